Context: an optimization exercise on an open-source flow, tuned for small area, a short achievable clock period and few clock cycles per item. The choices shown serve that exercise and are no tape-out recipe. RTL that was checked went through simulation tests only; none was proved equivalent to the original. Order is by start time. A run may have started before the one above it ended, and the first run may already hold edits. Not every run is shown, and edits may drop behaviour that the tests do not exercise. The RTL of runs 6, 10, 13 to 16, 19, 25, 27, 29 to 32, 36, 38, 39, 41 and 44 was laid out without a check of its function.

===== flow/constraint.sdc =====
create_clock -name core_clock -period 7.0 [get_ports {clk}]
set_input_delay 1.4000 -clock core_clock [delete_from_list [all_inputs] [get_ports {clk}]]
set_output_delay 1.4000 -clock core_clock [all_outputs]
set_load 0.01 [all_outputs]

===== flow/run.sh =====
#!/bin/bash
# synth_recipe.tcl (not shown) runs the flow's synth.tcl, then flattens the netlist and writes it again
# the make line also repeats each setting of config.mk as NAME=value (left out here)
make -C /OpenROAD-flow-scripts/flow DESIGN_CONFIG=/design/flow/config.mk WORK_HOME=/design/flow/orfs CLKGATE_MAP_FILE= SYNTH_SCRIPT=/design/flow/synth_recipe.tcl finish

===== flow/config.mk =====
export PLATFORM = sky130hd
export DESIGN_NAME = top
export DESIGN_NICKNAME = top
export VERILOG_FILES = /design/flow/design.v
export SDC_FILE = /design/flow/constraint.sdc
export NUM_CORES = 4
export LEC_CHECK = 0
export CAP_MARGIN = 20
export CORE_MARGIN = 2
export CORE_UTILIZATION = 40
export SLEW_MARGIN = 20

===== flow/design.v =====
module length (
	input wire [31:0] op,
	output wire [5:0] op_length
);
assign op_length = (op[31:16] == 16'd0)? 
						(
							(op[15:8] == 8'd0)?
								(
									(op[7:4] == 4'd0)?
									(
										(op[3:2] == 2'd0)?
											(
												(op[1] == 1'd0)?op[0]:6'd2
											)
											:
											(
												(op[3] == 1'd0)?6'd3:6'd4
											)
									)
									:
									(
										(op[7:6] == 2'd0)?
											(
												(op[5] == 1'd0)?6'd5:6'd6
											)
											:
											(
												(op[7] == 1'd0)?6'd7:6'd8
											)
									)
								)
								:
								(
									(op[15:12] == 4'd0)?
									(
										(op[11:10] == 2'd0)?
											(
												(op[9] == 1'd0)?6'd9:6'd10
											)
											:
											(
												(op[11] == 1'd0)?6'd11:6'd12
											)
									)
									:
									(
										(op[15:14] == 2'd0)?
											(
												(op[13] == 1'd0)?6'd13:6'd14
											)
											:
											(
												(op[15] == 1'd0)?6'd15:6'd16
											)
									)
								) 
						)
						: 
						(
								(op[31:24] == 8'd0)?
								(
									(op[23:20] == 4'd0)?
									(
										(op[19:18] == 2'd0)?
											(
												(op[17] == 1'd0)?6'd17:6'd18
											)
											:
											(
												(op[19] == 1'd0)?6'd19:6'd20
											)
									)
									:
									(
										(op[23:22] == 2'd0)?
											(
												(op[21] == 1'd0)?6'd21:6'd22
											)
											:
											(
												(op[23] == 1'd0)?6'd23:6'd24
											)
									)
								)
								:
								(
									(op[31:28] == 4'd0)?
									(
										(op[27:26] == 2'd0)?
											(
												(op[25] == 1'd0)?6'd25:6'd26
											)
											:
											(
												(op[27] == 1'd0)?6'd27:6'd28
											)
									)
									:
									(
										(op[31:30] == 2'd0)?
											(
												(op[29] == 1'd0)?6'd29:6'd30
											)
											:
											(
												(op[31] == 1'd0)?6'd31:6'd32
											)
									)
								) 
						) ;
endmodule
module top(
		input wire [31:0] opa,
		input wire [31:0] opb,
		input wire start,
		input wire rst,
		input wire clk,
		output reg done,
		output reg [31:0] result
);
reg [2:0] current_state;
reg [2:0] next_state;
reg [31:0] regopa;
reg [31:0] regopb;
reg [5:0] length_diff_reg;
wire [5:0] length_opa;
wire [5:0] length_opb;
wire [5:0] length_diff;
wire [31:0] length_in_opa;
wire [31:0] length_in_opb;
parameter IDLE = 3'd0;
parameter INPUT = 3'd1;
parameter ADJUDICATE = 3'd2;
parameter CAMP_SWITCH = 3'd3;
parameter ALIGN = 3'd4;
parameter ABSOLUTE = 3'd5;
parameter OUTPUT = 3'd6;
parameter ZEROS = 32'd0;
parameter ZEROS_C = 7'b0; 
always @(posedge clk or negedge rst) begin : proc_current_state
	if(~rst) begin
		current_state <= IDLE;
	end else begin
		current_state <= next_state ;
	end
end
always @ * begin : proc_next_state
	case (current_state)
		IDLE:begin 
			if(start == 1) 
				next_state <= INPUT;
			else 
				next_state <= IDLE;			
		end
		INPUT:next_state <= ADJUDICATE;
		ADJUDICATE:begin 
			if(regopa == regopb || regopa == 0 || regopb == 0) begin
				next_state <= OUTPUT;
			end
			else begin 
				next_state <= CAMP_SWITCH;
			end
		end
		CAMP_SWITCH:next_state <= ALIGN;
		ALIGN:next_state <= ABSOLUTE;
		ABSOLUTE:next_state <= ADJUDICATE;
		OUTPUT:begin 
			if(start == 1) 
				next_state <= INPUT;
			else 
				next_state <= IDLE;
		end
		default : next_state <= IDLE;
	endcase
end
always @(posedge clk or negedge rst) begin : proc_regopa
	if(~rst) begin
		regopa <= ZEROS;
	end else begin
		case (next_state)
			IDLE:regopa <= ZEROS;
			INPUT:regopa <= opa;
			ADJUDICATE:regopa <= regopa;
			CAMP_SWITCH:begin 
				if(regopa < regopb) begin
					regopa <= regopb;
				end
				else begin 
					regopa <= regopa;
				end
			end
			ALIGN:regopa <= regopa;
			ABSOLUTE:begin 
				if (regopa >= regopb ) begin 
					regopa <= regopa - regopb;
				end
				else begin 
					regopa <= regopb - regopa;
				end
			end		
			default :regopa <= regopa;
		endcase		
	end
end
always @(posedge clk or negedge rst) begin : proc_regopb
	if(~rst) begin
		regopb <= ZEROS;
	end else begin
		case (next_state)
			IDLE:regopb <= ZEROS;
			INPUT:regopb <= opb;
			ADJUDICATE:regopb <= regopb;
			CAMP_SWITCH:begin 
				if(regopa < regopb) begin
					regopb <= regopa <<< length_diff;
				end
				else begin 
					regopb <= regopb <<< length_diff;
				end
			end
			ALIGN:regopb <= regopb ;
			ABSOLUTE:regopb <= regopb >>> length_diff_reg;
			default:regopb <= regopb;
		endcase		
	end
end
assign length_in_opa = regopa;
assign length_in_opb = regopb;
length cal_opa_length(.op(length_in_opa), .op_length(length_opa));
length cal_opp_length(.op(length_in_opb), .op_length(length_opb));
assign length_diff = (length_opa >= length_opb)? (length_opa - length_opb):(length_opb - length_opa);
always @(posedge clk or negedge rst) begin : proc_length_diff_reg
	if(~rst) begin
		length_diff_reg <= 0;
	end else begin
		case (next_state)
			CAMP_SWITCH:begin 
				length_diff_reg <= length_diff;
			end
			default : length_diff_reg <= length_diff_reg;
		endcase
	end
end
always @(posedge clk or negedge rst) begin : proc_result
	if(~rst) begin
		result <= ZEROS;
	end else begin
		case (next_state)
			OUTPUT:begin 
				if(regopa == regopb) begin 
					result <= regopa ;
				end
				else if (regopa == 0 ) begin
					result <=  regopb ;
				end
				else begin 
					result <= regopa ;
				end
			end
			default : begin 
				result <= result;
			end
		endcase
	end
end
always @(posedge clk or negedge rst) begin : proc_done
	if(~rst) begin
		done <= 1'b0;
	end else begin
		case (next_state)
			OUTPUT: begin 
				done <= 1'b1;
			end
			default : done <= 1'b0;
		endcase
	end
end
endmodule  

==> results.sh, run 1 <==
export IMPL_synth_edf_count=0
export IMPL_io_buffers=99
export IMPL_synth_cells=1704
export IMPL_detail_route_vias_per_cell=6.65
export IMPL_grt_use_met1=0.449
export IMPL_grt_util_met3=0.0613
export IMPL_fp_dieH_um=185
export IMPL_dieArea_sq_um=34300
export IMPL_tritoncts="yes"
export IMPL_cts_sinks=106
export IMPL_outcome="complete, no violations"
export IMPL_cts_buffer_depth=2
export IMPL_finalSetupTns_ps=0
export IMPL_ant_nets=0
export IMPL_r2r_end="regopb[13]"
export IMPL_wl_per_cell_um=25.9
export IMPL_yosysWarnings=1
export IMPL_antenna_found_initial=0
export IMPL_fill_cells=3208
export IMPL_ff2ff_path_depth=19
export IMPL_fin_crit_sh=0.927
export IMPL_async_flop_share=1.00
export IMPL_rsz0062_at_grt="false"
export IMPL_fin_nets=1852
export IMPL_htreeDepth=3
export IMPL_max_stage_delay_ps=880
export IMPL_area_growth_synth_to_final_pct=11.8
export IMPL_clockRootBuffer="clkbuf_16"
export IMPL_fin_crit_ps=6490
export IMPL_grt_usage=0.325
export IMPL_cts_resized=0
export IMPL_synth_ff_type="dfrtp_1"
export IMPL_yosysTopAreaCell="dfrtp_1"
export IMPL_critPathArrivalTime_ps=6720
export IMPL_syn_mean_instance_area_sq_um=7.71
export IMPL_grt_busiest_layer="met2"
export IMPL_skew_ps=10.3
export IMPL_drt_wl_total_mm=55.9
export IMPL_fmax_mhz=154
export IMPL_core_sq_um=32500
export IMPL_rows=66
export IMPL_synth_fp_nets=1849
export IMPL_clkSlewWorstSetupHoldPaths_ps=80
export IMPL_cts_buffers_inserted=9
export IMPL_worstMarginPinSlew_ps=1100
export IMPL_start_kind="flop"
export IMPL_start_util=0.405
export IMPL_finalSetupViolations=0
export IMPL_cp_data_required_time_ps=7230
export IMPL_dieWidth_um=185
export IMPL_num_vias=14323
export IMPL_synth_top_cell_area_share=0.202
export IMPL_grt_pass1_wl_mm=84.1
export IMPL_endpoint_kind="flop"
export IMPL_drive_above_1_share=0.0970
export IMPL_crit_chain="nor4_1 > nand2_1 > nor2_1 > o21ai_0 > a32oi_1 > ha_1 > inv_1 > fa_1 > a21o_1 > a2111o_1 > o211ai_2 > nand2_1 > nand2_1 > o21ai_0 > mux2_2 > mux4_2 > nor2_2 > a21oi_2 > o21ai_1"
export IMPL_firstDrtPassIters=8
export IMPL_post_cts_setup_buffers=0
export IMPL_place_gp_congestion=1.01
export IMPL_mappedNetlistArea_sq_um=13100
export IMPL_clk_latency_ps=380
export IMPL_cp_slowest_cell="nand2_1"
export IMPL_yosysSeqAreaShare=0.202
export IMPL_slew_violations=0
export IMPL_met2_usage=0.503
export IMPL_rrSetupSlack_ps=510
export IMPL_max_slew_margin_rel=0.265
export IMPL_synthMostInstantiatedCell="a21oi_1"
export IMPL_cts_hold_buf=0
export IMPL_grt_overflow=0
export IMPL_min_path_type="reg -> reg"
export IMPL_timing_rr_start="regopb[12]"
export IMPL_crit_top_cell="nand2_1"
export IMPL_grt_pass1_vias=13338
export IMPL_holdPathEnd="result[14]"
export IMPL_cp_max_fo=28
export IMPL_drtIter0Drc=2183
export IMPL_drc=0
export IMPL_holdPathStages=2
export IMPL_synth_area_leaders="dfrtp_1, a21oi_1, ha_1"
export IMPL_diodes=0
export IMPL_drv_cap=0
export IMPL_largestRegisters="regopa x32, regopb x32, result x32"
export IMPL_crit_type="reg -> reg"
export IMPL_synth_common_cells="a21oi_1, nand2_1, nor2_1, o21ai_0, dfrtp_1"
export IMPL_grt_max_degree=69
export IMPL_postLayoutCoreUtil=0.453
export IMPL_hpwlAfterDp_mm=41.5
export IMPL_boundaryPins=100
export IMPL_hold_viol=0
export IMPL_holdCritStartpoint="result[14]"
export IMPL_synth_seq_cells=106
export IMPL_synth_distinct_cells=88
[critical path, delay by kind of cell (launching register included)]
| kind | cells | cell delay (ps) |
|---|---|---|
| compound gates | 8 | 1970 |
| fa+ha+maj | 2 | 650 |
| buf+inv | 1 | 70 |
| flops | 1 | 570 |
| mux | 2 | 870 |
| simple gates | 6 | 2190 |
[worst max-delay path by stage]
stage	endpoint	slack [ps]	depth (start not counted)	startpoint
2_1_floorplan	regopb[26]	2190	22	regopa[27]
3_3_place_gp	regopb[13]	740	19	regopb[12]
3_5_place_dp	regopb[13]	750	19	regopb[12]
4_1_cts	regopb[13]	700	19	regopb[12]
5_1_grt	regopb[28]	230	19	regopb[12]
6_report	regopb[13]	510	19	regopb[12]
[kinds of logic after synthesis]
| kind of cell | after synthesis | synth area share |
|---|---|---|
| AOI/OAI and AO/OA | 634 | 0.317 |
| xor gates and xnor gates | 33 | 0.0220 |
| adders and majority gates | 78 | 0.0766 |
| buffers and inverters | 257 | 0.0803 |
| DFF | 106 | 0.202 |
| muxes | 141 | 0.145 |
| and+or+nand+nor | 455 | 0.157 |
[cell usage in the layout, fill, tap and decap left out, types with 29 or more instances in the layout]
cell             count
a21oi_1            216
mux4_2              37
a211oi_1            29
nand2_1            178
inv_1              101
clkdlybuf4s50_1     98
ha_1                74
nor2_1             137
mux2i_1             80
a222oi_1            37
dfrtp_1            105
buf_4               48
o21ai_0            124
[layout make-up]
type / count / area [sq um] / area share
clock buffer: 10 / 229 / 0.0156
clock inverter: 6 / 48.8 / 0.00332
inverter: 103 / 387 / 0.0263
multi-input combinational: 1341 / 9470 / 0.645
sequential: 106 / 2650 / 0.181
tap: 442 / 553 / 0.0377
timing repair buffer: 146 / 1340 / 0.0913
[routing by layer]
metal / routed length (um) / part of all wire
met5: 0 / 0
met4: 2320 / 0.041
met3: 5930 / 0.11
met2: 24500 / 0.44
met1: 23200 / 0.41
[through the flow]
step                setup WS (ps)  instance area, sq um  hold WS, ps  instances
global placement              743                 14400          508       2138
floorplan                    2190                 13100          523       1704
CTS                           700                 14700          536       2154
finish                        514                 14700          531       2154
global route                  228                 14700          549       2154
detailed placement            745                 14400          519       2138
Testbench counts, summed over its fixed seeds: cycles 199,960, items 2,400.
Power of run 1 is left out: the tool's default activity adds up to more than one toggle a clock period on the data nets, which glitch-free logic cannot reach.
==> run 2, diff against run 1 <==
==> flow/design.v (replaced) <==
module absdiff (
	input  wire [30:0] x,
	input  wire [30:0] y,
	output wire [30:0] d,
	output wire        xlty
);
wire [31:0] d1 = {1'b0, x} - {1'b0, y};
assign xlty = d1[31];
assign d = xlty ? (y - x) : d1[30:0];
endmodule
module top(
		input wire [31:0] opa,
		input wire [31:0] opb,
		input wire start,
		input wire rst,
		input wire clk,
		output reg done,
		output reg [31:0] result
);
localparam SMAX = 4;
reg        busy;
reg        first;
reg        sb;      
reg  [4:0] k;
reg [31:0] a;
reg [31:0] b;
wire za  = (a == 32'd0);
wire eq  = (a == b);
wire kz  = (k == 5'd0);
wire eqt = eq & (first | b[0]);
wire fin = za | eqt;
always @* begin
	done   = busy & (first ? (za | eq) : ((fin | sb) & kz));
	result = b;
end
wire accept = start & (~busy | done);
wire shiftb = ~first & (fin | sb);
wire [30:0] ah = a[31:1];
wire [30:0] bh = b[31:1];
wire        altb;
wire [30:0] dh;
absdiff u_absdiff(.x(ah), .y(bh), .d(dh), .xlty(altb));
wire sub = a[0] & b[0];
wire [30:0] xh = sub ? dh : (~b[0] ? b[31:1] : a[31:1]);
wire [31:0] y  = sub ? (a ^ b) : (~b[0] ? b : a);
reg  [30:0] xs;
always @* begin
	if (y[1])      xs = xh;
	else if (y[2]) xs = {1'b0, xh[30:1]};
	else if (y[3]) xs = {2'b0, xh[30:2]};
	else           xs = {3'b0, xh[30:3]};
end
reg  [4:0] kinit;
wire [31:0] ab = a | b;
integer i;
always @* begin
	kinit = 5'd0;
	for (i = 31; i >= 0; i = i - 1)
		if (ab[i]) kinit = i[4:0];
	if (b == 32'd0) kinit = 5'd0;
end
always @(posedge clk or negedge rst) begin
	if (~rst) begin
		busy <= 1'b0;
	end else begin
		busy <= start | (busy & ~done);
	end
end
always @(posedge clk) begin
	first <= accept;
	sb    <= shiftb & ~accept;
	if (accept) begin
		a <= opa;
		b <= opb;
	end else begin
		a <= {1'b0, xs};
		if (shiftb)
			b <= {b[30:0], 1'b0};
		else if (~b[0] | (sub & altb))
			b <= a;
	end
	if (first)
		k <= kinit;
	else if (shiftb)
		k <= k - 5'd1;
end
endmodule
==> results.sh, run 2 <==
export IMPL_clk_latency_ps=360
export IMPL_pre_cts_slack_ps=2060
export IMPL_async_flop_share=0.0139
export IMPL_endpoint_kind="primary output"
export IMPL_grt_pass1_wl_mm=56.0
export IMPL_clkSlewWorstSetupHoldPaths_ps=70
export IMPL_area_growth_synth_to_final_pct=15.3
export IMPL_cp_num_buf_inv=2
export IMPL_drive_above_1_share=0.0615
export IMPL_core_sq_um=22600
export IMPL_synth_top_cell_area_share=0.129
export IMPL_cts_hold_buf=0
export IMPL_grt_max_degree=66
export IMPL_critPathArrivalTime_ps=3770
export IMPL_whs_ps=520
export IMPL_cp_max_fo=10
export IMPL_postLayoutCoreUtil=0.470
export IMPL_synthMostInstantiatedCell="a21oi_1"
export IMPL_synth_ff_type="edfxtp_1"
export IMPL_htreeDepth=3
export IMPL_synth_fp_nets=1389
export IMPL_cp_slowest_cell="or4_1"
export IMPL_post_cts_setup_buffers=0
export IMPL_tritoncts="yes"
export IMPL_wl_met3_mm=2.97
export IMPL_fin_crit_sh=0.738
export IMPL_met2_usage=0.466
export IMPL_detail_route_vias_per_cell=6.23
export IMPL_yosysSeqAreaShare=0.197
export IMPL_finalSetupTns_ps=0
export IMPL_crit_type="reg -> out"
export IMPL_finalNonFillerCells=1569
export IMPL_dieArea_sq_um=24300
export IMPL_diodes=0
export IMPL_top_layer="met5"
export IMPL_grt_util_met3=0.0522
export IMPL_cts_resized=0
export IMPL_drc=0
export IMPL_grt_use_met1=0.428
export IMPL_drt_met1_wl_mm=16.6
export IMPL_cts_buffers_inserted=9
export IMPL_wl_met2_mm=16.2
export IMPL_fmax_mhz=193
export IMPL_synth_edf_count=37
export IMPL_cts_buffer_depth=2
export IMPL_fin_nets=1443
export IMPL_setup_ws_ps=1830
export IMPL_skew_ps=8.24
export IMPL_grt_overflow=0
export IMPL_boundaryPins=100
export IMPL_synth_area_leaders="ha_1, edfxtp_1, dfxtp_1"
export IMPL_rows=55
export IMPL_drtIter0Drc=1138
export IMPL_drv_cap=0
export IMPL_most_common_layout_cells="a21oi_1, nor2_1, nand2_1, inv_1, clkdlybuf4s50_1"
export IMPL_ant_nets=0
export IMPL_grt_busiest_layer="met2"
export IMPL_cp_data_required_time_ps=5600
export IMPL_final_cell_area_sq_um=10600
export IMPL_grt_usage=0.305
export IMPL_syn_mean_instance_area_sq_um=7.53
export IMPL_wl_per_cell_um=23.7
export IMPL_io_buffers=99
export IMPL_antenna_found_initial=2
export IMPL_outcome="complete, no violations"
export IMPL_rsz0062_at_grt="false"
export IMPL_num_vias=9775
export IMPL_largestRegisters="a x32, b x32, k x5"
export IMPL_dp_cells=1553
export IMPL_rrSetupSlack_ps=1920
export IMPL_firstDrtPassIters=5
[run 2: cell count changes after synthesis, sizes merged, moves of 21 or more]
cell,change
a211oi,-25
a21oi,-86
a222oi,-37
clkbuf,-69
dfrtp,-105
dfxtp,+34
edfxtp,+37
ha,+21
mux2i,-41
mux4,-36
nand2,-59
nor4,+27
o21ai,-43
[run 2: path summary, 6_finish.rpt]
check,startpoint,end,cells past startpoint
setup / recovery,b[8],done,9
hold / removal,busy,busy,2
hold reg to reg,busy,busy,2
min in group asynchronous,rst,busy,1
setup reg to reg,b[8],a[2],15
max in group asynchronous,rst,busy,1
[run 2: worst min-delay path, stage by stage, from the launching register on]
cell and delay, ps:
dfrtp_1 340, nand2b_1 80, nand2b_1 70
[run 2: final cells by class]
| type | instances | area [sq um] |
|---|---|---|
| flip-flops and latches | 72 | 1820 |
| multi-input cells | 975 | 6680 |
| repair buffers | 111 | 1080 |
| clock buffers | 9 | 225 |
| inverters | 110 | 417 |
| fillers | 2310 | 12000 |
| clock inverters | 7 | 62.6 |
| well taps | 285 | 357 |
[run 2: cell families after synthesis]
logic type / synth area share
XOR/XNOR: 0.0237
AND/OR/NAND/NOR: 0.202
flip-flops: 0.197
AO/OA/AOI/OAI: 0.312
multiplexers: 0.0499
adder cells (fa/ha/maj): 0.133
buffers and inverters: 0.0821
Testbench counts for the RTL of run 2, summed over its fixed seeds: cycles 52,913, items 2,400.
Power of run 2 is left out for the same reason.
==> run 3, diff against run 2 <==
==> flow/design.v (replaced) <==
module absdiff (
	input  wire [30:0] x,
	input  wire [30:0] y,
	output wire [30:0] d,
	output wire        xgty,
	output wire        xeqy
);
localparam N = 31;
localparam L = 5;
wire [N-1:0] p0 = ~(x ^ y);
wire [N-1:0] g0 = x & ~y;
reg [N-1:0] G;
reg [N-1:0] P;
reg [N-1:0] c;
integer l, i;
always @* begin
	G = g0;
	P = p0;
	for (l = 0; l < L; l = l + 1)
		for (i = 0; i < N; i = i + 1)
			if ((i >> l) & 1) begin
				G[i] = G[i] | (P[i] & G[((i >> l) << l) - 1]);
				P[i] = P[i] & P[((i >> l) << l) - 1];
			end
	c[0] = G[N-1];
	for (i = 1; i < N; i = i + 1)
		c[i] = G[i-1] | (P[i-1] & G[N-1]);
end
wire gall = G[N-1];
assign d    = p0 ^ c ^ {N{~gall}};
assign xgty = gall;
assign xeqy = P[N-1];
endmodule
module top(
		input wire [31:0] opa,
		input wire [31:0] opb,
		input wire start,
		input wire rst,
		input wire clk,
		output reg done,
		output reg [31:0] result
);
reg        busy;
reg        sb;      
reg  [4:0] k;
reg [31:0] a;
reg [31:0] b;
wire        xgty;
wire        xeqy;
wire [30:0] dh;
wire [30:0] xh = a[31:1] & {31{b[0]}};
wire [30:0] yh = b[31:1] & {31{(a[0] | ~b[0]) & ~sb}};
absdiff u_absdiff(.x(xh), .y(yh), .d(dh), .xgty(xgty), .xeqy(xeqy));
wire za  = (a == 32'd0);
wire eqt = xeqy & a[0] & b[0];
wire fin = za | eqt;
wire kz  = (k == 5'd0);
always @* begin
	done   = busy & fin & kz;
	result = b;
end
wire accept = start & (~busy | done);
wire [2:0] tz = xh[2:0] ^ yh[2:0];
reg  [30:0] ds;
always @* begin
	if (tz[0])      ds = dh;
	else if (tz[1]) ds = {1'b0, dh[30:1]};
	else if (tz[2]) ds = {2'b0, dh[30:2]};
	else            ds = {3'b0, dh[30:3]};
end
reg  [4:0] kin;
wire [31:0] oab = opa | opb;
integer i;
always @* begin
	kin = 5'd0;
	for (i = 31; i >= 0; i = i - 1)
		if (oab[i]) kin = i[4:0];
	if (opa == 32'd0 || opb == 32'd0) kin = 5'd0;
end
always @(posedge clk or negedge rst) begin
	if (~rst) begin
		busy <= 1'b0;
	end else begin
		busy <= start | (busy & ~done);
	end
end
always @(posedge clk) begin
	sb <= fin & ~accept;
	if (accept) begin
		a <= opa;
		b <= opb;
		k <= kin;
	end else begin
		a <= {1'b0, ds};
		if (fin) begin
			b <= {b[30:0], 1'b0};
			k <= k - 5'd1;
		end else if (~xgty)
			b <= a;
	end
end
endmodule
==> results.sh, run 3 <==
export IMPL_post_cts_setup_buffers=0
export IMPL_cp_slowest_cell="edfxtp_1"
export IMPL_synth_area_leaders="edfxtp_1, dfxtp_1, nand2_1"
export IMPL_clkSlewWorstSetupHoldPaths_ps=60
export IMPL_fill_cells=1614
export IMPL_final_cell_area_sq_um=8080
export IMPL_finalSetupTns_ps=0
export IMPL_endpoint_kind="primary output"
export IMPL_placed_cell_area_sq_um=7760
export IMPL_largestRegisters="a x32, b x32, k x5"
export IMPL_fin_crit_sh=0.863
export IMPL_grt_usage=0.269
export IMPL_crit_type="reg -> out"
export IMPL_diodes=0
export IMPL_io_buffers=99
export IMPL_fp_dieH_um=133
export IMPL_tap_cells=216
export IMPL_seq_area_frac=0.222
export IMPL_synth_edf_count=37
export IMPL_clk_latency_ps=330
export IMPL_top_layer="met4"
export IMPL_fmax_mhz=166
export IMPL_boundaryPins=100
export IMPL_cp_max_fo=35
export IMPL_synth_seq_cells=71
export IMPL_ant_nets=0
export IMPL_dieArea_sq_um=17600
export IMPL_wl_met2_mm=10.1
export IMPL_detail_route_vias_per_cell=6.00
export IMPL_grt_use_met1=0.416
export IMPL_fin_crit_ps=6040
export IMPL_syn_mean_instance_area_sq_um=8.02
export IMPL_drt_met1_wl_mm=11.5
export IMPL_dieWidth_um=133
export IMPL_yosysSeqAreaShare=0.272
export IMPL_cts_sinks=71
export IMPL_rows=46
export IMPL_cp_num_buf_inv=2
export IMPL_drive_above_1_share=0.0695
export IMPL_synth_top_cell_area_share=0.168
export IMPL_multi_input_area_sq_um=4570
export IMPL_core_sq_um=16000
export IMPL_drv_cap=0
export IMPL_buffers=108
export IMPL_nClkBuffers=12
export IMPL_skew_ps=11.7
export IMPL_largest_cell_class="multi-input gates"
export IMPL_start_kind="flop"
export IMPL_antenna_found_initial=0
export IMPL_cp_top_family="simple AND/OR/NAND/NOR gates"
export IMPL_wl_met3_mm=1.87
export IMPL_crit_chain="a21oi_2 > buf_4 > nand2_1 > ha_1 > nand4_1 > nor2_1 > and3_1 > a41oi_4 > nor4b_1 > clkdlybuf4s50_1"
export IMPL_final_common_cell="nand2_1"
export IMPL_most_common_layout_cells="nand2_1, clkdlybuf4s50_1, nor2_1, o21ai_0, a21oi_1"
export IMPL_grt_busiest_layer="met1"
export IMPL_bufAreaShareNonClock=0.133
export IMPL_grt_overflow=0
export IMPL_yosysWarnings=2
export IMPL_area_growth_synth_to_final_pct=22.2
export IMPL_multi_input_area_share=0.566
export IMPL_seqCellArea_sq_um=1800
export IMPL_yosysTopAreaCell="edfxtp_1"
export IMPL_mappedNetlistArea_sq_um=6610
export IMPL_grt_pass1_vias=6372
export IMPL_worstMarginPinSlew_ps=1010
export IMPL_finalSetupViolations=0
export IMPL_synth_fp_nets=924
export IMPL_cts_hold_buf=0
export IMPL_outcome="complete, no violations"
export IMPL_max_slew_margin_rel=0.326
export IMPL_clk_share=0.0395
-- run 3: cell count changes in the layout (fill, tap and decap cells not counted), sizes merged, moves of 14 or more --
cell and change:
nor2 -41, and2 +29, xor2 +14, o211a -16, o21ai -17, a21oi -81
inv -95, ha -62
-- run 3: logic make-up (layout without fill, tap and decap cells) --
logic type      after synthesis  after routing  synth area share
buf+inv                      55            137            0.0413
compound gates              238            238             0.246
simple gates                336            336             0.242
mux                          43             43            0.0661
xor+xnor                     48             48            0.0704
flops                        71             71             0.272
fa+ha+maj                    33             33            0.0625
-- run 3: worst paths after layout --
| check | slack, ps | depth (start not counted) | endpoint | start |
|---|---|---|---|---|
| setup / recovery | 960 | 10 | done | b[0] |
| min in group asynchronous | 1210 | 1 | busy | rst |
| hold / removal | 620 | 2 | busy | busy |
| max in group asynchronous | 5700 | 1 | busy | rst |
| hold reg to reg | 620 | 2 | busy | busy |
| setup reg to reg | 1340 | 14 | a[12] | b[0] |
-- run 3: worst reg2reg max path, cell delays in order, from the launching register on --
cell	delay (ps)
edfxtp_1	800
a21oi_2	740
buf_4	330
nand2_1	90
ha_1	430
nand4_1	250
nor2_1	150
and3_1	320
a41oi_4	180
buf_4	390
o31ai_1	510
and2_2	690
nor2_1	290
a32oi_1	230
nand3_1	120
Testbench counts for the RTL of run 3, summed over its fixed seeds: cycles 52,913, items 2,400.
Power of run 3 is left out for the same reason.
==> run 4, diff against run 3 <==
--- a/flow/config.mk
+++ b/flow/config.mk
@@ -10,2 +10,3 @@
 export CORE_UTILIZATION = 40
+export SETUP_SLACK_MARGIN = 3.5
 export SLEW_MARGIN = 20
==> results.sh, run 4 <==
export IMPL_outcome="complete, no violations"
export IMPL_endpoint_kind="primary output"
export IMPL_grt_max_degree=58
export IMPL_rsz0062_at_grt="true"
export IMPL_yosysSeqAreaShare=0.272
export IMPL_hold_viol=0
export IMPL_pre_cts_slack_ps=1810
export IMPL_grt_pass1_vias=7332
export IMPL_synth_cells=824
export IMPL_dieWidth_um=133
export IMPL_skew_ps=5.94
export IMPL_fin_crit_ps=4220
export IMPL_most_common_layout_cells="clkdlybuf4s50_1, nand2_1, buf_4, nor2_1"
export IMPL_yosysTopAreaCell="edfxtp_1"
export IMPL_fmax_mhz=237
export IMPL_cp_slowest_cell="edfxtp_1"
export IMPL_cts_buffers_inserted=9
export IMPL_crit_type="reg -> out"
export IMPL_setup_ws_ps=2780
export IMPL_dp_cells=1102
export IMPL_cts_buffer_depth=2
export IMPL_async_flop_share=0.0141
export IMPL_cp_data_required_time_ps=5600
export IMPL_postLayoutCoreUtil=0.695
export IMPL_io_buffers=99
export IMPL_mappedNetlistArea_sq_um=6610
export IMPL_synth_common_cells="nand2_1, nor2_1, o21ai_0, a21oi_1, mux2i_1"
export IMPL_fin_crit_sh=0.603
export IMPL_worstMarginPinSlew_ps=1050
export IMPL_clkSlewWorstSetupHoldPaths_ps=60
export IMPL_synth_top_cell_area_share=0.168
export IMPL_cp_max_fo=8
export IMPL_drtIter0Drc=993
export IMPL_detail_route_vias_per_cell=6.29
export IMPL_fin_nets=1142
export IMPL_syn_mean_instance_area_sq_um=8.02
export IMPL_diodes=0
export IMPL_cts_hold_buf=0
export IMPL_firstDrtPassIters=7
export IMPL_place_gp_congestion=0.946
export IMPL_placed_cell_area_sq_um=7940
export IMPL_fill_cells=1235
export IMPL_grt_pass1_wl_mm=42.7
export IMPL_start_kind="flop"
export IMPL_grt_usage=0.317
export IMPL_drt_wl_total_mm=32.0
export IMPL_yosysWarnings=2
export IMPL_final_cell_area_sq_um=11100
export IMPL_largestRegisters="a x32, b x32, k x5"
export IMPL_synth_ff_type="edfxtp_1"
export IMPL_tritoncts="yes"
export IMPL_clockRootBuffer="clkbuf_16"
export IMPL_synth_seq_cells=71
export IMPL_cp_num_buf_inv=3
export IMPL_core_sq_um=16000
export IMPL_grt_overflow=0
export IMPL_start_util=0.413
export IMPL_drv_cap=0
export IMPL_cts_sinks=71
export IMPL_drive_above_1_share=0.367
export IMPL_synth_fp_nets=924
export IMPL_slew_violations=0
export IMPL_clk_latency_ps=340
export IMPL_max_stage_delay_ps=460
export IMPL_finalNonFillerCells=1263
export IMPL_synth_edf_count=37
export IMPL_final_common_cell="clkdlybuf4s50_1"
export IMPL_dieArea_sq_um=17600
export IMPL_area_growth_synth_to_final_pct=68.3
export IMPL_htreeDepth=3
export IMPL_num_vias=7940
## run 4: per-layer routing
metal  vias up  track usage  part of all wire
li1       3509            -                 -
met3        89       0.0697              0.10
met4         0       0.0986             0.036
met2       524        0.489              0.44
met5         -            0                 0
met1      3818        0.442              0.42
## run 4: cell type report
cell class | count | area, sq um | area share
multi-input cells | 704 | 6130 | 0.551
repair buffers | 243 | 2570 | 0.232
flip-flops and latches | 71 | 1800 | 0.162
well taps | 216 | 270 | 0.0243
clock buffers | 9 | 225 | 0.0202
clock inverters | 7 | 72.6 | 0.00652
inverters | 13 | 48.8 | 0.00439
## run 4: kinds of logic (layout without fill, tap and decap cells)
family / after synthesis / after routing / synth area share
compound gates: 238 / 238 / 0.246
xor+xnor: 48 / 48 / 0.0704
fa+ha+maj: 33 / 33 / 0.0625
buf+inv: 55 / 272 / 0.0413
flops: 71 / 71 / 0.272
mux: 43 / 43 / 0.0661
simple gates: 336 / 342 / 0.242
## run 4: path summary, 6_finish.rpt
kind / cells after the start / to / start
setup / recovery: 11 / done / b[0]
hold / removal: 2 / b[0] / a[0]
setup reg to reg: 17 / a[21] / b[0]
hold reg to reg: 2 / b[0] / a[0]
max in group asynchronous: 1 / busy / rst
min in group asynchronous: 1 / busy / rst
## run 4: what timing repair did
action,CTS,global route
setup endpoints to repair,109,101
setup buffers,51,75
pin swaps,36,105
gates resized for setup,110,205
gates cloned,8,11
Power of run 4 is left out for the same reason.
==> run 5, diff against run 4 <==
--- a/flow/config.mk
+++ b/flow/config.mk
@@ -10,3 +10,3 @@
 export CORE_UTILIZATION = 40
-export SETUP_SLACK_MARGIN = 3.5
+export SETUP_SLACK_MARGIN = 3
 export SLEW_MARGIN = 20
==> results.sh, run 5 <==
export IMPL_outcome="complete, no violations"
export IMPL_synth_edf_count=37
export IMPL_nClkBuffers=14
export IMPL_grt_pass1_wl_mm=40.7
export IMPL_final_cell_area_sq_um=9290
export IMPL_tap_cells=216
export IMPL_synth_area_leaders="edfxtp_1, dfxtp_1, nand2_1"
export IMPL_fp_dieH_um=133
export IMPL_multi_input_area_share=0.560
export IMPL_synth_top_cell_area_share=0.168
export IMPL_place_gp_congestion=0.960
export IMPL_synthMostInstantiatedCell="nand2_1"
export IMPL_finalNonFillerCells=1180
export IMPL_synth_adder_area_share=0.0625
export IMPL_synth_ff_type="edfxtp_1"
export IMPL_htreeDepth=3
export IMPL_hpwlAfterDp_mm=19.8
export IMPL_buffers=164
export IMPL_fmax_mhz=241
export IMPL_rsz0062_at_grt="true"
export IMPL_hold_viol=0
export IMPL_largestRegisters="a x32, b x32, k x5"
export IMPL_placed_cell_area_sq_um=7800
export IMPL_num_vias=7402
export IMPL_crit_type="reg -> out"
export IMPL_finalSetupTns_ps=0
export IMPL_critPathArrivalTime_ps=2750
export IMPL_pre_cts_slack_ps=1470
export IMPL_synth_common_cells="nand2_1, nor2_1, o21ai_0, a21oi_1, mux2i_1"
export IMPL_synth_xor_area_frac=0.0704
export IMPL_firstDrtPassIters=6
export IMPL_max_slew_margin_rel=0.480
export IMPL_yosysWarnings=2
export IMPL_drv_cap=0
export IMPL_cts_buffer_depth=2
export IMPL_fin_nets=1060
export IMPL_timing_rr_start="b[0]"
export IMPL_antenna_found_initial=0
export IMPL_wl_per_cell_um=23.5
export IMPL_min_path_type="reg -> reg"
export IMPL_cts_sinks=71
export IMPL_synth_top_family_by_area="compound AO/OA/AOI/OAI gates"
export IMPL_setup_ws_ps=2850
export IMPL_area_growth_synth_to_final_pct=40.5
export IMPL_dp_cells=1105
export IMPL_drc=0
export IMPL_boundaryPins=100
export IMPL_cp_data_required_time_ps=5600
export IMPL_sequential_cell_total=71
==> run 5: cell types whose count changed in the layout (fill, tap and decap cells not counted), moves of 12 or more <==
cell / before / now
buf_4: 88 / 48
buf_6: 29 / 6
xnor2_1: 10 / 22
nand2_1: 88 / 105
a21oi_1: 30 / 46
o21ai_0: 37 / 62
o21ai_2: 21 / 2
==> run 5: final timing paths <==
kind	endpoint	slack, ps	depth (start not counted)
worst min-delay path	busy	620	2
worst max register to register	a[4]	3020	16
min in group asynchronous	busy	1200	1
worst min register to register	busy	620	2
max in group asynchronous	busy	5710	1
worst max-delay path	done	2850	11
==> run 5: what timing repair did <==
item,in CTS,in global routing
hold endpoints to repair,0,0
endpoints found under the setup margin,109,70
pin swaps,14,27
gates cloned,4,1
buffers inserted,23,32
gates resized for setup,65,34
==> run 5: metal layers <==
metal	global-route usage	vias to the layer above
li1	-	3340
met1	0.442	3546
met2	0.447	460
met3	0.0433	56
met4	0.0908	0
met5	0	-
==> run 5: kinds of logic (layout without fill, tap and decap cells) <==
family,after synthesis,count (layout)
buffers and inverters,55,192
adders and majority gates,33,33
AOI/OAI and AO/OA,238,238
and+or+nand+nor,336,339
xor gates and xnor gates,48,48
muxes,43,43
DFF,71,71
==> run 5: through the flow <==
stage	utilization	hold slack, ps
after global placement	0.487	574
after floorplan	-	516
final	0.580	619
after global routing	0.580	663
after detailed placement	0.487	577
after CTS	0.553	577
Power of run 5 is left out for the same reason.
==> run 6, diff against run 5 <==
--- a/flow/design.v
+++ b/flow/design.v
@@ -43,3 +43,3 @@
 reg        busy;
-reg        sb;      
+reg        gy;      
 reg  [4:0] k;
@@ -51,3 +51,3 @@
 wire [30:0] xh = a[31:1] & {31{b[0]}};
-wire [30:0] yh = b[31:1] & {31{(a[0] | ~b[0]) & ~sb}};
+wire [30:0] yh = b[31:1] & {31{gy}};
 absdiff u_absdiff(.x(xh), .y(yh), .d(dh), .xgty(xgty), .xeqy(xeqy));
@@ -86,4 +86,6 @@
 end
+wire an0 = accept ? opa[0] : ((|tz) | dh[3]);
+wire bn0 = accept ? opb[0] : (~fin & (xgty ? b[0] : a[0]));
 always @(posedge clk) begin
-	sb <= fin & ~accept;
+	gy <= (an0 | ~bn0) & (accept | ~fin);
 	if (accept) begin
--- a/flow/config.mk
+++ b/flow/config.mk
@@ -10,3 +10,3 @@
 export CORE_UTILIZATION = 40
-export SETUP_SLACK_MARGIN = 3
+export SETUP_SLACK_MARGIN = 2
 export SLEW_MARGIN = 20
==> results.sh, run 6 <==
export IMPL_skew_ps=14.0
export IMPL_firstDrtPassIters=6
export IMPL_cp_data_required_time_ps=5600
export IMPL_finalNonFillerCells=1185
export IMPL_crit_top_cell="buf_4"
export IMPL_holdPathStages=2
export IMPL_largestRegisters="a x32, b x32, k x5"
export IMPL_start_kind="flop"
export IMPL_synth_common_cells="nand2_1, o21ai_0, nor2_1, a21oi_1, and2_1"
export IMPL_cp_max_fo=13
export IMPL_start_util=0.411
export IMPL_setup_ws_ps=2140
export IMPL_cts_buffer_depth=2
export IMPL_drt_wl_total_mm=27.1
export IMPL_r2r_end="a[21]"
export IMPL_wl_per_cell_um=22.9
export IMPL_final_common_cell="nand2_1"
export IMPL_clkSlewWorstSetupHoldPaths_ps=60
export IMPL_pre_cts_slack_ps=1570
export IMPL_drv_cap=0
export IMPL_grt_max_degree=39
export IMPL_io_buffers=99
export IMPL_placed_cell_area_sq_um=7970
export IMPL_cts_sinks=71
export IMPL_rows=47
export IMPL_fill_cells=1691
export IMPL_whs_ps=563
export IMPL_rsz0062_at_grt="false"
export IMPL_cts_hold_buf=0
export IMPL_fin_crit_ps=4860
export IMPL_rrSetupSlack_ps=2430
export IMPL_top_layer="met4"
export IMPL_min_path_type="reg -> reg"
export IMPL_hold_viol=0
export IMPL_synth_area_leaders="edfxtp_1, dfxtp_1, nand2_1"
export IMPL_mappedNetlistArea_sq_um=6840
export IMPL_holdCritStartpoint="busy"
export IMPL_yosysSeqAreaShare=0.263
export IMPL_drc=0
export IMPL_crit_type="reg -> out"
export IMPL_drt_met1_wl_mm=12.8
export IMPL_drtIter0Drc=732
export IMPL_syn_mean_instance_area_sq_um=7.74
export IMPL_wl_met3_mm=2.44
export IMPL_synth_edf_count=37
export IMPL_fmax_mhz=206
export IMPL_yosysTopAreaCell="edfxtp_1"
export IMPL_ant_nets=0
export IMPL_final_cell_area_sq_um=8400
export IMPL_finalSetupTns_ps=0
export IMPL_grt_pass1_vias=7044
export IMPL_detail_route_vias_per_cell=6.35
export IMPL_ff2ff_path_depth=13
export IMPL_place_gp_congestion=0.955
export IMPL_dieWidth_um=135
export IMPL_synth_ff_type="edfxtp_1"
export IMPL_clk_latency_ps=330
export IMPL_wl_met2_mm=11.3
export IMPL_synth_seq_cells=71
export IMPL_antenna_found_initial=0
export IMPL_most_common_layout_cells="nand2_1, clkdlybuf4s50_1, o21ai_0, nor2_1, a21oi_1"
export IMPL_drive_above_1_share=0.0560
export IMPL_outcome="complete, no violations"
export IMPL_slew_violations=0
export IMPL_grt_pass1_wl_mm=41.3
export IMPL_fin_crit_sh=0.694
export IMPL_area_growth_synth_to_final_pct=22.7
export IMPL_seqCellArea_sq_um=1800
export IMPL_diodes=0
export IMPL_synth_cells=884
export IMPL_max_stage_delay_ps=580
## run 6: layout make-up
cell class / instances / area share
Timing Repair Buffer: 112 / 0.131
Sequential cell: 71 / 0.214
Tap cell: 220 / 0.0328
Inverter: 10 / 0.00447
Clock buffer: 12 / 0.0307
Multi-Input combinational cell: 756 / 0.578
Clock inverter: 4 / 0.00924
## run 6: logic make-up after synthesis
kind of cell | synth area share
multiplexers | 0.0512
AO/OA/AOI/OAI | 0.293
flip-flops | 0.263
adder cells (fa/ha/maj) | 0.0585
XOR/XNOR | 0.0423
AND/OR/NAND/NOR | 0.255
buffers and inverters | 0.0380
## run 6: routing by layer
layer | GRT usage | up-vias
li1 | - | 3528
met1 | 0.454 | 3570
met2 | 0.417 | 386
met3 | 0.0601 | 35
met4 | 0.0754 | 0
met5 | 0 | -
## run 6: worst max-delay path by stage
stage,depth (start not counted),endpoint,slack (ps)
2_1_floorplan,11,done,2570
3_3_place_gp,8,done,1620
3_5_place_dp,12,k[0],1570
4_1_cts,9,done,2020
5_1_grt,9,done,2010
6_report,10,done,2140
## run 6: worst max-delay path: cells and delay by family, from the launching register on
family,cells,cell delay [ps]
adders and majority gates,1,390
and+or+nand+nor,5,1230
DFF,1,360
buffers and inverters,3,930
AOI/OAI and AO/OA,1,200
## run 6: what timing repair did
item,in CTS,in global routing
pin swaps,0,1
setup endpoints to repair,86,3
gates resized for setup,5,8
setup buffers,3,1
Power of run 6 is left out for the same reason.
==> run 7, diff against run 6 <==
--- a/flow/design.v
+++ b/flow/design.v
@@ -43,3 +43,3 @@
 reg        busy;
-reg        gy;      
+reg        sb;      
 reg  [4:0] k;
@@ -51,3 +51,3 @@
 wire [30:0] xh = a[31:1] & {31{b[0]}};
-wire [30:0] yh = b[31:1] & {31{gy}};
+wire [30:0] yh = b[31:1] & {31{(a[0] | ~b[0]) & ~sb}};
 absdiff u_absdiff(.x(xh), .y(yh), .d(dh), .xgty(xgty), .xeqy(xeqy));
@@ -86,6 +86,4 @@
 end
-wire an0 = accept ? opa[0] : ((|tz) | dh[3]);
-wire bn0 = accept ? opb[0] : (~fin & (xgty ? b[0] : a[0]));
 always @(posedge clk) begin
-	gy <= (an0 | ~bn0) & (accept | ~fin);
+	sb <= fin & ~accept;
 	if (accept) begin
==> results.sh, run 7 <==
export IMPL_cp_slowest_cell="a221oi_4"
export IMPL_synth_fp_nets=924
export IMPL_cts_buffers_inserted=9
export IMPL_mappedNetlistArea_sq_um=6610
export IMPL_grt_pass1_vias=6430
export IMPL_grt_pass1_wl_mm=37.4
export IMPL_ant_nets=0
export IMPL_fill_cells=1607
export IMPL_cp_num_buf_inv=3
export IMPL_synth_cells=824
export IMPL_synth_area_leaders="edfxtp_1, dfxtp_1, nand2_1"
export IMPL_yosysWarnings=2
export IMPL_cp_data_required_time_ps=7180
export IMPL_antenna_found_initial=0
export IMPL_io_buffers=99
export IMPL_clk_latency_ps=330
export IMPL_synth_top_cell_area_share=0.168
export IMPL_cts_sinks=71
export IMPL_synth_xor_area_frac=0.0704
export IMPL_holdPathStages=2
export IMPL_dp_cells=1106
export IMPL_synth_compound_area_frac=0.246
export IMPL_most_common_layout_cells="nand2_1, clkdlybuf4s50_1, nor2_1, o21ai_0, a21oi_1"
export IMPL_fin_crit_ps=4610
export IMPL_post_cts_setup_buffers=4
export IMPL_rows=46
export IMPL_hold_viol=0
export IMPL_worstMarginPinSlew_ps=795
export IMPL_grt_usage=0.272
export IMPL_final_common_cell="nand2_1"
export IMPL_hpwlAfterDp_mm=18.7
export IMPL_drtIter0Drc=631
export IMPL_finalSetupViolations=0
export IMPL_finalNonFillerCells=1126
export IMPL_core_sq_um=16000
export IMPL_synth_ff_type="edfxtp_1"
export IMPL_crit_type="reg -> reg"
export IMPL_drive_above_1_share=0.0824
export IMPL_pre_cts_slack_ps=1360
export IMPL_area_growth_synth_to_final_pct=23.2
export IMPL_synthMuxAreaShare=0.0661
export IMPL_drc=0
export IMPL_clockRootBuffer="clkbuf_16"
export IMPL_yosysTopAreaCell="edfxtp_1"
export IMPL_outcome="complete, no violations"
export IMPL_place_gp_congestion=0.897
export IMPL_max_slew_margin_rel=0.470
export IMPL_whs_ps=625
export IMPL_cp_max_fo=16
export IMPL_finalSetupTns_ps=0
export IMPL_ff2ff_path_depth=16
export IMPL_synth_distinct_cells=82
export IMPL_clkSlewWorstSetupHoldPaths_ps=60
export IMPL_async_flop_share=0.0141
export IMPL_synth_seq_cells=71
export IMPL_grt_max_degree=58
export IMPL_largestRegisters="a x32, b x32, k x5"
export IMPL_cp_top_family="compound AO/OA/AOI/OAI gates"
export IMPL_htreeDepth=3
export IMPL_drv_cap=0
export IMPL_cp_depth=16
export IMPL_seqCellArea_sq_um=1800
export IMPL_synth_edf_count=37
export IMPL_start_util=0.413
export IMPL_synthSimpleGateAreaFrac=0.242
export IMPL_fmax_mhz=217
export IMPL_skew_ps=14.5
export IMPL_diodes=0
export IMPL_synth_adder_area_share=0.0625
export IMPL_cts_hold_buf=0
export IMPL_fin_crit_sh=0.658
==> run 7: changes by cell type in the layout (fill, tap and decap cells not counted), sizes merged, moves of 7 or more <==
cell,before,now
a21o,17,8
a21oi,60,52
a221oi,16,5
a22oi,12,4
a31oi,20,8
nand3,26,17
nor2,67,81
nor3,19,12
o21ai,81,73
o22ai,6,18
xor2,7,16
==> run 7: cells by family after synthesis <==
| group | after synthesis |
|---|---|
| AO/OA/AOI/OAI | 238 |
| XOR/XNOR | 48 |
| adder cells (fa/ha/maj) | 33 |
| buffers and inverters | 55 |
| flip-flops | 71 |
| multiplexers | 43 |
| AND/OR/NAND/NOR | 336 |
==> run 7: final timing paths <==
path / from / endpoint / slack (ps)
max: a[0] / a[8] / 2390
min: busy / busy / 630
max reg2reg: a[0] / a[8] / 2390
min reg2reg: busy / busy / 630
max in group asynchronous: rst / busy / 5700
min in group asynchronous: rst / busy / 1210
==> run 7: cell type report <==
cell class / count / share of cell area
repair buffers: 112 / 0.136
flip-flops and latches: 71 / 0.221
clock buffers: 12 / 0.0329
multi-input cells: 698 / 0.565
well taps: 216 / 0.0332
clock inverters: 4 / 0.00630
inverters: 13 / 0.00599
==> run 7: routing by layer <==
metal,vias up,wire [um],global-route usage
met1,3172,11400,0.419
li1,3211,-,-
met3,37,1920,0.0383
met4,0,589,0.0830
met2,325,10100,0.389
met5,-,0,0
Testbench counts for the RTL of run 7, summed over its fixed seeds: cycles 52,913, items 2,400.
Power of run 7 is left out for the same reason.
==> run 8, diff against run 7 <==
==> flow/flow/run.sh (new file) <==
#!/bin/bash
# Standard layout, with plain buf_1 cells as the port buffers.
set -euo pipefail
export BUFFER_PORTS_ARGS="-buffer_cell sky130_fd_sc_hd__buf_1"
bash standard.sh > standard.log 2>&1
==> flow/standard.sh (new file) <==
#!/bin/bash
# synth_recipe.tcl (not shown) runs the flow's synth.tcl, then flattens the netlist and writes it again
# the make line also repeats each setting of config.mk as NAME=value (left out here)
make -C /OpenROAD-flow-scripts/flow DESIGN_CONFIG=/design/flow/config.mk WORK_HOME=/design/flow/orfs CLKGATE_MAP_FILE= SYNTH_SCRIPT=/design/flow/synth_recipe.tcl "${@:-finish}"
removed: flow/run.sh
==> results.sh, run 8 <==
export IMPL_fp_dieH_um=133
export IMPL_place_gp_congestion=0.941
export IMPL_grt_busiest_layer="met1"
export IMPL_synth_common_cells="nand2_1, nor2_1, o21ai_0, a21oi_1, mux2i_1"
export IMPL_outcome="complete, no violations"
export IMPL_mappedNetlistArea_sq_um=6610
export IMPL_num_vias=6936
export IMPL_grt_util_met3=0.0467
export IMPL_syn_mean_instance_area_sq_um=8.02
export IMPL_clockRootBuffer="clkbuf_16"
export IMPL_hpwlAfterDp_mm=18.3
export IMPL_setup_ws_ps=2180
export IMPL_fin_crit_sh=0.688
export IMPL_most_common_layout_cells="nand2_1, buf_1, nor2_1, o21ai_0, a21oi_1"
export IMPL_grt_max_degree=58
export IMPL_ant_nets=0
export IMPL_yosysSeqAreaShare=0.272
export IMPL_synth_distinct_cells=82
export IMPL_crit_type="reg -> out"
export IMPL_antenna_found_initial=0
export IMPL_drc=0
export IMPL_multi_input_area_sq_um=4580
export IMPL_fin_crit_ps=4820
export IMPL_start_kind="flop"
export IMPL_cp_data_required_time_ps=5600
export IMPL_htreeDepth=3
export IMPL_met2_usage=0.383
export IMPL_cts_buffer_depth=2
export IMPL_postLayoutCoreUtil=0.468
export IMPL_start_util=0.413
export IMPL_synthMostInstantiatedCell="nand2_1"
export IMPL_grt_overflow=0
export IMPL_fill_cells=1670
export IMPL_whs_ps=603
export IMPL_wl_met2_mm=10.0
export IMPL_hold_viol=0
export IMPL_min_path_type="reg -> reg"
export IMPL_synth_fp_nets=924
export IMPL_seqCellArea_sq_um=1800
export IMPL_synth_ff_type="edfxtp_1"
export IMPL_dieArea_sq_um=17600
export IMPL_clkSlewWorstSetupHoldPaths_ps=60
export IMPL_io_buffers=99
export IMPL_synth_cells=824
export IMPL_wl_met3_mm=2.07
export IMPL_synth_seq_cells=71
export IMPL_grt_pass1_wl_mm=36.6
export IMPL_yosysTopAreaCell="edfxtp_1"
export IMPL_area_growth_synth_to_final_pct=13.2
export IMPL_synth_edf_count=37
export IMPL_max_slew_margin_rel=0.392
export IMPL_finalNonFillerCells=1126
export IMPL_dieWidth_um=133
export IMPL_rsz0062_at_grt="false"
export IMPL_rows=46
export IMPL_boundaryPins=100
export IMPL_largestRegisters="a x32, b x32, k x5"
export IMPL_core_sq_um=16000
export IMPL_cp_num_buf_inv=4
export IMPL_finalSetupViolations=0
export IMPL_synth_top_cell_area_share=0.168
export IMPL_grt_use_met1=0.393
export IMPL_fin_nets=1005
export IMPL_cts_sinks=71
export IMPL_worstMarginPinSlew_ps=911
export IMPL_diodes=0
export IMPL_drt_met1_wl_mm=10.9
export IMPL_pre_cts_slack_ps=1590
export IMPL_synth_area_leaders="edfxtp_1, dfxtp_1, nand2_1"
export IMPL_dp_cells=1105
export IMPL_drt_wl_total_mm=23.7
==> run 8: layout make-up <==
| cell class | instances | share of cell area |
|---|---|---|
| flip-flops and latches | 71 | 0.240 |
| clock buffers | 10 | 0.0334 |
| inverters | 13 | 0.00652 |
| multi-input cells | 698 | 0.612 |
| well taps | 216 | 0.0361 |
| clock inverters | 6 | 0.00652 |
| repair buffers | 112 | 0.0649 |
==> run 8: path summary, 6_finish.rpt <==
path / from / to / slack, ps / depth (start not counted)
min reg2reg: busy / busy / 600 / 2
min: busy / busy / 600 / 2
max in group asynchronous: rst / busy / 6080 / 1
min in group asynchronous: rst / busy / 820 / 1
max reg2reg: a[0] / b[13] / 2380 / 12
max: a[0] / done / 2180 / 12
==> run 8: timing repair <==
item                       4_1_cts  5_1_grt
buffers inserted                 5        0
resized for setup                3        2
gates cloned                     0        0
pin swaps                        1        0
hold buffers                     0        0
setup endpoints to repair       93       37
==> run 8: logic make-up (layout without fill, tap and decap cells) <==
group | count (synthesis) | after routing | share of synthesized area
buffers and inverters | 55 | 141 | 0.0413
AND/OR/NAND/NOR | 336 | 336 | 0.242
XOR/XNOR | 48 | 48 | 0.0704
flip-flops | 71 | 71 | 0.272
adder cells (fa/ha/maj) | 33 | 33 | 0.0625
multiplexers | 43 | 43 | 0.0661
AO/OA/AOI/OAI | 238 | 238 | 0.246
Power of run 8 is left out for the same reason.
==> run 9, diff against run 8 <==
--- a/flow/config.mk
+++ b/flow/config.mk
@@ -9,3 +9,3 @@
 export CORE_MARGIN = 2
-export CORE_UTILIZATION = 40
+export CORE_UTILIZATION = 60
 export SETUP_SLACK_MARGIN = 2
==> results.sh, run 9 <==
export IMPL_firstDrtPassIters=7
export IMPL_num_vias=7032
export IMPL_synth_compound_area_frac=0.246
export IMPL_max_slew_margin_rel=0.289
export IMPL_hpwlAfterDp_mm=17.5
export IMPL_grt_util_met3=0.0944
export IMPL_holdPathStages=2
export IMPL_drtIter0Drc=953
export IMPL_start_kind="flop"
export IMPL_io_buffers=99
export IMPL_mappedNetlistArea_sq_um=6610
export IMPL_fmax_mhz=204
export IMPL_synth_ff_type="edfxtp_1"
export IMPL_rsz0062_at_grt="true"
export IMPL_drv_cap=0
export IMPL_cp_depth=12
export IMPL_final_common_cell="nand2_1"
export IMPL_antenna_found_initial=0
export IMPL_grt_pass1_wl_mm=35.2
export IMPL_synth_common_cells="nand2_1, nor2_1, o21ai_0, a21oi_1, mux2i_1"
export IMPL_synthMuxAreaShare=0.0661
export IMPL_async_flop_share=0.0141
export IMPL_grt_overflow=0
export IMPL_cts_buffer_depth=2
export IMPL_grt_usage=0.391
export IMPL_boundaryPins=100
export IMPL_max_stage_delay_ps=440
export IMPL_fill_cells=973
export IMPL_synth_cells=824
export IMPL_diodes=0
export IMPL_outcome="complete, no violations"
export IMPL_core_sq_um=10800
export IMPL_cp_top_family="simple AND/OR/NAND/NOR gates"
export IMPL_clk_latency_ps=370
export IMPL_wl_met3_mm=2.83
export IMPL_grt_use_met1=0.578
export IMPL_fp_dieH_um=109
export IMPL_yosysWarnings=2
export IMPL_cp_max_fo=36
export IMPL_cp_num_buf_inv=4
export IMPL_synth_area_leaders="edfxtp_1, dfxtp_1, nand2_1"
export IMPL_critPathArrivalTime_ps=3500
export IMPL_synth_fp_nets=924
export IMPL_met2_usage=0.544
export IMPL_largestRegisters="a x32, b x32, k x5"
export IMPL_top_layer="met4"
export IMPL_detail_route_vias_per_cell=6.70
export IMPL_area_growth_synth_to_final_pct=10.4
export IMPL_synth_top_family_by_area="compound AO/OA/AOI/OAI gates"
export IMPL_grt_max_degree=58
export IMPL_ant_nets=0
export IMPL_rrSetupSlack_ps=2310
export IMPL_finalSetupTns_ps=0
export IMPL_start_util=0.612
export IMPL_htreeDepth=3
export IMPL_drc=0
export IMPL_whs_ps=608
export IMPL_ff2ff_path_depth=14
export IMPL_fin_nets=1004
export IMPL_syn_mean_instance_area_sq_um=8.02
export IMPL_rows=38
export IMPL_min_path_type="reg -> reg"
export IMPL_skew_ps=14.3
export IMPL_synth_top_cell_area_share=0.168
export IMPL_yosysSeqAreaShare=0.272
export IMPL_endpoint_kind="primary output"
export IMPL_grt_pass1_vias=6429
export IMPL_clkSlewWorstSetupHoldPaths_ps=80
export IMPL_slew_violations=0
export IMPL_drive_above_1_share=0.0759
export IMPL_synth_xor_area_frac=0.0704
[run 9: cell counts after synthesis]
No cell type changed its count.
[run 9: layout make-up]
type / count / area [sq um] / share of cell area
multi-input cells: 699 / 4610 / 0.632
flip-flops and latches: 71 / 1800 / 0.246
repair buffers: 110 / 462 / 0.0632
well taps: 140 / 175 / 0.0240
clock buffers: 11 / 151 / 0.0207
clock inverters: 5 / 55.1 / 0.00754
inverters: 13 / 48.8 / 0.00668
[run 9: worst paths after layout]
path | from | end
min reg2reg | busy | busy
max reg2reg | a[0] | b[5]
min | busy | busy
max in group asynchronous | rst | busy
max | a[0] | done
min in group asynchronous | rst | busy
[run 9: per-stage QoR]
| step | worst slack, ps | util | cells | area, sq um |
|---|---|---|---|---|
| 2_1_floorplan | 2440 | - | 824 | 6610 |
| 3_3_place_gp | 1520 | 0.650 | 1028 | 7020 |
| 3_5_place_dp | 1160 | 0.650 | 1028 | 7020 |
| 4_1_cts | 2060 | 0.674 | 1048 | 7280 |
| 5_1_grt | 1920 | 0.676 | 1049 | 7300 |
| 6_report | 2100 | 0.676 | 1049 | 7300 |
[run 9: repair_timing]
item	CTS	global route
gates cloned	0	1
setup endpoints to repair	107	62
gates resized for setup	4	3
hold endpoints to repair	0	0
hold buffers	0	0
pin swaps	1	2
setup buffers	4	0
Power of run 9 is left out for the same reason.
==> run 10, diff against run 9 <==
--- a/flow/design.v
+++ b/flow/design.v
@@ -13,3 +13,3 @@
 reg [N-1:0] P;
-reg [N-1:0] c;
+reg [N-1:0] dt, df;
 integer l, i;
@@ -24,8 +24,11 @@
 			end
-	c[0] = G[N-1];
-	for (i = 1; i < N; i = i + 1)
-		c[i] = G[i-1] | (P[i-1] & G[N-1]);
+	dt[0] = ~p0[0];
+	df[0] = ~p0[0];
+	for (i = 1; i < N; i = i + 1) begin
+		dt[i] = p0[i] ^ (G[i-1] | P[i-1]);
+		df[i] = ~(p0[i] ^ G[i-1]);
+	end
 end
 wire gall = G[N-1];
-assign d    = p0 ^ c ^ {N{~gall}};
+assign d    = gall ? dt : df;
 assign xgty = gall;
@@ -43,3 +46,3 @@
 reg        busy;
-reg        sb;      
+reg        gy;      
 reg  [4:0] k;
@@ -51,3 +54,3 @@
 wire [30:0] xh = a[31:1] & {31{b[0]}};
-wire [30:0] yh = b[31:1] & {31{(a[0] | ~b[0]) & ~sb}};
+wire [30:0] yh = b[31:1] & {31{gy}};
 absdiff u_absdiff(.x(xh), .y(yh), .d(dh), .xgty(xgty), .xeqy(xeqy));
@@ -86,4 +89,6 @@
 end
+wire an0 = accept ? opa[0] : ((|tz) | dh[3]);
+wire bn0 = accept ? opb[0] : (~fin & (xgty ? b[0] : a[0]));
 always @(posedge clk) begin
-	sb <= fin & ~accept;
+	gy <= (an0 | ~bn0) & (accept | ~fin);
 	if (accept) begin
--- a/flow/config.mk
+++ b/flow/config.mk
@@ -9,4 +9,4 @@
 export CORE_MARGIN = 2
-export CORE_UTILIZATION = 60
-export SETUP_SLACK_MARGIN = 2
+export CORE_UTILIZATION = 40
+export SETUP_SLACK_MARGIN = 2.5
 export SLEW_MARGIN = 20
==> results.sh, run 10 <==
export IMPL_cts_hold_buf=0
export IMPL_clockRootBuffer="clkbuf_16"
export IMPL_fin_nets=1027
export IMPL_crit_type="reg -> out"
export IMPL_diodes=0
export IMPL_drtIter0Drc=677
export IMPL_timing_rr_start="b[0]"
export IMPL_min_path_type="reg -> reg"
export IMPL_grt_pass1_vias=6529
export IMPL_critPathArrivalTime_ps=2980
export IMPL_slew_violations=0
export IMPL_finalNonFillerCells=1150
export IMPL_crit_top_cell="buf_12"
export IMPL_start_kind="flop"
export IMPL_fmax_mhz=228
export IMPL_drv_cap=0
export IMPL_outcome="complete, no violations"
export IMPL_synth_distinct_cells=72
export IMPL_io_buffers=99
export IMPL_rows=48
export IMPL_finalSetupTns_ps=0
export IMPL_cts_sinks=71
export IMPL_cp_data_required_time_ps=5600
export IMPL_mappedNetlistArea_sq_um=6910
export IMPL_firstDrtPassIters=6
export IMPL_fin_crit_ps=4380
export IMPL_place_gp_congestion=0.965
export IMPL_ant_nets=0
export IMPL_r2r_end="a[14]"
export IMPL_yosysWarnings=2
export IMPL_cp_top_family="simple AND/OR/NAND/NOR gates"
export IMPL_yosysTopAreaCell="edfxtp_1"
export IMPL_antenna_found_initial=0
export IMPL_crit_chain="buf_12 > and2_1 > ha_1 > buf_12 > nand4_1 > nor4_4 > and4b_2 > o2111ai_4 > nor2_1 > clkbuf_2"
export IMPL_cp_max_fo=35
export IMPL_synth_top_cell_area_share=0.161
export IMPL_dieWidth_um=135
export IMPL_async_flop_share=0.0141
export IMPL_tritoncts="yes"
export IMPL_drive_above_1_share=0.0714
export IMPL_synth_cells=854
export IMPL_holdPathStages=1
export IMPL_hpwlAfterDp_mm=18.0
export IMPL_hold_viol=0
export IMPL_holdPathEnd="busy"
export IMPL_grt_max_degree=100
export IMPL_endpoint_kind="primary output"
export IMPL_synth_seq_cells=71
export IMPL_grt_overflow=0
export IMPL_synth_ff_type="edfxtp_1"
export IMPL_max_stage_delay_ps=410
export IMPL_rsz0062_at_grt="false"
export IMPL_final_common_cell="nand2_1"
export IMPL_setup_ws_ps=2620
export IMPL_rrSetupSlack_ps=2720
export IMPL_ff2ff_path_depth=17
export IMPL_htreeDepth=3
export IMPL_clk_latency_ps=360
export IMPL_fin_crit_sh=0.625
export IMPL_synthMostInstantiatedCell="nand2_1"
export IMPL_largestRegisters="a x32, b x32, k x5"
export IMPL_start_util=0.404
export IMPL_synth_fp_nets=959
export IMPL_wl_per_cell_um=21.1
export IMPL_drt_wl_total_mm=24.3
export IMPL_worstMarginPinSlew_ps=972
export IMPL_placed_cell_area_sq_um=7380
export IMPL_fp_dieH_um=135
export IMPL_cts_buffers_inserted=9
export IMPL_clkSlewWorstSetupHoldPaths_ps=60
export IMPL_num_vias=7083
[run 10: worst max-delay path by stage]
stage,startpoint,end,slack [ps],cells after the start
finish,b[0],done,2620,10
global route,b[0],a[16],2480,17
CTS,b[0],done,2490,9
detailed placement,gy,b[20],2120,10
global placement,gy,b[20],2270,10
floorplan,b[0],a[16],3110,17
[run 10: per-layer routing]
layer,GRT usage,up-vias,share of wire
li1,-,3340,-
met1,0.372,3330,0.45
met2,0.398,345,0.43
met3,0.0486,68,0.087
met4,0.101,0,0.034
met5,0,-,0
[run 10: final cells by class]
class / count / area [sq um]
Clock buffer: 12 / 246
Multi-Input combinational cell: 702 / 4850
Clock inverter: 2 / 8.76
Inverter: 27 / 101
Tap cell: 225 / 282
Timing Repair Buffer: 111 / 492
Fill cell: 1737 / 9340
Sequential cell: 71 / 1800
[run 10: kinds of logic after synthesis]
kind of cell / share of synthesized area
adder cells (fa/ha/maj): 0.0742
AND/OR/NAND/NOR: 0.223
XOR/XNOR: 0.0514
flip-flops: 0.260
AO/OA/AOI/OAI: 0.229
buffers and inverters: 0.0520
multiplexers: 0.111
[run 10: what timing repair did]
action	CTS	global route
setup buffers	3	2
gates resized for setup	10	16
setup endpoints to repair	44	42
pin swaps	2	4
gates cloned	0	0
[run 10: stage by stage]
step                utilization  hold slack, ps
floorplan                     -             494
global placement          0.431             567
detailed placement        0.431             580
CTS                       0.450             592
global route              0.455             635
finish                    0.455             615
Power of run 10 is left out for the same reason.
==> run 11, diff against run 10 <==
--- a/flow/design.v
+++ b/flow/design.v
@@ -13,3 +13,3 @@
 reg [N-1:0] P;
-reg [N-1:0] dt, df;
+reg [N-1:0] c;
 integer l, i;
@@ -24,11 +24,8 @@
 			end
-	dt[0] = ~p0[0];
-	df[0] = ~p0[0];
-	for (i = 1; i < N; i = i + 1) begin
-		dt[i] = p0[i] ^ (G[i-1] | P[i-1]);
-		df[i] = ~(p0[i] ^ G[i-1]);
-	end
+	c[0] = G[N-1];
+	for (i = 1; i < N; i = i + 1)
+		c[i] = G[i-1] | (P[i-1] & G[N-1]);
 end
 wire gall = G[N-1];
-assign d    = gall ? dt : df;
+assign d    = p0 ^ c ^ {N{~gall}};
 assign xgty = gall;
@@ -46,3 +43,3 @@
 reg        busy;
-reg        gy;      
+reg        sb;      
 reg  [4:0] k;
@@ -54,3 +51,3 @@
 wire [30:0] xh = a[31:1] & {31{b[0]}};
-wire [30:0] yh = b[31:1] & {31{gy}};
+wire [30:0] yh = b[31:1] & {31{(a[0] | ~b[0]) & ~sb}};
 absdiff u_absdiff(.x(xh), .y(yh), .d(dh), .xgty(xgty), .xeqy(xeqy));
@@ -89,6 +86,4 @@
 end
-wire an0 = accept ? opa[0] : ((|tz) | dh[3]);
-wire bn0 = accept ? opb[0] : (~fin & (xgty ? b[0] : a[0]));
 always @(posedge clk) begin
-	gy <= (an0 | ~bn0) & (accept | ~fin);
+	sb <= fin & ~accept;
 	if (accept) begin
--- a/flow/config.mk
+++ b/flow/config.mk
@@ -10,3 +10,3 @@
 export CORE_UTILIZATION = 40
-export SETUP_SLACK_MARGIN = 2.5
+export SETUP_SLACK_MARGIN = 3.5
 export SLEW_MARGIN = 20
==> results.sh, run 11 <==
export IMPL_dp_cells=1103
export IMPL_clockRootBuffer="clkbuf_16"
export IMPL_yosysWarnings=2
export IMPL_htreeDepth=3
export IMPL_final_cell_area_sq_um=9280
export IMPL_cp_max_fo=7
export IMPL_syn_mean_instance_area_sq_um=8.02
export IMPL_grt_pass1_wl_mm=39.2
export IMPL_max_stage_delay_ps=440
export IMPL_yosysSeqAreaShare=0.272
export IMPL_cts_hold_buf=0
export IMPL_cts_buffers_inserted=9
export IMPL_drive_above_1_share=0.261
export IMPL_synth_ff_type="edfxtp_1"
export IMPL_drv_cap=0
export IMPL_num_vias=7491
export IMPL_max_slew_margin_rel=0.357
export IMPL_worstMarginPinSlew_ps=965
export IMPL_critPathArrivalTime_ps=2810
export IMPL_synth_distinct_cells=82
export IMPL_firstDrtPassIters=6
export IMPL_hpwlAfterDp_mm=18.3
export IMPL_diodes=0
export IMPL_fmax_mhz=238
export IMPL_most_common_layout_cells="nand2_1, buf_1, nor2_1, buf_4, o21ai_0"
export IMPL_rows=46
export IMPL_cp_data_required_time_ps=5600
export IMPL_largestRegisters="a x32, b x32, k x5"
export IMPL_grt_overflow=0
export IMPL_boundaryPins=100
export IMPL_yosysTopAreaCell="edfxtp_1"
export IMPL_drc=0
export IMPL_pre_cts_slack_ps=1380
export IMPL_dieArea_sq_um=17600
export IMPL_fin_nets=1085
export IMPL_fin_crit_ps=4210
export IMPL_place_gp_congestion=0.923
export IMPL_whs_ps=589
export IMPL_min_path_type="reg -> reg"
export IMPL_outcome="complete, no violations"
export IMPL_mappedNetlistArea_sq_um=6610
export IMPL_drt_wl_total_mm=27.1
export IMPL_fin_crit_sh=0.601
export IMPL_endpoint_kind="primary output"
export IMPL_synth_seq_cells=71
export IMPL_grt_pass1_vias=6757
export IMPL_detail_route_vias_per_cell=6.21
export IMPL_synthMostInstantiatedCell="nand2_1"
export IMPL_async_flop_share=0.0141
export IMPL_start_util=0.413
export IMPL_post_cts_setup_buffers=39
export IMPL_setup_ws_ps=2790
export IMPL_crit_type="reg -> out"
export IMPL_synth_common_cells="nand2_1, nor2_1, o21ai_0, a21oi_1, mux2i_1"
export IMPL_synth_area_leaders="edfxtp_1, dfxtp_1, nand2_1"
export IMPL_antenna_found_initial=0
export IMPL_postLayoutCoreUtil=0.580
export IMPL_io_buffers=99
export IMPL_rsz0062_at_grt="true"
export IMPL_start_kind="flop"
export IMPL_synth_top_cell_area_share=0.168
export IMPL_cp_num_buf_inv=3
export IMPL_wl_per_cell_um=22.5
export IMPL_placed_cell_area_sq_um=7340
export IMPL_cp_slowest_cell="edfxtp_1"
export IMPL_area_growth_synth_to_final_pct=40.3
export IMPL_slew_violations=0
export IMPL_finalSetupTns_ps=0
export IMPL_synth_fp_nets=924
export IMPL_cts_resized=92
export IMPL_clk_latency_ps=330
## run 11: cell types whose count changed in the layout (fill, tap and decap cells not counted), moves of 10 or more
cell and change:
ha_4 +25, xnor2_2 +14, mux2i_1 -36, a21oi_2 +10
inv_1 -12, buf_6 +12, xnor2_1 -16, buf_4 +59
ha_1 -21, nor2_1 +21
## run 11: path summary, 6_finish.rpt
kind	startpoint	to	slack (ps)	cells after the start
worst max-delay path	b[0]	done	2790	11
worst min-delay path	a[0]	b[0]	590	2
worst max register to register	b[0]	a[4]	2800	22
worst min register to register	a[0]	b[0]	590	2
max in group asynchronous	rst	busy	6080	1
min in group asynchronous	rst	busy	820	1
## run 11: logic make-up after synthesis
logic type,synth area share
simple gates,0.242
compound gates,0.246
flops,0.272
buf+inv,0.0413
xor+xnor,0.0704
mux,0.0661
fa+ha+maj,0.0625
## run 11: final cells by class
type	count	area (sq um)	area share
timing repair buffer	189	1220	0.131
inverter	13	48.8	0.00526
clock buffer	11	243	0.0262
tap	216	270	0.0291
sequential	71	1800	0.194
multi-input combinational	701	5590	0.603
clock inverter	5	105	0.0113
## run 11: metal layers
metal  share of wire  track usage  vias to the layer above
met3           0.095       0.0418                       84
met5               0            0                        -
li1                -            -                     3384
met4           0.034       0.0974                        0
met1            0.43        0.419                     3555
met2            0.45        0.431                      468
Testbench counts for the RTL of run 11, summed over its fixed seeds: cycles 52,913, items 2,400.
Power of run 11 is left out for the same reason.
==> run 12, diff against run 11 <==
--- a/flow/config.mk
+++ b/flow/config.mk
@@ -10,3 +10,3 @@
 export CORE_UTILIZATION = 40
-export SETUP_SLACK_MARGIN = 3.5
+export SETUP_SLACK_MARGIN = 3
 export SLEW_MARGIN = 20
==> results.sh, run 12 <==
export IMPL_outcome="complete, no violations"
export IMPL_max_stage_delay_ps=460
export IMPL_synth_edf_count=37
export IMPL_setup_ws_ps=2800
export IMPL_yosysWarnings=2
export IMPL_seqCellArea_sq_um=1800
export IMPL_fin_nets=1042
export IMPL_rsz0062_at_grt="true"
export IMPL_whs_ps=599
export IMPL_num_vias=7079
export IMPL_cp_data_required_time_ps=5600
export IMPL_synth_area_leaders="edfxtp_1, dfxtp_1, nand2_1"
export IMPL_endpoint_kind="primary output"
export IMPL_cts_sinks=71
export IMPL_area_growth_synth_to_final_pct=29.3
export IMPL_detail_route_vias_per_cell=6.09
export IMPL_place_gp_congestion=0.941
export IMPL_grt_pass1_vias=6669
export IMPL_clk_latency_ps=340
export IMPL_firstDrtPassIters=5
export IMPL_start_util=0.413
export IMPL_drv_cap=0
export IMPL_dieWidth_um=133
export IMPL_synth_fp_nets=924
export IMPL_synth_top_cell_area_share=0.168
export IMPL_grt_overflow=0
export IMPL_synth_seq_cells=71
export IMPL_fin_crit_ps=4200
export IMPL_clockRootBuffer="clkbuf_16"
export IMPL_synth_distinct_cells=82
export IMPL_hpwlAfterDp_mm=18.3
export IMPL_multi_input_area_sq_um=5280
export IMPL_pre_cts_slack_ps=1590
export IMPL_crit_type="reg -> out"
export IMPL_ant_nets=0
export IMPL_synth_ff_type="edfxtp_1"
export IMPL_cp_num_buf_inv=3
export IMPL_wl_per_cell_um=21.8
export IMPL_mappedNetlistArea_sq_um=6610
export IMPL_holdCritStartpoint="busy"
export IMPL_r2r_end="a[4]"
export IMPL_htreeDepth=3
export IMPL_tritoncts="yes"
export IMPL_rows=46
export IMPL_syn_mean_instance_area_sq_um=8.02
export IMPL_post_cts_setup_buffers=9
export IMPL_fill_cells=1545
export IMPL_skew_ps=5.01
export IMPL_largestRegisters="a x32, b x32, k x5"
## run 12: cell counts after synthesis
No cell type changed its count.
## run 12: worst max path at each step
stage | from | end | slack (ps) | cells after the start
6_report | b[0] | done | 2800 | 11
5_1_grt | b[0] | done | 2730 | 11
4_1_cts | b[0] | done | 2840 | 10
3_5_place_dp | b[0] | a[4] | 1590 | 15
3_3_place_gp | b[0] | a[4] | 1680 | 15
2_1_floorplan | b[0] | done | 3000 | 12
## run 12: logic make-up (layout without fill, tap and decap cells)
group | count (synthesis) | in the layout | share of synthesized area
AOI/OAI and AO/OA | 238 | 238 | 0.246
xor gates and xnor gates | 48 | 48 | 0.0704
adders and majority gates | 33 | 33 | 0.0625
buffers and inverters | 55 | 177 | 0.0413
DFF | 71 | 71 | 0.272
muxes | 43 | 43 | 0.0661
and+or+nand+nor | 336 | 337 | 0.242
## run 12: metal layers
| layer | part of all wire | track usage | vias up |
|---|---|---|---|
| li1 | - | - | 3304 |
| met1 | 0.43 | 0.403 | 3339 |
| met2 | 0.45 | 0.423 | 389 |
| met3 | 0.10 | 0.0494 | 47 |
| met4 | 0.018 | 0.0675 | 0 |
| met5 | 0 | 0 | - |
## run 12: area by class of cell
class | instances | area share
clock inverter | 7 | 0.0101
clock buffer | 9 | 0.0263
sequential | 71 | 0.211
multi-input combinational | 699 | 0.617
timing repair buffer | 148 | 0.0986
tap | 216 | 0.0316
inverter | 13 | 0.00571
Power of run 12 is left out for the same reason.
==> run 13, diff against run 12 <==
--- a/flow/design.v
+++ b/flow/design.v
@@ -43,3 +43,3 @@
 reg        busy;
-reg        sb;      
+reg        gy;      
 reg  [4:0] k;
@@ -51,3 +51,3 @@
 wire [30:0] xh = a[31:1] & {31{b[0]}};
-wire [30:0] yh = b[31:1] & {31{(a[0] | ~b[0]) & ~sb}};
+wire [30:0] yh = b[31:1] & {31{gy}};
 absdiff u_absdiff(.x(xh), .y(yh), .d(dh), .xgty(xgty), .xeqy(xeqy));
@@ -86,16 +86,16 @@
 end
+wire        bkeep = ~accept & ~fin & xgty;
+wire        bcopy = ~accept & ~fin & ~xgty;
+wire [31:0] bn = ({32{accept}} & opb) | ({32{~accept & fin}} & {b[30:0], 1'b0})
+               | ({32{bkeep}} & b) | ({32{bcopy}} & a);
+wire an0 = accept ? opa[0] : ((|tz) | dh[3]);
+wire bn0 = accept ? opb[0] : (~fin & (xgty ? b[0] : a[0]));
 always @(posedge clk) begin
-	sb <= fin & ~accept;
-	if (accept) begin
-		a <= opa;
-		b <= opb;
+	gy <= (an0 | ~bn0) & (accept | ~fin);
+	a <= accept ? opa : {1'b0, ds};
+	b <= bn;
+	if (accept)
 		k <= kin;
-	end else begin
-		a <= {1'b0, ds};
-		if (fin) begin
-			b <= {b[30:0], 1'b0};
-			k <= k - 5'd1;
-		end else if (~xgty)
-			b <= a;
-	end
+	else if (fin)
+		k <= k - 5'd1;
 end
--- a/flow/config.mk
+++ b/flow/config.mk
@@ -10,3 +10,3 @@
 export CORE_UTILIZATION = 40
-export SETUP_SLACK_MARGIN = 3
+export SETUP_SLACK_MARGIN = 2
 export SLEW_MARGIN = 20
==> results.sh, run 13 <==
export IMPL_syn_mean_instance_area_sq_um=7.01
export IMPL_cp_max_fo=66
export IMPL_tritoncts="yes"
export IMPL_drive_above_1_share=0.0528
export IMPL_grt_util_met3=0.0522
export IMPL_cts_hold_buf=0
export IMPL_dieWidth_um=135
export IMPL_min_path_type="reg -> reg"
export IMPL_num_vias=8103
export IMPL_firstDrtPassIters=6
export IMPL_crit_type="reg -> out"
export IMPL_grt_pass1_vias=7228
export IMPL_io_buffers=99
export IMPL_drt_wl_total_mm=27.4
export IMPL_fill_cells=1779
export IMPL_core_sq_um=16700
export IMPL_cts_resized=4
export IMPL_yosysSeqAreaShare=0.215
export IMPL_holdPathStages=2
export IMPL_synth_ff_type="dfxtp_1"
export IMPL_drc=0
export IMPL_grt_usage=0.292
export IMPL_dp_cells=1243
export IMPL_start_kind="flop"
export IMPL_fmax_mhz=211
export IMPL_cts_buffers_inserted=9
export IMPL_synth_distinct_cells=81
export IMPL_grt_use_met1=0.422
export IMPL_rsz0062_at_grt="false"
export IMPL_detail_route_vias_per_cell=6.43
export IMPL_fin_crit_ps=4750
export IMPL_wl_per_cell_um=21.7
export IMPL_synth_area_leaders="dfxtp_1, nand2_1, o21ai_0"
export IMPL_r2r_end="k[4]"
export IMPL_clk_latency_ps=340
export IMPL_hpwlAfterDp_mm=20.8
export IMPL_cts_sinks=71
export IMPL_largestRegisters="a x32, b x32, k x5"
export IMPL_outcome="complete, no violations"
export IMPL_skew_ps=7.23
export IMPL_slew_violations=0
export IMPL_clkSlewWorstSetupHoldPaths_ps=60
export IMPL_holdCritStartpoint="busy"
export IMPL_area_growth_synth_to_final_pct=11.2
export IMPL_drv_cap=0
export IMPL_synth_seq_cells=71
export IMPL_postLayoutCoreUtil=0.457
export IMPL_antenna_found_initial=0
export IMPL_clockRootBuffer="clkbuf_16"
export IMPL_synth_edf_count=5
export IMPL_timing_rr_start="gy"
export IMPL_rows=47
export IMPL_finalNonFillerCells=1261
export IMPL_seqCellArea_sq_um=1480
export IMPL_drtIter0Drc=1013
export IMPL_async_flop_share=0.0141
export IMPL_synth_cells=980
export IMPL_critPathArrivalTime_ps=3350
export IMPL_cp_data_required_time_ps=5600
export IMPL_htreeDepth=3
export IMPL_mappedNetlistArea_sq_um=6870
export IMPL_grt_max_degree=67
export IMPL_fin_crit_sh=0.678
export IMPL_start_util=0.411
export IMPL_startpoint="gy"
export IMPL_synth_common_cells="nand2_1, o21ai_0, nor2_1, dfxtp_1, a21oi_1"
export IMPL_grt_busiest_layer="met2"
export IMPL_multi_input_area_sq_um=5090
export IMPL_synthMostInstantiatedCell="nand2_1"
export IMPL_endpoint_kind="primary output"
export IMPL_hold_viol=0
## run 13: cell types whose count changed after synthesis, moves of 12 or more
cell / change
edfxtp_1: -32
mux2i_1: -36
dfxtp_1: +32
o21ai_0: +34
nand3_1: +30
o22a_1: +12
nand2_1: +55
nor2_1: -13
## run 13: stage by stage
step,worst slack (ps),hold WS (ps),area (sq um)
finish,2250,549,7640
global route,2030,591,7640
CTS,2100,547,7610
detailed placement,1800,533,7300
global placement,1920,530,7300
floorplan,2800,494,6870
## run 13: kinds of logic after synthesis
family,count (synthesis),synth area share
adder cells (fa/ha/maj),32,0.0583
AO/OA/AOI/OAI,326,0.323
buffers and inverters,74,0.0468
XOR/XNOR,37,0.0483
multiplexers,5,0.00728
AND/OR/NAND/NOR,435,0.302
flip-flops,71,0.215
## run 13: layer usage
layer / up-vias / wire length, um
met5: - / 0
met4: 0 / 694
li1: 3794 / -
met1: 3771 / 12000
met3: 60 / 2710
met2: 478 / 12000
## run 13: final cells by class
cell class	count	share of cell area
Clock buffer	12	0.0323
Timing Repair Buffer	108	0.0588
Clock inverter	4	0.00721
Tap cell	220	0.0360
Inverter	11	0.00541
Multi-Input combinational cell	835	0.666
Sequential cell	71	0.194
## run 13: worst max-delay path, cell delays in order (launching register included)
cell and delay [ps]:
dfxtp_4 460, buf_4 210, nand2_1 80, ha_1 410, nand4_1 280, nor2_2 230
nand3_1 250, o31a_2 430, buf_6 230, nor3b_1 230, buf_1 180
Power of run 13 is left out for the same reason.
==> run 14, diff against run 13 <==
--- a/flow/config.mk
+++ b/flow/config.mk
@@ -10,3 +10,3 @@
 export CORE_UTILIZATION = 40
-export SETUP_SLACK_MARGIN = 2
+export SETUP_SLACK_MARGIN = 2.5
 export SLEW_MARGIN = 20
==> results.sh, run 14 <==
export IMPL_cp_top_family="simple AND/OR/NAND/NOR gates"
export IMPL_grt_busiest_layer="met2"
export IMPL_skew_ps=7.76
export IMPL_cp_data_required_time_ps=5600
export IMPL_synth_edf_count=5
export IMPL_crit_type="reg -> out"
export IMPL_dieWidth_um=135
export IMPL_fmax_mhz=225
export IMPL_drtIter0Drc=953
export IMPL_grt_usage=0.295
export IMPL_core_sq_um=16700
export IMPL_synthSimpleGateAreaFrac=0.302
export IMPL_grt_use_met1=0.422
export IMPL_mappedNetlistArea_sq_um=6870
export IMPL_synth_top_cell_area_share=0.189
export IMPL_min_path_type="reg -> reg"
export IMPL_num_vias=8096
export IMPL_largestRegisters="a x32, b x32, k x5"
export IMPL_drt_wl_total_mm=27.7
export IMPL_yosysWarnings=2
export IMPL_yosysTopAreaCell="dfxtp_1"
export IMPL_cts_hold_buf=0
export IMPL_yosysSeqAreaShare=0.215
export IMPL_synth_ff_type="dfxtp_1"
export IMPL_area_growth_synth_to_final_pct=13.4
export IMPL_place_gp_congestion=1.00
export IMPL_wl_met2_mm=12.2
export IMPL_slew_violations=0
export IMPL_antenna_found_initial=0
export IMPL_async_flop_share=0.0141
export IMPL_rsz0062_at_grt="true"
export IMPL_finalSetupTns_ps=0
export IMPL_fill_cells=1759
export IMPL_grt_max_degree=67
export IMPL_syn_mean_instance_area_sq_um=7.01
export IMPL_synth_cells=980
export IMPL_finalSetupViolations=0
export IMPL_cp_num_buf_inv=3
export IMPL_io_buffers=99
export IMPL_synth_xor_area_frac=0.0483
export IMPL_hpwlAfterDp_mm=20.8
export IMPL_clkSlewWorstSetupHoldPaths_ps=60
export IMPL_cts_sinks=71
export IMPL_outcome="complete, no violations"
export IMPL_max_slew_margin_rel=0.418
export IMPL_worstMarginPinSlew_ps=862
export IMPL_grt_util_met3=0.0529
export IMPL_synth_adder_area_share=0.0583
export IMPL_top_layer="met4"
export IMPL_fin_nets=1138
export IMPL_met2_usage=0.448
export IMPL_hold_viol=0
export IMPL_setup_ws_ps=2560
export IMPL_max_stage_delay_ps=430
export IMPL_cts_buffers_inserted=9
export IMPL_fin_crit_ps=4440
export IMPL_pre_cts_slack_ps=1800
export IMPL_drc=0
export IMPL_dp_cells=1243
export IMPL_wl_met3_mm=2.52
export IMPL_rows=47
export IMPL_postLayoutCoreUtil=0.466
export IMPL_grt_overflow=0
export IMPL_fp_dieH_um=135
export IMPL_synthMostInstantiatedCell="nand2_1"
export IMPL_grt_pass1_vias=7320
export IMPL_synth_area_leaders="dfxtp_1, nand2_1, o21ai_0"
export IMPL_fin_crit_sh=0.634
export IMPL_final_common_cell="nand2_1"
export IMPL_tritoncts="yes"
export IMPL_synthMuxAreaShare=0.00728
## run 14: changes by cell type in the layout (fill, tap and decap cells not counted), moves of 3 or more
cell	change
nand3_1	-3
nand3_2	+3
ha_2	+4
ha_4	+6
ha_1	-10
buf_4	+4
## run 14: cell type report
cell class	instances	area, sq um	share of cell area
multi-input cells	835	5220	0.670
clock inverters	4	55.1	0.00707
clock buffers	12	246	0.0316
flip-flops and latches	71	1480	0.191
inverters	11	41.3	0.00530
repair buffers	111	470	0.0604
well taps	220	275	0.0353
## run 14: worst paths after layout
check	from	end	slack (ps)	depth (start not counted)
worst max-delay path	gy	done	2560	10
worst max register to register	gy	a[17]	2750	12
min in group asynchronous	rst	busy	810	1
max in group asynchronous	rst	busy	6080	1
worst min register to register	busy	busy	580	2
worst min-delay path	busy	busy	580	2
## run 14: cell families after synthesis
logic type	count (synthesis)
flip-flops	71
AND/OR/NAND/NOR	435
buffers and inverters	74
XOR/XNOR	37
AO/OA/AOI/OAI	326
adder cells (fa/ha/maj)	32
multiplexers	5
## run 14: repair_timing
item / 4_1_cts / 5_1_grt
gates cloned: 0 / 0
resized for setup: 16 / 17
setup buffers: 5 / 0
endpoints found under the setup margin: 75 / 15
pin swaps: 3 / 1
## run 14: metrics by stage
step           hold WS, ps  cell area (sq um)
5_1_grt                633               7790
3_5_place_dp           533               7300
6_report               575               7790
2_1_floorplan          494               6870
4_1_cts                547               7710
3_3_place_gp           530               7300
Power of run 14 is left out for the same reason.
==> run 15, diff against run 14 <==
--- a/flow/config.mk
+++ b/flow/config.mk
@@ -10,2 +10,3 @@
 export CORE_UTILIZATION = 40
+export PLACE_DENSITY = 0.4
 export SETUP_SLACK_MARGIN = 2.5
==> results.sh, run 15 <==
export IMPL_grt_overflow=0
export IMPL_rows=47
export IMPL_top_layer="met4"
export IMPL_cts_hold_buf=0
export IMPL_fin_crit_ps=4390
export IMPL_grt_usage=0.325
export IMPL_async_flop_share=0.0141
export IMPL_place_gp_congestion=0.936
export IMPL_worstMarginPinSlew_ps=910
export IMPL_skew_ps=6.89
export IMPL_largestRegisters="a x32, b x32, k x5"
export IMPL_seqCellArea_sq_um=1480
export IMPL_wl_met2_mm=12.3
export IMPL_cts_buffer_depth=2
export IMPL_grt_util_met3=0.0608
export IMPL_critPathArrivalTime_ps=2990
export IMPL_clk_share=0.0396
export IMPL_synthSimpleGateAreaFrac=0.302
export IMPL_slew_violations=0
export IMPL_grt_max_degree=65
export IMPL_hold_viol=0
export IMPL_drtIter0Drc=805
export IMPL_finalSetupTns_ps=0
export IMPL_yosysWarnings=2
export IMPL_cp_max_fo=31
export IMPL_cts_sinks=71
export IMPL_ant_nets=0
export IMPL_synth_top_cell_area_share=0.189
export IMPL_dieArea_sq_um=18200
export IMPL_fmax_mhz=228
export IMPL_bufAreaShareNonClock=0.0627
export IMPL_tap_cells=220
export IMPL_grt_pass1_vias=7425
export IMPL_post_cts_setup_buffers=2
export IMPL_synth_top_family_by_area="compound AO/OA/AOI/OAI gates"
export IMPL_drt_wl_total_mm=29.9
export IMPL_rrSetupSlack_ps=2770
export IMPL_timing_rr_start="b[0]"
export IMPL_synth_common_cells="nand2_1, o21ai_0, nor2_1, dfxtp_1, a21oi_1"
export IMPL_clkSlewWorstSetupHoldPaths_ps=60
export IMPL_rsz0062_at_grt="false"
export IMPL_crit_top_cell="nand2_1"
export IMPL_min_path_type="reg -> reg"
export IMPL_synth_fp_nets=1079
export IMPL_dieWidth_um=135
export IMPL_drive_above_1_share=0.0707
export IMPL_grt_busiest_layer="met1"
export IMPL_max_slew_margin_rel=0.394
export IMPL_cp_slowest_cell="ha_1"
export IMPL_yosysTopAreaCell="dfxtp_1"
export IMPL_synth_adder_area_share=0.0583
export IMPL_nClkBuffers=12
export IMPL_outcome="complete, no violations"
export IMPL_fin_crit_sh=0.627
export IMPL_most_common_layout_cells="nand2_1, buf_1, o21ai_0, nor2_1, dfxtp_1"
export IMPL_fp_dieH_um=135
export IMPL_grt_pass1_wl_mm=45.4
export IMPL_met2_usage=0.461
export IMPL_cp_data_required_time_ps=5600
export IMPL_multi_input_cells=836
export IMPL_buffers=112
export IMPL_synth_cells=980
export IMPL_mappedNetlistArea_sq_um=6870
export IMPL_crit_type="reg -> out"
export IMPL_r2r_end="a[5]"
export IMPL_seq_area_frac=0.190
export IMPL_detail_route_vias_per_cell=6.37
export IMPL_max_stage_delay_ps=420
export IMPL_clk_latency_ps=340
export IMPL_hpwlAfterDp_mm=22.6
export IMPL_synth_area_leaders="dfxtp_1, nand2_1, o21ai_0"
-- run 15: changes by cell type in the layout (fill, tap and decap cells not counted), sizes merged --
cell,delta
clkbuf,-1
nor2,+1
buf,+2
clkinvlp,-1
inv,+1
-- run 15: how the worst max path moves through the flow --
stage                  to  slack, ps  start
finish               done       2610     gy
global route         done       2500   b[0]
CTS                  done       2510   b[0]
detailed placement  a[18]       1980   b[0]
global placement    a[18]       2020   b[0]
floorplan            done       2800     gy
-- run 15: critical path, delay by kind of cell, from the launching register on --
family / cells / cell delay (ps)
simple gates: 5 / 1040
buf+inv: 2 / 430
fa+ha+maj: 1 / 420
compound gates: 1 / 420
flops: 1 / 330
-- run 15: cell families (layout without fill, tap and decap cells) --
kind of cell | count (synthesis) | after routing
AOI/OAI and AO/OA | 326 | 326
xor gates and xnor gates | 37 | 37
adders and majority gates | 32 | 32
buffers and inverters | 74 | 139
DFF | 71 | 71
muxes | 5 | 5
and+or+nand+nor | 435 | 436
-- run 15: per-stage QoR --
stage	cell area [sq um]	hold slack [ps]	std cells	util
after floorplan	6870	494	980	-
after global routing	7800	606	1266	0.467
after global placement	7320	534	1245	0.439
after CTS	7710	553	1263	0.462
final	7800	550	1266	0.467
after detailed placement	7320	531	1245	0.439
Power of run 15 is left out for the same reason.
==> run 16, diff against run 15 <==
--- a/flow/config.mk
+++ b/flow/config.mk
@@ -10,3 +10,3 @@
 export CORE_UTILIZATION = 40
-export PLACE_DENSITY = 0.4
+export PLACE_DENSITY = 0.8
 export SETUP_SLACK_MARGIN = 2.5
==> results.sh, run 16 <==
export IMPL_firstDrtPassIters=6
export IMPL_max_slew_margin_rel=0.417
export IMPL_dieArea_sq_um=18200
export IMPL_tritoncts="yes"
export IMPL_crit_chain="and2_1 > ha_1 > nand4_1 > nor2_2 > nand3_2 > o31a_2 > nor3b_1 > buf_1"
export IMPL_clkSlewWorstSetupHoldPaths_ps=60
export IMPL_finalSetupViolations=0
export IMPL_start_kind="flop"
export IMPL_buffers=110
export IMPL_cp_slowest_cell="dfxtp_4"
export IMPL_grt_overflow=0
export IMPL_post_cts_setup_buffers=0
export IMPL_tap_cells=220
export IMPL_holdPathStages=2
export IMPL_hold_viol=0
export IMPL_most_common_layout_cells="nand2_1, buf_1, o21ai_0, nor2_1, dfxtp_1"
export IMPL_outcome="complete, no violations"
export IMPL_max_stage_delay_ps=450
export IMPL_syn_mean_instance_area_sq_um=7.01
export IMPL_synth_ff_type="dfxtp_1"
export IMPL_yosysSeqAreaShare=0.215
export IMPL_drtIter0Drc=1321
export IMPL_diodes=0
export IMPL_min_path_type="reg -> reg"
export IMPL_core_sq_um=16700
export IMPL_fill_cells=1701
export IMPL_ff2ff_path_depth=11
export IMPL_synth_common_cells="nand2_1, o21ai_0, nor2_1, dfxtp_1, a21oi_1"
export IMPL_cp_max_fo=35
export IMPL_critPathArrivalTime_ps=2980
export IMPL_cts_resized=7
export IMPL_cp_depth=8
export IMPL_grt_usage=0.285
export IMPL_cp_top_family="simple AND/OR/NAND/NOR gates"
export IMPL_synth_distinct_cells=81
export IMPL_cp_data_required_time_ps=5600
export IMPL_rows=47
export IMPL_num_vias=8490
export IMPL_rsz0062_at_grt="false"
export IMPL_seq_area_frac=0.192
export IMPL_sequential_cell_total=71
export IMPL_grt_pass1_vias=7562
export IMPL_fin_nets=1138
export IMPL_fmax_mhz=228
export IMPL_fin_crit_ps=4380
export IMPL_finalSetupTns_ps=0
export IMPL_clk_share=0.0397
export IMPL_htreeDepth=3
export IMPL_skew_ps=7.27
export IMPL_synth_top_cell_area_share=0.189
export IMPL_multi_input_area_share=0.667
export IMPL_synth_edf_count=5
export IMPL_hpwlAfterDp_mm=19.8
export IMPL_final_common_cell="nand2_1"
export IMPL_synth_seq_cells=71
export IMPL_drive_above_1_share=0.0632
export IMPL_clk_latency_ps=340
export IMPL_largest_cell_class="multi-input gates"
export IMPL_wl_per_cell_um=21.2
export IMPL_nClkBuffers=12
export IMPL_yosysTopAreaCell="dfxtp_1"
export IMPL_drc=0
export IMPL_async_flop_share=0.0141
export IMPL_worstMarginPinSlew_ps=874
export IMPL_endpoint_kind="primary output"
export IMPL_bufAreaShareNonClock=0.0604
export IMPL_detail_route_vias_per_cell=6.72
export IMPL_seqCellArea_sq_um=1480
export IMPL_multi_input_area_sq_um=5150
export IMPL_fin_crit_sh=0.626
export IMPL_mappedNetlistArea_sq_um=6870
==> run 16: cell counts after synthesis <==
Identical to the previous run, type by type.
==> run 16: worst paths after layout <==
kind                             end  from  slack (ps)
max in group asynchronous       busy   rst        6070
worst max register to register  a[9]  b[0]        2830
min in group asynchronous       busy   rst         820
worst min-delay path            busy  busy         570
worst max-delay path            done  b[0]        2620
worst min register to register  busy  busy         570
==> run 16: per-stage QoR <==
stage	cells	utilization	instance area, sq um	worst slack (ps)	hold slack (ps)
floorplan	980	-	6870	2800	494
global placement	1244	0.437	7300	2270	522
detailed placement	1244	0.437	7300	2160	548
CTS	1260	0.458	7640	2510	565
global route	1264	0.462	7720	2490	624
finish	1264	0.462	7720	2620	568
==> run 16: tightest hold or removal path: stages (launching register included) <==
cell      delay (ps)
dfrtp_1          340
o21ai_1          110
nand2b_1          80
==> run 16: layer usage <==
| metal | wire length [um] | GRT usage |
|---|---|---|
| met1 | 10400 | 0.377 |
| met2 | 11800 | 0.446 |
| met3 | 3360 | 0.0664 |
| met4 | 1210 | 0.120 |
| met5 | 0 | 0 |
==> run 16: cell families after synthesis <==
logic type,after synthesis,share of synthesized area
simple gates,435,0.302
compound gates,326,0.323
buf+inv,74,0.0468
flops,71,0.215
xor+xnor,37,0.0483
fa+ha+maj,32,0.0583
mux,5,0.00728
Power of run 16 is left out for the same reason.
==> run 17, diff against run 16 <==
--- a/flow/design.v
+++ b/flow/design.v
@@ -43,3 +43,3 @@
 reg        busy;
-reg        gy;      
+reg        sb;      
 reg  [4:0] k;
@@ -51,3 +51,3 @@
 wire [30:0] xh = a[31:1] & {31{b[0]}};
-wire [30:0] yh = b[31:1] & {31{gy}};
+wire [30:0] yh = b[31:1] & {31{(a[0] | ~b[0]) & ~sb}};
 absdiff u_absdiff(.x(xh), .y(yh), .d(dh), .xgty(xgty), .xeqy(xeqy));
@@ -86,16 +86,16 @@
 end
-wire        bkeep = ~accept & ~fin & xgty;
-wire        bcopy = ~accept & ~fin & ~xgty;
-wire [31:0] bn = ({32{accept}} & opb) | ({32{~accept & fin}} & {b[30:0], 1'b0})
-               | ({32{bkeep}} & b) | ({32{bcopy}} & a);
-wire an0 = accept ? opa[0] : ((|tz) | dh[3]);
-wire bn0 = accept ? opb[0] : (~fin & (xgty ? b[0] : a[0]));
 always @(posedge clk) begin
-	gy <= (an0 | ~bn0) & (accept | ~fin);
-	a <= accept ? opa : {1'b0, ds};
-	b <= bn;
-	if (accept)
+	sb <= fin & ~accept;
+	if (accept) begin
+		a <= opa;
+		b <= opb;
 		k <= kin;
-	else if (fin)
-		k <= k - 5'd1;
+	end else begin
+		a <= {1'b0, ds};
+		if (fin) begin
+			b <= {b[30:0], 1'b0};
+			k <= k - 5'd1;
+		end else if (~xgty)
+			b <= a;
+	end
 end
--- a/flow/config.mk
+++ b/flow/config.mk
@@ -10,3 +10,2 @@
 export CORE_UTILIZATION = 40
-export PLACE_DENSITY = 0.8
 export SETUP_SLACK_MARGIN = 2.5
==> results.sh, run 17 <==
export IMPL_outcome="complete, no violations"
export IMPL_largestRegisters="a x32, b x32, k x5"
export IMPL_drv_cap=0
export IMPL_synth_distinct_cells=82
export IMPL_synthMostInstantiatedCell="nand2_1"
export IMPL_whs_ps=612
export IMPL_synth_ff_type="edfxtp_1"
export IMPL_cp_slowest_cell="edfxtp_1"
export IMPL_min_path_type="reg -> reg"
export IMPL_cts_buffer_depth=2
export IMPL_grt_usage=0.264
export IMPL_placed_cell_area_sq_um=7110
export IMPL_wl_met2_mm=10.3
export IMPL_detail_route_vias_per_cell=6.08
export IMPL_area_growth_synth_to_final_pct=15.3
export IMPL_max_stage_delay_ps=460
export IMPL_final_common_cell="nand2_1"
export IMPL_worstMarginPinSlew_ps=836
export IMPL_synth_top_cell_area_share=0.168
export IMPL_cp_top_family="simple AND/OR/NAND/NOR gates"
export IMPL_dieWidth_um=133
export IMPL_dp_cells=1103
export IMPL_htreeDepth=3
export IMPL_setup_ws_ps=2650
export IMPL_async_flop_share=0.0141
export IMPL_cp_num_buf_inv=2
export IMPL_hold_viol=0
export IMPL_cp_max_fo=16
export IMPL_post_cts_setup_buffers=4
export IMPL_boundaryPins=100
export IMPL_yosysWarnings=2
export IMPL_fin_crit_ps=4350
export IMPL_grt_max_degree=58
export IMPL_drc=0
export IMPL_synth_seq_cells=71
export IMPL_drt_met1_wl_mm=11.0
export IMPL_top_layer="met4"
export IMPL_drt_wl_total_mm=23.8
export IMPL_synth_common_cells="nand2_1, nor2_1, o21ai_0, a21oi_1, mux2i_1"
export IMPL_finalSetupTns_ps=0
export IMPL_diodes=0
export IMPL_wl_met3_mm=1.83
export IMPL_drive_above_1_share=0.0996
export IMPL_synth_area_leaders="edfxtp_1, dfxtp_1, nand2_1"
export IMPL_postLayoutCoreUtil=0.476
export IMPL_start_util=0.413
export IMPL_grt_busiest_layer="met2"
export IMPL_ant_nets=0
export IMPL_grt_overflow=0
==> run 17: cell count changes after synthesis, moves of 7 or more <==
cell      change
o221ai_1      -7
nand3_1      -30
dfxtp_1      -32
edfxtp_1     +32
nand2_1      -55
nor2_1       +13
o21ai_0      -34
mux2i_1      +36
buf_2         -8
clkbuf_1     -10
and3_1        -8
a31oi_1       -8
nor3_1        -7
o22a_1       -12
==> run 17: path summary, 6_finish.rpt <==
path	start	endpoint	slack [ps]
max	b[0]	done	2650
min in group asynchronous	rst	busy	820
max reg2reg	b[0]	b[3]	2770
min reg2reg	busy	busy	610
min	busy	busy	610
max in group asynchronous	rst	busy	6080
==> run 17: cell families (layout without fill, tap and decap cells) <==
| logic type | Yosys count | count (layout) | share of synthesized area |
|---|---|---|---|
| compound gates | 238 | 238 | 0.246 |
| xor+xnor | 48 | 48 | 0.0704 |
| buf+inv | 55 | 145 | 0.0413 |
| fa+ha+maj | 33 | 33 | 0.0625 |
| simple gates | 336 | 336 | 0.242 |
| mux | 43 | 43 | 0.0661 |
| flops | 71 | 71 | 0.272 |
==> run 17: area by class of cell <==
class                   count  area (sq um)
clock buffers              10           239
clock inverters             6          60.1
inverters                  13          48.8
flip-flops and latches     71          1800
fillers                  1707          8380
well taps                 216           270
repair buffers            116           519
multi-input cells         698          4690
==> run 17: worst min-delay path, cell delays in order, from the launching register on <==
cell and delay, ps:
dfrtp_1 350, o31ai_1 130, nand2b_1 100
Testbench counts for the RTL of run 17, summed over its fixed seeds: cycles 52,913, items 2,400.
Power of run 17 is left out for the same reason.
==> run 18, diff against run 17 <==
--- a/flow/config.mk
+++ b/flow/config.mk
@@ -10,2 +10,3 @@
 export CORE_UTILIZATION = 40
+export PLACE_DENSITY = 0.8
 export SETUP_SLACK_MARGIN = 2.5
==> results.sh, run 18 <==
export IMPL_finalNonFillerCells=1134
export IMPL_endpoint_kind="primary output"
export IMPL_fmax_mhz=227
export IMPL_hpwlAfterDp_mm=17.0
export IMPL_grt_usage=0.254
export IMPL_final_common_cell="nand2_1"
export IMPL_synth_edf_count=37
export IMPL_cts_buffer_depth=2
export IMPL_wl_per_cell_um=20.9
export IMPL_synth_top_family_by_area="compound AO/OA/AOI/OAI gates"
export IMPL_dp_cells=1104
export IMPL_clk_latency_ps=340
export IMPL_ant_nets=0
export IMPL_start_util=0.413
export IMPL_core_sq_um=16000
export IMPL_slew_violations=0
export IMPL_synthMuxAreaShare=0.0661
export IMPL_boundaryPins=100
export IMPL_io_buffers=99
export IMPL_grt_pass1_wl_mm=35.6
export IMPL_htreeDepth=3
export IMPL_cts_buffers_inserted=9
export IMPL_clkSlewWorstSetupHoldPaths_ps=60
export IMPL_synthMostInstantiatedCell="nand2_1"
export IMPL_grt_pass1_vias=6678
export IMPL_place_gp_congestion=1.02
export IMPL_synth_distinct_cells=82
export IMPL_drv_cap=0
export IMPL_worstMarginPinSlew_ps=773
export IMPL_fill_cells=1549
export IMPL_detail_route_vias_per_cell=6.35
export IMPL_dieArea_sq_um=17600
export IMPL_largestRegisters="a x32, b x32, k x5"
export IMPL_num_vias=7200
export IMPL_pre_cts_slack_ps=1660
export IMPL_synth_adder_area_share=0.0625
export IMPL_holdCritStartpoint="busy"
export IMPL_most_common_layout_cells="nand2_1, buf_1, nor2_1, o21ai_0, a21oi_1"
export IMPL_placed_cell_area_sq_um=7120
export IMPL_fin_crit_sh=0.629
export IMPL_rsz0062_at_grt="true"
export IMPL_area_growth_synth_to_final_pct=17.5
export IMPL_yosysWarnings=2
export IMPL_finalSetupViolations=0
export IMPL_post_cts_setup_buffers=3
export IMPL_cts_resized=20
export IMPL_fp_dieH_um=133
export IMPL_dieWidth_um=133
export IMPL_drc=0
export IMPL_cts_sinks=71
export IMPL_timing_rr_start="b[0]"
export IMPL_tritoncts="yes"
export IMPL_synth_xor_area_frac=0.0704
export IMPL_async_flop_share=0.0141
export IMPL_finalSetupTns_ps=0
export IMPL_clockRootBuffer="clkbuf_16"
export IMPL_yosysTopAreaCell="edfxtp_1"
export IMPL_synthSimpleGateAreaFrac=0.242
export IMPL_critPathArrivalTime_ps=3000
export IMPL_skew_ps=8.10
export IMPL_postLayoutCoreUtil=0.485
export IMPL_hold_viol=0
export IMPL_grt_overflow=0
export IMPL_synth_fp_nets=924
export IMPL_synth_cells=824
export IMPL_startpoint="a[0]"
export IMPL_synth_ff_type="edfxtp_1"
export IMPL_diodes=0
export IMPL_grt_max_degree=59
export IMPL_yosysSeqAreaShare=0.272
export IMPL_outcome="complete, no violations"
[run 18: cell counts after synthesis]
No cell type changed its count.
[run 18: cell families after synthesis]
family,after synthesis
adder cells (fa/ha/maj),33
AO/OA/AOI/OAI,238
flip-flops,71
AND/OR/NAND/NOR,336
buffers and inverters,55
XOR/XNOR,48
multiplexers,43
[run 18: worst max-delay path, stage by stage, from the launching register on]
cell	delay, ps
dfxtp_2	380
inv_1	90
a21oi_4	220
buf_12	180
nand2_1	80
ha_2	390
nand4_1	170
nor2_1	160
and3_4	250
a41oi_4	180
buf_12	180
nor4b_2	220
buf_2	160
[run 18: layer usage]
metal  GRT usage  up-vias  share of wire
li1            -     3238              -
met1       0.339     3337           0.39
met2       0.401      532           0.46
met3      0.0421       93           0.12
met4       0.116        0          0.043
met5           0        -              0
[run 18: worst paths after layout]
path / endpoint / slack [ps] / cells after the start
min reg2reg: busy / 600 / 2
max: done / 2600 / 12
min in group asynchronous: busy / 810 / 1
max reg2reg: a[5] / 2640 / 16
max in group asynchronous: busy / 6090 / 1
min: busy / 600 / 2
[run 18: cell type report]
class	instances	area (sq um)	share of cell area
Timing Repair Buffer	120	609	0.0785
Sequential cell	71	1800	0.232
Multi-Input combinational cell	698	4720	0.608
Clock inverter	6	85.1	0.0110
Tap cell	216	270	0.0348
Clock buffer	10	229	0.0295
Inverter	13	48.8	0.00629
Power of run 18 is left out for the same reason.
==> run 19, diff against run 18 <==
==> flow/design.v (replaced) <==
module addc (
	input  wire [31:0] x,
	input  wire [31:0] y,
	input  wire        ci,
	output wire [31:0] s,
	output wire        ones
);
localparam N = 32;
localparam L = 5;
wire [N-1:0] p0 = x ^ y;
wire [N-1:0] g0 = x & y;
reg [N-1:0] G;
reg [N-1:0] P;
reg [N-1:0] c;
integer l, i;
always @* begin
	G = g0;
	P = p0;
	for (l = 0; l < L; l = l + 1)
		for (i = 0; i < N; i = i + 1)
			if ((i >> l) & 1) begin
				G[i] = G[i] | (P[i] & G[((i >> l) << l) - 1]);
				P[i] = P[i] & P[((i >> l) << l) - 1];
			end
	c[0] = ci;
	for (i = 1; i < N; i = i + 1)
		c[i] = G[i-1] | (P[i-1] & ci);
end
assign s    = p0 ^ c;
assign ones = P[N-1];
endmodule
module top(
		input wire [31:0] opa,
		input wire [31:0] opb,
		input wire start,
		input wire rst,
		input wire clk,
		output reg done,
		output reg [31:0] result
);
reg        busy;
reg        sb;      
reg  [4:0] k;
reg [32:0] a;
reg [31:0] b;
wire sub = a[0] & b[0];
wire [31:0] xh = a[32:1] & {32{b[0]}};
wire [31:0] yh = {1'b0, b[31:1]} & {32{(a[0] | ~b[0]) & ~sb}};
wire        inv = sub & ~a[32];
wire [31:0] yi  = yh ^ {32{inv}};
wire [31:0] dh;
wire        deq;
addc u_add(.x(xh), .y(yi), .ci(sub), .s(dh), .ones(deq));
wire za  = (a == 33'd0);
wire eqt = sub & deq;
wire fin = za | eqt;
wire kz  = (k == 5'd0);
always @* begin
	done   = busy & fin & kz;
	result = b;
end
wire accept = start & (~busy | done);
wire [2:0] tz = xh[2:0] ^ yi[2:0] ^ {3{sub}};
reg  [31:0] ds;
always @* begin
	if (tz[0])      ds = dh;
	else if (tz[1]) ds = {{1{dh[31]}}, dh[31:1]};
	else if (tz[2]) ds = {{2{dh[31]}}, dh[31:2]};
	else            ds = {{3{dh[31]}}, dh[31:3]};
end
wire        bcopy = ~b[0] | (sub & (dh[31] ^ a[32]));
wire [31:0] aabs  = a[32] ? {~a[31:1], 1'b1} : a[31:0];
reg  [4:0] kin;
wire [31:0] oab = opa | opb;
integer i;
always @* begin
	kin = 5'd0;
	for (i = 31; i >= 0; i = i - 1)
		if (oab[i]) kin = i[4:0];
	if (opa == 32'd0 || opb == 32'd0) kin = 5'd0;
end
always @(posedge clk or negedge rst) begin
	if (~rst) begin
		busy <= 1'b0;
	end else begin
		busy <= start | (busy & ~done);
	end
end
always @(posedge clk) begin
	sb <= fin & ~accept;
	if (accept) begin
		a <= {1'b0, opa};
		b <= opb;
		k <= kin;
	end else begin
		a <= {ds[31], ds};
		if (fin) begin
			b <= {b[30:0], 1'b0};
			k <= k - 5'd1;
		end else if (bcopy)
			b <= aabs;
	end
end
endmodule
--- a/flow/config.mk
+++ b/flow/config.mk
@@ -10,3 +10,2 @@
 export CORE_UTILIZATION = 40
-export PLACE_DENSITY = 0.8
 export SETUP_SLACK_MARGIN = 2.5
==> results.sh, run 19 <==
export IMPL_outcome="complete, no violations"
export IMPL_setup_ws_ps=2510
export IMPL_drt_met1_wl_mm=12.6
export IMPL_worstMarginPinSlew_ps=974
export IMPL_endpoint_kind="primary output"
export IMPL_holdPathEnd="busy"
export IMPL_synth_common_cells="nand2_1, o21ai_0, nor2_1, xnor2_1, xor2_1"
export IMPL_rsz0062_at_grt="true"
export IMPL_critPathArrivalTime_ps=3090
export IMPL_synth_distinct_cells=87
export IMPL_finalSetupTns_ps=0
export IMPL_diodes=0
export IMPL_drv_cap=0
export IMPL_holdCritStartpoint="busy"
export IMPL_wl_per_cell_um=22.1
export IMPL_synthMostInstantiatedCell="nand2_1"
export IMPL_fp_dieH_um=140
export IMPL_firstDrtPassIters=6
export IMPL_min_path_type="reg -> reg"
export IMPL_fmax_mhz=223
export IMPL_fin_crit_ps=4490
export IMPL_crit_chain="buf_12 > and2_4 > nand2b_4 > xor2_1 > ha_1 > nand3_2 > nor4_4 > a31oi_4 > and3b_1 > buf_2"
export IMPL_dieWidth_um=140
export IMPL_cts_sinks=72
export IMPL_grt_use_met1=0.406
export IMPL_clkSlewWorstSetupHoldPaths_ps=60
export IMPL_max_slew_margin_rel=0.347
export IMPL_place_gp_congestion=0.968
export IMPL_cts_hold_buf=0
export IMPL_cp_top_family="simple AND/OR/NAND/NOR gates"
export IMPL_grt_pass1_vias=7289
export IMPL_rrSetupSlack_ps=2530
export IMPL_grt_pass1_wl_mm=43.2
export IMPL_fin_crit_sh=0.641
export IMPL_start_kind="flop"
export IMPL_r2r_end="b[22]"
export IMPL_yosysSeqAreaShare=0.247
export IMPL_clockRootBuffer="clkbuf_16"
export IMPL_grt_busiest_layer="met2"
export IMPL_timing_rr_start="b[0]"
export IMPL_cts_buffer_depth=2
export IMPL_synth_area_leaders="edfxtp_1, dfxtp_1, nand2_1"
export IMPL_cp_slowest_cell="ha_1"
export IMPL_async_flop_share=0.0139
export IMPL_htreeDepth=3
export IMPL_synth_fp_nets=1072
export IMPL_wl_met3_mm=2.38
export IMPL_hold_viol=0
export IMPL_pre_cts_slack_ps=1280
-- run 19: cell families after synthesis --
logic type | synth area share
and+or+nand+nor | 0.258
AOI/OAI and AO/OA | 0.266
xor gates and xnor gates | 0.118
buffers and inverters | 0.0428
DFF | 0.247
adders and majority gates | 0.0571
muxes | 0.0114
-- run 19: how the worst max path moves through the flow --
stage	startpoint	to	slack [ps]	depth (start not counted)
floorplan	b[0]	b[0]	2540	16
global placement	b[0]	done	1440	10
detailed placement	b[0]	done	1280	10
CTS	b[0]	done	2510	12
global route	b[0]	done	2400	11
finish	b[0]	done	2510	10
-- run 19: area by class of cell --
| cell class | instances | area [sq um] | share of cell area |
|---|---|---|---|
| tap | 229 | 287 | 0.0325 |
| clock inverter | 7 | 62.6 | 0.00709 |
| clock buffer | 9 | 225 | 0.0255 |
| timing repair buffer | 153 | 852 | 0.0965 |
| multi-input combinational | 827 | 5520 | 0.625 |
| sequential | 72 | 1820 | 0.206 |
| inverter | 17 | 63.8 | 0.00723 |
-- run 19: through the flow --
step	instances	util	hold slack, ps	cell area, sq um
floorplan	972	-	503	7380
global placement	1256	0.441	586	7950
detailed placement	1256	0.441	578	7950
CTS	1307	0.482	590	8690
global route	1314	0.490	621	8830
finish	1314	0.490	589	8830
-- run 19: what timing repair did --
action	in CTS	in global routing
cloned	2	1
endpoints found under the setup margin	107	29
resized for setup	38	11
buffers inserted	33	6
pin swaps	25	14
Power of run 19 is left out for the same reason.
==> run 20, diff against run 19 <==
==> flow/design.v (replaced) <==
module absdiff (
	input  wire [30:0] x,
	input  wire [30:0] y,
	output wire [30:0] d,
	output wire        xgty,
	output wire        xeqy
);
localparam N = 31;
localparam L = 5;
wire [N-1:0] p0 = ~(x ^ y);
wire [N-1:0] g0 = x & ~y;
reg [N-1:0] G;
reg [N-1:0] P;
reg [N-1:0] c;
integer l, i;
always @* begin
	G = g0;
	P = p0;
	for (l = 0; l < L; l = l + 1)
		for (i = 0; i < N; i = i + 1)
			if ((i >> l) & 1) begin
				G[i] = G[i] | (P[i] & G[((i >> l) << l) - 1]);
				P[i] = P[i] & P[((i >> l) << l) - 1];
			end
	c[0] = G[N-1];
	for (i = 1; i < N; i = i + 1)
		c[i] = G[i-1] | (P[i-1] & G[N-1]);
end
wire gall = G[N-1];
assign d    = p0 ^ c ^ {N{~gall}};
assign xgty = gall;
assign xeqy = P[N-1];
endmodule
module top(
		input wire [31:0] opa,
		input wire [31:0] opb,
		input wire start,
		input wire rst,
		input wire clk,
		output reg done,
		output reg [31:0] result
);
reg        busy;
reg        sb;      
reg  [4:0] k;
reg [31:0] a;
reg [31:0] b;
wire        xgty;
wire        xeqy;
wire [30:0] dh;
wire [30:0] xh = a[31:1] & {31{b[0]}};
wire [30:0] yh = b[31:1] & {31{(a[0] | ~b[0]) & ~sb}};
absdiff u_absdiff(.x(xh), .y(yh), .d(dh), .xgty(xgty), .xeqy(xeqy));
wire za  = (a == 32'd0);
wire eqt = xeqy & a[0] & b[0];
wire fin = za | eqt;
wire kz  = (k == 5'd0);
always @* begin
	done   = busy & fin & kz;
	result = b;
end
wire accept = start & (~busy | done);
wire [2:0] tz = xh[2:0] ^ yh[2:0];
reg  [30:0] ds;
always @* begin
	if (tz[0])      ds = dh;
	else if (tz[1]) ds = {1'b0, dh[30:1]};
	else if (tz[2]) ds = {2'b0, dh[30:2]};
	else            ds = {3'b0, dh[30:3]};
end
reg  [4:0] kin;
wire [31:0] oab = opa | opb;
integer i;
always @* begin
	kin = 5'd0;
	for (i = 31; i >= 0; i = i - 1)
		if (oab[i]) kin = i[4:0];
	if (opa == 32'd0 || opb == 32'd0) kin = 5'd0;
end
always @(posedge clk or negedge rst) begin
	if (~rst) begin
		busy <= 1'b0;
	end else begin
		busy <= start | (busy & ~done);
	end
end
always @(posedge clk) begin
	sb <= fin & ~accept;
	if (accept) begin
		a <= opa;
		b <= opb;
		k <= kin;
	end else begin
		a <= {1'b0, ds};
		if (fin) begin
			b <= {b[30:0], 1'b0};
			k <= k - 5'd1;
		end else if (~xgty)
			b <= a;
	end
end
endmodule
--- a/flow/config.mk
+++ b/flow/config.mk
@@ -10,3 +10,3 @@
 export CORE_UTILIZATION = 40
-export SETUP_SLACK_MARGIN = 2.5
+export SETUP_SLACK_MARGIN = 2.75
 export SLEW_MARGIN = 20
==> results.sh, run 20 <==
export IMPL_wl_per_cell_um=22.0
export IMPL_async_flop_share=0.0141
export IMPL_antenna_found_initial=0
export IMPL_hold_viol=0
export IMPL_synth_cells=824
export IMPL_cts_buffers_inserted=9
export IMPL_synth_area_leaders="edfxtp_1, dfxtp_1, nand2_1"
export IMPL_outcome="complete, no violations"
export IMPL_cp_data_required_time_ps=5600
export IMPL_cp_slowest_cell="edfxtp_1"
export IMPL_holdPathStages=2
export IMPL_start_kind="flop"
export IMPL_largest_cell_class="multi-input gates"
export IMPL_pre_cts_slack_ps=1860
export IMPL_synth_seq_cells=71
export IMPL_cts_sinks=71
export IMPL_boundaryPins=100
export IMPL_rrSetupSlack_ps=2770
export IMPL_clk_latency_ps=330
export IMPL_fin_nets=1065
export IMPL_fin_crit_sh=0.622
export IMPL_clkSlewWorstSetupHoldPaths_ps=60
export IMPL_crit_top_cell="buf_12"
export IMPL_detail_route_vias_per_cell=6.21
export IMPL_fmax_mhz=229
export IMPL_multi_input_area_sq_um=5240
export IMPL_drv_cap=0
export IMPL_grt_max_degree=59
export IMPL_synthMostInstantiatedCell="nand2_1"
export IMPL_cp_depth=13
export IMPL_num_vias=7363
export IMPL_area_growth_synth_to_final_pct=32.9
export IMPL_sequential_cell_total=71
export IMPL_dieWidth_um=133
export IMPL_nClkBuffers=10
export IMPL_min_path_type="reg -> reg"
export IMPL_dieArea_sq_um=17600
export IMPL_skew_ps=7.30
export IMPL_grt_pass1_vias=6951
export IMPL_postLayoutCoreUtil=0.549
export IMPL_drt_wl_total_mm=26.1
export IMPL_io_buffers=99
export IMPL_multi_input_cells=698
export IMPL_whs_ps=594
export IMPL_max_slew_margin_rel=0.448
export IMPL_rsz0062_at_grt="true"
export IMPL_place_gp_congestion=0.908
export IMPL_grt_overflow=0
export IMPL_clockRootBuffer="clkbuf_16"
run 20: cell types whose count changed in the layout (fill, tap and decap cells not counted), moves of 9 or more:
cell	change
o22ai_1	+11
nand2_2	+13
xor2_1	-26
ha_1	-17
ha_4	+20
o21ai_0	-44
nor4_1	+10
xnor2_2	+9
buf_4	+13
mux2i_1	+35
xnor2_1	-32
nand2_1	-52
run 20: timing repair:
action                     4_1_cts  5_1_grt
pin swaps                       32       29
setup buffers                   39       21
setup endpoints to repair      106       72
gates resized for setup         84       39
gates cloned                     5        0
run 20: per-layer routing:
layer | share of wire | wire length [um] | vias up | track usage
li1 | - | - | 3340 | -
met1 | 0.42 | 11000 | 3482 | 0.401
met2 | 0.45 | 11800 | 471 | 0.433
met3 | 0.096 | 2510 | 70 | 0.0525
met4 | 0.032 | 840 | 0 | 0.106
met5 | 0 | 0 | - | 0
run 20: cells by family after synthesis:
| kind of cell | after synthesis | synth area share |
|---|---|---|
| XOR/XNOR | 48 | 0.0704 |
| AO/OA/AOI/OAI | 238 | 0.246 |
| buffers and inverters | 55 | 0.0413 |
| adder cells (fa/ha/maj) | 33 | 0.0625 |
| AND/OR/NAND/NOR | 336 | 0.242 |
| multiplexers | 43 | 0.0661 |
| flip-flops | 71 | 0.272 |
run 20: metrics by stage:
stage	instance area [sq um]	instances
floorplan	6630	824
global placement	7150	1105
detailed placement	7150	1105
CTS	8410	1165
global route	8780	1186
finish	8780	1186
Testbench counts for the RTL of run 20, summed over its fixed seeds: cycles 52,913, items 2,400.
Power of run 20 is left out for the same reason.
==> run 21, diff against run 20 <==
--- a/flow/config.mk
+++ b/flow/config.mk
@@ -7,6 +7,6 @@
 export LEC_CHECK = 0
-export CAP_MARGIN = 20
+export CAP_MARGIN = 0
 export CORE_MARGIN = 2
 export CORE_UTILIZATION = 40
-export SETUP_SLACK_MARGIN = 2.75
-export SLEW_MARGIN = 20
+export SETUP_SLACK_MARGIN = 2.5
+export SLEW_MARGIN = 0
==> results.sh, run 21 <==
export IMPL_outcome="complete, no violations"
export IMPL_cp_data_required_time_ps=5600
export IMPL_yosysTopAreaCell="edfxtp_1"
export IMPL_cts_buffers_inserted=9
export IMPL_cp_max_fo=16
export IMPL_synth_ff_type="edfxtp_1"
export IMPL_dp_cells=1103
export IMPL_finalSetupViolations=0
export IMPL_largestRegisters="a x32, b x32, k x5"
export IMPL_grt_usage=0.264
export IMPL_clkSlewWorstSetupHoldPaths_ps=60
export IMPL_htreeDepth=3
export IMPL_wl_per_cell_um=21.0
export IMPL_clockRootBuffer="clkbuf_16"
export IMPL_fin_nets=1009
export IMPL_cts_buffer_depth=2
export IMPL_fin_crit_sh=0.621
export IMPL_firstDrtPassIters=6
export IMPL_synth_fp_nets=924
export IMPL_whs_ps=612
export IMPL_synth_cells=824
export IMPL_fmax_mhz=230
export IMPL_hpwlAfterDp_mm=18.2
export IMPL_pre_cts_slack_ps=1460
export IMPL_drv_cap=0
export IMPL_grt_max_degree=58
export IMPL_dieArea_sq_um=17600
export IMPL_synth_top_cell_area_share=0.168
export IMPL_synthSimpleGateAreaFrac=0.242
export IMPL_drc=0
export IMPL_ant_nets=0
export IMPL_worstMarginPinSlew_ps=836
export IMPL_clk_latency_ps=340
export IMPL_synth_top_family_by_area="compound AO/OA/AOI/OAI gates"
export IMPL_rows=46
export IMPL_synth_distinct_cells=82
export IMPL_drt_wl_total_mm=23.8
export IMPL_yosysSeqAreaShare=0.272
export IMPL_final_cell_area_sq_um=7620
export IMPL_io_buffers=99
export IMPL_min_path_type="reg -> reg"
export IMPL_finalNonFillerCells=1130
export IMPL_detail_route_vias_per_cell=6.08
export IMPL_async_flop_share=0.0141
export IMPL_postLayoutCoreUtil=0.476
export IMPL_synth_xor_area_frac=0.0704
export IMPL_fin_crit_ps=4350
export IMPL_synthMuxAreaShare=0.0661
export IMPL_placed_cell_area_sq_um=7110
export IMPL_tritoncts="yes"
export IMPL_start_util=0.413
export IMPL_diodes=0
export IMPL_num_vias=6875
export IMPL_hold_viol=0
export IMPL_most_common_layout_cells="nand2_1, buf_1, nor2_1, o21ai_0, a21oi_1"
export IMPL_grt_busiest_layer="met2"
export IMPL_place_gp_congestion=0.934
export IMPL_cts_sinks=71
export IMPL_area_growth_synth_to_final_pct=15.3
export IMPL_grt_pass1_vias=6391
export IMPL_setup_ws_ps=2650
export IMPL_synth_seq_cells=71
export IMPL_syn_mean_instance_area_sq_um=8.02
export IMPL_top_layer="met4"
export IMPL_boundaryPins=100
export IMPL_wl_met2_mm=10.3
export IMPL_final_common_cell="nand2_1"
export IMPL_grt_use_met1=0.387
export IMPL_synth_area_leaders="edfxtp_1, dfxtp_1, nand2_1"
export IMPL_mappedNetlistArea_sq_um=6610
export IMPL_synth_edf_count=37
-- run 21: repair_timing --
item                       in CTS  in global routing
cloned                          0                  0
hold buffers                    0                  0
setup buffers                   4                  7
pin swaps                       2                  4
gates resized for setup        15                 17
setup endpoints to repair     107                 48
-- run 21: final timing paths --
| check | start | to | slack, ps | cells past startpoint |
|---|---|---|---|---|
| worst max register to register | b[0] | b[3] | 2770 | 12 |
| worst max-delay path | b[0] | done | 2650 | 10 |
| max in group asynchronous | rst | busy | 6080 | 1 |
| min in group asynchronous | rst | busy | 820 | 1 |
| worst min register to register | busy | busy | 610 | 2 |
| worst min-delay path | busy | busy | 610 | 2 |
-- run 21: critical path, stage by stage, from the launching register on --
cell	delay [ps]
edfxtp_1	460
a21oi_4	280
buf_8	190
nand2_1	100
ha_2	400
and4_1	230
nand3_2	160
nor2_4	180
a41oi_4	170
nor4b_2	280
clkbuf_2	170
-- run 21: logic make-up after synthesis --
kind of cell	Yosys count
AND/OR/NAND/NOR	336
buffers and inverters	55
XOR/XNOR	48
flip-flops	71
adder cells (fa/ha/maj)	33
AO/OA/AOI/OAI	238
multiplexers	43
-- run 21: layout make-up --
type | instances | area [sq um]
inverter | 13 | 48.8
timing repair buffer | 116 | 519
tap | 216 | 270
multi-input combinational | 698 | 4690
clock inverter | 6 | 60.1
fill | 1707 | 8380
sequential | 71 | 1800
clock buffer | 10 | 239
Power of run 21 is left out for the same reason.
==> run 22, diff against run 21 <==
--- a/flow/config.mk
+++ b/flow/config.mk
@@ -7,6 +7,6 @@
 export LEC_CHECK = 0
-export CAP_MARGIN = 0
+export CAP_MARGIN = 20
 export CORE_MARGIN = 2
-export CORE_UTILIZATION = 40
+export CORE_UTILIZATION = 50
 export SETUP_SLACK_MARGIN = 2.5
-export SLEW_MARGIN = 0
+export SLEW_MARGIN = 20
==> results.sh, run 22 <==
export IMPL_outcome="complete, no violations"
export IMPL_synth_top_cell_area_share=0.168
export IMPL_critPathArrivalTime_ps=3060
export IMPL_finalSetupTns_ps=0
export IMPL_slew_violations=0
export IMPL_hpwlAfterDp_mm=18.3
export IMPL_fin_crit_sh=0.638
export IMPL_cts_buffers_inserted=9
export IMPL_wl_met3_mm=2.45
export IMPL_ff2ff_path_depth=14
export IMPL_top_layer="met4"
export IMPL_dieWidth_um=119
export IMPL_fin_nets=1004
export IMPL_grt_overflow=0
export IMPL_mappedNetlistArea_sq_um=6610
export IMPL_startpoint="b[0]"
export IMPL_clockRootBuffer="clkbuf_16"
export IMPL_synth_seq_cells=71
export IMPL_fill_cells=1249
export IMPL_rsz0062_at_grt="false"
export IMPL_grt_pass1_vias=6514
export IMPL_endpoint_kind="primary output"
export IMPL_synth_xor_area_frac=0.0704
export IMPL_area_growth_synth_to_final_pct=13.8
export IMPL_clkSlewWorstSetupHoldPaths_ps=60
export IMPL_synth_top_family_by_area="compound AO/OA/AOI/OAI gates"
export IMPL_num_vias=6932
export IMPL_grt_pass1_wl_mm=36.5
export IMPL_io_buffers=99
export IMPL_synth_ff_type="edfxtp_1"
export IMPL_ant_nets=0
export IMPL_grt_util_met3=0.0647
export IMPL_synth_cells=824
export IMPL_grt_busiest_layer="met1"
export IMPL_tritoncts="yes"
export IMPL_setup_ws_ps=2540
export IMPL_met2_usage=0.475
export IMPL_synth_edf_count=37
export IMPL_max_slew_margin_rel=0.476
export IMPL_async_flop_share=0.0141
export IMPL_drc=0
export IMPL_cp_data_required_time_ps=5600
export IMPL_pre_cts_slack_ps=1380
export IMPL_yosysSeqAreaShare=0.272
export IMPL_wl_per_cell_um=22.2
export IMPL_antenna_found_initial=0
export IMPL_crit_type="reg -> out"
export IMPL_diodes=0
export IMPL_rrSetupSlack_ps=2740
export IMPL_drive_above_1_share=0.0858
export IMPL_postLayoutCoreUtil=0.575
export IMPL_skew_ps=7.99
export IMPL_finalNonFillerCells=1085
export IMPL_largestRegisters="a x32, b x32, k x5"
export IMPL_drt_met1_wl_mm=11.0
export IMPL_synth_area_leaders="edfxtp_1, dfxtp_1, nand2_1"
export IMPL_r2r_end="a[25]"
export IMPL_drv_cap=0
export IMPL_final_common_cell="nand2_1"
export IMPL_fmax_mhz=224
export IMPL_hold_viol=0
export IMPL_htreeDepth=3
export IMPL_timing_rr_start="b[0]"
export IMPL_synthMostInstantiatedCell="nand2_1"
export IMPL_start_util=0.505
export IMPL_place_gp_congestion=0.984
export IMPL_min_path_type="reg -> reg"
export IMPL_crit_path_end="done"
export IMPL_start_kind="flop"
export IMPL_fin_crit_ps=4460
export IMPL_fp_dieH_um=119
[run 22: cell count changes in the layout (fill, tap and decap cells not counted), sizes merged]
cell    before  now
buf        115  110
clkinv       4    3
nor2        81   82
[run 22: kinds of logic (layout without fill, tap and decap cells)]
group | Yosys count | after routing
AOI/OAI and AO/OA | 238 | 238
xor gates and xnor gates | 48 | 48
adders and majority gates | 33 | 33
buffers and inverters | 55 | 139
DFF | 71 | 71
muxes | 43 | 43
and+or+nand+nor | 336 | 337
[run 22: worst max-delay path: stages, from the launching register on]
cell and delay (ps):
edfxtp_1 440, buf_4 240, buf_6 180, and2_1 180, ha_1 410, nand4_1 230, nor2_1 150, and3_4 250
a41oi_4 170, nor4b_2 270, buf_1 180
[run 22: per-stage QoR]
step	instance area, sq um	hold slack [ps]
floorplan	6620	504
global placement	7070	550
detailed placement	7070	572
CTS	7470	584
global route	7520	644
finish	7520	577
[run 22: repair_timing]
action                     CTS  global route
gates cloned                 1             0
setup buffers                4             1
setup endpoints to repair  107            15
resized for setup           11            11
pin swaps                    3             1
[run 22: area by class of cell]
| type | instances | share of cell area |
|---|---|---|
| sequential | 71 | 0.239 |
| clock inverter | 5 | 0.00748 |
| multi-input combinational | 699 | 0.619 |
| inverter | 13 | 0.00649 |
| clock buffer | 11 | 0.0338 |
| timing repair buffer | 110 | 0.0647 |
| tap | 176 | 0.0293 |
Power of run 22 is left out for the same reason.
==> run 23, diff against run 22 <==
--- a/flow/config.mk
+++ b/flow/config.mk
@@ -9,3 +9,3 @@
 export CORE_MARGIN = 2
-export CORE_UTILIZATION = 50
+export CORE_UTILIZATION = 30
 export SETUP_SLACK_MARGIN = 2.5
==> results.sh, run 23 <==
export IMPL_outcome="complete, no violations"
export IMPL_drt_met1_wl_mm=10.7
export IMPL_cp_depth=11
export IMPL_clk_latency_ps=330
export IMPL_cts_sinks=71
export IMPL_worstMarginPinSlew_ps=826
export IMPL_cts_resized=2
export IMPL_ff2ff_path_depth=13
export IMPL_fp_dieH_um=152
export IMPL_ant_nets=0
export IMPL_cts_buffers_inserted=9
export IMPL_clkSlewWorstSetupHoldPaths_ps=50
export IMPL_drt_wl_total_mm=24.2
export IMPL_firstDrtPassIters=5
export IMPL_fin_nets=1010
export IMPL_fin_crit_ps=4370
export IMPL_hold_viol=0
export IMPL_grt_use_met1=0.283
export IMPL_dieArea_sq_um=23200
export IMPL_seqCellArea_sq_um=1800
export IMPL_drtIter0Drc=778
export IMPL_fmax_mhz=229
export IMPL_clockRootBuffer="clkbuf_16"
export IMPL_synth_area_leaders="edfxtp_1, dfxtp_1, nand2_1"
export IMPL_most_common_layout_cells="nand2_1, buf_1, nor2_1, o21ai_0, a21oi_1"
export IMPL_fin_crit_sh=0.624
export IMPL_grt_pass1_wl_mm=37.3
export IMPL_wl_met2_mm=10.9
export IMPL_grt_overflow=0
export IMPL_endpoint_kind="primary output"
export IMPL_num_vias=6854
export IMPL_antenna_found_initial=0
export IMPL_final_common_cell="nand2_1"
export IMPL_mappedNetlistArea_sq_um=6610
export IMPL_pre_cts_slack_ps=2180
export IMPL_wl_met3_mm=1.77
export IMPL_finalSetupViolations=0
export IMPL_top_layer="met4"
export IMPL_crit_type="reg -> out"
export IMPL_core_sq_um=21800
export IMPL_holdPathStages=2
export IMPL_yosysWarnings=2
export IMPL_grt_pass1_vias=6491
export IMPL_start_kind="flop"
export IMPL_largestRegisters="a x32, b x32, k x5"
export IMPL_async_flop_share=0.0141
export IMPL_met2_usage=0.314
export IMPL_cp_data_required_time_ps=5600
export IMPL_cp_top_family="simple AND/OR/NAND/NOR gates"
export IMPL_finalSetupTns_ps=0
export IMPL_wl_per_cell_um=20.2
export IMPL_htreeDepth=3
export IMPL_syn_mean_instance_area_sq_um=8.02
export IMPL_io_buffers=99
export IMPL_tritoncts="yes"
export IMPL_synth_fp_nets=924
export IMPL_synth_top_cell_area_share=0.168
export IMPL_grt_util_met3=0.0307
export IMPL_place_gp_congestion=0.924
export IMPL_slew_violations=0
export IMPL_area_growth_synth_to_final_pct=15.1
export IMPL_rrSetupSlack_ps=2770
export IMPL_grt_busiest_layer="met2"
export IMPL_multi_input_area_sq_um=4620
export IMPL_r2r_end="b[9]"
export IMPL_yosysSeqAreaShare=0.272
export IMPL_boundaryPins=100
export IMPL_crit_chain="a21oi_4 > buf_12 > buf_4 > nand2_1 > ha_2 > and3_1 > nand3_1 > nor2_2 > a41oi_4 > nor4b_2 > clkbuf_2"
export IMPL_cp_max_fo=14
export IMPL_dieWidth_um=152
export IMPL_cts_hold_buf=0
==> run 23: logic make-up (layout without fill, tap and decap cells) <==
group                    count (synthesis)  after routing  share of synthesized area
multiplexers                            43             43                     0.0661
buffers and inverters                   55            145                     0.0413
flip-flops                              71             71                      0.272
XOR/XNOR                                48             48                     0.0704
AO/OA/AOI/OAI                          238            239                      0.246
adder cells (fa/ha/maj)                 33             33                     0.0625
AND/OR/NAND/NOR                        336            336                      0.242
==> run 23: how the worst min path moves through the flow <==
stage          from  endpoint
3_3_place_gp   busy      busy
2_1_floorplan  busy      busy
5_1_grt        a[0]      b[0]
3_5_place_dp   busy      busy
4_1_cts        busy      busy
6_report       busy      busy
==> run 23: area by class of cell <==
class | count | area share
Clock buffer | 11 | 0.0306
Clock inverter | 5 | 0.00329
Inverter | 13 | 0.00641
Multi-Input combinational cell | 699 | 0.608
Sequential cell | 71 | 0.236
Tap cell | 280 | 0.0460
Timing Repair Buffer | 116 | 0.0696
==> run 23: stage by stage <==
step	hold slack, ps	std cells	utilization	instance area [sq um]
after floorplan	504	824	-	6620
after global placement	560	1170	0.332	7230
after CTS	589	1193	0.348	7570
after global routing	660	1195	0.350	7610
final	612	1195	0.350	7610
after detailed placement	574	1170	0.332	7230
Power of run 23 is left out for the same reason.
==> run 24, diff against run 23 <==
--- a/flow/config.mk
+++ b/flow/config.mk
@@ -9,4 +9,4 @@
 export CORE_MARGIN = 2
-export CORE_UTILIZATION = 30
-export SETUP_SLACK_MARGIN = 2.5
+export CORE_UTILIZATION = 40
+export SETUP_SLACK_MARGIN = 2.4
 export SLEW_MARGIN = 20
==> results.sh, run 24 <==
export IMPL_postLayoutCoreUtil=0.490
export IMPL_nClkBuffers=10
export IMPL_holdPathStages=2
export IMPL_synthMostInstantiatedCell="nand2_1"
export IMPL_bufAreaShareNonClock=0.0783
export IMPL_synth_ff_type="edfxtp_1"
export IMPL_synth_top_cell_area_share=0.168
export IMPL_io_buffers=99
export IMPL_rows=46
export IMPL_sequential_cell_total=71
export IMPL_timing_rr_start="b[0]"
export IMPL_placed_cell_area_sq_um=7130
export IMPL_ff2ff_path_depth=16
export IMPL_crit_type="reg -> out"
export IMPL_cts_buffer_depth=2
export IMPL_antenna_found_initial=0
export IMPL_clk_latency_ps=340
export IMPL_critPathArrivalTime_ps=3050
export IMPL_final_common_cell="nand2_1"
export IMPL_worstMarginPinSlew_ps=966
export IMPL_synth_distinct_cells=82
export IMPL_start_kind="flop"
export IMPL_finalSetupViolations=0
export IMPL_max_slew_margin_rel=0.355
export IMPL_drt_wl_total_mm=24.8
export IMPL_multi_input_cells=699
export IMPL_dp_cells=1105
export IMPL_hpwlAfterDp_mm=18.3
export IMPL_cp_top_family="simple AND/OR/NAND/NOR gates"
export IMPL_clkSlewWorstSetupHoldPaths_ps=60
export IMPL_num_vias=6988
export IMPL_cts_buffers_inserted=9
export IMPL_dieWidth_um=133
export IMPL_largestRegisters="a x32, b x32, k x5"
export IMPL_outcome="complete, no violations"
export IMPL_core_sq_um=16000
export IMPL_most_common_layout_cells="nand2_1, buf_1, nor2_1, o21ai_0, a21oi_1"
export IMPL_holdCritStartpoint="busy"
export IMPL_firstDrtPassIters=6
export IMPL_buffers=121
export IMPL_syn_mean_instance_area_sq_um=8.02
export IMPL_inverters=13
export IMPL_fin_crit_ps=4450
export IMPL_fp_dieH_um=133
export IMPL_seq_area_frac=0.230
export IMPL_clockRootBuffer="clkbuf_16"
export IMPL_synth_cells=824
export IMPL_clk_share=0.0382
export IMPL_yosysWarnings=2
export IMPL_r2r_end="a[14]"
export IMPL_htreeDepth=3
export IMPL_final_cell_area_sq_um=7830
export IMPL_area_growth_synth_to_final_pct=18.5
export IMPL_cp_data_required_time_ps=5600
export IMPL_diodes=0
export IMPL_skew_ps=10.3
export IMPL_endpoint_kind="primary output"
export IMPL_yosysTopAreaCell="edfxtp_1"
export IMPL_rrSetupSlack_ps=2580
export IMPL_tritoncts="yes"
export IMPL_setup_ws_ps=2550
export IMPL_largest_cell_class="multi-input gates"
export IMPL_cp_slowest_cell="edfxtp_1"
export IMPL_synth_area_leaders="edfxtp_1, dfxtp_1, nand2_1"
export IMPL_fill_cells=1622
export IMPL_finalNonFillerCells=1136
export IMPL_synth_seq_cells=71
export IMPL_grt_overflow=0
export IMPL_ant_nets=0
export IMPL_tap_cells=216
export IMPL_crit_chain="a21oi_4 > buf_4 > buf_8 > nand2_1 > ha_2 > and4_1 > nand3_4 > nor2_4 > a41oi_4 > buf_12 > nor4b_1 > buf_2"
[run 24: changes by cell type in the layout (fill, tap and decap cells not counted), sizes merged]
cell,delta
inv,+4
nor2,+1
clkinv,-3
buf,+4
a21oi,-1
[run 24: timing repair]
action,in CTS,in global routing
setup buffers,7,5
gates cloned,0,3
setup endpoints to repair,107,52
pin swaps,4,3
resized for setup,21,25
[run 24: worst max path at each step]
stage | from | endpoint | cells past startpoint
global route | b[0] | done | 11
CTS | a[0] | done | 12
floorplan | b[0] | done | 12
detailed placement | b[0] | b[6] | 13
global placement | b[0] | b[7] | 13
finish | b[0] | done | 12
[run 24: routing by layer]
metal / vias to the layer above / GRT usage / share of wire / wire length (um)
met5: - / 0 / 0 / 0
met4: 0 / 0.0848 / 0.025 / 632
met2: 400 / 0.392 / 0.43 / 10800
li1: 3239 / - / - / -
met3: 48 / 0.0448 / 0.086 / 2150
met1: 3301 / 0.395 / 0.45 / 11300
[run 24: logic make-up after synthesis]
logic type	after synthesis	synth area share
AND/OR/NAND/NOR	336	0.242
AO/OA/AOI/OAI	238	0.246
flip-flops	71	0.272
buffers and inverters	55	0.0413
XOR/XNOR	48	0.0704
multiplexers	43	0.0661
adder cells (fa/ha/maj)	33	0.0625
Power of run 24 is left out for the same reason.
==> run 25, diff against run 24 <==
--- a/flow/design.v
+++ b/flow/design.v
@@ -43,3 +43,4 @@
 reg        busy;
-reg        sb;      
+reg        zf;      
+reg        zbp;     
 reg  [4:0] k;
@@ -51,7 +52,6 @@
 wire [30:0] xh = a[31:1] & {31{b[0]}};
-wire [30:0] yh = b[31:1] & {31{(a[0] | ~b[0]) & ~sb}};
+wire [30:0] yh = b[31:1] & {31{(a[0] | ~b[0]) & ~zf}};
 absdiff u_absdiff(.x(xh), .y(yh), .d(dh), .xgty(xgty), .xeqy(xeqy));
-wire za  = (a == 32'd0);
 wire eqt = xeqy & a[0] & b[0];
-wire fin = za | eqt;
+wire fin = zf | eqt;
 wire kz  = (k == 5'd0);
@@ -70,2 +70,4 @@
 end
+wire opaz = (opa == 32'd0);
+wire opbz = (opb == 32'd0);
 reg  [4:0] kin;
@@ -77,3 +79,3 @@
 		if (oab[i]) kin = i[4:0];
-	if (opa == 32'd0 || opb == 32'd0) kin = 5'd0;
+	if (opaz || opbz) kin = 5'd0;
 end
@@ -87,3 +89,4 @@
 always @(posedge clk) begin
-	sb <= fin & ~accept;
+	zf  <= accept ? opaz : (fin | zbp);
+	zbp <= accept & opbz;
 	if (accept) begin
--- a/flow/config.mk
+++ b/flow/config.mk
@@ -10,3 +10,3 @@
 export CORE_UTILIZATION = 40
-export SETUP_SLACK_MARGIN = 2.4
+export SETUP_SLACK_MARGIN = 2.5
 export SLEW_MARGIN = 20
==> results.sh, run 25 <==
export IMPL_fp_dieH_um=131
export IMPL_whs_ps=462
export IMPL_synth_seq_cells=72
export IMPL_synth_compound_area_frac=0.249
export IMPL_cts_buffers_inserted=9
export IMPL_final_common_cell="nand2_1"
export IMPL_cp_data_required_time_ps=5600
export IMPL_drc=0
export IMPL_cp_slowest_cell="edfxtp_1"
export IMPL_fmax_mhz=223
export IMPL_grt_pass1_wl_mm=36.8
export IMPL_hpwlAfterDp_mm=17.0
export IMPL_clk_latency_ps=360
export IMPL_synthSimpleGateAreaFrac=0.238
export IMPL_synth_cells=822
export IMPL_clockRootBuffer="clkbuf_16"
export IMPL_grt_usage=0.274
export IMPL_tritoncts="yes"
export IMPL_yosysTopAreaCell="edfxtp_1"
export IMPL_min_path_type="reg -> reg"
export IMPL_htreeDepth=3
export IMPL_max_slew_margin_rel=0.339
export IMPL_grt_overflow=0
export IMPL_synth_fp_nets=922
export IMPL_rows=46
export IMPL_synth_distinct_cells=73
export IMPL_cts_buffer_depth=2
export IMPL_dieArea_sq_um=17300
export IMPL_worstMarginPinSlew_ps=988
export IMPL_synth_top_cell_area_share=0.171
export IMPL_most_common_layout_cells="nand2_1, buf_1, nor2_1, a21oi_1, o21ai_0"
export IMPL_synth_edf_count=37
export IMPL_diodes=0
export IMPL_start_kind="flop"
export IMPL_drt_met1_wl_mm=10.6
export IMPL_largestRegisters="a x32, b x32, k x5"
export IMPL_mappedNetlistArea_sq_um=6490
export IMPL_synthMuxAreaShare=0.0650
export IMPL_outcome="complete, no violations"
export IMPL_firstDrtPassIters=5
export IMPL_detail_route_vias_per_cell=6.09
export IMPL_clkSlewWorstSetupHoldPaths_ps=60
export IMPL_synth_xor_area_frac=0.0662
export IMPL_synth_common_cells="nand2_1, nor2_1, a21oi_1, o21ai_0, mux2i_1"
export IMPL_fill_cells=1568
export IMPL_yosysSeqAreaShare=0.280
export IMPL_critPathArrivalTime_ps=3080
export IMPL_grt_use_met1=0.377
export IMPL_core_sq_um=15900
run 25: cell types whose count changed in the layout (fill, tap and decap cells not counted), moves of 6 or more:
| cell | previous run | this run |
|---|---|---|
| nand2_1 | 118 | 101 |
| a21oi_1 | 46 | 61 |
| buf_4 | 15 | 25 |
| nor4_1 | 37 | 29 |
| nand2_2 | 1 | 7 |
| o21ai_1 | 9 | 3 |
| xnor2_1 | 29 | 35 |
run 25: path summary, 6_finish.rpt:
kind,start,to,depth (start not counted)
worst max-delay path,b[0],done,11
worst min-delay path,zbp,zf,2
worst max register to register,b[0],a[20],16
worst min register to register,zbp,zf,2
max in group asynchronous,rst,busy,1
min in group asynchronous,rst,busy,1
run 25: timing repair:
action | 4_1_cts | 5_1_grt
pin swaps | 16 | 6
cloned | 1 | 0
setup endpoints to repair | 99 | 79
gates resized for setup | 40 | 28
buffers inserted | 22 | 1
run 25: area by class of cell:
cell class                 count  area, sq um  area share
clock inverter                 6          106      0.0133
tap                          216          270      0.0338
multi-input combinational    693         4810       0.601
clock buffer                  10          239      0.0299
inverter                      18         67.6     0.00845
timing repair buffer         131          691      0.0863
sequential                    72         1820       0.228
run 25: through the flow:
stage,setup slack [ps],util,std cells,area (sq um)
6_report,2520,0.504,1146,8000
5_1_grt,2400,0.504,1146,8000
4_1_cts,2460,0.493,1145,7840
3_5_place_dp,1870,0.444,1106,7060
3_3_place_gp,1950,0.444,1106,7060
2_1_floorplan,2590,-,822,6510
Power of run 25 is left out for the same reason.
==> run 26, diff against run 25 <==
--- a/flow/design.v
+++ b/flow/design.v
@@ -43,4 +43,3 @@
 reg        busy;
-reg        zf;      
-reg        zbp;     
+reg        sb;      
 reg  [4:0] k;
@@ -52,6 +51,7 @@
 wire [30:0] xh = a[31:1] & {31{b[0]}};
-wire [30:0] yh = b[31:1] & {31{(a[0] | ~b[0]) & ~zf}};
+wire [30:0] yh = b[31:1] & {31{(a[0] | ~b[0]) & ~sb}};
 absdiff u_absdiff(.x(xh), .y(yh), .d(dh), .xgty(xgty), .xeqy(xeqy));
+wire za  = (a == 32'd0);
 wire eqt = xeqy & a[0] & b[0];
-wire fin = zf | eqt;
+wire fin = za | eqt;
 wire kz  = (k == 5'd0);
@@ -70,4 +70,2 @@
 end
-wire opaz = (opa == 32'd0);
-wire opbz = (opb == 32'd0);
 reg  [4:0] kin;
@@ -79,3 +77,3 @@
 		if (oab[i]) kin = i[4:0];
-	if (opaz || opbz) kin = 5'd0;
+	if (opa == 32'd0 || opb == 32'd0) kin = 5'd0;
 end
@@ -89,4 +87,3 @@
 always @(posedge clk) begin
-	zf  <= accept ? opaz : (fin | zbp);
-	zbp <= accept & opbz;
+	sb <= fin & ~accept;
 	if (accept) begin
--- a/flow/config.mk
+++ b/flow/config.mk
@@ -10,3 +10,3 @@
 export CORE_UTILIZATION = 40
-export SETUP_SLACK_MARGIN = 2.5
+export SETUP_SLACK_MARGIN = 2.6
 export SLEW_MARGIN = 20
==> results.sh, run 26 <==
export IMPL_outcome="complete, no violations"
export IMPL_crit_type="reg -> out"
export IMPL_start_util=0.413
export IMPL_num_vias=7055
export IMPL_clkSlewWorstSetupHoldPaths_ps=60
export IMPL_max_slew_margin_rel=0.459
export IMPL_ant_nets=0
export IMPL_drtIter0Drc=650
export IMPL_wl_per_cell_um=21.9
export IMPL_grt_overflow=0
export IMPL_dieWidth_um=133
export IMPL_dp_cells=1104
export IMPL_pre_cts_slack_ps=1380
export IMPL_holdPathStages=2
export IMPL_holdPathEnd="busy"
export IMPL_ff2ff_path_depth=17
export IMPL_drc=0
export IMPL_dieArea_sq_um=17600
export IMPL_clk_latency_ps=340
export IMPL_fill_cells=1604
export IMPL_synth_fp_nets=924
export IMPL_seqCellArea_sq_um=1800
export IMPL_rrSetupSlack_ps=2720
export IMPL_finalNonFillerCells=1165
export IMPL_rows=46
export IMPL_timing_rr_start="b[0]"
export IMPL_multi_input_area_sq_um=5000
export IMPL_endpoint_kind="primary output"
export IMPL_largestRegisters="a x32, b x32, k x5"
export IMPL_bufAreaShareNonClock=0.106
export IMPL_final_common_cell="nand2_1"
export IMPL_synth_top_cell_area_share=0.168
export IMPL_yosysWarnings=2
export IMPL_finalSetupViolations=0
export IMPL_clockRootBuffer="clkbuf_16"
export IMPL_crit_top_cell="buf_12"
export IMPL_setup_ws_ps=2570
export IMPL_fin_nets=1044
export IMPL_cts_hold_buf=0
export IMPL_cp_slowest_cell="edfxtp_1"
export IMPL_cp_num_buf_inv=4
export IMPL_grt_usage=0.270
export IMPL_slew_violations=0
export IMPL_firstDrtPassIters=5
export IMPL_cts_buffer_depth=2
export IMPL_fin_crit_ps=4430
export IMPL_multi_input_area_share=0.602
export IMPL_synth_ff_type="edfxtp_1"
export IMPL_clk_share=0.0376
export IMPL_io_buffers=99
export IMPL_start_kind="flop"
export IMPL_placed_cell_area_sq_um=7130
export IMPL_diodes=0
export IMPL_cts_sinks=71
export IMPL_grt_pass1_wl_mm=37.0
export IMPL_fmax_mhz=226
export IMPL_yosysSeqAreaShare=0.272
export IMPL_whs_ps=605
export IMPL_crit_chain="a21oi_4 > buf_12 > clkbuf_16 > nand2_4 > ha_4 > and3_4 > nand3_4 > nor2_4 > a41oi_4 > buf_12 > nor4b_4 > buf_2"
export IMPL_place_gp_congestion=0.948
export IMPL_cp_top_family="simple AND/OR/NAND/NOR gates"
export IMPL_syn_mean_instance_area_sq_um=8.02
export IMPL_most_common_layout_cells="nand2_1, buf_1, nor2_1, o21ai_0, a21oi_1"
export IMPL_detail_route_vias_per_cell=6.06
export IMPL_synth_distinct_cells=82
export IMPL_sequential_cell_total=71
export IMPL_synth_edf_count=37
export IMPL_antenna_found_initial=0
export IMPL_synth_cells=824
export IMPL_multi_input_cells=699
export IMPL_final_cell_area_sq_um=8310
## run 26: cell types whose count changed in the layout (fill, tap and decap cells not counted), sizes merged, moves of 5 or more
cell / delta
or3: -5
a21oi: -12
buf: +16
nor4: +7
nand2: +7
a31oi: -5
o22a: -5
o21ai: +12
## run 26: what timing repair did
action	in CTS	in global routing
gates cloned	1	4
setup buffers	5	35
endpoints found under the setup margin	109	88
pin swaps	5	24
resized for setup	14	70
## run 26: routing by layer
layer  track usage  up-vias  share of wire
met2         0.395      385           0.44
li1              -     3293              -
met1         0.395     3315           0.44
met3        0.0548       62          0.091
met5             0        -              0
met4        0.0902        0          0.029
## run 26: worst max-delay path by stage
stage	start	endpoint	slack (ps)	cells after the start
floorplan	b[0]	done	2650	12
global placement	b[0]	b[8]	1490	14
detailed placement	b[0]	b[7]	1380	14
CTS	b[0]	done	2410	11
global route	b[0]	done	2500	12
finish	b[0]	done	2570	12
## run 26: cells by family (layout without fill, tap and decap cells)
family / count (synthesis) / in the layout / share of synthesized area
buffers and inverters: 55 / 179 / 0.0413
multiplexers: 43 / 43 / 0.0661
XOR/XNOR: 48 / 48 / 0.0704
AND/OR/NAND/NOR: 336 / 337 / 0.242
flip-flops: 71 / 71 / 0.272
AO/OA/AOI/OAI: 238 / 238 / 0.246
adder cells (fa/ha/maj): 33 / 33 / 0.0625
Testbench counts for the RTL of run 26, summed over its fixed seeds: cycles 52,913, items 2,400.
Power of run 26 is left out for the same reason.
==> run 27, diff against run 26 <==
--- a/flow/design.v
+++ b/flow/design.v
@@ -43,3 +43,4 @@
 reg        busy;
-reg        sb;      
+reg        zf;      
+reg        zbp;     
 reg  [4:0] k;
@@ -51,7 +52,6 @@
 wire [30:0] xh = a[31:1] & {31{b[0]}};
-wire [30:0] yh = b[31:1] & {31{(a[0] | ~b[0]) & ~sb}};
+wire [30:0] yh = b[31:1] & {31{(a[0] | ~b[0]) & ~zf}};
 absdiff u_absdiff(.x(xh), .y(yh), .d(dh), .xgty(xgty), .xeqy(xeqy));
-wire za  = (a == 32'd0);
 wire eqt = xeqy & a[0] & b[0];
-wire fin = za | eqt;
+wire fin = zf | eqt;
 wire kz  = (k == 5'd0);
@@ -70,2 +70,4 @@
 end
+wire opaz = (opa == 32'd0);
+wire opbz = (opb == 32'd0);
 reg  [4:0] kin;
@@ -77,3 +79,3 @@
 		if (oab[i]) kin = i[4:0];
-	if (opa == 32'd0 || opb == 32'd0) kin = 5'd0;
+	if (opaz || opbz) kin = 5'd0;
 end
@@ -87,3 +89,4 @@
 always @(posedge clk) begin
-	sb <= fin & ~accept;
+	zf  <= accept ? opaz : (fin | zbp);
+	zbp <= accept & opbz;
 	if (accept) begin
--- a/flow/config.mk
+++ b/flow/config.mk
@@ -10,3 +10,3 @@
 export CORE_UTILIZATION = 40
-export SETUP_SLACK_MARGIN = 2.6
+export SETUP_SLACK_MARGIN = 2.3
 export SLEW_MARGIN = 20
==> results.sh, run 27 <==
export IMPL_synth_common_cells="nand2_1, nor2_1, a21oi_1, o21ai_0, mux2i_1"
export IMPL_grt_pass1_wl_mm=35.6
export IMPL_max_stage_delay_ps=470
export IMPL_synthMostInstantiatedCell="nand2_1"
export IMPL_outcome="complete, no violations"
export IMPL_cp_slowest_cell="edfxtp_1"
export IMPL_detail_route_vias_per_cell=6.09
export IMPL_drc=0
export IMPL_hold_viol=0
export IMPL_area_growth_synth_to_final_pct=16.2
export IMPL_core_sq_um=15900
export IMPL_place_gp_congestion=0.964
export IMPL_top_layer="met4"
export IMPL_mappedNetlistArea_sq_um=6490
export IMPL_final_common_cell="nand2_1"
export IMPL_yosysTopAreaCell="edfxtp_1"
export IMPL_cp_num_buf_inv=3
export IMPL_cp_top_family="simple AND/OR/NAND/NOR gates"
export IMPL_fin_crit_sh=0.653
export IMPL_synth_seq_cells=72
export IMPL_max_slew_margin_rel=0.348
export IMPL_cts_hold_buf=0
export IMPL_pre_cts_slack_ps=1450
export IMPL_wl_per_cell_um=20.5
export IMPL_min_path_type="reg -> reg"
export IMPL_largestRegisters="a x32, b x32, k x5"
export IMPL_drtIter0Drc=730
export IMPL_cp_max_fo=18
export IMPL_grt_max_degree=58
export IMPL_diodes=0
export IMPL_whs_ps=439
export IMPL_cts_buffer_depth=2
export IMPL_ant_nets=0
export IMPL_grt_pass1_vias=6279
export IMPL_synth_cells=822
export IMPL_worstMarginPinSlew_ps=969
export IMPL_wl_met3_mm=2.22
export IMPL_grt_use_met1=0.383
export IMPL_drt_wl_total_mm=23.2
export IMPL_fin_nets=1010
export IMPL_yosysSeqAreaShare=0.280
export IMPL_synth_area_leaders="edfxtp_1, dfxtp_1, nand2_1"
export IMPL_async_flop_share=0.0139
export IMPL_endpoint_kind="primary output"
export IMPL_drv_cap=0
export IMPL_grt_util_met3=0.0694
export IMPL_met2_usage=0.379
export IMPL_hpwlAfterDp_mm=16.8
export IMPL_synth_edf_count=37
export IMPL_start_kind="flop"
export IMPL_rsz0062_at_grt="false"
export IMPL_crit_type="reg -> out"
export IMPL_critPathArrivalTime_ps=3170
export IMPL_drt_met1_wl_mm=10.7
export IMPL_syn_mean_instance_area_sq_um=7.89
export IMPL_finalSetupViolations=0
export IMPL_skew_ps=9.12
export IMPL_io_buffers=99
export IMPL_slew_violations=0
export IMPL_htreeDepth=3
export IMPL_setup_ws_ps=2430
export IMPL_fin_crit_ps=4570
export IMPL_start_util=0.408
export IMPL_dieArea_sq_um=17300
export IMPL_cp_data_required_time_ps=5600
export IMPL_fmax_mhz=219
export IMPL_cts_sinks=72
export IMPL_grt_overflow=0
export IMPL_final_cell_area_sq_um=7540
export IMPL_firstDrtPassIters=8
export IMPL_most_common_layout_cells="nand2_1, buf_1, nor2_1, a21oi_1, o21ai_0"
[run 27: cell types whose count changed after synthesis, moves of 6 or more]
| cell | change |
|---|---|
| a21oi_1 | +16 |
| nand2_1 | -8 |
| nor4_1 | -8 |
| o21ai_1 | -6 |
| xnor2_1 | +6 |
[run 27: metrics by stage]
| step | instances | utilization |
|---|---|---|
| global route | 1131 | 0.475 |
| finish | 1131 | 0.475 |
| global placement | 1105 | 0.443 |
| CTS | 1125 | 0.470 |
| detailed placement | 1105 | 0.443 |
| floorplan | 822 | - |
[run 27: worst paths after layout]
path,from,to,slack [ps],depth (start not counted)
max in group asynchronous,rst,busy,6110,1
hold reg to reg,zbp,zf,440,2
setup / recovery,b[0],done,2430,10
min in group asynchronous,rst,busy,790,1
hold / removal,zbp,zf,440,2
setup reg to reg,b[0],a[3],2600,15
[run 27: cell families after synthesis]
group	Yosys count	synth area share
DFF	72	0.280
AOI/OAI and AO/OA	246	0.249
xor gates and xnor gates	49	0.0662
buffers and inverters	57	0.0388
adders and majority gates	33	0.0636
and+or+nand+nor	323	0.238
muxes	42	0.0650
[run 27: cell type report]
class	count	area [sq um]
Clock buffer	12	246
Clock inverter	4	20.0
Fill cell	1676	8350
Inverter	18	67.6
Multi-Input combinational cell	693	4560
Sequential cell	72	1820
Tap cell	216	270
Timing Repair Buffer	116	562
Power of run 27 is left out for the same reason.
==> run 28, diff against run 27 <==
--- a/flow/design.v
+++ b/flow/design.v
@@ -43,4 +43,3 @@
 reg        busy;
-reg        zf;      
-reg        zbp;     
+reg        sb;      
 reg  [4:0] k;
@@ -52,6 +51,7 @@
 wire [30:0] xh = a[31:1] & {31{b[0]}};
-wire [30:0] yh = b[31:1] & {31{(a[0] | ~b[0]) & ~zf}};
+wire [30:0] yh = b[31:1] & {31{(a[0] | ~b[0]) & ~sb}};
 absdiff u_absdiff(.x(xh), .y(yh), .d(dh), .xgty(xgty), .xeqy(xeqy));
+wire za  = (a == 32'd0);
 wire eqt = xeqy & a[0] & b[0];
-wire fin = zf | eqt;
+wire fin = za | eqt;
 wire kz  = (k == 5'd0);
@@ -70,4 +70,2 @@
 end
-wire opaz = (opa == 32'd0);
-wire opbz = (opb == 32'd0);
 reg  [4:0] kin;
@@ -79,3 +77,3 @@
 		if (oab[i]) kin = i[4:0];
-	if (opaz || opbz) kin = 5'd0;
+	if (opa == 32'd0 || opb == 32'd0) kin = 5'd0;
 end
@@ -89,4 +87,3 @@
 always @(posedge clk) begin
-	zf  <= accept ? opaz : (fin | zbp);
-	zbp <= accept & opbz;
+	sb <= fin & ~accept;
 	if (accept) begin
==> flow/flow/run.sh (replaced) <==
#!/bin/bash
# Standard layout, with plain buf_1 cells as the port buffers and a power
# (size) recovery pass on non-critical gates after global-route repair.
set -euo pipefail
export BUFFER_PORTS_ARGS="-buffer_cell sky130_fd_sc_hd__buf_1"
export RECOVER_POWER=100
bash standard.sh > standard.log 2>&1
--- a/flow/config.mk
+++ b/flow/config.mk
@@ -10,3 +10,3 @@
 export CORE_UTILIZATION = 40
-export SETUP_SLACK_MARGIN = 2.3
+export SETUP_SLACK_MARGIN = 2.5
 export SLEW_MARGIN = 20
==> results.sh, run 28 <==
export IMPL_outcome="complete, no violations"
export IMPL_rrSetupSlack_ps=1540
export IMPL_synth_cells=824
export IMPL_fp_dieH_um=133
export IMPL_clk_latency_ps=340
export IMPL_yosysTopAreaCell="edfxtp_1"
export IMPL_most_common_layout_cells="nand2_1, buf_1, nor2_1, o21ai_0, a21oi_1"
export IMPL_dieArea_sq_um=17600
export IMPL_num_vias=6853
export IMPL_final_cell_area_sq_um=7520
export IMPL_cp_top_family="compound AO/OA/AOI/OAI gates"
export IMPL_yosysSeqAreaShare=0.272
export IMPL_detail_route_vias_per_cell=6.06
export IMPL_setup_ws_ps=1540
export IMPL_drt_met1_wl_mm=11.2
export IMPL_antenna_found_initial=0
export IMPL_start_util=0.413
export IMPL_finalSetupViolations=0
export IMPL_top_layer="met4"
export IMPL_synth_top_family_by_area="compound AO/OA/AOI/OAI gates"
export IMPL_drc=0
export IMPL_synthMuxAreaShare=0.0661
export IMPL_tritoncts="yes"
export IMPL_drt_wl_total_mm=23.9
export IMPL_worstMarginPinSlew_ps=885
export IMPL_cp_num_buf_inv=2
export IMPL_skew_ps=4.75
export IMPL_fmax_mhz=183
export IMPL_cp_max_fo=17
export IMPL_fin_crit_ps=5460
export IMPL_wl_met2_mm=10.4
export IMPL_cp_slowest_cell="a221oi_1"
export IMPL_boundaryPins=100
export IMPL_diodes=0
export IMPL_cts_buffers_inserted=9
export IMPL_synth_fp_nets=924
export IMPL_yosysWarnings=2
export IMPL_final_common_cell="nand2_1"
export IMPL_fin_crit_sh=0.780
export IMPL_finalSetupTns_ps=0
export IMPL_ff2ff_path_depth=14
export IMPL_synth_seq_cells=71
export IMPL_core_sq_um=16000
export IMPL_timing_rr_start="b[0]"
export IMPL_ant_nets=0
export IMPL_async_flop_share=0.0141
export IMPL_grt_usage=0.264
export IMPL_synth_xor_area_frac=0.0704
export IMPL_synth_compound_area_frac=0.246
export IMPL_placed_cell_area_sq_um=7110
export IMPL_hold_viol=0
export IMPL_max_slew_margin_rel=0.410
export IMPL_synth_edf_count=37
export IMPL_synthMostInstantiatedCell="nand2_1"
export IMPL_drv_cap=0
export IMPL_max_stage_delay_ps=750
export IMPL_crit_type="reg -> reg"
export IMPL_min_path_type="reg -> reg"
export IMPL_postLayoutCoreUtil=0.470
export IMPL_cp_data_required_time_ps=7230
export IMPL_whs_ps=609
export IMPL_fill_cells=1723
export IMPL_synth_top_cell_area_share=0.168
export IMPL_dieWidth_um=133
export IMPL_synth_distinct_cells=82
export IMPL_synthSimpleGateAreaFrac=0.242
export IMPL_area_growth_synth_to_final_pct=13.7
export IMPL_critPathArrivalTime_ps=5690
export IMPL_slew_violations=0
export IMPL_clockRootBuffer="clkbuf_16"
export IMPL_pre_cts_slack_ps=1460
run 28: cell types whose count changed in the layout (fill, tap and decap cells not counted), sizes merged, moves of 5 or more:
cell / before / now
o22a: 8 / 3
o21ai: 61 / 73
nor4: 30 / 37
or3: 8 / 3
a31oi: 13 / 8
a21oi: 64 / 52
nand2: 112 / 119
run 28: kinds of logic after synthesis:
kind of cell / count (synthesis)
muxes: 43
adders and majority gates: 33
AOI/OAI and AO/OA: 238
xor gates and xnor gates: 48
DFF: 71
and+or+nand+nor: 336
buffers and inverters: 55
run 28: timing repair:
action / CTS / global route
pin swaps: 2 / 4
hold buffers: 0 / 0
buffers inserted: 4 / 7
endpoints found under the setup margin: 107 / 48
gates resized for setup: 15 / 17
run 28: per-layer routing:
metal,vias up,global-route usage
li1,3223,-
met1,3279,0.387
met2,308,0.400
met3,43,0.0372
met4,0,0.0824
met5,-,0
run 28: layout make-up:
cell class                      count  area (sq um)  area share
Timing Repair Buffer              116           508      0.0676
Clock buffer                       10           239      0.0318
Multi-Input combinational cell    698          4590       0.611
Tap cell                          216           270      0.0359
Clock inverter                      6          60.1     0.00799
Inverter                           13          48.8     0.00649
Sequential cell                    71          1800       0.239
run 28: worst min-delay path by stage:
stage                       to  from  depth (start not counted)
final                     busy  busy                          2
after global routing      b[0]  a[0]                          2
after CTS                 busy  busy                          2
after detailed placement  busy  busy                          2
after global placement    busy  busy                          2
after floorplan           busy  busy                          2
Testbench counts for the RTL of run 28, summed over its fixed seeds: cycles 52,913, items 2,400.
Power of run 28 is left out for the same reason.
==> run 29, diff against run 28 <==
--- a/flow/design.v
+++ b/flow/design.v
@@ -43,3 +43,4 @@
 reg        busy;
-reg        sb;      
+reg        zf;      
+reg        zbp;     
 reg  [4:0] k;
@@ -51,7 +52,6 @@
 wire [30:0] xh = a[31:1] & {31{b[0]}};
-wire [30:0] yh = b[31:1] & {31{(a[0] | ~b[0]) & ~sb}};
+wire [30:0] yh = b[31:1] & {31{(a[0] | ~b[0]) & ~zf}};
 absdiff u_absdiff(.x(xh), .y(yh), .d(dh), .xgty(xgty), .xeqy(xeqy));
-wire za  = (a == 32'd0);
 wire eqt = xeqy & a[0] & b[0];
-wire fin = za | eqt;
+wire fin = zf | eqt;
 wire kz  = (k == 5'd0);
@@ -70,2 +70,4 @@
 end
+wire opaz = (opa == 32'd0);
+wire opbz = (opb == 32'd0);
 reg  [4:0] kin;
@@ -77,3 +79,3 @@
 		if (oab[i]) kin = i[4:0];
-	if (opa == 32'd0 || opb == 32'd0) kin = 5'd0;
+	if (opaz || opbz) kin = 5'd0;
 end
@@ -87,3 +89,4 @@
 always @(posedge clk) begin
-	sb <= fin & ~accept;
+	zf  <= accept ? opaz : (fin | zbp);
+	zbp <= accept & opbz;
 	if (accept) begin
==> flow/flow/run.sh (replaced) <==
#!/bin/bash
# Standard layout, with plain buf_1 cells as the port buffers.
set -euo pipefail
export BUFFER_PORTS_ARGS="-buffer_cell sky130_fd_sc_hd__buf_1"
bash standard.sh > standard.log 2>&1
--- a/flow/config.mk
+++ b/flow/config.mk
@@ -10,3 +10,3 @@
 export CORE_UTILIZATION = 40
-export SETUP_SLACK_MARGIN = 2.5
+export SETUP_SLACK_MARGIN = 2.7
 export SLEW_MARGIN = 20
==> results.sh, run 29 <==
export IMPL_slew_violations=0
export IMPL_cp_top_family="simple AND/OR/NAND/NOR gates"
export IMPL_cp_slowest_cell="edfxtp_1"
export IMPL_fin_crit_sh=0.631
export IMPL_diodes=0
export IMPL_core_sq_um=15900
export IMPL_grt_util_met3=0.0548
export IMPL_drt_met1_wl_mm=10.8
export IMPL_fin_crit_ps=4410
export IMPL_clk_latency_ps=350
export IMPL_crit_chain="a21oi_4 > buf_12 > nand2_2 > ha_4 > nand4_4 > or3_4 > nor4_4 > a41oi_4 > nor4b_4 > buf_2"
export IMPL_antenna_found_initial=0
export IMPL_timing_rr_start="b[0]"
export IMPL_grt_overflow=0
export IMPL_place_gp_congestion=0.999
export IMPL_most_common_layout_cells="nand2_1, buf_1, nor2_1, a21oi_1, o21ai_0"
export IMPL_synth_top_cell_area_share=0.171
export IMPL_fin_nets=1033
export IMPL_syn_mean_instance_area_sq_um=7.89
export IMPL_top_layer="met4"
export IMPL_multi_input_area_share=0.604
export IMPL_fmax_mhz=227
export IMPL_ff2ff_path_depth=19
export IMPL_hpwlAfterDp_mm=17.6
export IMPL_cts_buffers_inserted=9
export IMPL_largestRegisters="a x32, b x32, k x5"
export IMPL_clkSlewWorstSetupHoldPaths_ps=60
export IMPL_grt_busiest_layer="met2"
export IMPL_grt_pass1_wl_mm=38.3
export IMPL_synth_ff_type="edfxtp_1"
export IMPL_num_vias=7126
export IMPL_drt_wl_total_mm=25.2
export IMPL_boundaryPins=100
export IMPL_postLayoutCoreUtil=0.500
export IMPL_synth_common_cells="nand2_1, nor2_1, a21oi_1, o21ai_0, mux2i_1"
export IMPL_tap_cells=216
export IMPL_ant_nets=0
export IMPL_area_growth_synth_to_final_pct=22.5
export IMPL_io_buffers=99
export IMPL_rows=46
export IMPL_synth_edf_count=37
export IMPL_clk_share=0.0354
export IMPL_placed_cell_area_sq_um=7060
export IMPL_mappedNetlistArea_sq_um=6490
export IMPL_rrSetupSlack_ps=2690
export IMPL_outcome="complete, no violations"
export IMPL_nClkBuffers=12
export IMPL_start_kind="flop"
export IMPL_cts_sinks=72
export IMPL_tritoncts="yes"
export IMPL_firstDrtPassIters=5
export IMPL_cp_max_fo=7
export IMPL_min_path_type="reg -> reg"
export IMPL_finalNonFillerCells=1154
export IMPL_r2r_end="a[18]"
export IMPL_multi_input_area_sq_um=4800
export IMPL_synth_area_leaders="edfxtp_1, dfxtp_1, nand2_1"
export IMPL_largest_cell_class="multi-input gates"
export IMPL_crit_type="reg -> out"
export IMPL_met2_usage=0.431
export IMPL_max_slew_margin_rel=0.193
export IMPL_whs_ps=446
export IMPL_yosysWarnings=2
export IMPL_inverters=18
export IMPL_holdPathStages=2
export IMPL_critPathArrivalTime_ps=3010
export IMPL_start_util=0.408
export IMPL_finalSetupTns_ps=0
export IMPL_final_common_cell="nand2_1"
export IMPL_cp_data_required_time_ps=5600
export IMPL_dp_cells=1106
==> run 29: changes by cell type in the layout (fill, tap and decap cells not counted), sizes merged, moves of 4 or more <==
cell and change:
buf +25, a21oi +12, o21ai -12, nand2 -7, nor4 -7, a31oi +5
o22a +5, or3 +5, inv +4
==> run 29: worst max-delay path by stage <==
stage | to | slack [ps] | cells past startpoint
final | done | 2590 | 10
after global routing | done | 2480 | 10
after CTS | done | 2510 | 11
after detailed placement | a[22] | 1830 | 16
after global placement | a[19] | 1900 | 16
after floorplan | done | 2710 | 11
==> run 29: timing repair <==
item	CTS	global route
endpoints found under the setup margin	98	78
pin swaps	10	15
gates cloned	2	0
buffers inserted	16	14
resized for setup	30	38
==> run 29: cells by family after synthesis <==
logic type / synth area share
simple gates: 0.238
compound gates: 0.249
flops: 0.280
buf+inv: 0.0388
xor+xnor: 0.0662
mux: 0.0650
fa+ha+maj: 0.0636
==> run 29: worst reg2reg max path, stage by stage, from the launching register on <==
cell and delay (ps):
edfxtp_1 440, a21oi_4 270, buf_6 150, buf_16 130, buf_6 110, nand2_2 60
ha_4 220, buf_4 130, buf_4 130, nand3_1 100, nand2_1 110, a2111o_1 440
a21oi_2 300, o21ba_4 280, buf_4 280, xnor2_1 130, xnor2_1 360, o22ai_1 160
a221oi_1 250, a21oi_1 110
Power of run 29 is left out for the same reason.
==> run 30, diff against run 29 <==
--- a/flow/config.mk
+++ b/flow/config.mk
@@ -10,3 +10,4 @@
 export CORE_UTILIZATION = 40
-export SETUP_SLACK_MARGIN = 2.7
+export CTS_BUF_LIST = sky130_fd_sc_hd__clkbuf_8
+export SETUP_SLACK_MARGIN = 2.5
 export SLEW_MARGIN = 20
==> results.sh, run 30 <==
export IMPL_holdPathEnd="zf"
export IMPL_drc=0
export IMPL_pre_cts_slack_ps=1870
export IMPL_yosysSeqAreaShare=0.280
export IMPL_dieArea_sq_um=17300
export IMPL_skew_ps=13.5
export IMPL_final_cell_area_sq_um=7970
export IMPL_tritoncts="yes"
export IMPL_start_util=0.408
export IMPL_wl_per_cell_um=21.0
export IMPL_whs_ps=464
export IMPL_htreeDepth=3
export IMPL_synth_ff_type="edfxtp_1"
export IMPL_min_path_type="reg -> reg"
export IMPL_r2r_end="a[20]"
export IMPL_clkSlewWorstSetupHoldPaths_ps=90
export IMPL_boundaryPins=100
export IMPL_setup_ws_ps=2460
export IMPL_dieWidth_um=131
export IMPL_rrSetupSlack_ps=2600
export IMPL_synth_top_cell_area_share=0.171
export IMPL_detail_route_vias_per_cell=6.16
export IMPL_cts_buffer_depth=2
export IMPL_grt_overflow=0
export IMPL_syn_mean_instance_area_sq_um=7.89
export IMPL_firstDrtPassIters=5
export IMPL_postLayoutCoreUtil=0.502
export IMPL_cts_resized=41
export IMPL_outcome="complete, no violations"
export IMPL_wl_met2_mm=10.3
export IMPL_start_kind="flop"
export IMPL_fin_crit_sh=0.648
export IMPL_hold_viol=0
export IMPL_synth_area_leaders="edfxtp_1, dfxtp_1, nand2_1"
export IMPL_slew_violations=0
export IMPL_drtIter0Drc=781
export IMPL_wl_met3_mm=2.01
export IMPL_holdPathStages=2
export IMPL_async_flop_share=0.0139
export IMPL_holdCritStartpoint="zbp"
export IMPL_max_stage_delay_ps=440
export IMPL_cts_buffers_inserted=9
export IMPL_timing_rr_start="b[0]"
export IMPL_ant_nets=0
export IMPL_max_slew_margin_rel=0.330
export IMPL_dp_cells=1106
export IMPL_synth_distinct_cells=73
export IMPL_placed_cell_area_sq_um=7060
export IMPL_mappedNetlistArea_sq_um=6490
export IMPL_clk_latency_ps=400
export IMPL_final_common_cell="nand2_1"
export IMPL_place_gp_congestion=0.947
export IMPL_largestRegisters="a x32, b x32, k x5"
export IMPL_cp_data_required_time_ps=5600
export IMPL_yosysWarnings=2
export IMPL_rsz0062_at_grt="true"
export IMPL_synthMostInstantiatedCell="nand2_1"
export IMPL_post_cts_setup_buffers=23
export IMPL_ff2ff_path_depth=15
export IMPL_drive_above_1_share=0.130
export IMPL_grt_usage=0.274
export IMPL_fp_dieH_um=131
export IMPL_most_common_layout_cells="nand2_1, buf_1, nor2_1, a21oi_1, o21ai_0"
export IMPL_drt_wl_total_mm=24.1
export IMPL_drv_cap=0
export IMPL_synth_seq_cells=72
export IMPL_diodes=0
export IMPL_num_vias=7067
export IMPL_finalSetupTns_ps=0
export IMPL_finalNonFillerCells=1148
export IMPL_io_buffers=99
-- run 30: area by class of cell --
type | count | area (sq um)
Clock buffer | 10 | 138
Clock inverter | 6 | 106
Fill cell | 1575 | 7910
Inverter | 18 | 67.6
Multi-Input combinational cell | 693 | 4860
Sequential cell | 72 | 1820
Tap cell | 216 | 270
Timing Repair Buffer | 133 | 706
-- run 30: worst max-delay path: cells and delay by family (launching register included) --
family,cells,cell delay [ps]
buf+inv,3,440
fa+ha+maj,1,280
simple gates,5,1090
compound gates,2,480
flops,1,440
-- run 30: metal layers --
metal | track usage | vias to the layer above
met2 | 0.409 | 387
met4 | 0.122 | 0
met3 | 0.0482 | 81
met1 | 0.385 | 3326
met5 | 0 | -
li1 | - | 3273
-- run 30: logic make-up (layout without fill, tap and decap cells) --
kind of cell	after synthesis	in the layout	share of synthesized area
AO/OA/AOI/OAI	246	246	0.249
XOR/XNOR	49	49	0.0662
AND/OR/NAND/NOR	323	323	0.238
adder cells (fa/ha/maj)	33	33	0.0636
multiplexers	42	42	0.0650
buffers and inverters	57	167	0.0388
flip-flops	72	72	0.280
-- run 30: how the worst max path moves through the flow --
stage,start,to,slack (ps),cells after the start
3_5_place_dp,a[0],a[3],1870,16
5_1_grt,b[0],done,2350,11
4_1_cts,b[0],done,2420,11
3_3_place_gp,a[0],a[7],1950,16
6_report,b[0],done,2460,11
2_1_floorplan,b[0],done,2590,11
Power of run 30 is left out for the same reason.
==> run 31, diff against run 30 <==
--- a/flow/design.v
+++ b/flow/design.v
@@ -11,4 +11,3 @@
 wire [N-1:0] g0 = x & ~y;
-reg [N-1:0] G;
-reg [N-1:0] P;
+reg [N-1:0] G, P, Gn, Pn;
 reg [N-1:0] c;
@@ -18,16 +17,17 @@
 	P = p0;
-	for (l = 0; l < L; l = l + 1)
-		for (i = 0; i < N; i = i + 1)
-			if ((i >> l) & 1) begin
-				G[i] = G[i] | (P[i] & G[((i >> l) << l) - 1]);
-				P[i] = P[i] & P[((i >> l) << l) - 1];
-			end
-	c[0] = G[N-1];
-	for (i = 1; i < N; i = i + 1)
-		c[i] = G[i-1] | (P[i-1] & G[N-1]);
+	for (l = 0; l < L; l = l + 1) begin
+		for (i = 0; i < N; i = i + 1) begin
+			Gn[i] = G[i] | (P[i] & G[(i + N - (1 << l)) % N]);
+			Pn[i] = P[i] & P[(i + N - (1 << l)) % N];
+		end
+		G = Gn;
+		P = Pn;
+	end
+	for (i = 0; i < N; i = i + 1)
+		c[i] = G[(i + N - 1) % N];
 end
-wire gall = G[N-1];
+wire gall = c[0];
 assign d    = p0 ^ c ^ {N{~gall}};
 assign xgty = gall;
-assign xeqy = P[N-1];
+assign xeqy = P[0];
 endmodule
--- a/flow/config.mk
+++ b/flow/config.mk
@@ -10,3 +10,2 @@
 export CORE_UTILIZATION = 40
-export CTS_BUF_LIST = sky130_fd_sc_hd__clkbuf_8
 export SETUP_SLACK_MARGIN = 2.5
==> results.sh, run 31 <==
export IMPL_outcome="complete, no violations"
export IMPL_clockRootBuffer="clkbuf_16"
export IMPL_skew_ps=8.44
export IMPL_grt_overflow=0
export IMPL_tritoncts="yes"
export IMPL_synth_area_leaders="edfxtp_1, dfxtp_1, nand2_1"
export IMPL_r2r_end="a[10]"
export IMPL_synthSimpleGateAreaFrac=0.263
export IMPL_synth_ff_type="edfxtp_1"
export IMPL_htreeDepth=3
export IMPL_cp_slowest_cell="edfxtp_1"
export IMPL_post_cts_setup_buffers=6
export IMPL_fin_nets=1174
export IMPL_fmax_mhz=220
export IMPL_synthMuxAreaShare=0.0442
export IMPL_grt_pass1_wl_mm=52.6
export IMPL_finalSetupTns_ps=0
export IMPL_dieWidth_um=145
export IMPL_finalNonFillerCells=1345
export IMPL_whs_ps=485
export IMPL_min_path_type="reg -> reg"
export IMPL_clkSlewWorstSetupHoldPaths_ps=70
export IMPL_firstDrtPassIters=5
export IMPL_final_cell_area_sq_um=9000
export IMPL_synth_cells=1017
export IMPL_endpoint_kind="primary output"
export IMPL_synth_common_cells="nand2_1, nor2_1, a21oi_1, o21ai_0"
export IMPL_holdPathEnd="zf"
export IMPL_crit_chain="buf_6 > buf_6 > and2_1 > ha_2 > nand4_4 > nor4_4 > a31oi_4 > buf_12 > nor3b_2 > buf_1"
export IMPL_place_gp_congestion=1.08
export IMPL_cts_hold_buf=0
export IMPL_synth_adder_area_share=0.0503
export IMPL_drc=0
export IMPL_final_common_cell="nand2_1"
export IMPL_antenna_found_initial=0
export IMPL_crit_top_cell="buf_6"
export IMPL_crit_type="reg -> out"
export IMPL_max_slew_margin_rel=0.200
export IMPL_holdCritStartpoint="zbp"
export IMPL_dp_cells=1322
export IMPL_io_buffers=99
export IMPL_drtIter0Drc=1235
export IMPL_yosysTopAreaCell="edfxtp_1"
export IMPL_fp_dieH_um=145
export IMPL_cp_max_fo=18
export IMPL_core_sq_um=19500
export IMPL_wl_per_cell_um=26.1
export IMPL_rows=51
export IMPL_num_vias=8928
export IMPL_dieArea_sq_um=21000
export IMPL_pre_cts_slack_ps=1810
export IMPL_async_flop_share=0.0139
export IMPL_diodes=0
export IMPL_synth_top_cell_area_share=0.140
export IMPL_ant_nets=0
export IMPL_grt_max_degree=79
export IMPL_max_stage_delay_ps=470
export IMPL_fin_crit_sh=0.648
export IMPL_mappedNetlistArea_sq_um=7950
export IMPL_synth_distinct_cells=93
export IMPL_cts_sinks=72
export IMPL_synth_fp_nets=1116
export IMPL_slew_violations=0
export IMPL_yosysWarnings=2
export IMPL_drt_wl_total_mm=35.2
export IMPL_synth_top_family_by_area="compound AO/OA/AOI/OAI gates"
export IMPL_rrSetupSlack_ps=2680
export IMPL_start_kind="flop"
export IMPL_cts_buffer_depth=2
export IMPL_multi_input_area_sq_um=5950
export IMPL_boundaryPins=100
run 31: cell count changes after synthesis, sizes merged, moves of 7 or more:
cell / change
nand2: +42
buf: +32
o21ai: +24
nand4: +22
a21oi: +18
nor2: +13
nor3: +12
a22oi: +10
a31oi: +10
o22ai: +10
mux2i: -7
or4: +7
run 31: worst max-delay path by stage:
stage | from | to | cells after the start
floorplan | b[0] | done | 11
global placement | b[0] | done | 10
detailed placement | b[0] | done | 10
CTS | b[0] | done | 10
global route | a[0] | done | 11
finish | b[0] | done | 10
run 31: per-layer routing:
layer  vias to the layer above  share of wire  track usage
li1                       3940              -            -
met5                         -              0            0
met3                        96           0.11       0.0368
met1                      4252           0.41        0.464
met4                         0          0.049        0.148
met2                       640           0.43        0.503
run 31: cell families (layout without fill, tap and decap cells):
kind of cell             Yosys count  count (layout)
AND/OR/NAND/NOR                  419             419
AO/OA/AOI/OAI                    321             321
buffers and inverters             80             143
flip-flops                        72              72
XOR/XNOR                          58              58
multiplexers                      35              35
adder cells (fa/ha/maj)           32              32
run 31: layout make-up:
type	count	area share
well taps	265	0.0368
inverters	14	0.00584
multi-input cells	865	0.661
clock buffers	10	0.0266
clock inverters	6	0.00834
flip-flops and latches	72	0.202
repair buffers	113	0.0598
Power of run 31 is left out for the same reason.
==> run 32, diff against run 31 <==
--- a/flow/design.v
+++ b/flow/design.v
@@ -11,3 +11,4 @@
 wire [N-1:0] g0 = x & ~y;
-reg [N-1:0] G, P, Gn, Pn;
+reg [N-1:0] G;
+reg [N-1:0] P;
 reg [N-1:0] c;
@@ -17,17 +18,16 @@
 	P = p0;
-	for (l = 0; l < L; l = l + 1) begin
-		for (i = 0; i < N; i = i + 1) begin
-			Gn[i] = G[i] | (P[i] & G[(i + N - (1 << l)) % N]);
-			Pn[i] = P[i] & P[(i + N - (1 << l)) % N];
-		end
-		G = Gn;
-		P = Pn;
-	end
-	for (i = 0; i < N; i = i + 1)
-		c[i] = G[(i + N - 1) % N];
+	for (l = 0; l < L; l = l + 1)
+		for (i = 0; i < N; i = i + 1)
+			if ((i >> l) & 1) begin
+				G[i] = G[i] | (P[i] & G[((i >> l) << l) - 1]);
+				P[i] = P[i] & P[((i >> l) << l) - 1];
+			end
+	c[0] = G[N-1];
+	for (i = 1; i < N; i = i + 1)
+		c[i] = G[i-1] | (P[i-1] & G[N-1]);
 end
-wire gall = c[0];
+wire gall = G[N-1];
 assign d    = p0 ^ c ^ {N{~gall}};
 assign xgty = gall;
-assign xeqy = P[0];
+assign xeqy = P[N-1];
 endmodule
--- a/flow/config.mk
+++ b/flow/config.mk
@@ -10,2 +10,3 @@
 export CORE_UTILIZATION = 40
+export CTS_BUF_LIST = sky130_fd_sc_hd__clkbuf_8 sky130_fd_sc_hd__clkbuf_16
 export SETUP_SLACK_MARGIN = 2.5
==> results.sh, run 32 <==
export IMPL_outcome="complete, no violations"
export IMPL_final_common_cell="nand2_1"
export IMPL_io_buffers=99
export IMPL_synth_fp_nets=922
export IMPL_fp_dieH_um=131
export IMPL_fin_nets=1025
export IMPL_boundaryPins=100
export IMPL_fmax_mhz=223
export IMPL_synth_top_cell_area_share=0.171
export IMPL_detail_route_vias_per_cell=6.09
export IMPL_finalSetupViolations=0
export IMPL_drt_met1_wl_mm=10.6
export IMPL_wl_met3_mm=1.97
export IMPL_rows=46
export IMPL_cp_slowest_cell="edfxtp_1"
export IMPL_critPathArrivalTime_ps=3080
export IMPL_crit_type="reg -> out"
export IMPL_synth_edf_count=37
export IMPL_drc=0
export IMPL_clockRootBuffer="clkbuf_16"
export IMPL_cp_data_required_time_ps=5600
export IMPL_drive_above_1_share=0.123
export IMPL_yosysSeqAreaShare=0.280
export IMPL_syn_mean_instance_area_sq_um=7.89
export IMPL_wl_per_cell_um=20.8
export IMPL_grt_busiest_layer="met2"
export IMPL_largestRegisters="a x32, b x32, k x5"
export IMPL_area_growth_synth_to_final_pct=23.3
export IMPL_worstMarginPinSlew_ps=988
export IMPL_most_common_layout_cells="nand2_1, buf_1, nor2_1, a21oi_1, o21ai_0"
export IMPL_clk_latency_ps=360
export IMPL_cts_buffers_inserted=9
export IMPL_dieArea_sq_um=17300
export IMPL_grt_usage=0.274
export IMPL_tritoncts="yes"
export IMPL_cp_num_buf_inv=3
export IMPL_cts_hold_buf=0
export IMPL_synth_ff_type="edfxtp_1"
export IMPL_crit_chain="a21oi_4 > buf_6 > buf_16 > nand2_4 > ha_4 > nand4_4 > or3_4 > nor4_4 > a41oi_4 > nor4b_4 > buf_2"
export IMPL_min_path_type="reg -> reg"
export IMPL_finalSetupTns_ps=0
export IMPL_hpwlAfterDp_mm=17.0
export IMPL_firstDrtPassIters=5
export IMPL_dp_cells=1106
export IMPL_slew_violations=0
export IMPL_grt_overflow=0
export IMPL_cts_sinks=72
export IMPL_pre_cts_slack_ps=1870
export IMPL_top_layer="met4"
run 32: timing repair:
action / 4_1_cts / 5_1_grt
cloned: 1 / 0
gates resized for setup: 40 / 28
setup buffers: 22 / 1
pin swaps: 16 / 6
endpoints found under the setup margin: 99 / 79
run 32: cell type report:
cell class / count / area, sq um / share of cell area
flip-flops and latches: 72 / 1820 / 0.228
repair buffers: 131 / 691 / 0.0863
well taps: 216 / 270 / 0.0338
clock inverters: 6 / 106 / 0.0133
clock buffers: 10 / 239 / 0.0299
multi-input cells: 693 / 4810 / 0.601
inverters: 18 / 67.6 / 0.00845
run 32: metrics by stage:
step | cell area [sq um] | util
after floorplan | 6510 | -
after global placement | 7060 | 0.444
after detailed placement | 7060 | 0.444
after CTS | 7840 | 0.493
after global routing | 8000 | 0.504
final | 8000 | 0.504
run 32: worst paths after layout:
path / cells past startpoint / slack [ps] / end / from
min in group asynchronous: 1 / 790 / busy / rst
max in group asynchronous: 1 / 6110 / busy / rst
worst max register to register: 16 / 2680 / a[20] / b[0]
worst min register to register: 2 / 460 / zf / zbp
worst max-delay path: 11 / 2520 / done / b[0]
worst min-delay path: 2 / 460 / zf / zbp
run 32: cells by family after synthesis:
group | count (synthesis) | share of synthesized area
mux | 42 | 0.0650
flops | 72 | 0.280
fa+ha+maj | 33 | 0.0636
simple gates | 323 | 0.238
xor+xnor | 49 | 0.0662
buf+inv | 57 | 0.0388
compound gates | 246 | 0.249
Power of run 32 is left out for the same reason.
==> run 33, diff against run 32 <==
--- a/flow/design.v
+++ b/flow/design.v
@@ -43,4 +43,3 @@
 reg        busy;
-reg        zf;      
-reg        zbp;     
+reg        sb;      
 reg  [4:0] k;
@@ -52,6 +51,7 @@
 wire [30:0] xh = a[31:1] & {31{b[0]}};
-wire [30:0] yh = b[31:1] & {31{(a[0] | ~b[0]) & ~zf}};
+wire [30:0] yh = b[31:1] & {31{(a[0] | ~b[0]) & ~sb}};
 absdiff u_absdiff(.x(xh), .y(yh), .d(dh), .xgty(xgty), .xeqy(xeqy));
+wire za  = (a == 32'd0);
 wire eqt = xeqy & a[0] & b[0];
-wire fin = zf | eqt;
+wire fin = za | eqt;
 wire kz  = (k == 5'd0);
@@ -70,4 +70,2 @@
 end
-wire opaz = (opa == 32'd0);
-wire opbz = (opb == 32'd0);
 reg  [4:0] kin;
@@ -79,3 +77,3 @@
 		if (oab[i]) kin = i[4:0];
-	if (opaz || opbz) kin = 5'd0;
+	if (opa == 32'd0 || opb == 32'd0) kin = 5'd0;
 end
@@ -89,4 +87,3 @@
 always @(posedge clk) begin
-	zf  <= accept ? opaz : (fin | zbp);
-	zbp <= accept & opbz;
+	sb <= fin & ~accept;
 	if (accept) begin
--- a/flow/config.mk
+++ b/flow/config.mk
@@ -10,3 +10,3 @@
 export CORE_UTILIZATION = 40
-export CTS_BUF_LIST = sky130_fd_sc_hd__clkbuf_8 sky130_fd_sc_hd__clkbuf_16
+export PLACE_DENSITY = 0.7
 export SETUP_SLACK_MARGIN = 2.5
==> results.sh, run 33 <==
export IMPL_grt_pass1_vias=6496
export IMPL_fp_dieH_um=133
export IMPL_dieArea_sq_um=17600
export IMPL_seqCellArea_sq_um=1800
export IMPL_synth_xor_area_frac=0.0704
export IMPL_start_util=0.413
export IMPL_synth_compound_area_frac=0.246
export IMPL_mappedNetlistArea_sq_um=6610
export IMPL_clkSlewWorstSetupHoldPaths_ps=60
export IMPL_grt_overflow=0
export IMPL_ff2ff_path_depth=13
export IMPL_tritoncts="yes"
export IMPL_diodes=0
export IMPL_synth_cells=824
export IMPL_endpoint_kind="primary output"
export IMPL_clk_latency_ps=340
export IMPL_drt_wl_total_mm=23.4
export IMPL_max_stage_delay_ps=400
export IMPL_yosysWarnings=2
export IMPL_yosysTopAreaCell="edfxtp_1"
export IMPL_fin_crit_ps=4340
export IMPL_area_growth_synth_to_final_pct=15.1
export IMPL_cp_max_fo=15
export IMPL_clockRootBuffer="clkbuf_16"
export IMPL_outcome="complete, no violations"
export IMPL_holdCritStartpoint="busy"
export IMPL_synth_adder_area_share=0.0625
export IMPL_setup_ws_ps=2660
export IMPL_cp_data_required_time_ps=5600
export IMPL_crit_type="reg -> out"
export IMPL_fin_nets=1009
export IMPL_holdPathEnd="busy"
export IMPL_rrSetupSlack_ps=2830
export IMPL_grt_max_degree=58
export IMPL_start_kind="flop"
export IMPL_crit_path_end="done"
export IMPL_finalSetupTns_ps=0
export IMPL_cts_sinks=71
export IMPL_synth_top_family_by_area="compound AO/OA/AOI/OAI gates"
export IMPL_boundaryPins=100
export IMPL_synth_edf_count=37
export IMPL_final_cell_area_sq_um=7610
export IMPL_startpoint="a[0]"
export IMPL_firstDrtPassIters=6
export IMPL_detail_route_vias_per_cell=6.17
export IMPL_place_gp_congestion=0.968
export IMPL_multi_input_area_sq_um=4650
export IMPL_rows=46
export IMPL_synthSimpleGateAreaFrac=0.242
[run 33: cell types whose count changed in the layout (fill, tap and decap cells not counted), sizes merged, moves of 4 or more]
cell,previous run,this run
o21ai,61,73
a21oi,64,52
a31oi,13,8
inv,17,13
nor4,30,37
or3,8,3
o22a,8,3
buf,131,115
nand2,112,119
[run 33: worst register-to-register path, delay by kind of cell (launching register included)]
family,cells,cell delay [ps]
DFF,1,400
adders and majority gates,1,390
and+or+nand+nor,5,1280
AOI/OAI and AO/OA,4,1080
buffers and inverters,3,750
[run 33: layer usage]
metal  vias up  global-route usage  wire length, um
met4         0               0.106              982
met3        85              0.0418             2520
li1       3236                   -                -
met2       479               0.398            10200
met5         -                   0                0
met1      3173               0.365             9760
[run 33: cell type report]
type	instances	share of cell area
clock inverters	4	0.00921
inverters	13	0.00641
well taps	216	0.0355
multi-input cells	699	0.611
flip-flops and latches	71	0.236
clock buffers	12	0.0324
repair buffers	115	0.0694
[run 33: timing repair]
action,CTS,global route
gates cloned,1,0
buffers inserted,5,4
pin swaps,3,3
endpoints found under the hold margin,0,0
resized for setup,5,15
endpoints found under the setup margin,107,75
[run 33: per-stage QoR]
| step | util | std cells |
|---|---|---|
| 2_1_floorplan | - | 824 |
| 3_3_place_gp | 0.445 | 1104 |
| 3_5_place_dp | 0.445 | 1104 |
| 4_1_cts | 0.470 | 1126 |
| 5_1_grt | 0.476 | 1130 |
| 6_report | 0.476 | 1130 |
Testbench counts for the RTL of run 33, summed over its fixed seeds: cycles 52,913, items 2,400.
Power of run 33 is left out for the same reason.
==> run 34, diff against run 33 <==
==> flow/flow/run.sh (replaced) <==
#!/bin/bash
# Standard layout, with plain buf_1 cells as the port buffers and timing
# repair limited to gate sizing and pin swaps (no buffer insertion).
set -euo pipefail
export BUFFER_PORTS_ARGS="-buffer_cell sky130_fd_sc_hd__buf_1"
export SETUP_MOVE_SEQUENCE="unbuffer,sizeup,swap"
bash standard.sh > standard.log 2>&1
--- a/flow/config.mk
+++ b/flow/config.mk
@@ -10,3 +10,2 @@
 export CORE_UTILIZATION = 40
-export PLACE_DENSITY = 0.7
 export SETUP_SLACK_MARGIN = 2.5
==> results.sh, run 34 <==
export IMPL_outcome="complete, no violations"
export IMPL_fin_crit_ps=4920
export IMPL_synth_adder_area_share=0.0625
export IMPL_synth_xor_area_frac=0.0704
export IMPL_diodes=0
export IMPL_critPathArrivalTime_ps=3520
export IMPL_mappedNetlistArea_sq_um=6610
export IMPL_grt_util_met3=0.0310
export IMPL_rows=46
export IMPL_yosysTopAreaCell="edfxtp_1"
export IMPL_final_cell_area_sq_um=7980
export IMPL_core_sq_um=16000
export IMPL_holdPathStages=2
export IMPL_synth_top_cell_area_share=0.168
export IMPL_ff2ff_path_depth=15
export IMPL_synth_fp_nets=924
export IMPL_setup_ws_ps=2080
export IMPL_hold_viol=0
export IMPL_rrSetupSlack_ps=2150
export IMPL_fmax_mhz=203
export IMPL_drc=0
export IMPL_drv_cap=0
export IMPL_grt_max_degree=58
export IMPL_finalNonFillerCells=1119
export IMPL_largestRegisters="a x32, b x32, k x5"
export IMPL_synthMuxAreaShare=0.0661
export IMPL_drtIter0Drc=554
export IMPL_dp_cells=1103
export IMPL_drt_wl_total_mm=24.1
export IMPL_synth_edf_count=37
export IMPL_wl_per_cell_um=21.6
export IMPL_slew_violations=0
export IMPL_dieWidth_um=133
export IMPL_fp_dieH_um=133
export IMPL_syn_mean_instance_area_sq_um=8.02
export IMPL_cp_max_fo=35
export IMPL_synth_seq_cells=71
export IMPL_area_growth_synth_to_final_pct=20.7
export IMPL_synthSimpleGateAreaFrac=0.242
export IMPL_grt_overflow=0
export IMPL_num_vias=6888
export IMPL_hpwlAfterDp_mm=18.2
export IMPL_synth_common_cells="nand2_1, nor2_1, o21ai_0, a21oi_1, mux2i_1"
export IMPL_cts_hold_buf=0
export IMPL_grt_use_met1=0.396
export IMPL_worstMarginPinSlew_ps=953
export IMPL_pre_cts_slack_ps=1460
export IMPL_start_kind="flop"
export IMPL_drive_above_1_share=0.140
export IMPL_cts_buffers_inserted=9
export IMPL_cp_data_required_time_ps=5600
export IMPL_met2_usage=0.398
export IMPL_clkSlewWorstSetupHoldPaths_ps=60
export IMPL_grt_usage=0.265
export IMPL_fill_cells=1633
export IMPL_io_buffers=99
export IMPL_grt_pass1_vias=6376
export IMPL_crit_chain="a21oi_4 > nand2_1 > ha_1 > nand3_2 > nor2_2 > and3_4 > a41oi_4 > nor4b_2 > buf_2"
export IMPL_finalSetupViolations=0
export IMPL_skew_ps=6.34
export IMPL_synth_distinct_cells=82
export IMPL_firstDrtPassIters=7
export IMPL_synth_area_leaders="edfxtp_1, dfxtp_1, nand2_1"
export IMPL_min_path_type="reg -> reg"
export IMPL_rsz0062_at_grt="true"
export IMPL_yosysWarnings=2
export IMPL_htreeDepth=3
export IMPL_synthMostInstantiatedCell="nand2_1"
export IMPL_antenna_found_initial=0
export IMPL_clockRootBuffer="clkbuf_16"
export IMPL_whs_ps=614
run 34: worst paths after layout:
| path | from | end |
|---|---|---|
| worst max-delay path | b[0] | done |
| worst min-delay path | busy | busy |
| worst max register to register | b[0] | a[4] |
| worst min register to register | busy | busy |
| max in group asynchronous | rst | busy |
| min in group asynchronous | rst | busy |
run 34: metal layers:
layer	vias up	wire length [um]
met4	0	536
met2	351	10600
met5	-	0
met1	3294	11000
li1	3204	-
met3	39	2010
run 34: critical path: cells and delay by family (launching register included):
kind	cells	cell delay [ps]
AOI/OAI and AO/OA	2	720
adders and majority gates	1	440
buffers and inverters	1	170
DFF	1	770
and+or+nand+nor	5	1070
run 34: timing repair:
action | CTS | global route
resized for setup | 50 | 42
endpoints found under the setup margin | 107 | 99
buffers inserted | 0 | 0
pin swaps | 17 | 20
run 34: area by class of cell:
class / instances / area [sq um] / share of cell area
well taps: 216 / 270 / 0.0339
clock inverters: 6 / 60.1 / 0.00753
repair buffers: 105 / 438 / 0.0549
multi-input cells: 698 / 5120 / 0.642
flip-flops and latches: 71 / 1800 / 0.225
inverters: 13 / 48.8 / 0.00612
clock buffers: 10 / 239 / 0.0300
run 34: cells by family after synthesis:
group | after synthesis
flops | 71
simple gates | 336
xor+xnor | 48
compound gates | 238
mux | 43
buf+inv | 55
fa+ha+maj | 33
Power of run 34 is left out for the same reason.
==> run 35, diff against run 34 <==
==> flow/flow/run.sh (replaced) <==
#!/bin/bash
# Standard layout, with plain buf_1 cells as the port buffers.
set -euo pipefail
export BUFFER_PORTS_ARGS="-buffer_cell sky130_fd_sc_hd__buf_1"
bash standard.sh > standard.log 2>&1
--- a/flow/config.mk
+++ b/flow/config.mk
@@ -10,2 +10,3 @@
 export CORE_UTILIZATION = 40
+export PLACE_DENSITY = 0.5
 export SETUP_SLACK_MARGIN = 2.5
==> results.sh, run 35 <==
export IMPL_worstMarginPinSlew_ps=817
export IMPL_clk_latency_ps=340
export IMPL_detail_route_vias_per_cell=6.07
export IMPL_synth_fp_nets=924
export IMPL_setup_ws_ps=2640
export IMPL_crit_type="reg -> out"
export IMPL_endpoint_kind="primary output"
export IMPL_cp_max_fo=34
export IMPL_area_growth_synth_to_final_pct=15.0
export IMPL_pre_cts_slack_ps=1760
export IMPL_placed_cell_area_sq_um=7150
export IMPL_skew_ps=10.5
export IMPL_synthSimpleGateAreaFrac=0.242
export IMPL_async_flop_share=0.0141
export IMPL_whs_ps=582
export IMPL_synth_common_cells="nand2_1, nor2_1, o21ai_0, a21oi_1, mux2i_1"
export IMPL_place_gp_congestion=0.931
export IMPL_largestRegisters="a x32, b x32, k x5"
export IMPL_fmax_mhz=230
export IMPL_outcome="complete, no violations"
export IMPL_start_kind="flop"
export IMPL_min_path_type="reg -> reg"
export IMPL_drive_above_1_share=0.0984
export IMPL_cts_buffers_inserted=9
export IMPL_grt_pass1_vias=6597
export IMPL_synth_ff_type="edfxtp_1"
export IMPL_finalSetupTns_ps=0
export IMPL_synthMostInstantiatedCell="nand2_1"
export IMPL_boundaryPins=100
export IMPL_finalNonFillerCells=1131
export IMPL_syn_mean_instance_area_sq_um=8.02
export IMPL_hpwlAfterDp_mm=20.3
export IMPL_yosysSeqAreaShare=0.272
export IMPL_dp_cells=1106
export IMPL_postLayoutCoreUtil=0.475
export IMPL_synth_compound_area_frac=0.246
export IMPL_most_common_layout_cells="nand2_1, buf_1, nor2_1, o21ai_0, a21oi_1"
export IMPL_mappedNetlistArea_sq_um=6610
export IMPL_drv_cap=0
export IMPL_cts_sinks=71
export IMPL_dieWidth_um=133
export IMPL_grt_max_degree=58
export IMPL_tritoncts="yes"
export IMPL_slew_violations=0
export IMPL_antenna_found_initial=0
export IMPL_clkSlewWorstSetupHoldPaths_ps=60
export IMPL_firstDrtPassIters=5
export IMPL_synth_adder_area_share=0.0625
export IMPL_rows=46
export IMPL_final_cell_area_sq_um=7600
export IMPL_final_common_cell="nand2_1"
export IMPL_core_sq_um=16000
export IMPL_fin_crit_sh=0.622
export IMPL_ant_nets=0
export IMPL_yosysWarnings=2
export IMPL_grt_pass1_wl_mm=39.4
export IMPL_start_util=0.413
export IMPL_fin_nets=1010
export IMPL_io_buffers=99
export IMPL_htreeDepth=3
export IMPL_synth_cells=824
export IMPL_clockRootBuffer="clkbuf_16"
export IMPL_synthMuxAreaShare=0.0661
export IMPL_hold_viol=0
export IMPL_finalSetupViolations=0
export IMPL_grt_usage=0.290
export IMPL_num_vias=6865
export IMPL_rsz0062_at_grt="false"
export IMPL_cts_buffer_depth=2
export IMPL_fin_crit_ps=4360
export IMPL_critPathArrivalTime_ps=2960
[run 35: cell counts after synthesis]
Identical to the previous run, type by type.
[run 35: cell type report]
| class | count | area (sq um) |
|---|---|---|
| multi-input combinational | 698 | 4660 |
| timing repair buffer | 117 | 536 |
| inverter | 13 | 48.8 |
| fill | 1713 | 8400 |
| sequential | 71 | 1800 |
| clock buffer | 10 | 250 |
| tap | 216 | 270 |
| clock inverter | 6 | 42.5 |
[run 35: critical path, cell delays in order, from the launching register on]
cell and delay, ps:
edfxtp_1 430, buf_4 270, and2_1 200, ha_2 390, nand3_2 190, nor2_2 210
and3_4 270, a41oi_4 180, nor4b_2 280, buf_1 180
[run 35: metal layers]
| layer | track usage | vias up | wire [um] |
|---|---|---|---|
| met5 | 0 | - | 0 |
| met3 | 0.0406 | 19 | 1930 |
| met2 | 0.428 | 302 | 10900 |
| met4 | 0.0526 | 0 | 263 |
| met1 | 0.448 | 3306 | 12800 |
| li1 | - | 3238 | - |
[run 35: path summary, 6_finish.rpt]
check | start | depth (start not counted) | end
worst max-delay path | b[0] | 9 | done
worst min-delay path | busy | 2 | busy
worst max register to register | a[0] | 15 | a[29]
worst min register to register | busy | 2 | busy
max in group asynchronous | rst | 1 | busy
min in group asynchronous | rst | 1 | busy
[run 35: timing repair]
item                                    CTS  global route
buffers inserted                          3             6
pin swaps                                 4             2
resized for setup                        11            11
hold buffers                              0             0
cloned                                    0             0
endpoints found under the setup margin  102            49
Power of run 35 is left out for the same reason.
==> run 36, diff against run 35 <==
--- a/flow/design.v
+++ b/flow/design.v
@@ -43,3 +43,5 @@
 reg        busy;
-reg        sb;      
+reg        zf;      
+reg        zbp;     
+reg        gy;      
 reg  [4:0] k;
@@ -51,7 +53,6 @@
 wire [30:0] xh = a[31:1] & {31{b[0]}};
-wire [30:0] yh = b[31:1] & {31{(a[0] | ~b[0]) & ~sb}};
+wire [30:0] yh = b[31:1] & {31{gy}};
 absdiff u_absdiff(.x(xh), .y(yh), .d(dh), .xgty(xgty), .xeqy(xeqy));
-wire za  = (a == 32'd0);
 wire eqt = xeqy & a[0] & b[0];
-wire fin = za | eqt;
+wire fin = zf | eqt;
 wire kz  = (k == 5'd0);
@@ -70,2 +71,4 @@
 end
+wire opaz = (opa == 32'd0);
+wire opbz = (opb == 32'd0);
 reg  [4:0] kin;
@@ -77,3 +80,3 @@
 		if (oab[i]) kin = i[4:0];
-	if (opa == 32'd0 || opb == 32'd0) kin = 5'd0;
+	if (opaz || opbz) kin = 5'd0;
 end
@@ -86,4 +89,9 @@
 end
+wire zfn = accept ? opaz : (fin | zbp);
+wire an0 = accept ? opa[0] : ((|tz) | dh[3]);
+wire bn0 = accept ? opb[0] : (~fin & (xgty ? b[0] : a[0]));
 always @(posedge clk) begin
-	sb <= fin & ~accept;
+	zf  <= zfn;
+	gy  <= (an0 | ~bn0) & ~zfn;
+	zbp <= accept & opbz;
 	if (accept) begin
--- a/flow/config.mk
+++ b/flow/config.mk
@@ -10,3 +10,2 @@
 export CORE_UTILIZATION = 40
-export PLACE_DENSITY = 0.5
 export SETUP_SLACK_MARGIN = 2.5
==> results.sh, run 36 <==
export IMPL_endpoint_kind="primary output"
export IMPL_synth_cells=871
export IMPL_async_flop_share=0.0137
export IMPL_hold_viol=0
export IMPL_grt_busiest_layer="met1"
export IMPL_ff2ff_path_depth=12
export IMPL_ant_nets=0
export IMPL_seq_area_frac=0.237
export IMPL_slew_violations=0
export IMPL_yosysWarnings=2
export IMPL_mappedNetlistArea_sq_um=6900
export IMPL_synthMostInstantiatedCell="nand2_1"
export IMPL_final_common_cell="nand2_1"
export IMPL_bufAreaShareNonClock=0.0605
export IMPL_drtIter0Drc=951
export IMPL_fin_nets=1046
export IMPL_synth_xor_area_frac=0.0615
export IMPL_buffers=110
export IMPL_nClkBuffers=12
export IMPL_cts_buffers_inserted=9
export IMPL_dieArea_sq_um=18300
export IMPL_synth_compound_area_frac=0.267
export IMPL_holdCritStartpoint="zbp"
export IMPL_finalSetupTns_ps=0
export IMPL_largest_cell_class="multi-input gates"
export IMPL_seqCellArea_sq_um=1840
export IMPL_grt_use_met1=0.408
export IMPL_cp_data_required_time_ps=5600
export IMPL_crit_chain="buf_12 > and2_1 > ha_2 > nand4_2 > nor4_4 > buf_4 > a41oi_4 > nor4b_1 > buf_1"
export IMPL_cp_depth=9
export IMPL_synth_edf_count=37
export IMPL_synth_fp_nets=970
export IMPL_synth_common_cells="nand2_1, nor2_1, o21ai_0, a21oi_1, and2_1"
export IMPL_synth_seq_cells=73
export IMPL_num_vias=7278
export IMPL_fin_crit_ps=4320
export IMPL_tap_cells=225
export IMPL_outcome="complete, no violations"
export IMPL_firstDrtPassIters=5
export IMPL_cp_slowest_cell="ha_2"
export IMPL_antenna_found_initial=0
export IMPL_synth_adder_area_share=0.0580
export IMPL_drv_cap=0
export IMPL_fin_crit_sh=0.618
export IMPL_synth_ff_type="edfxtp_1"
export IMPL_rows=48
export IMPL_grt_max_degree=47
export IMPL_dieWidth_um=135
export IMPL_cts_buffer_depth=2
run 36: kinds of logic (layout without fill, tap and decap cells):
group,Yosys count,count (layout)
flops,73,73
simple gates,362,362
buf+inv,58,139
fa+ha+maj,32,32
compound gates,266,266
mux,34,34
xor+xnor,46,46
run 36: worst min-delay path by stage:
stage	endpoint	slack [ps]	cells after the start
CTS	zf	510	2
floorplan	zf	440	2
finish	zf	510	2
global placement	zf	500	2
detailed placement	zf	510	2
global route	zf	550	2
run 36: what timing repair did:
action	CTS	global route
endpoints found under the setup margin	89	3
pin swaps	1	1
hold buffers	0	0
buffers inserted	4	0
gates cloned	0	0
resized for setup	2	5
hold endpoints to repair	0	0
run 36: layer usage:
| layer | part of all wire | up-vias | wire [um] |
|---|---|---|---|
| met5 | 0 | - | 0 |
| met4 | 0.030 | 0 | 771 |
| met3 | 0.094 | 51 | 2370 |
| met1 | 0.45 | 3417 | 11500 |
| li1 | - | 3432 | - |
| met2 | 0.42 | 378 | 10700 |
run 36: metrics by stage:
| step | std cells | area (sq um) | util | hold WS [ps] |
|---|---|---|---|---|
| finish | 1177 | 7770 | 0.456 | 510 |
| global route | 1177 | 7770 | 0.456 | 553 |
| CTS | 1177 | 7750 | 0.454 | 514 |
| detailed placement | 1157 | 7390 | 0.433 | 506 |
| global placement | 1157 | 7390 | 0.433 | 502 |
| floorplan | 871 | 6900 | - | 437 |
Power of run 36 is left out for the same reason.
==> run 37, diff against run 36 <==
--- a/flow/design.v
+++ b/flow/design.v
@@ -43,5 +43,3 @@
 reg        busy;
-reg        zf;      
-reg        zbp;     
-reg        gy;      
+reg        sb;      
 reg  [4:0] k;
@@ -53,6 +51,7 @@
 wire [30:0] xh = a[31:1] & {31{b[0]}};
-wire [30:0] yh = b[31:1] & {31{gy}};
+wire [30:0] yh = b[31:1] & {31{(a[0] | ~b[0]) & ~sb}};
 absdiff u_absdiff(.x(xh), .y(yh), .d(dh), .xgty(xgty), .xeqy(xeqy));
+wire za  = (a == 32'd0);
 wire eqt = xeqy & a[0] & b[0];
-wire fin = zf | eqt;
+wire fin = za | eqt;
 wire kz  = (k == 5'd0);
@@ -71,4 +70,2 @@
 end
-wire opaz = (opa == 32'd0);
-wire opbz = (opb == 32'd0);
 reg  [4:0] kin;
@@ -80,3 +77,3 @@
 		if (oab[i]) kin = i[4:0];
-	if (opaz || opbz) kin = 5'd0;
+	if (opa == 32'd0 || opb == 32'd0) kin = 5'd0;
 end
@@ -89,9 +86,4 @@
 end
-wire zfn = accept ? opaz : (fin | zbp);
-wire an0 = accept ? opa[0] : ((|tz) | dh[3]);
-wire bn0 = accept ? opb[0] : (~fin & (xgty ? b[0] : a[0]));
 always @(posedge clk) begin
-	zf  <= zfn;
-	gy  <= (an0 | ~bn0) & ~zfn;
-	zbp <= accept & opbz;
+	sb <= fin & ~accept;
 	if (accept) begin
==> flow/flow/run.sh (replaced) <==
#!/bin/bash
# Standard layout, with plain buf_1 cells as the port buffers and timing
# repair limited to gate sizing and pin swaps (no buffer insertion).
set -euo pipefail
export BUFFER_PORTS_ARGS="-buffer_cell sky130_fd_sc_hd__buf_1"
export SETUP_MOVE_SEQUENCE="unbuffer,sizeup,swap"
bash standard.sh > standard.log 2>&1
--- a/flow/config.mk
+++ b/flow/config.mk
@@ -10,3 +10,3 @@
 export CORE_UTILIZATION = 40
-export SETUP_SLACK_MARGIN = 2.5
+export SETUP_SLACK_MARGIN = 3
 export SLEW_MARGIN = 20
==> results.sh, run 37 <==
export IMPL_boundaryPins=100
export IMPL_fmax_mhz=196
export IMPL_holdPathEnd="busy"
export IMPL_start_kind="flop"
export IMPL_clkSlewWorstSetupHoldPaths_ps=60
export IMPL_grt_overflow=0
export IMPL_cp_data_required_time_ps=5600
export IMPL_rows=46
export IMPL_place_gp_congestion=0.941
export IMPL_min_path_type="reg -> reg"
export IMPL_synth_top_cell_area_share=0.168
export IMPL_final_common_cell="nand2_1"
export IMPL_cts_buffers_inserted=9
export IMPL_synth_area_leaders="edfxtp_1, dfxtp_1, nand2_1"
export IMPL_cts_buffer_depth=2
export IMPL_max_slew_margin_rel=0.326
export IMPL_finalSetupViolations=0
export IMPL_critPathArrivalTime_ps=3710
export IMPL_drt_wl_total_mm=24.1
export IMPL_mappedNetlistArea_sq_um=6610
export IMPL_syn_mean_instance_area_sq_um=8.02
export IMPL_met2_usage=0.411
export IMPL_synth_cells=824
export IMPL_detail_route_vias_per_cell=6.09
export IMPL_firstDrtPassIters=5
export IMPL_ff2ff_path_depth=15
export IMPL_synth_xor_area_frac=0.0704
export IMPL_crit_path_end="done"
export IMPL_core_sq_um=16000
export IMPL_synth_top_family_by_area="compound AO/OA/AOI/OAI gates"
export IMPL_htreeDepth=3
export IMPL_grt_busiest_layer="met2"
export IMPL_wl_per_cell_um=21.5
export IMPL_most_common_layout_cells="nand2_1, buf_1, nor2_1, o21ai_0, a21oi_1"
export IMPL_outcome="complete, no violations"
export IMPL_grt_use_met1=0.404
export IMPL_num_vias=6837
export IMPL_cp_top_family="simple AND/OR/NAND/NOR gates"
export IMPL_synthSimpleGateAreaFrac=0.242
export IMPL_holdPathStages=2
export IMPL_skew_ps=4.93
export IMPL_dieArea_sq_um=17600
export IMPL_largestRegisters="a x32, b x32, k x5"
export IMPL_drtIter0Drc=674
export IMPL_timing_rr_start="b[0]"
export IMPL_dieWidth_um=133
export IMPL_fp_dieH_um=133
export IMPL_holdCritStartpoint="busy"
export IMPL_yosysWarnings=2
export IMPL_hpwlAfterDp_mm=18.3
export IMPL_tritoncts="yes"
export IMPL_rrSetupSlack_ps=2050
export IMPL_fin_crit_ps=5110
export IMPL_endpoint_kind="primary output"
export IMPL_cts_sinks=71
export IMPL_synth_common_cells="nand2_1, nor2_1, o21ai_0, a21oi_1, mux2i_1"
export IMPL_synth_fp_nets=924
export IMPL_synthMostInstantiatedCell="nand2_1"
export IMPL_yosysTopAreaCell="edfxtp_1"
export IMPL_io_buffers=99
export IMPL_grt_max_degree=58
export IMPL_grt_pass1_vias=6631
export IMPL_max_stage_delay_ps=790
export IMPL_cp_slowest_cell="edfxtp_1"
export IMPL_grt_usage=0.275
export IMPL_synthMuxAreaShare=0.0661
export IMPL_yosysSeqAreaShare=0.272
export IMPL_synth_distinct_cells=82
export IMPL_synth_compound_area_frac=0.246
export IMPL_fill_cells=1608
export IMPL_synth_adder_area_share=0.0625
## run 37: repair_timing
| action | 4_1_cts | 5_1_grt |
|---|---|---|
| gates resized for setup | 62 | 22 |
| hold buffers | 0 | 0 |
| pin swaps | 24 | 12 |
| setup endpoints to repair | 108 | 108 |
| setup buffers | 0 | 0 |
## run 37: through the flow
| step | hold WS [ps] | worst slack (ps) | cells | instance area [sq um] |
|---|---|---|---|---|
| 2_1_floorplan | 516 | 3000 | 824 | 6700 |
| 3_3_place_gp | 585 | 1680 | 1106 | 7170 |
| 3_5_place_dp | 565 | 1590 | 1106 | 7170 |
| 4_1_cts | 600 | 1890 | 1122 | 7870 |
| 5_1_grt | 637 | 1660 | 1122 | 8000 |
| 6_report | 601 | 1890 | 1122 | 8000 |
## run 37: cell type report
cell class	count	share of cell area
multi-input combinational	698	0.639
clock buffer	9	0.0281
clock inverter	7	0.0108
inverter	13	0.00610
sequential	71	0.224
tap	216	0.0338
timing repair buffer	108	0.0582
## run 37: metal layers
metal	routed length, um	vias to the layer above
met5	0	-
met4	457	0
met3	2230	36
met2	10600	350
met1	10800	3228
li1	-	3223
## run 37: worst min-delay path: stages, from the launching register on
cell and delay, ps:
dfrtp_1 350, o31ai_1 120, nand2b_1 90
Testbench counts for the RTL of run 37, summed over its fixed seeds: cycles 52,913, items 2,400.
Power of run 37 is left out for the same reason.
==> run 38, diff against run 37 <==
--- a/flow/design.v
+++ b/flow/design.v
@@ -43,3 +43,5 @@
 reg        busy;
-reg        sb;      
+reg        zf;      
+reg        zbp;     
+reg        gy;      
 reg  [4:0] k;
@@ -51,7 +53,6 @@
 wire [30:0] xh = a[31:1] & {31{b[0]}};
-wire [30:0] yh = b[31:1] & {31{(a[0] | ~b[0]) & ~sb}};
+wire [30:0] yh = b[31:1] & {31{gy}};
 absdiff u_absdiff(.x(xh), .y(yh), .d(dh), .xgty(xgty), .xeqy(xeqy));
-wire za  = (a == 32'd0);
 wire eqt = xeqy & a[0] & b[0];
-wire fin = za | eqt;
+wire fin = zf | eqt;
 wire kz  = (k == 5'd0);
@@ -70,2 +71,4 @@
 end
+wire opaz = (opa == 32'd0);
+wire opbz = (opb == 32'd0);
 reg  [4:0] kin;
@@ -77,3 +80,3 @@
 		if (oab[i]) kin = i[4:0];
-	if (opa == 32'd0 || opb == 32'd0) kin = 5'd0;
+	if (opaz || opbz) kin = 5'd0;
 end
@@ -86,4 +89,9 @@
 end
+wire zfn = accept ? opaz : (fin | zbp);
+wire an0 = accept ? opa[0] : ((|tz) | dh[3]);
+wire bn0 = accept ? opb[0] : (~fin & (xgty ? b[0] : a[0]));
 always @(posedge clk) begin
-	sb <= fin & ~accept;
+	zf  <= zfn;
+	gy  <= (an0 | ~bn0) & ~zfn;
+	zbp <= accept & opbz;
 	if (accept) begin
==> flow/flow/run.sh (replaced) <==
#!/bin/bash
# Standard layout, with plain buf_1 cells as the port buffers.
set -euo pipefail
export BUFFER_PORTS_ARGS="-buffer_cell sky130_fd_sc_hd__buf_1"
bash standard.sh > standard.log 2>&1
--- a/flow/config.mk
+++ b/flow/config.mk
@@ -10,3 +10,3 @@
 export CORE_UTILIZATION = 40
-export SETUP_SLACK_MARGIN = 3
+export SETUP_SLACK_MARGIN = 2.7
 export SLEW_MARGIN = 20
==> results.sh, run 38 <==
export IMPL_outcome="complete, no violations"
export IMPL_syn_mean_instance_area_sq_um=7.92
export IMPL_skew_ps=5.77
export IMPL_max_slew_margin_rel=0.373
export IMPL_fmax_mhz=235
export IMPL_drive_above_1_share=0.0836
export IMPL_yosysTopAreaCell="edfxtp_1"
export IMPL_cp_slowest_cell="edfxtp_1"
export IMPL_whs_ps=471
export IMPL_finalSetupTns_ps=0
export IMPL_synth_area_leaders="edfxtp_1, dfxtp_1, nand2_1"
export IMPL_synth_common_cells="nand2_1, nor2_1, o21ai_0, a21oi_1, and2_1"
export IMPL_min_path_type="reg -> reg"
export IMPL_yosysSeqAreaShare=0.266
export IMPL_rsz0062_at_grt="true"
export IMPL_crit_top_cell="buf_4"
export IMPL_start_kind="flop"
export IMPL_max_stage_delay_ps=460
export IMPL_clockRootBuffer="clkbuf_16"
export IMPL_clkSlewWorstSetupHoldPaths_ps=60
export IMPL_largestRegisters="a x32, b x32, k x5"
export IMPL_synth_seq_cells=73
export IMPL_drt_wl_total_mm=26.1
export IMPL_endpoint_kind="primary output"
export IMPL_cp_max_fo=8
export IMPL_synth_ff_type="edfxtp_1"
export IMPL_fin_nets=1051
export IMPL_drc=0
export IMPL_dieArea_sq_um=18300
export IMPL_boundaryPins=100
export IMPL_cp_data_required_time_ps=5600
export IMPL_tritoncts="yes"
export IMPL_drtIter0Drc=1044
export IMPL_async_flop_share=0.0137
export IMPL_postLayoutCoreUtil=0.464
export IMPL_diodes=0
export IMPL_grt_use_met1=0.417
export IMPL_post_cts_setup_buffers=5
export IMPL_antenna_found_initial=0
export IMPL_synth_cells=871
export IMPL_slew_violations=0
export IMPL_ant_nets=0
export IMPL_fin_crit_sh=0.608
export IMPL_grt_max_degree=64
export IMPL_grt_pass1_wl_mm=39.6
export IMPL_mappedNetlistArea_sq_um=6900
export IMPL_cp_top_family="simple AND/OR/NAND/NOR gates"
export IMPL_wl_per_cell_um=22.1
export IMPL_cts_hold_buf=0
export IMPL_hpwlAfterDp_mm=19.8
export IMPL_grt_overflow=0
export IMPL_yosysWarnings=2
export IMPL_clk_latency_ps=340
export IMPL_seqCellArea_sq_um=1840
export IMPL_synth_distinct_cells=87
export IMPL_most_common_layout_cells="nand2_1, buf_1, nor2_1, o21ai_0, a21oi_1"
export IMPL_io_buffers=99
export IMPL_synthMostInstantiatedCell="nand2_1"
export IMPL_crit_type="reg -> out"
export IMPL_htreeDepth=3
export IMPL_hold_viol=0
export IMPL_rows=48
export IMPL_cts_resized=12
export IMPL_synth_fp_nets=970
export IMPL_worstMarginPinSlew_ps=938
export IMPL_core_sq_um=17100
export IMPL_drv_cap=0
export IMPL_cts_sinks=73
export IMPL_cts_buffer_depth=2
export IMPL_rrSetupSlack_ps=2920
export IMPL_firstDrtPassIters=6
-- run 38: final timing paths --
path	startpoint	end	cells past startpoint
worst max-delay path	b[0]	done	9
worst min-delay path	zbp	zf	2
worst max register to register	b[0]	a[20]	12
worst min register to register	zbp	zf	2
max in group asynchronous	rst	busy	1
min in group asynchronous	rst	busy	1
-- run 38: stage by stage --
stage | cell area (sq um) | instances
final | 7920 | 1182
after global routing | 7920 | 1182
after CTS | 7820 | 1177
after detailed placement | 7400 | 1156
after global placement | 7400 | 1156
after floorplan | 6900 | 871
-- run 38: final cells by class --
class,count,share of cell area
flip-flops and latches,73,0.232
clock inverters,7,0.0119
repair buffers,115,0.0668
multi-input cells,740,0.619
well taps,225,0.0356
inverters,13,0.00616
clock buffers,9,0.0284
-- run 38: logic make-up (layout without fill, tap and decap cells) --
group                      after synthesis  in the layout  synth area share
buffers and inverters                   58            144            0.0423
muxes                                   34             34            0.0495
DFF                                     73             73             0.266
adders and majority gates               32             32            0.0580
AOI/OAI and AO/OA                      266            266             0.267
xor gates and xnor gates                46             46            0.0615
and+or+nand+nor                        362            362             0.255
-- run 38: layer usage --
| metal | wire length, um | vias up |
|---|---|---|
| met1 | 11800 | 3469 |
| met4 | 883 | 0 |
| met2 | 11000 | 410 |
| li1 | - | 3457 |
| met3 | 2460 | 54 |
| met5 | 0 | - |
Power of run 38 is left out for the same reason.
==> run 39, diff against run 38 <==
--- a/flow/config.mk
+++ b/flow/config.mk
@@ -9,4 +9,4 @@
 export CORE_MARGIN = 2
-export CORE_UTILIZATION = 40
-export SETUP_SLACK_MARGIN = 2.7
+export CORE_UTILIZATION = 30
+export SETUP_SLACK_MARGIN = 2.5
 export SLEW_MARGIN = 20
==> results.sh, run 39 <==
export IMPL_place_gp_congestion=0.950
export IMPL_yosysSeqAreaShare=0.266
export IMPL_cts_buffer_depth=2
export IMPL_post_cts_setup_buffers=9
export IMPL_dp_cells=1218
export IMPL_rows=55
export IMPL_cp_slowest_cell="edfxtp_1"
export IMPL_tritoncts="yes"
export IMPL_synth_seq_cells=73
export IMPL_start_kind="flop"
export IMPL_dieArea_sq_um=24200
export IMPL_synth_top_cell_area_share=0.161
export IMPL_hold_viol=0
export IMPL_fin_crit_sh=0.632
export IMPL_grt_usage=0.212
export IMPL_cp_max_fo=8
export IMPL_max_slew_margin_rel=0.373
export IMPL_most_common_layout_cells="nand2_1, buf_1, nor2_1, o21ai_0, a21oi_1"
export IMPL_max_stage_delay_ps=440
export IMPL_htreeDepth=3
export IMPL_firstDrtPassIters=5
export IMPL_cts_hold_buf=0
export IMPL_wl_per_cell_um=21.4
export IMPL_dieWidth_um=156
export IMPL_clk_latency_ps=340
export IMPL_fin_nets=1068
export IMPL_min_path_type="reg -> reg"
export IMPL_drive_above_1_share=0.108
export IMPL_grt_busiest_layer="met2"
export IMPL_async_flop_share=0.0137
export IMPL_clockRootBuffer="clkbuf_16"
export IMPL_cts_sinks=73
export IMPL_start_util=0.306
export IMPL_cts_buffers_inserted=9
export IMPL_mappedNetlistArea_sq_um=6900
export IMPL_synth_cells=871
export IMPL_worstMarginPinSlew_ps=933
export IMPL_grt_pass1_wl_mm=39.8
export IMPL_num_vias=7546
export IMPL_met2_usage=0.318
export IMPL_endpoint_kind="primary output"
export IMPL_synth_compound_area_frac=0.267
export IMPL_fin_crit_ps=4420
export IMPL_detail_route_vias_per_cell=5.99
export IMPL_grt_pass1_vias=6845
export IMPL_rsz0062_at_grt="false"
export IMPL_synth_xor_area_frac=0.0615
export IMPL_critPathArrivalTime_ps=3020
export IMPL_ant_nets=0
export IMPL_drtIter0Drc=934
export IMPL_fp_dieH_um=156
export IMPL_grt_util_met3=0.0317
export IMPL_grt_use_met1=0.304
export IMPL_synth_adder_area_share=0.0580
export IMPL_outcome="complete, no violations"
export IMPL_slew_violations=0
export IMPL_syn_mean_instance_area_sq_um=7.92
export IMPL_finalSetupViolations=0
export IMPL_drc=0
export IMPL_synthSimpleGateAreaFrac=0.255
export IMPL_crit_type="reg -> out"
export IMPL_clkSlewWorstSetupHoldPaths_ps=60
export IMPL_finalSetupTns_ps=0
export IMPL_drt_wl_total_mm=27.0
export IMPL_grt_max_degree=47
export IMPL_io_buffers=99
export IMPL_final_common_cell="nand2_1"
export IMPL_synth_fp_nets=970
export IMPL_grt_overflow=0
export IMPL_cp_data_required_time_ps=5600
export IMPL_core_sq_um=22600
## run 39: cell counts after synthesis
Identical to the previous run, type by type.
## run 39: cell type report
class                      instances  area (sq um)
clock buffer                      10           239
fill                            2376         14300
multi-input combinational        740          4990
sequential                        73          1840
timing repair buffer             132           683
clock inverter                     6          90.1
tap                              285           357
inverter                          13          48.8
## run 39: metrics by stage
step                      setup WS (ps)  utilization  instance area, sq um  hold slack [ps]
after detailed placement           2010        0.331                  7460              485
after floorplan                    2610            -                  6900              437
final                              2580        0.365                  8240              485
after global placement             2060        0.331                  7460              468
after global routing               2480        0.365                  8240              523
after CTS                          2440        0.350                  7890              496
## run 39: critical path: cells and delay by family, from the launching register on
family / cells / cell delay, ps
buf+inv: 4 / 730
simple gates: 4 / 1010
flops: 1 / 440
fa+ha+maj: 1 / 330
compound gates: 1 / 180
## run 39: worst paths after layout
check,slack [ps],end,from,cells past startpoint
hold / removal,490,zf,zbp,2
max in group asynchronous,6080,busy,rst,1
setup reg to reg,2670,a[1],b[0],15
min in group asynchronous,820,busy,rst,1
hold reg to reg,490,zf,zbp,2
setup / recovery,2580,done,b[0],10
## run 39: per-layer routing
layer | up-vias | share of wire | wire (um)
met4 | 0 | 0.041 | 1120
met2 | 463 | 0.42 | 11400
met3 | 66 | 0.096 | 2600
met5 | - | 0 | 0
met1 | 3528 | 0.44 | 11800
li1 | 3489 | - | -
Power of run 39 is left out for the same reason.
==> run 40, diff against run 39 <==
--- a/flow/design.v
+++ b/flow/design.v
@@ -56,3 +56,4 @@
 wire eqt = xeqy & a[0] & b[0];
-wire fin = zf | eqt;
+wire b1  = (b == 32'd1);    
+wire fin = zf | eqt | b1;
 wire kz  = (k == 5'd0);
--- a/flow/config.mk
+++ b/flow/config.mk
@@ -9,3 +9,3 @@
 export CORE_MARGIN = 2
-export CORE_UTILIZATION = 30
+export CORE_UTILIZATION = 40
 export SETUP_SLACK_MARGIN = 2.5
==> results.sh, run 40 <==
export IMPL_synth_seq_cells=73
export IMPL_hold_viol=0
export IMPL_rsz0062_at_grt="true"
export IMPL_syn_mean_instance_area_sq_um=7.80
export IMPL_finalNonFillerCells=1175
export IMPL_cts_sinks=73
export IMPL_drtIter0Drc=809
export IMPL_dieWidth_um=133
export IMPL_synth_xor_area_frac=0.0610
export IMPL_cts_buffers_inserted=9
export IMPL_drc=0
export IMPL_clockRootBuffer="clkbuf_16"
export IMPL_boundaryPins=100
export IMPL_final_cell_area_sq_um=7860
export IMPL_fin_nets=1049
export IMPL_largestRegisters="a x32, b x32, k x5"
export IMPL_synthSimpleGateAreaFrac=0.272
export IMPL_antenna_found_initial=0
export IMPL_ant_nets=0
export IMPL_grt_pass1_wl_mm=39.7
export IMPL_core_sq_um=16400
export IMPL_crit_top_cell="buf_4"
export IMPL_mappedNetlistArea_sq_um=6670
export IMPL_min_path_type="reg -> reg"
export IMPL_wl_per_cell_um=22.4
export IMPL_num_vias=7355
export IMPL_max_stage_delay_ps=400
export IMPL_postLayoutCoreUtil=0.479
export IMPL_critPathArrivalTime_ps=3030
export IMPL_synth_adder_area_share=0.0601
export IMPL_endpoint_kind="primary output"
export IMPL_synthMostInstantiatedCell="nand2_1"
export IMPL_start_util=0.406
export IMPL_synth_cells=855
export IMPL_outcome="complete, no violations"
export IMPL_dieArea_sq_um=17700
export IMPL_synthMuxAreaShare=0.0571
export IMPL_fin_crit_sh=0.633
export IMPL_rows=47
export IMPL_firstDrtPassIters=6
export IMPL_yosysSeqAreaShare=0.276
export IMPL_start_kind="flop"
export IMPL_dp_cells=1142
export IMPL_cp_slowest_cell="ha_1"
export IMPL_drt_wl_total_mm=26.3
export IMPL_multi_input_area_sq_um=4770
export IMPL_area_growth_synth_to_final_pct=17.9
export IMPL_finalSetupTns_ps=0
export IMPL_synth_area_leaders="edfxtp_1, dfxtp_1, nand2_1"
## run 40: changes by cell type after synthesis, moves of 9 or more
cell,change
nor3_1,-11
nor4_1,+10
clkbuf_1,+12
and2_1,+11
a221oi_1,-10
buf_4,-9
## run 40: final cells by class
| cell class | count | area share |
|---|---|---|
| Timing Repair Buffer | 125 | 0.0813 |
| Clock buffer | 11 | 0.0296 |
| Tap cell | 220 | 0.0350 |
| Sequential cell | 73 | 0.234 |
| Clock inverter | 5 | 0.00716 |
| Multi-Input combinational cell | 729 | 0.607 |
| Inverter | 12 | 0.00573 |
## run 40: metal layers
layer / track usage / routed length [um]
met1: 0.403 / 11500
met4: 0.111 / 845
met2: 0.454 / 11800
met3: 0.0529 / 2230
met5: 0 / 0
## run 40: what timing repair did
action                     in CTS  in global routing
cloned                          1                  1
resized for setup              17                 19
buffers inserted                3                 12
setup endpoints to repair      93                 83
pin swaps                       0                  4
## run 40: path summary, 6_finish.rpt
| path | end | slack, ps | cells after the start | start |
|---|---|---|---|---|
| worst min register to register | zf | 480 | 2 | zbp |
| max in group asynchronous | busy | 6100 | 1 | rst |
| worst max-delay path | done | 2570 | 11 | b[0] |
| min in group asynchronous | busy | 800 | 1 | rst |
| worst min-delay path | zf | 480 | 2 | zbp |
| worst max register to register | a[26] | 2700 | 14 | b[0] |
Testbench counts for the RTL of run 40, summed over its fixed seeds: cycles 51,745, items 2,400.
Power of run 40 is left out for the same reason.
==> run 41, diff against run 40 <==
--- a/flow/design.v
+++ b/flow/design.v
@@ -46,2 +46,3 @@
 reg        gy;      
+reg        gx;      
 reg  [4:0] k;
@@ -52,3 +53,3 @@
 wire [30:0] dh;
-wire [30:0] xh = a[31:1] & {31{b[0]}};
+wire [30:0] xh = a[31:1] & {31{gx}};
 wire [30:0] yh = b[31:1] & {31{gy}};
@@ -96,2 +97,3 @@
 	gy  <= (an0 | ~bn0) & ~zfn;
+	gx  <= bn0;
 	zbp <= accept & opbz;
==> results.sh, run 41 <==
export IMPL_post_cts_setup_buffers=1
export IMPL_whs_ps=481
export IMPL_yosysSeqAreaShare=0.251
export IMPL_grt_busiest_layer="met2"
export IMPL_drt_wl_total_mm=27.8
export IMPL_cp_top_family="simple AND/OR/NAND/NOR gates"
export IMPL_cts_hold_buf=0
export IMPL_drv_cap=0
export IMPL_synthMostInstantiatedCell="nand2_1"
export IMPL_dieArea_sq_um=19600
export IMPL_drc=0
export IMPL_cp_data_required_time_ps=5600
export IMPL_wl_met3_mm=2.13
export IMPL_place_gp_congestion=0.933
export IMPL_synth_fp_nets=1030
export IMPL_outcome="complete, no violations"
export IMPL_drive_above_1_share=0.0879
export IMPL_grt_max_degree=52
export IMPL_cts_sinks=74
export IMPL_synth_top_cell_area_share=0.150
export IMPL_top_layer="met4"
export IMPL_drt_met1_wl_mm=11.8
export IMPL_grt_usage=0.271
export IMPL_setup_ws_ps=2660
export IMPL_async_flop_share=0.0135
export IMPL_detail_route_vias_per_cell=6.47
export IMPL_largestRegisters="a x32, b x32, k x5"
export IMPL_drtIter0Drc=822
export IMPL_htreeDepth=3
export IMPL_placed_cell_area_sq_um=7880
export IMPL_endpoint_kind="primary output"
export IMPL_tritoncts="yes"
export IMPL_core_sq_um=18100
export IMPL_syn_mean_instance_area_sq_um=7.95
export IMPL_dieWidth_um=140
export IMPL_synth_ff_type="edfxtp_1"
export IMPL_ant_nets=0
export IMPL_antenna_found_initial=0
export IMPL_wl_per_cell_um=22.4
export IMPL_grt_pass1_wl_mm=41.8
export IMPL_start_kind="flop"
export IMPL_cts_resized=6
export IMPL_grt_overflow=0
export IMPL_hpwlAfterDp_mm=21.5
export IMPL_synth_distinct_cells=95
export IMPL_wl_met2_mm=13.0
export IMPL_yosysTopAreaCell="edfxtp_1"
export IMPL_yosysWarnings=2
export IMPL_clockRootBuffer="clkbuf_16"
export IMPL_dp_cells=1213
export IMPL_rsz0062_at_grt="false"
export IMPL_grt_util_met3=0.0441
export IMPL_finalSetupTns_ps=0
export IMPL_synth_cells=931
export IMPL_crit_chain="buf_4 > and2_1 > ha_1 > buf_12 > and3_4 > nand3_1 > nor2_4 > a41oi_4 > nor3b_1 > buf_1"
export IMPL_num_vias=8031
export IMPL_final_common_cell="nand2_1"
export IMPL_clkSlewWorstSetupHoldPaths_ps=60
export IMPL_clk_latency_ps=330
export IMPL_fp_dieH_um=140
export IMPL_critPathArrivalTime_ps=2940
export IMPL_met2_usage=0.441
export IMPL_finalNonFillerCells=1241
export IMPL_synth_edf_count=37
export IMPL_synth_common_cells="nand2_1, o21ai_0, nor2_1, a21oi_1"
export IMPL_cts_buffer_depth=2
export IMPL_grt_use_met1=0.367
export IMPL_cts_buffers_inserted=9
export IMPL_pre_cts_slack_ps=2150
export IMPL_fin_crit_sh=0.619
export IMPL_fin_nets=1106
## run 41: changes by cell type in the layout (fill, tap and decap cells not counted), moves of 5 or more
cell | previous run | this run
a21oi_1 | 61 | 52
buf_4 | 21 | 16
o21a_1 | 2 | 7
o21ai_1 | 1 | 10
o21ai_0 | 58 | 69
o2bb2ai_1 | 1 | 8
nand2b_1 | 4 | 10
o22a_1 | 8 | 13
nor2_1 | 83 | 66
inv_1 | 11 | 16
and2_1 | 46 | 39
and3_1 | 3 | 10
## run 41: logic make-up (layout without fill, tap and decap cells)
kind of cell,Yosys count,after routing,synth area share
AOI/OAI and AO/OA,299,299,0.285
adders and majority gates,32,32,0.0541
buffers and inverters,73,153,0.0461
xor gates and xnor gates,35,35,0.0434
muxes,43,43,0.0590
and+or+nand+nor,375,376,0.262
DFF,74,74,0.251
## run 41: area by class of cell
cell class,instances,area [sq um]
Fill cell,1820,9780
Multi-Input combinational cell,785,5270
Sequential cell,74,1860
Timing Repair Buffer,119,554
Tap cell,229,287
Clock buffer,11,243
Inverter,18,67.6
Clock inverter,5,30.0
## run 41: worst paths after layout
kind / from / end / slack [ps] / cells after the start
max reg2reg: gy / a[10] / 2840 / 12
min reg2reg: zbp / zf / 480 / 2
max in group asynchronous: rst / busy / 6060 / 1
min: zbp / zf / 480 / 2
max: gx / done / 2660 / 10
min in group asynchronous: rst / busy / 840 / 1
Power of run 41 is left out for the same reason.
==> run 42, diff against run 41 <==
--- a/flow/design.v
+++ b/flow/design.v
@@ -46,3 +46,2 @@
 reg        gy;      
-reg        gx;      
 reg  [4:0] k;
@@ -53,3 +52,3 @@
 wire [30:0] dh;
-wire [30:0] xh = a[31:1] & {31{gx}};
+wire [30:0] xh = a[31:1] & {31{b[0]}};
 wire [30:0] yh = b[31:1] & {31{gy}};
@@ -97,3 +96,2 @@
 	gy  <= (an0 | ~bn0) & ~zfn;
-	gx  <= bn0;
 	zbp <= accept & opbz;
--- a/flow/config.mk
+++ b/flow/config.mk
@@ -10,3 +10,3 @@
 export CORE_UTILIZATION = 40
-export SETUP_SLACK_MARGIN = 2.5
+export SETUP_SLACK_MARGIN = 2.7
 export SLEW_MARGIN = 20
==> results.sh, run 42 <==
export IMPL_grt_max_degree=39
export IMPL_synth_edf_count=37
export IMPL_worstMarginPinSlew_ps=1220
export IMPL_cp_slowest_cell="edfxtp_1"
export IMPL_final_cell_area_sq_um=7970
export IMPL_antenna_found_initial=0
export IMPL_post_cts_setup_buffers=8
export IMPL_num_vias=7363
export IMPL_async_flop_share=0.0137
export IMPL_syn_mean_instance_area_sq_um=7.80
export IMPL_clockRootBuffer="clkbuf_16"
export IMPL_crit_path_end="done"
export IMPL_wl_per_cell_um=22.4
export IMPL_diodes=0
export IMPL_drc=0
export IMPL_dieArea_sq_um=17700
export IMPL_r2r_end="a[10]"
export IMPL_fin_nets=1052
export IMPL_grt_pass1_vias=6769
export IMPL_cts_buffer_depth=2
export IMPL_synth_top_family_by_area="simple AND/OR/NAND/NOR gates"
export IMPL_synthSimpleGateAreaFrac=0.272
export IMPL_synth_top_cell_area_share=0.167
export IMPL_grt_overflow=0
export IMPL_fp_dieH_um=133
export IMPL_max_slew_margin_rel=0.181
export IMPL_skew_ps=8.46
export IMPL_drv_cap=0
export IMPL_most_common_layout_cells="nand2_1, buf_1, nor2_1, a21oi_1, o21ai_0"
export IMPL_rsz0062_at_grt="false"
export IMPL_wl_met3_mm=2.33
export IMPL_multi_input_area_sq_um=4910
export IMPL_drive_above_1_share=0.104
export IMPL_wl_met2_mm=11.4
export IMPL_io_buffers=99
export IMPL_startpoint="b[0]"
export IMPL_timing_rr_start="b[0]"
export IMPL_dieWidth_um=133
export IMPL_fin_crit_ps=4250
export IMPL_area_growth_synth_to_final_pct=19.6
export IMPL_outcome="complete, no violations"
export IMPL_grt_busiest_layer="met1"
export IMPL_yosysWarnings=2
export IMPL_yosysTopAreaCell="edfxtp_1"
export IMPL_drt_wl_total_mm=26.4
export IMPL_clk_latency_ps=350
export IMPL_slew_violations=0
export IMPL_cts_buffers_inserted=9
export IMPL_largestRegisters="a x32, b x32, k x5"
## run 42: how the worst min path moves through the flow
stage                     cells past startpoint  slack (ps)  to  from
final                                         2         500  zf   zbp
after global routing                          2         520  zf   zbp
after CTS                                     2         490  zf   zbp
after detailed placement                      2         480  zf   zbp
after global placement                        2         480  zf   zbp
after floorplan                               2         440  zf   zbp
## run 42: area by class of cell
| cell class | instances | area share |
|---|---|---|
| clock inverters | 3 | 0.00204 |
| clock buffers | 13 | 0.0314 |
| flip-flops and latches | 73 | 0.231 |
| inverters | 12 | 0.00565 |
| repair buffers | 128 | 0.0801 |
| well taps | 220 | 0.0345 |
| multi-input cells | 729 | 0.615 |
## run 42: cell families (layout without fill, tap and decap cells)
group	Yosys count	in the layout
AOI/OAI and AO/OA	242	242
xor gates and xnor gates	44	44
adders and majority gates	32	32
buffers and inverters	53	156
DFF	73	73
muxes	38	38
and+or+nand+nor	373	373
## run 42: through the flow
step / util / worst slack (ps) / instances / hold WS, ps
finish: 0.486 / 2750 / 1178 / 502
global route: 0.486 / 2690 / 1178 / 525
CTS: 0.470 / 2700 / 1167 / 490
detailed placement: 0.442 / 1820 / 1142 / 483
global placement: 0.442 / 1940 / 1142 / 480
floorplan: - / 2720 / 855 / 439
## run 42: worst max-delay path: cells and delay by family (launching register included)
kind	cells	cell delay, ps
compound gates	1	160
fa+ha+maj	1	300
buf+inv	4	660
flops	1	350
simple gates	5	1010
Testbench counts for the RTL of run 42, summed over its fixed seeds: cycles 51,745, items 2,400.
Power of run 42 is left out for the same reason.
==> run 43, diff against run 42 <==
--- a/flow/config.mk
+++ b/flow/config.mk
@@ -9,4 +9,4 @@
 export CORE_MARGIN = 2
-export CORE_UTILIZATION = 40
-export SETUP_SLACK_MARGIN = 2.7
+export CORE_UTILIZATION = 30
+export SETUP_SLACK_MARGIN = 2.5
 export SLEW_MARGIN = 20
==> results.sh, run 43 <==
export IMPL_ant_nets=0
export IMPL_antenna_found_initial=0
export IMPL_cts_hold_buf=0
export IMPL_rsz0062_at_grt="true"
export IMPL_crit_type="reg -> out"
export IMPL_fmax_mhz=227
export IMPL_rrSetupSlack_ps=2610
export IMPL_core_sq_um=21800
export IMPL_grt_max_degree=56
export IMPL_cts_buffer_depth=2
export IMPL_finalSetupViolations=0
export IMPL_rows=54
export IMPL_r2r_end="b[30]"
export IMPL_syn_mean_instance_area_sq_um=7.80
export IMPL_largestRegisters="a x32, b x32, k x5"
export IMPL_holdPathStages=2
export IMPL_grt_util_met3=0.0448
export IMPL_clkSlewWorstSetupHoldPaths_ps=60
export IMPL_dieWidth_um=153
export IMPL_synth_cells=855
export IMPL_cp_num_buf_inv=3
export IMPL_place_gp_congestion=0.965
export IMPL_hpwlAfterDp_mm=19.7
export IMPL_cp_data_required_time_ps=5600
export IMPL_fin_crit_sh=0.628
export IMPL_ff2ff_path_depth=12
export IMPL_whs_ps=493
export IMPL_outcome="complete, no violations"
export IMPL_grt_usage=0.219
export IMPL_diodes=0
export IMPL_tritoncts="yes"
export IMPL_timing_rr_start="b[0]"
export IMPL_post_cts_setup_buffers=2
export IMPL_yosysSeqAreaShare=0.276
export IMPL_critPathArrivalTime_ps=3000
export IMPL_cts_buffers_inserted=9
export IMPL_fp_dieH_um=153
export IMPL_clockRootBuffer="clkbuf_16"
export IMPL_grt_pass1_vias=6956
export IMPL_synth_edf_count=37
export IMPL_min_path_type="reg -> reg"
export IMPL_clk_latency_ps=360
export IMPL_drv_cap=0
export IMPL_holdCritStartpoint="zbp"
export IMPL_cp_max_fo=19
export IMPL_finalSetupTns_ps=0
export IMPL_synth_ff_type="edfxtp_1"
export IMPL_dieArea_sq_um=23400
export IMPL_synthSimpleGateAreaFrac=0.272
export IMPL_startpoint="b[0]"
export IMPL_synth_top_cell_area_share=0.167
export IMPL_synth_compound_area_frac=0.243
export IMPL_crit_path_end="done"
export IMPL_num_vias=7414
export IMPL_grt_use_met1=0.285
export IMPL_cts_resized=6
export IMPL_synth_area_leaders="edfxtp_1, dfxtp_1, nand2_1"
export IMPL_grt_pass1_wl_mm=40.2
export IMPL_start_util=0.305
export IMPL_max_stage_delay_ps=410
export IMPL_cp_top_family="simple AND/OR/NAND/NOR gates"
export IMPL_drt_wl_total_mm=27.0
export IMPL_synth_seq_cells=73
export IMPL_crit_chain="buf_12 > and2_1 > ha_2 > buf_12 > nand4_1 > nor2_2 > and2_4 > a41oi_4 > nor4bb_1 > clkbuf_2"
export IMPL_drive_above_1_share=0.0903
export IMPL_boundaryPins=100
export IMPL_slew_violations=0
export IMPL_worstMarginPinSlew_ps=1110
export IMPL_synth_top_family_by_area="simple AND/OR/NAND/NOR gates"
export IMPL_grt_busiest_layer="met2"
export IMPL_fin_nets=1046
## run 43: cell counts after synthesis
No cell type changed its count.
## run 43: layer usage
| metal | part of all wire | wire (um) |
|---|---|---|
| met3 | 0.084 | 2260 |
| met2 | 0.45 | 12300 |
| met5 | 0 | 0 |
| met1 | 0.42 | 11300 |
| met4 | 0.045 | 1210 |
## run 43: cell type report
class / count / area, sq um / share of cell area
multi-input combinational: 729 / 4770 / 0.597
sequential: 73 / 1840 / 0.231
timing repair buffer: 122 / 612 / 0.0766
tap: 280 / 350 / 0.0439
clock buffer: 9 / 225 / 0.0282
clock inverter: 7 / 141 / 0.0177
inverter: 12 / 45.0 / 0.00564
## run 43: worst reg2reg max path, cell delays in order, from the launching register on
cell      delay, ps
edfxtp_1        410
buf_12          180
buf_6           170
and2_1          150
ha_1            340
nand4_1         210
nor2_2           80
and2_4          180
a41oi_4         360
o41ai_2         170
nand2_2          80
buf_4           500
nand3_2         990
## run 43: stage by stage
stage / utilization / std cells / setup slack [ps] / instance area, sq um
floorplan: - / 855 / 2540 / 6670
global placement: 0.335 / 1201 / 1800 / 7310
detailed placement: 0.335 / 1201 / 1660 / 7310
CTS: 0.354 / 1219 / 2480 / 7720
global route: 0.366 / 1232 / 2420 / 7980
finish: 0.366 / 1232 / 2600 / 7980
Power of run 43 is left out for the same reason.
==> run 44, diff against run 43 <==
--- a/flow/design.v
+++ b/flow/design.v
@@ -46,2 +46,3 @@
 reg        gy;      
+reg        gx;      
 reg  [4:0] k;
@@ -52,3 +53,3 @@
 wire [30:0] dh;
-wire [30:0] xh = a[31:1] & {31{b[0]}};
+wire [30:0] xh = a[31:1] & {31{gx}};
 wire [30:0] yh = b[31:1] & {31{gy}};
@@ -96,2 +97,3 @@
 	gy  <= (an0 | ~bn0) & ~zfn;
+	gx  <= bn0;
 	zbp <= accept & opbz;
--- a/flow/config.mk
+++ b/flow/config.mk
@@ -9,4 +9,4 @@
 export CORE_MARGIN = 2
-export CORE_UTILIZATION = 30
-export SETUP_SLACK_MARGIN = 2.5
+export CORE_UTILIZATION = 40
+export SETUP_SLACK_MARGIN = 2.7
 export SLEW_MARGIN = 20
==> results.sh, run 44 <==
export IMPL_grt_busiest_layer="met2"
export IMPL_grt_pass1_wl_mm=42.0
export IMPL_rows=49
export IMPL_core_sq_um=18100
export IMPL_synthMostInstantiatedCell="nand2_1"
export IMPL_antenna_found_initial=0
export IMPL_synth_cells=931
export IMPL_timing_rr_start="gx"
export IMPL_rrSetupSlack_ps=2960
export IMPL_place_gp_congestion=0.933
export IMPL_dieWidth_um=140
export IMPL_grt_max_degree=52
export IMPL_wl_per_cell_um=22.6
export IMPL_clk_share=0.0326
export IMPL_synth_fp_nets=1030
export IMPL_cts_buffers_inserted=9
export IMPL_worstMarginPinSlew_ps=963
export IMPL_yosysWarnings=2
export IMPL_slew_violations=0
export IMPL_top_layer="met4"
export IMPL_buffers=122
export IMPL_cp_max_fo=31
export IMPL_fin_crit_ps=4180
export IMPL_area_growth_synth_to_final_pct=13.1
export IMPL_min_path_type="reg -> reg"
export IMPL_detail_route_vias_per_cell=6.50
export IMPL_sequential_cell_total=74
export IMPL_largestRegisters="a x32, b x32, k x5"
export IMPL_drtIter0Drc=744
export IMPL_hpwlAfterDp_mm=21.5
export IMPL_synth_ff_type="edfxtp_1"
export IMPL_grt_overflow=0
export IMPL_fmax_mhz=239
export IMPL_drt_wl_total_mm=28.1
export IMPL_r2r_end="a[10]"
export IMPL_synth_seq_cells=74
export IMPL_grt_usage=0.273
export IMPL_drv_cap=0
export IMPL_holdPathEnd="zf"
export IMPL_tap_cells=229
export IMPL_final_common_cell="nand2_1"
export IMPL_drt_met1_wl_mm=11.9
export IMPL_clockRootBuffer="clkbuf_16"
export IMPL_synth_edf_count=37
export IMPL_nClkBuffers=11
export IMPL_outcome="complete, no violations"
export IMPL_drive_above_1_share=0.0956
export IMPL_max_slew_margin_rel=0.352
export IMPL_fin_crit_sh=0.598
export IMPL_synth_top_cell_area_share=0.150
export IMPL_multi_input_cells=785
export IMPL_fin_nets=1109
export IMPL_synth_common_cells="nand2_1, o21ai_0, nor2_1, a21oi_1"
export IMPL_cts_sinks=74
export IMPL_io_buffers=99
export IMPL_async_flop_share=0.0135
export IMPL_clkSlewWorstSetupHoldPaths_ps=60
export IMPL_fp_dieH_um=140
export IMPL_most_common_layout_cells="nand2_1, buf_1, o21ai_0, nor2_1, a21oi_1"
export IMPL_endpoint_kind="primary output"
export IMPL_tritoncts="yes"
export IMPL_start_kind="flop"
export IMPL_holdPathStages=2
export IMPL_fill_cells=1816
export IMPL_htreeDepth=3
export IMPL_crit_type="reg -> out"
export IMPL_firstDrtPassIters=24
export IMPL_diodes=0
export IMPL_cts_buffer_depth=2
export IMPL_multi_input_area_sq_um=5300
export IMPL_boundaryPins=100
-- run 44: cell count changes in the layout (fill, tap and decap cells not counted), moves of 6 or more --
cell,delta
nor2_1,-17
o21ai_0,+11
a21oi_1,-9
o21ai_1,+9
and2_1,-7
and3_1,+7
o2bb2ai_1,+7
nand2b_1,+6
-- run 44: cell families after synthesis --
kind of cell	count (synthesis)	synth area share
compound gates	299	0.285
xor+xnor	35	0.0434
fa+ha+maj	32	0.0541
buf+inv	73	0.0461
flops	74	0.251
mux	43	0.0590
simple gates	375	0.262
-- run 44: per-stage QoR --
step | cells | hold WS [ps] | util | setup slack (ps) | instance area [sq um]
2_1_floorplan | 931 | 438 | - | 2930 | 7400
3_3_place_gp | 1213 | 471 | 0.436 | 2290 | 7880
3_5_place_dp | 1213 | 470 | 0.436 | 2150 | 7880
4_1_cts | 1233 | 477 | 0.454 | 2580 | 8210
5_1_grt | 1244 | 498 | 0.463 | 2740 | 8380
6_report | 1244 | 484 | 0.463 | 2820 | 8380
-- run 44: what timing repair did --
action                                 in CTS  in global routing
setup buffers                               3                 10
resized for setup                           8                 14
endpoints found under the hold margin       0                  0
pin swaps                                   3                  2
cloned                                      1                  1
setup endpoints to repair                 106                 97
-- run 44: critical path: stages, from the launching register on --
cell	delay, ps
dfxtp_1	290
buf_4	210
and2_1	180
ha_2	410
buf_12	180
and3_4	240
nand3_2	170
nor2_4	200
a41oi_4	140
nor3b_2	230
buf_1	170
Power of run 44 is left out for the same reason.
==> run 45, diff against run 44 <==
--- a/flow/design.v
+++ b/flow/design.v
@@ -46,3 +46,2 @@
 reg        gy;      
-reg        gx;      
 reg  [4:0] k;
@@ -53,3 +52,3 @@
 wire [30:0] dh;
-wire [30:0] xh = a[31:1] & {31{gx}};
+wire [30:0] xh = a[31:1] & {31{b[0]}};
 wire [30:0] yh = b[31:1] & {31{gy}};
@@ -97,3 +96,2 @@
 	gy  <= (an0 | ~bn0) & ~zfn;
-	gx  <= bn0;
 	zbp <= accept & opbz;
--- a/flow/config.mk
+++ b/flow/config.mk
@@ -9,3 +9,3 @@
 export CORE_MARGIN = 2
-export CORE_UTILIZATION = 40
+export CORE_UTILIZATION = 30
 export SETUP_SLACK_MARGIN = 2.7
==> results.sh, run 45 <==
export IMPL_outcome="complete, no violations"
export IMPL_fp_dieH_um=153
export IMPL_crit_top_cell="buf_12"
export IMPL_detail_route_vias_per_cell=5.93
export IMPL_grt_overflow=0
export IMPL_synthMuxAreaShare=0.0571
export IMPL_fin_nets=1040
export IMPL_htreeDepth=3
export IMPL_finalSetupTns_ps=0
export IMPL_synth_ff_type="edfxtp_1"
export IMPL_cts_buffers_inserted=9
export IMPL_final_cell_area_sq_um=7900
export IMPL_synth_compound_area_frac=0.243
export IMPL_drt_wl_total_mm=27.1
export IMPL_cts_buffer_depth=2
export IMPL_ant_nets=0
export IMPL_grt_usage=0.224
export IMPL_yosysWarnings=2
export IMPL_wl_per_cell_um=22.1
export IMPL_worstMarginPinSlew_ps=1030
export IMPL_crit_type="reg -> out"
export IMPL_clockRootBuffer="clkbuf_16"
export IMPL_yosysSeqAreaShare=0.276
export IMPL_synth_distinct_cells=69
export IMPL_cp_max_fo=36
export IMPL_seqCellArea_sq_um=1840
export IMPL_cp_top_family="simple AND/OR/NAND/NOR gates"
export IMPL_largestRegisters="a x32, b x32, k x5"
export IMPL_max_slew_margin_rel=0.304
export IMPL_diodes=0
export IMPL_drc=0
export IMPL_rows=54
export IMPL_async_flop_share=0.0137
export IMPL_synth_adder_area_share=0.0601
export IMPL_placed_cell_area_sq_um=7340
export IMPL_slew_violations=0
export IMPL_skew_ps=12.6
export IMPL_finalSetupViolations=0
export IMPL_finalNonFillerCells=1226
export IMPL_dp_cells=1203
export IMPL_dieArea_sq_um=23400
export IMPL_cp_slowest_cell="edfxtp_1"
export IMPL_setup_ws_ps=2780
export IMPL_multi_input_area_sq_um=4830
export IMPL_fin_crit_ps=4220
export IMPL_clkSlewWorstSetupHoldPaths_ps=60
export IMPL_drv_cap=0
export IMPL_synth_seq_cells=73
export IMPL_firstDrtPassIters=5
export IMPL_grt_pass1_wl_mm=41.0
export IMPL_crit_chain="buf_12 > and2_1 > ha_4 > buf_12 > nand4_1 > nor2_2 > and2_4 > a41oi_4 > nor4bb_2 > buf_2"
export IMPL_hold_viol=0
export IMPL_min_path_type="reg -> reg"
export IMPL_grt_pass1_vias=6910
export IMPL_synth_fp_nets=954
export IMPL_dieWidth_um=153
export IMPL_yosysTopAreaCell="edfxtp_1"
export IMPL_synth_top_family_by_area="simple AND/OR/NAND/NOR gates"
export IMPL_mappedNetlistArea_sq_um=6670
export IMPL_cp_num_buf_inv=3
export IMPL_clk_latency_ps=360
export IMPL_place_gp_congestion=0.924
export IMPL_io_buffers=99
export IMPL_syn_mean_instance_area_sq_um=7.80
export IMPL_synthSimpleGateAreaFrac=0.272
export IMPL_num_vias=7273
export IMPL_synth_xor_area_frac=0.0610
export IMPL_final_common_cell="nand2_1"
export IMPL_synth_common_cells="nand2_1, nor2_1, a21oi_1, o21ai_0, and2_1"
export IMPL_whs_ps=515
export IMPL_hpwlAfterDp_mm=20.4
[run 45: path summary, 6_finish.rpt]
kind	cells past startpoint	slack [ps]	startpoint	to
worst max register to register	14	2820	b[0]	a[20]
max in group asynchronous	1	6100	rst	busy
worst min-delay path	2	520	zbp	zf
min in group asynchronous	1	800	rst	busy
worst min register to register	2	520	zbp	zf
worst max-delay path	10	2780	b[0]	done
[run 45: timing repair]
item,4_1_cts,5_1_grt
endpoints found under the setup margin,95,21
cloned,0,1
buffers inserted,2,4
gates resized for setup,22,27
pin swaps,4,4
[run 45: cell families after synthesis]
family	count (synthesis)
AO/OA/AOI/OAI	242
XOR/XNOR	44
adder cells (fa/ha/maj)	32
buffers and inverters	53
flip-flops	73
multiplexers	38
AND/OR/NAND/NOR	373
[run 45: layout make-up]
type | count | area share
Clock buffer | 13 | 0.0329
Clock inverter | 3 | 0.00190
Inverter | 12 | 0.00570
Multi-Input combinational cell | 729 | 0.612
Sequential cell | 73 | 0.233
Tap cell | 280 | 0.0443
Timing Repair Buffer | 116 | 0.0703
[run 45: routing by layer]
layer | global-route usage | up-vias | share of wire
met5 | 0 | - | 0
met4 | 0.0838 | 0 | 0.030
met3 | 0.0360 | 51 | 0.056
met2 | 0.358 | 316 | 0.46
met1 | 0.305 | 3508 | 0.45
li1 | - | 3398 | -
Testbench counts for the RTL of run 45, summed over its fixed seeds: cycles 51,745, items 2,400.
Power of run 45 is left out for the same reason.
==> run 46, diff against run 45 <==
--- a/flow/design.v
+++ b/flow/design.v
@@ -20,5 +20,11 @@
 		for (i = 0; i < N; i = i + 1)
-			if ((i >> l) & 1) begin
-				G[i] = G[i] | (P[i] & G[((i >> l) << l) - 1]);
-				P[i] = P[i] & P[((i >> l) << l) - 1];
+			if ((i + 1) % (2 << l) == 0) begin
+				G[i] = G[i] | (P[i] & G[i - (1 << l)]);
+				P[i] = P[i] & P[i - (1 << l)];
+			end
+	for (l = L - 2; l >= 0; l = l - 1)
+		for (i = 0; i < N; i = i + 1)
+			if ((i + 1) % (2 << l) == (1 << l) && i >= (2 << l)) begin
+				G[i] = G[i] | (P[i] & G[i - (1 << l)]);
+				P[i] = P[i] & P[i - (1 << l)];
 			end
--- a/flow/config.mk
+++ b/flow/config.mk
@@ -9,3 +9,3 @@
 export CORE_MARGIN = 2
-export CORE_UTILIZATION = 30
+export CORE_UTILIZATION = 40
 export SETUP_SLACK_MARGIN = 2.7
==> results.sh, run 46 <==
export IMPL_start_util=0.406
export IMPL_fill_cells=1728
export IMPL_io_buffers=99
export IMPL_skew_ps=8.32
export IMPL_final_cell_area_sq_um=7800
export IMPL_boundaryPins=100
export IMPL_syn_mean_instance_area_sq_um=7.94
export IMPL_cts_sinks=73
export IMPL_max_slew_margin_rel=0.440
export IMPL_outcome="complete, no violations"
export IMPL_yosysSeqAreaShare=0.274
export IMPL_yosysTopAreaCell="edfxtp_1"
export IMPL_area_growth_synth_to_final_pct=16.6
export IMPL_max_stage_delay_ps=420
export IMPL_async_flop_share=0.0137
export IMPL_fmax_mhz=236
export IMPL_largestRegisters="a x32, b x32, k x5"
export IMPL_postLayoutCoreUtil=0.474
export IMPL_synth_top_family_by_area="simple AND/OR/NAND/NOR gates"
export IMPL_grt_usage=0.271
export IMPL_synthSimpleGateAreaFrac=0.246
export IMPL_holdCritStartpoint="zbp"
export IMPL_tritoncts="yes"
export IMPL_core_sq_um=16500
export IMPL_placed_cell_area_sq_um=7220
export IMPL_rrSetupSlack_ps=2900
export IMPL_synth_adder_area_share=0.0598
export IMPL_cp_max_fo=18
export IMPL_holdPathStages=2
export IMPL_htreeDepth=3
export IMPL_clk_latency_ps=340
export IMPL_synthMostInstantiatedCell="nand2_1"
export IMPL_grt_pass1_wl_mm=37.3
export IMPL_ant_nets=0
export IMPL_synth_top_cell_area_share=0.166
export IMPL_mappedNetlistArea_sq_um=6690
export IMPL_dieArea_sq_um=17800
export IMPL_synth_xor_area_frac=0.0699
export IMPL_cp_top_family="simple AND/OR/NAND/NOR gates"
export IMPL_grt_overflow=0
export IMPL_grt_max_degree=93
export IMPL_synthMuxAreaShare=0.0752
export IMPL_crit_chain="buf_4 > clkbuf_16 > and2_1 > ha_1 > nand4_1 > nor2_4 > and4_4 > o21ai_2 > nor2_1 > clkbuf_2"
export IMPL_final_common_cell="nand2_1"
export IMPL_synth_ff_type="edfxtp_1"
export IMPL_detail_route_vias_per_cell=6.11
export IMPL_drt_wl_total_mm=25.1
export IMPL_cp_slowest_cell="edfxtp_1"
export IMPL_start_kind="flop"
## run 46: through the flow
stage / hold slack, ps / instances
floorplan: 522 / 843
global placement: 569 / 1130
detailed placement: 565 / 1130
CTS: 581 / 1150
global route: 585 / 1163
finish: 567 / 1164
## run 46: final cells by class
type / count / area, sq um / share of cell area
sequential: 73 / 1840 / 0.236
clock buffer: 10 / 239 / 0.0306
clock inverter: 6 / 66.3 / 0.00850
timing repair buffer: 123 / 621 / 0.0796
multi-input combinational: 721 / 4720 / 0.605
inverter: 10 / 37.5 / 0.00481
tap: 220 / 275 / 0.0353
antenna: 1 / 2.50 / 0.000321
## run 46: per-layer routing
| metal | track usage | part of all wire | up-vias |
|---|---|---|---|
| met5 | 0 | 0 | - |
| met4 | 0.0757 | 0.025 | 0 |
| li1 | - | - | 3367 |
| met3 | 0.0384 | 0.099 | 49 |
| met1 | 0.407 | 0.45 | 3307 |
| met2 | 0.403 | 0.43 | 385 |
## run 46: how the worst max path moves through the flow
stage / from / endpoint / slack [ps] / cells after the start
floorplan: b[0] / done / 3210 / 9
global placement: b[0] / b[18] / 2150 / 11
detailed placement: b[0] / b[18] / 2040 / 11
CTS: b[0] / done / 2640 / 9
global route: b[0] / done / 2660 / 10
finish: b[0] / done / 2760 / 10
## run 46: repair_timing
item,4_1_cts,5_1_grt
cloned,0,2
pin swaps,4,7
setup endpoints to repair,102,34
setup buffers,4,11
hold endpoints to repair,0,0
gates resized for setup,8,20
Testbench counts for the RTL of run 46, summed over its fixed seeds: cycles 51,745, items 2,400.
Power of run 46 is left out for the same reason.
==> run 47, diff against run 46 <==
--- a/flow/config.mk
+++ b/flow/config.mk
@@ -10,3 +10,3 @@
 export CORE_UTILIZATION = 40
-export SETUP_SLACK_MARGIN = 2.7
+export SETUP_SLACK_MARGIN = 2.5
 export SLEW_MARGIN = 20
==> results.sh, run 47 <==
export IMPL_outcome="complete, no violations"
export IMPL_grt_pass1_wl_mm=37.2
export IMPL_fp_dieH_um=133
export IMPL_grt_pass1_vias=6449
export IMPL_grt_usage=0.270
export IMPL_fin_nets=1026
export IMPL_slew_violations=0
export IMPL_yosysWarnings=2
export IMPL_hpwlAfterDp_mm=18.6
export IMPL_htreeDepth=3
export IMPL_mappedNetlistArea_sq_um=6690
export IMPL_io_buffers=99
export IMPL_detail_route_vias_per_cell=6.14
export IMPL_start_util=0.406
export IMPL_seqCellArea_sq_um=1840
export IMPL_startpoint="b[0]"
export IMPL_syn_mean_instance_area_sq_um=7.94
export IMPL_wl_per_cell_um=21.2
export IMPL_endpoint_kind="primary output"
export IMPL_synth_distinct_cells=71
export IMPL_drtIter0Drc=880
export IMPL_hold_viol=0
export IMPL_dieWidth_um=133
export IMPL_finalSetupViolations=0
export IMPL_drc=0
export IMPL_grt_busiest_layer="met1"
export IMPL_grt_max_degree=93
export IMPL_crit_path_end="done"
export IMPL_yosysSeqAreaShare=0.274
export IMPL_top_layer="met4"
export IMPL_firstDrtPassIters=7
export IMPL_synth_seq_cells=73
export IMPL_holdCritStartpoint="zbp"
export IMPL_area_growth_synth_to_final_pct=13.8
export IMPL_yosysTopAreaCell="edfxtp_1"
export IMPL_ff2ff_path_depth=11
export IMPL_grt_use_met1=0.406
export IMPL_multi_input_area_sq_um=4680
export IMPL_min_path_type="reg -> reg"
export IMPL_worstMarginPinSlew_ps=871
export IMPL_cts_sinks=73
export IMPL_rrSetupSlack_ps=2820
export IMPL_synth_top_cell_area_share=0.166
export IMPL_critPathArrivalTime_ps=2960
export IMPL_cts_buffer_depth=2
export IMPL_grt_util_met3=0.0384
export IMPL_fin_crit_sh=0.623
export IMPL_core_sq_um=16500
export IMPL_clockRootBuffer="clkbuf_16"
export IMPL_async_flop_share=0.0137
export IMPL_start_kind="flop"
export IMPL_cp_num_buf_inv=2
export IMPL_synthMostInstantiatedCell="nand2_1"
export IMPL_clk_latency_ps=340
export IMPL_holdPathStages=2
export IMPL_synth_area_leaders="edfxtp_1, dfxtp_1, nand2_1"
export IMPL_drive_above_1_share=0.0676
export IMPL_max_slew_margin_rel=0.417
export IMPL_synth_cells=843
export IMPL_wl_met3_mm=2.35
export IMPL_timing_rr_start="b[0]"
export IMPL_most_common_layout_cells="nand2_1, buf_1, o21ai_0, nor2_1, a21oi_1"
export IMPL_largestRegisters="a x32, b x32, k x5"
export IMPL_cts_buffers_inserted=9
export IMPL_rows=47
export IMPL_ant_nets=0
export IMPL_synth_ff_type="edfxtp_1"
export IMPL_cp_slowest_cell="ha_1"
export IMPL_finalSetupTns_ps=0
export IMPL_met2_usage=0.402
export IMPL_rsz0062_at_grt="false"
-- run 47: cell counts after synthesis --
No cell type changed its count.
-- run 47: through the flow --
stage,utilization,hold WS [ps],worst slack (ps),instances,instance area (sq um)
floorplan,-,522,3210,843,6690
global placement,0.439,569,2150,1130,7220
detailed placement,0.439,565,2040,1130,7220
CTS,0.460,581,2550,1148,7570
global route,0.462,590,2490,1152,7610
finish,0.462,580,2640,1153,7610
-- run 47: logic make-up after synthesis --
family / after synthesis / share of synthesized area
flops: 73 / 0.274
buf+inv: 49 / 0.0333
mux: 48 / 0.0752
xor+xnor: 50 / 0.0699
fa+ha+maj: 32 / 0.0598
compound gates: 251 / 0.242
simple gates: 340 / 0.246
-- run 47: area by class of cell --
class / instances / area share
clock inverter: 6 / 0.00871
clock buffer: 10 / 0.0314
inverter: 10 / 0.00493
multi-input combinational: 721 / 0.615
timing repair buffer: 112 / 0.0621
antenna: 1 / 0.000329
sequential: 73 / 0.241
tap: 220 / 0.0362
-- run 47: worst min-delay path, stage by stage, from the launching register on --
cell     delay [ps]
dfxtp_1         310
nor3_1           40
a21oi_1         180
-- run 47: timing repair --
item	4_1_cts	5_1_grt
resized for setup	6	5
pin swaps	2	3
setup endpoints to repair	80	50
buffers inserted	2	4
cloned	0	0
endpoints found under the hold margin	0	0
Power of run 47 is left out for the same reason.
==> run 48, diff against run 47 <==
--- a/flow/design.v
+++ b/flow/design.v
@@ -20,11 +20,5 @@
 		for (i = 0; i < N; i = i + 1)
-			if ((i + 1) % (2 << l) == 0) begin
-				G[i] = G[i] | (P[i] & G[i - (1 << l)]);
-				P[i] = P[i] & P[i - (1 << l)];
-			end
-	for (l = L - 2; l >= 0; l = l - 1)
-		for (i = 0; i < N; i = i + 1)
-			if ((i + 1) % (2 << l) == (1 << l) && i >= (2 << l)) begin
-				G[i] = G[i] | (P[i] & G[i - (1 << l)]);
-				P[i] = P[i] & P[i - (1 << l)];
+			if ((i >> l) & 1) begin
+				G[i] = G[i] | (P[i] & G[((i >> l) << l) - 1]);
+				P[i] = P[i] & P[((i >> l) << l) - 1];
 			end
--- a/flow/config.mk
+++ b/flow/config.mk
@@ -9,4 +9,4 @@
 export CORE_MARGIN = 2
-export CORE_UTILIZATION = 40
-export SETUP_SLACK_MARGIN = 2.5
+export CORE_UTILIZATION = 30
+export SETUP_SLACK_MARGIN = 2.8
 export SLEW_MARGIN = 20
==> results.sh, run 48 <==
export IMPL_drive_above_1_share=0.161
export IMPL_grt_max_degree=44
export IMPL_async_flop_share=0.0137
export IMPL_yosysTopAreaCell="edfxtp_1"
export IMPL_drtIter0Drc=724
export IMPL_worstMarginPinSlew_ps=1100
export IMPL_boundaryPins=100
export IMPL_grt_overflow=0
export IMPL_holdPathEnd="zf"
export IMPL_drc=0
export IMPL_area_growth_synth_to_final_pct=28.9
export IMPL_synthSimpleGateAreaFrac=0.272
export IMPL_synth_fp_nets=954
export IMPL_synthMuxAreaShare=0.0571
export IMPL_synth_top_family_by_area="simple AND/OR/NAND/NOR gates"
export IMPL_num_vias=7575
export IMPL_placed_cell_area_sq_um=7340
export IMPL_r2r_end="a[10]"
export IMPL_io_buffers=99
export IMPL_yosysWarnings=2
export IMPL_start_kind="flop"
export IMPL_synth_edf_count=37
export IMPL_synth_top_cell_area_share=0.167
export IMPL_min_path_type="reg -> reg"
export IMPL_mappedNetlistArea_sq_um=6670
export IMPL_dieArea_sq_um=23400
export IMPL_ff2ff_path_depth=14
export IMPL_final_common_cell="nand2_1"
export IMPL_cp_max_fo=5
export IMPL_holdCritStartpoint="zbp"
export IMPL_fin_nets=1073
export IMPL_finalSetupTns_ps=0
export IMPL_synth_area_leaders="edfxtp_1, dfxtp_1, nand2_1"
export IMPL_synth_cells=855
export IMPL_cts_buffer_depth=2
export IMPL_dieWidth_um=153
export IMPL_detail_route_vias_per_cell=6.02
export IMPL_finalSetupViolations=0
export IMPL_syn_mean_instance_area_sq_um=7.80
export IMPL_slew_violations=0
export IMPL_ant_nets=0
export IMPL_synth_adder_area_share=0.0601
export IMPL_most_common_layout_cells="nand2_1, buf_1, nor2_1, a21oi_1, o21ai_0"
export IMPL_start_util=0.305
export IMPL_met2_usage=0.364
export IMPL_crit_path_end="done"
export IMPL_diodes=0
export IMPL_synth_ff_type="edfxtp_1"
export IMPL_skew_ps=5.88
export IMPL_fin_crit_ps=4250
export IMPL_cts_buffers_inserted=9
export IMPL_grt_usage=0.229
export IMPL_holdPathStages=2
export IMPL_cts_hold_buf=0
export IMPL_critPathArrivalTime_ps=2850
export IMPL_htreeDepth=3
export IMPL_core_sq_um=21800
export IMPL_outcome="complete, no violations"
export IMPL_synth_distinct_cells=69
export IMPL_pre_cts_slack_ps=1950
export IMPL_firstDrtPassIters=7
export IMPL_tritoncts="yes"
export IMPL_rows=54
export IMPL_dp_cells=1203
export IMPL_hold_viol=0
export IMPL_grt_pass1_wl_mm=41.8
export IMPL_cp_data_required_time_ps=5600
export IMPL_fp_dieH_um=153
export IMPL_setup_ws_ps=2750
export IMPL_clockRootBuffer="clkbuf_16"
export IMPL_clkSlewWorstSetupHoldPaths_ps=60
==> run 48: cell types whose count changed in the layout (fill, tap and decap cells not counted), sizes merged, moves of 5 or more <==
cell / previous run / this run
nand3: 11 / 22
nor2: 63 / 85
mux2i: 46 / 38
a21oi: 54 / 63
and2: 36 / 49
nor3: 17 / 23
o22ai: 20 / 9
buf: 112 / 146
or3: 0 / 7
nand2b: 9 / 4
nand4: 15 / 10
nand2: 132 / 109
o22a: 1 / 8
o21ai: 80 / 59
==> run 48: routing by layer <==
metal	wire [um]	part of all wire	vias up
met4	1130	0.039	0
li1	-	-	3454
met5	0	0	-
met1	12500	0.44	3656
met2	13000	0.46	388
met3	1920	0.067	77
==> run 48: cell type report <==
type                            instances  area, sq um
Tap cell                              280          350
Inverter                               12         45.0
Sequential cell                        73         1840
Multi-Input combinational cell        729         5220
Clock inverter                          6         36.3
Timing Repair Buffer                  149          872
Fill cell                            2216        13200
Clock buffer                           10          229
==> run 48: worst max-delay path: stages, from the launching register on <==
cell      delay, ps
edfxtp_1        410
buf_4           170
and2_1          160
ha_4            320
buf_12          120
nand4_1         150
nor2_2          190
and2_4          180
a41oi_4         190
buf_12          190
nor4bb_4        240
buf_2           160
==> run 48: timing repair <==
action                     CTS  global route
setup buffers               12            24
gates cloned                 2             2
setup endpoints to repair  109            57
pin swaps                    4            29
resized for setup           39            78
Testbench counts for the RTL of run 48, summed over its fixed seeds: cycles 51,745, items 2,400.
Power of run 48 is left out for the same reason.
==> run 49, diff against run 48 <==
--- a/flow/design.v
+++ b/flow/design.v
@@ -43,5 +43,3 @@
 reg        busy;
-reg        zf;      
-reg        zbp;     
-reg        gy;      
+reg        sb;      
 reg  [4:0] k;
@@ -53,7 +51,7 @@
 wire [30:0] xh = a[31:1] & {31{b[0]}};
-wire [30:0] yh = b[31:1] & {31{gy}};
+wire [30:0] yh = b[31:1] & {31{(a[0] | ~b[0]) & ~sb}};
 absdiff u_absdiff(.x(xh), .y(yh), .d(dh), .xgty(xgty), .xeqy(xeqy));
+wire za  = (a == 32'd0);
 wire eqt = xeqy & a[0] & b[0];
-wire b1  = (b == 32'd1);    
-wire fin = zf | eqt | b1;
+wire fin = za | eqt;
 wire kz  = (k == 5'd0);
@@ -72,4 +70,2 @@
 end
-wire opaz = (opa == 32'd0);
-wire opbz = (opb == 32'd0);
 reg  [4:0] kin;
@@ -81,3 +77,3 @@
 		if (oab[i]) kin = i[4:0];
-	if (opaz || opbz) kin = 5'd0;
+	if (opa == 32'd0 || opb == 32'd0) kin = 5'd0;
 end
@@ -90,9 +86,4 @@
 end
-wire zfn = accept ? opaz : (fin | zbp);
-wire an0 = accept ? opa[0] : ((|tz) | dh[3]);
-wire bn0 = accept ? opb[0] : (~fin & (xgty ? b[0] : a[0]));
 always @(posedge clk) begin
-	zf  <= zfn;
-	gy  <= (an0 | ~bn0) & ~zfn;
-	zbp <= accept & opbz;
+	sb <= fin & ~accept;
 	if (accept) begin
--- a/flow/config.mk
+++ b/flow/config.mk
@@ -10,3 +10,3 @@
 export CORE_UTILIZATION = 30
-export SETUP_SLACK_MARGIN = 2.8
+export SETUP_SLACK_MARGIN = 2.7
 export SLEW_MARGIN = 20
==> results.sh, run 49 <==
export IMPL_synth_area_leaders="edfxtp_1, dfxtp_1, nand2_1"
export IMPL_diodes=0
export IMPL_max_slew_margin_rel=0.475
export IMPL_crit_chain="a21oi_4 > buf_8 > nand2_1 > ha_4 > and4_1 > nand3_4 > nor2_4 > a41oi_4 > nor4b_4 > clkbuf_2"
export IMPL_mappedNetlistArea_sq_um=6610
export IMPL_pre_cts_slack_ps=1940
export IMPL_outcome="complete, no violations"
export IMPL_grt_overflow=0
export IMPL_htreeDepth=3
export IMPL_dp_cells=1169
export IMPL_start_util=0.304
export IMPL_crit_path_end="done"
export IMPL_critPathArrivalTime_ps=2880
export IMPL_boundaryPins=100
export IMPL_fin_crit_ps=4280
export IMPL_wl_per_cell_um=20.7
export IMPL_firstDrtPassIters=6
export IMPL_worstMarginPinSlew_ps=787
export IMPL_rows=54
export IMPL_synthMostInstantiatedCell="nand2_1"
export IMPL_fin_crit_sh=0.611
export IMPL_synth_top_cell_area_share=0.168
export IMPL_synth_fp_nets=924
export IMPL_setup_ws_ps=2720
export IMPL_holdPathStages=2
export IMPL_synth_ff_type="edfxtp_1"
export IMPL_io_buffers=99
export IMPL_cts_buffer_depth=2
export IMPL_crit_type="reg -> out"
export IMPL_skew_ps=5.39
export IMPL_synth_cells=824
export IMPL_grt_max_degree=58
export IMPL_num_vias=6941
export IMPL_cp_max_fo=17
export IMPL_rrSetupSlack_ps=2860
export IMPL_async_flop_share=0.0141
export IMPL_yosysWarnings=2
export IMPL_rsz0062_at_grt="true"
export IMPL_syn_mean_instance_area_sq_um=8.02
export IMPL_drtIter0Drc=879
export IMPL_clockRootBuffer="clkbuf_16"
export IMPL_grt_pass1_vias=6539
export IMPL_dieWidth_um=152
export IMPL_synth_seq_cells=71
export IMPL_ant_nets=0
export IMPL_dieArea_sq_um=23200
export IMPL_endpoint_kind="primary output"
export IMPL_cp_num_buf_inv=2
export IMPL_most_common_layout_cells="nand2_1, buf_1, nor2_1, o21ai_0, a21oi_1"
-- run 49: cell types whose count changed in the layout (fill, tap and decap cells not counted), sizes merged, moves of 10 or more --
cell,delta
o21ai,+14
nor3,-11
buf,-24
a21oi,-11
nand2,+10
and2,-13
-- run 49: kinds of logic (layout without fill, tap and decap cells) --
group                      after synthesis  after routing  share of synthesized area
buffers and inverters                   55            152                     0.0413
AOI/OAI and AO/OA                      238            238                      0.246
xor gates and xnor gates                48             48                     0.0704
and+or+nand+nor                        336            338                      0.242
DFF                                     71             71                      0.272
muxes                                   43             43                     0.0661
adders and majority gates               33             33                     0.0625
-- run 49: what timing repair did --
item | in CTS | in global routing
pin swaps | 4 | 7
gates cloned | 1 | 1
resized for setup | 19 | 40
setup endpoints to repair | 102 | 75
buffers inserted | 2 | 14
-- run 49: layer usage --
metal	vias to the layer above	GRT usage	wire, um
met5	-	0	0
met4	0	0.0767	904
met3	64	0.0347	1930
met2	355	0.321	11300
met1	3259	0.277	10800
li1	3263	-	-
-- run 49: stage by stage --
step,hold WS [ps],utilization
floorplan,516,-
global placement,573,0.332
detailed placement,578,0.332
CTS,593,0.351
global route,642,0.369
finish,600,0.369
-- run 49: layout make-up --
class / instances / area [sq um]
fill: 2286 / 13700
clock inverter: 6 / 85.1
multi-input combinational: 700 / 4950
tap: 280 / 350
inverter: 13 / 48.8
sequential: 71 / 1800
clock buffer: 10 / 229
timing repair buffer: 123 / 568
Testbench counts for the RTL of run 49, summed over its fixed seeds: cycles 52,913, items 2,400.
Power of run 49 is left out for the same reason.
==> run 50, diff against run 49 <==
--- a/flow/design.v
+++ b/flow/design.v
@@ -43,3 +43,5 @@
 reg        busy;
-reg        sb;      
+reg        zf;      
+reg        zbp;     
+reg        gy;      
 reg  [4:0] k;
@@ -51,7 +53,7 @@
 wire [30:0] xh = a[31:1] & {31{b[0]}};
-wire [30:0] yh = b[31:1] & {31{(a[0] | ~b[0]) & ~sb}};
+wire [30:0] yh = b[31:1] & {31{gy}};
 absdiff u_absdiff(.x(xh), .y(yh), .d(dh), .xgty(xgty), .xeqy(xeqy));
-wire za  = (a == 32'd0);
 wire eqt = xeqy & a[0] & b[0];
-wire fin = za | eqt;
+wire b1  = (b == 32'd1);    
+wire fin = zf | eqt | b1;
 wire kz  = (k == 5'd0);
@@ -70,2 +72,4 @@
 end
+wire opaz = (opa == 32'd0);
+wire opbz = (opb == 32'd0);
 reg  [4:0] kin;
@@ -77,3 +81,3 @@
 		if (oab[i]) kin = i[4:0];
-	if (opa == 32'd0 || opb == 32'd0) kin = 5'd0;
+	if (opaz || opbz) kin = 5'd0;
 end
@@ -86,4 +90,9 @@
 end
+wire zfn = accept ? opaz : (fin | zbp);
+wire an0 = accept ? opa[0] : ((|tz) | dh[3]);
+wire bn0 = accept ? opb[0] : (~fin & (xgty ? b[0] : a[0]));
 always @(posedge clk) begin
-	sb <= fin & ~accept;
+	zf  <= zfn;
+	gy  <= (an0 | ~bn0) & ~zfn;
+	zbp <= accept & opbz;
 	if (accept) begin
--- a/flow/config.mk
+++ b/flow/config.mk
@@ -10,3 +10,3 @@
 export CORE_UTILIZATION = 30
-export SETUP_SLACK_MARGIN = 2.7
+export SETUP_SLACK_MARGIN = 2.6
 export SLEW_MARGIN = 20
==> results.sh, run 50 <==
export IMPL_holdCritStartpoint="zbp"
export IMPL_most_common_layout_cells="nand2_1, buf_1, nor2_1, a21oi_1, o21ai_0"
export IMPL_boundaryPins=100
export IMPL_setup_ws_ps=2710
export IMPL_cts_sinks=73
export IMPL_wl_per_cell_um=21.5
export IMPL_skew_ps=12.2
export IMPL_synth_common_cells="nand2_1, nor2_1, a21oi_1, o21ai_0, and2_1"
export IMPL_place_gp_congestion=0.908
export IMPL_tritoncts="yes"
export IMPL_cts_buffers_inserted=9
export IMPL_cp_num_buf_inv=2
export IMPL_whs_ps=479
export IMPL_fin_crit_sh=0.612
export IMPL_critPathArrivalTime_ps=2890
export IMPL_synth_cells=855
export IMPL_dp_cells=1202
export IMPL_core_sq_um=21800
export IMPL_grt_pass1_wl_mm=40.5
export IMPL_drt_wl_total_mm=26.5
export IMPL_diodes=0
export IMPL_rrSetupSlack_ps=2720
export IMPL_postLayoutCoreUtil=0.361
export IMPL_clkSlewWorstSetupHoldPaths_ps=60
export IMPL_synth_area_leaders="edfxtp_1, dfxtp_1, nand2_1"
export IMPL_cp_slowest_cell="nor4_4"
export IMPL_drv_cap=0
export IMPL_fp_dieH_um=153
export IMPL_synth_edf_count=37
export IMPL_dieArea_sq_um=23400
export IMPL_rows=54
export IMPL_fin_crit_ps=4290
export IMPL_async_flop_share=0.0137
export IMPL_yosysWarnings=2
export IMPL_mappedNetlistArea_sq_um=6670
export IMPL_top_layer="met4"
export IMPL_dieWidth_um=153
export IMPL_finalSetupTns_ps=0
export IMPL_cp_data_required_time_ps=5600
export IMPL_start_util=0.305
export IMPL_clk_latency_ps=350
export IMPL_detail_route_vias_per_cell=5.96
export IMPL_startpoint="b[0]"
export IMPL_ant_nets=0
export IMPL_drt_met1_wl_mm=11.5
export IMPL_rsz0062_at_grt="false"
export IMPL_r2r_end="a[17]"
export IMPL_ff2ff_path_depth=14
export IMPL_finalNonFillerCells=1229
export IMPL_cp_depth=9
export IMPL_synth_seq_cells=73
export IMPL_wl_met3_mm=1.98
export IMPL_crit_type="reg -> out"
export IMPL_htreeDepth=3
export IMPL_io_buffers=99
export IMPL_hpwlAfterDp_mm=20.0
export IMPL_yosysTopAreaCell="edfxtp_1"
export IMPL_pre_cts_slack_ps=1780
export IMPL_min_path_type="reg -> reg"
export IMPL_max_slew_margin_rel=0.281
export IMPL_start_kind="flop"
export IMPL_finalSetupViolations=0
export IMPL_grt_pass1_vias=6848
export IMPL_holdPathEnd="zf"
export IMPL_endpoint_kind="primary output"
export IMPL_final_cell_area_sq_um=7880
export IMPL_area_growth_synth_to_final_pct=18.2
export IMPL_outcome="complete, no violations"
export IMPL_wl_met2_mm=12.2
export IMPL_holdPathStages=2
export IMPL_synth_top_cell_area_share=0.167
-- run 50: changes by cell type after synthesis, sizes merged, moves of 9 or more --
cell	delta
o21ai	-14
and2	+13
a21oi	+11
nor3	+11
nand2	-10
o22ai	-9
-- run 50: what timing repair did --
action,in CTS,in global routing
pin swaps,0,5
gates cloned,0,0
setup endpoints to repair,107,64
resized for setup,13,22
hold buffers,0,0
buffers inserted,5,6
-- run 50: per-layer routing --
metal	up-vias	global-route usage
met5	-	0
met4	0	0.0728
met2	373	0.350
met1	3519	0.303
li1	3390	-
met3	45	0.0332
-- run 50: cells by family (layout without fill, tap and decap cells) --
| family | after synthesis | count (layout) | share of synthesized area |
|---|---|---|---|
| AO/OA/AOI/OAI | 242 | 242 | 0.243 |
| XOR/XNOR | 44 | 44 | 0.0610 |
| adder cells (fa/ha/maj) | 32 | 32 | 0.0601 |
| buffers and inverters | 53 | 147 | 0.0315 |
| flip-flops | 73 | 73 | 0.276 |
| multiplexers | 38 | 38 | 0.0571 |
| AND/OR/NAND/NOR | 373 | 373 | 0.272 |
-- run 50: layout make-up --
cell class / count / area [sq um]
clock inverter: 7 / 78.8
tap: 280 / 350
fill: 2333 / 13900
multi-input combinational: 729 / 4790
timing repair buffer: 119 / 546
inverter: 12 / 45.0
clock buffer: 9 / 225
sequential: 73 / 1840
Testbench counts for the RTL of run 50, summed over its fixed seeds: cycles 51,745, items 2,400.
Power of run 50 is left out for the same reason.
==> run 51, diff against run 50 <==
--- a/flow/design.v
+++ b/flow/design.v
@@ -20,5 +20,11 @@
 		for (i = 0; i < N; i = i + 1)
-			if ((i >> l) & 1) begin
-				G[i] = G[i] | (P[i] & G[((i >> l) << l) - 1]);
-				P[i] = P[i] & P[((i >> l) << l) - 1];
+			if ((i + 1) % (2 << l) == 0) begin
+				G[i] = G[i] | (P[i] & G[i - (1 << l)]);
+				P[i] = P[i] & P[i - (1 << l)];
+			end
+	for (l = L - 2; l >= 0; l = l - 1)
+		for (i = 0; i < N; i = i + 1)
+			if ((i + 1) % (2 << l) == (1 << l) && i >= (2 << l)) begin
+				G[i] = G[i] | (P[i] & G[i - (1 << l)]);
+				P[i] = P[i] & P[i - (1 << l)];
 			end
--- a/flow/config.mk
+++ b/flow/config.mk
@@ -10,3 +10,3 @@
 export CORE_UTILIZATION = 30
-export SETUP_SLACK_MARGIN = 2.6
+export SETUP_SLACK_MARGIN = 2.7
 export SLEW_MARGIN = 20
==> results.sh, run 51 <==
export IMPL_rsz0062_at_grt="true"
export IMPL_timing_rr_start="b[0]"
export IMPL_crit_chain="buf_4 > buf_4 > and2_1 > ha_4 > nand4_1 > nor4_4 > and4_4 > o21ai_4 > nor2_2 > buf_2"
export IMPL_grt_overflow=0
export IMPL_startpoint="b[0]"
export IMPL_clk_latency_ps=340
export IMPL_hold_viol=0
export IMPL_met2_usage=0.321
export IMPL_diodes=0
export IMPL_grt_pass1_vias=6694
export IMPL_clkSlewWorstSetupHoldPaths_ps=60
export IMPL_seq_area_frac=0.234
export IMPL_area_growth_synth_to_final_pct=17.3
export IMPL_most_common_layout_cells="nand2_1, buf_1, o21ai_0, nor2_1, a21oi_1"
export IMPL_synth_distinct_cells=71
export IMPL_cts_buffer_depth=2
export IMPL_firstDrtPassIters=8
export IMPL_post_cts_setup_buffers=4
export IMPL_min_path_type="reg -> reg"
export IMPL_mappedNetlistArea_sq_um=6690
export IMPL_cp_slowest_cell="edfxtp_1"
export IMPL_io_buffers=99
export IMPL_start_kind="flop"
export IMPL_max_stage_delay_ps=400
export IMPL_async_flop_share=0.0137
export IMPL_clk_share=0.0395
export IMPL_boundaryPins=100
export IMPL_multi_input_area_sq_um=4750
export IMPL_grt_busiest_layer="met2"
export IMPL_crit_top_cell="buf_4"
export IMPL_yosysTopAreaCell="edfxtp_1"
export IMPL_worstMarginPinSlew_ps=860
export IMPL_dieArea_sq_um=23500
export IMPL_fin_crit_ps=4230
export IMPL_detail_route_vias_per_cell=5.99
export IMPL_fp_dieH_um=153
export IMPL_start_util=0.306
export IMPL_place_gp_congestion=0.975
export IMPL_yosysWarnings=2
export IMPL_critPathArrivalTime_ps=2830
export IMPL_hpwlAfterDp_mm=19.7
export IMPL_fill_cells=2364
export IMPL_final_common_cell="nand2_1"
export IMPL_seqCellArea_sq_um=1840
export IMPL_synth_common_cells="nand2_1, o21ai_0, nor2_1, a21oi_1, mux2i_1"
export IMPL_finalSetupViolations=0
export IMPL_fmax_mhz=237
export IMPL_rows=54
export IMPL_synth_top_cell_area_share=0.166
export IMPL_inverters=10
export IMPL_cp_top_family="simple AND/OR/NAND/NOR gates"
export IMPL_synth_area_leaders="edfxtp_1, dfxtp_1, nand2_1"
export IMPL_slew_violations=0
export IMPL_outcome="complete, no violations"
export IMPL_antenna_found_initial=0
export IMPL_dieWidth_um=153
export IMPL_largest_cell_class="multi-input gates"
export IMPL_multi_input_area_share=0.605
export IMPL_skew_ps=5.71
export IMPL_clockRootBuffer="clkbuf_16"
export IMPL_buffers=124
export IMPL_largestRegisters="a x32, b x32, k x5"
export IMPL_synthMostInstantiatedCell="nand2_1"
export IMPL_synth_fp_nets=942
export IMPL_sequential_cell_total=73
export IMPL_tap_cells=280
export IMPL_fin_crit_sh=0.604
export IMPL_wl_met3_mm=2.29
export IMPL_cts_sinks=73
export IMPL_cts_hold_buf=0
export IMPL_grt_usage=0.212
==> run 51: changes by cell type in the layout (fill, tap and decap cells not counted), moves of 7 or more <==
cell / delta
o21ai_0: +13
o22ai_1: +12
nor2_1: -23
buf_4: +7
o22a_1: -7
and2_1: -11
or3_1: -7
nand2_1: +25
nand3_1: -9
a21oi_1: -11
==> run 51: metrics by stage <==
stage	hold slack, ps	instance area (sq um)	std cells	util	setup WS [ps]
2_1_floorplan	522	6690	843	-	3210
6_report	609	7850	1224	0.359	2770
3_5_place_dp	588	7300	1190	0.333	1930
5_1_grt	643	7850	1224	0.359	2640
4_1_cts	598	7660	1210	0.350	2440
3_3_place_gp	587	7300	1190	0.333	2010
==> run 51: path summary, 6_finish.rpt <==
check | endpoint | slack [ps] | cells past startpoint
min in group asynchronous | busy | 820 | 1
min | busy | 610 | 1
max in group asynchronous | busy | 6090 | 1
max reg2reg | a[7] | 2900 | 15
max | done | 2770 | 10
min reg2reg | busy | 610 | 1
==> run 51: kinds of logic (layout without fill, tap and decap cells) <==
kind of cell	Yosys count	in the layout	share of synthesized area
compound gates	251	251	0.242
xor+xnor	50	50	0.0699
fa+ha+maj	32	32	0.0598
buf+inv	49	150	0.0333
flops	73	73	0.274
mux	48	48	0.0752
simple gates	340	340	0.246
Testbench counts for the RTL of run 51, summed over its fixed seeds: cycles 51,745, items 2,400.
Power of run 51 is left out for the same reason.
==> run 52, diff against run 51 <==
--- a/flow/design.v
+++ b/flow/design.v
@@ -20,11 +20,5 @@
 		for (i = 0; i < N; i = i + 1)
-			if ((i + 1) % (2 << l) == 0) begin
-				G[i] = G[i] | (P[i] & G[i - (1 << l)]);
-				P[i] = P[i] & P[i - (1 << l)];
-			end
-	for (l = L - 2; l >= 0; l = l - 1)
-		for (i = 0; i < N; i = i + 1)
-			if ((i + 1) % (2 << l) == (1 << l) && i >= (2 << l)) begin
-				G[i] = G[i] | (P[i] & G[i - (1 << l)]);
-				P[i] = P[i] & P[i - (1 << l)];
+			if ((i >> l) & 1) begin
+				G[i] = G[i] | (P[i] & G[((i >> l) << l) - 1]);
+				P[i] = P[i] & P[((i >> l) << l) - 1];
 			end
--- a/flow/config.mk
+++ b/flow/config.mk
@@ -9,3 +9,3 @@
 export CORE_MARGIN = 2
-export CORE_UTILIZATION = 30
+export CORE_UTILIZATION = 35
 export SETUP_SLACK_MARGIN = 2.7
==> results.sh, run 52 <==
export IMPL_cp_depth=10
export IMPL_critPathArrivalTime_ps=2870
export IMPL_timing_rr_start="b[0]"
export IMPL_tritoncts="yes"
export IMPL_antenna_found_initial=0
export IMPL_hold_viol=0
export IMPL_clk_latency_ps=350
export IMPL_core_sq_um=18700
export IMPL_ant_nets=0
export IMPL_drv_cap=0
export IMPL_io_buffers=99
export IMPL_cp_max_fo=36
export IMPL_ff2ff_path_depth=13
export IMPL_fp_dieH_um=142
export IMPL_synth_compound_area_frac=0.243
export IMPL_wl_per_cell_um=22.2
export IMPL_start_util=0.356
export IMPL_rrSetupSlack_ps=2800
export IMPL_placed_cell_area_sq_um=7280
export IMPL_crit_type="reg -> out"
export IMPL_mappedNetlistArea_sq_um=6670
export IMPL_largestRegisters="a x32, b x32, k x5"
export IMPL_cp_num_buf_inv=3
export IMPL_boundaryPins=100
export IMPL_skew_ps=5.69
export IMPL_syn_mean_instance_area_sq_um=7.80
export IMPL_yosysSeqAreaShare=0.276
export IMPL_cp_slowest_cell="edfxtp_1"
export IMPL_top_layer="met4"
export IMPL_synthSimpleGateAreaFrac=0.272
export IMPL_diodes=0
export IMPL_slew_violations=0
export IMPL_drt_met1_wl_mm=11.3
export IMPL_setup_ws_ps=2730
export IMPL_pre_cts_slack_ps=1760
export IMPL_synth_adder_area_share=0.0601
export IMPL_startpoint="b[0]"
export IMPL_outcome="complete, no violations"
export IMPL_fmax_mhz=234
export IMPL_synth_xor_area_frac=0.0610
export IMPL_fin_crit_sh=0.610
export IMPL_cts_sinks=73
export IMPL_synth_seq_cells=73
export IMPL_grt_pass1_wl_mm=39.6
export IMPL_num_vias=7347
export IMPL_firstDrtPassIters=5
export IMPL_final_common_cell="nand2_1"
export IMPL_fin_crit_ps=4270
export IMPL_hpwlAfterDp_mm=19.0
-- run 52: cell count changes in the layout (fill, tap and decap cells not counted), sizes merged, moves of 6 or more --
cell   previous run  this run
o22a              1         8
nor2             63        85
a21oi            54        63
mux2i            46        38
and2             36        49
nand3            11        22
o21ai            80        59
nor3             17        23
o22ai            20         9
nand2           132       109
or3               0         7
-- run 52: logic make-up (layout without fill, tap and decap cells) --
group / count (synthesis) / count (layout)
DFF: 73 / 73
AOI/OAI and AO/OA: 242 / 242
xor gates and xnor gates: 44 / 44
and+or+nand+nor: 373 / 373
muxes: 38 / 38
adders and majority gates: 32 / 32
buffers and inverters: 53 / 148
-- run 52: what timing repair did --
| action | CTS | global route |
|---|---|---|
| hold endpoints to repair | 0 | 0 |
| cloned | 0 | 1 |
| buffers inserted | 4 | 6 |
| pin swaps | 4 | 6 |
| gates resized for setup | 24 | 26 |
| setup endpoints to repair | 108 | 56 |
-- run 52: worst min-delay path by stage --
stage | endpoint | cells past startpoint
after floorplan | zf | 2
after global placement | zf | 2
after global routing | zf | 2
final | zf | 2
after CTS | zf | 2
after detailed placement | zf | 2
-- run 52: area by class of cell --
class	count	area (sq um)
multi-input combinational	729	4830
timing repair buffer	120	589
fill	1971	10800
clock buffer	12	246
tap	234	293
clock inverter	4	43.8
sequential	73	1840
inverter	12	45.0
-- run 52: tightest hold or removal path: stages (launching register included) --
cell,delay [ps]
dfxtp_1,300
inv_1,40
a31oi_1,140
Testbench counts for the RTL of run 52, summed over its fixed seeds: cycles 51,745, items 2,400.
Power of run 52 is left out for the same reason.
==> run 53, diff against run 52 <==
--- a/flow/config.mk
+++ b/flow/config.mk
@@ -9,3 +9,3 @@
 export CORE_MARGIN = 2
-export CORE_UTILIZATION = 35
+export CORE_UTILIZATION = 25
 export SETUP_SLACK_MARGIN = 2.7
==> results.sh, run 53 <==
export IMPL_outcome="complete, no violations"
export IMPL_fin_nets=1060
export IMPL_drt_wl_total_mm=27.9
export IMPL_grt_overflow=0
export IMPL_start_kind="flop"
export IMPL_yosysTopAreaCell="edfxtp_1"
export IMPL_io_buffers=99
export IMPL_diodes=0
export IMPL_placed_cell_area_sq_um=7400
export IMPL_synth_common_cells="nand2_1, nor2_1, a21oi_1, o21ai_0, and2_1"
export IMPL_synth_area_leaders="edfxtp_1, dfxtp_1, nand2_1"
export IMPL_synth_compound_area_frac=0.243
export IMPL_ant_nets=0
export IMPL_whs_ps=500
export IMPL_cp_max_fo=8
export IMPL_slew_violations=0
export IMPL_synth_edf_count=37
export IMPL_rsz0062_at_grt="true"
export IMPL_hpwlAfterDp_mm=20.6
export IMPL_postLayoutCoreUtil=0.322
export IMPL_final_cell_area_sq_um=8430
export IMPL_detail_route_vias_per_cell=5.69
export IMPL_largestRegisters="a x32, b x32, k x5"
export IMPL_fin_crit_sh=0.612
export IMPL_cts_sinks=73
export IMPL_finalNonFillerCells=1301
export IMPL_final_common_cell="nand2_1"
export IMPL_core_sq_um=26100
export IMPL_mappedNetlistArea_sq_um=6670
export IMPL_clkSlewWorstSetupHoldPaths_ps=60
export IMPL_holdPathEnd="zf"
export IMPL_min_path_type="reg -> reg"
export IMPL_yosysSeqAreaShare=0.276
export IMPL_synthSimpleGateAreaFrac=0.272
export IMPL_synth_xor_area_frac=0.0610
export IMPL_fmax_mhz=233
export IMPL_antenna_found_initial=0
export IMPL_synthMuxAreaShare=0.0571
export IMPL_grt_pass1_wl_mm=41.0
export IMPL_skew_ps=9.95
export IMPL_synthMostInstantiatedCell="nand2_1"
export IMPL_synth_cells=855
export IMPL_wl_per_cell_um=21.4
export IMPL_synth_fp_nets=954
export IMPL_htreeDepth=3
export IMPL_ff2ff_path_depth=16
export IMPL_syn_mean_instance_area_sq_um=7.80
export IMPL_num_vias=7403
export IMPL_drive_above_1_share=0.139
## run 53: logic make-up (layout without fill, tap and decap cells)
group | count (synthesis) | in the layout
simple gates | 373 | 373
compound gates | 242 | 242
flops | 73 | 73
buf+inv | 53 | 164
xor+xnor | 44 | 44
mux | 38 | 38
fa+ha+maj | 32 | 32
## run 53: layout make-up
type	count	area, sq um
Tap cell	335	419
Clock buffer	11	253
Clock inverter	5	53.8
Fill cell	2824	17700
Inverter	12	45.0
Timing Repair Buffer	136	718
Sequential cell	73	1840
Multi-Input combinational cell	729	5100
## run 53: routing by layer
| layer | up-vias | routed length (um) | track usage |
|---|---|---|---|
| met2 | 392 | 13000 | 0.308 |
| met1 | 3533 | 11900 | 0.249 |
| met3 | 54 | 2190 | 0.0326 |
| met4 | 0 | 801 | 0.0692 |
| met5 | - | 0 | 0 |
| li1 | 3424 | - | - |
## run 53: timing repair
item	in CTS	in global routing
resized for setup	20	67
endpoints found under the hold margin	0	0
setup buffers	7	19
cloned	0	2
pin swaps	5	16
setup endpoints to repair	108	52
## run 53: worst max path at each step
stage                 end  cells past startpoint  start  slack (ps)
floorplan            done                     10   b[0]        2720
global placement    a[10]                     13   b[0]        1870
detailed placement  b[20]                     10   b[0]        1790
CTS                  done                     10   b[0]        2700
global route        a[10]                     16   b[0]        2640
finish               done                     10   b[0]        2710
Power of run 53 is left out for the same reason.
==> run 54, diff against run 53 <==
--- a/flow/config.mk
+++ b/flow/config.mk
@@ -9,3 +9,4 @@
 export CORE_MARGIN = 2
-export CORE_UTILIZATION = 25
+export CORE_UTILIZATION = 30
+export PLACE_DENSITY = 0.7
 export SETUP_SLACK_MARGIN = 2.7
==> results.sh, run 54 <==
export IMPL_cts_buffer_depth=2
export IMPL_min_path_type="reg -> reg"
export IMPL_met2_usage=0.339
export IMPL_clk_share=0.0328
export IMPL_grt_use_met1=0.292
export IMPL_finalSetupViolations=0
export IMPL_skew_ps=11.1
export IMPL_bufAreaShareNonClock=0.0959
export IMPL_slew_violations=0
export IMPL_top_layer="met4"
export IMPL_grt_pass1_wl_mm=39.7
export IMPL_hold_viol=0
export IMPL_rows=54
export IMPL_yosysSeqAreaShare=0.276
export IMPL_drv_cap=0
export IMPL_cp_data_required_time_ps=5600
export IMPL_whs_ps=490
export IMPL_dieWidth_um=153
export IMPL_most_common_layout_cells="nand2_1, buf_1, nor2_1, a21oi_1, o21ai_0"
export IMPL_cp_top_family="simple AND/OR/NAND/NOR gates"
export IMPL_drive_above_1_share=0.140
export IMPL_endpoint_kind="primary output"
export IMPL_synth_fp_nets=954
export IMPL_drtIter0Drc=1086
export IMPL_yosysTopAreaCell="edfxtp_1"
export IMPL_tritoncts="yes"
export IMPL_crit_top_cell="buf_6"
export IMPL_async_flop_share=0.0137
export IMPL_boundaryPins=100
export IMPL_drt_met1_wl_mm=11.1
export IMPL_fin_crit_sh=0.608
export IMPL_start_util=0.305
export IMPL_hpwlAfterDp_mm=19.9
export IMPL_place_gp_congestion=0.975
export IMPL_fin_crit_ps=4260
export IMPL_wl_met2_mm=12.4
export IMPL_yosysWarnings=2
export IMPL_multi_input_cells=729
export IMPL_grt_usage=0.215
export IMPL_max_stage_delay_ps=410
export IMPL_outcome="complete, no violations"
export IMPL_cts_sinks=73
export IMPL_ant_nets=0
export IMPL_io_buffers=99
export IMPL_wl_met3_mm=2.44
export IMPL_mappedNetlistArea_sq_um=6670
export IMPL_sequential_cell_total=73
export IMPL_diodes=0
export IMPL_area_growth_synth_to_final_pct=25.2
export IMPL_grt_pass1_vias=6941
export IMPL_fin_nets=1072
export IMPL_final_common_cell="nand2_1"
export IMPL_wl_per_cell_um=21.7
export IMPL_multi_input_area_share=0.604
export IMPL_clkSlewWorstSetupHoldPaths_ps=60
export IMPL_fill_cells=2252
export IMPL_antenna_found_initial=0
export IMPL_grt_overflow=0
export IMPL_synth_distinct_cells=69
export IMPL_drc=0
export IMPL_fmax_mhz=235
export IMPL_synth_edf_count=37
export IMPL_firstDrtPassIters=6
export IMPL_start_kind="flop"
export IMPL_cp_num_buf_inv=3
export IMPL_clockRootBuffer="clkbuf_16"
export IMPL_tap_cells=280
export IMPL_synth_ff_type="edfxtp_1"
export IMPL_worstMarginPinSlew_ps=1010
export IMPL_crit_chain="buf_6 > buf_6 > and2_1 > ha_4 > nand4_1 > nor2_2 > and2_4 > a41oi_4 > nor4bb_2 > buf_2"
export IMPL_drt_wl_total_mm=27.3
run 54: stage by stage:
stage               cells  cell area [sq um]  worst slack [ps]  utilization
global placement     1203               7340              2120        0.336
floorplan             855               6680              2720            -
CTS                  1221               7690              2510        0.352
global route         1258               8350              2650        0.383
detailed placement   1203               7340              2040        0.336
finish               1258               8350              2740        0.383
run 54: path summary, 6_finish.rpt:
check / start / depth (start not counted) / to / slack (ps)
max reg2reg: b[0] / 14 / a[10] / 2770
min in group asynchronous: rst / 1 / busy / 810
min: zbp / 2 / zf / 490
min reg2reg: zbp / 2 / zf / 490
max in group asynchronous: rst / 1 / busy / 6100
max: b[0] / 10 / done / 2740
run 54: worst register-to-register path, delay by kind of cell, from the launching register on:
kind / cells / cell delay (ps)
AO/OA/AOI/OAI: 8 / 2400
XOR/XNOR: 1 / 270
adder cells (fa/ha/maj): 1 / 270
buffers and inverters: 2 / 290
flip-flops: 1 / 410
AND/OR/NAND/NOR: 2 / 490
run 54: timing repair:
action	in CTS	in global routing
pin swaps	0	19
resized for setup	13	74
setup buffers	2	34
endpoints found under the setup margin	105	79
cloned	0	3
hold buffers	0	0
run 54: kinds of logic after synthesis:
logic type	after synthesis	share of synthesized area
compound gates	242	0.243
xor+xnor	44	0.0610
fa+ha+maj	32	0.0601
buf+inv	53	0.0315
flops	73	0.276
mux	38	0.0571
simple gates	373	0.272
Power of run 54 is left out for the same reason.
==> run 55, diff against run 54 <==
--- a/flow/design.v
+++ b/flow/design.v
@@ -20,5 +20,11 @@
 		for (i = 0; i < N; i = i + 1)
-			if ((i >> l) & 1) begin
-				G[i] = G[i] | (P[i] & G[((i >> l) << l) - 1]);
-				P[i] = P[i] & P[((i >> l) << l) - 1];
+			if ((i + 1) % (2 << l) == 0) begin
+				G[i] = G[i] | (P[i] & G[i - (1 << l)]);
+				P[i] = P[i] & P[i - (1 << l)];
+			end
+	for (l = L - 2; l >= 0; l = l - 1)
+		for (i = 0; i < N; i = i + 1)
+			if ((i + 1) % (2 << l) == (1 << l) && i >= (2 << l)) begin
+				G[i] = G[i] | (P[i] & G[i - (1 << l)]);
+				P[i] = P[i] & P[i - (1 << l)];
 			end
--- a/flow/config.mk
+++ b/flow/config.mk
@@ -9,5 +9,4 @@
 export CORE_MARGIN = 2
-export CORE_UTILIZATION = 30
-export PLACE_DENSITY = 0.7
-export SETUP_SLACK_MARGIN = 2.7
+export CORE_UTILIZATION = 40
+export SETUP_SLACK_MARGIN = 2.6
 export SLEW_MARGIN = 20
==> results.sh, run 55 <==
export IMPL_outcome="complete, no violations"
export IMPL_finalSetupTns_ps=0
export IMPL_yosysSeqAreaShare=0.274
export IMPL_synth_compound_area_frac=0.242
export IMPL_fp_dieH_um=133
export IMPL_drc=0
export IMPL_dieArea_sq_um=17800
export IMPL_drive_above_1_share=0.0739
export IMPL_wl_per_cell_um=21.0
export IMPL_endpoint_kind="primary output"
export IMPL_postLayoutCoreUtil=0.465
export IMPL_mappedNetlistArea_sq_um=6690
export IMPL_detail_route_vias_per_cell=6.15
export IMPL_synthMostInstantiatedCell="nand2_1"
export IMPL_diodes=0
export IMPL_synth_top_family_by_area="simple AND/OR/NAND/NOR gates"
export IMPL_dieWidth_um=133
export IMPL_yosysWarnings=2
export IMPL_max_slew_margin_rel=0.446
export IMPL_synth_adder_area_share=0.0598
export IMPL_finalSetupViolations=0
export IMPL_fin_crit_sh=0.611
export IMPL_clkSlewWorstSetupHoldPaths_ps=60
export IMPL_rsz0062_at_grt="false"
export IMPL_hpwlAfterDp_mm=18.6
export IMPL_cts_buffers_inserted=9
export IMPL_drtIter0Drc=865
export IMPL_grt_use_met1=0.405
export IMPL_wl_met2_mm=10.5
export IMPL_synth_common_cells="nand2_1, o21ai_0, nor2_1, a21oi_1, mux2i_1"
export IMPL_largestRegisters="a x32, b x32, k x5"
export IMPL_syn_mean_instance_area_sq_um=7.94
export IMPL_min_path_type="reg -> reg"
export IMPL_synthMuxAreaShare=0.0752
export IMPL_cp_top_family="simple AND/OR/NAND/NOR gates"
export IMPL_cts_sinks=73
export IMPL_synth_ff_type="edfxtp_1"
export IMPL_fin_crit_ps=4280
export IMPL_tritoncts="yes"
export IMPL_crit_path_end="done"
export IMPL_grt_usage=0.270
export IMPL_holdPathEnd="zf"
export IMPL_wl_met3_mm=2.23
export IMPL_drv_cap=0
export IMPL_met2_usage=0.404
export IMPL_yosysTopAreaCell="edfxtp_1"
export IMPL_synthSimpleGateAreaFrac=0.246
export IMPL_place_gp_congestion=0.915
export IMPL_synth_seq_cells=73
==> run 55: kinds of logic (layout without fill, tap and decap cells) <==
| family | count (synthesis) | count (layout) |
|---|---|---|
| AO/OA/AOI/OAI | 251 | 251 |
| AND/OR/NAND/NOR | 340 | 340 |
| XOR/XNOR | 50 | 50 |
| flip-flops | 73 | 73 |
| adder cells (fa/ha/maj) | 32 | 32 |
| buffers and inverters | 49 | 140 |
| multiplexers | 48 | 48 |
==> run 55: area by class of cell <==
| class | instances | area, sq um | share of cell area |
|---|---|---|---|
| flip-flops and latches | 73 | 1840 | 0.240 |
| well taps | 220 | 275 | 0.0359 |
| inverters | 10 | 37.5 | 0.00490 |
| clock buffers | 10 | 239 | 0.0312 |
| clock inverters | 6 | 66.3 | 0.00866 |
| repair buffers | 114 | 504 | 0.0658 |
| multi-input cells | 721 | 4700 | 0.614 |
==> run 55: repair_timing <==
| item | 4_1_cts | 5_1_grt |
|---|---|---|
| setup buffers | 3 | 5 |
| endpoints found under the setup margin | 97 | 51 |
| gates resized for setup | 7 | 13 |
| pin swaps | 4 | 6 |
==> run 55: through the flow <==
stage / hold WS (ps) / instance area (sq um) / instances
floorplan: 522 / 6690 / 843
global placement: 569 / 7220 / 1130
detailed placement: 565 / 7220 / 1130
CTS: 581 / 7580 / 1149
global route: 590 / 7660 / 1154
finish: 572 / 7660 / 1154
Testbench counts for the RTL of run 55, summed over its fixed seeds: cycles 51,745, items 2,400.
Power of run 55 is left out for the same reason.
==> run 56, diff against run 55 <==
--- a/flow/design.v
+++ b/flow/design.v
@@ -20,11 +20,5 @@
 		for (i = 0; i < N; i = i + 1)
-			if ((i + 1) % (2 << l) == 0) begin
-				G[i] = G[i] | (P[i] & G[i - (1 << l)]);
-				P[i] = P[i] & P[i - (1 << l)];
-			end
-	for (l = L - 2; l >= 0; l = l - 1)
-		for (i = 0; i < N; i = i + 1)
-			if ((i + 1) % (2 << l) == (1 << l) && i >= (2 << l)) begin
-				G[i] = G[i] | (P[i] & G[i - (1 << l)]);
-				P[i] = P[i] & P[i - (1 << l)];
+			if ((i >> l) & 1) begin
+				G[i] = G[i] | (P[i] & G[((i >> l) << l) - 1]);
+				P[i] = P[i] & P[((i >> l) << l) - 1];
 			end
--- a/flow/config.mk
+++ b/flow/config.mk
@@ -9,4 +9,4 @@
 export CORE_MARGIN = 2
-export CORE_UTILIZATION = 40
-export SETUP_SLACK_MARGIN = 2.6
+export CORE_UTILIZATION = 30
+export SETUP_SLACK_MARGIN = 2.9
 export SLEW_MARGIN = 20
==> results.sh, run 56 <==
export IMPL_outcome="complete, no violations"
export IMPL_synth_xor_area_frac=0.0610
export IMPL_worstMarginPinSlew_ps=1130
export IMPL_placed_cell_area_sq_um=7360
export IMPL_wl_met3_mm=2.24
export IMPL_cts_hold_buf=0
export IMPL_firstDrtPassIters=5
export IMPL_final_cell_area_sq_um=8480
export IMPL_antenna_found_initial=1
export IMPL_synthSimpleGateAreaFrac=0.272
export IMPL_io_buffers=99
export IMPL_fin_nets=1065
export IMPL_finalNonFillerCells=1251
export IMPL_detail_route_vias_per_cell=6.03
export IMPL_synth_ff_type="edfxtp_1"
export IMPL_synth_common_cells="nand2_1, nor2_1, a21oi_1, o21ai_0, and2_1"
export IMPL_hpwlAfterDp_mm=20.3
export IMPL_drv_cap=0
export IMPL_synthMuxAreaShare=0.0571
export IMPL_yosysSeqAreaShare=0.276
export IMPL_crit_type="reg -> out"
export IMPL_skew_ps=9.16
export IMPL_cts_resized=60
export IMPL_rows=54
export IMPL_endpoint_kind="primary output"
export IMPL_fp_dieH_um=153
export IMPL_dieWidth_um=153
export IMPL_drt_wl_total_mm=28.1
export IMPL_largestRegisters="a x32, b x32, k x5"
export IMPL_postLayoutCoreUtil=0.389
export IMPL_grt_busiest_layer="met2"
export IMPL_synth_top_family_by_area="simple AND/OR/NAND/NOR gates"
export IMPL_yosysTopAreaCell="edfxtp_1"
export IMPL_wl_per_cell_um=22.5
export IMPL_hold_viol=0
export IMPL_max_slew_margin_rel=0.240
export IMPL_grt_usage=0.235
export IMPL_num_vias=7544
export IMPL_final_common_cell="nand2_1"
export IMPL_drc=0
export IMPL_drtIter0Drc=908
export IMPL_ant_nets=0
export IMPL_critPathArrivalTime_ps=2760
export IMPL_pre_cts_slack_ps=1790
export IMPL_yosysWarnings=2
export IMPL_diodes=0
export IMPL_synth_fp_nets=954
export IMPL_synth_compound_area_frac=0.243
export IMPL_finalSetupTns_ps=0
export IMPL_cts_buffers_inserted=9
export IMPL_mappedNetlistArea_sq_um=6670
export IMPL_core_sq_um=21800
export IMPL_post_cts_setup_buffers=23
export IMPL_grt_pass1_vias=7152
export IMPL_cts_sinks=73
export IMPL_synth_distinct_cells=69
export IMPL_fin_crit_sh=0.595
export IMPL_min_path_type="reg -> reg"
export IMPL_area_growth_synth_to_final_pct=27.2
export IMPL_clockRootBuffer="clkbuf_16"
export IMPL_synth_top_cell_area_share=0.167
export IMPL_met2_usage=0.374
export IMPL_clk_latency_ps=370
export IMPL_grt_util_met3=0.0425
export IMPL_clkSlewWorstSetupHoldPaths_ps=60
export IMPL_dp_cells=1203
export IMPL_whs_ps=491
export IMPL_boundaryPins=100
export IMPL_tritoncts="yes"
export IMPL_grt_overflow=0
export IMPL_top_layer="met4"
[run 56: changes by cell type after synthesis, sizes merged, moves of 7 or more]
cell	before	now
o21ai	80	59
and2	36	49
nand2	132	109
a21oi	54	63
mux2i	46	38
nand3	11	22
o22ai	20	9
nor2	63	85
clkbuf	22	30
or3	0	7
o22a	1	8
[run 56: kinds of logic after synthesis]
logic type / Yosys count
XOR/XNOR: 44
multiplexers: 38
AND/OR/NAND/NOR: 373
flip-flops: 73
AO/OA/AOI/OAI: 242
adder cells (fa/ha/maj): 32
buffers and inverters: 53
[run 56: layout make-up]
type,count,area (sq um)
flip-flops and latches,73,1840
multi-input cells,729,5170
inverters,12,45.0
repair buffers,141,753
fillers,2258,13300
well taps,280,350
clock buffers,10,239
clock inverters,6,81.3
[run 56: worst max-delay path: stages (launching register included)]
cell and delay, ps:
edfxtp_1 430, buf_6 180, buf_12 150, and2_4 150
ha_4 280, nand2_4 60, nor4_4 330, and2_4 230
a41oi_4 140, nor4bb_4 280, buf_2 170
[run 56: final timing paths]
check,start,end,slack [ps],cells after the start
min,zbp,zf,490,2
max reg2reg,b[0],a[10],2950,15
max,b[0],done,2840,10
min in group asynchronous,rst,busy,780,1
min reg2reg,zbp,zf,490,2
max in group asynchronous,rst,busy,6120,1
Testbench counts for the RTL of run 56, summed over its fixed seeds: cycles 51,745, items 2,400.
Power of run 56 is left out for the same reason.
==> run 57, diff against run 56 <==
--- a/flow/design.v
+++ b/flow/design.v
@@ -20,5 +20,11 @@
 		for (i = 0; i < N; i = i + 1)
-			if ((i >> l) & 1) begin
-				G[i] = G[i] | (P[i] & G[((i >> l) << l) - 1]);
-				P[i] = P[i] & P[((i >> l) << l) - 1];
+			if ((i + 1) % (2 << l) == 0) begin
+				G[i] = G[i] | (P[i] & G[i - (1 << l)]);
+				P[i] = P[i] & P[i - (1 << l)];
+			end
+	for (l = L - 2; l >= 0; l = l - 1)
+		for (i = 0; i < N; i = i + 1)
+			if ((i + 1) % (2 << l) == (1 << l) && i >= (2 << l)) begin
+				G[i] = G[i] | (P[i] & G[i - (1 << l)]);
+				P[i] = P[i] & P[i - (1 << l)];
 			end
--- a/flow/config.mk
+++ b/flow/config.mk
@@ -9,4 +9,4 @@
 export CORE_MARGIN = 2
-export CORE_UTILIZATION = 30
-export SETUP_SLACK_MARGIN = 2.9
+export CORE_UTILIZATION = 40
+export SETUP_SLACK_MARGIN = 2.8
 export SLEW_MARGIN = 20
==> results.sh, run 57 <==
export IMPL_crit_chain="buf_12 > and2_1 > ha_4 > buf_12 > nand4_1 > nor4_4 > and4_4 > o21ai_2 > nor2_1 > clkbuf_2"
export IMPL_drc=0
export IMPL_synth_ff_type="edfxtp_1"
export IMPL_antenna_found_initial=0
export IMPL_synth_top_cell_area_share=0.166
export IMPL_htreeDepth=3
export IMPL_synth_distinct_cells=71
export IMPL_outcome="complete, no violations"
export IMPL_worstMarginPinSlew_ps=851
export IMPL_start_kind="flop"
export IMPL_cp_depth=10
export IMPL_max_slew_margin_rel=0.430
export IMPL_timing_rr_start="b[0]"
export IMPL_endpoint_kind="primary output"
export IMPL_num_vias=7219
export IMPL_area_growth_synth_to_final_pct=16.7
export IMPL_synthMostInstantiatedCell="nand2_1"
export IMPL_async_flop_share=0.0137
export IMPL_fin_nets=1037
export IMPL_ant_nets=0
export IMPL_detail_route_vias_per_cell=6.21
export IMPL_synth_edf_count=37
export IMPL_fin_crit_ps=4210
export IMPL_crit_path_end="done"
export IMPL_fp_dieH_um=133
export IMPL_clk_latency_ps=340
export IMPL_syn_mean_instance_area_sq_um=7.94
export IMPL_ff2ff_path_depth=15
export IMPL_clkSlewWorstSetupHoldPaths_ps=60
export IMPL_met2_usage=0.403
export IMPL_grt_max_degree=93
export IMPL_grt_use_met1=0.407
export IMPL_cts_buffer_depth=2
export IMPL_final_common_cell="nand2_1"
export IMPL_grt_util_met3=0.0384
export IMPL_core_sq_um=16500
export IMPL_hold_viol=0
export IMPL_skew_ps=7.88
export IMPL_io_buffers=99
export IMPL_cp_slowest_cell="edfxtp_1"
export IMPL_dp_cells=1130
export IMPL_yosysSeqAreaShare=0.274
export IMPL_fmax_mhz=238
export IMPL_drive_above_1_share=0.0859
export IMPL_critPathArrivalTime_ps=2810
export IMPL_yosysTopAreaCell="edfxtp_1"
export IMPL_synth_seq_cells=73
export IMPL_fin_crit_sh=0.601
export IMPL_grt_pass1_vias=6461
export IMPL_grt_usage=0.271
export IMPL_start_util=0.406
export IMPL_cp_num_buf_inv=3
export IMPL_drt_wl_total_mm=25.1
export IMPL_finalSetupViolations=0
export IMPL_crit_type="reg -> out"
export IMPL_holdPathStages=2
export IMPL_wl_per_cell_um=21.6
export IMPL_grt_pass1_wl_mm=37.3
export IMPL_synth_area_leaders="edfxtp_1, dfxtp_1, nand2_1"
export IMPL_cp_top_family="simple AND/OR/NAND/NOR gates"
export IMPL_grt_overflow=0
export IMPL_dieArea_sq_um=17800
export IMPL_startpoint="b[0]"
export IMPL_diodes=0
export IMPL_crit_top_cell="buf_12"
export IMPL_max_stage_delay_ps=420
export IMPL_clockRootBuffer="clkbuf_16"
export IMPL_rrSetupSlack_ps=2980
export IMPL_boundaryPins=100
export IMPL_cp_max_fo=18
export IMPL_cts_hold_buf=0
==> run 57: final cells by class <==
cell class              instances  area [sq um]
fillers                      1725          8660
multi-input cells             721          4730
clock buffers                  10           239
well taps                     220           275
inverters                      10          37.5
flip-flops and latches         73          1840
repair buffers                123           621
clock inverters                 6          66.3
==> run 57: timing repair <==
| action | in CTS | in global routing |
|---|---|---|
| endpoints found under the setup margin | 103 | 47 |
| gates resized for setup | 8 | 22 |
| setup buffers | 4 | 11 |
| cloned | 0 | 2 |
| pin swaps | 4 | 7 |
==> run 57: cells by family (layout without fill, tap and decap cells) <==
group	Yosys count	after routing	synth area share
AND/OR/NAND/NOR	340	340	0.246
AO/OA/AOI/OAI	251	251	0.242
flip-flops	73	73	0.274
XOR/XNOR	50	50	0.0699
buffers and inverters	49	149	0.0333
multiplexers	48	48	0.0752
adder cells (fa/ha/maj)	32	32	0.0598
==> run 57: per-stage QoR <==
| step | worst slack [ps] | utilization | hold WS, ps |
|---|---|---|---|
| finish | 2790 | 0.474 | 572 |
| global route | 2660 | 0.474 | 585 |
| CTS | 2640 | 0.461 | 581 |
| detailed placement | 2040 | 0.439 | 565 |
| global placement | 2150 | 0.439 | 569 |
| floorplan | 3210 | - | 522 |
==> run 57: metal layers <==
metal,up-vias,wire length (um)
met5,-,0
met4,0,702
met3,59,2520
met2,422,10700
met1,3372,11100
li1,3366,-
Testbench counts for the RTL of run 57, summed over its fixed seeds: cycles 51,745, items 2,400.
Power of run 57 is left out for the same reason.
==> run 58, diff against run 57 <==
--- a/flow/config.mk
+++ b/flow/config.mk
@@ -10,3 +10,3 @@
 export CORE_UTILIZATION = 40
-export SETUP_SLACK_MARGIN = 2.8
+export SETUP_SLACK_MARGIN = 2.9
 export SLEW_MARGIN = 20
==> results.sh, run 58 <==
export IMPL_rsz0062_at_grt="true"
export IMPL_outcome="complete, no violations"
export IMPL_pre_cts_slack_ps=2040
export IMPL_grt_pass1_vias=6461
export IMPL_yosysTopAreaCell="edfxtp_1"
export IMPL_placed_cell_area_sq_um=7220
export IMPL_wl_met3_mm=2.43
export IMPL_max_slew_margin_rel=0.427
export IMPL_synth_area_leaders="edfxtp_1, dfxtp_1, nand2_1"
export IMPL_drc=0
export IMPL_grt_overflow=0
export IMPL_async_flop_share=0.0137
export IMPL_dp_cells=1130
export IMPL_grt_use_met1=0.407
export IMPL_cp_data_required_time_ps=5600
export IMPL_largestRegisters="a x32, b x32, k x5"
export IMPL_io_buffers=99
export IMPL_cts_hold_buf=0
export IMPL_area_growth_synth_to_final_pct=18.4
export IMPL_dieArea_sq_um=17800
export IMPL_synth_top_cell_area_share=0.166
export IMPL_setup_ws_ps=2840
export IMPL_fmax_mhz=241
export IMPL_fp_dieH_um=133
export IMPL_synth_common_cells="nand2_1, o21ai_0, nor2_1, a21oi_1, mux2i_1"
export IMPL_firstDrtPassIters=9
export IMPL_synth_distinct_cells=71
export IMPL_wl_per_cell_um=21.3
export IMPL_synth_edf_count=37
export IMPL_rows=47
export IMPL_dieWidth_um=133
export IMPL_detail_route_vias_per_cell=6.09
export IMPL_clkSlewWorstSetupHoldPaths_ps=60
export IMPL_critPathArrivalTime_ps=2760
export IMPL_tritoncts="yes"
export IMPL_synth_seq_cells=73
export IMPL_wl_met2_mm=10.7
export IMPL_holdCritStartpoint="zbp"
export IMPL_grt_usage=0.271
export IMPL_endpoint_kind="primary output"
export IMPL_timing_rr_start="b[0]"
export IMPL_synthMostInstantiatedCell="nand2_1"
export IMPL_antenna_found_initial=0
export IMPL_skew_ps=9.07
export IMPL_crit_type="reg -> out"
export IMPL_yosysSeqAreaShare=0.274
export IMPL_htreeDepth=3
export IMPL_yosysWarnings=2
export IMPL_met2_usage=0.403
export IMPL_holdPathEnd="zf"
export IMPL_drt_met1_wl_mm=11.2
export IMPL_cp_max_fo=13
export IMPL_min_path_type="reg -> reg"
export IMPL_most_common_layout_cells="nand2_1, buf_1, o21ai_0, nor2_1, a21oi_1"
export IMPL_place_gp_congestion=0.915
export IMPL_drt_wl_total_mm=24.9
export IMPL_r2r_end="a[18]"
export IMPL_grt_util_met3=0.0384
export IMPL_ant_nets=0
export IMPL_rrSetupSlack_ps=3150
export IMPL_finalNonFillerCells=1169
export IMPL_hpwlAfterDp_mm=18.6
export IMPL_core_sq_um=16500
export IMPL_diodes=0
export IMPL_drive_above_1_share=0.0969
export IMPL_fin_crit_ps=4160
export IMPL_num_vias=7115
export IMPL_fill_cells=1710
export IMPL_fin_crit_sh=0.594
export IMPL_hold_viol=0
export IMPL_holdPathStages=2
## run 58: cell counts after synthesis
No cell type changed its count.
## run 58: what timing repair did
| action | 4_1_cts | 5_1_grt |
|---|---|---|
| gates resized for setup | 9 | 33 |
| setup buffers | 4 | 17 |
| gates cloned | 0 | 2 |
| endpoints found under the setup margin | 108 | 88 |
| pin swaps | 4 | 11 |
## run 58: worst max path at each step
stage          slack, ps    end
2_1_floorplan       3210   done
3_3_place_gp        2150  b[18]
3_5_place_dp        2040  b[18]
4_1_cts             2640   done
5_1_grt             2750   done
6_report            2840   done
## run 58: cells by family after synthesis
family,share of synthesized area
adders and majority gates,0.0598
buffers and inverters,0.0333
muxes,0.0752
xor gates and xnor gates,0.0699
AOI/OAI and AO/OA,0.242
and+or+nand+nor,0.246
DFF,0.274
## run 58: final cells by class
type / count / area [sq um] / area share
Multi-Input combinational cell: 721 / 4780 / 0.604
Sequential cell: 73 / 1840 / 0.232
Timing Repair Buffer: 129 / 686 / 0.0865
Tap cell: 220 / 275 / 0.0347
Clock buffer: 10 / 239 / 0.0302
Clock inverter: 6 / 66.3 / 0.00837
Inverter: 10 / 37.5 / 0.00474
## run 58: critical path, cell delays in order, from the launching register on
cell	delay [ps]
edfxtp_1	430
buf_12	170
and2_1	160
ha_4	290
buf_12	130
nand4_1	220
nor4_4	350
and4_4	310
o21ai_4	80
nor2_1	130
buf_2	140
Power of run 58 is left out for the same reason.
==> run 59, diff against run 58 <==
--- a/flow/config.mk
+++ b/flow/config.mk
@@ -10,3 +10,3 @@
 export CORE_UTILIZATION = 40
-export SETUP_SLACK_MARGIN = 2.9
+export SETUP_SLACK_MARGIN = 3.0
 export SLEW_MARGIN = 20
==> results.sh, run 59 <==
export IMPL_syn_mean_instance_area_sq_um=7.94
export IMPL_drt_wl_total_mm=25.0
export IMPL_clockRootBuffer="clkbuf_16"
export IMPL_cts_resized=9
export IMPL_wl_met3_mm=2.49
export IMPL_antenna_found_initial=0
export IMPL_cp_num_buf_inv=3
export IMPL_synth_edf_count=37
export IMPL_met2_usage=0.403
export IMPL_cts_buffers_inserted=9
export IMPL_finalSetupViolations=0
export IMPL_min_path_type="reg -> reg"
export IMPL_ant_nets=0
export IMPL_synthMostInstantiatedCell="nand2_1"
export IMPL_grt_util_met3=0.0384
export IMPL_outcome="complete, no violations"
export IMPL_rrSetupSlack_ps=3140
export IMPL_cp_top_family="simple AND/OR/NAND/NOR gates"
export IMPL_cp_slowest_cell="edfxtp_1"
export IMPL_crit_type="reg -> out"
export IMPL_grt_pass1_vias=6461
export IMPL_mappedNetlistArea_sq_um=6690
export IMPL_final_common_cell="nand2_1"
export IMPL_synth_area_leaders="edfxtp_1, dfxtp_1, nand2_1"
export IMPL_grt_busiest_layer="met1"
export IMPL_max_slew_margin_rel=0.456
export IMPL_synth_common_cells="nand2_1, o21ai_0, nor2_1, a21oi_1, mux2i_1"
export IMPL_synth_distinct_cells=71
export IMPL_yosysSeqAreaShare=0.274
export IMPL_rows=47
export IMPL_synth_fp_nets=942
export IMPL_yosysWarnings=2
export IMPL_drive_above_1_share=0.100
export IMPL_synth_cells=843
export IMPL_fin_crit_ps=4160
export IMPL_wl_met2_mm=10.8
export IMPL_drc=0
export IMPL_largestRegisters="a x32, b x32, k x5"
export IMPL_cp_data_required_time_ps=5600
export IMPL_drv_cap=0
export IMPL_io_buffers=99
export IMPL_synth_seq_cells=73
export IMPL_area_growth_synth_to_final_pct=18.7
export IMPL_start_kind="flop"
export IMPL_post_cts_setup_buffers=4
export IMPL_cts_sinks=73
export IMPL_grt_usage=0.271
export IMPL_synth_ff_type="edfxtp_1"
export IMPL_fin_crit_sh=0.595
-- run 59: cell types whose count changed in the layout (fill, tap and decap cells not counted) --
cell     change
xnor2_1      -1
xnor2_2      +1
xor2_1       -2
xor2_2       +2
-- run 59: layout make-up --
class / count / area, sq um
Clock buffer: 10 / 239
Timing Repair Buffer: 129 / 686
Sequential cell: 73 / 1840
Tap cell: 220 / 275
Clock inverter: 6 / 66.3
Inverter: 10 / 37.5
Fill cell: 1708 / 8520
Multi-Input combinational cell: 721 / 4800
-- run 59: path summary, 6_finish.rpt --
path | start | end | depth (start not counted)
setup / recovery | b[0] | done | 10
hold / removal | zbp | zf | 2
setup reg to reg | b[0] | a[18] | 15
hold reg to reg | zbp | zf | 2
max in group asynchronous | rst | busy | 1
min in group asynchronous | rst | busy | 1
-- run 59: stage by stage --
step	setup WS, ps	instances	area, sq um	utilization	hold slack [ps]
2_1_floorplan	3210	843	6690	-	522
3_3_place_gp	2150	1130	7220	0.439	569
3_5_place_dp	2040	1130	7220	0.439	565
4_1_cts	2640	1150	7590	0.461	581
5_1_grt	2750	1169	7950	0.483	585
6_report	2840	1169	7950	0.483	566
-- run 59: logic make-up after synthesis --
kind of cell / share of synthesized area
AOI/OAI and AO/OA: 0.242
adders and majority gates: 0.0598
and+or+nand+nor: 0.246
DFF: 0.274
buffers and inverters: 0.0333
muxes: 0.0752
xor gates and xnor gates: 0.0699
Power of run 59 is left out for the same reason.
==> run 60, diff against run 59 <==
--- a/flow/config.mk
+++ b/flow/config.mk
@@ -9,4 +9,4 @@
 export CORE_MARGIN = 2
-export CORE_UTILIZATION = 40
-export SETUP_SLACK_MARGIN = 3.0
+export CORE_UTILIZATION = 35
+export SETUP_SLACK_MARGIN = 2.8
 export SLEW_MARGIN = 20
==> results.sh, run 60 <==
export IMPL_min_path_type="reg -> reg"
export IMPL_crit_chain="buf_6 > buf_6 > and2_1 > ha_1 > nand4_1 > nor2_4 > and4_4 > o21ai_4 > nor2_2 > buf_2"
export IMPL_synth_common_cells="nand2_1, o21ai_0, nor2_1, a21oi_1, mux2i_1"
export IMPL_dieArea_sq_um=20200
export IMPL_rsz0062_at_grt="true"
export IMPL_antenna_found_initial=0
export IMPL_wl_per_cell_um=21.9
export IMPL_synth_fp_nets=942
export IMPL_clkSlewWorstSetupHoldPaths_ps=60
export IMPL_cts_hold_buf=0
export IMPL_met2_usage=0.390
export IMPL_fin_crit_sh=0.594
export IMPL_max_slew_margin_rel=0.425
export IMPL_rows=50
export IMPL_place_gp_congestion=0.940
export IMPL_grt_max_degree=95
export IMPL_drive_above_1_share=0.118
export IMPL_max_stage_delay_ps=400
export IMPL_final_common_cell="nand2_1"
export IMPL_post_cts_setup_buffers=9
export IMPL_tritoncts="yes"
export IMPL_mappedNetlistArea_sq_um=6690
export IMPL_synth_edf_count=37
export IMPL_grt_util_met3=0.0279
export IMPL_yosysSeqAreaShare=0.274
export IMPL_syn_mean_instance_area_sq_um=7.94
export IMPL_rrSetupSlack_ps=3000
export IMPL_io_buffers=99
export IMPL_fin_crit_ps=4160
export IMPL_grt_pass1_wl_mm=38.6
export IMPL_dieWidth_um=142
export IMPL_yosysTopAreaCell="edfxtp_1"
export IMPL_final_cell_area_sq_um=8140
export IMPL_cp_depth=10
export IMPL_clockRootBuffer="clkbuf_16"
export IMPL_synthMostInstantiatedCell="nand2_1"
export IMPL_grt_pass1_vias=6570
export IMPL_holdPathStages=1
export IMPL_ff2ff_path_depth=18
export IMPL_cp_slowest_cell="ha_1"
export IMPL_grt_busiest_layer="met2"
export IMPL_crit_top_cell="buf_6"
export IMPL_drc=0
export IMPL_outcome="complete, no violations"
export IMPL_yosysWarnings=2
export IMPL_drtIter0Drc=915
export IMPL_hold_viol=0
export IMPL_crit_type="reg -> out"
export IMPL_synth_cells=843
export IMPL_firstDrtPassIters=6
export IMPL_crit_path_end="done"
export IMPL_drt_wl_total_mm=26.1
export IMPL_fp_dieH_um=142
export IMPL_top_layer="met4"
export IMPL_boundaryPins=100
export IMPL_ant_nets=0
export IMPL_postLayoutCoreUtil=0.435
export IMPL_core_sq_um=18700
export IMPL_synth_area_leaders="edfxtp_1, dfxtp_1, nand2_1"
export IMPL_grt_usage=0.248
export IMPL_timing_rr_start="b[0]"
export IMPL_setup_ws_ps=2840
export IMPL_r2r_end="a[3]"
export IMPL_pre_cts_slack_ps=1840
export IMPL_start_util=0.358
export IMPL_cts_sinks=73
export IMPL_diodes=0
export IMPL_worstMarginPinSlew_ps=863
export IMPL_cp_top_family="simple AND/OR/NAND/NOR gates"
export IMPL_wl_met2_mm=11.8
export IMPL_hpwlAfterDp_mm=19.0
## run 60: cell counts after synthesis
No cell type changed its count.
## run 60: kinds of logic (layout without fill, tap and decap cells)
family          Yosys count  in the layout  share of synthesized area
simple gates            340            340                      0.246
flops                    73             73                      0.274
fa+ha+maj                32             32                     0.0598
compound gates          251            252                      0.242
buf+inv                  49            165                     0.0333
mux                      48             48                     0.0752
xor+xnor                 50             50                     0.0699
## run 60: worst register-to-register path, cell delays in order (launching register included)
cell	delay, ps
edfxtp_1	390
buf_6	150
buf_8	130
buf_6	130
and2_1	170
ha_4	260
nand4_1	190
buf_4	150
buf_4	110
nor2_1	50
a221oi_2	380
a21oi_2	170
a21oi_4	270
buf_4	310
mux2i_1	240
xor2_1	360
a221oi_1	170
a21oi_1	170
a21oi_1	60
## run 60: final cells by class
| class | count | area [sq um] |
|---|---|---|
| fill | 1841 | 10600 |
| multi-input combinational | 722 | 4910 |
| sequential | 73 | 1840 |
| timing repair buffer | 139 | 781 |
| tap | 234 | 293 |
| clock buffer | 10 | 229 |
| clock inverter | 6 | 42.5 |
| inverter | 10 | 37.5 |
## run 60: per-stage QoR
step / std cells / hold WS (ps)
floorplan: 843 / 522
global placement: 1144 / 572
detailed placement: 1144 / 576
CTS: 1170 / 587
global route: 1194 / 603
finish: 1194 / 586
Power of run 60 is left out for the same reason.
==> run 61, diff against run 60 <==
--- a/flow/config.mk
+++ b/flow/config.mk
@@ -9,4 +9,5 @@
 export CORE_MARGIN = 2
-export CORE_UTILIZATION = 35
-export SETUP_SLACK_MARGIN = 2.8
+export CORE_UTILIZATION = 40
+export SETUP_SLACK_MARGIN = 3.0
 export SLEW_MARGIN = 20
+export TNS_END_PERCENT = 5
==> results.sh, run 61 <==
export IMPL_ant_nets=0
export IMPL_clockRootBuffer="clkbuf_16"
export IMPL_postLayoutCoreUtil=0.481
export IMPL_dieArea_sq_um=17800
export IMPL_drv_cap=0
export IMPL_synth_seq_cells=73
export IMPL_grt_pass1_vias=6461
export IMPL_async_flop_share=0.0137
export IMPL_grt_overflow=0
export IMPL_final_cell_area_sq_um=7910
export IMPL_start_kind="flop"
export IMPL_synth_edf_count=37
export IMPL_synth_common_cells="nand2_1, o21ai_0, nor2_1, a21oi_1, mux2i_1"
export IMPL_num_vias=7173
export IMPL_fin_nets=1043
export IMPL_whs_ps=569
export IMPL_io_buffers=99
export IMPL_detail_route_vias_per_cell=6.14
export IMPL_min_path_type="reg -> reg"
export IMPL_fin_crit_ps=4160
export IMPL_yosysTopAreaCell="edfxtp_1"
export IMPL_htreeDepth=3
export IMPL_dp_cells=1130
export IMPL_most_common_layout_cells="nand2_1, buf_1, o21ai_0, nor2_1, a21oi_1"
export IMPL_synth_ff_type="edfxtp_1"
export IMPL_finalNonFillerCells=1169
export IMPL_cts_sinks=73
export IMPL_pre_cts_slack_ps=2040
export IMPL_placed_cell_area_sq_um=7220
export IMPL_mappedNetlistArea_sq_um=6690
export IMPL_cts_hold_buf=0
export IMPL_synth_top_cell_area_share=0.166
export IMPL_antenna_found_initial=0
export IMPL_r2r_end="a[27]"
export IMPL_timing_rr_start="b[0]"
export IMPL_grt_pass1_wl_mm=37.3
export IMPL_final_common_cell="nand2_1"
export IMPL_diodes=0
export IMPL_outcome="complete, no violations"
export IMPL_drt_wl_total_mm=25.0
export IMPL_boundaryPins=100
export IMPL_dieWidth_um=133
export IMPL_clk_latency_ps=340
export IMPL_crit_type="reg -> out"
export IMPL_tritoncts="yes"
export IMPL_cp_max_fo=13
export IMPL_cp_data_required_time_ps=5600
export IMPL_fin_crit_sh=0.595
export IMPL_syn_mean_instance_area_sq_um=7.94
export IMPL_finalSetupViolations=0
export IMPL_setup_ws_ps=2840
export IMPL_synthMostInstantiatedCell="nand2_1"
export IMPL_wl_per_cell_um=21.4
export IMPL_drtIter0Drc=1002
export IMPL_synth_area_leaders="edfxtp_1, dfxtp_1, nand2_1"
export IMPL_holdCritStartpoint="zbp"
export IMPL_core_sq_um=16500
export IMPL_synth_cells=843
export IMPL_ff2ff_path_depth=15
export IMPL_startpoint="b[0]"
export IMPL_max_slew_margin_rel=0.402
export IMPL_skew_ps=7.98
export IMPL_rrSetupSlack_ps=3030
export IMPL_clkSlewWorstSetupHoldPaths_ps=60
export IMPL_yosysSeqAreaShare=0.274
export IMPL_grt_usage=0.271
export IMPL_fp_dieH_um=133
export IMPL_largestRegisters="a x32, b x32, k x5"
export IMPL_crit_path_end="done"
export IMPL_worstMarginPinSlew_ps=893
export IMPL_synth_fp_nets=942
[run 61: cell counts after synthesis]
No cell type changed its count.
[run 61: worst max-delay path, stage by stage, from the launching register on]
cell      delay [ps]
edfxtp_1         430
buf_12           170
and2_1           160
ha_4             290
buf_12           130
nand4_1          220
nor4_4           350
and4_4           310
o21ai_4           80
nor2_1           130
buf_2            140
[run 61: area by class of cell]
| cell class | instances | area, sq um |
|---|---|---|
| inverters | 10 | 37.5 |
| flip-flops and latches | 73 | 1840 |
| multi-input cells | 721 | 4780 |
| fillers | 1711 | 8550 |
| repair buffers | 129 | 678 |
| well taps | 220 | 275 |
| clock buffers | 10 | 239 |
| clock inverters | 6 | 66.3 |
[run 61: cell families after synthesis]
logic type,synth area share
AO/OA/AOI/OAI,0.242
XOR/XNOR,0.0699
adder cells (fa/ha/maj),0.0598
buffers and inverters,0.0333
flip-flops,0.274
multiplexers,0.0752
AND/OR/NAND/NOR,0.246
[run 61: metal layers]
| layer | part of all wire | vias to the layer above | GRT usage |
|---|---|---|---|
| met5 | 0 | - | 0 |
| met1 | 0.44 | 3337 | 0.407 |
| met2 | 0.43 | 414 | 0.403 |
| met4 | 0.026 | 0 | 0.0757 |
| met3 | 0.10 | 48 | 0.0384 |
| li1 | - | 3374 | - |
[run 61: timing repair]
item	CTS	global route
endpoints found under the setup margin	108	100
pin swaps	4	11
setup buffers	4	17
gates cloned	0	2
resized for setup	9	30
Power of run 61 is left out for the same reason.
==> run 62, diff against run 61 <==
--- a/flow/config.mk
+++ b/flow/config.mk
@@ -10,3 +10,3 @@
 export CORE_UTILIZATION = 40
-export SETUP_SLACK_MARGIN = 3.0
+export SETUP_SLACK_MARGIN = 2.8
 export SLEW_MARGIN = 20
==> results.sh, run 62 <==
export IMPL_yosysWarnings=2
export IMPL_grt_overflow=0
export IMPL_synth_cells=843
export IMPL_grt_busiest_layer="met1"
export IMPL_clk_latency_ps=340
export IMPL_yosysSeqAreaShare=0.274
export IMPL_critPathArrivalTime_ps=2810
export IMPL_detail_route_vias_per_cell=6.21
export IMPL_cts_buffers_inserted=9
export IMPL_fin_nets=1037
export IMPL_met2_usage=0.403
export IMPL_grt_max_degree=93
export IMPL_cp_slowest_cell="edfxtp_1"
export IMPL_min_path_type="reg -> reg"
export IMPL_grt_util_met3=0.0384
export IMPL_synth_seq_cells=73
export IMPL_grt_usage=0.271
export IMPL_skew_ps=7.88
export IMPL_max_stage_delay_ps=420
export IMPL_crit_top_cell="buf_12"
export IMPL_drive_above_1_share=0.0859
export IMPL_boundaryPins=100
export IMPL_grt_pass1_wl_mm=37.3
export IMPL_synth_distinct_cells=71
export IMPL_firstDrtPassIters=6
export IMPL_mappedNetlistArea_sq_um=6690
export IMPL_synth_edf_count=37
export IMPL_top_layer="met4"
export IMPL_wl_per_cell_um=21.6
export IMPL_cts_hold_buf=0
export IMPL_largestRegisters="a x32, b x32, k x5"
export IMPL_hpwlAfterDp_mm=18.6
export IMPL_rows=47
export IMPL_diodes=0
export IMPL_cp_max_fo=18
export IMPL_num_vias=7219
export IMPL_start_kind="flop"
export IMPL_grt_use_met1=0.407
export IMPL_synth_top_cell_area_share=0.166
export IMPL_wl_met3_mm=2.52
export IMPL_rsz0062_at_grt="true"
export IMPL_drc=0
export IMPL_place_gp_congestion=0.915
export IMPL_syn_mean_instance_area_sq_um=7.94
export IMPL_drtIter0Drc=920
export IMPL_fin_crit_ps=4210
export IMPL_slew_violations=0
export IMPL_drt_wl_total_mm=25.1
export IMPL_io_buffers=99
export IMPL_outcome="complete, no violations"
export IMPL_cts_buffer_depth=2
export IMPL_cts_sinks=73
export IMPL_tritoncts="yes"
export IMPL_synth_fp_nets=942
export IMPL_whs_ps=572
export IMPL_dieArea_sq_um=17800
export IMPL_synth_area_leaders="edfxtp_1, dfxtp_1, nand2_1"
export IMPL_post_cts_setup_buffers=4
export IMPL_final_common_cell="nand2_1"
export IMPL_antenna_found_initial=0
export IMPL_wl_met2_mm=10.7
export IMPL_synth_common_cells="nand2_1, o21ai_0, nor2_1, a21oi_1, mux2i_1"
export IMPL_crit_type="reg -> out"
export IMPL_fp_dieH_um=133
export IMPL_start_util=0.406
export IMPL_async_flop_share=0.0137
export IMPL_ant_nets=0
export IMPL_yosysTopAreaCell="edfxtp_1"
export IMPL_fmax_mhz=238
export IMPL_grt_pass1_vias=6461
export IMPL_finalSetupTns_ps=0
## run 62: cell counts after synthesis
Identical to the previous run, type by type.
## run 62: final cells by class
class	instances	area, sq um
fillers	1725	8660
multi-input cells	721	4730
flip-flops and latches	73	1840
repair buffers	123	621
well taps	220	275
clock buffers	10	239
clock inverters	6	66.3
inverters	10	37.5
## run 62: cells by family after synthesis
kind of cell             Yosys count  share of synthesized area
XOR/XNOR                          50                     0.0699
flip-flops                        73                      0.274
AO/OA/AOI/OAI                    251                      0.242
AND/OR/NAND/NOR                  340                      0.246
buffers and inverters             49                     0.0333
adder cells (fa/ha/maj)           32                     0.0598
multiplexers                      48                     0.0752
## run 62: worst max-delay path, delay by kind of cell, from the launching register on
kind / cells / cell delay (ps)
AND/OR/NAND/NOR: 5 / 1150
buffers and inverters: 3 / 470
flip-flops: 1 / 420
adder cells (fa/ha/maj): 1 / 320
AO/OA/AOI/OAI: 1 / 100
## run 62: through the flow
stage	cells	area (sq um)	setup slack (ps)	util
after CTS	1150	7590	2640	0.461
after global routing	1163	7810	2660	0.474
after detailed placement	1130	7220	2040	0.439
after floorplan	843	6690	3210	-
final	1163	7810	2790	0.474
after global placement	1130	7220	2150	0.439
## run 62: final timing paths
kind / start / endpoint / cells after the start
min: zbp / zf / 2
min in group asynchronous: rst / busy / 1
max: b[0] / done / 10
min reg2reg: zbp / zf / 2
max reg2reg: b[0] / a[9] / 15
max in group asynchronous: rst / busy / 1
Power of run 62 is left out for the same reason.
==> run 63, diff against run 62 <==
--- a/flow/config.mk
+++ b/flow/config.mk
@@ -12,2 +12,2 @@
 export SLEW_MARGIN = 20
-export TNS_END_PERCENT = 5
+export TNS_END_PERCENT = 20
==> results.sh, run 63 <==
export IMPL_most_common_layout_cells="nand2_1, buf_1, o21ai_0, nor2_1, a21oi_1"
export IMPL_drive_above_1_share=0.0859
export IMPL_grt_max_degree=93
export IMPL_largest_cell_class="multi-input gates"
export IMPL_tap_cells=220
export IMPL_crit_path_end="done"
export IMPL_synth_cells=843
export IMPL_synth_ff_type="edfxtp_1"
export IMPL_finalNonFillerCells=1163
export IMPL_bufAreaShareNonClock=0.0795
export IMPL_critPathArrivalTime_ps=2810
export IMPL_yosysSeqAreaShare=0.274
export IMPL_clkSlewWorstSetupHoldPaths_ps=60
export IMPL_drt_wl_total_mm=25.1
export IMPL_cts_buffers_inserted=9
export IMPL_synth_edf_count=37
export IMPL_synth_top_cell_area_share=0.166
export IMPL_slew_violations=0
export IMPL_cp_data_required_time_ps=5600
export IMPL_postLayoutCoreUtil=0.474
export IMPL_grt_usage=0.271
export IMPL_outcome="complete, no violations"
export IMPL_dieArea_sq_um=17800
export IMPL_rsz0062_at_grt="true"
export IMPL_crit_type="reg -> out"
export IMPL_seqCellArea_sq_um=1840
export IMPL_area_growth_synth_to_final_pct=16.7
export IMPL_dieWidth_um=133
export IMPL_multi_input_area_share=0.606
export IMPL_grt_pass1_wl_mm=37.3
export IMPL_startpoint="b[0]"
export IMPL_synthMostInstantiatedCell="nand2_1"
export IMPL_yosysWarnings=2
export IMPL_tritoncts="yes"
export IMPL_cp_slowest_cell="edfxtp_1"
export IMPL_start_kind="flop"
export IMPL_drtIter0Drc=920
export IMPL_core_sq_um=16500
export IMPL_synth_adder_area_share=0.0598
export IMPL_io_buffers=99
export IMPL_cts_buffer_depth=2
export IMPL_dp_cells=1130
export IMPL_synth_distinct_cells=71
export IMPL_clockRootBuffer="clkbuf_16"
export IMPL_timing_rr_start="b[0]"
export IMPL_min_path_type="reg -> reg"
export IMPL_synthSimpleGateAreaFrac=0.246
export IMPL_skew_ps=7.88
export IMPL_cts_hold_buf=0
## run 63: cell counts in the layout (fill, tap and decap cells not counted)
Identical to the previous run, type by type.
## run 63: cell families (layout without fill, tap and decap cells)
kind of cell | after synthesis | in the layout
DFF | 73 | 73
buffers and inverters | 49 | 149
and+or+nand+nor | 340 | 340
adders and majority gates | 32 | 32
xor gates and xnor gates | 50 | 50
muxes | 48 | 48
AOI/OAI and AO/OA | 251 | 251
## run 63: how the worst min path moves through the flow
stage | start | endpoint
floorplan | zbp | zf
global placement | zbp | zf
detailed placement | zbp | zf
CTS | zbp | zf
global route | zbp | zf
finish | zbp | zf
## run 63: critical path, delay by kind of cell (launching register included)
kind	cells	cell delay, ps
AND/OR/NAND/NOR	5	1150
adder cells (fa/ha/maj)	1	320
flip-flops	1	420
AO/OA/AOI/OAI	1	100
buffers and inverters	3	470
## run 63: routing by layer
layer  GRT usage  part of all wire
met5           0                 0
met4      0.0757             0.028
met3      0.0384              0.10
met2       0.403              0.43
met1       0.407              0.44
## run 63: per-stage QoR
stage,instance area [sq um],setup slack [ps]
3_3_place_gp,7220,2150
4_1_cts,7590,2640
6_report,7810,2790
3_5_place_dp,7220,2040
2_1_floorplan,6690,3210
5_1_grt,7810,2660
## run 63: repair_timing
item                       CTS  global route
gates resized for setup      8            22
pin swaps                    4             7
setup endpoints to repair  103            47
gates cloned                 0             2
buffers inserted             4            11
Power of run 63 is left out for the same reason.
==> run 64, diff against run 63 <==
--- a/flow/config.mk
+++ b/flow/config.mk
@@ -10,4 +10,4 @@
 export CORE_UTILIZATION = 40
-export SETUP_SLACK_MARGIN = 2.8
+export SETUP_SLACK_MARGIN = 3.2
 export SLEW_MARGIN = 20
-export TNS_END_PERCENT = 20
+export TNS_END_PERCENT = 5
==> results.sh, run 64 <==
export IMPL_startpoint="b[0]"
export IMPL_synth_area_leaders="edfxtp_1, dfxtp_1, nand2_1"
export IMPL_grt_max_degree=93
export IMPL_clkSlewWorstSetupHoldPaths_ps=60
export IMPL_drt_wl_total_mm=26.0
export IMPL_start_util=0.406
export IMPL_async_flop_share=0.0137
export IMPL_postLayoutCoreUtil=0.513
export IMPL_fp_dieH_um=133
export IMPL_dp_cells=1130
export IMPL_drv_cap=0
export IMPL_io_buffers=99
export IMPL_crit_type="reg -> out"
export IMPL_place_gp_congestion=0.915
export IMPL_crit_top_cell="buf_12"
export IMPL_hpwlAfterDp_mm=18.6
export IMPL_max_slew_margin_rel=0.449
export IMPL_timing_rr_start="b[0]"
export IMPL_fin_crit_sh=0.597
export IMPL_drc=0
export IMPL_cts_hold_buf=0
export IMPL_dieWidth_um=133
export IMPL_rows=47
export IMPL_cp_max_fo=8
export IMPL_endpoint_kind="primary output"
export IMPL_finalNonFillerCells=1194
export IMPL_skew_ps=9.75
export IMPL_holdPathStages=2
export IMPL_synth_edf_count=37
export IMPL_rrSetupSlack_ps=2930
export IMPL_crit_path_end="done"
export IMPL_slew_violations=0
export IMPL_rsz0062_at_grt="true"
export IMPL_largestRegisters="a x32, b x32, k x5"
export IMPL_max_stage_delay_ps=430
export IMPL_core_sq_um=16500
export IMPL_min_path_type="reg -> reg"
export IMPL_grt_pass1_vias=6616
export IMPL_antenna_found_initial=0
export IMPL_yosysTopAreaCell="edfxtp_1"
export IMPL_drive_above_1_share=0.151
export IMPL_fmax_mhz=239
export IMPL_finalSetupViolations=0
export IMPL_start_kind="flop"
export IMPL_cts_buffer_depth=2
export IMPL_syn_mean_instance_area_sq_um=7.94
export IMPL_htreeDepth=3
export IMPL_holdCritStartpoint="zbp"
export IMPL_synthMostInstantiatedCell="nand2_1"
export IMPL_r2r_end="a[19]"
export IMPL_crit_chain="buf_12 > and2_1 > ha_4 > buf_12 > nand4_1 > nor4_4 > and4_4 > o21ai_4 > nor2_1 > buf_2"
export IMPL_mappedNetlistArea_sq_um=6690
export IMPL_grt_overflow=0
export IMPL_num_vias=7402
export IMPL_area_growth_synth_to_final_pct=26.1
export IMPL_cp_slowest_cell="edfxtp_1"
export IMPL_synth_fp_nets=942
export IMPL_clk_latency_ps=340
export IMPL_holdPathEnd="zf"
export IMPL_synth_cells=843
export IMPL_ff2ff_path_depth=14
export IMPL_ant_nets=0
export IMPL_post_cts_setup_buffers=17
export IMPL_synth_ff_type="edfxtp_1"
export IMPL_synth_distinct_cells=71
export IMPL_fin_nets=1067
export IMPL_cp_data_required_time_ps=5600
export IMPL_tritoncts="yes"
export IMPL_firstDrtPassIters=7
export IMPL_outcome="complete, no violations"
export IMPL_synth_common_cells="nand2_1, o21ai_0, nor2_1, a21oi_1, mux2i_1"
==> run 64: metrics by stage <==
stage | hold slack [ps] | worst slack [ps]
after CTS | 581 | 2960
after global routing | 585 | 2740
final | 573 | 2820
after floorplan | 522 | 3210
after global placement | 569 | 2150
after detailed placement | 565 | 2040
==> run 64: cells by family (layout without fill, tap and decap cells) <==
logic type                 Yosys count  after routing  synth area share
xor gates and xnor gates            50             50            0.0699
AOI/OAI and AO/OA                  251            251             0.242
and+or+nand+nor                    340            340             0.246
DFF                                 73             73             0.274
adders and majority gates           32             32            0.0598
muxes                               48             48            0.0752
buffers and inverters               49            179            0.0333
other                                0              1                 0
==> run 64: per-layer routing <==
metal	track usage	vias to the layer above	share of wire	routed length, um
li1	-	3430	-	-
met1	0.406	3454	0.43	11300
met2	0.411	461	0.44	11400
met3	0.0460	57	0.10	2620
met4	0.0822	0	0.026	678
met5	0	-	0	0
==> run 64: final cells by class <==
cell class                 instances  area (sq um)
fill                            1629          8020
multi-input combinational        721          5080
sequential                        73          1840
timing repair buffer             153           897
tap                              220           275
clock buffer                      10           239
clock inverter                     6          66.3
inverter                          10          37.5
antenna                            1          2.50
==> run 64: worst max-delay path: cells and delay by family, from the launching register on <==
family	cells	cell delay, ps
DFF	1	430
adders and majority gates	1	290
buffers and inverters	3	420
AOI/OAI and AO/OA	1	80
and+or+nand+nor	5	1220
Power of run 64 is left out for the same reason.
==> run 65, diff against run 64 <==
--- a/flow/design.v
+++ b/flow/design.v
@@ -52,2 +52,3 @@
 reg        gy;      
+reg        gx;      
 reg  [4:0] k;
@@ -58,3 +59,3 @@
 wire [30:0] dh;
-wire [30:0] xh = a[31:1] & {31{b[0]}};
+wire [30:0] xh = a[31:1] & {31{gx}};
 wire [30:0] yh = b[31:1] & {31{gy}};
@@ -102,2 +103,3 @@
 	gy  <= (an0 | ~bn0) & ~zfn;
+	gx  <= bn0;
 	zbp <= accept & opbz;
--- a/flow/config.mk
+++ b/flow/config.mk
@@ -10,4 +10,3 @@
 export CORE_UTILIZATION = 40
-export SETUP_SLACK_MARGIN = 3.2
+export SETUP_SLACK_MARGIN = 2.8
 export SLEW_MARGIN = 20
-export TNS_END_PERCENT = 5
==> results.sh, run 65 <==
export IMPL_synthMostInstantiatedCell="nand2_1"
export IMPL_fin_crit_ps=4120
export IMPL_clockRootBuffer="clkbuf_16"
export IMPL_grt_pass1_wl_mm=38.4
export IMPL_antenna_found_initial=0
export IMPL_htreeDepth=3
export IMPL_drt_wl_total_mm=25.3
export IMPL_async_flop_share=0.0135
export IMPL_dp_cells=1123
export IMPL_clk_latency_ps=340
export IMPL_fmax_mhz=243
export IMPL_synth_cells=839
export IMPL_synth_fp_nets=938
export IMPL_cts_buffer_depth=2
export IMPL_grt_pass1_vias=6691
export IMPL_yosysSeqAreaShare=0.274
export IMPL_wl_per_cell_um=22.0
export IMPL_outcome="complete, no violations"
export IMPL_fp_dieH_um=134
export IMPL_cp_data_required_time_ps=5600
export IMPL_cp_slowest_cell="ha_4"
export IMPL_placed_cell_area_sq_um=7250
export IMPL_cp_max_fo=31
export IMPL_holdCritStartpoint="zbp"
export IMPL_rsz0062_at_grt="false"
export IMPL_dieWidth_um=134
export IMPL_worstMarginPinSlew_ps=751
export IMPL_most_common_layout_cells="nand2_1, buf_1, o21ai_0, nor2_1, a21oi_1"
export IMPL_area_growth_synth_to_final_pct=15.6
export IMPL_rows=47
export IMPL_pre_cts_slack_ps=2180
export IMPL_ff2ff_path_depth=13
export IMPL_start_kind="flop"
export IMPL_setup_ws_ps=2880
export IMPL_seqCellArea_sq_um=1860
export IMPL_finalNonFillerCells=1152
export IMPL_cts_sinks=74
export IMPL_finalSetupTns_ps=0
export IMPL_fin_nets=1026
export IMPL_critPathArrivalTime_ps=2720
export IMPL_syn_mean_instance_area_sq_um=8.06
export IMPL_synth_compound_area_frac=0.261
export IMPL_synth_edf_count=37
export IMPL_whs_ps=530
export IMPL_synth_seq_cells=74
export IMPL_drive_above_1_share=0.0794
export IMPL_fin_crit_sh=0.588
export IMPL_boundaryPins=100
export IMPL_hold_viol=0
export IMPL_synth_ff_type="edfxtp_1"
export IMPL_place_gp_congestion=0.968
export IMPL_cp_top_family="simple AND/OR/NAND/NOR gates"
export IMPL_timing_rr_start="gy"
export IMPL_max_slew_margin_rel=0.495
export IMPL_firstDrtPassIters=6
export IMPL_grt_usage=0.275
export IMPL_synth_area_leaders="edfxtp_1, dfxtp_1, nand2_1"
export IMPL_min_path_type="reg -> reg"
export IMPL_synth_distinct_cells=78
export IMPL_holdPathEnd="zf"
export IMPL_drtIter0Drc=1167
export IMPL_max_stage_delay_ps=390
export IMPL_synth_adder_area_share=0.0592
export IMPL_tritoncts="yes"
export IMPL_final_common_cell="nand2_1"
export IMPL_slew_violations=0
export IMPL_finalSetupViolations=0
export IMPL_num_vias=7271
export IMPL_io_buffers=99
export IMPL_cts_buffers_inserted=9
export IMPL_post_cts_setup_buffers=4
-- run 65: cell count changes in the layout (fill, tap and decap cells not counted), moves of 6 or more --
cell / delta
a22oi_1: -6
buf_4: -29
ha_1: +11
ha_4: -12
nand2_1: -13
o221ai_1: +7
xnor2_1: +15
-- run 65: how the worst max path moves through the flow --
stage,start,to,slack [ps],depth (start not counted)
floorplan,gy,done,2940,11
global placement,gx,a[9],2300,12
detailed placement,gx,a[9],2180,12
CTS,gy,done,2810,9
global route,gy,done,2800,9
finish,gy,done,2880,9
-- run 65: logic make-up after synthesis --
logic type,after synthesis
compound gates,263
xor+xnor,52
fa+ha+maj,32
buf+inv,55
flops,74
mux,38
simple gates,325
-- run 65: routing by layer --
| metal | global-route usage | part of all wire | vias to the layer above | wire length, um |
|---|---|---|---|---|
| li1 | - | - | 3349 | - |
| met1 | 0.406 | 0.45 | 3438 | 11500 |
| met2 | 0.401 | 0.42 | 412 | 10700 |
| met3 | 0.0537 | 0.094 | 72 | 2390 |
| met4 | 0.0895 | 0.031 | 0 | 794 |
| met5 | 0 | 0 | - | 0 |
-- run 65: layout make-up --
type | instances | share of cell area
flip-flops and latches | 74 | 0.238
inverters | 16 | 0.00768
repair buffers | 115 | 0.0645
well taps | 220 | 0.0352
clock inverters | 4 | 0.0126
clock buffers | 12 | 0.0315
multi-input cells | 711 | 0.611
Testbench counts for the RTL of run 65, summed over its fixed seeds: cycles 51,745, items 2,400.
Power of run 65 is left out for the same reason.
==> run 66, diff against run 65 <==
--- a/flow/config.mk
+++ b/flow/config.mk
@@ -10,3 +10,3 @@
 export CORE_UTILIZATION = 40
-export SETUP_SLACK_MARGIN = 2.8
+export SETUP_SLACK_MARGIN = 2.6
 export SLEW_MARGIN = 20
==> results.sh, run 66 <==
export IMPL_holdPathStages=2
export IMPL_synth_top_cell_area_share=0.164
export IMPL_startpoint="gy"
export IMPL_grt_overflow=0
export IMPL_cts_hold_buf=0
export IMPL_synth_seq_cells=74
export IMPL_fp_dieH_um=134
export IMPL_fin_crit_sh=0.608
export IMPL_fin_nets=1017
export IMPL_grt_busiest_layer="met1"
export IMPL_rrSetupSlack_ps=2810
export IMPL_crit_type="reg -> out"
export IMPL_synthMostInstantiatedCell="nand2_1"
export IMPL_boundaryPins=100
export IMPL_start_util=0.408
export IMPL_holdCritStartpoint="zbp"
export IMPL_holdPathEnd="zf"
export IMPL_diodes=0
export IMPL_place_gp_congestion=0.968
export IMPL_max_slew_margin_rel=0.444
export IMPL_antenna_found_initial=0
export IMPL_start_kind="flop"
export IMPL_wl_met3_mm=2.28
export IMPL_synth_common_cells="nand2_1, o21ai_0, nor2_1, a21oi_1, xnor2_1"
export IMPL_grt_use_met1=0.408
export IMPL_async_flop_share=0.0135
export IMPL_synth_cells=839
export IMPL_drt_met1_wl_mm=11.3
export IMPL_mappedNetlistArea_sq_um=6770
export IMPL_drc=0
export IMPL_num_vias=7121
export IMPL_yosysWarnings=2
export IMPL_grt_usage=0.274
export IMPL_ant_nets=0
export IMPL_outcome="complete, no violations"
export IMPL_drt_wl_total_mm=24.8
export IMPL_finalSetupTns_ps=0
export IMPL_whs_ps=525
export IMPL_cts_buffer_depth=2
export IMPL_clk_latency_ps=340
export IMPL_grt_max_degree=55
export IMPL_grt_util_met3=0.0503
export IMPL_hold_viol=0
export IMPL_worstMarginPinSlew_ps=834
export IMPL_synth_ff_type="edfxtp_1"
export IMPL_cp_data_required_time_ps=5600
export IMPL_yosysTopAreaCell="edfxtp_1"
export IMPL_r2r_end="a[18]"
export IMPL_rows=47
export IMPL_cp_max_fo=31
export IMPL_synth_area_leaders="edfxtp_1, dfxtp_1, nand2_1"
export IMPL_firstDrtPassIters=6
export IMPL_slew_violations=0
export IMPL_finalNonFillerCells=1143
export IMPL_grt_pass1_vias=6650
export IMPL_min_path_type="reg -> reg"
export IMPL_fill_cells=1702
export IMPL_placed_cell_area_sq_um=7250
export IMPL_detail_route_vias_per_cell=6.23
export IMPL_ff2ff_path_depth=12
export IMPL_final_cell_area_sq_um=7680
export IMPL_crit_path_end="done"
export IMPL_fin_crit_ps=4260
export IMPL_most_common_layout_cells="nand2_1, buf_1, o21ai_0, nor2_1, a21oi_1"
export IMPL_cts_sinks=74
export IMPL_wl_per_cell_um=21.7
export IMPL_clockRootBuffer="clkbuf_16"
export IMPL_met2_usage=0.397
export IMPL_critPathArrivalTime_ps=2860
export IMPL_rsz0062_at_grt="false"
export IMPL_tritoncts="yes"
## run 66: cell count changes in the layout (fill, tap and decap cells not counted), sizes merged
cell and delta:
buf -8, a31oi -1
## run 66: cell families after synthesis
group | after synthesis | synth area share
mux | 38 | 0.0564
xor+xnor | 52 | 0.0706
buf+inv | 55 | 0.0399
fa+ha+maj | 32 | 0.0592
flops | 74 | 0.274
compound gates | 263 | 0.261
simple gates | 325 | 0.239
## run 66: layout make-up
cell class / count / area (sq um) / share of cell area
clock inverter: 4 / 98.8 / 0.0129
tap: 220 / 275 / 0.0358
timing repair buffer: 107 / 435 / 0.0567
multi-input combinational: 710 / 4700 / 0.612
sequential: 74 / 1860 / 0.242
inverter: 16 / 60.1 / 0.00782
clock buffer: 12 / 246 / 0.0321
## run 66: timing repair
| item | in CTS | in global routing |
|---|---|---|
| gates cloned | 0 | 0 |
| gates resized for setup | 8 | 3 |
| buffers inserted | 0 | 4 |
| endpoints found under the hold margin | 0 | 0 |
| pin swaps | 1 | 4 |
| endpoints found under the setup margin | 69 | 61 |
## run 66: critical path, cell delays in order (launching register included)
cell and delay (ps):
dfxtp_1 320, buf_6 250, nand2_1 110, ha_1 450
nand4_2 210, or2_4 310, nor3_4 240, a31oi_4 170
nor3b_1 270, buf_1 180
Power of run 66 is left out for the same reason.
==> run 67, diff against run 66 <==
--- a/flow/config.mk
+++ b/flow/config.mk
@@ -10,3 +10,3 @@
 export CORE_UTILIZATION = 40
-export SETUP_SLACK_MARGIN = 2.6
+export SETUP_SLACK_MARGIN = 3.0
 export SLEW_MARGIN = 20
==> results.sh, run 67 <==
export IMPL_outcome="complete, no violations"
export IMPL_hpwlAfterDp_mm=19.2
export IMPL_most_common_layout_cells="nand2_1, buf_1, o21ai_0, nor2_1, a21oi_1"
export IMPL_synthMuxAreaShare=0.0564
export IMPL_min_path_type="reg -> reg"
export IMPL_fmax_mhz=246
export IMPL_drive_above_1_share=0.121
export IMPL_yosysSeqAreaShare=0.274
export IMPL_final_common_cell="nand2_1"
export IMPL_whs_ps=504
export IMPL_hold_viol=0
export IMPL_clkSlewWorstSetupHoldPaths_ps=60
export IMPL_synthMostInstantiatedCell="nand2_1"
export IMPL_r2r_end="a[12]"
export IMPL_cp_data_required_time_ps=5600
export IMPL_antenna_found_initial=0
export IMPL_holdCritStartpoint="zbp"
export IMPL_grt_usage=0.281
export IMPL_start_util=0.408
export IMPL_synth_cells=839
export IMPL_worstMarginPinSlew_ps=774
export IMPL_synth_compound_area_frac=0.261
export IMPL_start_kind="flop"
export IMPL_synthSimpleGateAreaFrac=0.239
export IMPL_fin_nets=1044
export IMPL_cp_depth=11
export IMPL_rsz0062_at_grt="true"
export IMPL_drv_cap=0
export IMPL_dp_cells=1125
export IMPL_setup_ws_ps=2930
export IMPL_synth_ff_type="edfxtp_1"
export IMPL_synth_common_cells="nand2_1, o21ai_0, nor2_1, a21oi_1, xnor2_1"
export IMPL_holdPathStages=2
export IMPL_cts_sinks=74
export IMPL_ant_nets=0
export IMPL_firstDrtPassIters=6
export IMPL_synth_adder_area_share=0.0592
export IMPL_rows=47
export IMPL_grt_pass1_vias=6779
export IMPL_yosysTopAreaCell="edfxtp_1"
export IMPL_clk_latency_ps=340
export IMPL_crit_type="reg -> out"
export IMPL_finalSetupViolations=0
export IMPL_grt_overflow=0
export IMPL_syn_mean_instance_area_sq_um=8.06
export IMPL_grt_max_degree=56
export IMPL_synth_edf_count=37
export IMPL_seqCellArea_sq_um=1860
export IMPL_synth_distinct_cells=78
export IMPL_place_gp_congestion=0.963
export IMPL_diodes=0
export IMPL_ff2ff_path_depth=14
export IMPL_fin_crit_sh=0.581
export IMPL_fin_crit_ps=4070
export IMPL_cts_buffers_inserted=9
export IMPL_largestRegisters="a x32, b x32, k x5"
export IMPL_async_flop_share=0.0135
export IMPL_pre_cts_slack_ps=1800
export IMPL_synth_seq_cells=74
export IMPL_finalSetupTns_ps=0
export IMPL_cts_buffer_depth=2
export IMPL_synth_top_family_by_area="compound AO/OA/AOI/OAI gates"
export IMPL_rrSetupSlack_ps=3030
export IMPL_synth_xor_area_frac=0.0706
export IMPL_yosysWarnings=2
export IMPL_synth_fp_nets=938
export IMPL_postLayoutCoreUtil=0.498
export IMPL_holdPathEnd="zf"
export IMPL_wl_per_cell_um=22.7
export IMPL_finalNonFillerCells=1170
export IMPL_num_vias=7437
[run 67: changes by cell type in the layout (fill, tap and decap cells not counted), moves of 3 or more]
cell / delta
ha_2: +3
clkbuf_16: +3
ha_4: +10
xor2_1: -3
buf_4: +18
buf_12: +4
ha_1: -13
xor2_2: +3
[run 67: worst min-delay path: cells and delay by family, from the launching register on]
family                 cells  cell delay (ps)
AOI/OAI and AO/OA          1              110
buffers and inverters      1               40
DFF                        1              300
[run 67: cell type report]
class	instances	share of cell area
multi-input cells	711	0.601
flip-flops and latches	74	0.226
repair buffers	133	0.0929
well taps	220	0.0333
clock buffers	11	0.0320
clock inverters	5	0.00818
inverters	16	0.00727
[run 67: repair_timing]
item	in CTS	in global routing
endpoints found under the setup margin	109	25
pin swaps	5	14
cloned	2	3
buffers inserted	9	15
resized for setup	23	34
[run 67: routing by layer]
| metal | wire [um] | global-route usage | vias to the layer above |
|---|---|---|---|
| li1 | - | - | 3379 |
| met5 | 0 | 0 | - |
| met2 | 11300 | 0.407 | 477 |
| met3 | 2940 | 0.0631 | 68 |
| met1 | 11300 | 0.410 | 3513 |
| met4 | 1050 | 0.0971 | 0 |
[run 67: worst max path at each step]
stage and to:
2_1_floorplan done, 3_3_place_gp done, 3_5_place_dp done, 4_1_cts done, 5_1_grt done, 6_report done
Power of run 67 is left out for the same reason.
==> run 68, diff against run 67 <==
--- a/flow/config.mk
+++ b/flow/config.mk
@@ -10,3 +10,3 @@
 export CORE_UTILIZATION = 40
-export SETUP_SLACK_MARGIN = 3.0
+export SETUP_SLACK_MARGIN = 2.7
 export SLEW_MARGIN = 20
==> results.sh, run 68 <==
export IMPL_clk_latency_ps=340
export IMPL_drv_cap=0
export IMPL_firstDrtPassIters=6
export IMPL_start_util=0.408
export IMPL_crit_top_cell="buf_4"
export IMPL_wl_per_cell_um=21.7
export IMPL_cts_buffers_inserted=9
export IMPL_diodes=0
export IMPL_multi_input_area_sq_um=4710
export IMPL_tritoncts="yes"
export IMPL_async_flop_share=0.0135
export IMPL_outcome="complete, no violations"
export IMPL_fmax_mhz=239
export IMPL_synth_compound_area_frac=0.261
export IMPL_detail_route_vias_per_cell=6.27
export IMPL_yosysWarnings=2
export IMPL_grt_overflow=0
export IMPL_mappedNetlistArea_sq_um=6770
export IMPL_drc=0
export IMPL_cp_data_required_time_ps=5600
export IMPL_yosysSeqAreaShare=0.274
export IMPL_synth_distinct_cells=78
export IMPL_postLayoutCoreUtil=0.464
export IMPL_htreeDepth=3
export IMPL_timing_rr_start="gy"
export IMPL_seqCellArea_sq_um=1860
export IMPL_slew_violations=0
export IMPL_rows=47
export IMPL_boundaryPins=100
export IMPL_clkSlewWorstSetupHoldPaths_ps=60
export IMPL_synth_cells=839
export IMPL_finalSetupTns_ps=0
export IMPL_holdCritStartpoint="zbp"
export IMPL_largestRegisters="a x32, b x32, k x5"
export IMPL_core_sq_um=16600
export IMPL_placed_cell_area_sq_um=7250
export IMPL_final_common_cell="nand2_1"
export IMPL_critPathArrivalTime_ps=2790
export IMPL_dieArea_sq_um=18000
export IMPL_drtIter0Drc=1020
export IMPL_start_kind="flop"
export IMPL_worstMarginPinSlew_ps=848
export IMPL_synthSimpleGateAreaFrac=0.239
export IMPL_cts_sinks=74
export IMPL_most_common_layout_cells="nand2_1, buf_1, o21ai_0, nor2_1, a21oi_1"
export IMPL_ant_nets=0
export IMPL_synth_common_cells="nand2_1, o21ai_0, nor2_1, a21oi_1, xnor2_1"
export IMPL_final_cell_area_sq_um=7700
export IMPL_rsz0062_at_grt="false"
==> run 68: cell counts after synthesis <==
No cell type changed its count.
==> run 68: metrics by stage <==
step | hold slack [ps] | std cells | setup WS [ps]
final | 522 | 1144 | 2810
after global routing | 539 | 1144 | 2700
after CTS | 519 | 1141 | 2750
after detailed placement | 511 | 1123 | 2180
after global placement | 495 | 1123 | 2300
after floorplan | 437 | 839 | 2940
==> run 68: area by class of cell <==
type                    instances  area share
multi-input cells             710       0.611
clock inverters                 4      0.0128
repair buffers                108      0.0587
well taps                     220      0.0357
flip-flops and latches         74       0.242
inverters                      16     0.00780
clock buffers                  12      0.0320
==> run 68: per-layer routing <==
metal / wire (um) / up-vias / track usage
li1: - / 3342 / -
met1: 11300 / 3361 / 0.406
met2: 10300 / 405 / 0.400
met3: 2450 / 62 / 0.0537
met4: 814 / 0 / 0.0895
met5: 0 / - / 0
==> run 68: worst max-delay path, delay by kind of cell (launching register included) <==
| family | cells | cell delay, ps |
|---|---|---|
| flip-flops | 1 | 360 |
| adder cells (fa/ha/maj) | 1 | 440 |
| AND/OR/NAND/NOR | 4 | 730 |
| buffers and inverters | 4 | 750 |
| AO/OA/AOI/OAI | 1 | 140 |
==> run 68: what timing repair did <==
item | CTS | global route
setup buffers | 2 | 3
endpoints found under the setup margin | 100 | 61
pin swaps | 2 | 3
gates resized for setup | 11 | 4
hold buffers | 0 | 0
Power of run 68 is left out for the same reason.
==> run 69, diff against run 68 <==
--- a/flow/config.mk
+++ b/flow/config.mk
@@ -10,3 +10,3 @@
 export CORE_UTILIZATION = 40
-export SETUP_SLACK_MARGIN = 2.7
+export SETUP_SLACK_MARGIN = 3.1
 export SLEW_MARGIN = 20
==> results.sh, run 69 <==
export IMPL_area_growth_synth_to_final_pct=24.4
export IMPL_synth_ff_type="edfxtp_1"
export IMPL_grt_busiest_layer="met2"
export IMPL_tritoncts="yes"
export IMPL_firstDrtPassIters=7
export IMPL_synth_seq_cells=74
export IMPL_clk_latency_ps=340
export IMPL_synth_top_family_by_area="compound AO/OA/AOI/OAI gates"
export IMPL_top_layer="met4"
export IMPL_drt_met1_wl_mm=11.7
export IMPL_skew_ps=7.37
export IMPL_grt_util_met3=0.0469
export IMPL_grt_overflow=0
export IMPL_fp_dieH_um=134
export IMPL_hpwlAfterDp_mm=19.0
export IMPL_fin_nets=1053
export IMPL_cts_sinks=74
export IMPL_final_common_cell="nand2_1"
export IMPL_cp_slowest_cell="nor4_4"
export IMPL_crit_chain="buf_6 > and2_1 > ha_4 > nand4_1 > nor4_4 > a31oi_4 > buf_12 > nor3b_4 > buf_2"
export IMPL_synth_adder_area_share=0.0592
export IMPL_drt_wl_total_mm=26.9
export IMPL_outcome="complete, no violations"
export IMPL_drv_cap=0
export IMPL_place_gp_congestion=0.969
export IMPL_grt_pass1_wl_mm=40.4
export IMPL_wl_met2_mm=11.6
export IMPL_synth_cells=839
export IMPL_yosysTopAreaCell="edfxtp_1"
export IMPL_rrSetupSlack_ps=3240
export IMPL_synthSimpleGateAreaFrac=0.239
export IMPL_synth_distinct_cells=78
export IMPL_grt_usage=0.293
export IMPL_start_kind="flop"
export IMPL_finalNonFillerCells=1179
export IMPL_cp_max_fo=8
export IMPL_dieArea_sq_um=18000
export IMPL_synth_edf_count=37
export IMPL_critPathArrivalTime_ps=2610
export IMPL_mappedNetlistArea_sq_um=6770
export IMPL_synth_fp_nets=938
export IMPL_core_sq_um=16600
export IMPL_min_path_type="reg -> reg"
export IMPL_boundaryPins=100
export IMPL_synthMostInstantiatedCell="nand2_1"
export IMPL_yosysWarnings=2
export IMPL_syn_mean_instance_area_sq_um=8.06
export IMPL_synthMuxAreaShare=0.0564
export IMPL_ant_nets=0
==> run 69: path summary, 6_finish.rpt <==
check,from,endpoint,cells past startpoint
max in group asynchronous,rst,busy,1
worst min-delay path,zbp,zf,2
worst max register to register,gx,a[8],12
worst max-delay path,gx,done,9
worst min register to register,zbp,zf,2
min in group asynchronous,rst,busy,1
==> run 69: per-stage QoR <==
step | hold slack, ps | utilization | instance area (sq um)
after floorplan | 437 | - | 6770
after global placement | 530 | 0.437 | 7250
after detailed placement | 512 | 0.437 | 7250
after CTS | 519 | 0.488 | 8090
after global routing | 526 | 0.508 | 8420
final | 530 | 0.508 | 8420
==> run 69: logic make-up (layout without fill, tap and decap cells) <==
logic type,count (synthesis),in the layout
AOI/OAI and AO/OA,263,265
xor gates and xnor gates,52,52
and+or+nand+nor,325,325
buffers and inverters,55,173
DFF,74,74
adders and majority gates,32,32
muxes,38,38
==> run 69: timing repair <==
action                                  CTS  global route
buffers inserted                         17            19
endpoints found under the setup margin  109            34
resized for setup                        37            32
gates cloned                              4             0
pin swaps                                10            23
hold buffers                              0             0
==> run 69: cell type report <==
cell class / instances / area (sq um) / share of cell area
Clock buffer: 12 / 236 / 0.0281
Timing Repair Buffer: 141 / 806 / 0.0957
Sequential cell: 74 / 1860 / 0.221
Inverter: 16 / 60.1 / 0.00713
Tap cell: 220 / 275 / 0.0327
Multi-Input combinational cell: 712 / 5080 / 0.603
Clock inverter: 4 / 98.8 / 0.0117
Power of run 69 is left out for the same reason.
==> run 70, diff against run 69 <==
--- a/flow/config.mk
+++ b/flow/config.mk
@@ -10,3 +10,3 @@
 export CORE_UTILIZATION = 40
-export SETUP_SLACK_MARGIN = 3.1
+export SETUP_SLACK_MARGIN = 2.9
 export SLEW_MARGIN = 20
==> results.sh, run 70 <==
export IMPL_outcome="complete, no violations"
export IMPL_start_util=0.408
export IMPL_start_kind="flop"
export IMPL_synth_area_leaders="edfxtp_1, dfxtp_1, nand2_1"
export IMPL_crit_chain="buf_12 > nand2_1 > ha_1 > nand4_1 > nor4_4 > buf_4 > a31oi_4 > nor3b_2 > buf_1"
export IMPL_synth_ff_type="edfxtp_1"
export IMPL_drv_cap=0
export IMPL_endpoint_kind="primary output"
export IMPL_finalSetupTns_ps=0
export IMPL_drt_met1_wl_mm=11.5
export IMPL_skew_ps=5.97
export IMPL_largestRegisters="a x32, b x32, k x5"
export IMPL_place_gp_congestion=0.968
export IMPL_async_flop_share=0.0135
export IMPL_finalNonFillerCells=1160
export IMPL_synth_distinct_cells=78
export IMPL_cts_hold_buf=0
export IMPL_synth_fp_nets=938
export IMPL_clockRootBuffer="clkbuf_16"
export IMPL_fmax_mhz=247
export IMPL_core_sq_um=16600
export IMPL_cp_top_family="simple AND/OR/NAND/NOR gates"
export IMPL_fin_crit_ps=4040
export IMPL_tritoncts="yes"
export IMPL_ant_nets=0
export IMPL_dieArea_sq_um=18000
export IMPL_grt_use_met1=0.410
export IMPL_yosysWarnings=2
export IMPL_drive_above_1_share=0.0947
export IMPL_most_common_layout_cells="nand2_1, buf_1, o21ai_0, nor2_1, a21oi_1"
export IMPL_grt_max_degree=55
export IMPL_whs_ps=525
export IMPL_final_common_cell="nand2_1"
export IMPL_clk_latency_ps=340
export IMPL_cts_sinks=74
export IMPL_worstMarginPinSlew_ps=845
export IMPL_synth_top_cell_area_share=0.164
export IMPL_fin_nets=1034
export IMPL_detail_route_vias_per_cell=6.32
export IMPL_synth_edf_count=37
export IMPL_met2_usage=0.404
export IMPL_fp_dieH_um=134
export IMPL_finalSetupViolations=0
export IMPL_rsz0062_at_grt="false"
export IMPL_max_slew_margin_rel=0.435
export IMPL_cp_num_buf_inv=3
export IMPL_dieWidth_um=134
export IMPL_syn_mean_instance_area_sq_um=8.06
export IMPL_critPathArrivalTime_ps=2640
export IMPL_grt_pass1_wl_mm=38.6
export IMPL_startpoint="gy"
export IMPL_rows=47
export IMPL_io_buffers=99
export IMPL_top_layer="met4"
export IMPL_cts_buffers_inserted=9
export IMPL_rrSetupSlack_ps=3000
export IMPL_slew_violations=0
export IMPL_area_growth_synth_to_final_pct=17.6
export IMPL_crit_path_end="done"
export IMPL_drtIter0Drc=1165
export IMPL_cp_slowest_cell="dfxtp_4"
export IMPL_grt_usage=0.276
export IMPL_timing_rr_start="gy"
export IMPL_fin_crit_sh=0.578
export IMPL_cp_data_required_time_ps=5600
export IMPL_yosysTopAreaCell="edfxtp_1"
export IMPL_synth_cells=839
export IMPL_placed_cell_area_sq_um=7250
export IMPL_boundaryPins=100
export IMPL_dp_cells=1123
export IMPL_drc=0
## run 70: kinds of logic after synthesis
kind of cell / synth area share
AOI/OAI and AO/OA: 0.261
xor gates and xnor gates: 0.0706
adders and majority gates: 0.0592
buffers and inverters: 0.0399
DFF: 0.274
muxes: 0.0564
and+or+nand+nor: 0.239
## run 70: layout make-up
cell class                      instances  area [sq um]
Clock buffer                           12           246
Clock inverter                          4          98.8
Fill cell                            1673          8630
Inverter                               16          60.1
Multi-Input combinational cell        713          4840
Sequential cell                        74          1860
Tap cell                              220           275
Timing Repair Buffer                  121           567
## run 70: through the flow
step,utilization,worst slack [ps]
final,0.480,2960
after global routing,0.480,2920
after CTS,0.466,2910
after detailed placement,0.437,2180
after global placement,0.437,2300
after floorplan,-,2940
## run 70: how the worst min path moves through the flow
stage	cells past startpoint	startpoint	end	slack (ps)
floorplan	2	zbp	zf	440
global placement	2	zbp	zf	500
detailed placement	2	zbp	zf	510
CTS	2	zbp	zf	520
global route	2	zbp	zf	540
finish	2	zbp	zf	520
## run 70: what timing repair did
action | in CTS | in global routing
cloned | 0 | 4
buffers inserted | 7 | 10
endpoints found under the setup margin | 102 | 64
gates resized for setup | 16 | 18
pin swaps | 7 | 7
## run 70: tightest hold or removal path, cell delays in order, from the launching register on
cell	delay [ps]
dfxtp_1	290
inv_1	40
a31oi_1	130
Power of run 70 is left out for the same reason.
==> run 71, diff against run 70 <==
--- a/flow/config.mk
+++ b/flow/config.mk
@@ -9,3 +9,3 @@
 export CORE_MARGIN = 2
-export CORE_UTILIZATION = 40
+export CORE_UTILIZATION = 30
 export SETUP_SLACK_MARGIN = 2.9
==> results.sh, run 71 <==
export IMPL_grt_usage=0.211
export IMPL_htreeDepth=3
export IMPL_place_gp_congestion=0.973
export IMPL_async_flop_share=0.0135
export IMPL_synth_area_leaders="edfxtp_1, dfxtp_1, nand2_1"
export IMPL_fp_dieH_um=154
export IMPL_fin_crit_ps=4050
export IMPL_start_util=0.308
export IMPL_antenna_found_initial=0
export IMPL_yosysSeqAreaShare=0.274
export IMPL_grt_util_met3=0.0308
export IMPL_whs_ps=543
export IMPL_synth_seq_cells=74
export IMPL_rrSetupSlack_ps=3110
export IMPL_yosysTopAreaCell="edfxtp_1"
export IMPL_fin_crit_sh=0.579
export IMPL_synth_edf_count=37
export IMPL_dieArea_sq_um=23800
export IMPL_firstDrtPassIters=7
export IMPL_finalNonFillerCells=1217
export IMPL_final_common_cell="nand2_1"
export IMPL_ant_nets=0
export IMPL_clk_latency_ps=340
export IMPL_yosysWarnings=2
export IMPL_grt_busiest_layer="met2"
export IMPL_setup_ws_ps=2950
export IMPL_skew_ps=6.63
export IMPL_startpoint="gx"
export IMPL_grt_pass1_wl_mm=39.1
export IMPL_syn_mean_instance_area_sq_um=8.06
export IMPL_synthMostInstantiatedCell="nand2_1"
export IMPL_slew_violations=0
export IMPL_final_cell_area_sq_um=8050
export IMPL_area_growth_synth_to_final_pct=18.9
export IMPL_max_stage_delay_ps=410
export IMPL_synth_fp_nets=938
export IMPL_clockRootBuffer="clkbuf_16"
export IMPL_hold_viol=0
export IMPL_rows=54
export IMPL_grt_overflow=0
export IMPL_mappedNetlistArea_sq_um=6770
export IMPL_drive_above_1_share=0.0982
export IMPL_critPathArrivalTime_ps=2650
export IMPL_drtIter0Drc=966
export IMPL_synth_common_cells="nand2_1, o21ai_0, nor2_1, a21oi_1, xnor2_1"
export IMPL_timing_rr_start="gx"
export IMPL_cp_slowest_cell="dfxtp_4"
export IMPL_num_vias=7347
export IMPL_outcome="complete, no violations"
export IMPL_hpwlAfterDp_mm=19.9
export IMPL_tritoncts="yes"
export IMPL_crit_type="reg -> out"
export IMPL_start_kind="flop"
export IMPL_rsz0062_at_grt="true"
export IMPL_top_layer="met4"
export IMPL_cts_sinks=74
export IMPL_finalSetupViolations=0
export IMPL_drv_cap=0
export IMPL_postLayoutCoreUtil=0.366
export IMPL_placed_cell_area_sq_um=7340
export IMPL_clkSlewWorstSetupHoldPaths_ps=60
export IMPL_wl_per_cell_um=21.7
export IMPL_fill_cells=2259
export IMPL_synth_distinct_cells=78
export IMPL_wl_met3_mm=2.54
export IMPL_grt_pass1_vias=6649
export IMPL_cts_buffer_depth=2
export IMPL_cts_buffers_inserted=9
export IMPL_detail_route_vias_per_cell=6.04
export IMPL_diodes=0
export IMPL_worstMarginPinSlew_ps=807
[run 71: layout make-up]
cell class	count	area (sq um)	area share
Clock buffer	10	229	0.0285
Clock inverter	6	82.6	0.0103
Inverter	16	60.1	0.00746
Multi-Input combinational cell	711	4850	0.603
Sequential cell	74	1860	0.232
Tap cell	280	350	0.0435
Timing Repair Buffer	120	606	0.0753
[run 71: worst paths after layout]
| kind | endpoint | depth (start not counted) |
|---|---|---|
| max | done | 10 |
| min | zf | 2 |
| max reg2reg | a[27] | 13 |
| min reg2reg | zf | 2 |
| max in group asynchronous | busy | 1 |
| min in group asynchronous | busy | 1 |
[run 71: worst max-delay path: cells and delay by family (launching register included)]
kind                       cells  cell delay [ps]
and+or+nand+nor                4              780
buffers and inverters          4              640
AOI/OAI and AO/OA              1              150
DFF                            1              410
adders and majority gates      1              300
[run 71: logic make-up (layout without fill, tap and decap cells)]
logic type	Yosys count	in the layout	share of synthesized area
xor gates and xnor gates	52	52	0.0706
DFF	74	74	0.274
and+or+nand+nor	325	325	0.239
AOI/OAI and AO/OA	263	264	0.261
buffers and inverters	55	152	0.0399
muxes	38	38	0.0564
adders and majority gates	32	32	0.0592
[run 71: timing repair]
action / in CTS / in global routing
pin swaps: 5 / 7
buffers inserted: 8 / 5
cloned: 1 / 2
setup endpoints to repair: 108 / 45
endpoints found under the hold margin: 0 / 0
gates resized for setup: 19 / 26
hold buffers: 0 / 0
Power of run 71 is left out for the same reason.
==> run 72, diff against run 71 <==
--- a/flow/config.mk
+++ b/flow/config.mk
@@ -9,3 +9,4 @@
 export CORE_MARGIN = 2
-export CORE_UTILIZATION = 30
+export CORE_UTILIZATION = 40
+export PLACE_DENSITY = 0.7
 export SETUP_SLACK_MARGIN = 2.9
==> results.sh, run 72 <==
export IMPL_crit_chain="buf_6 > and2_1 > ha_4 > nand4_1 > nor4_4 > buf_4 > a31oi_4 > buf_12 > nor3b_2 > buf_2"
export IMPL_post_cts_setup_buffers=14
export IMPL_skew_ps=6.41
export IMPL_max_stage_delay_ps=390
export IMPL_synth_seq_cells=74
export IMPL_cts_hold_buf=0
export IMPL_cts_buffers_inserted=9
export IMPL_critPathArrivalTime_ps=2650
export IMPL_hold_viol=0
export IMPL_fin_crit_ps=4050
export IMPL_detail_route_vias_per_cell=6.49
export IMPL_met2_usage=0.436
export IMPL_boundaryPins=100
export IMPL_cp_data_required_time_ps=5600
export IMPL_min_path_type="reg -> reg"
export IMPL_drt_wl_total_mm=26.5
export IMPL_whs_ps=489
export IMPL_fmax_mhz=247
export IMPL_holdPathStages=2
export IMPL_core_sq_um=16600
export IMPL_slew_violations=0
export IMPL_grt_util_met3=0.0620
export IMPL_fp_dieH_um=134
export IMPL_cts_sinks=74
export IMPL_worstMarginPinSlew_ps=888
export IMPL_tritoncts="yes"
export IMPL_start_kind="flop"
export IMPL_max_slew_margin_rel=0.403
export IMPL_finalSetupViolations=0
export IMPL_fin_nets=1041
export IMPL_ff2ff_path_depth=13
export IMPL_async_flop_share=0.0135
export IMPL_diodes=0
export IMPL_hpwlAfterDp_mm=18.9
export IMPL_synth_distinct_cells=78
export IMPL_yosysSeqAreaShare=0.274
export IMPL_synth_common_cells="nand2_1, o21ai_0, nor2_1, a21oi_1, xnor2_1"
export IMPL_synth_fp_nets=938
export IMPL_pre_cts_slack_ps=1920
export IMPL_mappedNetlistArea_sq_um=6770
export IMPL_drive_above_1_share=0.113
export IMPL_setup_ws_ps=2950
export IMPL_grt_usage=0.283
export IMPL_area_growth_synth_to_final_pct=20.7
export IMPL_cts_buffer_depth=2
export IMPL_num_vias=7569
export IMPL_cp_max_fo=15
export IMPL_dieWidth_um=134
export IMPL_grt_busiest_layer="met2"
export IMPL_endpoint_kind="primary output"
export IMPL_cp_slowest_cell="dfxtp_4"
export IMPL_crit_type="reg -> out"
export IMPL_htreeDepth=3
export IMPL_yosysTopAreaCell="edfxtp_1"
export IMPL_grt_pass1_wl_mm=39.6
export IMPL_postLayoutCoreUtil=0.492
export IMPL_synth_area_leaders="edfxtp_1, dfxtp_1, nand2_1"
export IMPL_antenna_found_initial=0
export IMPL_clk_latency_ps=340
export IMPL_synth_edf_count=37
export IMPL_drv_cap=0
export IMPL_drtIter0Drc=1121
export IMPL_clkSlewWorstSetupHoldPaths_ps=60
export IMPL_cts_resized=31
export IMPL_outcome="complete, no violations"
export IMPL_synthMostInstantiatedCell="nand2_1"
export IMPL_grt_max_degree=53
export IMPL_ant_nets=0
export IMPL_rsz0062_at_grt="false"
export IMPL_firstDrtPassIters=7
export IMPL_syn_mean_instance_area_sq_um=8.06
-- run 72: cell counts after synthesis --
Identical to the previous run, type by type.
-- run 72: stage by stage --
stage / cells / area, sq um
finish: 1167 / 8170
global route: 1167 / 8170
floorplan: 839 / 6770
CTS: 1156 / 7980
detailed placement: 1124 / 7260
global placement: 1124 / 7260
-- run 72: layout make-up --
cell class                      instances  area [sq um]  share of cell area
Clock buffer                           10           250              0.0306
Clock inverter                          6          63.8             0.00781
Inverter                               16          60.1             0.00735
Multi-Input combinational cell        712          4930               0.604
Sequential cell                        74          1860               0.228
Tap cell                              220           275              0.0337
Timing Repair Buffer                  129           722              0.0884
-- run 72: worst paths after layout --
path	start	end	slack, ps
max in group asynchronous	rst	busy	6090
worst max register to register	gx	a[0]	3030
min in group asynchronous	rst	busy	820
worst min-delay path	zbp	zf	490
worst min register to register	zbp	zf	490
worst max-delay path	gx	done	2950
-- run 72: kinds of logic (layout without fill, tap and decap cells) --
group,after synthesis,in the layout,share of synthesized area
xor+xnor,52,52,0.0706
buf+inv,55,161,0.0399
mux,38,38,0.0564
flops,74,74,0.274
compound gates,263,265,0.261
fa+ha+maj,32,32,0.0592
simple gates,325,325,0.239
-- run 72: layer usage --
layer / routed length, um / part of all wire
met1: 10500 / 0.39
met2: 11600 / 0.44
met3: 3190 / 0.12
met4: 1260 / 0.048
met5: 0 / 0
Power of run 72 is left out for the same reason.
==> run 73, diff against run 72 <==
--- a/flow/config.mk
+++ b/flow/config.mk
@@ -10,4 +10,3 @@
 export CORE_UTILIZATION = 40
-export PLACE_DENSITY = 0.7
-export SETUP_SLACK_MARGIN = 2.9
+export SETUP_SLACK_MARGIN = 2.95
 export SLEW_MARGIN = 20
==> results.sh, run 73 <==
export IMPL_synth_distinct_cells=78
export IMPL_drc=0
export IMPL_fp_dieH_um=134
export IMPL_finalSetupTns_ps=0
export IMPL_skew_ps=8.34
export IMPL_synth_common_cells="nand2_1, o21ai_0, nor2_1, a21oi_1, xnor2_1"
export IMPL_dieArea_sq_um=18000
export IMPL_rows=47
export IMPL_startpoint="gx"
export IMPL_r2r_end="a[18]"
export IMPL_fin_crit_ps=4060
export IMPL_endpoint_kind="primary output"
export IMPL_clockRootBuffer="clkbuf_16"
export IMPL_slew_violations=0
export IMPL_diodes=0
export IMPL_fin_nets=1043
export IMPL_cp_num_buf_inv=4
export IMPL_start_kind="flop"
export IMPL_area_growth_synth_to_final_pct=21.3
export IMPL_syn_mean_instance_area_sq_um=8.06
export IMPL_synth_area_leaders="edfxtp_1, dfxtp_1, nand2_1"
export IMPL_drive_above_1_share=0.114
export IMPL_antenna_found_initial=0
export IMPL_cp_slowest_cell="dfxtp_4"
export IMPL_place_gp_congestion=0.963
export IMPL_clk_latency_ps=340
export IMPL_crit_type="reg -> out"
export IMPL_outcome="complete, no violations"
export IMPL_max_slew_margin_rel=0.459
export IMPL_rrSetupSlack_ps=3020
export IMPL_min_path_type="reg -> reg"
export IMPL_num_vias=7318
export IMPL_firstDrtPassIters=5
export IMPL_grt_pass1_vias=6779
export IMPL_hpwlAfterDp_mm=19.2
export IMPL_crit_chain="buf_12 > and2_4 > ha_4 > buf_12 > nand4_1 > or2_4 > nor3_4 > a31oi_4 > buf_12 > nor3b_4 > buf_2"
export IMPL_io_buffers=99
export IMPL_finalSetupViolations=0
export IMPL_timing_rr_start="gx"
export IMPL_cp_top_family="simple AND/OR/NAND/NOR gates"
export IMPL_wl_per_cell_um=22.4
export IMPL_drv_cap=0
export IMPL_hold_viol=0
export IMPL_synthMostInstantiatedCell="nand2_1"
export IMPL_yosysWarnings=2
export IMPL_fin_crit_sh=0.579
export IMPL_fmax_mhz=247
export IMPL_detail_route_vias_per_cell=6.26
export IMPL_ant_nets=0
export IMPL_grt_overflow=0
export IMPL_async_flop_share=0.0135
export IMPL_crit_path_end="done"
export IMPL_mappedNetlistArea_sq_um=6770
export IMPL_synth_ff_type="edfxtp_1"
export IMPL_synth_seq_cells=74
export IMPL_crit_top_cell="buf_12"
export IMPL_cts_buffers_inserted=9
export IMPL_yosysSeqAreaShare=0.274
export IMPL_critPathArrivalTime_ps=2660
export IMPL_cts_sinks=74
export IMPL_cp_depth=11
export IMPL_core_sq_um=16600
export IMPL_worstMarginPinSlew_ps=804
export IMPL_clkSlewWorstSetupHoldPaths_ps=60
export IMPL_grt_max_degree=56
export IMPL_cp_max_fo=8
export IMPL_boundaryPins=100
export IMPL_tritoncts="yes"
export IMPL_grt_usage=0.281
export IMPL_drt_wl_total_mm=26.2
export IMPL_htreeDepth=3
-- run 73: repair_timing --
item,in CTS,in global routing
pin swaps,5,13
buffers inserted,9,15
setup endpoints to repair,108,16
resized for setup,23,27
gates cloned,2,2
endpoints found under the hold margin,0,0
-- run 73: final cells by class --
cell class	count	area (sq um)	share of cell area
multi-input cells	710	4910	0.598
flip-flops and latches	74	1860	0.227
repair buffers	133	767	0.0935
well taps	220	275	0.0335
clock buffers	11	264	0.0322
clock inverters	5	67.6	0.00823
inverters	16	60.1	0.00732
-- run 73: cells by family after synthesis --
group | Yosys count | synth area share
compound gates | 263 | 0.261
flops | 74 | 0.274
fa+ha+maj | 32 | 0.0592
mux | 38 | 0.0564
buf+inv | 55 | 0.0399
xor+xnor | 52 | 0.0706
simple gates | 325 | 0.239
-- run 73: per-layer routing --
layer | wire, um | vias to the layer above | global-route usage
met5 | 0 | - | 0
met4 | 1010 | 0 | 0.0971
met3 | 2740 | 64 | 0.0631
met2 | 11200 | 445 | 0.407
met1 | 11300 | 3432 | 0.410
li1 | - | 3377 | -
-- run 73: metrics by stage --
step                      cell area [sq um]  worst slack [ps]  hold WS [ps]  instances   util
after floorplan                        6770              3030           437        839      -
after global placement                 7270              1860           492       1125  0.438
after detailed placement               7270              1800           495       1125  0.438
after CTS                              7870              2860           503       1152  0.474
after global routing                   8210              2840           533       1169  0.495
final                                  8210              2940           504       1169  0.495
Power of run 73 is left out for the same reason.
==> run 74, diff against run 73 <==
--- a/flow/config.mk
+++ b/flow/config.mk
@@ -10,3 +10,3 @@
 export CORE_UTILIZATION = 40
-export SETUP_SLACK_MARGIN = 2.95
+export SETUP_SLACK_MARGIN = 2.85
 export SLEW_MARGIN = 20
==> results.sh, run 74 <==
export IMPL_rows=47
export IMPL_holdCritStartpoint="zbp"
export IMPL_hpwlAfterDp_mm=19.1
export IMPL_io_buffers=99
export IMPL_yosysWarnings=2
export IMPL_final_common_cell="nand2_1"
export IMPL_grt_max_degree=55
export IMPL_fin_crit_ps=4060
export IMPL_cts_buffer_depth=2
export IMPL_max_slew_margin_rel=0.501
export IMPL_grt_use_met1=0.409
export IMPL_hold_viol=0
export IMPL_synth_top_family_by_area="compound AO/OA/AOI/OAI gates"
export IMPL_placed_cell_area_sq_um=7250
export IMPL_rsz0062_at_grt="false"
export IMPL_grt_usage=0.276
export IMPL_cts_hold_buf=0
export IMPL_startpoint="gy"
export IMPL_finalNonFillerCells=1158
export IMPL_dieArea_sq_um=18000
export IMPL_grt_overflow=0
export IMPL_place_gp_congestion=0.968
export IMPL_synth_fp_nets=938
export IMPL_boundaryPins=100
export IMPL_fp_dieH_um=134
export IMPL_ff2ff_path_depth=11
export IMPL_synth_edf_count=37
export IMPL_worstMarginPinSlew_ps=742
export IMPL_finalSetupViolations=0
export IMPL_fill_cells=1683
export IMPL_synth_top_cell_area_share=0.164
export IMPL_cts_resized=15
export IMPL_synthMuxAreaShare=0.0564
export IMPL_clkSlewWorstSetupHoldPaths_ps=60
export IMPL_firstDrtPassIters=6
export IMPL_cts_buffers_inserted=9
export IMPL_synth_cells=839
export IMPL_endpoint_kind="primary output"
export IMPL_drtIter0Drc=1041
export IMPL_finalSetupTns_ps=0
export IMPL_clockRootBuffer="clkbuf_16"
export IMPL_num_vias=7334
export IMPL_setup_ws_ps=2940
export IMPL_start_util=0.408
export IMPL_async_flop_share=0.0135
export IMPL_skew_ps=7.08
export IMPL_r2r_end="a[18]"
export IMPL_synthSimpleGateAreaFrac=0.239
export IMPL_min_path_type="reg -> reg"
export IMPL_slew_violations=0
export IMPL_final_cell_area_sq_um=7890
export IMPL_crit_type="reg -> out"
export IMPL_grt_pass1_vias=6725
export IMPL_cp_data_required_time_ps=5600
export IMPL_grt_busiest_layer="met1"
export IMPL_area_growth_synth_to_final_pct=16.7
export IMPL_diodes=0
export IMPL_tritoncts="yes"
export IMPL_outcome="complete, no violations"
export IMPL_ant_nets=0
export IMPL_synthMostInstantiatedCell="nand2_1"
export IMPL_post_cts_setup_buffers=7
export IMPL_synth_common_cells="nand2_1, o21ai_0, nor2_1, a21oi_1, xnor2_1"
export IMPL_largestRegisters="a x32, b x32, k x5"
export IMPL_cp_max_fo=31
export IMPL_antenna_found_initial=0
export IMPL_crit_chain="buf_12 > nand2_1 > ha_2 > nand4_1 > or2_4 > nor3_4 > a31oi_4 > nor3b_2 > buf_1"
export IMPL_wl_per_cell_um=22.0
export IMPL_fin_crit_sh=0.581
export IMPL_grt_util_met3=0.0510
export IMPL_drv_cap=0
[run 74: metal layers]
metal | part of all wire | wire length (um)
met5 | 0 | 0
met4 | 0.033 | 847
met3 | 0.099 | 2530
met2 | 0.42 | 10700
met1 | 0.45 | 11400
[run 74: cell type report]
| class | instances | area [sq um] | area share |
|---|---|---|---|
| clock inverter | 4 | 98.8 | 0.0125 |
| multi-input combinational | 711 | 4800 | 0.608 |
| sequential | 74 | 1860 | 0.236 |
| inverter | 16 | 60.1 | 0.00761 |
| timing repair buffer | 121 | 549 | 0.0696 |
| clock buffer | 12 | 246 | 0.0312 |
| tap | 220 | 275 | 0.0349 |
[run 74: how the worst min path moves through the flow]
stage	to	slack [ps]	cells after the start
after floorplan	zf	440	2
after global placement	zf	500	2
after detailed placement	zf	510	2
after CTS	zf	520	2
after global routing	zf	540	2
final	zf	520	2
[run 74: critical path: cells and delay by family, from the launching register on]
family | cells | cell delay (ps)
buffers and inverters | 2 | 360
flip-flops | 1 | 360
adder cells (fa/ha/maj) | 1 | 390
AND/OR/NAND/NOR | 5 | 1030
AO/OA/AOI/OAI | 1 | 180
[run 74: kinds of logic (layout without fill, tap and decap cells)]
kind of cell | count (synthesis) | in the layout
compound gates | 263 | 264
xor+xnor | 52 | 52
fa+ha+maj | 32 | 32
buf+inv | 55 | 153
flops | 74 | 74
mux | 38 | 38
simple gates | 325 | 325
Power of run 74 is left out for the same reason.
==> run 75, diff against run 74 <==
--- a/flow/config.mk
+++ b/flow/config.mk
@@ -10,3 +10,4 @@
 export CORE_UTILIZATION = 40
-export SETUP_SLACK_MARGIN = 2.85
+export CTS_BUF_LIST = sky130_fd_sc_hd__clkbuf_8
+export SETUP_SLACK_MARGIN = 2.9
 export SLEW_MARGIN = 20
==> results.sh, run 75 <==
export IMPL_antenna_found_initial=0
export IMPL_synth_edf_count=37
export IMPL_synth_fp_nets=938
export IMPL_mappedNetlistArea_sq_um=6770
export IMPL_boundaryPins=100
export IMPL_synth_compound_area_frac=0.261
export IMPL_fin_crit_ps=4090
export IMPL_clk_latency_ps=370
export IMPL_synth_area_leaders="edfxtp_1, dfxtp_1, nand2_1"
export IMPL_num_vias=7244
export IMPL_wl_met3_mm=2.52
export IMPL_rows=47
export IMPL_dieArea_sq_um=18000
export IMPL_cts_resized=20
export IMPL_wl_met2_mm=10.8
export IMPL_synth_adder_area_share=0.0592
export IMPL_detail_route_vias_per_cell=6.28
export IMPL_grt_usage=0.277
export IMPL_drc=0
export IMPL_io_buffers=99
export IMPL_placed_cell_area_sq_um=7250
export IMPL_final_common_cell="nand2_1"
export IMPL_finalNonFillerCells=1153
export IMPL_drtIter0Drc=1208
export IMPL_dp_cells=1123
export IMPL_synthMuxAreaShare=0.0564
export IMPL_start_kind="flop"
export IMPL_drive_above_1_share=0.0868
export IMPL_largestRegisters="a x32, b x32, k x5"
export IMPL_top_layer="met4"
export IMPL_fmax_mhz=245
export IMPL_async_flop_share=0.0135
export IMPL_crit_path_end="done"
export IMPL_cp_max_fo=16
export IMPL_postLayoutCoreUtil=0.470
export IMPL_syn_mean_instance_area_sq_um=8.06
export IMPL_grt_pass1_wl_mm=38.6
export IMPL_outcome="complete, no violations"
export IMPL_startpoint="gy"
export IMPL_whs_ps=515
export IMPL_fp_dieH_um=134
export IMPL_endpoint_kind="primary output"
export IMPL_grt_pass1_vias=6743
export IMPL_yosysWarnings=2
export IMPL_finalSetupTns_ps=0
export IMPL_drt_wl_total_mm=25.7
export IMPL_diodes=0
export IMPL_hold_viol=0
export IMPL_synth_seq_cells=74
export IMPL_rsz0062_at_grt="true"
export IMPL_ff2ff_path_depth=13
export IMPL_place_gp_congestion=0.968
export IMPL_tritoncts="yes"
export IMPL_yosysSeqAreaShare=0.274
export IMPL_synth_distinct_cells=78
export IMPL_fin_crit_sh=0.584
export IMPL_area_growth_synth_to_final_pct=15.2
export IMPL_firstDrtPassIters=6
export IMPL_setup_ws_ps=2910
export IMPL_ant_nets=0
export IMPL_synth_ff_type="edfxtp_1"
export IMPL_synth_top_cell_area_share=0.164
export IMPL_synth_top_family_by_area="compound AO/OA/AOI/OAI gates"
export IMPL_synth_cells=839
export IMPL_most_common_layout_cells="nand2_1, buf_1, o21ai_0, nor2_1, a21oi_1"
export IMPL_wl_per_cell_um=22.3
export IMPL_synth_common_cells="nand2_1, o21ai_0, nor2_1, a21oi_1, xnor2_1"
export IMPL_grt_max_degree=55
export IMPL_rrSetupSlack_ps=3040
export IMPL_grt_overflow=0
export IMPL_cts_hold_buf=0
-- run 75: routing by layer --
| metal | up-vias | global-route usage |
|---|---|---|
| li1 | 3351 | - |
| met1 | 3400 | 0.411 |
| met2 | 435 | 0.403 |
| met3 | 58 | 0.0476 |
| met4 | 0 | 0.0971 |
| met5 | - | 0 |
-- run 75: cell type report --
class | instances | area, sq um | share of cell area
clock buffer | 10 | 138 | 0.0177
multi-input combinational | 712 | 4830 | 0.619
sequential | 74 | 1860 | 0.239
tap | 220 | 275 | 0.0353
timing repair buffer | 115 | 522 | 0.0670
inverter | 16 | 60.1 | 0.00771
clock inverter | 6 | 106 | 0.0136
-- run 75: how the worst min path moves through the flow --
stage,from,to,slack (ps)
2_1_floorplan,zbp,zf,440
3_3_place_gp,zbp,zf,500
3_5_place_dp,zbp,zf,510
4_1_cts,zbp,zf,520
5_1_grt,zbp,zf,540
6_report,zbp,zf,510
-- run 75: cells by family (layout without fill, tap and decap cells) --
kind of cell	count (synthesis)	count (layout)
AO/OA/AOI/OAI	263	265
XOR/XNOR	52	52
adder cells (fa/ha/maj)	32	32
buffers and inverters	55	147
flip-flops	74	74
multiplexers	38	38
AND/OR/NAND/NOR	325	325
-- run 75: worst max-delay path, cell delays in order, from the launching register on --
cell,delay [ps]
dfxtp_4,410
buf_12,160
nand2_1,70
ha_1,370
nand4_1,250
nor4_4,450
a31oi_4,190
nor3b_2,240
buf_1,170
Power of run 75 is left out for the same reason.
==> run 76, diff against run 75 <==
--- a/flow/config.mk
+++ b/flow/config.mk
@@ -11,3 +11,3 @@
 export CTS_BUF_LIST = sky130_fd_sc_hd__clkbuf_8
-export SETUP_SLACK_MARGIN = 2.9
+export SETUP_SLACK_MARGIN = 2.8
 export SLEW_MARGIN = 20
==> results.sh, run 76 <==
export IMPL_outcome="complete, no violations"
export IMPL_postLayoutCoreUtil=0.469
export IMPL_seqCellArea_sq_um=1860
export IMPL_synth_compound_area_frac=0.261
export IMPL_num_vias=7222
export IMPL_htreeDepth=3
export IMPL_crit_type="reg -> out"
export IMPL_dp_cells=1123
export IMPL_grt_util_met3=0.0495
export IMPL_clockRootBuffer="clkbuf_8"
export IMPL_synth_ff_type="edfxtp_1"
export IMPL_cts_sinks=74
export IMPL_multi_input_area_sq_um=4780
export IMPL_synth_xor_area_frac=0.0706
export IMPL_finalNonFillerCells=1156
export IMPL_synth_edf_count=37
export IMPL_async_flop_share=0.0135
export IMPL_cp_data_required_time_ps=5600
export IMPL_rows=47
export IMPL_syn_mean_instance_area_sq_um=8.06
export IMPL_yosysSeqAreaShare=0.274
export IMPL_synth_fp_nets=938
export IMPL_synth_adder_area_share=0.0592
export IMPL_grt_use_met1=0.409
export IMPL_diodes=0
export IMPL_core_sq_um=16600
export IMPL_yosysTopAreaCell="edfxtp_1"
export IMPL_timing_rr_start="gy"
export IMPL_cts_buffer_depth=2
export IMPL_clk_latency_ps=370
export IMPL_rsz0062_at_grt="true"
export IMPL_dieWidth_um=134
export IMPL_fin_crit_sh=0.589
export IMPL_area_growth_synth_to_final_pct=14.9
export IMPL_grt_overflow=0
export IMPL_finalSetupTns_ps=0
export IMPL_largestRegisters="a x32, b x32, k x5"
export IMPL_drive_above_1_share=0.0844
export IMPL_clkSlewWorstSetupHoldPaths_ps=80
export IMPL_drt_wl_total_mm=25.3
export IMPL_max_slew_margin_rel=0.393
export IMPL_drv_cap=0
export IMPL_wl_per_cell_um=21.9
export IMPL_fp_dieH_um=134
export IMPL_hpwlAfterDp_mm=19.1
export IMPL_mappedNetlistArea_sq_um=6770
export IMPL_grt_busiest_layer="met1"
export IMPL_fin_crit_ps=4120
export IMPL_fill_cells=1698
export IMPL_synth_common_cells="nand2_1, o21ai_0, nor2_1, a21oi_1, xnor2_1"
export IMPL_fmax_mhz=243
export IMPL_skew_ps=9.22
export IMPL_dieArea_sq_um=18000
export IMPL_cts_hold_buf=0
export IMPL_synth_cells=839
export IMPL_synthSimpleGateAreaFrac=0.239
export IMPL_post_cts_setup_buffers=6
export IMPL_endpoint_kind="primary output"
export IMPL_min_path_type="reg -> reg"
export IMPL_yosysWarnings=2
export IMPL_ant_nets=0
export IMPL_cp_max_fo=31
export IMPL_place_gp_congestion=0.968
export IMPL_synth_seq_cells=74
export IMPL_critPathArrivalTime_ps=2720
export IMPL_drtIter0Drc=1254
export IMPL_cts_resized=13
export IMPL_synth_top_cell_area_share=0.164
export IMPL_most_common_layout_cells="nand2_1, buf_1, o21ai_0, nor2_1, a21oi_1"
export IMPL_boundaryPins=100
export IMPL_tritoncts="yes"
## run 76: cell counts after synthesis
No cell type changed its count.
## run 76: layer usage
layer  part of all wire  up-vias  routed length, um
met4              0.030        0                747
met1               0.46     3404              11600
met3              0.093       60               2340
li1                   -     3348                  -
met5                  0        -                  0
met2               0.42      410              10600
## run 76: cell type report
class / instances / share of cell area
multi-input combinational: 711 / 0.616
sequential: 74 / 0.239
timing repair buffer: 119 / 0.0704
tap: 220 / 0.0354
clock buffer: 10 / 0.0177
clock inverter: 6 / 0.0137
inverter: 16 / 0.00773
## run 76: final timing paths
| check | endpoint | slack [ps] | cells after the start |
|---|---|---|---|
| worst max-delay path | done | 2880 | 8 |
| worst min-delay path | zf | 520 | 2 |
| worst max register to register | a[18] | 2970 | 13 |
| worst min register to register | zf | 520 | 2 |
| max in group asynchronous | busy | 6120 | 1 |
| min in group asynchronous | busy | 790 | 1 |
## run 76: per-stage QoR
stage          cell area, sq um  hold slack [ps]  setup slack (ps)
4_1_cts                    7600              522              2810
5_1_grt                    7770              542              2780
2_1_floorplan              6770              437              2940
3_3_place_gp               7250              495              2300
3_5_place_dp               7250              511              2180
6_report                   7770              521              2880
## run 76: critical path, cell delays in order (launching register included)
cell and delay [ps]:
dfxtp_1 370, buf_12 200, nand2_1 90, ha_1 390, nand4_1 220, nor4_4 460
a31oi_4 190, nor3b_2 230, buf_1 170
Power of run 76 is left out for the same reason.
==> run 77, diff against run 76 <==
--- a/flow/config.mk
+++ b/flow/config.mk
@@ -11,3 +11,3 @@
 export CTS_BUF_LIST = sky130_fd_sc_hd__clkbuf_8
-export SETUP_SLACK_MARGIN = 2.8
+export SETUP_SLACK_MARGIN = 2.85
 export SLEW_MARGIN = 20
==> results.sh, run 77 <==
export IMPL_holdPathStages=2
export IMPL_drc=0
export IMPL_cts_buffer_depth=2
export IMPL_synth_top_family_by_area="compound AO/OA/AOI/OAI gates"
export IMPL_num_vias=7260
export IMPL_core_sq_um=16600
export IMPL_start_util=0.408
export IMPL_synth_seq_cells=74
export IMPL_cts_hold_buf=0
export IMPL_critPathArrivalTime_ps=2710
export IMPL_synth_xor_area_frac=0.0706
export IMPL_synth_fp_nets=938
export IMPL_fin_crit_ps=4110
export IMPL_io_buffers=99
export IMPL_cp_data_required_time_ps=5600
export IMPL_min_path_type="reg -> reg"
export IMPL_synth_edf_count=37
export IMPL_htreeDepth=3
export IMPL_fin_nets=1031
export IMPL_drive_above_1_share=0.0896
export IMPL_holdPathEnd="zf"
export IMPL_cts_sinks=74
export IMPL_cp_max_fo=16
export IMPL_skew_ps=9.69
export IMPL_boundaryPins=100
export IMPL_grt_pass1_vias=6666
export IMPL_dieWidth_um=134
export IMPL_grt_pass1_wl_mm=38.3
export IMPL_cts_resized=16
export IMPL_rows=47
export IMPL_cp_num_buf_inv=2
export IMPL_synthMostInstantiatedCell="nand2_1"
export IMPL_clk_latency_ps=370
export IMPL_diodes=0
export IMPL_synth_distinct_cells=78
export IMPL_ant_nets=0
export IMPL_drv_cap=0
export IMPL_mappedNetlistArea_sq_um=6770
export IMPL_most_common_layout_cells="nand2_1, buf_1, o21ai_0, nor2_1, a21oi_1"
export IMPL_outcome="complete, no violations"
export IMPL_slew_violations=0
export IMPL_synth_ff_type="edfxtp_1"
export IMPL_fp_dieH_um=134
export IMPL_synth_top_cell_area_share=0.164
export IMPL_rrSetupSlack_ps=3080
export IMPL_synthSimpleGateAreaFrac=0.239
export IMPL_dieArea_sq_um=18000
export IMPL_wl_per_cell_um=22.2
export IMPL_synth_compound_area_frac=0.261
export IMPL_synth_adder_area_share=0.0592
export IMPL_endpoint_kind="primary output"
export IMPL_area_growth_synth_to_final_pct=15.4
export IMPL_start_kind="flop"
export IMPL_fmax_mhz=244
export IMPL_cp_slowest_cell="dfxtp_4"
export IMPL_crit_type="reg -> out"
export IMPL_whs_ps=522
export IMPL_yosysTopAreaCell="edfxtp_1"
export IMPL_grt_max_degree=55
export IMPL_drtIter0Drc=1215
export IMPL_final_common_cell="nand2_1"
export IMPL_finalSetupViolations=0
export IMPL_max_slew_margin_rel=0.508
export IMPL_holdCritStartpoint="zbp"
export IMPL_placed_cell_area_sq_um=7250
export IMPL_rsz0062_at_grt="false"
export IMPL_synth_cells=839
export IMPL_postLayoutCoreUtil=0.471
export IMPL_timing_rr_start="gy"
export IMPL_hpwlAfterDp_mm=19.1
export IMPL_post_cts_setup_buffers=6
## run 77: cell count changes in the layout (fill, tap and decap cells not counted)
| cell | change |
|---|---|
| and2_2 | -1 |
| and2_4 | +1 |
| buf_12 | -1 |
| buf_4 | +1 |
| clkbuf_16 | +1 |
| dfxtp_1 | -1 |
| dfxtp_4 | +1 |
| ha_1 | -3 |
| ha_2 | +2 |
| ha_4 | +1 |
## run 77: final cells by class
class	instances	area (sq um)
multi-input combinational	711	4800
sequential	74	1860
tap	220	275
clock buffer	10	138
timing repair buffer	120	559
clock inverter	6	106
inverter	16	60.1
fill	1689	8780
## run 77: routing by layer
layer	up-vias	routed length, um	GRT usage
met2	425	10700	0.400
met3	69	2370	0.0442
met4	0	865	0.0924
li1	3355	-	-
met1	3411	11700	0.411
met5	-	0	0
## run 77: worst max-delay path by stage
stage / from / to / slack [ps] / depth (start not counted)
2_1_floorplan: gy / done / 2940 / 11
3_3_place_gp: gx / a[9] / 2300 / 12
3_5_place_dp: gx / a[9] / 2180 / 12
4_1_cts: gy / done / 2890 / 9
5_1_grt: gy / done / 2850 / 9
6_report: gy / done / 2890 / 9
## run 77: metrics by stage
stage,setup WS (ps),cells
after global routing,2850,1157
after CTS,2890,1145
after floorplan,2940,839
final,2890,1157
after detailed placement,2180,1123
after global placement,2300,1123
Power of run 77 is left out for the same reason.
==> run 78, diff against run 77 <==
--- a/flow/config.mk
+++ b/flow/config.mk
@@ -11,3 +11,4 @@
 export CTS_BUF_LIST = sky130_fd_sc_hd__clkbuf_8
-export SETUP_SLACK_MARGIN = 2.85
+export CTS_CLUSTER_SIZE = 30
+export SETUP_SLACK_MARGIN = 2.9
 export SLEW_MARGIN = 20
==> results.sh, run 78 <==
export IMPL_area_growth_synth_to_final_pct=15.2
export IMPL_fin_nets=1027
export IMPL_skew_ps=10.5
export IMPL_final_common_cell="nand2_1"
export IMPL_grt_pass1_wl_mm=38.6
export IMPL_cp_max_fo=16
export IMPL_start_util=0.408
export IMPL_hold_viol=0
export IMPL_wl_per_cell_um=22.3
export IMPL_start_kind="flop"
export IMPL_placed_cell_area_sq_um=7250
export IMPL_synth_area_leaders="edfxtp_1, dfxtp_1, nand2_1"
export IMPL_synth_fp_nets=938
export IMPL_drc=0
export IMPL_most_common_layout_cells="nand2_1, buf_1, o21ai_0, nor2_1, a21oi_1"
export IMPL_clockRootBuffer="clkbuf_8"
export IMPL_synth_adder_area_share=0.0592
export IMPL_min_path_type="reg -> reg"
export IMPL_synth_compound_area_frac=0.261
export IMPL_outcome="complete, no violations"
export IMPL_boundaryPins=100
export IMPL_tritoncts="yes"
export IMPL_num_vias=7244
export IMPL_seqCellArea_sq_um=1860
export IMPL_dieArea_sq_um=18000
export IMPL_core_sq_um=16600
export IMPL_fp_dieH_um=134
export IMPL_syn_mean_instance_area_sq_um=8.06
export IMPL_synth_top_cell_area_share=0.164
export IMPL_cts_buffers_inserted=9
export IMPL_whs_ps=515
export IMPL_postLayoutCoreUtil=0.470
export IMPL_endpoint_kind="primary output"
export IMPL_crit_type="reg -> out"
export IMPL_yosysSeqAreaShare=0.274
export IMPL_max_slew_margin_rel=0.472
export IMPL_synthMuxAreaShare=0.0564
export IMPL_synth_distinct_cells=78
export IMPL_setup_ws_ps=2910
export IMPL_synthSimpleGateAreaFrac=0.239
export IMPL_fmax_mhz=245
export IMPL_dp_cells=1123
export IMPL_io_buffers=99
export IMPL_synth_top_family_by_area="compound AO/OA/AOI/OAI gates"
export IMPL_synth_common_cells="nand2_1, o21ai_0, nor2_1, a21oi_1, xnor2_1"
export IMPL_synth_ff_type="edfxtp_1"
export IMPL_cts_buffer_depth=2
export IMPL_grt_max_degree=55
export IMPL_grt_pass1_vias=6743
export IMPL_fin_crit_ps=4090
export IMPL_detail_route_vias_per_cell=6.28
export IMPL_htreeDepth=3
export IMPL_pre_cts_slack_ps=2180
export IMPL_yosysWarnings=2
export IMPL_antenna_found_initial=0
export IMPL_critPathArrivalTime_ps=2690
export IMPL_synth_cells=839
export IMPL_drive_above_1_share=0.0868
export IMPL_firstDrtPassIters=6
export IMPL_worstMarginPinSlew_ps=784
export IMPL_rows=47
export IMPL_synth_seq_cells=74
export IMPL_yosysTopAreaCell="edfxtp_1"
export IMPL_final_cell_area_sq_um=7790
export IMPL_finalNonFillerCells=1153
export IMPL_finalSetupViolations=0
export IMPL_finalSetupTns_ps=0
export IMPL_grt_overflow=0
export IMPL_synthMostInstantiatedCell="nand2_1"
export IMPL_multi_input_area_sq_um=4830
export IMPL_drv_cap=0
run 78: cell count changes in the layout (fill, tap and decap cells not counted), sizes merged:
| cell | previous run | this run |
|---|---|---|
| a31o | 1 | 2 |
| buf | 119 | 114 |
run 78: worst paths after layout:
path	start	end	slack [ps]	depth (start not counted)
min reg2reg	zbp	zf	510	2
max	gy	done	2910	8
min in group asynchronous	rst	busy	790	1
max reg2reg	gy	a[11]	3040	13
min	zbp	zf	510	2
max in group asynchronous	rst	busy	6120	1
run 78: what timing repair did:
action	4_1_cts	5_1_grt
resized for setup	20	13
gates cloned	0	3
hold buffers	0	0
setup endpoints to repair	102	57
pin swaps	7	5
buffers inserted	9	2
run 78: final cells by class:
| cell class | count | share of cell area |
|---|---|---|
| Multi-Input combinational cell | 712 | 0.619 |
| Sequential cell | 74 | 0.239 |
| Tap cell | 220 | 0.0353 |
| Timing Repair Buffer | 115 | 0.0670 |
| Clock inverter | 6 | 0.0136 |
| Clock buffer | 10 | 0.0177 |
| Inverter | 16 | 0.00771 |
run 78: per-layer routing:
layer	global-route usage	wire length (um)
met1	0.411	11600
met4	0.0971	815
met5	0	0
met2	0.403	10800
met3	0.0476	2520
run 78: worst max-delay path, cell delays in order (launching register included):
cell and delay (ps):
dfxtp_4 410, buf_12 160, nand2_1 70, ha_1 370, nand4_1 250, nor4_4 450
a31oi_4 190, nor3b_2 240, buf_1 170
Power of run 78 is left out for the same reason.
==> run 79, diff against run 78 <==
--- a/flow/config.mk
+++ b/flow/config.mk
@@ -11,3 +11,3 @@
 export CTS_BUF_LIST = sky130_fd_sc_hd__clkbuf_8
-export CTS_CLUSTER_SIZE = 30
+export CTS_CLUSTER_SIZE = 20
 export SETUP_SLACK_MARGIN = 2.9
==> results.sh, run 79 <==
export IMPL_skew_ps=10.5
export IMPL_nClkBuffers=10
export IMPL_finalSetupTns_ps=0
export IMPL_multi_input_area_share=0.619
export IMPL_clk_share=0.0313
export IMPL_fin_crit_sh=0.584
export IMPL_grt_max_degree=55
export IMPL_drt_met1_wl_mm=11.6
export IMPL_mappedNetlistArea_sq_um=6770
export IMPL_io_buffers=99
export IMPL_cp_data_required_time_ps=5600
export IMPL_num_vias=7244
export IMPL_fin_nets=1027
export IMPL_grt_pass1_wl_mm=38.6
export IMPL_yosysSeqAreaShare=0.274
export IMPL_hpwlAfterDp_mm=19.1
export IMPL_holdCritStartpoint="zbp"
export IMPL_drt_wl_total_mm=25.7
export IMPL_whs_ps=515
export IMPL_clockRootBuffer="clkbuf_8"
export IMPL_cts_buffers_inserted=9
export IMPL_fp_dieH_um=134
export IMPL_yosysTopAreaCell="edfxtp_1"
export IMPL_htreeDepth=3
export IMPL_rrSetupSlack_ps=3040
export IMPL_largest_cell_class="multi-input gates"
export IMPL_core_sq_um=16600
export IMPL_final_common_cell="nand2_1"
export IMPL_fmax_mhz=245
export IMPL_setup_ws_ps=2910
export IMPL_critPathArrivalTime_ps=2690
export IMPL_async_flop_share=0.0135
export IMPL_synth_area_leaders="edfxtp_1, dfxtp_1, nand2_1"
export IMPL_drv_cap=0
export IMPL_wl_per_cell_um=22.3
export IMPL_yosysWarnings=2
export IMPL_synth_ff_type="edfxtp_1"
export IMPL_top_layer="met4"
export IMPL_place_gp_congestion=0.968
export IMPL_slew_violations=0
export IMPL_drc=0
export IMPL_boundaryPins=100
export IMPL_finalSetupViolations=0
export IMPL_seqCellArea_sq_um=1860
export IMPL_grt_usage=0.277
export IMPL_endpoint_kind="primary output"
export IMPL_synth_top_cell_area_share=0.164
export IMPL_most_common_layout_cells="nand2_1, buf_1, o21ai_0, nor2_1, a21oi_1"
export IMPL_synth_seq_cells=74
export IMPL_hold_viol=0
export IMPL_fill_cells=1699
export IMPL_ff2ff_path_depth=13
export IMPL_sequential_cell_total=74
export IMPL_cts_buffer_depth=2
export IMPL_pre_cts_slack_ps=2180
export IMPL_firstDrtPassIters=6
export IMPL_synthMostInstantiatedCell="nand2_1"
export IMPL_start_util=0.408
export IMPL_synth_fp_nets=938
export IMPL_wl_met3_mm=2.52
export IMPL_worstMarginPinSlew_ps=784
export IMPL_outcome="complete, no violations"
export IMPL_synth_edf_count=37
export IMPL_cts_hold_buf=0
export IMPL_min_path_type="reg -> reg"
export IMPL_wl_met2_mm=10.8
export IMPL_area_growth_synth_to_final_pct=15.2
export IMPL_buffers=115
export IMPL_detail_route_vias_per_cell=6.28
export IMPL_cp_max_fo=16
export IMPL_dieWidth_um=134
## run 79: routing by layer
layer	up-vias	global-route usage
met4	0	0.0971
met2	435	0.403
met5	-	0
met1	3400	0.411
met3	58	0.0476
li1	3351	-
## run 79: cells by family (layout without fill, tap and decap cells)
| kind of cell | count (synthesis) | count (layout) | synth area share |
|---|---|---|---|
| xor+xnor | 52 | 52 | 0.0706 |
| buf+inv | 55 | 147 | 0.0399 |
| compound gates | 263 | 265 | 0.261 |
| fa+ha+maj | 32 | 32 | 0.0592 |
| mux | 38 | 38 | 0.0564 |
| simple gates | 325 | 325 | 0.239 |
| flops | 74 | 74 | 0.274 |
## run 79: timing repair
action | CTS | global route
gates resized for setup | 20 | 13
buffers inserted | 9 | 2
endpoints found under the setup margin | 102 | 57
gates cloned | 0 | 3
pin swaps | 7 | 5
## run 79: critical path, cell delays in order (launching register included)
cell	delay (ps)
dfxtp_4	410
buf_12	160
nand2_1	70
ha_1	370
nand4_1	250
nor4_4	450
a31oi_4	190
nor3b_2	240
buf_1	170
## run 79: worst max path at each step
stage,startpoint,to,slack (ps),cells after the start
after floorplan,gy,done,2940,11
after global placement,gx,a[9],2300,12
after detailed placement,gx,a[9],2180,12
after CTS,gy,done,2900,8
after global routing,gy,done,2850,8
final,gy,done,2910,8
Power of run 79 is left out for the same reason.

-- what the ideal ports hide --
The results above use ideal ports. As a check the final layouts listed here were re-extracted and re-timed, cells and wires unchanged.
Step 1, drivers: a clkbuf_16 drives clk and a buf_2 each remaining input, both assumed.
Step 2 also shifts input and output timing later by t, the mid clock arrival at the registers, as if the neighbouring blocks saw the same clock.
a / b / c = ideal / step 1 / step 2; a / b = the first two.
run | t (ns) | slack for setup (ns) | worst setup path at the end | worst register clock-pin slew, ns
run 1 | 0.428 | 0.514 / 0.514 / 0.514 | register to register | 0.08 / 0.08
run 2 | 0.407 | 1.831 / 1.781 / 1.922 | register to register | 0.07 / 0.07
run 3 | 0.365 | 0.962 / 0.923 / 1.288 | register to output | 0.06 / 0.06
run 4 | 0.374 | 2.781 / 2.740 / 2.980 | register to register | 0.06 / 0.06
run 5 | 0.376 | 2.853 / 2.814 / 2.993 | input to register | 0.06 / 0.06
run 6 | 0.368 | 2.140 / 2.099 / 2.432 | register to register | 0.06 / 0.06
run 7 | 0.365 | 2.395 / 2.395 / 2.395 | register to register | 0.06 / 0.06
run 8 | 0.373 | 2.185 / 2.148 / 2.383 | register to register | 0.07 / 0.07
run 9 | 0.395 | 2.100 / 2.068 / 2.307 | register to register | 0.09 / 0.09
run 10 | 0.393 | 2.622 / 2.582 / 2.719 | register to register | 0.07 / 0.07
run 11 | 0.368 | 2.790 / 2.750 / 2.796 | register to register | 0.06 / 0.06
run 12 | 0.377 | 2.804 / 2.765 / 2.989 | register to register | 0.06 / 0.06
run 13 | 0.370 | 2.254 / 2.218 / 2.405 | register to register | 0.06 / 0.06
run 14 | 0.373 | 2.561 / 2.525 / 2.745 | register to register | 0.06 / 0.06
run 15 | 0.381 | 2.608 / 2.567 / 2.774 | register to register | 0.06 / 0.06
run 16 | 0.375 | 2.618 / 2.579 / 2.831 | register to register | 0.06 / 0.06
run 17 | 0.371 | 2.651 / 2.613 / 2.775 | register to register | 0.06 / 0.06
run 18 | 0.369 | 2.599 / 2.565 / 2.641 | register to register | 0.06 / 0.06
run 19 | 0.402 | 2.510 / 2.464 / 2.533 | register to register | 0.07 / 0.07
run 20 | 0.367 | 2.643 / 2.604 / 2.770 | register to register | 0.06 / 0.06
run 21 | 0.371 | 2.651 / 2.613 / 2.775 | register to register | 0.06 / 0.06
run 22 | 0.381 | 2.537 / 2.497 / 2.745 | register to register | 0.06 / 0.06
run 23 | 0.367 | 2.634 / 2.596 / 2.769 | register to register | 0.06 / 0.06
run 24 | 0.367 | 2.549 / 2.512 / 2.580 | register to register | 0.07 / 0.07
run 25 | 0.397 | 2.522 / 2.479 / 2.679 | register to register | 0.06 / 0.06
run 26 | 0.368 | 2.568 / 2.533 / 2.719 | register to register | 0.06 / 0.06
run 27 | 0.399 | 2.427 / 2.386 / 2.601 | register to register | 0.06 / 0.06
run 28 | 0.371 | 1.539 / 1.539 / 1.539 | register to register | 0.06 / 0.06
run 29 | 0.387 | 2.585 / 2.544 / 2.685 | register to register | 0.06 / 0.06
run 30 | 0.432 | 2.463 / 2.425 / 2.604 | register to register | 0.09 / 0.09
run 31 | 0.399 | 2.464 / 2.417 / 2.683 | register to register | 0.07 / 0.07
run 32 | 0.397 | 2.522 / 2.479 / 2.679 | register to register | 0.06 / 0.06
run 33 | 0.370 | 2.656 / 2.618 / 2.831 | register to register | 0.06 / 0.06
run 34 | 0.372 | 2.078 / 2.039 / 2.149 | register to register | 0.06 / 0.06
run 35 | 0.378 | 2.645 / 2.604 / 2.785 | register to register | 0.07 / 0.07
run 36 | 0.368 | 2.677 / 2.637 / 2.708 | register to register | 0.06 / 0.06
run 37 | 0.376 | 1.891 / 1.851 / 2.051 | register to register | 0.06 / 0.06
run 38 | 0.379 | 2.745 / 2.705 / 2.919 | register to register | 0.06 / 0.06
run 39 | 0.366 | 2.579 / 2.543 / 2.673 | register to register | 0.06 / 0.06
run 40 | 0.392 | 2.566 / 2.520 / 2.699 | register to register | 0.07 / 0.07
run 41 | 0.362 | 2.664 / 2.624 / 2.839 | register to register | 0.06 / 0.06
run 42 | 0.392 | 2.753 / 2.705 / 2.866 | register to register | 0.06 / 0.06
run 43 | 0.394 | 2.601 / 2.560 / 2.609 | register to register | 0.07 / 0.07
run 44 | 0.361 | 2.817 / 2.777 / 2.957 | register to register | 0.06 / 0.06
run 45 | 0.394 | 2.776 / 2.736 / 2.817 | register to register | 0.07 / 0.07
run 46 | 0.382 | 2.762 / 2.719 / 2.899 | register to register | 0.07 / 0.07
run 47 | 0.384 | 2.636 / 2.592 / 2.816 | register to register | 0.07 / 0.07
run 48 | 0.394 | 2.752 / 2.706 / 2.865 | register to register | 0.06 / 0.06
run 49 | 0.374 | 2.722 / 2.684 / 2.859 | register to register | 0.06 / 0.06
run 50 | 0.387 | 2.715 / 2.673 / 2.724 | register to register | 0.07 / 0.07
run 51 | 0.371 | 2.773 / 2.734 / 2.898 | register to register | 0.06 / 0.06
run 52 | 0.392 | 2.731 / 2.689 / 2.799 | register to register | 0.06 / 0.06
run 53 | 0.393 | 2.713 / 2.671 / 2.754 | register to register | 0.06 / 0.06
run 54 | 0.381 | 2.744 / 2.702 / 2.769 | register to register | 0.07 / 0.07
run 55 | 0.383 | 2.724 / 2.680 / 2.865 | register to register | 0.07 / 0.07
run 56 | 0.415 | 2.837 / 2.788 / 2.951 | register to register | 0.07 / 0.07
run 57 | 0.382 | 2.792 / 2.749 / 2.982 | register to register | 0.07 / 0.07
run 58 | 0.383 | 2.843 / 2.799 / 3.153 | register to register | 0.07 / 0.07
run 59 | 0.387 | 2.837 / 2.793 / 3.141 | register to register | 0.07 / 0.07
run 60 | 0.386 | 2.843 / 2.800 / 3.005 | register to register | 0.06 / 0.06
run 61 | 0.383 | 2.838 / 2.795 / 3.026 | register to register | 0.07 / 0.07
run 62 | 0.382 | 2.792 / 2.749 / 2.982 | register to register | 0.07 / 0.07
run 63 | 0.382 | 2.792 / 2.749 / 2.982 | register to register | 0.07 / 0.07
run 64 | 0.383 | 2.820 / 2.776 / 2.930 | register to register | 0.07 / 0.07
run 65 | 0.376 | 2.881 / 2.841 / 2.928 | register to register | 0.06 / 0.06
run 66 | 0.378 | 2.742 / 2.702 / 2.814 | register to register | 0.06 / 0.06
run 67 | 0.383 | 2.932 / 2.889 / 3.034 | register to register | 0.07 / 0.07
run 68 | 0.377 | 2.813 / 2.774 / 2.895 | register to register | 0.06 / 0.06
run 69 | 0.382 | 2.995 / 2.951 / 3.242 | register to register | 0.07 / 0.07
run 70 | 0.379 | 2.957 / 2.916 / 2.996 | register to register | 0.06 / 0.06
run 71 | 0.377 | 2.948 / 2.908 / 3.108 | register to register | 0.06 / 0.06
run 72 | 0.378 | 2.953 / 2.912 / 3.033 | register to register | 0.06 / 0.06
run 73 | 0.382 | 2.944 / 2.901 / 3.023 | register to register | 0.07 / 0.07
run 74 | 0.378 | 2.936 / 2.895 / 3.052 | register to register | 0.06 / 0.06
run 75 | 0.397 | 2.913 / 2.878 / 3.042 | register to register | 0.09 / 0.09
run 76 | 0.397 | 2.879 / 2.843 / 2.968 | register to register | 0.09 / 0.09
run 77 | 0.399 | 2.894 / 2.858 / 3.076 | register to register | 0.09 / 0.09
run 78 | 0.397 | 2.913 / 2.878 / 3.042 | register to register | 0.09 / 0.09
run 79 | 0.397 | 2.913 / 2.878 / 3.042 | register to register | 0.09 / 0.09
After both steps setup and hold are still met in every run listed.
